This is an optimization exercise on Yosys and OpenROAD, whose aim is small area, a short achievable clock period and few clock cycles per item, not a production implementation. RTL that was checked went through simulation tests only; none was proved equivalent to the original. Runs are listed by start time; runs that overlapped did not see each other's results, and the first one shown may already differ from the original design. Not every run is shown, and edits may drop behaviour that the tests do not exercise. The RTL of runs 3, 4, 7 to 14, 17, 19, 20, 23, 26 and 27 was laid out without a check of its function.

==> run.sh <==
#!/bin/bash
# synth_recipe.tcl (not shown) runs the flow's synth.tcl, then flattens the netlist and writes it again
# the make line also repeats each setting of config.mk as NAME=value (left out here)
make -C /OpenROAD-flow-scripts/flow DESIGN_CONFIG=/design/flow/config.mk WORK_HOME=/design/flow/orfs CLKGATE_MAP_FILE= SYNTH_SCRIPT=/design/flow/synth_recipe.tcl finish
==> config.mk <==
export PLATFORM = sky130hd
export DESIGN_NAME = RSA_decrypt
export DESIGN_NICKNAME = RSA_decrypt
export VERILOG_FILES = /design/flow/design.v
export SDC_FILE = /design/flow/constraint.sdc
export NUM_CORES = 4
export LEC_CHECK = 0
export CAP_MARGIN = 20
export CORE_MARGIN = 2
export CORE_UTILIZATION = 40
export SLEW_MARGIN = 20
==> constraint.sdc <==
create_clock -name core_clock -period 5.5 [get_ports {clk}]
set_input_delay 1.1000 -clock core_clock [delete_from_list [all_inputs] [get_ports {clk}]]
set_output_delay 1.1000 -clock core_clock [all_outputs]
set_load 0.01 [all_outputs]
==> design.v <==
module RSA_decrypt #(parameter WIDTH = 8)(
    input                clk,
    input                rst_n,
    input                start,
    input  [2*WIDTH-1:0] c,
    input  [2*WIDTH-1:0] d,
    input  [2*WIDTH-1:0] n,
    output [2*WIDTH-1:0] m_decrypted,
    output reg           finish
);
localparam IDLE = 2'd0;
localparam CHK  = 2'd1;
localparam SQ   = 2'd2;
localparam MUL  = 2'd3;
reg  [1:0]  state;
reg  [15:0] r;       
reg  [15:0] a;       
reg  [15:0] nr;      
reg  [15:0] dr;      
reg  [15:0] acc;     
reg  [3:0]  j;       
reg  [3:0]  e;       
reg         full;    
assign m_decrypted = r;
reg [3:0] nl, dl;
integer i;
always @(*) begin
    nl = 4'd0;
    dl = 4'd0;
    for (i = 0; i < 16; i = i + 1) begin
        if (nr[i]) nl = i;
        if (dr[i]) dl = i;
    end
end
wire        x   = (state == CHK) | ((state == SQ) ? r[j] : a[j]);
wire [17:0] s   = {1'b0, acc, 1'b0} + (x ? {2'b00, r} : 18'd0);
wire [18:0] d1  = {1'b0, s} - {3'b000, nr};
wire [18:0] d2  = {1'b0, s} - {2'b00, nr, 1'b0};
wire [15:0] nxt = !d2[18] ? d2[15:0] : !d1[18] ? d1[15:0] : s[15:0];
wire        last  = (j == 4'd0);
wire [3:0]  jmul  = full ? 4'd15 : nl;
always @(posedge clk or negedge rst_n) begin
    if (!rst_n) begin
        state  <= IDLE;
        finish <= 1'b0;
    end else begin
        finish <= 1'b0;
        case (state)
        IDLE: if (start) state <= CHK;
        CHK: begin
            if (!d1[18]) state <= MUL;                   
            else if (dl == 4'd0) begin state <= IDLE; finish <= 1'b1; end
            else state <= SQ;
        end
        SQ: if (last) begin
            if (dr[e]) state <= MUL;
            else if (e == 4'd0) begin state <= IDLE; finish <= 1'b1; end
        end
        MUL: if (last) begin
            if (e == 4'd0) begin state <= IDLE; finish <= 1'b1; end
            else state <= SQ;
        end
        endcase
    end
end
always @(posedge clk) begin
    case (state)
    IDLE: if (start) begin
        r    <= c;
        a    <= c;
        nr   <= n;
        dr   <= d;
        acc  <= 16'd0;
    end
    CHK: begin
        full <= !d1[18];
        if (!d1[18]) begin
            r <= 16'd1;
            e <= dl;
            j <= 4'd15;
        end else begin
            e <= dl - 4'd1;
            j <= nl;
        end
    end
    SQ: if (last) begin
        r   <= nxt;
        acc <= 16'd0;
        if (dr[e]) j <= jmul;
        else begin
            e <= e - 4'd1;
            j <= nl;
        end
    end else begin
        acc <= nxt;
        j   <= j - 4'd1;
    end
    MUL: if (last) begin
        r   <= nxt;
        acc <= 16'd0;
        e   <= e - 4'd1;
        j   <= nl;
    end else begin
        acc <= nxt;
        j   <= j - 4'd1;
    end
    endcase
end
endmodule
==> summary.txt, run 1 <==
- Status: finished with violations
- Blocking Checks: negative setup slack
- Row cnt: 47
- R2R depth: 29
- Final instance area: ~10000 µm²
- Worst R2R Setup Slack: -0.49 ns
- Synth Flop Type: edfxtp_1
- CP Class: reg2reg
- CTS Sinks: 92
- Num CTS Buffers: 9
- Slowest cell on crit path: mux4_2
- Synthesis-to-finish area growth: 50.5%
- Worst hold endpoint: state[0]$_DFFE_PN0P_
- Nets: slightly below 1000
- R2R Path End: r[11]$_DFFE_PP_
- Die area: around 18000 µm²
- CP Launch Type: flop
- Core area: 16500 µm²
- Synth area leader: edfxtp_1
- Synth top area share: 0.400
- Fraction of layout cells with a size suffix above 1: 0.355
- Initial DRC count: 375
- Max cap viols: 0
- Max clock buf depth: 2
- Ys async rst share: 0.0326
- Setup-failing EPs final: 60
- Slowest Stage Delay on Critical Path: roughly 0.53 ns
- Vias in the first global route: approximately 5900
- Post-Syn Area: 6690 µm²
- Htree depth: 3
- Reg2reg start: state[0]$_DFFE_PN0P_
- Initial Util: 0.406
- PortBufs: 67
- Yosys synthesis warning count: 1
- Yosys cell types: approximately 70
- EDFF count, synth: around 90
- GR Util All Layers: 0.221
- Crit path launch: state[0]$_DFFE_PN0P_
- Total gr overflow: 0
- Unrepaired setup endpoints after global routing: yes
- Hold WS: around 0.64 ns
- WL final: approximately 20000 µm
- Setup TNS: -25.37 ns
- Initial antenna violation count: 0
- Register clock-pin slew on the reported worst setup and hold paths: approximately 0.06 ns
- Die Wd: between 100 and 150 µm
- Number of inserted diodes: 0
- Clock skew: 0.0107 ns
- # placed instances: about 1000
- Minimum clock period: about 6.0 ns
- Routed vias: ~5900
- First-pass GRT wire length: around 31000 µm
- Clk root buf: clkbuf_16
- Top post-synthesis cells by area: edfxtp_1, ha_1, mux4_2
- Multi-input gate area: about 4500 µm²
- Endpoints failing hold: 0
- Antenna viol nets, final: 0
- Fillers: 1340
- Placer Congestion: around 0.88
- Worst skew pair latency: roughly 0.36 ns
- Fmax: 167 MHz
- Post-synthesis net count: 742
- Post-route insts no fill: around 1100
- Register Area: 2750 µm²
- Worst Path Arrival: ~6.1 ns
- Post-Syn Instances: 633
- HP Start: state[0]$_DFFE_PN0P_
- Hold Path Class: reg2reg
- Vias/cell: 5.45
- Max Fanout on Critical Path: 16
- Required @ worst endpoint: roughly 5.6 ns
- Die Ht: ~130 µm
- Nature of the critical path endpoint: flop
- First-pass DRT Iterations: 5
- Average size of a mapped cell: between 10 and 15 µm²
- Fin crit share: 1.09
- Min-Delay Path Depth: 3
- Hpwl dp: 14700 µm
- Setup ws final: -0.491 ns
- # DRC: 0
- DR WL/cell: between 15 and 20 µm
- Post-Place Cell Area: approximately 8700 µm²
- Largest net degree at the start of global routing: 33
- Sequential share of the synthesized area: 0.411
- Ports: 68
- Seq cells post-synth: slightly above 90
- Max_slew headroom: 0.215
- CTS Hold Buffers Added: 0
- Max Slew Vio Count: 0
- Pin slew with the least headroom to its limit: 1.17 ns
- CTS tree: yes
==> how the worst max path moves through the flow <==
| stage | endpoint | slack [ns] | cells after the start |
|---|---|---|---|
| after floorplan | r[7]$_DFFE_PP_ | -0.39 | 27 |
| after global placement | r[14]$_DFFE_PP_ | -0.82 | 25 |
| after detailed placement | r[8]$_DFFE_PP_ | -0.96 | 24 |
| after CTS | r[15]$_DFFE_PP_ | -0.50 | 28 |
| after global routing | e[3]$_DFFE_PP_ | -0.74 | 28 |
| final | r[11]$_DFFE_PP_ | -0.49 | 29 |
==> worst max-delay path: cells and delay by family, from the launching register on <==
kind,cells,cell delay [ns]
AOI/OAI and AO/OA,10,1.68
DFF,1,0.39
muxes,1,0.53
buffers and inverters,9,1.22
adders and majority gates,3,0.67
and+or+nand+nor,5,1.00
xor gates and xnor gates,1,0.20
==> through the flow <==
step                       util  worst slack, ns
after floorplan               -           -0.395
after global placement    0.527           -0.820
after CTS                 0.587           -0.501
after global routing      0.611           -0.741
final                     0.611           -0.491
after detailed placement  0.527           -0.958
==> synthesized netlist by cell type, drive strengths merged, types with 6 or more instances <==
library cell,count
a211oi,9
a21o,9
a21oi,52
a22o,7
a31oi,7
and2,26
buf,6
clkbuf,11
edfxtp,89
ha,55
inv,38
mux2,7
mux2i,18
mux4,12
nand2,36
nand3,9
nor2,46
nor2b,15
nor3,15
o21a,8
o21ai,37
o21bai,6
o31ai,8
xnor2,27
xor2,16
==> metal layers <==
layer | track usage | share of wire | vias to the layer above
met4 | 0.0827 | 0.028 | 0
li1 | - | - | 2824
met2 | 0.355 | 0.47 | 153
met3 | 0.0358 | 0.045 | 28
met5 | 0 | 0 | -
met1 | 0.302 | 0.46 | 2896
==> kinds of logic after synthesis <==
logic type	count (synthesis)	synth area share
AOI/OAI and AO/OA	175	0.176
xor gates and xnor gates	43	0.0574
adders and majority gates	58	0.112
buffers and inverters	55	0.0342
DFF	92	0.411
muxes	37	0.0797
and+or+nand+nor	173	0.130
==> area by class of cell <==
cell class / instances / area share
clock buffer: 12 / 0.0235
timing repair inverter: 1 / 0.00112
multi-input combinational: 486 / 0.446
timing repair buffer: 229 / 0.206
tap: 220 / 0.0273
sequential: 92 / 0.273
inverter: 38 / 0.0157
clock inverter: 4 / 0.00733
==> registers in the layout, summed over array words and instances (netlist names) <==
name and count:
r 16, finish 1, dr 16, acc 16
nr 16, j 4, a 16, full 1
state 2, e 4
==> cells in the final DEF (no fill, tap or decap), types with 7 or more instances in the layout <==
cell type / count
ha_1: 43
clkdlybuf4s50_1: 67
nand2_1: 34
and2_1: 21
a21oi_4: 9
inv_1: 35
nor2b_1: 12
a21oi_1: 37
edfxtp_1: 89
a21o_1: 9
ha_4: 11
buf_6: 13
mux4_2: 12
nor3_1: 10
xor2_1: 14
o21ai_0: 16
o21ai_1: 16
mux2i_4: 8
nor2_1: 38
a22o_1: 7
buf_4: 139
o21a_1: 8
clkbuf_16: 9
xnor2_1: 23
==> what timing repair did <==
item	CTS	global route
gates cloned	4	0
pin swaps	44	41
setup endpoints to repair	60	60
buffers inserted	16	8
gates resized for setup	100	66
Testbench counts, summed over its fixed seeds: cycles 4,065, ops 12.
Power of run 1 is not shown: default switching activity piles up to over one toggle a cycle in this logic, so the estimate is an artifact.
==> run 2, diff against run 1 <==
==> design.v (replaced) <==
module RSA_decrypt #(parameter WIDTH = 8)(
    input                clk,
    input                rst_n,
    input                start,
    input  [2*WIDTH-1:0] c,
    input  [2*WIDTH-1:0] d,
    input  [2*WIDTH-1:0] n,
    output [2*WIDTH-1:0] m_decrypted,
    output reg           finish
);
localparam IDLE  = 3'd0;
localparam NORM  = 3'd1;
localparam STEP  = 3'd2;
localparam CONV  = 3'd3;
localparam FIX   = 3'd4;
localparam SHIFT = 3'd5;
localparam OP_INIT = 2'd0;
localparam OP_SQ   = 2'd1;
localparam OP_MUL  = 2'd2;
localparam OP_FIX  = 2'd3;
reg  [2:0]  state;
reg  [1:0]  op;
reg  [16:0] r;       
reg  [15:0] a;       
reg  [15:0] nn;      
reg  [16:0] dd;      
reg  [3:0]  k;       
reg  [4:0]  j;       
reg         xb;      
reg  [17:0] vs, vc;  
assign m_decrypted = r[15:0];
wire        neg  = j[4];                         
wire [18:0] ax   = {{2{r[16]}}, r} ^ {19{neg}};
wire [18:0] x1   = {vs, xb & neg};
wire [18:0] x2   = {vc, 1'b0};
wire [18:0] x3   = ax & {19{xb}};
wire [18:0] s1   = x1 ^ x2 ^ x3;
wire [18:0] c1   = {(x1[17:0] & x2[17:0]) | (x1[17:0] & x3[17:0]) | (x2[17:0] & x3[17:0]), 1'b0};
wire [5:0]  west = s1[18:13] + c1[18:13];
wire signed [5:0] ws = west;
wire        n14  = nn[14];
wire        qz_e = (ws >= -6'sd4) && (ws < 6'sd0);
wire        qp_e = !ws[5];
wire        q2_e = n14 ? ((ws < -6'sd10) || (ws >= 6'sd8)) : ((ws < -6'sd8) || (ws >= 6'sd6));
wire        fixs = (state == FIX);
wire        qz   = fixs ? !r[16] : qz_e;
wire        qp   = fixs ? 1'b0   : qp_e;
wire        q2   = fixs ? 1'b0   : q2_e;
wire [18:0] mag  = q2 ? {2'b00, nn, 1'b0} : {3'b000, nn};
wire [18:0] mm   = qz ? 19'd0 : (qp ? ~mag : mag);
wire [18:0] c1i  = {c1[18:1], qp & !qz};
wire [18:0] s2   = s1 ^ c1i ^ mm;
wire [18:0] c2   = {(s1[17:0] & c1i[17:0]) | (s1[17:0] & mm[17:0]) | (c1i[17:0] & mm[17:0]), 1'b0};
wire [16:0] vsum = vs[16:0] + vc[16:0];
wire        run   = (state == STEP) || (state == FIX);
wire [3:0]  jend  = (op == OP_SQ) ? k : 4'd0;
wire        last  = (j[3:0] == jend) && !j[4];
wire [4:0]  jn    = j - 5'd1;
wire        xsq   = r[jn];
wire        xmul  = a[jn[3:0]];
wire        dlast = (dd[15:0] == 16'h8000);
always @(posedge clk) begin
    vs <= run ? s2[17:0] : 18'd0;
    vc <= run ? c2[17:0] : 18'd0;
end
always @(posedge clk or negedge rst_n) begin
    if (!rst_n) begin
        state  <= IDLE;
        finish <= 1'b0;
    end else begin
        finish <= 1'b0;
        case (state)
        IDLE:  if (start) state <= NORM;
        NORM:  if ((nn[15] | nn[14]) & (dd[16] | dd[15])) state <= STEP;
        STEP:  if (last) state <= CONV;
        FIX:   state <= CONV;
        CONV:  begin
            if (op == OP_FIX) begin
                if (k == 4'd0) begin state <= IDLE; finish <= 1'b1; end
                else state <= SHIFT;
            end else if (!dd[16] && dlast) state <= FIX;
            else state <= STEP;
        end
        SHIFT: if (k == 4'd1) begin state <= IDLE; finish <= 1'b1; end
        default: state <= IDLE;
        endcase
    end
end
always @(posedge clk) begin
    case (state)
    IDLE: if (start) begin
        r  <= {1'b0, c};
        a  <= c;
        nn <= n;
        dd <= {d, 1'b1};
        k  <= 4'd0;
    end
    NORM: begin
        if (!nn[15]) begin
            nn <= {nn[14:0], 1'b0};
            k  <= k + 4'd1;
        end
        if (!dd[16]) dd <= {dd[15:0], 1'b0};
        if ((nn[15] | nn[14]) & (dd[16] | dd[15])) begin
            dd[16] <= 1'b0;
            op     <= OP_INIT;
            j      <= {1'b0, k + {3'b000, !nn[15]}};
            xb     <= 1'b1;
        end
    end
    STEP: begin
        j  <= jn;
        xb <= (op == OP_SQ) ? xsq : (op == OP_MUL) ? xmul : 1'b0;
    end
    CONV: begin
        if (op != OP_FIX) begin
            r <= vsum;
            if (dd[16]) begin
                dd[16] <= 1'b0;
                op     <= OP_MUL;
                j      <= 5'd15;
                xb     <= a[15];
            end else if (dlast) begin
                op     <= OP_FIX;
                xb     <= 1'b1;
                j      <= 5'd0;
            end else begin
                dd     <= {dd[15:0], 1'b0};
                op     <= OP_SQ;
                j      <= 5'd16;
                xb     <= vsum[16];
            end
        end else begin
            r <= vsum;
        end
    end
    SHIFT: begin
        r <= {1'b0, r[16:1]};
        k <= k - 4'd1;
    end
    default: ;
    endcase
end
endmodule
==> run 2 against run 1 <==
Compared with the run above: the run now finishes clean; first-iteration DRC count is 9.3% higher; die area is 21% higher; flip-flop and latch count is 25 higher; critical endpoint is now vs[1]$_SDFF_PN0_.
==> summary.txt, run 2 <==
- Post-Syn Area: 8140 µm² (was 6690 µm²)
- Status: timing/DRC/antenna clean (was finished with violations)
- Top reg by flops: vs
- WL final: 20300 µm (was 19900 µm)
- Register Area: 3140 µm² (was 2750 µm²)
- Total gr overflow: 0 (unchanged)
- Register clock-pin slew on the reported worst setup and hold paths: 0.06 ns (about the same)
- Nets: 973 (was 966)
- Clock skew: 0.0126 ns (was 0.0107 ns)
- Vias/cell: 5.43 (was 5.45)
- Pin slew with the least headroom to its limit: 0.851 ns (was 1.17 ns)
- Nature of the critical path endpoint: flop (unchanged)
- Htree depth: 4 (was 3)
- Most common cell after layout, fill and taps aside: nand2_1 (was buf_4)
- Setup Fix Bufs, Post-CTS: 0 (was 16)
- Number of inserted diodes: 0 (unchanged)
- Clk root buf: clkbuf_16 (unchanged)
- Die Ht: 147 µm (was 133 µm)
- Average size of a mapped cell: 9.87 µm² (was 10.6 µm²)
- Initial DRC count: 410 (was 375)
- Max clock buf depth: 2 (unchanged)
- Max cap viols: 0 (unchanged)
- Endpoints failing hold: 0 (unchanged)
- Die area: 21500 µm² (was 17800 µm²)
- Core area: 20100 µm² (was 16500 µm²)
- Top post-synthesis cells by area: edfxtp_1, dfxtp_1, fa_1 (was edfxtp_1, ha_1, mux4_2)
- CP Class: reg2reg (unchanged)
- Max_slew headroom: 0.431 (was 0.215)
- # placed instances: 1109 (was 1042)
- Fin crit share: 0.880 (was 1.09)
- Yosys cell types: 71 (was 69)
- Max Fanout on Critical Path: 16 (unchanged)
- Fmax: 207 MHz (was 167 MHz)
- Synth area leader: edfxtp_1 (unchanged)
- Post-Syn Instances: 824 (was 633)
- DR WL/cell: 17.8 µm (was 18.4 µm)
- Antenna viol nets, final: 0 (unchanged)
- Seq cells post-synth: 117 (was 92)
- Die Wd: 147 µm (was 133 µm)
- Multi-input gate area: 4420 µm² (was 4490 µm²)
- Hold Path Class: reg2reg (unchanged)
- First-pass DRT Iterations: 5 (unchanged)
- Placer Congestion: 0.853 (was 0.883)
- Worst skew pair latency: 0.43 ns (was 0.36 ns)
- Row cnt: 52 (was 47)
- Number of flip-flops in the largest register: 18
- Hpwl dp: 14800 µm (was 14700 µm)
- Minimum clock period: 4.84 ns (was 5.99 ns)
- Fraction of layout cells with a size suffix above 1: 0.0884 (was 0.355)
- CP Launch Type: flop (unchanged)
- Ys async rst share: 0.0342 (was 0.0326)
- Post-route insts no fill: 1141 (was 1082)
- Setup TNS: 0 ns (was -25.37 ns)
- Routed vias: 6201 (was 5901)
- Synth top area share: 0.288 (was 0.400)
- Initial Util: 0.405 (was 0.406)
- EDFF count, synth: 78 (was 89)
- Synthesis-to-finish area growth: 17.3% (was 50.5%)
- CTS resizes: 0 (was 100)
- Sequential share of the synthesized area: 0.386 (was 0.411)
- Most common cell in the netlist: nand2_1 (was edfxtp_1)
- First-pass GRT wire length: 32700 µm (was 30600 µm)
- Unrepaired setup endpoints after global routing: no (was yes)
- Vias in the first global route: 5956 (was 5918)
- Num CTS Buffers: 17 (was 9)
- Ports: 68 (unchanged)
- Yosys synthesis warning count: 1 (unchanged)
- Required @ worst endpoint: 5.82 ns (was 5.57 ns)
- PortBufs: 67 (unchanged)
- # DRC: 0 (unchanged)
- Setup-failing EPs final: 0 (was 60)
- CTS tree: yes (unchanged)
- CTS Sinks: 117 (was 92)
- Synth Flop Type: edfxtp_1 (unchanged)
- Worst Path Arrival: 5.16 ns (was 6.06 ns)
- Most frequent cells in the layout: nand2_1, edfxtp_1, inv_1, clkdlybuf4s50_1, nor2_1 (was buf_4, edfxtp_1, clkdlybuf4s50_1, ha_1, nor2_1)
- CTS Hold Buffers Added: 0 (unchanged)
- Largest net degree at the start of global routing: 35 (was 33)
- Post-synth top cells: nand2_1, edfxtp_1, inv_1 (was edfxtp_1, ha_1, a21oi_1)
- Fillers: 1905 (was 1340)
- GR Util All Layers: 0.196 (was 0.221)
- Initial antenna violation count: 0 (unchanged)
- Max Slew Vio Count: 0 (unchanged)
- Post-synthesis net count: 939 (was 742)
run 2: layer usage:
metal | track usage | wire [µm] | vias up
li1 | - | - | 3000
met1 | 0.286 | 9740 | 2976
met2 | 0.294 | 8980 | 194
met3 | 0.0397 | 1190 | 31
met4 | 0.0607 | 386 | 0
met5 | 0 | 0 | -
run 2: logic make-up (layout without fill, tap and decap cells):
family | count (synthesis) | in the layout | share of synthesized area
and+or+nand+nor | 228 | 228 | 0.134
AOI/OAI and AO/OA | 207 | 207 | 0.172
buffers and inverters | 132 | 179 | 0.0710
DFF | 117 | 117 | 0.386
adders and majority gates | 64 | 64 | 0.131
xor gates and xnor gates | 40 | 40 | 0.0447
muxes | 36 | 36 | 0.0614
run 2: area by class of cell:
class | instances | share of cell area
Clock buffer | 17 | 0.0446
Clock inverter | 15 | 0.0214
Inverter | 69 | 0.0271
Multi-Input combinational cell | 575 | 0.463
Sequential cell | 117 | 0.329
Tap cell | 270 | 0.0354
Timing Repair Buffer | 78 | 0.0789
run 2: final timing paths:
check                                 from                   end  slack [ns]  cells past startpoint
hold reg to reg            dd[9]$_DFFE_PP_      dd[10]$_DFFE_PP_        0.58                      1
setup reg to reg            j[4]$_DFFE_PP_      vs[1]$_SDFF_PN0_        0.66                     14
setup / recovery            j[4]$_DFFE_PP_      vs[1]$_SDFF_PN0_        0.66                     14
max in group asynchronous            rst_n      finish$_DFF_PN0_        4.46                      1
hold / removal             dd[9]$_DFFE_PP_      dd[10]$_DFFE_PP_        0.58                      1
min in group asynchronous            rst_n  state[2]$_DFFE_PN0P_        0.88                      1
run 2: critical path: stages (launching register included):
cell and delay, ns:
edfxtp_1 0.48, buf_4 0.27, xor2_1 0.16, and2_1 0.18
fa_1 0.52, fa_1 0.47, and3_1 0.19, or3_1 0.38
and4_1 0.25, a22oi_2 0.61, o21ai_1 0.19, nor4b_1 0.31
or3b_1 0.17, fa_1 0.40, and2_1 0.14
run 2: stage by stage:
step	hold WS [ns]	utilization	worst slack [ns]	cell area, µm²
2_1_floorplan	0.552	-	0.712	8140
3_3_place_gp	0.565	0.443	0.780	8910
3_5_place_dp	0.572	0.443	0.672	8910
4_1_cts	0.584	0.475	0.655	9540
5_1_grt	0.602	0.475	0.399	9540
6_report	0.581	0.475	0.660	9540
Testbench counts for the RTL of run 2, summed over its fixed seeds: cycles 4,612, ops 12.
Power of run 2 is left out for the same reason.
==> run 3, diff against run 2 <==
--- a/design.v
+++ b/design.v
@@ -25,15 +25,13 @@
 reg  [15:0] nn;      
 reg  [16:0] dd;      
 reg  [3:0]  k;       
-reg  [4:0]  j;       
+reg  [3:0]  j;       
 reg         xb;      
 reg  [17:0] vs, vc;  
 assign m_decrypted = r[15:0];
-wire        neg  = j[4];                         
-wire [18:0] ax   = {{2{r[16]}}, r} ^ {19{neg}};
-wire [18:0] x1   = {vs, xb & neg};
+wire [18:0] x1   = {vs, 1'b0};
 wire [18:0] x2   = {vc, 1'b0};
-wire [18:0] x3   = ax & {19{xb}};
+wire [18:0] x3   = {{2{r[16]}}, r} & {19{xb}};
 wire [18:0] s1   = x1 ^ x2 ^ x3;
 wire [18:0] c1   = {(x1[17:0] & x2[17:0]) | (x1[17:0] & x3[17:0]) | (x2[17:0] & x3[17:0]), 1'b0};
 wire [5:0]  west = s1[18:13] + c1[18:13];
@@ -54,14 +52,23 @@
 wire [16:0] vsum = vs[16:0] + vc[16:0];
 wire        run   = (state == STEP) || (state == FIX);
 wire [3:0]  jend  = (op == OP_SQ) ? k : 4'd0;
-wire        last  = (j[3:0] == jend) && !j[4];
-wire [4:0]  jn    = j - 5'd1;
+wire        last  = (j == jend);
+wire [3:0]  jn    = j - 4'd1;
 wire        xsq   = r[jn];
-wire        xmul  = a[jn[3:0]];
+wire        xmul  = a[jn];
 wire        dlast = (dd[15:0] == 16'h8000);
+reg  [3:0]  amsb;
+integer i;
+always @(*) begin
+    amsb = 4'd0;
+    for (i = 0; i < 16; i = i + 1)
+        if (a[i]) amsb = i;
+end
+wire        tosq  = (state == CONV) && (op != OP_FIX) && !dd[16] && !dlast;
+wire        sneg  = tosq & vsum[16];
 always @(posedge clk) begin
-    vs <= run ? s2[17:0] : 18'd0;
-    vc <= run ? c2[17:0] : 18'd0;
+    vs <= run ? s2[17:0] : ({18{sneg}} & ~{vsum[16], vsum});
+    vc <= run ? c2[17:0] : {17'd0, sneg};
 end
 always @(posedge clk or negedge rst_n) begin
     if (!rst_n) begin
@@ -104,7 +111,7 @@
         if ((nn[15] | nn[14]) & (dd[16] | dd[15])) begin
             dd[16] <= 1'b0;
             op     <= OP_INIT;
-            j      <= {1'b0, k + {3'b000, !nn[15]}};
+            j      <= k + {3'b000, !nn[15]};
             xb     <= 1'b1;
         end
     end
@@ -118,17 +125,17 @@
             if (dd[16]) begin
                 dd[16] <= 1'b0;
                 op     <= OP_MUL;
-                j      <= 5'd15;
-                xb     <= a[15];
+                j      <= amsb;
+                xb     <= a[amsb];
             end else if (dlast) begin
                 op     <= OP_FIX;
                 xb     <= 1'b1;
-                j      <= 5'd0;
+                j      <= 4'd0;
             end else begin
                 dd     <= {dd[15:0], 1'b0};
                 op     <= OP_SQ;
-                j      <= 5'd16;
-                xb     <= vsum[16];
+                j      <= 4'd15;
+                xb     <= vsum[15];
             end
         end else begin
             r <= vsum;
--- a/config.mk
+++ b/config.mk
@@ -5,7 +5,9 @@
 export SDC_FILE = /design/flow/constraint.sdc
 export NUM_CORES = 4
 export LEC_CHECK = 0
+export ABC_AREA = 1
 export CAP_MARGIN = 20
 export CORE_MARGIN = 2
 export CORE_UTILIZATION = 40
+export SETUP_SLACK_MARGIN = 1.5
 export SLEW_MARGIN = 20
==> run 3 against run 2 <==
Compared with the run above: synthesized cell count increased by 16%; critical path depth rose by 9; flip-flop and latch count unchanged; final cell count is 15% higher; synthesized area down 3.2%; hold slack better by 0.029 ns; die area shrank 3.1%; critical endpoint is now vs[8]$_DFF_P_.
==> summary.txt, run 3 <==
- Status: timing/DRC/antenna clean (unchanged)
- Most used cell, CP: nand2_1 (was fa_1)
- Die Wd: 144 µm (was 147 µm)
- CTS Sinks: 117 (unchanged)
- Max Slew Vio Count: 0 (unchanged)
- Register Area: 3130 µm² (was 3140 µm²)
- Post-route insts no fill: 1314 (was 1141)
- Nets: 1151 (was 973)
- Nature of the critical path endpoint: flop (unchanged)
- Largest net degree at the start of global routing: 35 (unchanged)
- Antenna viol nets, final: 0 (unchanged)
- EDFF count, synth: 77 (was 78)
- Sequential share of the synthesized area: 0.398 (was 0.386)
- Unrepaired setup endpoints after global routing: yes (was no)
- Post-Syn Area: 7880 µm² (was 8140 µm²)
- Fraction of layout cells with a size suffix above 1: 0.109 (was 0.0884)
- Max cap viols: 0 (unchanged)
- Delay-heaviest family, CP: adder cells (was simple AND/OR/NAND/NOR gates)
- Setup-failing EPs final: 0 (unchanged)
- Total gr overflow: 0 (unchanged)
- WL final: 20900 µm (was 20300 µm)
- Worst R2R Setup Slack: 1.48 ns (was 0.66 ns)
- Worst path buffer plus inverter count: 3 (was 1)
- Yosys synthesis warning count: 1 (unchanged)
- Fin crit share: 0.731 (was 0.880)
- R2R Path End: vs[8]$_DFF_P_ (was vs[1]$_SDFF_PN0_)
- Slowest Stage Delay on Critical Path: 0.61 ns (about the same)
- Min-Delay Path Depth: 2 (was 1)
- Post-synth top cells: nand2_1, inv_1, nand3_1 (was nand2_1, edfxtp_1, inv_1)
- First-pass GRT wire length: 33200 µm (was 32700 µm)
- Worst skew pair latency: 0.43 ns (about the same)
- Top post-synthesis cells by area: edfxtp_1, nand2_1, dfxtp_1 (was edfxtp_1, dfxtp_1, fa_1)
- Initial DRC count: 446 (was 410)
- Most common cell in the netlist: nand2_1 (unchanged)
- Routed vias: 6619 (was 6201)
- Most frequent cells in the layout: nand2_1, inv_1, nand3_1, edfxtp_1, clkdlybuf4s50_1 (was nand2_1, edfxtp_1, inv_1, clkdlybuf4s50_1, nor2_1)
- Pin slew with the least headroom to its limit: 1.10 ns (was 0.851 ns)
- Row cnt: 51 (was 52)
- CP Class: reg2reg (unchanged)
- Htree depth: 4 (unchanged)
- Ports: 68 (unchanged)
- Hold Path Class: reg2reg (unchanged)
- Ys async rst share: 0.0342 (unchanged)
- Clk root buf: clkbuf_16 (unchanged)
- Hpwl dp: 15400 µm (was 14800 µm)
- Vias in the first global route: 6412 (was 5956)
- Post-Place Cell Area: 8710 µm² (was 8910 µm²)
- Final instance area: 9730 µm² (was 9540 µm²)
- Synth top area share: 0.294 (was 0.288)
- Number of inserted diodes: 0 (unchanged)
- Die Ht: 144 µm (was 147 µm)
- Reg2reg start: xb$_DFFE_PP_ (was j[4]$_DFFE_PP_)
- GR Util All Layers: 0.208 (was 0.196)
- Num CTS Buffers: 17 (unchanged)
- Most common cell after layout, fill and taps aside: nand2_1 (unchanged)
- Post-Syn Instances: 956 (was 824)
- CTS Hold Buffers Added: 0 (unchanged)
- Vias/cell: 5.04 (was 5.43)
- Synth area leader: edfxtp_1 (unchanged)
- Placer Congestion: 0.898 (was 0.853)
- Worst hold endpoint: dd[12]$_DFFE_PP_ (was dd[10]$_DFFE_PP_)
- Synthesis-to-finish area growth: 23.5% (was 17.3%)
- Slowest cell on crit path: fa_2 (was a22oi_2)
- Core area: 19400 µm² (was 20100 µm²)
- Setup TNS: 0 ns (unchanged)
- Minimum clock period: 4.02 ns (was 4.84 ns)
- Yosys cell types: 46 (was 71)
- Fmax: 249 MHz (was 207 MHz)
- PortBufs: 67 (unchanged)
- Max clock buf depth: 2 (unchanged)
- Worst Path Arrival: 4.29 ns (was 5.16 ns)
- Clock skew: 0.0114 ns (was 0.0126 ns)
- CP Launch Type: flop (unchanged)
- Max_slew headroom: 0.266 (was 0.431)
- HP Start: dd[11]$_DFFE_PP_ (was dd[9]$_DFFE_PP_)
- Required @ worst endpoint: 5.77 ns (was 5.82 ns)
- Multi-input gate area: 4070 µm² (was 4420 µm²)
- Initial antenna violation count: 0 (unchanged)
- Max Fanout on Critical Path: 6 (was 16)
- # DRC: 0 (unchanged)
- Average size of a mapped cell: 8.24 µm² (was 9.87 µm²)
- Post-synthesis net count: 1071 (was 939)
- Seq cells post-synth: 117 (unchanged)
- Cells along the critical path: nand2_1, inv_2, fa_2, ha_4, a21oi_4, nand2_1, nand2_1, nand2_1, a21oi_2, xor2_2, nor2_2, o21ai_2, nand2_2, a21oi_4, buf_12, nand2_8, buf_6, nand2_2, nand2_1, nand2_1, nand3_2, fa_1, o22ai_2 (was buf_4, xor2_1, and2_1, fa_1, fa_1, and3_1, or3_1, and4_1, a22oi_2, o21ai_1, nor4b_1, or3b_1, fa_1, and2_1)
- Register clock-pin slew on the reported worst setup and hold paths: 0.06 ns (about the same)
- CTS tree: yes (unchanged)
- Top flop regs: vc x18, vs x18
- R2R depth: 23 (was 14)
- Fillers: 1863 (was 1905)
- Endpoints failing hold: 0 (unchanged)
- DR WL/cell: 15.9 µm (was 17.8 µm)
- Initial Util: 0.406 (was 0.405)
- # placed instances: 1255 (was 1109)
- Synth Flop Type: edfxtp_1 (unchanged)
- Die area: 20800 µm² (was 21500 µm²)
- First-pass DRT Iterations: 6 (was 5)
run 3: cell types whose count changed after synthesis, moves of 8 or more:
| cell | previous run | this run |
|---|---|---|
| nand3_1 | 6 | 88 |
| buf_2 | 9 | 1 |
| clkbuf_1 | 31 | 21 |
| nand2_1 | 88 | 216 |
| nand2_2 | 0 | 9 |
| o211a_1 | 15 | 0 |
| o21ai_0 | 44 | 62 |
| mux2_2 | 18 | 0 |
| mux2i_1 | 8 | 0 |
| and2_1 | 37 | 1 |
| mux4_2 | 9 | 0 |
| a21oi_1 | 34 | 43 |
| o22ai_1 | 35 | 13 |
| inv_1 | 69 | 157 |
run 3: timing repair:
action,in CTS,in global routing
resized for setup,17,29
endpoints found under the setup margin,34,35
pin swaps,10,22
hold endpoints to repair,0,0
buffers inserted,15,10
cloned,2,0
run 3: metal layers:
metal | vias to the layer above | track usage | share of wire
met2 | 192 | 0.323 | 0.46
met5 | - | 0 | 0
met4 | 0 | 0.0634 | 0.017
met3 | 26 | 0.0391 | 0.053
met1 | 3114 | 0.294 | 0.47
li1 | 3287 | - | -
run 3: stage by stage:
| stage | hold slack, ns | worst slack, ns | util |
|---|---|---|---|
| finish | 0.610 | 1.48 | 0.502 |
| floorplan | 0.574 | 1.50 | - |
| CTS | 0.606 | 1.50 | 0.492 |
| global route | 0.660 | 1.23 | 0.502 |
| global placement | 0.591 | 1.14 | 0.449 |
| detailed placement | 0.594 | 1.08 | 0.449 |
run 3: cell type report:
| cell class | count | share of cell area |
|---|---|---|
| timing repair buffer | 102 | 0.101 |
| multi-input combinational | 637 | 0.419 |
| clock buffer | 19 | 0.0445 |
| tap | 265 | 0.0341 |
| sequential | 117 | 0.322 |
| inverter | 161 | 0.0625 |
| clock inverter | 13 | 0.0167 |
run 3: how the worst max path moves through the flow:
stage / startpoint / to / slack (ns) / cells after the start
after detailed placement: xb$_DFFE_PP_ / vs[3]$_DFF_P_ / 1.08 / 22
after floorplan: xb$_DFFE_PP_ / vs[11]$_DFF_P_ / 1.50 / 22
after global routing: xb$_DFFE_PP_ / vs[8]$_DFF_P_ / 1.23 / 23
final: xb$_DFFE_PP_ / vs[8]$_DFF_P_ / 1.48 / 23
after CTS: xb$_DFFE_PP_ / vs[16]$_DFF_P_ / 1.50 / 23
after global placement: xb$_DFFE_PP_ / vs[15]$_DFF_P_ / 1.14 / 20
run 3: logic make-up (layout without fill, tap and decap cells):
logic type,Yosys count,count (layout),share of synthesized area
AND/OR/NAND/NOR,386,388,0.210
buffers and inverters,204,295,0.107
AO/OA/AOI/OAI,153,153,0.113
flip-flops,117,117,0.398
adder cells (fa/ha/maj),64,64,0.135
XOR/XNOR,32,32,0.0365
run 3: worst reg2reg max path: stages (launching register included):
cell      delay, ns
edfxtp_1       0.45
nand2_1        0.12
inv_2          0.05
fa_2           0.61
ha_4           0.23
a21oi_4        0.13
nand2_1        0.06
nand2_1        0.08
nand2_1        0.07
a21oi_2        0.17
xor2_2         0.23
nor2_2         0.08
o21ai_2        0.07
nand2_2        0.08
a21oi_4        0.19
buf_12         0.15
nand2_8        0.06
buf_6          0.14
nand2_2        0.06
nand2_1        0.04
nand2_1        0.08
nand3_2        0.08
fa_1           0.55
o22ai_2        0.08
Power of run 3 is not shown: the default activity estimate is doubtful for this run.
==> run 4, diff against run 3 <==
--- a/config.mk
+++ b/config.mk
@@ -9,5 +9,4 @@
 export CAP_MARGIN = 20
 export CORE_MARGIN = 2
 export CORE_UTILIZATION = 40
-export SETUP_SLACK_MARGIN = 1.5
 export SLEW_MARGIN = 20
==> run 4 against run 3 <==
Compared with the run above: first-iteration DRC count shrank 4.7%; clock-buffer cell count unchanged; via count fell by 3.0%; critical path depth is 2 lower; die area stayed put; final cell count shrank 2.1%; sequential share of layout area grew 1.5 points; worst setup slack lost 0.44 ns; highest routed layer unchanged.
==> summary.txt, run 4 <==
- Yosys cell types: 46 (unchanged)
- Largest net degree at the start of global routing: 35 (unchanged)
- Nature of the critical path endpoint: flop (unchanged)
- Met2 WL: 8780 µm (was 9520 µm)
- Post-Syn Area: 7880 µm² (unchanged)
- Setup ws final: 1.04 ns (was 1.48 ns)
- Max Slew Vio Count: 0 (unchanged)
- Seq cells post-synth: 117 (unchanged)
- Antenna viol nets, final: 0 (unchanged)
- Synthesis-to-finish area growth: 18.2% (was 23.5%)
- Delay-heaviest family, CP: simple AND/OR/NAND/NOR gates (was adder cells)
- Worst Setup EP: vs[15]$_DFF_P_ (was vs[8]$_DFF_P_)
- Post-synth top cells: nand2_1, inv_1, nand3_1 (unchanged)
- # DRC: 0 (unchanged)
- Worst path buffer plus inverter count: 2 (was 3)
- Fmax: 224 MHz (was 249 MHz)
- Top flop regs: vc x18, vs x18 (unchanged)
- Hold Path Class: reg2reg (unchanged)
- Fraction of layout cells with a size suffix above 1: 0.0528 (was 0.109)
- DR WL/cell: 15.4 µm (was 15.9 µm)
- Cells along the critical path: buf_4, nand2_1, inv_1, fa_1, ha_1, a21oi_1, nand2_1, nand2_1, nand2_1, a21oi_1, xor2_1, nand3_1, o21ai_1, nand2_2, nand2_4, nand2_1, nand3_1, nand2_1, nor2_1, fa_1, a22o_1 (was nand2_1, inv_2, fa_2, ha_4, a21oi_4, nand2_1, nand2_1, nand2_1, a21oi_2, xor2_2, nor2_2, o21ai_2, nand2_2, a21oi_4, buf_12, nand2_8, buf_6, nand2_2, nand2_1, nand2_1, nand3_2, fa_1, o22ai_2)
- Average size of a mapped cell: 8.24 µm² (unchanged)
- Total gr overflow: 0 (unchanged)
- Most common cell in the netlist: nand2_1 (unchanged)
- Setup TNS: 0 ns (unchanged)
- Worst skew pair latency: 0.43 ns (about the same)
- CP Depth: 21 (was 23)
- Fillers: 1914 (was 1863)
- Top post-synthesis cells by area: edfxtp_1, nand2_1, dfxtp_1 (unchanged)
- EDFF count, synth: 77 (unchanged)
- PortBufs: 67 (unchanged)
- Routed vias: 6419 (was 6619)
- Dpl ws: 1.08 ns (unchanged)
- Num CTS Buffers: 17 (unchanged)
- Worst R2R Setup Slack: 1.04 ns (was 1.48 ns)
- Core area: 19400 µm² (unchanged)
- Vias/cell: 4.99 (was 5.04)
- Synth Flop Type: edfxtp_1 (unchanged)
- Hpwl dp: 15400 µm (unchanged)
- Max clock buf depth: 2 (unchanged)
- Nets: 1124 (was 1151)
- Initial antenna violation count: 0 (unchanged)
- Fin crit share: 0.812 (was 0.731)
- Initial Util: 0.406 (unchanged)
- Metal3 WL: 1150 µm (was 1100 µm)
- Endpoints failing hold: 0 (unchanged)
- CP Class: reg2reg (unchanged)
- Synth area leader: edfxtp_1 (unchanged)
- Setup-failing EPs final: 0 (unchanged)
- Ys async rst share: 0.0342 (unchanged)
- HP Start: dd[11]$_DFFE_PP_ (unchanged)
- CTS Hold Buffers Added: 0 (unchanged)
- Slowest Stage Delay on Critical Path: 0.53 ns (was 0.61 ns)
- WL final: 19900 µm (was 20900 µm)
- Register Area: 3130 µm² (unchanged)
- Die area: 20800 µm² (unchanged)
- Post-Syn Instances: 956 (unchanged)
- Minimum clock period: 4.46 ns (was 4.02 ns)
- Setup Fix Bufs, Post-CTS: 0 (was 15)
- Slowest cell on crit path: fa_1 (was fa_2)
- Routed met1 length: 9630 µm (was 9890 µm)
- DR top layer: met4 (unchanged)
- Status: timing/DRC/antenna clean (unchanged)
- Max Fanout on Critical Path: 18 (was 6)
- Row cnt: 51 (unchanged)
- Initial DRC count: 425 (was 446)
- Yosys synthesis warning count: 1 (unchanged)
- First-pass DRT Iterations: 5 (was 6)
- Pin slew with the least headroom to its limit: 1.05 ns (was 1.10 ns)
- Post-synthesis net count: 1071 (unchanged)
- CTS resizes: 0 (was 17)
- Multi-input gate area: 3900 µm² (was 4070 µm²)
- Die Wd: 144 µm (unchanged)
- Unrepaired setup endpoints after global routing: no (was yes)
- Htree depth: 4 (unchanged)
- Sequential share of the synthesized area: 0.398 (unchanged)
- Ports: 68 (unchanged)
- Most frequent cells in the layout: nand2_1, inv_1, nand3_1, edfxtp_1, clkdlybuf4s50_1 (unchanged)
- First-pass GRT wire length: 32400 µm (was 33200 µm)
- Crit path launch: xb$_DFFE_PP_ (unchanged)
- Placer Congestion: 0.898 (unchanged)
- Max cap viols: 0 (unchanged)
- CTS tree: yes (unchanged)
- CTS Sinks: 117 (unchanged)
- Number of inserted diodes: 0 (unchanged)
- R2R Path End: vs[15]$_DFF_P_ (was vs[8]$_DFF_P_)
- Die Ht: 144 µm (unchanged)
- Max_slew headroom: 0.298 (was 0.266)
- R2R depth: 21 (was 23)
- Clk root buf: clkbuf_16 (unchanged)
- Register clock-pin slew on the reported worst setup and hold paths: 0.06 ns (about the same)
- Most used cell, CP: nand2_1 (unchanged)
- Synth top area share: 0.294 (unchanged)
- Required @ worst endpoint: 5.81 ns (was 5.77 ns)
- Reg2reg start: xb$_DFFE_PP_ (unchanged)
- GR Util All Layers: 0.203 (was 0.208)
- Clock skew: 0.0123 ns (was 0.0114 ns)
- Most common cell after layout, fill and taps aside: nand2_1 (unchanged)
- Vias in the first global route: 6272 (was 6412)
- CP Launch Type: flop (unchanged)
- Worst Path Arrival: 4.78 ns (was 4.29 ns)
run 4: kinds of logic after synthesis:
group	synth area share
adder cells (fa/ha/maj)	0.135
XOR/XNOR	0.0365
flip-flops	0.398
AO/OA/AOI/OAI	0.113
buffers and inverters	0.107
AND/OR/NAND/NOR	0.210
run 4: worst reg2reg max path, stage by stage (launching register included):
cell and delay, ns:
edfxtp_1 0.49, buf_4 0.23, nand2_1 0.08, inv_1 0.07
fa_1 0.53, ha_1 0.24, a21oi_1 0.18, nand2_1 0.07
nand2_1 0.07, nand2_1 0.05, a21oi_1 0.15, xor2_1 0.27
nand3_1 0.16, o21ai_1 0.19, nand2_2 0.23, nand2_4 0.31
nand2_1 0.11, nand3_1 0.08, nand2_1 0.06, nor2_1 0.15
fa_1 0.43, a22o_1 0.21
run 4: routing by layer:
metal	global-route usage	up-vias
li1	-	3230
met3	0.0391	21
met2	0.312	177
met4	0.0634	0
met5	0	-
met1	0.291	2991
run 4: worst min-delay path by stage:
stage | end | depth (start not counted)
after floorplan | dd[11]$_DFFE_PP_ | 2
after global placement | dd[12]$_DFFE_PP_ | 2
after detailed placement | dd[12]$_DFFE_PP_ | 2
after CTS | dd[12]$_DFFE_PP_ | 2
after global routing | dd[12]$_DFFE_PP_ | 2
final | dd[12]$_DFFE_PP_ | 2
run 4: through the flow:
step / hold WS (ns) / util / area [µm²] / instances
detailed placement: 0.594 / 0.449 / 8710 / 1255
global route: 0.660 / 0.480 / 9310 / 1287
CTS: 0.606 / 0.480 / 9310 / 1287
global placement: 0.591 / 0.449 / 8710 / 1255
finish: 0.610 / 0.480 / 9310 / 1287
floorplan: 0.574 / - / 7880 / 956
run 4: area by class of cell:
cell class              instances  area share
clock buffers                  19      0.0465
flip-flops and latches        117       0.337
multi-input cells             635       0.419
well taps                     265      0.0356
inverters                     161      0.0649
repair buffers                 77      0.0801
clock inverters                13      0.0175
Power of run 4 is not shown: the default activity estimate is doubtful for this run.
==> run 5, diff against run 4 <==
--- a/design.v
+++ b/design.v
@@ -34,12 +34,12 @@
 wire [18:0] x3   = {{2{r[16]}}, r} & {19{xb}};
 wire [18:0] s1   = x1 ^ x2 ^ x3;
 wire [18:0] c1   = {(x1[17:0] & x2[17:0]) | (x1[17:0] & x3[17:0]) | (x2[17:0] & x3[17:0]), 1'b0};
-wire [5:0]  west = s1[18:13] + c1[18:13];
-wire signed [5:0] ws = west;
+wire [4:0]  west = s1[18:14] + c1[18:14];
+wire signed [4:0] ws = west;
 wire        n14  = nn[14];
-wire        qz_e = (ws >= -6'sd4) && (ws < 6'sd0);
-wire        qp_e = !ws[5];
-wire        q2_e = n14 ? ((ws < -6'sd10) || (ws >= 6'sd8)) : ((ws < -6'sd8) || (ws >= 6'sd6));
+wire        qz_e = (west[4:1] == 4'b1111);           
+wire        qp_e = !west[4];                         
+wire        q2_e = n14 ? ((ws < -5'sd5) || (ws >= 5'sd4)) : ((ws < -5'sd4) || (ws >= 5'sd3));
 wire        fixs = (state == FIX);
 wire        qz   = fixs ? !r[16] : qz_e;
 wire        qp   = fixs ? 1'b0   : qp_e;
--- a/config.mk
+++ b/config.mk
@@ -9,4 +9,6 @@
 export CAP_MARGIN = 20
 export CORE_MARGIN = 2
 export CORE_UTILIZATION = 40
+export CTS_BUF_LIST = sky130_fd_sc_hd__clkbuf_4 sky130_fd_sc_hd__clkbuf_8
+export SETUP_SLACK_MARGIN = 1.5
 export SLEW_MARGIN = 20
==> run 5 against run 4 <==
Compared with the run above: flip-flop and latch count did not move; worst setup slack gained 0.42 ns; critical endpoint unchanged; sequential share of layout area shrank 0.35 points; critical path type unchanged; register-to-register slack gained 0.42 ns; synthesized area down 1.3%; design area grew 1.1%; routed wire length fell by 0.67%; fmax grew 11%; still clean.
==> summary.txt, run 5 <==
- Synth top area share: 0.297 (was 0.294)
- Die Wd: 143 µm (was 144 µm)
- Placer Congestion: 0.914 (was 0.898)
- Pin slew with the least headroom to its limit: 0.810 ns (was 1.05 ns)
- Htree depth: 4 (unchanged)
- Row cnt: 50 (was 51)
- CTS tree: yes (unchanged)
- CP Class: reg2reg (unchanged)
- Initial Util: 0.411 (was 0.406)
- Most frequent cells in the layout: nand2_1, inv_1, edfxtp_1, clkdlybuf4s50_1, o21ai_0 (was nand2_1, inv_1, nand3_1, edfxtp_1, clkdlybuf4s50_1)
- Min-Delay Path Depth: 2 (unchanged)
- Slowest cell on crit path: fa_1 (unchanged)
- Top flop regs: vc x18, vs x18 (unchanged)
- Max clock buf depth: 2 (unchanged)
- Synth area leader: edfxtp_1 (unchanged)
- Nature of the critical path endpoint: flop (unchanged)
- Register clock-pin slew on the reported worst setup and hold paths: 0.07 ns (was 0.06 ns)
- # DRC: 0 (unchanged)
- Required @ worst endpoint: 5.85 ns (was 5.81 ns)
- Status: timing/DRC/antenna clean (unchanged)
- Routed vias: 6314 (was 6419)
- Seq cells post-synth: 117 (unchanged)
- EDFF count, synth: 77 (unchanged)
- Vias/cell: 4.93 (was 4.99)
- First-pass DRT Iterations: 5 (unchanged)
- Initial antenna violation count: 0 (unchanged)
- Endpoints failing hold: 0 (unchanged)
- HP Start: dd[10]$_DFFE_PP_ (was dd[11]$_DFFE_PP_)
- Average size of a mapped cell: 8.31 µm² (was 8.24 µm²)
- Largest net degree at the start of global routing: 36 (was 35)
- Most common cell after layout, fill and taps aside: nand2_1 (unchanged)
- Nets: 1123 (was 1124)
- Cells along the critical path: nand2_1, inv_2, fa_1, ha_2, inv_2, fa_2, or2_4, nand2_2, a21oi_2, xor2_2, nand2_2, a21oi_2, o21ai_2, nand3_4, buf_6, nand2_2, nand3_2, nand2_2, nor2_4, fa_2, a22o_1 (was buf_4, nand2_1, inv_1, fa_1, ha_1, a21oi_1, nand2_1, nand2_1, nand2_1, a21oi_1, xor2_1, nand3_1, o21ai_1, nand2_2, nand2_4, nand2_1, nand3_1, nand2_1, nor2_1, fa_1, a22o_1)
- Delay-heaviest family, CP: adder cells (was simple AND/OR/NAND/NOR gates)
- CTS Hold Buffers Added: 0 (unchanged)
- Ys async rst share: 0.0342 (unchanged)
- Top post-synthesis cells by area: edfxtp_1, nand2_1, dfxtp_1 (unchanged)
- Post-Syn Area: 7770 µm² (was 7880 µm²)
- Post-synth top cells: nand2_1, inv_1, edfxtp_1 (was nand2_1, inv_1, nand3_1)
- CP Depth: 21 (unchanged)
- Ports: 68 (unchanged)
- Synthesis-to-finish area growth: 21.0% (was 18.2%)
- Post-synthesis net count: 1051 (was 1071)
- WL final: 19700 µm (was 19900 µm)
- Synth Flop Type: edfxtp_1 (unchanged)
- Hold Path Class: reg2reg (unchanged)
- Fillers: 1831 (was 1914)
- Worst Path Arrival: 4.39 ns (was 4.78 ns)
- PortBufs: 67 (unchanged)
- Post-route insts no fill: 1281 (was 1287)
- Yosys synthesis warning count: 1 (unchanged)
- CP Launch Type: flop (unchanged)
- Die area: 20600 µm² (was 20800 µm²)
- Setup TNS: 0 ns (unchanged)
- DR WL/cell: 15.4 µm (about the same)
- Fraction of layout cells with a size suffix above 1: 0.113 (was 0.0528)
- Max cap viols: 0 (unchanged)
- GR Util All Layers: 0.198 (was 0.203)
- Reg2reg start: xb$_DFFE_PP_ (unchanged)
- Vias in the first global route: 5979 (was 6272)
- Hpwl dp: 14800 µm (was 15400 µm)
- R2R depth: 21 (unchanged)
- Slowest Stage Delay on Critical Path: 0.54 ns (was 0.53 ns)
- Total gr overflow: 0 (unchanged)
- Worst skew pair latency: 0.46 ns (was 0.43 ns)
- Sequential share of the synthesized area: 0.403 (was 0.398)
- Number of inserted diodes: 0 (unchanged)
- Minimum clock period: 4.04 ns (was 4.46 ns)
- First-pass GRT wire length: 31300 µm (was 32400 µm)
- Most common cell in the netlist: nand2_1 (unchanged)
- Initial DRC count: 374 (was 425)
- Max Fanout on Critical Path: 4 (was 18)
- Most used cell, CP: nand2_2 (was nand2_1)
- Max_slew headroom: 0.456 (was 0.298)
- CTS Sinks: 117 (unchanged)
- Antenna viol nets, final: 0 (unchanged)
- Fmax: 248 MHz (was 224 MHz)
- Clock skew: 0.00891 ns (was 0.0123 ns)
- Num CTS Buffers: 17 (unchanged)
- Unrepaired setup endpoints after global routing: yes (was no)
- Max Slew Vio Count: 0 (unchanged)
- Fin crit share: 0.734 (was 0.812)
- Crit path launch: xb$_DFFE_PP_ (unchanged)
- Core area: 18900 µm² (was 19400 µm²)
- Worst path buffer plus inverter count: 3 (was 2)
- # placed instances: 1231 (was 1255)
- Yosys cell types: 50 (was 46)
- Post-Syn Instances: 936 (was 956)
- Setup-failing EPs final: 0 (unchanged)
- Die Ht: 143 µm (was 144 µm)
- Clk root buf: clkbuf_8 (was clkbuf_16)
-- run 5: worst paths after layout --
| check | to | slack [ns] |
|---|---|---|
| worst min register to register | dd[11]$_DFFE_PP_ | 0.62 |
| worst min-delay path | dd[11]$_DFFE_PP_ | 0.62 |
| max in group asynchronous | state[2]$_DFFE_PN0P_ | 4.49 |
| worst max-delay path | vs[15]$_DFF_P_ | 1.46 |
| min in group asynchronous | finish$_DFF_PN0_ | 0.84 |
| worst max register to register | vs[15]$_DFF_P_ | 1.46 |
-- run 5: kinds of logic after synthesis --
group,share of synthesized area
AND/OR/NAND/NOR,0.197
adder cells (fa/ha/maj),0.137
AO/OA/AOI/OAI,0.119
XOR/XNOR,0.0370
flip-flops,0.403
buffers and inverters,0.107
-- run 5: repair_timing --
item                                    4_1_cts  5_1_grt
pin swaps                                     7       23
resized for setup                            12       39
buffers inserted                             10        8
endpoints found under the setup margin       34       32
-- run 5: area by class of cell --
cell class,count,area (µm²),area share
tap,260,325,0.0346
clock buffer,19,262,0.0278
clock inverter,13,204,0.0217
inverter,154,592,0.0629
timing repair buffer,95,921,0.0979
sequential,117,3130,0.333
multi-input combinational,623,3970,0.422
-- run 5: worst min-delay path, stage by stage, from the launching register on --
cell	delay, ns
edfxtp_1	0.33
inv_1	0.04
o21ai_0	0.14
-- run 5: metrics by stage --
step / instance area [µm²] / hold slack (ns) / setup slack (ns) / util
floorplan: 7800 / 0.574 / 1.46 / -
global placement: 8610 / 0.585 / 0.794 / 0.456
detailed placement: 8610 / 0.600 / 0.728 / 0.456
CTS: 9210 / 0.621 / 1.50 / 0.488
global route: 9410 / 0.658 / 1.25 / 0.498
finish: 9410 / 0.617 / 1.46 / 0.498
-- run 5: layer usage --
layer,GRT usage,vias up,share of wire
li1,-,3192,-
met1,0.288,2960,0.49
met2,0.305,148,0.45
met3,0.0370,14,0.049
met4,0.0526,0,0.0089
met5,0,-,0
Testbench counts for the RTL of run 5, summed over its fixed seeds: cycles 4,286, ops 12.
Power of run 5 is not shown: the default activity estimate is doubtful for this run.
==> run 6, diff against run 5 <==
==> flow/run.sh (new file) <==
#!/bin/bash
set -e
cp standard.sh standard_copy.sh.txt 2>/dev/null || true
export BUFFER_PORTS_ARGS="-buffer_cell sky130_fd_sc_hd__buf_1"
bash standard.sh > standard.log 2>&1
==> standard.sh (new file) <==
#!/bin/bash
# synth_recipe.tcl (not shown) runs the flow's synth.tcl, then flattens the netlist and writes it again
# the make line also repeats each setting of config.mk as NAME=value (left out here)
make -C /OpenROAD-flow-scripts/flow DESIGN_CONFIG=/design/flow/config.mk WORK_HOME=/design/flow/orfs CLKGATE_MAP_FILE= SYNTH_SCRIPT=/design/flow/synth_recipe.tcl "${@:-finish}"
removed: run.sh
==> run 6 against run 5 <==
Compared with the run above: synthesized cell count did not move; fmax fell by 0.74%; critical path depth did not move; non-clock buffer count fell by 9; flip-flop and latch count did not move; register-to-register slack got worse by 0.03 ns; first-iteration DRC count rose by 53%; global-route usage rose by 0.27 points; die area did not move; utilization fell by 3.8 points; final cell count fell by 0.70%; critical path type unchanged; critical endpoint unchanged; largest cell class unchanged; highest routed layer unchanged.
==> summary.txt, run 6 <==
- Vias/cell: 4.99 (was 4.93)
- Synth Flop Type: edfxtp_1 (unchanged)
- Yosys synthesis warning count: 1 (unchanged)
- Nets: 1114 (was 1123)
- Endpoints failing hold: 0 (unchanged)
- Synthesis-to-finish area growth: 11.8% (was 21.0%)
- Final instance area: 8690 µm² (was 9410 µm²)
- R2R Path End: vs[15]$_DFF_P_ (unchanged)
- Yosys cell types: 50 (unchanged)
- First-pass GRT wire length: 31900 µm (was 31300 µm)
- Hold Path Class: in2async (was reg2reg)
- Cells along the critical path: nand2_1, inv_1, fa_1, ha_2, inv_2, fa_2, or2_4, nand2_2, a21oi_2, xor2_2, nand2_2, nor2_2, a21oi_2, nand3_4, buf_12, nand2_1, nand3_1, nand2_1, nor2_2, fa_1, a22o_1 (was nand2_1, inv_2, fa_1, ha_2, inv_2, fa_2, or2_4, nand2_2, a21oi_2, xor2_2, nand2_2, a21oi_2, o21ai_2, nand3_4, buf_6, nand2_2, nand3_2, nand2_2, nor2_4, fa_2, a22o_1)
- Slowest Stage Delay on Critical Path: 0.51 ns (was 0.54 ns)
- Worst R2R Setup Slack: 1.43 ns (was 1.46 ns)
- Met1 Usage GRT: 0.290 (was 0.288)
- Register clock-pin slew on the reported worst setup and hold paths: 0.08 ns (was 0.07 ns)
- Row cnt: 50 (unchanged)
- Hpwl dp: 14800 µm (about the same)
- Reg2reg start: xb$_DFFE_PP_ (unchanged)
- Register Area: 3130 µm² (unchanged)
- Core area: 18900 µm² (unchanged)
- Final Util: 0.460 (was 0.498)
- Initial DRC count: 571 (was 374)
- CP Launch Type: flop (unchanged)
- EDFF count, synth: 77 (unchanged)
- Most common cell in the netlist: nand2_1 (unchanged)
- Vias in the first global route: 6220 (was 5979)
- Worst path buffer plus inverter count: 3 (unchanged)
- R2R depth: 21 (unchanged)
- Max clock buf depth: 2 (unchanged)
- Slowest cell on crit path: fa_1 (unchanged)
- First-pass DRT Iterations: 5 (unchanged)
- Minimum clock period: 4.07 ns (was 4.04 ns)
- Worst skew pair latency: 0.46 ns (about the same)
- Pin slew with the least headroom to its limit: 0.981 ns (was 0.810 ns)
- Synth top area share: 0.297 (unchanged)
- Average size of a mapped cell: 8.31 µm² (unchanged)
- Post-Syn Instances: 936 (unchanged)
- Fillers: 1910 (was 1831)
- Max Fanout on Critical Path: 17 (was 4)
- CTS tree: yes (unchanged)
- Die area: 20600 µm² (unchanged)
- Antenna viol nets, final: 0 (unchanged)
- Setup TNS: 0 ns (unchanged)
- Ports: 68 (unchanged)
- Num CTS Buffers: 17 (unchanged)
- GR Util All Layers: 0.201 (was 0.198)
- Routed vias: 6342 (was 6314)
- Fraction of layout cells with a size suffix above 1: 0.0909 (was 0.113)
- Post-Place Cell Area: 8190 µm² (was 8610 µm²)
- Status: timing/DRC/antenna clean (unchanged)
- Most common cell after layout, fill and taps aside: nand2_1 (unchanged)
- Clock skew: 0.0171 ns (was 0.00891 ns)
- # DRC: 0 (unchanged)
- Fmax: 246 MHz (was 248 MHz)
- Multi-input gate area: 3900 µm² (was 3970 µm²)
- Post-synthesis net count: 1051 (unchanged)
- Fin crit share: 0.740 (was 0.734)
- Top post-synthesis cells by area: edfxtp_1, nand2_1, dfxtp_1 (unchanged)
- Number of inserted diodes: 0 (unchanged)
- Top flop regs: vc x18, vs x18 (unchanged)
- WL final: 19600 µm (was 19700 µm)
- Post-synth top cells: nand2_1, inv_1, edfxtp_1 (unchanged)
- CP Class: reg2reg (unchanged)
- Largest net degree at the start of global routing: 36 (unchanged)
- Ys async rst share: 0.0342 (unchanged)
- Total gr overflow: 0 (unchanged)
- Synth area leader: edfxtp_1 (unchanged)
- Sequential share of the synthesized area: 0.403 (unchanged)
- Delay-heaviest family, CP: adder cells (unchanged)
- Placer Congestion: 0.891 (was 0.914)
- Met2 Resource Use GR: 0.306 (was 0.305)
- Max cap viols: 0 (unchanged)
- Die Ht: 143 µm (unchanged)
- Initial antenna violation count: 0 (unchanged)
- Most used cell, CP: nand2_1 (was nand2_2)
- Most frequent cells in the layout: nand2_1, inv_1, edfxtp_1, buf_1, o21ai_0 (was nand2_1, inv_1, edfxtp_1, clkdlybuf4s50_1, o21ai_0)
- DR WL/cell: 15.4 µm (about the same)
- PortBufs: 67 (unchanged)
- Clk root buf: clkbuf_8 (unchanged)
- Nature of the critical path endpoint: flop (unchanged)
- Unrepaired setup endpoints after global routing: yes (unchanged)
- Met3 usage in global routing: 0.0437 (was 0.0370)
- Htree depth: 4 (unchanged)
- Post-Syn Area: 7770 µm² (unchanged)
- Seq cells post-synth: 117 (unchanged)
- Worst Path Arrival: 4.41 ns (was 4.39 ns)
- Max_slew headroom: 0.341 (was 0.456)
- Die Wd: 143 µm (unchanged)
- CTS Hold Buffers Added: 0 (unchanged)
- CTS Sinks: 117 (unchanged)
- Required @ worst endpoint: 5.84 ns (was 5.85 ns)
- Setup-failing EPs final: 0 (unchanged)
- Initial Util: 0.411 (unchanged)
- Layer with the highest usage: met2 (unchanged)
- Max Slew Vio Count: 0 (unchanged)
-- run 6: cell counts after synthesis --
No cell type changed its count.
-- run 6: metrics by stage --
step | setup WS, ns | instances | hold slack, ns
3_3_place_gp | 0.824 | 1230 | 0.587
4_1_cts | 1.52 | 1270 | 0.456
2_1_floorplan | 1.46 | 936 | 0.574
3_5_place_dp | 0.702 | 1230 | 0.593
5_1_grt | 1.13 | 1272 | 0.463
6_report | 1.43 | 1272 | 0.461
-- run 6: cells by family (layout without fill, tap and decap cells) --
logic type | Yosys count | count (layout) | synth area share
flops | 117 | 117 | 0.403
xor+xnor | 32 | 32 | 0.0370
simple gates | 366 | 366 | 0.197
buf+inv | 196 | 272 | 0.107
compound gates | 161 | 161 | 0.119
fa+ha+maj | 64 | 64 | 0.137
-- run 6: how the worst max path moves through the flow --
stage	from	end	cells after the start
after floorplan	xb$_DFFE_PP_	vs[5]$_DFF_P_	22
after global placement	xb$_DFFE_PP_	vs[15]$_DFF_P_	20
after detailed placement	xb$_DFFE_PP_	vs[15]$_DFF_P_	20
after CTS	r[15]$_DFFE_PP_	vs[15]$_DFF_P_	20
after global routing	xb$_DFFE_PP_	vs[15]$_DFF_P_	21
final	xb$_DFFE_PP_	vs[15]$_DFF_P_	21
-- run 6: final cells by class --
cell class | count | area share
Clock buffer | 22 | 0.0327
Clock inverter | 10 | 0.00648
Inverter | 154 | 0.0676
Multi-Input combinational cell | 623 | 0.449
Sequential cell | 117 | 0.360
Tap cell | 260 | 0.0374
Timing Repair Buffer | 86 | 0.0468
-- run 6: per-layer routing --
metal	routed length (µm)	vias up
met5	0	-
met1	9370	2966
li1	-	3170
met2	8770	180
met3	1140	26
met4	272	0
-- run 6: what timing repair did --
action | CTS | global route
setup endpoints to repair | 34 | 32
buffers inserted | 8 | 2
pin swaps | 4 | 1
resized for setup | 10 | 11
Power of run 6 is not shown: the default activity estimate is doubtful for this run.
==> run 7, diff against run 6 <==
--- a/design.v
+++ b/design.v
@@ -41,14 +41,19 @@
 wire        qp_e = !west[4];                         
 wire        q2_e = n14 ? ((ws < -5'sd5) || (ws >= 5'sd4)) : ((ws < -5'sd4) || (ws >= 5'sd3));
 wire        fixs = (state == FIX);
-wire        qz   = fixs ? !r[16] : qz_e;
-wire        qp   = fixs ? 1'b0   : qp_e;
-wire        q2   = fixs ? 1'b0   : q2_e;
-wire [18:0] mag  = q2 ? {2'b00, nn, 1'b0} : {3'b000, nn};
-wire [18:0] mm   = qz ? 19'd0 : (qp ? ~mag : mag);
-wire [18:0] c1i  = {c1[18:1], qp & !qz};
-wire [18:0] s2   = s1 ^ c1i ^ mm;
-wire [18:0] c2   = {(s1[17:0] & c1i[17:0]) | (s1[17:0] & mm[17:0]) | (c1i[17:0] & mm[17:0]), 1'b0};
+wire        addn  = fixs ? r[16] : (!qz_e && !qp_e && !q2_e);    
+wire        add2n = !fixs && !qp_e && q2_e;                      
+wire        subn  = !fixs && qp_e && !q2_e;                      
+wire        sub2n = !fixs && qp_e && q2_e;                       
+wire [18:0] n1   = {3'b000, nn};
+wire [18:0] n2   = {2'b00, nn, 1'b0};
+wire [18:0] mm   = ({19{addn}} & n1) | ({19{add2n}} & n2) | ({19{subn}} & ~n1) | ({19{sub2n}} & ~n2);
+wire [18:0] c1i  = {c1[18:1], subn | sub2n};
+wire [18:0] p2   = s1 ^ c1i;
+wire [18:0] g2   = s1 & c1i;
+wire [18:0] o2   = s1 | c1i;
+wire [18:0] s2   = p2 ^ mm;
+wire [18:0] c2   = {(mm[17:0] & o2[17:0]) | g2[17:0], 1'b0};
 wire [16:0] vsum = vs[16:0] + vc[16:0];
 wire        run   = (state == STEP) || (state == FIX);
 wire [3:0]  jend  = (op == OP_SQ) ? k : 4'd0;
==> flow/run.sh (replaced) <==
#!/bin/bash
set -e
export BUFFER_PORTS_ARGS="-buffer_cell sky130_fd_sc_hd__buf_1"
bash standard.sh > standard.log 2>&1
==> run 7 against run 6 <==
Compared with the run above: fmax decreased by 1.0%; final cell count decreased by 1.0%; critical path type unchanged; synthesized area decreased by 0.32%; still clean on timing, DRC and antenna; synthesized cell count decreased by 1.5%; worst setup slack got worse by 0.043 ns.
==> summary.txt, run 7 <==
- Status: timing/DRC/antenna clean (unchanged)
- Yosys synthesis warning count: 1 (unchanged)
- Vias in the first global route: 6079 (was 6220)
- Htree depth: 4 (unchanged)
- Fin crit share: 0.748 (was 0.740)
- WL final: 20400 µm (was 19600 µm)
- Initial DRC count: 484 (was 571)
- Fmax: 243 MHz (was 246 MHz)
- Post-synthesis net count: 1037 (was 1051)
- Delay-heaviest family, CP: adder cells (unchanged)
- Worst R2R Setup Slack: 1.39 ns (was 1.43 ns)
- EDFF count, synth: 77 (unchanged)
- Worst Path Arrival: 4.45 ns (was 4.41 ns)
- Post-Syn Instances: 922 (was 936)
- Ys async rst share: 0.0342 (unchanged)
- Placer Congestion: 0.910 (was 0.891)
- Hold Path Class: in2async (unchanged)
- Total gr overflow: 0 (unchanged)
- GR Util All Layers: 0.208 (was 0.201)
- Top flop regs: vc x18, vs x18 (unchanged)
- Die area: 20500 µm² (was 20600 µm²)
- CTS Sinks: 117 (unchanged)
- Die Wd: 143 µm (about the same)
- Sequential share of the synthesized area: 0.404 (was 0.403)
- Synth area leader: edfxtp_1 (unchanged)
- First-pass DRT Iterations: 5 (unchanged)
- Minimum clock period: 4.11 ns (was 4.07 ns)
- Pin slew with the least headroom to its limit: 0.818 ns (was 0.981 ns)
- Most used cell, CP: nand2_2 (was nand2_1)
- Required @ worst endpoint: 5.84 ns (about the same)
- Number of inserted diodes: 0 (unchanged)
- Unrepaired setup endpoints after global routing: yes (unchanged)
- R2R Path End: vs[3]$_DFF_P_ (was vs[15]$_DFF_P_)
- Cells along the critical path: nand2_2, fa_1, inv_2, ha_4, fa_2, nand2_2, nand2_2, a21oi_4, xor2_2, o21ai_1, nand2_1, nand2_2, nand2_4, inv_4, nor3_4, buf_12, nand2_2, o2111ai_2, fa_1, a32o_1 (was nand2_1, inv_1, fa_1, ha_2, inv_2, fa_2, or2_4, nand2_2, a21oi_2, xor2_2, nand2_2, nor2_2, a21oi_2, nand3_4, buf_12, nand2_1, nand3_1, nand2_1, nor2_2, fa_1, a22o_1)
- Top post-synthesis cells by area: edfxtp_1, nand2_1, dfxtp_1 (unchanged)
- Slowest Stage Delay on Critical Path: 0.52 ns (was 0.51 ns)
- CTS Hold Buffers Added: 0 (unchanged)
- Seq cells post-synth: 117 (unchanged)
- Max cap viols: 0 (unchanged)
- Reg2reg start: xb$_DFFE_PP_ (unchanged)
- Worst skew pair latency: 0.45 ns (was 0.46 ns)
- Clk root buf: clkbuf_8 (unchanged)
- Vias/cell: 5.05 (was 4.99)
- Average size of a mapped cell: 8.40 µm² (was 8.31 µm²)
- Post-Syn Area: 7750 µm² (was 7770 µm²)
- Setup-failing EPs final: 0 (unchanged)
- DR WL/cell: 16.2 µm (was 15.4 µm)
- PortBufs: 67 (unchanged)
- Most common cell after layout, fill and taps aside: nand2_1 (unchanged)
- Nets: 1102 (was 1114)
- Synth Flop Type: edfxtp_1 (unchanged)
- First-pass GRT wire length: 32300 µm (was 31900 µm)
- Worst path buffer plus inverter count: 3 (unchanged)
- Synthesis-to-finish area growth: 15.7% (was 11.8%)
- R2R depth: 20 (was 21)
- # DRC: 0 (unchanged)
- Ports: 68 (unchanged)
- Nature of the critical path endpoint: flop (unchanged)
- Fraction of layout cells with a size suffix above 1: 0.102 (was 0.0909)
- Max clock buf depth: 2 (unchanged)
- Most frequent cells in the layout: nand2_1, inv_1, edfxtp_1, buf_1, o21ai_0 (unchanged)
- CP Launch Type: flop (unchanged)
- Hpwl dp: 15400 µm (was 14800 µm)
- Clock skew: 0.00879 ns (was 0.0171 ns)
- Most common cell in the netlist: nand2_1 (unchanged)
- Register clock-pin slew on the reported worst setup and hold paths: 0.07 ns (was 0.08 ns)
- Post-synth top cells: nand2_1, inv_1, edfxtp_1 (unchanged)
- Slowest cell on crit path: fa_1 (unchanged)
- Die Ht: 143 µm (about the same)
- Setup TNS: 0 ns (unchanged)
- Max Fanout on Critical Path: 8 (was 17)
- Antenna viol nets, final: 0 (unchanged)
- Yosys cell types: 46 (was 50)
- Row cnt: 50 (unchanged)
- Endpoints failing hold: 0 (unchanged)
- Initial Util: 0.411 (about the same)
- Crit path launch: xb$_DFFE_PP_ (unchanged)
- CP Class: reg2reg (unchanged)
- Max Slew Vio Count: 0 (unchanged)
- Num CTS Buffers: 17 (unchanged)
- Max_slew headroom: 0.451 (was 0.341)
- Routed vias: 6364 (was 6342)
- Largest net degree at the start of global routing: 36 (unchanged)
- CP Depth: 20 (was 21)
- CTS tree: yes (unchanged)
- Synth top area share: 0.298 (was 0.297)
- Initial antenna violation count: 0 (unchanged)
- Core area: 18800 µm² (was 18900 µm²)
-- run 7: cell families after synthesis --
kind of cell,synth area share
AOI/OAI and AO/OA,0.126
xor gates and xnor gates,0.0381
adders and majority gates,0.137
buffers and inverters,0.104
DFF,0.404
and+or+nand+nor,0.190
-- run 7: worst max path at each step --
stage,to
2_1_floorplan,vs[13]$_DFF_P_
3_3_place_gp,vs[3]$_DFF_P_
3_5_place_dp,vs[13]$_DFF_P_
4_1_cts,vs[13]$_DFF_P_
5_1_grt,vs[3]$_DFF_P_
6_report,vs[3]$_DFF_P_
-- run 7: layout make-up --
class                      instances  area [µm²]
sequential                       117        3130
timing repair inverter             1        7.51
multi-input combinational        613        4060
timing repair buffer              86         440
inverter                         151         573
fill                            1797        9870
tap                              260         325
clock inverter                    13         188
clock buffer                      18         241
-- run 7: per-layer routing --
layer	vias up	track usage	part of all wire
li1	3147	-	-
met1	2987	0.305	0.48
met2	207	0.307	0.44
met3	23	0.0453	0.068
met4	0	0.0578	0.018
met5	-	0	0
-- run 7: metrics by stage --
step	std cells	hold slack [ns]	area (µm²)	util	setup slack, ns
CTS	1255	0.447	8710	0.462	1.47
global route	1259	0.460	8960	0.476	1.19
finish	1259	0.467	8960	0.476	1.39
global placement	1218	0.540	8180	0.434	0.934
floorplan	922	0.521	7770	-	1.51
detailed placement	1218	0.543	8180	0.434	0.807
-- run 7: what timing repair did --
action                     CTS  global route
setup endpoints to repair   34            33
pin swaps                    5            36
buffers inserted             5             3
resized for setup            6            55
cloned                       1             1
Power of run 7 is not shown: the default activity estimate is doubtful for this run.
==> run 8, diff against run 7 <==
--- a/design.v
+++ b/design.v
@@ -34,7 +34,15 @@
 wire [18:0] x3   = {{2{r[16]}}, r} & {19{xb}};
 wire [18:0] s1   = x1 ^ x2 ^ x3;
 wire [18:0] c1   = {(x1[17:0] & x2[17:0]) | (x1[17:0] & x3[17:0]) | (x2[17:0] & x3[17:0]), 1'b0};
-wire [4:0]  west = s1[18:14] + c1[18:14];
+wire [4:0]  eg   = s1[18:14] & c1[18:14];
+wire [4:0]  ep   = s1[18:14] ^ c1[18:14];
+wire [4:0]  ecy;                                     
+assign ecy[0] = 1'b0;
+assign ecy[1] = eg[0];
+assign ecy[2] = eg[1] | (ep[1] & eg[0]);
+assign ecy[3] = eg[2] | (ep[2] & eg[1]) | (ep[2] & ep[1] & eg[0]);
+assign ecy[4] = eg[3] | (ep[3] & eg[2]) | (ep[3] & ep[2] & eg[1]) | (ep[3] & ep[2] & ep[1] & eg[0]);
+wire [4:0]  west = ep ^ ecy;
 wire signed [4:0] ws = west;
 wire        n14  = nn[14];
 wire        qz_e = (west[4:1] == 4'b1111);           
--- a/config.mk
+++ b/config.mk
@@ -10,5 +10,5 @@
 export CORE_MARGIN = 2
 export CORE_UTILIZATION = 40
 export CTS_BUF_LIST = sky130_fd_sc_hd__clkbuf_4 sky130_fd_sc_hd__clkbuf_8
-export SETUP_SLACK_MARGIN = 1.5
+export SETUP_SLACK_MARGIN = 0.8
 export SLEW_MARGIN = 20
==> run 8 against run 7 <==
Compared with the run above: clock skew up 0.0033 ns; worst setup slack worse by 0.11 ns; hold slack better by 0.011 ns; register-to-register slack worse by 0.11 ns.
==> summary.txt, run 8 <==
- Worst skew pair latency: 0.45 ns (about the same)
- Vias in the first global route: 6050 (was 6079)
- Xor/xnor share of the synthesized area: 0.0396 (was 0.0381)
- WL final: 20100 µm (was 20400 µm)
- Slowest Stage Delay on Critical Path: 0.56 ns (was 0.52 ns)
- Yosys cell types: 54 (was 46)
- Initial antenna violation count: 0 (unchanged)
- EDFF count, synth: 77 (unchanged)
- Nature of the critical path endpoint: flop (unchanged)
- Largest net degree at the start of global routing: 32 (was 36)
- Die area: 20400 µm² (was 20500 µm²)
- DR WL/cell: 16.3 µm (was 16.2 µm)
- Post-Syn Area: 7710 µm² (was 7750 µm²)
- Adder-Cell Fraction of Synth Area: 0.136 (was 0.137)
- Post-Syn Instances: 912 (was 922)
- Minimum clock period: 4.22 ns (was 4.11 ns)
- Setup TNS: 0 ns (unchanged)
- Mux contribution to synthesized area: 0 (unchanged)
- Hpwl dp: 15900 µm (was 15400 µm)
- Htree depth: 4 (unchanged)
- Max Slew Vio Count: 0 (unchanged)
- Cells along the critical path: nand2_4, fa_1, inv_1, ha_1, a21oi_1, nand2_1, a21o_1, xor2_2, inv_2, nand2_1, o21ai_1, o21ai_2, nand2_4, nor3_4, nand2_1, o2111ai_1, fa_1, a22o_1 (was nand2_2, fa_1, inv_2, ha_4, fa_2, nand2_2, nand2_2, a21oi_4, xor2_2, o21ai_1, nand2_1, nand2_2, nand2_4, inv_4, nor3_4, buf_12, nand2_2, o2111ai_2, fa_1, a32o_1)
- Dpl ws: 1.08 ns (was 0.807 ns)
- # DRC: 0 (unchanged)
- CTS resizes: 0 (was 6)
- Synth Area in Simple Gates: 0.189 (was 0.190)
- Ports: 68 (unchanged)
- Fraction of layout cells with a size suffix above 1: 0.0573 (was 0.102)
- Clk root buf: clkbuf_8 (unchanged)
- Top post-synthesis cells by area: edfxtp_1, nand2_1, dfxtp_1 (unchanged)
- Post-synthesis net count: 1026 (was 1037)
- Slowest cell on crit path: edfxtp_1 (was fa_1)
- Total gr overflow: 0 (unchanged)
- Vias/cell: 5.06 (was 5.05)
- GR Util All Layers: 0.209 (was 0.208)
- Placer Congestion: 0.888 (was 0.910)
- Nets: 1078 (was 1102)
- Seq cells post-synth: 117 (unchanged)
- Synth top area share: 0.300 (was 0.298)
- Unrepaired setup endpoints after global routing: no (was yes)
- Most common cell in the netlist: nand2_1 (unchanged)
- Max Fanout on Critical Path: 16 (was 8)
- Endpoints failing hold: 0 (unchanged)
- Post-synth top cells: nand2_1, inv_1, edfxtp_1 (unchanged)
- CTS tree: yes (unchanged)
- Antenna viol nets, final: 0 (unchanged)
- Max cap viols: 0 (unchanged)
- PortBufs: 67 (unchanged)
- Yosys synthesis warning count: 1 (unchanged)
- Met3 usage in global routing: 0.0389 (was 0.0453)
- Most used cell, CP: nand2_1 (was nand2_2)
- Worst path buffer plus inverter count: 2 (was 3)
- Layer with the highest usage: met1 (was met2)
- Pin slew with the least headroom to its limit: 0.921 ns (was 0.818 ns)
- Max clock buf depth: 2 (unchanged)
- Row cnt: 50 (unchanged)
- Register clock-pin slew on the reported worst setup and hold paths: 0.07 ns (about the same)
- Synth Flop Type: edfxtp_1 (unchanged)
- Top flop regs: vc x18, vs x18 (unchanged)
- Routed vias: 6256 (was 6364)
- Setup-failing EPs final: 0 (unchanged)
- Largest family of logic cells by synthesized area: simple AND/OR/NAND/NOR gates (unchanged)
- Setup ws final: 1.28 ns (was 1.39 ns)
- Initial DRC count: 478 (was 484)
- Met1 Usage GRT: 0.311 (was 0.305)
- Most common cell after layout, fill and taps aside: nand2_1 (unchanged)
- First-pass DRT Iterations: 4 (was 5)
- Synth Area in Compound Gates: 0.128 (was 0.126)
- Num CTS Buffers: 17 (unchanged)
- Delay-heaviest family, CP: adder cells (unchanged)
- Core area: 18800 µm² (unchanged)
- CP Class: reg2reg (unchanged)
- CP Launch Type: flop (unchanged)
- Die Wd: 143 µm (about the same)
- Die Ht: 143 µm (about the same)
- Ys async rst share: 0.0342 (unchanged)
- CTS Sinks: 117 (unchanged)
- Synthesis-to-finish area growth: 10.9% (was 15.7%)
- Clock skew: 0.0121 ns (was 0.00879 ns)
- Number of inserted diodes: 0 (unchanged)
- Worst Path Arrival: 4.55 ns (was 4.45 ns)
- Average size of a mapped cell: 8.46 µm² (was 8.40 µm²)
- Synth area leader: edfxtp_1 (unchanged)
- Max_slew headroom: 0.381 (was 0.451)
- Fmax: 237 MHz (was 243 MHz)
- Fin crit share: 0.767 (was 0.748)
- Hold Path Class: in2async (unchanged)
- First-pass GRT wire length: 32400 µm (was 32300 µm)
- Required @ worst endpoint: 5.83 ns (was 5.84 ns)
- Initial Util: 0.410 (was 0.411)
- Sequential share of the synthesized area: 0.406 (was 0.404)
- Met2 Resource Use GR: 0.309 (was 0.307)
- Most frequent cells in the layout: nand2_1, inv_1, edfxtp_1, buf_1, o21ai_0 (unchanged)
- Status: timing/DRC/antenna clean (unchanged)
## run 8: final timing paths
| path | from | to | slack [ns] | cells past startpoint |
|---|---|---|---|---|
| worst max-delay path | xb$_DFFE_PP_ | vs[13]$_DFF_P_ | 1.28 | 18 |
| worst min-delay path | rst_n | state[0]$_DFFE_PN0P_ | 0.48 | 1 |
| worst max register to register | xb$_DFFE_PP_ | vs[13]$_DFF_P_ | 1.28 | 18 |
| worst min register to register | dd[14]$_DFFE_PP_ | dd[15]$_DFFE_PP_ | 0.56 | 2 |
| max in group asynchronous | rst_n | state[1]$_DFFE_PN0P_ | 4.84 | 1 |
| min in group core_clock | dd[14]$_DFFE_PP_ | dd[15]$_DFFE_PP_ | 0.56 | 2 |
## run 8: cells by family after synthesis
logic type,count (synthesis)
flops,117
compound gates,161
xor+xnor,31
buf+inv,187
simple gates,353
fa+ha+maj,63
## run 8: final cells by class
class	instances	area [µm²]
fillers	1885	10300
multi-input cells	608	3800
flip-flops and latches	117	3130
inverters	145	544
well taps	260	325
repair buffers	75	312
clock buffers	22	284
clock inverters	10	155
## run 8: metal layers
metal | share of wire | vias to the layer above
met5 | 0 | -
met1 | 0.50 | 2944
met2 | 0.43 | 201
li1 | - | 3085
met3 | 0.059 | 26
met4 | 0.016 | 0
## run 8: what timing repair did
item / 4_1_cts / 5_1_grt
endpoints found under the setup margin: 0 / 15
buffers inserted: 0 / 3
hold buffers: 0 / 0
## run 8: stage by stage
stage	cell area (µm²)	util	hold slack, ns	instances
floorplan	7710	-	0.520	912
global placement	8090	0.430	0.537	1202
detailed placement	8090	0.430	0.542	1202
CTS	8530	0.453	0.465	1234
global route	8550	0.454	0.462	1237
finish	8550	0.454	0.479	1237
Power of run 8 is not shown: the default activity estimate is doubtful for this run.
==> run 9, diff against run 8 <==
--- a/config.mk
+++ b/config.mk
@@ -10,5 +10,5 @@
 export CORE_MARGIN = 2
 export CORE_UTILIZATION = 40
 export CTS_BUF_LIST = sky130_fd_sc_hd__clkbuf_4 sky130_fd_sc_hd__clkbuf_8
-export SETUP_SLACK_MARGIN = 0.8
+export SETUP_SLACK_MARGIN = 1.5
 export SLEW_MARGIN = 20
==> run 9 against run 8 <==
Compared with the run above: non-clock buffer count up 12; via count up 2.0%; final cell count up 1.1%; first-iteration DRC count up 14%; register-to-register slack better by 0.28 ns; critical path type unchanged.
==> summary.txt, run 9 <==
- Setup TNS: 0 ns (unchanged)
- Die area: 20400 µm² (unchanged)
- Initial antenna violation count: 0 (unchanged)
- Hpwl dp: 15900 µm (unchanged)
- Post-Syn Area: 7710 µm² (unchanged)
- Nature of the critical path endpoint: flop (unchanged)
- Pin slew with the least headroom to its limit: 0.891 ns (was 0.921 ns)
- EDFF count, synth: 77 (unchanged)
- Worst Path Arrival: 4.26 ns (was 4.55 ns)
- Synth top area share: 0.300 (unchanged)
- Ports: 68 (unchanged)
- Register clock-pin slew on the reported worst setup and hold paths: 0.07 ns (about the same)
- CP Class: reg2reg (unchanged)
- Initial DRC count: 547 (was 478)
- Placer Congestion: 0.888 (unchanged)
- Fmax: 254 MHz (was 237 MHz)
- Clk root buf: clkbuf_8 (unchanged)
- GR Util All Layers: 0.210 (was 0.209)
- # DRC: 0 (unchanged)
- Post-Syn Instances: 912 (unchanged)
- PortBufs: 67 (unchanged)
- Core area: 18800 µm² (unchanged)
- Fin crit share: 0.717 (was 0.767)
- Seq cells post-synth: 117 (unchanged)
- Routed vias: 6384 (was 6256)
- Row cnt: 50 (unchanged)
- Unrepaired setup endpoints after global routing: yes (was no)
- DR WL/cell: 16.8 µm (was 16.3 µm)
- Die Ht: 143 µm (unchanged)
- Max clock buf depth: 2 (unchanged)
- CTS Sinks: 117 (unchanged)
- CTS tree: yes (unchanged)
- Worst R2R Setup Slack: 1.56 ns (was 1.28 ns)
- Post-synth top cells: nand2_1, inv_1, edfxtp_1 (unchanged)
- Endpoints failing hold: 0 (unchanged)
- Die Wd: 143 µm (unchanged)
- Htree depth: 4 (unchanged)
- Top flop regs: vc x18, vs x18 (unchanged)
- Average size of a mapped cell: 8.46 µm² (unchanged)
- Nets: 1091 (was 1078)
- Sequential share of the synthesized area: 0.406 (unchanged)
- Antenna viol nets, final: 0 (unchanged)
- WL final: 20900 µm (was 20100 µm)
- CP Launch Type: flop (unchanged)
- Max Fanout on Critical Path: 8 (was 16)
- Max cap viols: 0 (unchanged)
- Setup-failing EPs final: 0 (unchanged)
- Required @ worst endpoint: 5.82 ns (was 5.83 ns)
- Clock skew: 0.0171 ns (was 0.0121 ns)
- Yosys synthesis warning count: 1 (unchanged)
- Synth Flop Type: edfxtp_1 (unchanged)
- Fraction of layout cells with a size suffix above 1: 0.104 (was 0.0573)
- Minimum clock period: 3.94 ns (was 4.22 ns)
- Most common cell after layout, fill and taps aside: nand2_1 (unchanged)
- Most frequent cells in the layout: nand2_1, inv_1, edfxtp_1, buf_1, o21ai_0 (unchanged)
- Largest net degree at the start of global routing: 32 (unchanged)
- Synth area leader: edfxtp_1 (unchanged)
- Synthesis-to-finish area growth: 15.3% (was 10.9%)
- Worst skew pair latency: 0.45 ns (about the same)
- Vias/cell: 5.11 (was 5.06)
- Status: timing/DRC/antenna clean (unchanged)
- Vias in the first global route: 6078 (was 6050)
- CTS Hold Buffers Added: 0 (unchanged)
- First-pass DRT Iterations: 5 (was 4)
- Max_slew headroom: 0.401 (was 0.381)
- Ys async rst share: 0.0342 (unchanged)
- Hold Path Class: in2async (unchanged)
- Max Slew Vio Count: 0 (unchanged)
- Number of inserted diodes: 0 (unchanged)
- Total gr overflow: 0 (unchanged)
- First-pass GRT wire length: 32500 µm (was 32400 µm)
- Num CTS Buffers: 17 (unchanged)
- Top post-synthesis cells by area: edfxtp_1, nand2_1, dfxtp_1 (unchanged)
- Yosys cell types: 54 (unchanged)
- Post-synthesis net count: 1026 (unchanged)
- Most common cell in the netlist: nand2_1 (unchanged)
- Initial Util: 0.410 (unchanged)
## run 9: kinds of logic after synthesis
family,synth area share
xor+xnor,0.0396
flops,0.406
simple gates,0.189
buf+inv,0.101
compound gates,0.128
fa+ha+maj,0.136
## run 9: worst max-delay path, stage by stage, from the launching register on
cell and delay (ns):
edfxtp_1 0.54, nand2_4 0.13, fa_1 0.54, inv_2 0.06
ha_4 0.22, a21oi_2 0.11, nand2_1 0.08, a21o_1 0.21
xor2_2 0.19, buf_4 0.16, nand2_2 0.06, o21ai_2 0.06
o21ai_2 0.10, nand2_4 0.12, nor3_4 0.25, clkbuf_16 0.22
nand2_1 0.06, o2111ai_2 0.09, fa_1 0.45, nand2_1 0.09
o21ai_1 0.08
## run 9: final cells by class
cell class	count	area, µm²
fill	1845	9940
multi-input combinational	609	4010
sequential	117	3130
inverter	145	547
timing repair buffer	87	435
tap	260	325
clock buffer	22	284
clock inverter	10	155
## run 9: worst paths after layout
kind	from	to	cells after the start
worst max-delay path	xb$_DFFE_PP_	vs[5]$_DFF_P_	20
worst min-delay path	rst_n	state[0]$_DFFE_PN0P_	1
worst max register to register	xb$_DFFE_PP_	vs[5]$_DFF_P_	20
worst min register to register	dd[12]$_DFFE_PP_	dd[13]$_DFFE_PP_	2
max in group asynchronous	rst_n	state[1]$_DFFE_PN0P_	1
min in group core_clock	dd[12]$_DFFE_PP_	dd[13]$_DFFE_PP_	2
## run 9: timing repair
action | 4_1_cts | 5_1_grt
pin swaps | 1 | 33
cloned | 0 | 2
gates resized for setup | 4 | 45
setup buffers | 4 | 10
setup endpoints to repair | 33 | 21
## run 9: per-layer routing
| layer | up-vias | global-route usage | share of wire | wire length [µm] |
|---|---|---|---|---|
| met2 | 207 | 0.313 | 0.43 | 9050 |
| met5 | - | 0 | 0 | 0 |
| met1 | 3025 | 0.311 | 0.49 | 10300 |
| met4 | 0 | 0.0584 | 0.017 | 353 |
| met3 | 34 | 0.0389 | 0.057 | 1200 |
| li1 | 3118 | - | - | - |
## run 9: metrics by stage
stage / setup WS (ns) / hold slack (ns) / util / area, µm² / instances
finish: 1.56 / 0.477 / 0.472 / 8890 / 1250
detailed placement: 1.08 / 0.542 / 0.430 / 8090 / 1202
CTS: 1.54 / 0.465 / 0.456 / 8590 / 1238
floorplan: 1.65 / 0.520 / - / 7710 / 912
global placement: 1.22 / 0.537 / 0.430 / 8090 / 1202
global route: 1.41 / 0.462 / 0.472 / 8890 / 1250
Power of run 9 is not shown: the default activity estimate is doubtful for this run.
==> run 10, diff against run 9 <==
==> design.v (replaced) <==
module RSA_decrypt #(parameter WIDTH = 8)(
    input                clk,
    input                rst_n,
    input                start,
    input  [2*WIDTH-1:0] c,
    input  [2*WIDTH-1:0] d,
    input  [2*WIDTH-1:0] n,
    output [2*WIDTH-1:0] m_decrypted,
    output reg           finish
);
localparam IDLE  = 3'd0;
localparam NORM  = 3'd1;
localparam STEP  = 3'd2;
localparam CONV  = 3'd3;
localparam SHIFT = 3'd4;
localparam OP_INIT = 2'd0;
localparam OP_SQ   = 2'd1;
localparam OP_MUL  = 2'd2;
localparam OP_FIX  = 2'd3;
reg  [2:0]  state;
reg  [1:0]  op;
reg  [16:0] r;       
reg  [15:0] a;       
reg  [15:0] nn;      
reg  [16:0] dd;      
reg  [3:0]  k;       
reg  [3:0]  j;       
reg         xb;      
reg         lst;     
reg  [18:0] ws, wc;  
reg         pend;    
assign m_decrypted = r[15:0];
wire [4:0]  eg   = ws[18:14] & wc[18:14];
wire [4:0]  ep   = ws[18:14] ^ wc[18:14];
wire [4:0]  ecy;
assign ecy[0] = 1'b0;
assign ecy[1] = eg[0];
assign ecy[2] = eg[1] | (ep[1] & eg[0]);
assign ecy[3] = eg[2] | (ep[2] & eg[1]) | (ep[2] & ep[1] & eg[0]);
assign ecy[4] = eg[3] | (ep[3] & eg[2]) | (ep[3] & ep[2] & eg[1]) | (ep[3] & ep[2] & ep[1] & eg[0]);
wire [4:0]  west = ep ^ ecy;
wire signed [4:0] ws5 = west;
wire        n14  = nn[14];
wire        qz_e = (west[4:1] == 4'b1111);           
wire        qp_e = !west[4];                         
wire        q2_e = n14 ? ((ws5 < -5'sd5) || (ws5 >= 5'sd4)) : ((ws5 < -5'sd4) || (ws5 >= 5'sd3));
wire        fixs = (op == OP_FIX);                   
wire        addn  = fixs ? r[16] : (!qz_e && !qp_e && !q2_e);    
wire        add2n = !fixs && !qp_e && q2_e;                      
wire        subn  = !fixs && qp_e && !q2_e;                      
wire        sub2n = !fixs && qp_e && q2_e;                       
wire [18:0] x1   = {ws[17:0], 1'b0};
wire [18:0] x2   = {wc[17:0], 1'b0};
wire [18:0] x3   = {{2{r[16]}}, r} & {19{xb}};
wire [18:0] s1   = x1 ^ x2 ^ x3;
wire [18:0] c1   = {(x1[17:0] & x2[17:0]) | (x1[17:0] & x3[17:0]) | (x2[17:0] & x3[17:0]), 1'b0};
wire [18:0] n2   = {2'b00, nn, 1'b0};
wire [18:0] n4   = {1'b0, nn, 2'b00};
wire [18:0] mm   = ({19{addn}} & n2) | ({19{add2n}} & n4) | ({19{subn}} & ~n2) | ({19{sub2n}} & ~n4);
wire [18:0] c1i  = {c1[18:2], pend, subn | sub2n};    
wire [18:0] p2   = s1 ^ c1i;
wire [18:0] g2   = s1 & c1i;
wire [18:0] o2   = s1 | c1i;
wire [18:0] s2   = p2 ^ mm;
wire [18:0] c2   = {(mm[17:0] & o2[17:0]) | g2[17:0], 1'b0};
wire [16:0] vsum = ws[17:1] + wc[17:1];
wire [3:0]  jend  = (op == OP_SQ) ? k : 4'd0;
wire [3:0]  jn    = j - 4'd1;
wire        xnext = (op == OP_SQ) ? r[jn] : (op == OP_MUL) ? a[jn] : 1'b0;
wire        dlast = (dd[15:0] == 16'h8000);
reg  [3:0]  amsb;
integer i;
always @(*) begin
    amsb = 4'd0;
    for (i = 0; i < 16; i = i + 1)
        if (a[i]) amsb = i;
end
wire        go_mul = (op != OP_FIX) && dd[16];
wire        go_fix = (op != OP_FIX) && !dd[16] && dlast;
wire        go_sq  = (op != OP_FIX) && !dd[16] && !dlast;
wire        cv     = (state == CONV) && (op != OP_FIX);
wire        ldneg  = cv && go_sq && vsum[16];
wire        ldx1   = cv && (go_sq ? vsum[15] : go_mul ? a[amsb] : 1'b1);
wire [18:0] rx     = {{2{vsum[16]}}, vsum};
always @(posedge clk) begin
    if (state == STEP) begin
        ws   <= s2;
        wc   <= c2;
        pend <= 1'b0;
    end else begin
        ws   <= rx & {19{ldx1}};
        wc   <= {~rx[17:0], 1'b1} & {19{ldneg}};
        pend <= ldneg;
    end
end
always @(posedge clk or negedge rst_n) begin
    if (!rst_n) begin
        state  <= IDLE;
        finish <= 1'b0;
    end else begin
        finish <= 1'b0;
        case (state)
        IDLE:  if (start) state <= NORM;
        NORM:  if ((nn[15] | nn[14]) & (dd[16] | dd[15])) state <= STEP;
        STEP:  if (lst) state <= CONV;
        CONV:  begin
            if (op == OP_FIX) begin
                if (k == 4'd0) begin state <= IDLE; finish <= 1'b1; end
                else state <= SHIFT;
            end else state <= STEP;
        end
        SHIFT: if (k == 4'd1) begin state <= IDLE; finish <= 1'b1; end
        default: state <= IDLE;
        endcase
    end
end
always @(posedge clk) begin
    case (state)
    IDLE: begin                  
        r  <= {1'b0, c};
        a  <= c;
        nn <= n;
        dd <= {d, 1'b1};
        k  <= 4'd0;
    end
    NORM: begin
        if (!nn[15]) begin
            nn <= {nn[14:0], 1'b0};
            k  <= k + 4'd1;
        end
        if (!dd[16]) dd <= {dd[15:0], 1'b0};
        if ((nn[15] | nn[14]) & (dd[16] | dd[15])) begin
            dd[16] <= 1'b0;
            op     <= OP_INIT;
            j      <= k + {3'b000, !nn[15]};
            xb     <= 1'b1;
            lst    <= 1'b0;
        end
    end
    STEP: begin
        if (j == jend) begin
            lst <= 1'b1;
            xb  <= 1'b0;
        end else begin
            j   <= jn;
            xb  <= xnext;
        end
    end
    CONV: begin
        r <= vsum;
        if (go_mul) begin
            dd[16] <= 1'b0;
            op     <= OP_MUL;
            j      <= amsb - 4'd1;
            xb     <= (amsb != 4'd0) & a[amsb - 4'd1];
            lst    <= (amsb == 4'd0);
        end else if (go_fix) begin
            op     <= OP_FIX;
            xb     <= 1'b0;
            lst    <= 1'b1;
        end else if (go_sq) begin
            dd     <= {dd[15:0], 1'b0};
            op     <= OP_SQ;
            j      <= 4'd14;
            xb     <= vsum[14];
            lst    <= 1'b0;
        end
    end
    SHIFT: begin
        r <= {1'b0, r[16:1]};
        k <= k - 4'd1;
    end
    default: ;
    endcase
end
endmodule
--- a/config.mk
+++ b/config.mk
@@ -10,5 +10,5 @@
 export CORE_MARGIN = 2
 export CORE_UTILIZATION = 40
 export CTS_BUF_LIST = sky130_fd_sc_hd__clkbuf_4 sky130_fd_sc_hd__clkbuf_8
-export SETUP_SLACK_MARGIN = 1.5
+export SETUP_SLACK_MARGIN = 1.8
 export SLEW_MARGIN = 20
==> run 10 against run 9 <==
Compared with the run above: still clean on timing, DRC and antenna; clock skew is 0.0024 ns lower; critical path depth is 6 lower; design area is 0.14% lower; clock-buffer cell count is 1 higher; highest routed layer unchanged.
==> summary.txt, run 10 <==
- Yosys synthesis warning count: 1 (unchanged)
- Most common cell after layout, fill and taps aside: nand2_1 (unchanged)
- Xor/xnor share of the synthesized area: 0.0314 (was 0.0396)
- Synth Area in Simple Gates: 0.231 (was 0.189)
- Num CTS Buffers: 17 (unchanged)
- Placer Congestion: 0.879 (was 0.888)
- Setup TNS: 0 ns (unchanged)
- Largest family of logic cells by synthesized area: simple AND/OR/NAND/NOR gates (unchanged)
- DR top layer: met4 (unchanged)
- Routed vias: 6767 (was 6384)
- Hpwl dp: 16400 µm (was 15900 µm)
- Setup-failing EPs final: 0 (unchanged)
- Routed met1 length: 10500 µm (was 10300 µm)
- Max cap viols: 0 (unchanged)
- Total gr overflow: 0 (unchanged)
- Vias in the first global route: 6482 (was 6078)
- Max Slew Vio Count: 0 (unchanged)
- Endpoints failing hold: 0 (unchanged)
- Antenna viol nets, final: 0 (unchanged)
- Required @ worst endpoint: 5.84 ns (was 5.82 ns)
- Number of inserted diodes: 0 (unchanged)
- GR Util All Layers: 0.208 (was 0.210)
- Top flop regs: wc x19, ws x19 (was vc x18, vs x18)
- Worst R2R Setup Slack: 2.14 ns (was 1.56 ns)
- Seq cells post-synth: 120 (was 117)
- Initial antenna violation count: 0 (unchanged)
- Fin crit share: 0.610 (was 0.717)
- R2R depth: 14 (was 20)
- Die Ht: 147 µm (was 143 µm)
- Clock skew: 0.0147 ns (was 0.0171 ns)
- Initial Util: 0.405 (was 0.410)
- DR WL/cell: 16.7 µm (was 16.8 µm)
- PortBufs: 67 (unchanged)
- Vias/cell: 5.21 (was 5.11)
- Metal3 WL: 1220 µm (was 1200 µm)
- Ports: 68 (unchanged)
- First-pass DRT Iterations: 5 (unchanged)
- Synth top area share: 0.288 (was 0.300)
- Fraction of layout cells with a size suffix above 1: 0.0825 (was 0.104)
- Synth area leader: edfxtp_1 (unchanged)
- First-pass GRT wire length: 34700 µm (was 32500 µm)
- Htree depth: 4 (unchanged)
- Reg2reg start: ws[16]$_DFF_P_ (was xb$_DFFE_PP_)
- Max clock buf depth: 2 (unchanged)
- Average size of a mapped cell: 8.37 µm² (was 8.46 µm²)
- Synth Flop Type: edfxtp_1 (unchanged)
- Post-synthesis net count: 1083 (was 1026)
- Post-Syn Instances: 972 (was 912)
- Most common cell in the netlist: nand2_1 (unchanged)
- Minimum clock period: 3.36 ns (was 3.94 ns)
- Fillers: 2032 (was 1845)
- Core area: 20100 µm² (was 18800 µm²)
- Yosys cell types: 49 (was 54)
- Mux contribution to synthesized area: 0 (unchanged)
- Largest net degree at the start of global routing: 38 (was 32)
- # DRC: 0 (unchanged)
- Register clock-pin slew on the reported worst setup and hold paths: 0.07 ns (about the same)
- Met2 WL: 9710 µm (was 9050 µm)
- Hold Path Class: in2async (unchanged)
- Top post-synthesis cells by area: edfxtp_1, nand2_1, dfxtp_1 (unchanged)
- Max_slew headroom: 0.305 (was 0.401)
- Most frequent cells in the layout: nand2_1, inv_1, edfxtp_1, nand3_1, buf_1 (was nand2_1, inv_1, edfxtp_1, buf_1, o21ai_0)
- WL final: 21700 µm (was 20900 µm)
- Pin slew with the least headroom to its limit: 1.04 ns (was 0.891 ns)
- CTS Sinks: 120 (was 117)
- Worst skew pair latency: 0.46 ns (was 0.45 ns)
- Unrepaired setup endpoints after global routing: no (was yes)
- Fmax: 298 MHz (was 254 MHz)
- EDFF count, synth: 78 (was 77)
- R2R Path End: ws[8]$_DFF_P_ (was vs[5]$_DFF_P_)
- Sequential share of the synthesized area: 0.394 (was 0.406)
- CP Class: reg2reg (unchanged)
- Initial DRC count: 533 (was 547)
- Post-Syn Area: 8130 µm² (was 7710 µm²)
- Die area: 21500 µm² (was 20400 µm²)
- Clk root buf: clkbuf_8 (unchanged)
- Nature of the critical path endpoint: flop (unchanged)
- Synth Area in Compound Gates: 0.127 (was 0.128)
- Adder-Cell Fraction of Synth Area: 0.126 (was 0.136)
- Row cnt: 52 (was 50)
- Synthesis-to-finish area growth: 9.18% (was 15.3%)
- Status: timing/DRC/antenna clean (unchanged)
- Ys async rst share: 0.0333 (was 0.0342)
- Worst Path Arrival: 3.69 ns (was 4.26 ns)
- Nets: 1128 (was 1091)
- Max Fanout on Critical Path: 15 (was 8)
- Die Wd: 147 µm (was 143 µm)
- CTS tree: yes (unchanged)
- CP Launch Type: flop (unchanged)
- Post-synth top cells: nand2_1, inv_1, edfxtp_1 (unchanged)
-- run 10: cell types whose count changed after synthesis, moves of 4 or more --
cell,delta
a21oi_1,-8
nand2_1,+53
o21ai_0,-19
nand3_1,+30
o21ai_2,+10
o221ai_1,+7
buf_2,+4
nand2_2,+8
nor4_1,+6
nor2_1,-13
ha_1,-4
inv_1,-22
-- run 10: how the worst max path moves through the flow --
stage          depth (start not counted)  slack, ns                 start              end
5_1_grt                               14       1.89        ws[16]$_DFF_P_    ws[6]$_DFF_P_
6_report                              14       2.14        ws[16]$_DFF_P_    ws[8]$_DFF_P_
3_3_place_gp                           7       1.28  state[2]$_DFFE_PN0P_   j[3]$_DFFE_PP_
3_5_place_dp                           7       1.07  state[2]$_DFFE_PN0P_   j[3]$_DFFE_PP_
4_1_cts                                7       2.06  state[2]$_DFFE_PN0P_   j[3]$_DFFE_PP_
2_1_floorplan                          5       2.16  state[1]$_DFFE_PN0P_  dd[0]$_DFFE_PP_
-- run 10: area by class of cell --
cell class | count | area, µm² | area share
Clock buffer | 23 | 292 | 0.0328
Clock inverter | 9 | 77.6 | 0.00874
Inverter | 125 | 473 | 0.0533
Multi-Input combinational cell | 681 | 4210 | 0.474
Sequential cell | 120 | 3200 | 0.361
Tap cell | 270 | 338 | 0.0380
Timing Repair Buffer | 71 | 282 | 0.0317
Timing Repair inverter | 1 | 5.00 | 0.000564
-- run 10: what timing repair did --
item                                    4_1_cts  5_1_grt
gates cloned                                  1        0
hold buffers                                  0        0
setup buffers                                 0        1
endpoints found under the setup margin      100        5
gates resized for setup                       4        1
endpoints found under the hold margin         0        0
-- run 10: logic make-up (layout without fill, tap and decap cells) --
group	count (synthesis)	count (layout)
DFF	120	120
AOI/OAI and AO/OA	152	152
adders and majority gates	60	60
and+or+nand+nor	442	442
xor gates and xnor gates	27	27
buffers and inverters	171	229
-- run 10: stage by stage --
step	worst slack [ns]	hold WS [ns]	instance area, µm²	instances	util
after floorplan	2.16	0.499	8130	972	-
after global placement	1.28	0.547	8480	1266	0.422
after detailed placement	1.07	0.544	8480	1266	0.422
after CTS	2.06	0.470	8870	1299	0.441
after global routing	1.89	0.471	8880	1300	0.442
final	2.14	0.478	8880	1300	0.442
-- run 10: layer usage --
layer	track usage	up-vias
li1	-	3318
met1	0.299	3201
met2	0.327	226
met3	0.0347	22
met4	0.0539	0
met5	0	-
-- run 10: critical path, cell delays in order, from the launching register on --
cell,delay [ns]
dfxtp_1,0.34
ha_1,0.39
a21oi_4,0.19
nand2_2,0.11
a21oi_4,0.19
xnor2_4,0.17
nor2_2,0.06
nand4_1,0.09
nand3_2,0.16
nor2_2,0.49
nand2_1,0.11
o2111ai_1,0.30
fa_1,0.52
nand2_1,0.08
nand2_1,0.05
Power of run 10 is not shown: the default activity estimate is doubtful for this run.
==> run 11, diff against run 10 <==
--- a/config.mk
+++ b/config.mk
@@ -10,5 +10,5 @@
 export CORE_MARGIN = 2
 export CORE_UTILIZATION = 40
 export CTS_BUF_LIST = sky130_fd_sc_hd__clkbuf_4 sky130_fd_sc_hd__clkbuf_8
-export SETUP_SLACK_MARGIN = 1.8
+export SETUP_SLACK_MARGIN = 2.2
 export SLEW_MARGIN = 20
==> run 11 against run 10 <==
Compared with the run above: still clean; clock skew shrank 0.00055 ns; flip-flop and latch count is the same; synthesized area is the same; final cell count grew 0.92%; critical path depth is the same; global-route usage grew 0.51 points; die area is the same; routed wire length grew 3.1%; utilization grew 1.3 points; non-clock buffer count grew 10; critical path type unchanged; critical endpoint is now ws[1]$_DFF_P_.
==> summary.txt, run 11 <==
- Ys async rst share: 0.0333 (unchanged)
- Hold Path Class: in2async (unchanged)
- Vias/cell: 5.20 (was 5.21)
- Number of inserted diodes: 0 (unchanged)
- Dpl ws: 1.07 ns (about the same)
- Worst path buffer plus inverter count: 0 (unchanged)
- CP Launch Type: flop (unchanged)
- CTS Hold Buffers Added: 0 (unchanged)
- Yosys synthesis warning count: 1 (unchanged)
- Placer Congestion: 0.906 (was 0.879)
- Xor/xnor share of the synthesized area: 0.0314 (unchanged)
- Setup ws final: 2.38 ns (was 2.14 ns)
- Hpwl dp: 16400 µm (about the same)
- EDFF count, synth: 78 (unchanged)
- Final Util: 0.454 (was 0.442)
- Endpoints failing hold: 0 (unchanged)
- Max cap viols: 0 (unchanged)
- Clk root buf: clkbuf_8 (unchanged)
- Top post-synthesis cells by area: edfxtp_1, nand2_1, dfxtp_1 (unchanged)
- Largest net degree at the start of global routing: 37 (was 38)
- Fillers: 1980 (was 2032)
- Initial Util: 0.405 (unchanged)
- Seq cells post-synth: 120 (unchanged)
- Max_slew headroom: 0.270 (was 0.305)
- Fmax: 320 MHz (was 298 MHz)
- Num CTS Buffers: 17 (unchanged)
- Worst Path Arrival: 3.52 ns (was 3.69 ns)
- Fin crit share: 0.568 (was 0.610)
- Status: timing/DRC/antenna clean (unchanged)
- Most common cell after layout, fill and taps aside: nand2_1 (unchanged)
- Yosys cell types: 49 (unchanged)
- Die area: 21500 µm² (unchanged)
- Pin slew with the least headroom to its limit: 1.10 ns (was 1.04 ns)
- Synthesis-to-finish area growth: 12.3% (was 9.18%)
- Average size of a mapped cell: 8.37 µm² (unchanged)
- Unrepaired setup endpoints after global routing: yes (was no)
- Core area: 20100 µm² (unchanged)
- DR WL/cell: 17.0 µm (was 16.7 µm)
- Total gr overflow: 0 (unchanged)
- Slowest cell on crit path: fa_1 (unchanged)
- CTS tree: yes (unchanged)
- Synth Flop Type: edfxtp_1 (unchanged)
- Most frequent cells in the layout: nand2_1, inv_1, edfxtp_1, nand3_1, buf_1 (unchanged)
- Die Wd: 147 µm (unchanged)
- Setup TNS: 0 ns (unchanged)
- Reg2reg start: ws[16]$_DFF_P_ (unchanged)
- Nature of the critical path endpoint: flop (unchanged)
- Crit path launch: ws[16]$_DFF_P_ (unchanged)
- Synth top area share: 0.288 (unchanged)
- Setup-failing EPs final: 0 (unchanged)
- Register clock-pin slew on the reported worst setup and hold paths: 0.09 ns (was 0.07 ns)
- Antenna viol nets, final: 0 (unchanged)
- Post-synthesis net count: 1083 (unchanged)
- First-pass GRT wire length: 35200 µm (was 34700 µm)
- Most common cell in the netlist: nand2_1 (unchanged)
- Synth area leader: edfxtp_1 (unchanged)
- Delay-heaviest family, CP: simple AND/OR/NAND/NOR gates (unchanged)
- Fraction of layout cells with a size suffix above 1: 0.107 (was 0.0825)
- Max clock buf depth: 2 (unchanged)
- Sequential share of the synthesized area: 0.394 (unchanged)
- Post-Syn Instances: 972 (unchanged)
- Synth Area in Compound Gates: 0.127 (unchanged)
- Slowest Stage Delay on Critical Path: 0.44 ns (was 0.52 ns)
- Synth Area in Simple Gates: 0.231 (unchanged)
- Post-synth top cells: nand2_1, inv_1, edfxtp_1 (unchanged)
- Largest family of logic cells by synthesized area: simple AND/OR/NAND/NOR gates (unchanged)
- First-pass DRT Iterations: 5 (unchanged)
- CP Depth: 14 (unchanged)
- CTS Sinks: 120 (unchanged)
- Die Ht: 147 µm (unchanged)
- Vias in the first global route: 6444 (was 6482)
- PortBufs: 67 (unchanged)
- GR Util All Layers: 0.213 (was 0.208)
- Post-Syn Area: 8130 µm² (unchanged)
- Row cnt: 52 (unchanged)
- Max Fanout on Critical Path: 8 (was 15)
- Worst skew pair latency: 0.46 ns (about the same)
- Required @ worst endpoint: 5.90 ns (was 5.84 ns)
- Mux contribution to synthesized area: 0 (unchanged)
- Initial DRC count: 523 (was 533)
- WL final: 22400 µm (was 21700 µm)
- Ports: 68 (unchanged)
- R2R depth: 14 (unchanged)
- Cells along the critical path: ha_2, a21oi_4, nand2_2, a21oi_4, xnor2_4, nor2_2, nand4_1, nand3_4, nand3_2, o21ai_4, a21oi_1, fa_1, or2_2, nand2_1 (was ha_1, a21oi_4, nand2_2, a21oi_4, xnor2_4, nor2_2, nand4_1, nand3_2, nor2_2, nand2_1, o2111ai_1, fa_1, nand2_1, nand2_1)
- CP Class: reg2reg (unchanged)
- Nets: 1140 (was 1128)
- Max Slew Vio Count: 0 (unchanged)
- Most used cell, CP: a21oi_4 (was nand2_1)
- Post-Place Cell Area: 8480 µm² (unchanged)
- Initial antenna violation count: 0 (unchanged)
- Top flop regs: wc x19, ws x19 (unchanged)
- Minimum clock period: 3.12 ns (was 3.36 ns)
- Adder-Cell Fraction of Synth Area: 0.126 (unchanged)
- # DRC: 0 (unchanged)
- Routed vias: 6825 (was 6767)
- Htree depth: 4 (unchanged)
- Clock skew: 0.0142 ns (was 0.0147 ns)
- Final instance area: 9140 µm² (was 8880 µm²)
-- run 11: changes by cell type in the layout (fill, tap and decap cells not counted), moves of 3 or more --
cell       before  now
o2111ai_1      16    5
o2111ai_2       0    9
buf_4           4   12
inv_6           0    6
clkbuf_4        4    0
clkinv_4        1    4
-- run 11: cell type report --
class	count	area (µm²)	area share
Tap cell	270	338	0.0370
Timing Repair inverter	2	10.0	0.00110
Sequential cell	120	3200	0.351
Clock buffer	17	234	0.0256
Timing Repair Buffer	81	382	0.0418
Inverter	125	477	0.0522
Clock inverter	15	143	0.0156
Multi-Input combinational cell	682	4350	0.476
-- run 11: final timing paths --
kind	slack, ns	endpoint
setup / recovery	2.38	ws[1]$_DFF_P_
hold / removal	0.46	state[1]$_DFFE_PN0P_
setup reg to reg	2.38	ws[1]$_DFF_P_
hold reg to reg	0.56	dd[15]$_DFFE_PP_
max in group asynchronous	4.83	state[0]$_DFFE_PN0P_
min in group core_clock	0.56	dd[15]$_DFFE_PP_
-- run 11: metal layers --
metal	wire, µm	track usage	up-vias
met3	1470	0.0453	19
li1	-	-	3345
met1	10500	0.310	3236
met2	10100	0.326	225
met4	245	0.0490	0
met5	0	0	-
-- run 11: cells by family after synthesis --
| family | count (synthesis) |
|---|---|
| simple gates | 442 |
| buf+inv | 171 |
| compound gates | 152 |
| flops | 120 |
| fa+ha+maj | 60 |
| xor+xnor | 27 |
-- run 11: repair_timing --
action                     in CTS  in global routing
buffers inserted                4                  7
setup endpoints to repair     144                 45
gates resized for setup         7                 19
hold endpoints to repair        0                  0
pin swaps                       1                  2
cloned                          2                  1
-- run 11: metrics by stage --
step | hold WS [ns] | instances
finish | 0.460 | 1312
global route | 0.461 | 1312
CTS | 0.452 | 1304
detailed placement | 0.538 | 1266
global placement | 0.541 | 1266
floorplan | 0.499 | 972
Power of run 11 is not shown: the default activity estimate is doubtful for this run.
==> run 12, diff against run 11 <==
--- a/config.mk
+++ b/config.mk
@@ -5,7 +5,7 @@
 export SDC_FILE = /design/flow/constraint.sdc
 export NUM_CORES = 4
 export LEC_CHECK = 0
-export ABC_AREA = 1
+export ABC_AREA = 0
 export CAP_MARGIN = 20
 export CORE_MARGIN = 2
 export CORE_UTILIZATION = 40
==> run 12 against run 11 <==
Compared with the run above: still clean on timing, DRC and antenna; worst setup slack got worse by 0.16 ns; synthesized area rose by 1.4%; clock-buffer cell count is the same; first-iteration DRC count down 9.0%; via count shrank 4.8%; flip-flop and latch count unchanged.
==> summary.txt, run 12 <==
- Status: timing/DRC/antenna clean (unchanged)
- CP Class: reg2reg (unchanged)
- Crit path launch: ws[14]$_DFF_P_ (was ws[16]$_DFF_P_)
- Initial Util: 0.408 (was 0.405)
- Post-synth top cells: nand2_1, edfxtp_1, nor2_1 (was nand2_1, inv_1, edfxtp_1)
- Num CTS Buffers: 17 (unchanged)
- Sequential share of the synthesized area: 0.388 (was 0.394)
- Core area: 20200 µm² (was 20100 µm²)
- Die area: 21800 µm² (was 21500 µm²)
- Cells along the critical path: ha_4, fa_2, nor2_4, o21ba_4, o31ai_4, o211ai_1, nand2_4, nor3_4, buf_6, a221o_1, fa_1, a22o_1 (was ha_2, a21oi_4, nand2_2, a21oi_4, xnor2_4, nor2_2, nand4_1, nand3_4, nand3_2, o21ai_4, a21oi_1, fa_1, or2_2, nand2_1)
- Initial DRC count: 476 (was 523)
- DR WL/cell: 19.6 µm (was 17.0 µm)
- Setup TNS: 0 ns (unchanged)
- Synth area leader: edfxtp_1 (unchanged)
- Synth Flop Type: edfxtp_1 (unchanged)
- Synth Area in Compound Gates: 0.183 (was 0.127)
- PortBufs: 67 (unchanged)
- Nature of the critical path endpoint: flop (unchanged)
- Max Slew Vio Count: 0 (unchanged)
- Ys async rst share: 0.0333 (unchanged)
- Fraction of layout cells with a size suffix above 1: 0.143 (was 0.107)
- Clock skew: 0.0147 ns (was 0.0142 ns)
- Worst Setup EP: ws[16]$_DFF_P_ (was ws[1]$_DFF_P_)
- Most frequent cells in the layout: nand2_1, edfxtp_1, buf_1, nor2_1 (was nand2_1, inv_1, edfxtp_1, nand3_1, buf_1)
- Post-Syn Area: 8250 µm² (was 8130 µm²)
- Htree depth: 4 (unchanged)
- Largest net degree at the start of global routing: 35 (was 37)
- # DRC: 0 (unchanged)
- Yosys cell types: 77 (was 49)
- Nets: 959 (was 1140)
- Max cap viols: 0 (unchanged)
- CP Launch Type: flop (unchanged)
- R2R Path End: ws[16]$_DFF_P_ (was ws[1]$_DFF_P_)
- CTS tree: yes (unchanged)
- Worst Path Arrival: 3.62 ns (was 3.52 ns)
- Adder-Cell Fraction of Synth Area: 0.124 (was 0.126)
- Seq cells post-synth: 120 (unchanged)
- Clk root buf: clkbuf_8 (unchanged)
- First-pass DRT Iterations: 5 (unchanged)
- Xor/xnor share of the synthesized area: 0.0316 (was 0.0314)
- EDFF count, synth: 78 (unchanged)
- Initial antenna violation count: 0 (unchanged)
- Ports: 68 (unchanged)
- Post-Syn Instances: 797 (was 972)
- Max_slew headroom: 0.409 (was 0.270)
- Most common cell in the netlist: nand2_1 (unchanged)
- Yosys synthesis warning count: 1 (unchanged)
- Row cnt: 52 (unchanged)
- Top post-synthesis cells by area: edfxtp_1, dfxtp_1, fa_1 (was edfxtp_1, nand2_1, dfxtp_1)
- Largest family of logic cells by synthesized area: compound AO/OA/AOI/OAI gates (was simple AND/OR/NAND/NOR gates)
- Total gr overflow: 0 (unchanged)
- Synth Area in Simple Gates: 0.150 (was 0.231)
- Top flop regs: wc x19, ws x19 (unchanged)
- CTS Hold Buffers Added: 0 (unchanged)
- Most common cell after layout, fill and taps aside: nand2_1 (unchanged)
- Minimum clock period: 3.28 ns (was 3.12 ns)
- Slowest Stage Delay on Critical Path: 0.48 ns (was 0.44 ns)
- Slowest cell on crit path: fa_2 (was fa_1)
- Synth top area share: 0.284 (was 0.288)
- Vias in the first global route: 6235 (was 6444)
- Hpwl dp: 15900 µm (was 16400 µm)
- Required @ worst endpoint: 5.84 ns (was 5.90 ns)
- CTS Sinks: 120 (unchanged)
- Max Fanout on Critical Path: 8 (unchanged)
- Setup-failing EPs final: 0 (unchanged)
- Pin slew with the least headroom to its limit: 0.886 ns (was 1.10 ns)
- Register clock-pin slew on the reported worst setup and hold paths: 0.08 ns (was 0.09 ns)
- Vias/cell: 5.74 (was 5.20)
- Hold Path Class: in2async (unchanged)
- Die Ht: 148 µm (was 147 µm)
- Synthesis-to-finish area growth: 13.6% (was 12.3%)
- Mux contribution to synthesized area: 0.0759 (was 0)
- Number of inserted diodes: 0 (unchanged)
- Max clock buf depth: 2 (unchanged)
- Unrepaired setup endpoints after global routing: yes (unchanged)
- Worst skew pair latency: 0.45 ns (was 0.46 ns)
- WL final: 22200 µm (was 22400 µm)
- GR Util All Layers: 0.206 (was 0.213)
- Placer Congestion: 0.847 (was 0.906)
- Average size of a mapped cell: 10.3 µm² (was 8.37 µm²)
- Fillers: 1905 (was 1980)
- Worst R2R Setup Slack: 2.22 ns (was 2.38 ns)
- First-pass GRT wire length: 35300 µm (was 35200 µm)
- R2R depth: 12 (was 14)
- Fin crit share: 0.597 (was 0.568)
- Routed vias: 6496 (was 6825)
- Die Wd: 148 µm (was 147 µm)
- Post-synthesis net count: 908 (was 1083)
- Reg2reg start: ws[14]$_DFF_P_ (was ws[16]$_DFF_P_)
- Endpoints failing hold: 0 (unchanged)
- Antenna viol nets, final: 0 (unchanged)
- Fmax: 305 MHz (was 320 MHz)
[run 12: changes by cell type after synthesis, sizes merged, moves of 16 or more]
| cell | previous run | this run |
|---|---|---|
| mux2i | 0 | 22 |
| mux2 | 0 | 16 |
| a221o | 0 | 16 |
| nand2 | 303 | 99 |
| a22o | 0 | 21 |
| nand3 | 74 | 8 |
| inv | 122 | 15 |
| and2 | 0 | 38 |
| o2111ai | 16 | 0 |
[run 12: metrics by stage]
stage,worst slack (ns),hold slack [ns],util,instance area (µm²),std cells
floorplan,2.20,0.483,-,8260,797
global placement,1.58,0.542,0.425,8610,1083
detailed placement,1.52,0.546,0.425,8610,1083
CTS,2.20,0.452,0.451,9130,1122
global route,2.08,0.457,0.463,9370,1131
finish,2.22,0.475,0.463,9370,1131
[run 12: what timing repair did]
action | CTS | global route
setup buffers | 7 | 7
cloned | 0 | 1
resized for setup | 7 | 36
endpoints found under the setup margin | 31 | 33
pin swaps | 4 | 10
[run 12: worst min-delay path by stage]
stage	start	cells past startpoint	end	slack, ns
after floorplan	lst$_DFFE_PP_	2	state[0]$_DFFE_PN0P_	0.48
after global placement	lst$_DFFE_PP_	2	state[0]$_DFFE_PN0P_	0.54
after detailed placement	lst$_DFFE_PP_	2	state[0]$_DFFE_PN0P_	0.55
after CTS	rst_n	1	finish$_DFF_PN0_	0.45
after global routing	rst_n	1	finish$_DFF_PN0_	0.46
final	rst_n	1	finish$_DFF_PN0_	0.48
[run 12: cell families (layout without fill, tap and decap cells)]
kind of cell	Yosys count	in the layout
and+or+nand+nor	252	252
AOI/OAI and AO/OA	213	213
DFF	120	120
buffers and inverters	76	140
adders and majority gates	60	60
muxes	48	48
xor gates and xnor gates	28	28
[run 12: cell type report]
| type | count | area (µm²) | share of cell area |
|---|---|---|---|
| Clock buffer | 17 | 234 | 0.0250 |
| Clock inverter | 15 | 184 | 0.0196 |
| Inverter | 16 | 60.1 | 0.00641 |
| Multi-Input combinational cell | 601 | 4860 | 0.518 |
| Sequential cell | 120 | 3210 | 0.343 |
| Tap cell | 270 | 338 | 0.0361 |
| Timing Repair Buffer | 92 | 487 | 0.0519 |
[run 12: critical path, delay by kind of cell (launching register included)]
| kind | cells | cell delay (ns) |
|---|---|---|
| AOI/OAI and AO/OA | 5 | 1.16 |
| adders and majority gates | 3 | 1.11 |
| buffers and inverters | 1 | 0.17 |
| DFF | 1 | 0.36 |
| and+or+nand+nor | 3 | 0.36 |
[run 12: per-layer routing]
metal,wire [µm],track usage
met1,10500,0.317
met4,333,0.0553
met2,9840,0.301
met5,0,0
met3,1460,0.0340
Power of run 12 is not shown: the default activity estimate is doubtful for this run.
==> run 13, diff against run 12 <==
--- a/config.mk
+++ b/config.mk
@@ -5,10 +5,10 @@
 export SDC_FILE = /design/flow/constraint.sdc
 export NUM_CORES = 4
 export LEC_CHECK = 0
-export ABC_AREA = 0
+export ABC_AREA = 1
 export CAP_MARGIN = 20
 export CORE_MARGIN = 2
 export CORE_UTILIZATION = 40
 export CTS_BUF_LIST = sky130_fd_sc_hd__clkbuf_4 sky130_fd_sc_hd__clkbuf_8
-export SETUP_SLACK_MARGIN = 2.2
+export SETUP_SLACK_MARGIN = 2.6
 export SLEW_MARGIN = 20
==> run 13 against run 12 <==
Compared with the run above: final cell count increased by 19%; sequential share of layout area fell by 1.5 points; largest cell class unchanged; clock skew is 0.0024 ns lower; hold slack worse by 0.0060 ns; synthesized cell count rose by 22%; clock-buffer cell count unchanged; die area down 1.3%; routed wire length grew 6.6%; still clean; utilization grew 2.6 points; first-iteration DRC count grew 17%; synthesized area is 1.4% lower.
==> summary.txt, run 13 <==
- Final Util: 0.489 (was 0.463)
- Setup TNS: 0 ns (unchanged)
- Slowest Stage Delay on Critical Path: 0.60 ns (was 0.48 ns)
- CTS Sinks: 120 (unchanged)
- Initial antenna violation count: 0 (unchanged)
- Synthesis-to-finish area growth: 20.9% (was 13.6%)
- Max cap viols: 0 (unchanged)
- Required @ worst endpoint: 5.90 ns (was 5.84 ns)
- Reg2reg start: ws[15]$_DFF_P_ (was ws[14]$_DFF_P_)
- DR WL/cell: 17.6 µm (was 19.6 µm)
- Worst Path Arrival: 3.49 ns (was 3.62 ns)
- Unrepaired setup endpoints after global routing: yes (unchanged)
- WL final: 23600 µm (was 22200 µm)
- Sequential share of the synthesized area: 0.394 (was 0.388)
- Vias/cell: 5.27 (was 5.74)
- Yosys synthesis warning count: 1 (unchanged)
- Nets: 1169 (was 959)
- Fraction of layout cells with a size suffix above 1: 0.191 (was 0.143)
- Final instance area: 9830 µm² (was 9370 µm²)
- Number of inserted diodes: 0 (unchanged)
- Die area: 21500 µm² (was 21800 µm²)
- Ys async rst share: 0.0333 (unchanged)
- Routed vias: 7067 (was 6496)
- Cells along the critical path: ha_4, nand3_2, nand2_4, xor2_2, inv_1, nor2_2, nand4_1, nand3_4, nor3_4, buf_6, buf_12, buf_4, nand2_4, o2111ai_4, fa_2, nand2_1, nand2_1 (was ha_4, fa_2, nor2_4, o21ba_4, o31ai_4, o211ai_1, nand2_4, nor3_4, buf_6, a221o_1, fa_1, a22o_1)
- Ports: 68 (unchanged)
- Worst skew pair latency: 0.46 ns (was 0.45 ns)
- Placer Congestion: 0.906 (was 0.847)
- Met2 Resource Use GR: 0.348 (was 0.301)
- Post-Syn Instances: 972 (was 797)
- Synth area leader: edfxtp_1 (unchanged)
- CP Class: reg2reg (unchanged)
- Met1 Usage GRT: 0.311 (was 0.317)
- Row cnt: 52 (unchanged)
- Die Ht: 147 µm (was 148 µm)
- Max Slew Vio Count: 0 (unchanged)
- Crit path launch: ws[15]$_DFF_P_ (was ws[14]$_DFF_P_)
- Post-synthesis net count: 1083 (was 908)
- Total gr overflow: 0 (unchanged)
- Core area: 20100 µm² (was 20200 µm²)
- Yosys cell types: 49 (was 77)
- Max Fanout on Critical Path: 7 (was 8)
- Average size of a mapped cell: 8.37 µm² (was 10.3 µm²)
- Layer with the highest usage: met2 (was met1)
- Register clock-pin slew on the reported worst setup and hold paths: 0.09 ns (was 0.08 ns)
- CTS tree: yes (unchanged)
- Max_slew headroom: 0.506 (was 0.409)
- Clock skew: 0.0123 ns (was 0.0147 ns)
- Initial Util: 0.405 (was 0.408)
- First-pass GRT wire length: 36600 µm (was 35300 µm)
- Nature of the critical path endpoint: flop (unchanged)
- First-pass DRT Iterations: 5 (unchanged)
- GR Util All Layers: 0.222 (was 0.206)
- EDFF count, synth: 78 (unchanged)
- Antenna viol nets, final: 0 (unchanged)
- Hpwl dp: 16400 µm (was 15900 µm)
- Fin crit share: 0.562 (was 0.597)
- Synth Flop Type: edfxtp_1 (unchanged)
- Mux contribution to synthesized area: 0 (was 0.0759)
- Synth top area share: 0.288 (was 0.284)
- Fmax: 324 MHz (was 305 MHz)
- Endpoints failing hold: 0 (unchanged)
- Setup-failing EPs final: 0 (unchanged)
- Largest net degree at the start of global routing: 37 (was 35)
- Clk root buf: clkbuf_8 (unchanged)
- Adder-Cell Fraction of Synth Area: 0.126 (was 0.124)
- Met3 usage in global routing: 0.0506 (was 0.0340)
- # DRC: 0 (unchanged)
- Die Wd: 147 µm (was 148 µm)
- PortBufs: 67 (unchanged)
- Post-Place Cell Area: 8480 µm² (was 8610 µm²)
- Hold WS: 0.469 ns (was 0.475 ns)
- Fillers: 1889 (was 1905)
- Slowest cell on crit path: fa_2 (unchanged)
- Num CTS Buffers: 17 (unchanged)
- Synth Area in Simple Gates: 0.231 (was 0.150)
- Xor/xnor share of the synthesized area: 0.0314 (was 0.0316)
- Most frequent cells in the layout: nand2_1, inv_1, edfxtp_1, nand3_1, buf_1 (was nand2_1, edfxtp_1, buf_1, nor2_1)
- Post-Syn Area: 8130 µm² (was 8250 µm²)
- Largest family of logic cells by synthesized area: simple AND/OR/NAND/NOR gates (was compound AO/OA/AOI/OAI gates)
- Max clock buf depth: 2 (unchanged)
- Seq cells post-synth: 120 (unchanged)
- Htree depth: 4 (unchanged)
- Initial DRC count: 558 (was 476)
- Synth Area in Compound Gates: 0.127 (was 0.183)
- Pin slew with the least headroom to its limit: 0.739 ns (was 0.886 ns)
- Hold Path Class: in2async (unchanged)
- Vias in the first global route: 6698 (was 6235)
- CP Launch Type: flop (unchanged)
- Top post-synthesis cells by area: edfxtp_1, nand2_1, dfxtp_1 (was edfxtp_1, dfxtp_1, fa_1)
- Post-synth top cells: nand2_1, inv_1, edfxtp_1 (was nand2_1, edfxtp_1, nor2_1)
- Status: timing/DRC/antenna clean (unchanged)
- Top flop regs: wc x19, ws x19 (unchanged)
- Minimum clock period: 3.09 ns (was 3.28 ns)
- Most common cell in the netlist: nand2_1 (unchanged)
- Most common cell after layout, fill and taps aside: nand2_1 (unchanged)
==> run 13: cell families after synthesis <==
logic type      count (synthesis)
fa+ha+maj                      60
compound gates                152
flops                         120
xor+xnor                       27
buf+inv                       171
simple gates                  442
==> run 13: worst paths after layout <==
kind | cells past startpoint | to | slack (ns)
setup / recovery | 17 | ws[5]$_DFF_P_ | 2.41
min in group core_clock | 2 | dd[15]$_DFFE_PP_ | 0.56
hold / removal | 1 | state[1]$_DFFE_PN0P_ | 0.47
setup reg to reg | 17 | ws[5]$_DFF_P_ | 2.41
hold reg to reg | 2 | dd[15]$_DFFE_PP_ | 0.56
max in group asynchronous | 1 | state[0]$_DFFE_PN0P_ | 4.82
==> run 13: cell type report <==
| type | instances | area (µm²) | area share |
|---|---|---|---|
| tap | 270 | 338 | 0.0344 |
| timing repair inverter | 2 | 10.0 | 0.00102 |
| clock inverter | 15 | 143 | 0.0145 |
| sequential | 120 | 3230 | 0.328 |
| multi-input combinational | 682 | 4740 | 0.482 |
| timing repair buffer | 110 | 659 | 0.0671 |
| inverter | 125 | 485 | 0.0494 |
| clock buffer | 17 | 234 | 0.0238 |
==> run 13: metrics by stage <==
stage,instances,worst slack (ns)
final,1341,2.41
after CTS,1318,2.55
after detailed placement,1266,1.07
after floorplan,972,2.65
after global placement,1266,1.33
after global routing,1341,2.31
==> run 13: critical path: cells and delay by family, from the launching register on <==
kind	cells	cell delay, ns
flops	1	0.38
buf+inv	4	0.47
simple gates	9	0.95
xor+xnor	1	0.18
fa+ha+maj	2	0.89
compound gates	1	0.16
==> run 13: routing by layer <==
metal  part of all wire  vias to the layer above  routed length, µm
li1                   -                     3406                  -
met1               0.46                     3387              10800
met2               0.46                      244              11000
met3              0.061                       30               1450
met4              0.017                        0                412
met5                  0                        -                  0
==> run 13: timing repair <==
action	CTS	global route
setup buffers	16	22
hold buffers	0	0
pin swaps	43	23
gates resized for setup	75	52
endpoints found under the setup margin	145	91
gates cloned	4	1
Power of run 13 is not shown: the default activity estimate is doubtful for this run.
==> run 14, diff against run 13 <==
--- a/design.v
+++ b/design.v
@@ -44,20 +44,24 @@
 wire        qz_e = (west[4:1] == 4'b1111);           
 wire        qp_e = !west[4];                         
 wire        q2_e = n14 ? ((ws5 < -5'sd5) || (ws5 >= 5'sd4)) : ((ws5 < -5'sd4) || (ws5 >= 5'sd3));
+wire        stp  = (state == STEP);
 wire        fixs = (op == OP_FIX);                   
-wire        addn  = fixs ? r[16] : (!qz_e && !qp_e && !q2_e);    
-wire        add2n = !fixs && !qp_e && q2_e;                      
-wire        subn  = !fixs && qp_e && !q2_e;                      
-wire        sub2n = !fixs && qp_e && q2_e;                       
+wire        addn  = stp && (fixs ? r[16] : (!qz_e && !qp_e && !q2_e));    
+wire        add2n = stp && !fixs && !qp_e && q2_e;                      
+wire        subn  = stp && !fixs && qp_e && !q2_e;                      
+wire        sub2n = stp && !fixs && qp_e && q2_e;                       
+wire [18:0] ldws, ldwc;              
 wire [18:0] x1   = {ws[17:0], 1'b0};
 wire [18:0] x2   = {wc[17:0], 1'b0};
 wire [18:0] x3   = {{2{r[16]}}, r} & {19{xb}};
-wire [18:0] s1   = x1 ^ x2 ^ x3;
-wire [18:0] c1   = {(x1[17:0] & x2[17:0]) | (x1[17:0] & x3[17:0]) | (x2[17:0] & x3[17:0]), 1'b0};
+wire [18:0] s1a  = x1 ^ x2 ^ x3;
+wire [18:0] c1a  = {(x1[17:0] & x2[17:0]) | (x1[17:0] & x3[17:0]) | (x2[17:0] & x3[17:0]), 1'b0};
+wire [18:0] s1   = stp ? s1a : ldws;
 wire [18:0] n2   = {2'b00, nn, 1'b0};
 wire [18:0] n4   = {1'b0, nn, 2'b00};
 wire [18:0] mm   = ({19{addn}} & n2) | ({19{add2n}} & n4) | ({19{subn}} & ~n2) | ({19{sub2n}} & ~n4);
-wire [18:0] c1i  = {c1[18:2], pend, subn | sub2n};    
+wire [18:0] c1i  = stp ? {c1a[18:2], pend, subn | sub2n}    
+                        : ldwc;
 wire [18:0] p2   = s1 ^ c1i;
 wire [18:0] g2   = s1 & c1i;
 wire [18:0] o2   = s1 | c1i;
@@ -75,23 +79,19 @@
     for (i = 0; i < 16; i = i + 1)
         if (a[i]) amsb = i;
 end
-wire        go_mul = (op != OP_FIX) && dd[16];
-wire        go_fix = (op != OP_FIX) && !dd[16] && dlast;
-wire        go_sq  = (op != OP_FIX) && !dd[16] && !dlast;
-wire        cv     = (state == CONV) && (op != OP_FIX);
+wire        go_mul = (state == CONV) && (op != OP_FIX) && dd[16];
+wire        go_fix = (state == CONV) && (op != OP_FIX) && !dd[16] && dlast;
+wire        go_sq  = (state == CONV) && (op != OP_FIX) && !dd[16] && !dlast;
+wire        cv     = (state == CONV) || (state == SHIFT);
 wire        ldneg  = cv && go_sq && vsum[16];
 wire        ldx1   = cv && (go_sq ? vsum[15] : go_mul ? a[amsb] : 1'b1);
 wire [18:0] rx     = {{2{vsum[16]}}, vsum};
+assign      ldws   = rx & {19{ldx1}};
+assign      ldwc   = {~rx[17:0], 1'b1} & {19{ldneg}};
 always @(posedge clk) begin
-    if (state == STEP) begin
-        ws   <= s2;
-        wc   <= c2;
-        pend <= 1'b0;
-    end else begin
-        ws   <= rx & {19{ldx1}};
-        wc   <= {~rx[17:0], 1'b1} & {19{ldneg}};
-        pend <= ldneg;
-    end
+    ws   <= s2;
+    wc   <= c2;
+    pend <= !stp && ldneg;
 end
 always @(posedge clk or negedge rst_n) begin
     if (!rst_n) begin
@@ -167,7 +167,7 @@
         end
     end
     SHIFT: begin
-        r <= {1'b0, r[16:1]};
+        r <= vsum;
         k <= k - 4'd1;
     end
     default: ;
--- a/config.mk
+++ b/config.mk
@@ -10,5 +10,5 @@
 export CORE_MARGIN = 2
 export CORE_UTILIZATION = 40
 export CTS_BUF_LIST = sky130_fd_sc_hd__clkbuf_4 sky130_fd_sc_hd__clkbuf_8
-export SETUP_SLACK_MARGIN = 2.6
+export SETUP_SLACK_MARGIN = 2.2
 export SLEW_MARGIN = 20
==> run 14 against run 13 <==
Compared with the run above: critical path type unchanged; largest cell class unchanged; fmax fell by 1.8%; still clean on timing, DRC and antenna; flip-flop and latch count stayed put; die area is 2.2% lower.
==> summary.txt, run 14 <==
- Minimum clock period: 3.15 ns (was 3.09 ns)
- Antenna viol nets, final: 0 (unchanged)
- Ports: 68 (unchanged)
- Hpwl dp: 15300 µm (was 16400 µm)
- Met2 WL: 8960 µm (was 11000 µm)
- Max Slew Vio Count: 0 (unchanged)
- Metal3 WL: 1040 µm (was 1450 µm)
- CTS Hold Buffers Added: 0 (unchanged)
- Vias/cell: 5.06 (was 5.27)
- Fmax: 318 MHz (was 324 MHz)
- Placer Congestion: 0.901 (was 0.906)
- Top flop regs: ws x19, wc x18 (was wc x19, ws x19)
- Delay-heaviest family, CP: adder cells (was simple AND/OR/NAND/NOR gates)
- Initial DRC count: 463 (was 558)
- Register clock-pin slew on the reported worst setup and hold paths: 0.07 ns (was 0.09 ns)
- Die area: 21000 µm² (was 21500 µm²)
- Endpoints failing hold: 0 (unchanged)
- Max clock buf depth: 2 (unchanged)
- Htree depth: 4 (unchanged)
- Max_slew headroom: 0.474 (was 0.506)
- WL final: 20400 µm (was 23600 µm)
- Final instance area: 9150 µm² (was 9830 µm²)
- Clock skew: 0.0124 ns (was 0.0123 ns)
- Unrepaired setup endpoints after global routing: yes (unchanged)
- Max cap viols: 0 (unchanged)
- Slowest Stage Delay on Critical Path: 0.41 ns (was 0.60 ns)
- Most common cell in the netlist: nand2_1 (unchanged)
- Nature of the critical path endpoint: flop (unchanged)
- Fin crit share: 0.572 (was 0.562)
- CP Launch Type: flop (unchanged)
- Number of flip-flops in the largest register: 19
- Setup-failing EPs final: 0 (unchanged)
- Nets: 1123 (was 1169)
- Average size of a mapped cell: 8.46 µm² (was 8.37 µm²)
- Yosys cell types: 56 (was 49)
- CTS Sinks: 120 (unchanged)
- Seq cells post-synth: 120 (unchanged)
- # DRC: 0 (unchanged)
- CP Class: reg2reg (unchanged)
- Max Fanout on Critical Path: 4 (was 7)
- Synth top area share: 0.295 (was 0.288)
- PortBufs: 67 (unchanged)
- DR WL/cell: 15.8 µm (was 17.6 µm)
- Post-Place Cell Area: 8320 µm² (was 8480 µm²)
- EDFF count, synth: 78 (unchanged)
- Sequential share of the synthesized area: 0.403 (was 0.394)
- Worst path buffer plus inverter count: 3 (was 4)
- Die Wd: 145 µm (was 147 µm)
- Hold Path Class: in2async (unchanged)
- Initial antenna violation count: 0 (unchanged)
- Top reg by flops: ws
- DR top layer: met4 (unchanged)
- Synth area leader: edfxtp_1 (unchanged)
- Initial Util: 0.408 (was 0.405)
- Most common cell after layout, fill and taps aside: nand2_1 (unchanged)
- Post-Syn Instances: 939 (was 972)
- Pin slew with the least headroom to its limit: 0.786 ns (was 0.739 ns)
- Ys async rst share: 0.0333 (unchanged)
- Clk root buf: clkbuf_8 (unchanged)
- Worst Path Arrival: 3.48 ns (was 3.49 ns)
- Core area: 19500 µm² (was 20100 µm²)
- Post-synth top cells: nand2_1, inv_1, edfxtp_1 (unchanged)
- Post-Syn Area: 7950 µm² (was 8130 µm²)
- Routed met1 length: 10000 µm (was 10800 µm)
- Row cnt: 51 (was 52)
- Most frequent cells in the layout: nand2_1, inv_1, edfxtp_1, buf_1, o21ai_0 (was nand2_1, inv_1, edfxtp_1, nand3_1, buf_1)
- Status: timing/DRC/antenna clean (unchanged)
- Fraction of layout cells with a size suffix above 1: 0.129 (was 0.191)
- Yosys synthesis warning count: 1 (unchanged)
- Worst R2R Setup Slack: 2.35 ns (was 2.41 ns)
- Routed vias: 6527 (was 7067)
- Vias in the first global route: 6214 (was 6698)
- Largest net degree at the start of global routing: 40 (was 37)
- Synth Flop Type: edfxtp_1 (unchanged)
- First-pass DRT Iterations: 5 (unchanged)
- First-pass GRT wire length: 32900 µm (was 36600 µm)
- Fillers: 1917 (was 1889)
- Total gr overflow: 0 (unchanged)
- Die Ht: 145 µm (was 147 µm)
- Setup TNS: 0 ns (unchanged)
- Cells along the critical path: ha_4, inv_2, fa_2, nand3b_1, nand2_2, inv_2, o21ai_4, a21boi_2, o21ai_2, a21oi_2, o21bai_2, xor2_2, nor2_4, buf_6, nand2_1, nand2_2, fa_1 (was ha_4, nand3_2, nand2_4, xor2_2, inv_1, nor2_2, nand4_1, nand3_4, nor3_4, buf_6, buf_12, buf_4, nand2_4, o2111ai_4, fa_2, nand2_1, nand2_1)
- Worst skew pair latency: 0.45 ns (was 0.46 ns)
- Number of inserted diodes: 0 (unchanged)
- Post-synthesis net count: 1051 (was 1083)
- Num CTS Buffers: 17 (unchanged)
- Slowest cell on crit path: fa_1 (was fa_2)
- CTS tree: yes (unchanged)
- GR Util All Layers: 0.198 (was 0.222)
- Top post-synthesis cells by area: edfxtp_1, nand2_1, dfxtp_1 (unchanged)
- Synthesis-to-finish area growth: 15.1% (was 20.9%)
- Required @ worst endpoint: 5.83 ns (was 5.90 ns)
## run 14: changes by cell type in the layout (fill, tap and decap cells not counted), sizes merged, moves of 4 or more
cell      before  now
o211ai        11    3
o21ai         56   78
clkbuf        18   23
o221ai         9    4
nor3           9    5
inv          124  120
bufinv         1    6
clkinv         9    5
nand3         74   45
clkinvlp       8    2
a31oi          5    1
nand2        304  290
buf          109   93
nor2          40   48
## run 14: metrics by stage
stage,hold WS [ns],instances,util,setup slack (ns)
after floorplan,0.520,939,-,2.54
after global placement,0.536,1234,0.428,1.94
after detailed placement,0.541,1234,0.428,1.82
after CTS,0.462,1273,0.456,2.19
after global routing,0.467,1289,0.470,2.19
final,0.483,1289,0.470,2.35
## run 14: layout make-up
cell class | instances | area [µm²] | area share
multi-input cells | 655 | 4170 | 0.455
flip-flops and latches | 120 | 3210 | 0.351
repair buffers | 93 | 483 | 0.0528
inverters | 123 | 475 | 0.0520
well taps | 265 | 332 | 0.0362
clock buffers | 23 | 285 | 0.0312
clock inverters | 9 | 196 | 0.0215
repair inverters | 1 | 5.00 | 0.000547
## run 14: logic make-up (layout without fill, tap and decap cells)
logic type / Yosys count / after routing / share of synthesized area
AND/OR/NAND/NOR: 403 / 403 / 0.211
buffers and inverters: 164 / 249 / 0.0889
XOR/XNOR: 30 / 30 / 0.0364
AO/OA/AOI/OAI: 161 / 161 / 0.130
flip-flops: 120 / 120 / 0.403
adder cells (fa/ha/maj): 61 / 61 / 0.130
## run 14: layer usage
metal  up-vias  global-route usage
met5         -                   0
met4         0              0.0604
met1      3077               0.294
met3        29              0.0387
met2       187               0.291
li1       3234                   -
## run 14: path summary, 6_finish.rpt
path	startpoint	end	depth (start not counted)
worst max-delay path	wc[1]$_DFF_P_	ws[16]$_DFF_P_	17
worst min-delay path	rst_n	finish$_DFF_PN0_	1
worst max register to register	wc[1]$_DFF_P_	ws[16]$_DFF_P_	17
worst min register to register	dd[14]$_DFFE_PP_	dd[15]$_DFFE_PP_	2
max in group asynchronous	rst_n	state[2]$_DFFE_PN0P_	1
min in group core_clock	dd[14]$_DFFE_PP_	dd[15]$_DFFE_PP_	2
## run 14: worst register-to-register path, stage by stage (launching register included)
cell      delay [ns]
dfxtp_4         0.37
ha_4            0.13
inv_2           0.04
fa_2            0.35
nand3b_1        0.17
nand2_2         0.10
inv_2           0.05
o21ai_4         0.16
a21boi_2        0.09
o21ai_2         0.18
a21oi_2         0.09
o21bai_2        0.21
xor2_2          0.12
nor2_4          0.24
buf_6           0.16
nand2_1         0.06
nand2_2         0.10
fa_1            0.41
## run 14: timing repair
item                                    in CTS  in global routing
endpoints found under the setup margin      52                 37
cloned                                       1                  0
gates resized for setup                      4                 39
pin swaps                                    2                 15
buffers inserted                             6                 16
Power of run 14 is not shown: the default activity estimate is doubtful for this run.
==> run 15, diff against run 14 <==
--- a/design.v
+++ b/design.v
@@ -44,24 +44,20 @@
 wire        qz_e = (west[4:1] == 4'b1111);           
 wire        qp_e = !west[4];                         
 wire        q2_e = n14 ? ((ws5 < -5'sd5) || (ws5 >= 5'sd4)) : ((ws5 < -5'sd4) || (ws5 >= 5'sd3));
-wire        stp  = (state == STEP);
 wire        fixs = (op == OP_FIX);                   
-wire        addn  = stp && (fixs ? r[16] : (!qz_e && !qp_e && !q2_e));    
-wire        add2n = stp && !fixs && !qp_e && q2_e;                      
-wire        subn  = stp && !fixs && qp_e && !q2_e;                      
-wire        sub2n = stp && !fixs && qp_e && q2_e;                       
-wire [18:0] ldws, ldwc;              
+wire        addn  = fixs ? r[16] : (!qz_e && !qp_e && !q2_e);    
+wire        add2n = !fixs && !qp_e && q2_e;                      
+wire        subn  = !fixs && qp_e && !q2_e;                      
+wire        sub2n = !fixs && qp_e && q2_e;                       
 wire [18:0] x1   = {ws[17:0], 1'b0};
 wire [18:0] x2   = {wc[17:0], 1'b0};
 wire [18:0] x3   = {{2{r[16]}}, r} & {19{xb}};
-wire [18:0] s1a  = x1 ^ x2 ^ x3;
-wire [18:0] c1a  = {(x1[17:0] & x2[17:0]) | (x1[17:0] & x3[17:0]) | (x2[17:0] & x3[17:0]), 1'b0};
-wire [18:0] s1   = stp ? s1a : ldws;
+wire [18:0] s1   = x1 ^ x2 ^ x3;
+wire [18:0] c1   = {(x1[17:0] & x2[17:0]) | (x1[17:0] & x3[17:0]) | (x2[17:0] & x3[17:0]), 1'b0};
 wire [18:0] n2   = {2'b00, nn, 1'b0};
 wire [18:0] n4   = {1'b0, nn, 2'b00};
 wire [18:0] mm   = ({19{addn}} & n2) | ({19{add2n}} & n4) | ({19{subn}} & ~n2) | ({19{sub2n}} & ~n4);
-wire [18:0] c1i  = stp ? {c1a[18:2], pend, subn | sub2n}    
-                        : ldwc;
+wire [18:0] c1i  = {c1[18:2], pend, subn | sub2n};    
 wire [18:0] p2   = s1 ^ c1i;
 wire [18:0] g2   = s1 & c1i;
 wire [18:0] o2   = s1 | c1i;
@@ -86,12 +82,16 @@
 wire        ldneg  = cv && go_sq && vsum[16];
 wire        ldx1   = cv && (go_sq ? vsum[15] : go_mul ? a[amsb] : 1'b1);
 wire [18:0] rx     = {{2{vsum[16]}}, vsum};
-assign      ldws   = rx & {19{ldx1}};
-assign      ldwc   = {~rx[17:0], 1'b1} & {19{ldneg}};
 always @(posedge clk) begin
-    ws   <= s2;
-    wc   <= c2;
-    pend <= !stp && ldneg;
+    if (state == STEP) begin
+        ws   <= s2;
+        wc   <= c2;
+        pend <= 1'b0;
+    end else begin
+        ws   <= rx & {19{ldx1}};
+        wc   <= {~rx[17:0], 1'b1} & {19{ldneg}};
+        pend <= ldneg;
+    end
 end
 always @(posedge clk or negedge rst_n) begin
     if (!rst_n) begin
==> run 15 against run 14 <==
Compared with the run above: clock-buffer cell count is 6 lower; die area barely moved; register-to-register slack barely moved; critical endpoint is now ws[1]$_DFF_P_; utilization fell by 1.7 points; clock skew fell by 0.00092 ns; flip-flop and latch count did not move; design area shrank 3.7%; first-iteration DRC count shrank 5.2%; non-clock buffer count decreased by 19; synthesized area hardly changed.
==> summary.txt, run 15 <==
- Status: timing/DRC/antenna clean (unchanged)
- Initial antenna violation count: 0 (unchanged)
- Worst R2R Setup Slack: 2.36 ns (was 2.35 ns)
- Vias/cell: 5.12 (was 5.06)
- Top post-synthesis cells by area: edfxtp_1, nand2_1, dfxtp_1 (unchanged)
- Synthesis-to-finish area growth: 10.8% (was 15.1%)
- Clock skew: 0.0114 ns (was 0.0124 ns)
- Antenna viol nets, final: 0 (unchanged)
- Fmax: 318 MHz (about the same)
- First-pass GRT wire length: 33900 µm (was 32900 µm)
- Fin crit share: 0.571 (was 0.572)
- Max Fanout on Critical Path: 16 (was 4)
- Required @ worst endpoint: 5.89 ns (was 5.83 ns)
- Pin slew with the least headroom to its limit: 0.866 ns (was 0.786 ns)
- Top flop regs: wc x19, ws x19 (was ws x19, wc x18)
- Hold Path Class: in2async (unchanged)
- Total gr overflow: 0 (unchanged)
- GR Util All Layers: 0.205 (was 0.198)
- Fillers: 1963 (was 1917)
- Fraction of layout cells with a size suffix above 1: 0.0917 (was 0.129)
- Max_slew headroom: 0.419 (was 0.474)
- EDFF count, synth: 78 (unchanged)
- Synth Flop Type: edfxtp_1 (unchanged)
- Clk root buf: clkbuf_8 (unchanged)
- Post-synthesis net count: 1052 (was 1051)
- Minimum clock period: 3.14 ns (was 3.15 ns)
- Largest net degree at the start of global routing: 38 (was 40)
- Endpoints failing hold: 0 (unchanged)
- CTS tree: yes (unchanged)
- Crit path launch: wc[14]$_DFF_P_ (was wc[1]$_DFF_P_)
- Ys async rst share: 0.0333 (unchanged)
- Max Slew Vio Count: 0 (unchanged)
- Reg2reg start: wc[14]$_DFF_P_ (was wc[1]$_DFF_P_)
- Core area: 19500 µm² (unchanged)
- First-pass DRT Iterations: 5 (unchanged)
- Unrepaired setup endpoints after global routing: yes (unchanged)
- Dpl ws: 2.28 ns (was 1.82 ns)
- Die Wd: 145 µm (about the same)
- Vias in the first global route: 6234 (was 6214)
- Synth area leader: edfxtp_1 (unchanged)
- Post-Syn Area: 7950 µm² (about the same)
- # DRC: 0 (unchanged)
- Seq cells post-synth: 120 (unchanged)
- Setup ws final: 2.36 ns (was 2.35 ns)
- WL final: 20800 µm (was 20400 µm)
- CP Launch Type: flop (unchanged)
- Max clock buf depth: 2 (unchanged)
- Final instance area: 8820 µm² (was 9150 µm²)
- Yosys cell types: 52 (was 56)
- Most common cell after layout, fill and taps aside: nand2_1 (unchanged)
- Die area: 21000 µm² (about the same)
- Setup TNS: 0 ns (unchanged)
- Hpwl dp: 16100 µm (was 15300 µm)
- Placer Congestion: 0.887 (was 0.901)
- Routed vias: 6488 (was 6527)
- Most frequent cells in the layout: nand2_1, inv_1, edfxtp_1, buf_1, o21ai_0 (unchanged)
- Number of inserted diodes: 0 (unchanged)
- Row cnt: 51 (unchanged)
- Post-synth top cells: nand2_1, inv_1, edfxtp_1 (unchanged)
- CP Class: reg2reg (unchanged)
- Htree depth: 4 (unchanged)
- Worst Path Arrival: 3.54 ns (was 3.48 ns)
- Register clock-pin slew on the reported worst setup and hold paths: 0.08 ns (was 0.07 ns)
- R2R Path End: ws[1]$_DFF_P_ (was ws[16]$_DFF_P_)
- Hold WS: 0.477 ns (was 0.483 ns)
- Initial Util: 0.409 (was 0.408)
- Yosys synthesis warning count: 1 (unchanged)
- Initial DRC count: 439 (was 463)
- Ports: 68 (unchanged)
- Setup-failing EPs final: 0 (unchanged)
- CTS Hold Buffers Added: 0 (unchanged)
- DR WL/cell: 16.4 µm (was 15.8 µm)
- Num CTS Buffers: 17 (unchanged)
- Nature of the critical path endpoint: flop (unchanged)
- Synth top area share: 0.294 (was 0.295)
- Worst skew pair latency: 0.45 ns (about the same)
- Post-Place Cell Area: 8330 µm² (was 8320 µm²)
- R2R depth: 14 (was 17)
- Post-Syn Instances: 941 (was 939)
- Max cap viols: 0 (unchanged)
- CTS Sinks: 120 (unchanged)
- Average size of a mapped cell: 8.45 µm² (was 8.46 µm²)
- PortBufs: 67 (unchanged)
- Nets: 1102 (was 1123)
- Sequential share of the synthesized area: 0.403 (about the same)
- Most common cell in the netlist: nand2_1 (unchanged)
- Die Ht: 145 µm (about the same)
run 15: cell types whose count changed after synthesis, sizes merged, moves of 4 or more:
cell / change
a21oi: +6
buf: +5
inv: -10
nand2: +20
nand3: -5
nand4: +13
o21ai: -21
o311ai: +4
run 15: how the worst max path moves through the flow:
stage / slack [ns] / depth (start not counted) / end
floorplan: 2.35 / 5 / dd[0]$_DFFE_PP_
global placement: 2.30 / 13 / wc[9]$_DFF_P_
detailed placement: 2.28 / 14 / ws[10]$_DFF_P_
CTS: 2.27 / 14 / ws[10]$_DFF_P_
global route: 2.17 / 15 / ws[15]$_DFF_P_
finish: 2.36 / 14 / ws[1]$_DFF_P_
run 15: kinds of logic after synthesis:
group / count (synthesis) / share of synthesized area
buffers and inverters: 155 / 0.0853
adders and majority gates: 60 / 0.128
DFF: 120 / 0.403
xor gates and xnor gates: 31 / 0.0374
and+or+nand+nor: 430 / 0.228
AOI/OAI and AO/OA: 145 / 0.118
run 15: per-layer routing:
layer / up-vias / GRT usage / part of all wire
li1: 3220 / - / -
met1: 3038 / 0.301 / 0.48
met2: 208 / 0.310 / 0.45
met3: 22 / 0.0393 / 0.058
met4: 0 / 0.0540 / 0.013
met5: - / 0 / 0
run 15: cell type report:
class | count | area, µm² | area share
sequential | 120 | 3200 | 0.363
clock inverter | 14 | 141 | 0.0160
tap | 265 | 332 | 0.0376
multi-input combinational | 666 | 4170 | 0.473
inverter | 112 | 420 | 0.0477
clock buffer | 17 | 234 | 0.0265
timing repair buffer | 74 | 317 | 0.0359
run 15: through the flow:
| step | util | std cells |
|---|---|---|
| after floorplan | - | 941 |
| after global placement | 0.428 | 1236 |
| after detailed placement | 0.428 | 1236 |
| after CTS | 0.447 | 1267 |
| after global routing | 0.453 | 1268 |
| final | 0.453 | 1268 |
run 15: critical path, cell delays in order (launching register included):
cell and delay [ns]:
dfxtp_1 0.34, ha_1 0.21, fa_1 0.44, or2_2 0.30
nand2_1 0.06, inv_1 0.06, a31oi_1 0.13, nand3_1 0.11
nand3_2 0.21, nand3_1 0.15, nand2_4 0.19, a21oi_2 0.11
fa_1 0.43, or2_2 0.29, nand2_1 0.06
run 15: repair_timing:
item	4_1_cts	5_1_grt
gates resized for setup	0	16
setup buffers	0	1
hold endpoints to repair	0	0
setup endpoints to repair	0	40
Testbench counts for the RTL of run 15, summed over its fixed seeds: cycles 4,298, ops 12.
Power of run 15 is not shown: the default activity estimate is doubtful for this run.
==> run 16, diff against run 15 <==
--- a/config.mk
+++ b/config.mk
@@ -8,7 +8,7 @@
 export ABC_AREA = 1
 export CAP_MARGIN = 20
 export CORE_MARGIN = 2
-export CORE_UTILIZATION = 40
+export CORE_UTILIZATION = 60
 export CTS_BUF_LIST = sky130_fd_sc_hd__clkbuf_4 sky130_fd_sc_hd__clkbuf_8
 export SETUP_SLACK_MARGIN = 2.2
 export SLEW_MARGIN = 20
==> run 16 against run 15 <==
Compared with the run above: synthesized area stayed put; critical path depth is 1 lower; die area is 33% lower; via count is 4.9% higher; synthesized cell count stayed put; clock skew is 0.00055 ns higher; final cell count is 6.8% lower; routed wire length is 0.36% lower; largest cell class unchanged; first-iteration DRC count is 43% higher; critical path type unchanged; worst setup slack worse by 0.068 ns; register-to-register slack worse by 0.07 ns; fmax is 2.1% lower.
==> summary.txt, run 16 <==
- Status: timing/DRC/antenna clean (unchanged)
- DR WL/cell: 17.6 µm (was 16.4 µm)
- Post-Syn Instances: 941 (unchanged)
- Minimum clock period: 3.21 ns (was 3.14 ns)
- Yosys cell types: 52 (unchanged)
- Top flop regs: wc x19, ws x19 (unchanged)
- Worst Path Arrival: 3.54 ns (about the same)
- Synth top area share: 0.294 (unchanged)
- Core area: 13100 µm² (was 19500 µm²)
- Nets: 1104 (was 1102)
- Top post-synthesis cells by area: edfxtp_1, nand2_1, dfxtp_1 (unchanged)
- Clk root buf: clkbuf_8 (unchanged)
- Ys async rst share: 0.0333 (unchanged)
- First-pass DRT Iterations: 5 (unchanged)
- Fin crit share: 0.584 (was 0.571)
- Clock skew: 0.0120 ns (was 0.0114 ns)
- Met2 Resource Use GR: 0.474 (was 0.310)
- GR Util All Layers: 0.299 (was 0.205)
- Average size of a mapped cell: 8.45 µm² (unchanged)
- Final Util: 0.670 (was 0.453)
- Yosys synthesis warning count: 1 (unchanged)
- CP Class: reg2reg (unchanged)
- Num CTS Buffers: 17 (unchanged)
- EDFF count, synth: 78 (unchanged)
- Post-Syn Area: 7950 µm² (unchanged)
- Synth area leader: edfxtp_1 (unchanged)
- Most frequent cells in the layout: nand2_1, inv_1, edfxtp_1, buf_1, o21ai_0 (unchanged)
- Most used cell, CP: nand2_1
- Die Ht: 119 µm (was 145 µm)
- Met3 usage in global routing: 0.0699 (was 0.0393)
- Unrepaired setup endpoints after global routing: yes (unchanged)
- Sequential share of the synthesized area: 0.403 (unchanged)
- # DRC: 0 (unchanged)
- Initial Util: 0.608 (was 0.409)
- Vias in the first global route: 6411 (was 6234)
- WL final: 20800 µm (about the same)
- Fillers: 1092 (was 1963)
- CP Launch Type: flop (unchanged)
- Row cnt: 42 (was 51)
- Die area: 14200 µm² (was 21000 µm²)
- Met1 Usage GRT: 0.415 (was 0.301)
- Number of inserted diodes: 0 (unchanged)
- PortBufs: 67 (unchanged)
- Worst skew pair latency: 0.45 ns (about the same)
- Htree depth: 4 (unchanged)
- Slowest cell on crit path: fa_1 (unchanged)
- Max Slew Vio Count: 0 (unchanged)
- Antenna viol nets, final: 0 (unchanged)
- Pin slew with the least headroom to its limit: 0.860 ns (was 0.866 ns)
- Die Wd: 119 µm (was 145 µm)
- Most common cell after layout, fill and taps aside: nand2_1 (unchanged)
- Required @ worst endpoint: 5.83 ns (was 5.89 ns)
- Fraction of layout cells with a size suffix above 1: 0.0885 (was 0.0917)
- CTS Hold Buffers Added: 0 (unchanged)
- Max_slew headroom: 0.423 (was 0.419)
- Max clock buf depth: 2 (unchanged)
- Setup-failing EPs final: 0 (unchanged)
- Worst R2R Setup Slack: 2.29 ns (was 2.36 ns)
- Register clock-pin slew on the reported worst setup and hold paths: 0.08 ns (about the same)
- Ports: 68 (unchanged)
- Setup TNS: 0 ns (unchanged)
- Endpoints failing hold: 0 (unchanged)
- Placer Congestion: 0.974 (was 0.887)
- CTS Sinks: 120 (unchanged)
- Routed vias: 6806 (was 6488)
- Initial antenna violation count: 0 (unchanged)
- Max cap viols: 0 (unchanged)
- Post-synth top cells: nand2_1, inv_1, edfxtp_1 (unchanged)
- Largest net degree at the start of global routing: 38 (unchanged)
- Max Fanout on Critical Path: 16 (unchanged)
- Seq cells post-synth: 120 (unchanged)
- Initial DRC count: 627 (was 439)
- Synthesis-to-finish area growth: 10.2% (was 10.8%)
- Slowest Stage Delay on Critical Path: 0.49 ns (was 0.44 ns)
- Fmax: 312 MHz (was 318 MHz)
- Total gr overflow: 0 (unchanged)
- Hold Path Class: in2async (unchanged)
- Nature of the critical path endpoint: flop (unchanged)
- CTS tree: yes (unchanged)
- Vias/cell: 5.76 (was 5.12)
- Layer with the highest usage: met2 (unchanged)
- Post-synthesis net count: 1052 (unchanged)
- Most common cell in the netlist: nand2_1 (unchanged)
- First-pass GRT wire length: 32900 µm (was 33900 µm)
- Cells along the critical path: ha_1, fa_2, or2_2, nand2_1, inv_1, a31oi_1, nand3_1, nand3_4, nand2_4, o2111ai_1, fa_1, nand2_1, nand2_1 (was ha_1, fa_1, or2_2, nand2_1, inv_1, a31oi_1, nand3_1, nand3_2, nand3_1, nand2_4, a21oi_2, fa_1, or2_2, nand2_1)
- Synth Flop Type: edfxtp_1 (unchanged)
- Hpwl dp: 15500 µm (was 16100 µm)
[run 16: cell counts after synthesis]
Identical to the previous run, type by type.
[run 16: timing repair]
action | in CTS | in global routing
buffers inserted | 0 | 4
endpoints found under the setup margin | 0 | 43
gates resized for setup | 0 | 15
[run 16: worst max-delay path: cells and delay by family, from the launching register on]
| kind | cells | cell delay [ns] |
|---|---|---|
| buffers and inverters | 1 | 0.06 |
| adder cells (fa/ha/maj) | 3 | 1.09 |
| flip-flops | 1 | 0.34 |
| AND/OR/NAND/NOR | 7 | 0.99 |
| AO/OA/AOI/OAI | 2 | 0.60 |
[run 16: final timing paths]
check / end / startpoint / cells after the start
worst max-delay path: ws[7]$_DFF_P_ / ws[14]$_DFF_P_ / 13
worst min-delay path: state[1]$_DFFE_PN0P_ / rst_n / 1
worst max register to register: ws[7]$_DFF_P_ / ws[14]$_DFF_P_ / 13
worst min register to register: dd[2]$_DFFE_PP_ / dd[1]$_DFFE_PP_ / 2
max in group asynchronous: state[2]$_DFFE_PN0P_ / rst_n / 1
min in group core_clock: dd[2]$_DFFE_PP_ / dd[1]$_DFFE_PP_ / 2
[run 16: cell families (layout without fill, tap and decap cells)]
| kind of cell | Yosys count | in the layout | synth area share |
|---|---|---|---|
| AO/OA/AOI/OAI | 145 | 145 | 0.118 |
| flip-flops | 120 | 120 | 0.403 |
| AND/OR/NAND/NOR | 430 | 431 | 0.228 |
| XOR/XNOR | 31 | 31 | 0.0374 |
| buffers and inverters | 155 | 219 | 0.0853 |
| adder cells (fa/ha/maj) | 60 | 60 | 0.128 |
[run 16: per-layer routing]
metal	part of all wire	vias to the layer above	wire [µm]
met5	0	-	0
met4	0.019	0	396
met3	0.072	36	1500
met2	0.47	275	9750
met1	0.44	3279	9120
li1	-	3216	-
[run 16: final cells by class]
class                           instances  area (µm²)  area share
Clock buffer                           19         255      0.0291
Timing Repair Buffer                   75         337      0.0384
Inverter                              112         420      0.0480
Tap cell                              176         220      0.0251
Clock inverter                         13         154      0.0176
Multi-Input combinational cell        667        4170       0.476
Sequential cell                       120        3200       0.366
[run 16: through the flow]
| stage | cell area [µm²] | hold WS [ns] | setup slack, ns | cells |
|---|---|---|---|---|
| after detailed placement | 8210 | 0.543 | 2.27 | 1145 |
| after global placement | 8210 | 0.528 | 2.32 | 1145 |
| after floorplan | 7950 | 0.499 | 2.35 | 941 |
| final | 8760 | 0.469 | 2.29 | 1182 |
| after global routing | 8760 | 0.473 | 2.12 | 1182 |
| after CTS | 8620 | 0.451 | 2.25 | 1177 |
Power of run 16 is not shown: the default activity estimate is doubtful for this run.
==> run 17, diff against run 16 <==
--- a/design.v
+++ b/design.v
@@ -78,9 +78,10 @@
 wire        go_mul = (state == CONV) && (op != OP_FIX) && dd[16];
 wire        go_fix = (state == CONV) && (op != OP_FIX) && !dd[16] && dlast;
 wire        go_sq  = (state == CONV) && (op != OP_FIX) && !dd[16] && !dlast;
+wire        fdone  = (op == OP_FIX) || (go_fix && !vsum[16]);
 wire        cv     = (state == CONV) || (state == SHIFT);
 wire        ldneg  = cv && go_sq && vsum[16];
-wire        ldx1   = cv && (go_sq ? vsum[15] : go_mul ? a[amsb] : 1'b1);
+wire        ldx1   = cv && (go_sq ? vsum[15] : go_mul ? (a != 16'd0) : 1'b1);
 wire [18:0] rx     = {{2{vsum[16]}}, vsum};
 always @(posedge clk) begin
     if (state == STEP) begin
@@ -104,7 +105,7 @@
         NORM:  if ((nn[15] | nn[14]) & (dd[16] | dd[15])) state <= STEP;
         STEP:  if (lst) state <= CONV;
         CONV:  begin
-            if (op == OP_FIX) begin
+            if (fdone) begin
                 if (k == 4'd0) begin state <= IDLE; finish <= 1'b1; end
                 else state <= SHIFT;
             end else state <= STEP;
@@ -154,7 +155,7 @@
             j      <= amsb - 4'd1;
             xb     <= (amsb != 4'd0) & a[amsb - 4'd1];
             lst    <= (amsb == 4'd0);
-        end else if (go_fix) begin
+        end else if (go_fix && vsum[16]) begin
             op     <= OP_FIX;
             xb     <= 1'b0;
             lst    <= 1'b1;
--- a/config.mk
+++ b/config.mk
@@ -8,7 +8,7 @@
 export ABC_AREA = 1
 export CAP_MARGIN = 20
 export CORE_MARGIN = 2
-export CORE_UTILIZATION = 60
+export CORE_UTILIZATION = 40
 export CTS_BUF_LIST = sky130_fd_sc_hd__clkbuf_4 sky130_fd_sc_hd__clkbuf_8
 export SETUP_SLACK_MARGIN = 2.2
 export SLEW_MARGIN = 20
==> run 17 against run 16 <==
Compared with the run above: clock-buffer cell count is 1 lower; non-clock buffer count decreased by 3; clock skew is 0.0033 ns lower; hold slack improved by 0.0028 ns; flip-flop and latch count stayed put; largest cell class unchanged; highest routed layer unchanged.
==> summary.txt, run 17 <==
- Max cap viols: 0 (unchanged)
- Top post-synthesis cells by area: edfxtp_1, nand2_1, dfxtp_1 (unchanged)
- Routed met1 length: 9790 µm (was 9120 µm)
- Met2 WL: 9280 µm (was 9750 µm)
- Endpoints failing hold: 0 (unchanged)
- Yosys synthesis warning count: 1 (unchanged)
- Post-Place Cell Area: 8220 µm² (was 8210 µm²)
- Fin crit share: 0.583 (was 0.584)
- GR Util All Layers: 0.210 (was 0.299)
- Setup-failing EPs final: 0 (unchanged)
- Worst skew pair latency: 0.45 ns (about the same)
- Post-synthesis net count: 1026 (was 1052)
- Placer Congestion: 0.883 (was 0.974)
- Sequential share of the synthesized area: 0.408 (was 0.403)
- Max_slew headroom: 0.509 (was 0.423)
- Synth Flop Type: edfxtp_1 (unchanged)
- Register clock-pin slew on the reported worst setup and hold paths: 0.07 ns (was 0.08 ns)
- Largest net degree at the start of global routing: 33 (was 38)
- Ys async rst share: 0.0333 (unchanged)
- Worst Path Arrival: 3.54 ns (about the same)
- Pin slew with the least headroom to its limit: 0.731 ns (was 0.860 ns)
- Multi-input gate area: 4040 µm² (was 4170 µm²)
- First-pass GRT wire length: 33000 µm (was 32900 µm)
- Required @ worst endpoint: 5.83 ns (about the same)
- Nets: 1075 (was 1104)
- Average size of a mapped cell: 8.58 µm² (was 8.45 µm²)
- Status: timing/DRC/antenna clean (unchanged)
- Slowest cell on crit path: fa_1 (unchanged)
- Hpwl dp: 16000 µm (was 15500 µm)
- Vias in the first global route: 6231 (was 6411)
- Post-Syn Area: 7850 µm² (was 7950 µm²)
- CP Launch Type: flop (unchanged)
- Most common cell after layout, fill and taps aside: nand2_1 (unchanged)
- Hold WS: 0.471 ns (was 0.469 ns)
- DR WL/cell: 16.7 µm (was 17.6 µm)
- WL final: 20800 µm (about the same)
- Vias/cell: 5.18 (was 5.76)
- Max Fanout on Critical Path: 16 (unchanged)
- Most frequent cells in the layout: nand2_1, inv_1, edfxtp_1, buf_1, o21ai_0 (unchanged)
- Final instance area: 8740 µm² (was 8760 µm²)
- Register Area: 3200 µm² (unchanged)
- Fraction of layout cells with a size suffix above 1: 0.0757 (was 0.0885)
- Synthesis-to-finish area growth: 11.3% (was 10.2%)
- First-pass DRT Iterations: 5 (unchanged)
- Minimum clock period: 3.21 ns (about the same)
- CTS tree: yes (unchanged)
- Cells along the critical path: ha_2, a21oi_4, nand2_2, a21oi_4, xor2_4, nand4_1, o31ai_1, nand2_2, nand2_4, nand2_4, o2111ai_1, fa_1, nand2_1, o21ai_0 (was ha_1, fa_2, or2_2, nand2_1, inv_1, a31oi_1, nand3_1, nand3_4, nand2_4, o2111ai_1, fa_1, nand2_1, nand2_1)
- Initial DRC count: 500 (was 627)
- Seq cells post-synth: 120 (unchanged)
- Slowest Stage Delay on Critical Path: 0.49 ns (about the same)
- Die Wd: 144 µm (was 119 µm)
- Fillers: 1924 (was 1092)
- Max clock buf depth: 2 (unchanged)
- Initial antenna violation count: 0 (unchanged)
- Htree depth: 4 (unchanged)
- Unrepaired setup endpoints after global routing: yes (unchanged)
- Dpl ws: 1.81 ns (was 2.27 ns)
- Core area: 19300 µm² (was 13100 µm²)
- Die area: 20800 µm² (was 14200 µm²)
- PortBufs: 67 (unchanged)
- Antenna viol nets, final: 0 (unchanged)
- CTS Hold Buffers Added: 0 (unchanged)
- Yosys cell types: 49 (was 52)
- Post-synth top cells: nand2_1, inv_1, edfxtp_1 (unchanged)
- Routed vias: 6439 (was 6806)
- Hold Path Class: in2async (unchanged)
- Total gr overflow: 0 (unchanged)
- Row cnt: 51 (was 42)
- Initial Util: 0.406 (was 0.608)
- Clk root buf: clkbuf_8 (unchanged)
- Post-Syn Instances: 915 (was 941)
- Max Slew Vio Count: 0 (unchanged)
- EDFF count, synth: 78 (unchanged)
- Num CTS Buffers: 17 (unchanged)
- Top flop regs: wc x19, ws x19 (unchanged)
- Nature of the critical path endpoint: flop (unchanged)
- Most common cell in the netlist: nand2_1 (unchanged)
- Clock skew: 0.00874 ns (was 0.0120 ns)
- Metal3 WL: 1170 µm (was 1500 µm)
- Ports: 68 (unchanged)
- CTS Sinks: 120 (unchanged)
- DR top layer: met4 (unchanged)
- Die Ht: 144 µm (was 119 µm)
- Synth top area share: 0.298 (was 0.294)
- CP Class: reg2reg (unchanged)
- Setup TNS: 0 ns (unchanged)
- # DRC: 0 (unchanged)
- Number of inserted diodes: 0 (unchanged)
- Fmax: 312 MHz (about the same)
- Setup ws final: 2.29 ns (about the same)
- Synth area leader: edfxtp_1 (unchanged)
-- run 17: cell types whose count changed in the layout (fill, tap and decap cells not counted), sizes merged, moves of 4 or more --
cell	previous run	this run
inv	110	114
o21ai	57	78
nand4	19	4
nand2	311	269
nor2	47	43
a32o	0	4
-- run 17: final timing paths --
check | start | end | slack (ns) | depth (start not counted)
worst max-delay path | ws[16]$_DFF_P_ | ws[8]$_DFF_P_ | 2.29 | 14
worst min-delay path | rst_n | finish$_DFF_PN0_ | 0.47 | 1
worst max register to register | ws[16]$_DFF_P_ | ws[8]$_DFF_P_ | 2.29 | 14
worst min register to register | dd[3]$_DFFE_PP_ | dd[4]$_DFFE_PP_ | 0.56 | 2
max in group asynchronous | rst_n | state[2]$_DFFE_PN0P_ | 4.84 | 1
min in group core_clock | dd[3]$_DFFE_PP_ | dd[4]$_DFFE_PP_ | 0.56 | 2
-- run 17: cell type report --
cell class	instances	area share
Multi-Input combinational cell	636	0.462
Timing Repair inverter	1	0.000573
Tap cell	265	0.0379
Inverter	116	0.0503
Sequential cell	120	0.367
Timing Repair Buffer	72	0.0345
Clock buffer	18	0.0276
Clock inverter	14	0.0206
-- run 17: stage by stage --
step	utilization	cells
floorplan	-	915
global placement	0.425	1207
detailed placement	0.425	1207
CTS	0.449	1241
global route	0.452	1242
finish	0.452	1242
-- run 17: worst max-delay path: cells and delay by family (launching register included) --
| kind | cells | cell delay, ns |
|---|---|---|
| XOR/XNOR | 1 | 0.24 |
| AO/OA/AOI/OAI | 5 | 0.94 |
| adder cells (fa/ha/maj) | 2 | 0.84 |
| flip-flops | 1 | 0.38 |
| AND/OR/NAND/NOR | 6 | 0.69 |
-- run 17: logic make-up after synthesis --
kind of cell | share of synthesized area
compound gates | 0.136
fa+ha+maj | 0.130
buf+inv | 0.0871
flops | 0.408
simple gates | 0.200
xor+xnor | 0.0398
-- run 17: per-layer routing --
metal / track usage / vias to the layer above
met5: 0 / -
met4: 0.0795 / 0
met3: 0.0450 / 38
met2: 0.320 / 203
met1: 0.294 / 3057
li1: - / 3141
-- run 17: repair_timing --
| action | 4_1_cts | 5_1_grt |
|---|---|---|
| gates cloned | 1 | 0 |
| gates resized for setup | 3 | 8 |
| buffers inserted | 1 | 1 |
| pin swaps | 1 | 0 |
| setup endpoints to repair | 53 | 23 |
Power of run 17 is not shown: the default activity estimate is doubtful for this run.
==> run 18, diff against run 17 <==
--- a/design.v
+++ b/design.v
@@ -78,10 +78,9 @@
 wire        go_mul = (state == CONV) && (op != OP_FIX) && dd[16];
 wire        go_fix = (state == CONV) && (op != OP_FIX) && !dd[16] && dlast;
 wire        go_sq  = (state == CONV) && (op != OP_FIX) && !dd[16] && !dlast;
-wire        fdone  = (op == OP_FIX) || (go_fix && !vsum[16]);
 wire        cv     = (state == CONV) || (state == SHIFT);
 wire        ldneg  = cv && go_sq && vsum[16];
-wire        ldx1   = cv && (go_sq ? vsum[15] : go_mul ? (a != 16'd0) : 1'b1);
+wire        ldx1   = cv && (go_sq ? vsum[15] : go_mul ? a[amsb] : 1'b1);
 wire [18:0] rx     = {{2{vsum[16]}}, vsum};
 always @(posedge clk) begin
     if (state == STEP) begin
@@ -105,7 +104,7 @@
         NORM:  if ((nn[15] | nn[14]) & (dd[16] | dd[15])) state <= STEP;
         STEP:  if (lst) state <= CONV;
         CONV:  begin
-            if (fdone) begin
+            if (op == OP_FIX) begin
                 if (k == 4'd0) begin state <= IDLE; finish <= 1'b1; end
                 else state <= SHIFT;
             end else state <= STEP;
@@ -155,7 +154,7 @@
             j      <= amsb - 4'd1;
             xb     <= (amsb != 4'd0) & a[amsb - 4'd1];
             lst    <= (amsb == 4'd0);
-        end else if (go_fix && vsum[16]) begin
+        end else if (go_fix) begin
             op     <= OP_FIX;
             xb     <= 1'b0;
             lst    <= 1'b1;
--- a/config.mk
+++ b/config.mk
@@ -10,5 +10,7 @@
 export CORE_MARGIN = 2
 export CORE_UTILIZATION = 40
 export CTS_BUF_LIST = sky130_fd_sc_hd__clkbuf_4 sky130_fd_sc_hd__clkbuf_8
+export CTS_CLUSTER_DIAMETER = 100
+export CTS_CLUSTER_SIZE = 40
 export SETUP_SLACK_MARGIN = 2.2
 export SLEW_MARGIN = 20
==> run 18 against run 17 <==
Compared with the run above: hold slack improved by 0.0051 ns; first-iteration DRC count decreased by 12%; clock-buffer cell count decreased by 1; via count increased by 0.76%; critical path type unchanged; fmax increased by 2.0%; global-route usage decreased by 0.55 points.
==> summary.txt, run 18 <==
- Status: timing/DRC/antenna clean (unchanged)
- Largest family of logic cells by synthesized area: simple AND/OR/NAND/NOR gates (unchanged)
- Minimum clock period: 3.14 ns (was 3.21 ns)
- EDFF count, synth: 78 (unchanged)
- Post-Syn Area: 7950 µm² (was 7850 µm²)
- Worst Path Arrival: 3.54 ns (about the same)
- Fmax: 318 MHz (was 312 MHz)
- Number of inserted diodes: 0 (unchanged)
- Cells along the critical path: ha_1, fa_1, or2_2, nand2_1, inv_1, a31oi_1, nand3_1, nand3_2, nand3_1, nand2_4, a21oi_2, fa_1, or2_2, nand2_1 (was ha_2, a21oi_4, nand2_2, a21oi_4, xor2_4, nand4_1, o31ai_1, nand2_2, nand2_4, nand2_4, o2111ai_1, fa_1, nand2_1, o21ai_0)
- Initial DRC count: 439 (was 500)
- WL final: 20800 µm (about the same)
- Num CTS Buffers: 17 (unchanged)
- Post-synth top cells: nand2_1, inv_1, edfxtp_1 (unchanged)
- Vias in the first global route: 6234 (was 6231)
- Post-synthesis net count: 1052 (was 1026)
- DR WL/cell: 16.4 µm (was 16.7 µm)
- Synth area leader: edfxtp_1 (unchanged)
- Xor/xnor share of the synthesized area: 0.0374 (was 0.0398)
- Fillers: 1963 (was 1924)
- Max clock buf depth: 2 (unchanged)
- # DRC: 0 (unchanged)
- Core area: 19500 µm² (was 19300 µm²)
- Max_slew headroom: 0.419 (was 0.509)
- Nature of the critical path endpoint: flop (unchanged)
- Register clock-pin slew on the reported worst setup and hold paths: 0.08 ns (was 0.07 ns)
- Row cnt: 51 (unchanged)
- Fraction of layout cells with a size suffix above 1: 0.0917 (was 0.0757)
- Largest net degree at the start of global routing: 38 (was 33)
- Most frequent cells in the layout: nand2_1, inv_1, edfxtp_1, buf_1, o21ai_0 (unchanged)
- First-pass DRT Iterations: 5 (unchanged)
- Average size of a mapped cell: 8.45 µm² (was 8.58 µm²)
- Clock skew: 0.0114 ns (was 0.00874 ns)
- Synth Area in Compound Gates: 0.118 (was 0.136)
- Worst path buffer plus inverter count: 1 (was 0)
- Seq cells post-synth: 120 (unchanged)
- Mux contribution to synthesized area: 0 (unchanged)
- Max Slew Vio Count: 0 (unchanged)
- Synthesis-to-finish area growth: 10.8% (was 11.3%)
- Yosys synthesis warning count: 1 (unchanged)
- Top flop regs: wc x19, ws x19 (unchanged)
- Placer Congestion: 0.887 (was 0.883)
- Unrepaired setup endpoints after global routing: yes (unchanged)
- Die area: 21000 µm² (was 20800 µm²)
- Post-Syn Instances: 941 (was 915)
- Slowest cell on crit path: fa_1 (unchanged)
- Pin slew with the least headroom to its limit: 0.866 ns (was 0.731 ns)
- Slowest Stage Delay on Critical Path: 0.44 ns (was 0.49 ns)
- Setup-failing EPs final: 0 (unchanged)
- First-pass GRT wire length: 33900 µm (was 33000 µm)
- Adder-Cell Fraction of Synth Area: 0.128 (was 0.130)
- Delay-heaviest family, CP: simple AND/OR/NAND/NOR gates (was compound AO/OA/AOI/OAI gates)
- Total gr overflow: 0 (unchanged)
- Ports: 68 (unchanged)
- PortBufs: 67 (unchanged)
- Setup TNS: 0 ns (unchanged)
- Required @ worst endpoint: 5.89 ns (was 5.83 ns)
- Hpwl dp: 16100 µm (was 16000 µm)
- Ys async rst share: 0.0333 (unchanged)
- Vias/cell: 5.12 (was 5.18)
- Synth Flop Type: edfxtp_1 (unchanged)
- Die Wd: 145 µm (was 144 µm)
- Hold Path Class: in2async (unchanged)
- Initial antenna violation count: 0 (unchanged)
- CP Class: reg2reg (unchanged)
- CTS Sinks: 120 (unchanged)
- Top post-synthesis cells by area: edfxtp_1, nand2_1, dfxtp_1 (unchanged)
- Fin crit share: 0.571 (was 0.583)
- Max cap viols: 0 (unchanged)
- Antenna viol nets, final: 0 (unchanged)
- Synth Area in Simple Gates: 0.228 (was 0.200)
- Sequential share of the synthesized area: 0.403 (was 0.408)
- Synth top area share: 0.294 (was 0.298)
- CTS tree: yes (unchanged)
- CP Launch Type: flop (unchanged)
- Die Ht: 145 µm (was 144 µm)
- Clk root buf: clkbuf_8 (unchanged)
- Routed vias: 6488 (was 6439)
- GR Util All Layers: 0.205 (was 0.210)
- Endpoints failing hold: 0 (unchanged)
- Htree depth: 4 (unchanged)
- Most common cell after layout, fill and taps aside: nand2_1 (unchanged)
- Nets: 1102 (was 1075)
- Initial Util: 0.409 (was 0.406)
- Yosys cell types: 52 (was 49)
- Most common cell in the netlist: nand2_1 (unchanged)
- Max Fanout on Critical Path: 16 (unchanged)
- Worst skew pair latency: 0.45 ns (about the same)
-- run 18: area by class of cell --
class / count / area [µm²] / share of cell area
sequential: 120 / 3200 / 0.363
inverter: 112 / 420 / 0.0477
multi-input combinational: 666 / 4170 / 0.473
clock buffer: 17 / 234 / 0.0265
clock inverter: 14 / 141 / 0.0160
tap: 265 / 332 / 0.0376
timing repair buffer: 74 / 317 / 0.0359
-- run 18: per-stage QoR --
step	hold WS, ns	utilization	instances	instance area, µm²	setup slack [ns]
2_1_floorplan	0.499	-	941	7950	2.35
3_3_place_gp	0.536	0.428	1236	8330	2.30
3_5_place_dp	0.538	0.428	1236	8330	2.28
4_1_cts	0.459	0.447	1267	8710	2.27
5_1_grt	0.470	0.453	1268	8820	2.17
6_report	0.477	0.453	1268	8820	2.36
-- run 18: cell families after synthesis --
| kind of cell | Yosys count |
|---|---|
| and+or+nand+nor | 430 |
| AOI/OAI and AO/OA | 145 |
| DFF | 120 |
| buffers and inverters | 155 |
| xor gates and xnor gates | 31 |
| adders and majority gates | 60 |
-- run 18: worst paths after layout --
kind	from	to	slack, ns	cells after the start
max	wc[14]$_DFF_P_	ws[1]$_DFF_P_	2.36	14
min	rst_n	finish$_DFF_PN0_	0.48	1
max reg2reg	wc[14]$_DFF_P_	ws[1]$_DFF_P_	2.36	14
min reg2reg	dd[1]$_DFFE_PP_	dd[2]$_DFFE_PP_	0.55	2
max in group asynchronous	rst_n	state[1]$_DFFE_PN0P_	4.82	1
min in group core_clock	dd[1]$_DFFE_PP_	dd[2]$_DFFE_PP_	0.55	2
-- run 18: per-layer routing --
metal  part of all wire  up-vias  GRT usage
li1                   -     3220          -
met1               0.48     3038      0.301
met2               0.45      208      0.310
met3              0.058       22     0.0393
met4              0.013        0     0.0540
met5                  0        -          0
-- run 18: repair_timing --
item	CTS	global route
hold buffers	0	0
setup endpoints to repair	0	40
resized for setup	0	16
setup buffers	0	1
Testbench counts for the RTL of run 18, summed over its fixed seeds: cycles 4,298, ops 12.
Power of run 18 is not shown: the default activity estimate is doubtful for this run.
==> run 19, diff against run 18 <==
--- a/design.v
+++ b/design.v
@@ -78,9 +78,10 @@
 wire        go_mul = (state == CONV) && (op != OP_FIX) && dd[16];
 wire        go_fix = (state == CONV) && (op != OP_FIX) && !dd[16] && dlast;
 wire        go_sq  = (state == CONV) && (op != OP_FIX) && !dd[16] && !dlast;
+wire        fdone  = (op == OP_FIX) || (go_fix && !vsum[16]);
 wire        cv     = (state == CONV) || (state == SHIFT);
 wire        ldneg  = cv && go_sq && vsum[16];
-wire        ldx1   = cv && (go_sq ? vsum[15] : go_mul ? a[amsb] : 1'b1);
+wire        ldx1   = cv && (go_sq ? vsum[15] : go_mul ? (a != 16'd0) : 1'b1);
 wire [18:0] rx     = {{2{vsum[16]}}, vsum};
 always @(posedge clk) begin
     if (state == STEP) begin
@@ -104,7 +105,7 @@
         NORM:  if ((nn[15] | nn[14]) & (dd[16] | dd[15])) state <= STEP;
         STEP:  if (lst) state <= CONV;
         CONV:  begin
-            if (op == OP_FIX) begin
+            if (fdone) begin
                 if (k == 4'd0) begin state <= IDLE; finish <= 1'b1; end
                 else state <= SHIFT;
             end else state <= STEP;
@@ -154,7 +155,7 @@
             j      <= amsb - 4'd1;
             xb     <= (amsb != 4'd0) & a[amsb - 4'd1];
             lst    <= (amsb == 4'd0);
-        end else if (go_fix) begin
+        end else if (go_fix && vsum[16]) begin
             op     <= OP_FIX;
             xb     <= 1'b0;
             lst    <= 1'b1;
--- a/config.mk
+++ b/config.mk
@@ -10,7 +10,5 @@
 export CORE_MARGIN = 2
 export CORE_UTILIZATION = 40
 export CTS_BUF_LIST = sky130_fd_sc_hd__clkbuf_4 sky130_fd_sc_hd__clkbuf_8
-export CTS_CLUSTER_DIAMETER = 100
-export CTS_CLUSTER_SIZE = 40
-export SETUP_SLACK_MARGIN = 2.2
+export SETUP_SLACK_MARGIN = 2.4
 export SLEW_MARGIN = 20
==> run 19 against run 18 <==
Compared with the run above: still clean on timing, DRC and antenna; synthesized area decreased by 1.3%; design area rose by 4.5%; fmax increased by 1.6%; flip-flop and latch count unchanged; non-clock buffer count rose by 15; final cell count down 0.71%; critical path depth is 1 higher; global-route usage rose by 1.0 points; register-to-register slack gained 0.05 ns; clock-buffer cell count stayed put; routed wire length increased by 5.4%.
==> summary.txt, run 19 <==
- Status: timing/DRC/antenna clean (unchanged)
- Post-route insts no fill: 1259 (was 1268)
- Max Fanout on Critical Path: 8 (was 16)
- Post-Place Cell Area: 8220 µm² (was 8330 µm²)
- Max Slew Vio Count: 0 (unchanged)
- Metal3 WL: 1300 µm (was 1200 µm)
- Row cnt: 51 (unchanged)
- Most common cell in the netlist: nand2_1 (unchanged)
- Fmax: 323 MHz (was 318 MHz)
- Seq cells post-synth: 120 (unchanged)
- CP Launch Type: flop (unchanged)
- Die Ht: 144 µm (was 145 µm)
- Initial DRC count: 418 (was 439)
- Die Wd: 144 µm (was 145 µm)
- Core area: 19300 µm² (was 19500 µm²)
- Synth top area share: 0.298 (was 0.294)
- Average size of a mapped cell: 8.58 µm² (was 8.45 µm²)
- CTS Sinks: 120 (unchanged)
- Num CTS Buffers: 17 (unchanged)
- Slowest cell on crit path: fa_1 (unchanged)
- EDFF count, synth: 78 (unchanged)
- Clk root buf: clkbuf_8 (unchanged)
- Register Area: 3220 µm² (was 3200 µm²)
- Post-synth top cells: nand2_1, inv_1, edfxtp_1 (unchanged)
- Nature of the critical path endpoint: flop (unchanged)
- Die area: 20800 µm² (was 21000 µm²)
- Max clock buf depth: 2 (unchanged)
- Yosys synthesis warning count: 1 (unchanged)
- Clock skew: 0.0126 ns (was 0.0114 ns)
- # DRC: 0 (unchanged)
- Post-Syn Area: 7850 µm² (was 7950 µm²)
- Number of inserted diodes: 0 (unchanged)
- Routed vias: 6515 (was 6488)
- Required @ worst endpoint: 5.84 ns (was 5.89 ns)
- Fraction of layout cells with a size suffix above 1: 0.139 (was 0.0917)
- Synth area leader: edfxtp_1 (unchanged)
- Synthesis-to-finish area growth: 17.3% (was 10.8%)
- PortBufs: 67 (unchanged)
- Minimum clock period: 3.09 ns (was 3.14 ns)
- DR WL/cell: 17.4 µm (was 16.4 µm)
- Endpoints failing hold: 0 (unchanged)
- Register clock-pin slew on the reported worst setup and hold paths: 0.08 ns (about the same)
- Max_slew headroom: 0.503 (was 0.419)
- Unrepaired setup endpoints after global routing: yes (unchanged)
- Antenna viol nets, final: 0 (unchanged)
- CTS tree: yes (unchanged)
- Initial Util: 0.406 (was 0.409)
- Top flop regs: wc x19, ws x19 (unchanged)
- Worst skew pair latency: 0.45 ns (about the same)
- Initial antenna violation count: 0 (unchanged)
- Multi-input gate area: 4380 µm² (was 4170 µm²)
- Sequential share of the synthesized area: 0.408 (was 0.403)
- Most frequent cells in the layout: nand2_1, inv_1, edfxtp_1, buf_1, o21ai_0 (unchanged)
- Routed met1 length: 10100 µm (about the same)
- Worst Path Arrival: 3.43 ns (was 3.54 ns)
- Pin slew with the least headroom to its limit: 0.745 ns (was 0.866 ns)
- Yosys cell types: 49 (was 52)
- Fillers: 1865 (was 1963)
- Fin crit share: 0.562 (was 0.571)
- Vias in the first global route: 6071 (was 6234)
- Ys async rst share: 0.0333 (unchanged)
- Largest net degree at the start of global routing: 34 (was 38)
- Htree depth: 4 (unchanged)
- Vias/cell: 5.17 (was 5.12)
- Post-synthesis net count: 1026 (was 1052)
- Post-Syn Instances: 915 (was 941)
- Hpwl dp: 16200 µm (was 16100 µm)
- Ports: 68 (unchanged)
- Final instance area: 9210 µm² (was 8820 µm²)
- Placer Congestion: 0.939 (was 0.887)
- First-pass DRT Iterations: 5 (unchanged)
- GR Util All Layers: 0.215 (was 0.205)
- CP Class: reg2reg (unchanged)
- Met2 WL: 10200 µm (was 9320 µm)
- Max cap viols: 0 (unchanged)
- Slowest Stage Delay on Critical Path: 0.46 ns (was 0.44 ns)
- # placed instances: 1207 (was 1236)
- Hold Path Class: in2async (unchanged)
- Most common cell after layout, fill and taps aside: nand2_1 (unchanged)
- Setup-failing EPs final: 0 (unchanged)
- DR top layer: met4 (unchanged)
- First-pass GRT wire length: 33300 µm (was 33900 µm)
- Top post-synthesis cells by area: edfxtp_1, nand2_1, dfxtp_1 (unchanged)
- Nets: 1093 (was 1102)
- Setup TNS: 0 ns (unchanged)
- Synth Flop Type: edfxtp_1 (unchanged)
- Cells along the critical path: ha_4, a21oi_4, nand2_4, a21oi_4, xor2_4, nand4_1, o31ai_2, nand2_2, nand2_4, nand3_4, nand2_8, nand2_1, o2111ai_2, fa_1, a22o_1 (was ha_1, fa_1, or2_2, nand2_1, inv_1, a31oi_1, nand3_1, nand3_2, nand3_1, nand2_4, a21oi_2, fa_1, or2_2, nand2_1)
- WL final: 22000 µm (was 20800 µm)
- Total gr overflow: 0 (unchanged)
[run 19: changes by cell type in the layout (fill, tap and decap cells not counted), moves of 4 or more]
cell       delta
o21ai_0      +14
o2111ai_4     +8
nand4_1      -15
nand2_1      -61
dfxtp_1       -4
nand2_4       +6
nor2_1        -6
o21ai_2       -7
nand2_2      +13
o21ai_1      +14
buf_4        +12
[run 19: stage by stage]
step | worst slack [ns] | utilization | hold slack, ns
after CTS | 2.41 | 0.451 | 0.457
after floorplan | 2.62 | - | 0.520
final | 2.41 | 0.476 | 0.471
after detailed placement | 1.99 | 0.425 | 0.539
after global routing | 2.27 | 0.476 | 0.457
after global placement | 2.19 | 0.425 | 0.534
[run 19: worst paths after layout]
check	startpoint	endpoint	slack (ns)	cells past startpoint
min reg2reg	dd[11]$_DFFE_PP_	dd[12]$_DFFE_PP_	0.55	2
max in group asynchronous	rst_n	state[2]$_DFFE_PN0P_	4.84	1
min	rst_n	state[1]$_DFFE_PN0P_	0.47	1
min in group core_clock	dd[11]$_DFFE_PP_	dd[12]$_DFFE_PP_	0.55	2
max	ws[16]$_DFF_P_	ws[14]$_DFF_P_	2.41	15
max reg2reg	ws[16]$_DFF_P_	ws[14]$_DFF_P_	2.41	15
[run 19: logic make-up after synthesis]
logic type,count (synthesis),synth area share
AOI/OAI and AO/OA,171,0.136
xor gates and xnor gates,34,0.0398
adders and majority gates,60,0.130
buffers and inverters,159,0.0871
DFF,120,0.408
and+or+nand+nor,371,0.200
[run 19: critical path: cells and delay by family, from the launching register on]
kind,cells,cell delay [ns]
AND/OR/NAND/NOR,7,0.91
XOR/XNOR,1,0.23
adder cells (fa/ha/maj),2,0.70
flip-flops,1,0.36
AO/OA/AOI/OAI,5,0.78
[run 19: timing repair]
| item | in CTS | in global routing |
|---|---|---|
| cloned | 1 | 3 |
| hold buffers | 0 | 0 |
| setup endpoints to repair | 80 | 42 |
| pin swaps | 1 | 26 |
| resized for setup | 18 | 67 |
| buffers inserted | 2 | 15 |
[run 19: cell type report]
type / count / share of cell area
multi-input combinational: 637 / 0.475
clock inverter: 14 / 0.0139
inverter: 116 / 0.0481
clock buffer: 17 / 0.0254
tap: 265 / 0.0360
timing repair inverter: 1 / 0.000543
timing repair buffer: 89 / 0.0517
sequential: 120 / 0.349
[run 19: per-layer routing]
layer / global-route usage / vias up
met1: 0.306 / 3118
met4: 0.0588 / 0
met5: 0 / -
met2: 0.335 / 190
li1: - / 3183
met3: 0.0437 / 24
Power of run 19 is not shown: the default activity estimate is doubtful for this run.
==> run 20, diff against run 19 <==
--- a/config.mk
+++ b/config.mk
@@ -10,5 +10,5 @@
 export CORE_MARGIN = 2
 export CORE_UTILIZATION = 40
 export CTS_BUF_LIST = sky130_fd_sc_hd__clkbuf_4 sky130_fd_sc_hd__clkbuf_8
-export SETUP_SLACK_MARGIN = 2.4
+export SETUP_SLACK_MARGIN = 2.0
 export SLEW_MARGIN = 20
==> run 20 against run 19 <==
Compared with the run above: first-iteration DRC count rose by 2.4%; sequential share of layout area rose by 2.0 points; critical path depth fell by 3; synthesized cell count did not move; register-to-register slack got worse by 0.16 ns; global-route usage fell by 0.63 points; flip-flop and latch count did not move.
==> summary.txt, run 20 <==
- Synth top area share: 0.298 (unchanged)
- Clock skew: 0.00946 ns (was 0.0126 ns)
- Most common cell after layout, fill and taps aside: nand2_1 (unchanged)
- Synth area leader: edfxtp_1 (unchanged)
- Antenna viol nets, final: 0 (unchanged)
- Die area: 20800 µm² (unchanged)
- Minimum clock period: 3.26 ns (was 3.09 ns)
- Nets: 1075 (was 1093)
- Required @ worst endpoint: 5.84 ns (about the same)
- Setup-failing EPs final: 0 (unchanged)
- Row cnt: 51 (unchanged)
- Sequential share of the synthesized area: 0.408 (unchanged)
- Post-synthesis net count: 1026 (unchanged)
- Synth Flop Type: edfxtp_1 (unchanged)
- Max Fanout on Critical Path: 15 (was 8)
- Ys async rst share: 0.0333 (unchanged)
- Initial antenna violation count: 0 (unchanged)
- Fillers: 1918 (was 1865)
- Post-synth top cells: nand2_1, inv_1, edfxtp_1 (unchanged)
- Post-Syn Area: 7850 µm² (unchanged)
- Endpoints failing hold: 0 (unchanged)
- Total gr overflow: 0 (unchanged)
- Most frequent cells in the layout: nand2_1, inv_1, edfxtp_1, buf_1, o21ai_0 (unchanged)
- Top post-synthesis cells by area: edfxtp_1, nand2_1, dfxtp_1 (unchanged)
- Ports: 68 (unchanged)
- Core area: 19300 µm² (unchanged)
- Hold Path Class: in2async (unchanged)
- Average size of a mapped cell: 8.58 µm² (unchanged)
- Setup ws final: 2.24 ns (was 2.41 ns)
- DR WL/cell: 16.6 µm (was 17.4 µm)
- Post-Place Cell Area: 8220 µm² (unchanged)
- Num CTS Buffers: 17 (unchanged)
- Final instance area: 8690 µm² (was 9210 µm²)
- GR Util All Layers: 0.209 (was 0.215)
- CTS Hold Buffers Added: 0 (unchanged)
- Max_slew headroom: 0.498 (was 0.503)
- Routed vias: 6428 (was 6515)
- Number of inserted diodes: 0 (unchanged)
- Die Wd: 144 µm (unchanged)
- Most common cell in the netlist: nand2_1 (unchanged)
- CTS tree: yes (unchanged)
- Final Util: 0.449 (was 0.476)
- EDFF count, synth: 78 (unchanged)
- Htree depth: 4 (unchanged)
- CTS Sinks: 120 (unchanged)
- Initial Util: 0.406 (unchanged)
- Fraction of layout cells with a size suffix above 1: 0.0706 (was 0.139)
- Pin slew with the least headroom to its limit: 0.748 ns (was 0.745 ns)
- Nature of the critical path endpoint: flop (unchanged)
- Hpwl dp: 16000 µm (was 16200 µm)
- Max clock buf depth: 2 (unchanged)
- Fin crit share: 0.592 (was 0.562)
- Max Slew Vio Count: 0 (unchanged)
- Top flop regs: wc x19, ws x19 (unchanged)
- Unrepaired setup endpoints after global routing: yes (unchanged)
- Yosys synthesis warning count: 1 (unchanged)
- # DRC: 0 (unchanged)
- Register clock-pin slew on the reported worst setup and hold paths: 0.07 ns (was 0.08 ns)
- Largest net degree at the start of global routing: 33 (was 34)
- Post-Syn Instances: 915 (unchanged)
- Seq cells post-synth: 120 (unchanged)
- Worst Path Arrival: 3.60 ns (was 3.43 ns)
- Status: timing/DRC/antenna clean (unchanged)
- First-pass GRT wire length: 32700 µm (was 33300 µm)
- Vias in the first global route: 6203 (was 6071)
- First-pass DRT Iterations: 4 (was 5)
- Placer Congestion: 0.883 (was 0.939)
- Vias/cell: 5.18 (was 5.17)
- Synthesis-to-finish area growth: 10.7% (was 17.3%)
- Setup TNS: 0 ns (unchanged)
- Yosys cell types: 49 (unchanged)
- Max cap viols: 0 (unchanged)
- PortBufs: 67 (unchanged)
- CP Class: reg2reg (unchanged)
- Worst skew pair latency: 0.45 ns (about the same)
- Initial DRC count: 428 (was 418)
- WL final: 20700 µm (was 22000 µm)
- Clk root buf: clkbuf_8 (unchanged)
- Die Ht: 144 µm (unchanged)
- Fmax: 307 MHz (was 323 MHz)
- Dpl ws: 1.81 ns (was 1.99 ns)
- CP Launch Type: flop (unchanged)
[run 20: kinds of logic (layout without fill, tap and decap cells)]
| group | after synthesis | in the layout | synth area share |
|---|---|---|---|
| and+or+nand+nor | 371 | 371 | 0.200 |
| buffers and inverters | 159 | 221 | 0.0871 |
| DFF | 120 | 120 | 0.408 |
| AOI/OAI and AO/OA | 171 | 171 | 0.136 |
| xor gates and xnor gates | 34 | 34 | 0.0398 |
| adders and majority gates | 60 | 60 | 0.130 |
[run 20: path summary, 6_finish.rpt]
| path | start | slack [ns] | cells after the start | end |
|---|---|---|---|---|
| max reg2reg | ws[16]$_DFF_P_ | 2.24 | 12 | ws[2]$_DFF_P_ |
| max in group asynchronous | rst_n | 4.84 | 1 | state[2]$_DFFE_PN0P_ |
| min reg2reg | dd[3]$_DFFE_PP_ | 0.57 | 2 | dd[4]$_DFFE_PP_ |
| max | ws[16]$_DFF_P_ | 2.24 | 12 | ws[2]$_DFF_P_ |
| min in group core_clock | dd[3]$_DFFE_PP_ | 0.57 | 2 | dd[4]$_DFFE_PP_ |
| min | rst_n | 0.47 | 1 | finish$_DFF_PN0_ |
[run 20: area by class of cell]
cell class	count	area, µm²	share of cell area
timing repair buffer	72	302	0.0347
timing repair inverter	1	5.00	0.000576
clock inverter	14	180	0.0207
tap	265	332	0.0382
inverter	116	439	0.0505
clock buffer	18	241	0.0278
sequential	120	3200	0.369
multi-input combinational	636	3990	0.459
[run 20: timing repair]
item	4_1_cts	5_1_grt
setup buffers	0	2
resized for setup	1	2
pin swaps	0	1
setup endpoints to repair	4	19
cloned	0	1
endpoints found under the hold margin	0	0
[run 20: worst max-delay path, stage by stage (launching register included)]
cell and delay [ns]:
dfxtp_1 0.34, ha_1 0.42, a21oi_4 0.19, nand2_2 0.11
a21oi_4 0.15, xor2_2 0.12, nor2_1 0.36, inv_2 0.15
nor2_4 0.33, nand2_1 0.10, o2111ai_1 0.19, fa_1 0.48
a22o_1 0.21
[run 20: layer usage]
metal | GRT usage | vias up | part of all wire
li1 | - | 3139 | -
met1 | 0.291 | 3053 | 0.47
met2 | 0.318 | 205 | 0.45
met3 | 0.0450 | 31 | 0.058
met4 | 0.0795 | 0 | 0.023
met5 | 0 | - | 0
[run 20: stage by stage]
step / hold slack, ns / std cells
final: 0.473 / 1242
after global placement: 0.541 / 1207
after detailed placement: 0.541 / 1207
after CTS: 0.449 / 1239
after global routing: 0.443 / 1242
after floorplan: 0.520 / 915
Power of run 20 is not shown: the default activity estimate is doubtful for this run.
==> run 21, diff against run 20 <==
--- a/design.v
+++ b/design.v
@@ -78,10 +78,9 @@
 wire        go_mul = (state == CONV) && (op != OP_FIX) && dd[16];
 wire        go_fix = (state == CONV) && (op != OP_FIX) && !dd[16] && dlast;
 wire        go_sq  = (state == CONV) && (op != OP_FIX) && !dd[16] && !dlast;
-wire        fdone  = (op == OP_FIX) || (go_fix && !vsum[16]);
 wire        cv     = (state == CONV) || (state == SHIFT);
 wire        ldneg  = cv && go_sq && vsum[16];
-wire        ldx1   = cv && (go_sq ? vsum[15] : go_mul ? (a != 16'd0) : 1'b1);
+wire        ldx1   = cv && (go_sq ? vsum[15] : go_mul ? a[amsb] : 1'b1);
 wire [18:0] rx     = {{2{vsum[16]}}, vsum};
 always @(posedge clk) begin
     if (state == STEP) begin
@@ -105,7 +104,7 @@
         NORM:  if ((nn[15] | nn[14]) & (dd[16] | dd[15])) state <= STEP;
         STEP:  if (lst) state <= CONV;
         CONV:  begin
-            if (fdone) begin
+            if (op == OP_FIX) begin
                 if (k == 4'd0) begin state <= IDLE; finish <= 1'b1; end
                 else state <= SHIFT;
             end else state <= STEP;
@@ -155,7 +154,7 @@
             j      <= amsb - 4'd1;
             xb     <= (amsb != 4'd0) & a[amsb - 4'd1];
             lst    <= (amsb == 4'd0);
-        end else if (go_fix && vsum[16]) begin
+        end else if (go_fix) begin
             op     <= OP_FIX;
             xb     <= 1'b0;
             lst    <= 1'b1;
--- a/config.mk
+++ b/config.mk
@@ -6,9 +6,9 @@
 export NUM_CORES = 4
 export LEC_CHECK = 0
 export ABC_AREA = 1
-export CAP_MARGIN = 20
+export CAP_MARGIN = 0
 export CORE_MARGIN = 2
 export CORE_UTILIZATION = 40
 export CTS_BUF_LIST = sky130_fd_sc_hd__clkbuf_4 sky130_fd_sc_hd__clkbuf_8
-export SETUP_SLACK_MARGIN = 2.0
-export SLEW_MARGIN = 20
+export SETUP_SLACK_MARGIN = 2.2
+export SLEW_MARGIN = 0
==> run 21 against run 20 <==
Compared with the run above: sequential share of layout area shrank 0.52 points; utilization grew 0.35 points; critical endpoint is now ws[1]$_DFF_P_; flip-flop and latch count is the same; still clean on timing, DRC and antenna; worst setup slack gained 0.11 ns; largest cell class unchanged.
==> summary.txt, run 21 <==
- Sequential share of the synthesized area: 0.403 (was 0.408)
- Slowest Stage Delay on Critical Path: 0.44 ns (was 0.48 ns)
- Slowest cell on crit path: fa_1 (unchanged)
- Delay-heaviest family, CP: simple AND/OR/NAND/NOR gates (unchanged)
- R2R depth: 14 (was 12)
- Synth top area share: 0.294 (was 0.298)
- Clock skew: 0.0114 ns (was 0.00946 ns)
- CP Launch Type: flop (unchanged)
- Nature of the critical path endpoint: flop (unchanged)
- Vias/cell: 5.12 (was 5.18)
- Clk root buf: clkbuf_8 (unchanged)
- Post-Syn Area: 7950 µm² (was 7850 µm²)
- Core area: 19500 µm² (was 19300 µm²)
- Top post-synthesis cells by area: edfxtp_1, nand2_1, dfxtp_1 (unchanged)
- CTS tree: yes (unchanged)
- Hold WS: 0.477 ns (was 0.473 ns)
- Routed vias: 6488 (was 6428)
- Top flop regs: wc x19, ws x19 (unchanged)
- Max Fanout on Critical Path: 16 (was 15)
- Ports: 68 (unchanged)
- Worst R2R Setup Slack: 2.36 ns (was 2.24 ns)
- Htree depth: 4 (unchanged)
- PortBufs: 67 (unchanged)
- Synth Flop Type: edfxtp_1 (unchanged)
- # DRC: 0 (unchanged)
- Required @ worst endpoint: 5.89 ns (was 5.84 ns)
- Post-synthesis net count: 1052 (was 1026)
- Antenna viol nets, final: 0 (unchanged)
- Minimum clock period: 3.14 ns (was 3.26 ns)
- Hpwl dp: 16100 µm (was 16000 µm)
- Max_slew headroom: 0.419 (was 0.498)
- Largest net degree at the start of global routing: 38 (was 33)
- Pin slew with the least headroom to its limit: 0.866 ns (was 0.748 ns)
- Nets: 1102 (was 1075)
- CTS Hold Buffers Added: 0 (unchanged)
- WL final: 20800 µm (was 20700 µm)
- Die area: 21000 µm² (was 20800 µm²)
- Max clock buf depth: 2 (unchanged)
- Ys async rst share: 0.0333 (unchanged)
- Synth area leader: edfxtp_1 (unchanged)
- Register clock-pin slew on the reported worst setup and hold paths: 0.08 ns (was 0.07 ns)
- DR WL/cell: 16.4 µm (was 16.6 µm)
- Worst path buffer plus inverter count: 1 (unchanged)
- Num CTS Buffers: 17 (unchanged)
- R2R Path End: ws[1]$_DFF_P_ (was ws[2]$_DFF_P_)
- First-pass GRT wire length: 33900 µm (was 32700 µm)
- Endpoints failing hold: 0 (unchanged)
- Die Wd: 145 µm (was 144 µm)
- Post-Syn Instances: 941 (was 915)
- Vias in the first global route: 6234 (was 6203)
- Yosys synthesis warning count: 1 (unchanged)
- Fraction of layout cells with a size suffix above 1: 0.0917 (was 0.0706)
- Worst Path Arrival: 3.54 ns (was 3.60 ns)
- Final instance area: 8820 µm² (was 8690 µm²)
- Hold Path Class: in2async (unchanged)
- Post-Place Cell Area: 8330 µm² (was 8220 µm²)
- CTS Sinks: 120 (unchanged)
- Total gr overflow: 0 (unchanged)
- EDFF count, synth: 78 (unchanged)
- Average size of a mapped cell: 8.45 µm² (was 8.58 µm²)
- Initial DRC count: 439 (was 428)
- Yosys cell types: 52 (was 49)
- Worst skew pair latency: 0.45 ns (about the same)
- Placer Congestion: 0.887 (was 0.883)
- Fmax: 318 MHz (was 307 MHz)
- Synthesis-to-finish area growth: 10.8% (was 10.7%)
- First-pass DRT Iterations: 5 (was 4)
- GR Util All Layers: 0.205 (was 0.209)
- Setup TNS: 0 ns (unchanged)
- Most frequent cells in the layout: nand2_1, inv_1, edfxtp_1, buf_1, o21ai_0 (unchanged)
- Initial Util: 0.409 (was 0.406)
- Row cnt: 51 (unchanged)
- Post-synth top cells: nand2_1, inv_1, edfxtp_1 (unchanged)
- Reg2reg start: wc[14]$_DFF_P_ (was ws[16]$_DFF_P_)
- Die Ht: 145 µm (was 144 µm)
- CP Class: reg2reg (unchanged)
- Most common cell in the netlist: nand2_1 (unchanged)
- Most common cell after layout, fill and taps aside: nand2_1 (unchanged)
- Status: timing/DRC/antenna clean (unchanged)
- Fin crit share: 0.571 (was 0.592)
- Seq cells post-synth: 120 (unchanged)
- Max Slew Vio Count: 0 (unchanged)
- Max cap viols: 0 (unchanged)
- Initial antenna violation count: 0 (unchanged)
- Unrepaired setup endpoints after global routing: yes (unchanged)
- Cells along the critical path: ha_1, fa_1, or2_2, nand2_1, inv_1, a31oi_1, nand3_1, nand3_2, nand3_1, nand2_4, a21oi_2, fa_1, or2_2, nand2_1 (was ha_1, a21oi_4, nand2_2, a21oi_4, xor2_2, nor2_1, inv_2, nor2_4, nand2_1, o2111ai_1, fa_1, a22o_1)
- Number of inserted diodes: 0 (unchanged)
- Setup-failing EPs final: 0 (unchanged)
==> run 21: worst reg2reg max path, stage by stage, from the launching register on <==
cell and delay, ns:
dfxtp_1 0.34, ha_1 0.21, fa_1 0.44, or2_2 0.30, nand2_1 0.06, inv_1 0.06, a31oi_1 0.13, nand3_1 0.11
nand3_2 0.21, nand3_1 0.15, nand2_4 0.19, a21oi_2 0.11, fa_1 0.43, or2_2 0.29, nand2_1 0.06
==> run 21: final cells by class <==
cell class                      instances  area (µm²)
Clock buffer                           17         234
Clock inverter                         14         141
Fill cell                            1963       10600
Inverter                              112         420
Multi-Input combinational cell        666        4170
Sequential cell                       120        3200
Tap cell                              265         332
Timing Repair Buffer                   74         317
==> run 21: worst max path at each step <==
stage,startpoint,endpoint,slack [ns],cells past startpoint
3_5_place_dp,ws[16]$_DFF_P_,ws[10]$_DFF_P_,2.28,14
3_3_place_gp,ws[1]$_DFF_P_,wc[9]$_DFF_P_,2.30,13
4_1_cts,ws[15]$_DFF_P_,ws[10]$_DFF_P_,2.27,14
2_1_floorplan,state[0]$_DFFE_PN0P_,dd[0]$_DFFE_PP_,2.35,5
5_1_grt,ws[15]$_DFF_P_,ws[15]$_DFF_P_,2.17,15
6_report,wc[14]$_DFF_P_,ws[1]$_DFF_P_,2.36,14
==> run 21: cell families after synthesis <==
family / Yosys count / share of synthesized area
AOI/OAI and AO/OA: 145 / 0.118
xor gates and xnor gates: 31 / 0.0374
adders and majority gates: 60 / 0.128
buffers and inverters: 155 / 0.0853
DFF: 120 / 0.403
and+or+nand+nor: 430 / 0.228
==> run 21: metal layers <==
layer	vias up	global-route usage	wire length [µm]
li1	3220	-	-
met1	3038	0.301	10100
met2	208	0.310	9320
met3	22	0.0393	1200
met4	0	0.0540	262
met5	-	0	0
==> run 21: repair_timing <==
action                     in CTS  in global routing
gates resized for setup         0                 16
setup endpoints to repair       0                 40
buffers inserted                0                  1
==> run 21: through the flow <==
| step | instances | setup slack [ns] | util |
|---|---|---|---|
| after floorplan | 941 | 2.35 | - |
| after global routing | 1268 | 2.17 | 0.453 |
| after CTS | 1267 | 2.27 | 0.447 |
| after global placement | 1236 | 2.30 | 0.428 |
| after detailed placement | 1236 | 2.28 | 0.428 |
| final | 1268 | 2.36 | 0.453 |
Testbench counts for the RTL of run 21, summed over its fixed seeds: cycles 4,298, ops 12.
Power of run 21 is not shown: the default activity estimate is doubtful for this run.
==> run 22, diff against run 21 <==
--- a/config.mk
+++ b/config.mk
@@ -6,9 +6,10 @@
 export NUM_CORES = 4
 export LEC_CHECK = 0
 export ABC_AREA = 1
-export CAP_MARGIN = 0
+export CAP_MARGIN = 20
 export CORE_MARGIN = 2
 export CORE_UTILIZATION = 40
 export CTS_BUF_LIST = sky130_fd_sc_hd__clkbuf_4 sky130_fd_sc_hd__clkbuf_8
+export PLACE_DENSITY = 0.75
 export SETUP_SLACK_MARGIN = 2.2
-export SLEW_MARGIN = 0
+export SLEW_MARGIN = 20
==> run 22 against run 21 <==
Compared with the run above: fmax is 1.8% lower; worst setup slack worse by 0.056 ns; non-clock buffer count fell by 1; design area down 0.11%; die area unchanged; synthesized cell count unchanged; utilization shrank 0.051 points; still clean on timing, DRC and antenna; critical path type unchanged; flip-flop and latch count unchanged.
==> summary.txt, run 22 <==
- Status: timing/DRC/antenna clean (unchanged)
- Endpoints failing hold: 0 (unchanged)
- Most used cell, CP: nand2_1
- Post-Syn Instances: 941 (unchanged)
- Worst Path Arrival: 3.55 ns (was 3.54 ns)
- Max Fanout on Critical Path: 16 (unchanged)
- Core area: 19500 µm² (unchanged)
- Total gr overflow: 0 (unchanged)
- Max clock buf depth: 2 (unchanged)
- Largest net degree at the start of global routing: 38 (unchanged)
- Most common cell in the netlist: nand2_1 (unchanged)
- Nature of the critical path endpoint: flop (unchanged)
- Unrepaired setup endpoints after global routing: yes (unchanged)
- Antenna viol nets, final: 0 (unchanged)
- Most common cell after layout, fill and taps aside: nand2_1 (unchanged)
- Worst path buffer plus inverter count: 1 (unchanged)
- Htree depth: 4 (unchanged)
- Mux contribution to synthesized area: 0 (unchanged)
- Vias/cell: 5.28 (was 5.12)
- Hpwl dp: 15600 µm (was 16100 µm)
- Most frequent cells in the layout: nand2_1, inv_1, edfxtp_1, buf_1, o21ai_0 (unchanged)
- CTS tree: yes (unchanged)
- Top post-synthesis cells by area: edfxtp_1, nand2_1, dfxtp_1 (unchanged)
- First-pass GRT wire length: 33500 µm (was 33900 µm)
- Seq cells post-synth: 120 (unchanged)
- Largest family of logic cells by synthesized area: simple AND/OR/NAND/NOR gates (unchanged)
- CP Launch Type: flop (unchanged)
- Die Ht: 145 µm (unchanged)
- Vias in the first global route: 6499 (was 6234)
- Post-Syn Area: 7950 µm² (unchanged)
- Yosys synthesis warning count: 1 (unchanged)
- Slowest Stage Delay on Critical Path: 0.48 ns (was 0.44 ns)
- Max cap viols: 0 (unchanged)
- Required @ worst endpoint: 5.85 ns (was 5.89 ns)
- WL final: 20600 µm (was 20800 µm)
- Average size of a mapped cell: 8.45 µm² (unchanged)
- Synth Area in Simple Gates: 0.228 (unchanged)
- Fmax: 313 MHz (was 318 MHz)
- Die Wd: 145 µm (unchanged)
- Initial antenna violation count: 0 (unchanged)
- Ys async rst share: 0.0333 (unchanged)
- Placer Congestion: 0.918 (was 0.887)
- First-pass DRT Iterations: 5 (unchanged)
- Synthesis-to-finish area growth: 10.7% (was 10.8%)
- Adder-Cell Fraction of Synth Area: 0.128 (unchanged)
- GR Util All Layers: 0.200 (was 0.205)
- Synth top area share: 0.294 (unchanged)
- Setup TNS: 0 ns (unchanged)
- Delay-heaviest family, CP: adder cells (was simple AND/OR/NAND/NOR gates)
- EDFF count, synth: 78 (unchanged)
- Ports: 68 (unchanged)
- DR WL/cell: 16.2 µm (was 16.4 µm)
- Synth Flop Type: edfxtp_1 (unchanged)
- Die area: 21000 µm² (unchanged)
- Routed vias: 6699 (was 6488)
- Initial Util: 0.409 (unchanged)
- Row cnt: 51 (unchanged)
- Number of inserted diodes: 0 (unchanged)
- Post-synth top cells: nand2_1, inv_1, edfxtp_1 (unchanged)
- Fin crit share: 0.581 (was 0.571)
- Clk root buf: clkbuf_8 (unchanged)
- Register clock-pin slew on the reported worst setup and hold paths: 0.08 ns (about the same)
- Cells along the critical path: ha_1, fa_1, or2_2, nand2_1, inv_1, a31oi_1, nand3_1, nand3_2, nand2_2, o2111ai_1, fa_1, nand2_1, nand2_1 (was ha_1, fa_1, or2_2, nand2_1, inv_1, a31oi_1, nand3_1, nand3_2, nand3_1, nand2_4, a21oi_2, fa_1, or2_2, nand2_1)
- PortBufs: 67 (unchanged)
- Xor/xnor share of the synthesized area: 0.0374 (unchanged)
- CTS Sinks: 120 (unchanged)
- Clock skew: 0.00779 ns (was 0.0114 ns)
- Setup-failing EPs final: 0 (unchanged)
- Sequential share of the synthesized area: 0.403 (unchanged)
- Top flop regs: wc x19, ws x19 (unchanged)
- Max_slew headroom: 0.392 (was 0.419)
- Minimum clock period: 3.20 ns (was 3.14 ns)
- Post-synthesis net count: 1052 (unchanged)
- Pin slew with the least headroom to its limit: 0.907 ns (was 0.866 ns)
- CP Class: reg2reg (unchanged)
- Yosys cell types: 52 (unchanged)
- Synth Area in Compound Gates: 0.118 (unchanged)
- Num CTS Buffers: 17 (unchanged)
- Slowest cell on crit path: fa_1 (unchanged)
- Initial DRC count: 535 (was 439)
- Nets: 1101 (was 1102)
- # DRC: 0 (unchanged)
- Worst skew pair latency: 0.46 ns (was 0.45 ns)
- Fillers: 1888 (was 1963)
- Fraction of layout cells with a size suffix above 1: 0.0818 (was 0.0917)
- Hold Path Class: in2async (unchanged)
- Max Slew Vio Count: 0 (unchanged)
- Synth area leader: edfxtp_1 (unchanged)
run 22: layout make-up:
cell class	instances	area [µm²]	area share
inverters	112	420	0.0477
clock buffers	17	234	0.0266
well taps	265	332	0.0377
flip-flops and latches	120	3200	0.364
clock inverters	15	201	0.0229
multi-input cells	666	4110	0.466
repair buffers	73	309	0.0351
run 22: worst paths after layout:
kind / from / end / slack [ns] / cells after the start
min: rst_n / finish$_DFF_PN0_ / 0.45 / 1
min in group core_clock: dd[2]$_DFFE_PP_ / dd[3]$_DFFE_PP_ / 0.56 / 2
max: ws[14]$_DFF_P_ / ws[9]$_DFF_P_ / 2.30 / 13
max in group asynchronous: rst_n / state[2]$_DFFE_PN0P_ / 4.86 / 1
max reg2reg: ws[14]$_DFF_P_ / ws[9]$_DFF_P_ / 2.30 / 13
min reg2reg: dd[2]$_DFFE_PP_ / dd[3]$_DFFE_PP_ / 0.56 / 2
run 22: cells by family (layout without fill, tap and decap cells):
family / after synthesis / after routing
and+or+nand+nor: 430 / 430
buffers and inverters: 155 / 217
DFF: 120 / 120
AOI/OAI and AO/OA: 145 / 145
adders and majority gates: 60 / 60
xor gates and xnor gates: 31 / 31
run 22: metrics by stage:
stage	instances	cell area, µm²	worst slack [ns]	hold slack (ns)	util
after CTS	1267	8760	2.31	0.452	0.450
after floorplan	941	7950	2.35	0.499	-
final	1268	8810	2.30	0.453	0.452
after global routing	1268	8810	2.16	0.444	0.452
after global placement	1235	8330	2.35	0.532	0.428
after detailed placement	1235	8330	2.32	0.547	0.428
run 22: routing by layer:
metal | part of all wire | GRT usage | up-vias
met5 | 0 | 0 | -
met4 | 0.014 | 0.0609 | 0
met3 | 0.086 | 0.0575 | 27
met2 | 0.43 | 0.296 | 294
met1 | 0.46 | 0.285 | 3163
li1 | - | - | 3215
run 22: timing repair:
action	4_1_cts	5_1_grt
endpoints found under the setup margin	0	37
buffers inserted	0	1
resized for setup	0	5
hold buffers	0	0
Power of run 22 is not shown: the default activity estimate is doubtful for this run.
==> run 23, diff against run 22 <==
--- a/design.v
+++ b/design.v
@@ -78,9 +78,10 @@
 wire        go_mul = (state == CONV) && (op != OP_FIX) && dd[16];
 wire        go_fix = (state == CONV) && (op != OP_FIX) && !dd[16] && dlast;
 wire        go_sq  = (state == CONV) && (op != OP_FIX) && !dd[16] && !dlast;
+wire        fdone  = (op == OP_FIX) || (go_fix && !vsum[16]);
 wire        cv     = (state == CONV) || (state == SHIFT);
 wire        ldneg  = cv && go_sq && vsum[16];
-wire        ldx1   = cv && (go_sq ? vsum[15] : go_mul ? a[amsb] : 1'b1);
+wire        ldx1   = cv && (go_sq ? vsum[15] : go_mul ? (a != 16'd0) : 1'b1);
 wire [18:0] rx     = {{2{vsum[16]}}, vsum};
 always @(posedge clk) begin
     if (state == STEP) begin
@@ -104,7 +105,7 @@
         NORM:  if ((nn[15] | nn[14]) & (dd[16] | dd[15])) state <= STEP;
         STEP:  if (lst) state <= CONV;
         CONV:  begin
-            if (op == OP_FIX) begin
+            if (fdone) begin
                 if (k == 4'd0) begin state <= IDLE; finish <= 1'b1; end
                 else state <= SHIFT;
             end else state <= STEP;
@@ -154,7 +155,7 @@
             j      <= amsb - 4'd1;
             xb     <= (amsb != 4'd0) & a[amsb - 4'd1];
             lst    <= (amsb == 4'd0);
-        end else if (go_fix) begin
+        end else if (go_fix && vsum[16]) begin
             op     <= OP_FIX;
             xb     <= 1'b0;
             lst    <= 1'b1;
--- a/config.mk
+++ b/config.mk
@@ -10,6 +10,5 @@
 export CORE_MARGIN = 2
 export CORE_UTILIZATION = 40
 export CTS_BUF_LIST = sky130_fd_sc_hd__clkbuf_4 sky130_fd_sc_hd__clkbuf_8
-export PLACE_DENSITY = 0.75
-export SETUP_SLACK_MARGIN = 2.2
+export SETUP_SLACK_MARGIN = 2.3
 export SLEW_MARGIN = 20
==> run 23 against run 22 <==
Compared with the run above: synthesized cell count decreased by 2.8%; via count decreased by 3.5%; routed wire length up 1.6%.
==> summary.txt, run 23 <==
- Register clock-pin slew on the reported worst setup and hold paths: 0.07 ns (was 0.08 ns)
- Row cnt: 51 (unchanged)
- Worst Path Arrival: 3.42 ns (was 3.55 ns)
- Synth top area share: 0.298 (was 0.294)
- Initial DRC count: 380 (was 535)
- Multi-input gate area: 4080 µm² (was 4110 µm²)
- First-pass GRT wire length: 33100 µm (was 33500 µm)
- Clock skew: 0.00897 ns (was 0.00779 ns)
- Max cap viols: 0 (unchanged)
- Required @ worst endpoint: 5.83 ns (was 5.85 ns)
- Ports: 68 (unchanged)
- Vias in the first global route: 6273 (was 6499)
- Post-synthesis net count: 1026 (was 1052)
- CP Depth: 14 (was 13)
- Nets: 1083 (was 1101)
- Htree depth: 4 (unchanged)
- GR Util All Layers: 0.211 (was 0.200)
- # DRC: 0 (unchanged)
- Hpwl dp: 16000 µm (was 15600 µm)
- Hold Path Class: in2async (unchanged)
- R2R Path End: ws[9]$_DFF_P_ (unchanged)
- Slowest cell on crit path: fa_1 (unchanged)
- Delay-heaviest family, CP: compound AO/OA/AOI/OAI gates (was adder cells)
- Minimum clock period: 3.09 ns (was 3.20 ns)
- PortBufs: 67 (unchanged)
- Fin crit share: 0.562 (was 0.581)
- Cells along the critical path: ha_4, a21oi_4, nand2_2, a21oi_4, xor2_4, nand4_1, o31ai_1, nand2_2, nand2_4, nand2_4, o2111ai_1, fa_1, nand2_1, o21ai_0 (was ha_1, fa_1, or2_2, nand2_1, inv_1, a31oi_1, nand3_1, nand3_2, nand2_2, o2111ai_1, fa_1, nand2_1, nand2_1)
- Pin slew with the least headroom to its limit: 0.735 ns (was 0.907 ns)
- Reg2reg start: wc[16]$_DFF_P_ (was ws[14]$_DFF_P_)
- Worst R2R Setup Slack: 2.41 ns (was 2.30 ns)
- Top post-synthesis cells by area: edfxtp_1, nand2_1, dfxtp_1 (unchanged)
- Most common cell after layout, fill and taps aside: nand2_1 (unchanged)
- Die Wd: 144 µm (was 145 µm)
- R2R depth: 14 (was 13)
- Yosys cell types: 49 (was 52)
- Max_slew headroom: 0.506 (was 0.392)
- Yosys synthesis warning count: 1 (unchanged)
- Max Slew Vio Count: 0 (unchanged)
- Setup TNS: 0 ns (unchanged)
- Initial antenna violation count: 0 (unchanged)
- DR WL/cell: 16.7 µm (was 16.2 µm)
- EDFF count, synth: 78 (unchanged)
- Fraction of layout cells with a size suffix above 1: 0.0934 (was 0.0818)
- Seq cells post-synth: 120 (unchanged)
- Unrepaired setup endpoints after global routing: yes (unchanged)
- Worst path buffer plus inverter count: 0 (was 1)
- CTS tree: yes (unchanged)
- CTS Sinks: 120 (unchanged)
- Average size of a mapped cell: 8.58 µm² (was 8.45 µm²)
- Die Ht: 144 µm (was 145 µm)
- Antenna viol nets, final: 0 (unchanged)
- Setup-failing EPs final: 0 (unchanged)
- Max clock buf depth: 2 (unchanged)
- Number of inserted diodes: 0 (unchanged)
- Fmax: 324 MHz (was 313 MHz)
- Fillers: 1920 (was 1888)
- Num CTS Buffers: 17 (unchanged)
- Routed vias: 6466 (was 6699)
- Register Area: 3210 µm² (was 3200 µm²)
- CP Launch Type: flop (unchanged)
- Endpoints failing hold: 0 (unchanged)
- Vias/cell: 5.17 (was 5.28)
- Max Fanout on Critical Path: 16 (unchanged)
- Post-Syn Instances: 915 (was 941)
- Worst skew pair latency: 0.45 ns (was 0.46 ns)
- Most common cell in the netlist: nand2_1 (unchanged)
- Initial Util: 0.406 (was 0.409)
- Placer Congestion: 0.883 (was 0.918)
- Nature of the critical path endpoint: flop (unchanged)
- Slowest Stage Delay on Critical Path: 0.47 ns (was 0.48 ns)
- Synthesis-to-finish area growth: 12.7% (was 10.7%)
- Post-synth top cells: nand2_1, inv_1, edfxtp_1 (unchanged)
- Ys async rst share: 0.0333 (unchanged)
- CP Class: reg2reg (unchanged)
- First-pass DRT Iterations: 5 (unchanged)
- Synth Flop Type: edfxtp_1 (unchanged)
- WL final: 20900 µm (was 20600 µm)
- Clk root buf: clkbuf_8 (unchanged)
- Most frequent cells in the layout: nand2_1, inv_1, edfxtp_1, buf_1, o21ai_0 (unchanged)
- Status: timing/DRC/antenna clean (unchanged)
- Largest net degree at the start of global routing: 33 (was 38)
- Die area: 20800 µm² (was 21000 µm²)
- Synth area leader: edfxtp_1 (unchanged)
- Total gr overflow: 0 (unchanged)
- Post-Syn Area: 7850 µm² (was 7950 µm²)
- Sequential share of the synthesized area: 0.408 (was 0.403)
- Top flop regs: wc x19, ws x19 (unchanged)
- Core area: 19300 µm² (was 19500 µm²)
run 23: changes by cell type after synthesis, moves of 5 or more:
cell,change
inv_1,+5
nand2_1,-42
nand4_1,-15
o21ai_0,+20
o21ai_1,+8
o21ai_2,-7
run 23: timing repair:
action                                  in CTS  in global routing
endpoints found under the setup margin      82                 40
resized for setup                            6                 16
buffers inserted                             2                  8
hold buffers                                 0                  0
pin swaps                                    1                  1
gates cloned                                 1                  0
run 23: how the worst max path moves through the flow:
stage | startpoint | to | slack (ns)
after floorplan | state[1]$_DFFE_PN0P_ | dd[0]$_DFFE_PP_ | 2.31
after global placement | state[2]$_DFFE_PN0P_ | j[1]$_DFFE_PP_ | 2.09
after detailed placement | state[2]$_DFFE_PN0P_ | j[1]$_DFFE_PP_ | 1.81
after CTS | ws[16]$_DFF_P_ | wc[5]$_DFF_P_ | 2.30
after global routing | wc[16]$_DFF_P_ | ws[9]$_DFF_P_ | 2.23
final | wc[16]$_DFF_P_ | ws[9]$_DFF_P_ | 2.41
run 23: cells by family (layout without fill, tap and decap cells):
group | after synthesis | count (layout) | synth area share
fa+ha+maj | 60 | 60 | 0.130
compound gates | 171 | 171 | 0.136
simple gates | 371 | 371 | 0.200
flops | 120 | 120 | 0.408
buf+inv | 159 | 229 | 0.0871
xor+xnor | 34 | 34 | 0.0398
run 23: routing by layer:
metal	routed length [µm]	track usage	part of all wire
met5	0	0	0
met4	554	0.0836	0.027
met3	1120	0.0457	0.054
met2	9370	0.322	0.45
met1	9840	0.294	0.47
run 23: area by class of cell:
type / instances / area share
clock inverter: 14 / 0.0204
timing repair inverter: 1 / 0.000566
tap: 265 / 0.0375
timing repair buffer: 80 / 0.0409
clock buffer: 18 / 0.0273
multi-input combinational: 636 / 0.461
sequential: 120 / 0.362
inverter: 116 / 0.0500
run 23: worst register-to-register path: stages, from the launching register on:
cell       delay (ns)
dfxtp_1          0.41
ha_4             0.26
a21oi_4          0.15
nand2_2          0.11
a21oi_4          0.19
xor2_4           0.24
nand4_1          0.11
o31ai_1          0.10
nand2_2          0.10
nand2_4          0.16
nand2_4          0.16
o2111ai_1        0.36
fa_1             0.47
nand2_1          0.07
o21ai_0          0.07
run 23: per-stage QoR:
stage / cells / setup WS [ns] / utilization / area (µm²) / hold WS (ns)
floorplan: 915 / 2.31 / - / 7850 / 0.520
global placement: 1207 / 2.09 / 0.425 / 8220 / 0.541
detailed placement: 1207 / 1.81 / 0.425 / 8220 / 0.541
CTS: 1242 / 2.30 / 0.450 / 8700 / 0.449
global route: 1250 / 2.23 / 0.458 / 8850 / 0.443
finish: 1250 / 2.41 / 0.458 / 8850 / 0.470
Power of run 23 is not shown: the default activity estimate is doubtful for this run.
==> run 24, diff against run 23 <==
--- a/design.v
+++ b/design.v
@@ -78,10 +78,9 @@
 wire        go_mul = (state == CONV) && (op != OP_FIX) && dd[16];
 wire        go_fix = (state == CONV) && (op != OP_FIX) && !dd[16] && dlast;
 wire        go_sq  = (state == CONV) && (op != OP_FIX) && !dd[16] && !dlast;
-wire        fdone  = (op == OP_FIX) || (go_fix && !vsum[16]);
 wire        cv     = (state == CONV) || (state == SHIFT);
 wire        ldneg  = cv && go_sq && vsum[16];
-wire        ldx1   = cv && (go_sq ? vsum[15] : go_mul ? (a != 16'd0) : 1'b1);
+wire        ldx1   = cv && (go_sq ? vsum[15] : go_mul ? a[amsb] : 1'b1);
 wire [18:0] rx     = {{2{vsum[16]}}, vsum};
 always @(posedge clk) begin
     if (state == STEP) begin
@@ -105,7 +104,7 @@
         NORM:  if ((nn[15] | nn[14]) & (dd[16] | dd[15])) state <= STEP;
         STEP:  if (lst) state <= CONV;
         CONV:  begin
-            if (fdone) begin
+            if (op == OP_FIX) begin
                 if (k == 4'd0) begin state <= IDLE; finish <= 1'b1; end
                 else state <= SHIFT;
             end else state <= STEP;
@@ -155,7 +154,7 @@
             j      <= amsb - 4'd1;
             xb     <= (amsb != 4'd0) & a[amsb - 4'd1];
             lst    <= (amsb == 4'd0);
-        end else if (go_fix && vsum[16]) begin
+        end else if (go_fix) begin
             op     <= OP_FIX;
             xb     <= 1'b0;
             lst    <= 1'b1;
==> run 24 against run 23 <==
Compared with the run above: still clean; first-iteration DRC count increased by 20%; die area up 1.2%; clock skew is 0.0018 ns higher; global-route usage down 0.63 points; largest cell class unchanged; via count up 0.97%.
==> summary.txt, run 24 <==
- Fin crit share: 0.548 (was 0.562)
- Hold WS: 0.477 ns (was 0.470 ns)
- Initial antenna violation count: 0 (unchanged)
- Hpwl dp: 16100 µm (was 16000 µm)
- Status: timing/DRC/antenna clean (unchanged)
- Die Ht: 145 µm (was 144 µm)
- Row cnt: 51 (unchanged)
- Pin slew with the least headroom to its limit: 0.889 ns (was 0.735 ns)
- Worst skew pair latency: 0.45 ns (about the same)
- R2R depth: 13 (was 14)
- First-pass GRT wire length: 34000 µm (was 33100 µm)
- Post-synth top cells: nand2_1, inv_1, edfxtp_1 (unchanged)
- Initial Util: 0.409 (was 0.406)
- Yosys cell types: 52 (was 49)
- Fillers: 1949 (was 1920)
- Endpoints failing hold: 0 (unchanged)
- Synthesis-to-finish area growth: 12.7% (about the same)
- Top post-synthesis cells by area: edfxtp_1, nand2_1, dfxtp_1 (unchanged)
- Worst Path Arrival: 3.36 ns (was 3.42 ns)
- Synth area leader: edfxtp_1 (unchanged)
- Synth top area share: 0.294 (was 0.298)
- Average size of a mapped cell: 8.45 µm² (was 8.58 µm²)
- CP Class: reg2reg (unchanged)
- Synth Area in Simple Gates: 0.228 (was 0.200)
- Yosys synthesis warning count: 1 (unchanged)
- Top flop regs: wc x19, ws x19 (unchanged)
- Minimum clock period: 3.02 ns (was 3.09 ns)
- Xor/xnor share of the synthesized area: 0.0374 (was 0.0398)
- CTS Hold Buffers Added: 0 (unchanged)
- Reg2reg start: wc[14]$_DFF_P_ (was wc[16]$_DFF_P_)
- Setup-failing EPs final: 0 (unchanged)
- Hold Path Class: in2async (unchanged)
- Vias/cell: 5.13 (was 5.17)
- Post-Syn Instances: 941 (was 915)
- Die Wd: 145 µm (was 144 µm)
- CTS Sinks: 120 (unchanged)
- Nature of the critical path endpoint: flop (unchanged)
- Post-synthesis net count: 1052 (was 1026)
- Max Fanout on Critical Path: 16 (unchanged)
- Synth Flop Type: edfxtp_1 (unchanged)
- Core area: 19500 µm² (was 19300 µm²)
- Most common cell after layout, fill and taps aside: nand2_1 (unchanged)
- Most used cell, CP: nand2_1
- GR Util All Layers: 0.205 (was 0.211)
- Setup TNS: 0 ns (unchanged)
- Register clock-pin slew on the reported worst setup and hold paths: 0.08 ns (was 0.07 ns)
- Cells along the critical path: ha_1, fa_2, or2_2, nand2_1, inv_1, a31oi_1, nand3_1, nand3_4, nand2_4, o2111ai_1, fa_1, nand2_1, nand2_1 (was ha_4, a21oi_4, nand2_2, a21oi_4, xor2_4, nand4_1, o31ai_1, nand2_2, nand2_4, nand2_4, o2111ai_1, fa_1, nand2_1, o21ai_0)
- Slowest cell on crit path: fa_1 (unchanged)
- Num CTS Buffers: 17 (unchanged)
- Htree depth: 4 (unchanged)
- First-pass DRT Iterations: 5 (unchanged)
- Most frequent cells in the layout: nand2_1, inv_1, edfxtp_1, buf_1, o21ai_0 (unchanged)
- Vias in the first global route: 6243 (was 6273)
- Total gr overflow: 0 (unchanged)
- Die area: 21000 µm² (was 20800 µm²)
- Largest family of logic cells by synthesized area: simple AND/OR/NAND/NOR gates (unchanged)
- Fmax: 332 MHz (was 324 MHz)
- Placer Congestion: 0.887 (was 0.883)
- Seq cells post-synth: 120 (unchanged)
- Unrepaired setup endpoints after global routing: yes (unchanged)
- WL final: 21100 µm (was 20900 µm)
- Slowest Stage Delay on Critical Path: 0.47 ns (about the same)
- Fraction of layout cells with a size suffix above 1: 0.105 (was 0.0934)
- PortBufs: 67 (unchanged)
- Ys async rst share: 0.0333 (unchanged)
- Ports: 68 (unchanged)
- Initial DRC count: 457 (was 380)
- Max_slew headroom: 0.404 (was 0.506)
- Required @ worst endpoint: 5.84 ns (was 5.83 ns)
- Post-Syn Area: 7950 µm² (was 7850 µm²)
- Number of inserted diodes: 0 (unchanged)
- Largest net degree at the start of global routing: 38 (was 33)
- Worst R2R Setup Slack: 2.48 ns (was 2.41 ns)
- Synth Area in Compound Gates: 0.118 (was 0.136)
- EDFF count, synth: 78 (unchanged)
- Routed vias: 6529 (was 6466)
- Most common cell in the netlist: nand2_1 (unchanged)
- Clock skew: 0.0108 ns (was 0.00897 ns)
- Adder-Cell Fraction of Synth Area: 0.128 (was 0.130)
- Max Slew Vio Count: 0 (unchanged)
- Max clock buf depth: 2 (unchanged)
- # DRC: 0 (unchanged)
- Nets: 1107 (was 1083)
- CP Launch Type: flop (unchanged)
- Sequential share of the synthesized area: 0.403 (was 0.408)
- Mux contribution to synthesized area: 0 (unchanged)
- CTS tree: yes (unchanged)
- Clk root buf: clkbuf_8 (unchanged)
- DR WL/cell: 16.6 µm (was 16.7 µm)
- Max cap viols: 0 (unchanged)
- R2R Path End: ws[12]$_DFF_P_ (was ws[9]$_DFF_P_)
- Worst path buffer plus inverter count: 1 (was 0)
- Antenna viol nets, final: 0 (unchanged)
- Delay-heaviest family, CP: adder cells (was compound AO/OA/AOI/OAI gates)
[run 24: cell count changes after synthesis, moves of 3 or more]
cell and change:
nor2_1 +4, a22o_1 -3, clkbuf_1 -4, o21ai_0 -20, a32o_1 -4, nand2_1 +42
nand4_1 +15, o21ai_1 -8, inv_1 -5, o21ai_2 +7, or2_2 +3
[run 24: area by class of cell]
cell class | count | area, µm² | share of cell area
inverter | 112 | 424 | 0.0473
timing repair buffer | 78 | 372 | 0.0415
clock buffer | 17 | 234 | 0.0261
clock inverter | 14 | 141 | 0.0158
multi-input combinational | 667 | 4260 | 0.475
sequential | 120 | 3200 | 0.357
tap | 265 | 332 | 0.0370
[run 24: how the worst max path moves through the flow]
stage | from | to | slack, ns | cells after the start
floorplan | state[0]$_DFFE_PN0P_ | dd[0]$_DFFE_PP_ | 2.35 | 5
global placement | ws[1]$_DFF_P_ | wc[9]$_DFF_P_ | 2.30 | 13
detailed placement | ws[16]$_DFF_P_ | ws[10]$_DFF_P_ | 2.28 | 14
CTS | ws[15]$_DFF_P_ | ws[10]$_DFF_P_ | 2.28 | 14
global route | ws[15]$_DFF_P_ | ws[15]$_DFF_P_ | 2.27 | 15
finish | wc[14]$_DFF_P_ | ws[12]$_DFF_P_ | 2.48 | 13
[run 24: kinds of logic after synthesis]
family / after synthesis
AOI/OAI and AO/OA: 145
adders and majority gates: 60
buffers and inverters: 155
DFF: 120
xor gates and xnor gates: 31
and+or+nand+nor: 430
[run 24: layer usage]
metal	vias up	share of wire	GRT usage
met1	3052	0.48	0.301
met4	0	0.013	0.0540
met5	-	0	0
met2	220	0.45	0.311
li1	3237	-	-
met3	20	0.058	0.0393
[run 24: metrics by stage]
stage                util  setup slack [ns]  area (µm²)  std cells
detailed placement  0.428              2.28        8330       1236
global route        0.461              2.27        8960       1273
global placement    0.428              2.30        8330       1236
floorplan               -              2.35        7950        941
finish              0.461              2.48        8960       1273
CTS                 0.448              2.28        8720       1267
[run 24: timing repair]
action / in CTS / in global routing
gates resized for setup: 2 / 27
pin swaps: 0 / 8
gates cloned: 0 / 1
setup buffers: 0 / 5
setup endpoints to repair: 2 / 50
Testbench counts for the RTL of run 24, summed over its fixed seeds: cycles 4,298, ops 12.
Power of run 24 is not shown: the default activity estimate is doubtful for this run.
==> run 25, diff against run 24 <==
--- a/config.mk
+++ b/config.mk
@@ -10,5 +10,5 @@
 export CORE_MARGIN = 2
 export CORE_UTILIZATION = 40
 export CTS_BUF_LIST = sky130_fd_sc_hd__clkbuf_4 sky130_fd_sc_hd__clkbuf_8
-export SETUP_SLACK_MARGIN = 2.3
+export SETUP_SLACK_MARGIN = 2.4
 export SLEW_MARGIN = 20
==> run 25 against run 24 <==
Compared with the run above: fmax shrank 4.9%; flip-flop and latch count unchanged; final cell count is 1.4% higher; clock skew grew 0.0027 ns; worst setup slack got worse by 0.16 ns; critical path type unchanged; highest routed layer unchanged.
==> summary.txt, run 25 <==
- Most frequent cells in the layout: nand2_1, inv_1, edfxtp_1, buf_1, o21ai_0 (unchanged)
- Post-synthesis net count: 1052 (unchanged)
- CTS tree: yes (unchanged)
- First-pass GRT wire length: 33700 µm (was 34000 µm)
- Placer Congestion: 0.889 (was 0.887)
- Synth Flop Type: edfxtp_1 (unchanged)
- Final Util: 0.488 (was 0.461)
- GR Util All Layers: 0.202 (was 0.205)
- Row cnt: 51 (unchanged)
- Max Fanout on Critical Path: 7 (was 16)
- Most common cell after layout, fill and taps aside: nand2_1 (unchanged)
- Fraction of layout cells with a size suffix above 1: 0.153 (was 0.105)
- Register clock-pin slew on the reported worst setup and hold paths: 0.08 ns (about the same)
- Minimum clock period: 3.17 ns (was 3.02 ns)
- Pin slew with the least headroom to its limit: 0.813 ns (was 0.889 ns)
- Max clock buf depth: 2 (unchanged)
- DR WL/cell: 16.9 µm (was 16.6 µm)
- Synth top area share: 0.294 (unchanged)
- Post-route insts no fill: 1291 (was 1273)
- Setup TNS: 0 ns (unchanged)
- Nets: 1124 (was 1107)
- Seq cells post-synth: 120 (unchanged)
- Top post-synthesis cells by area: edfxtp_1, nand2_1, dfxtp_1 (unchanged)
- Ys async rst share: 0.0333 (unchanged)
- CP Launch Type: flop (unchanged)
- Synthesis-to-finish area growth: 19.4% (was 12.7%)
- Nature of the critical path endpoint: flop (unchanged)
- Post-Syn Instances: 941 (unchanged)
- Initial Util: 0.409 (unchanged)
- Slowest Stage Delay on Critical Path: 0.44 ns (was 0.47 ns)
- Slowest cell on crit path: fa_1 (unchanged)
- Hold WS: 0.476 ns (was 0.477 ns)
- Num CTS Buffers: 17 (unchanged)
- Clk root buf: clkbuf_8 (unchanged)
- PortBufs: 67 (unchanged)
- Max_slew headroom: 0.454 (was 0.404)
- Hold Path Class: in2async (unchanged)
- Max Slew Vio Count: 0 (unchanged)
- Yosys cell types: 52 (unchanged)
- Unrepaired setup endpoints after global routing: yes (unchanged)
- Total gr overflow: 0 (unchanged)
- Antenna viol nets, final: 0 (unchanged)
- Cells along the critical path: ha_4, a21oi_4, o21ai_4, a21oi_4, xnor2_4, nor2_2, nand4_1, nand3_4, nor3_4, buf_12, buf_4, nand2_2, o2111ai_4, fa_1, nand2_1, nand2_1 (was ha_1, fa_2, or2_2, nand2_1, inv_1, a31oi_1, nand3_1, nand3_4, nand2_4, o2111ai_1, fa_1, nand2_1, nand2_1)
- Clock skew: 0.0135 ns (was 0.0108 ns)
- Max cap viols: 0 (unchanged)
- Largest net degree at the start of global routing: 38 (unchanged)
- Sequential share of the synthesized area: 0.403 (unchanged)
- # placed instances: 1236 (unchanged)
- # DRC: 0 (unchanged)
- Die Wd: 145 µm (unchanged)
- Fin crit share: 0.577 (was 0.548)
- Hpwl dp: 15900 µm (was 16100 µm)
- First-pass DRT Iterations: 5 (unchanged)
- Synth area leader: edfxtp_1 (unchanged)
- Top flop regs: wc x19, ws x19 (unchanged)
- Delay-heaviest family, CP: simple AND/OR/NAND/NOR gates (was adder cells)
- Routed vias: 6623 (was 6529)
- Post-Syn Area: 7950 µm² (unchanged)
- Initial antenna violation count: 0 (unchanged)
- Worst Path Arrival: 3.52 ns (was 3.36 ns)
- Die area: 21000 µm² (unchanged)
- Vias/cell: 5.13 (about the same)
- Vias in the first global route: 6173 (was 6243)
- Setup-failing EPs final: 0 (unchanged)
- Endpoints failing hold: 0 (unchanged)
- EDFF count, synth: 78 (unchanged)
- Fmax: 315 MHz (was 332 MHz)
- Number of inserted diodes: 0 (unchanged)
- WL final: 21800 µm (was 21100 µm)
- Fillers: 1900 (was 1949)
- Core area: 19500 µm² (unchanged)
- Ports: 68 (unchanged)
- CTS Sinks: 120 (unchanged)
- Most common cell in the netlist: nand2_1 (unchanged)
- CP Class: reg2reg (unchanged)
- Average size of a mapped cell: 8.45 µm² (unchanged)
- Die Ht: 145 µm (unchanged)
- Status: timing/DRC/antenna clean (unchanged)
- Required @ worst endpoint: 5.84 ns (about the same)
- Htree depth: 4 (unchanged)
- Worst skew pair latency: 0.46 ns (was 0.45 ns)
- Yosys synthesis warning count: 1 (unchanged)
- Initial DRC count: 452 (was 457)
- Worst path buffer plus inverter count: 2 (was 1)
- Post-synth top cells: nand2_1, inv_1, edfxtp_1 (unchanged)
==> run 25: final cells by class <==
class	count	area (µm²)	area share
Sequential cell	120	3220	0.339
Clock buffer	17	234	0.0246
Tap cell	265	332	0.0349
Inverter	112	428	0.0450
Clock inverter	15	189	0.0199
Multi-Input combinational cell	667	4580	0.482
Timing Repair Buffer	95	524	0.0552
==> run 25: worst reg2reg max path: cells and delay by family, from the launching register on <==
kind,cells,cell delay [ns]
buffers and inverters,2,0.28
AND/OR/NAND/NOR,7,0.94
AO/OA/AOI/OAI,4,0.61
adder cells (fa/ha/maj),2,0.71
XOR/XNOR,1,0.16
flip-flops,1,0.37
==> run 25: kinds of logic after synthesis <==
| kind of cell | Yosys count | synth area share |
|---|---|---|
| buffers and inverters | 155 | 0.0853 |
| and+or+nand+nor | 430 | 0.228 |
| AOI/OAI and AO/OA | 145 | 0.118 |
| adders and majority gates | 60 | 0.128 |
| xor gates and xnor gates | 31 | 0.0374 |
| DFF | 120 | 0.403 |
==> run 25: path summary, 6_finish.rpt <==
| path | from | to | slack (ns) | depth (start not counted) |
|---|---|---|---|---|
| worst max register to register | wc[16]$_DFF_P_ | ws[14]$_DFF_P_ | 2.33 | 16 |
| worst max-delay path | wc[16]$_DFF_P_ | ws[14]$_DFF_P_ | 2.33 | 16 |
| worst min register to register | dd[13]$_DFFE_PP_ | dd[14]$_DFFE_PP_ | 0.56 | 2 |
| worst min-delay path | rst_n | finish$_DFF_PN0_ | 0.48 | 1 |
| min in group core_clock | dd[13]$_DFFE_PP_ | dd[14]$_DFFE_PP_ | 0.56 | 2 |
| max in group asynchronous | rst_n | state[1]$_DFFE_PN0P_ | 4.81 | 1 |
==> run 25: what timing repair did <==
item                       CTS  global route
cloned                       1             1
resized for setup            7            92
hold buffers                 0             0
setup endpoints to repair   17            78
hold endpoints to repair     0             0
pin swaps                    2            53
setup buffers                1            20
==> run 25: metrics by stage <==
step / area [µm²] / worst slack [ns]
global route: 9500 / 2.22
finish: 9500 / 2.33
floorplan: 7960 / 2.59
detailed placement: 8330 / 2.29
CTS: 8820 / 2.39
global placement: 8330 / 2.32
==> run 25: layer usage <==
layer  wire length (µm)  GRT usage  share of wire  vias up
met4                344     0.0515          0.016        0
met3               1070     0.0406          0.049       30
li1                   -          -              -     3257
met2               9850      0.305           0.45      215
met1              10500      0.298           0.48     3121
met5                  0          0              0        -
Power of run 25 is not shown: the default activity estimate is doubtful for this run.
==> run 26, diff against run 25 <==
--- a/design.v
+++ b/design.v
@@ -93,6 +93,35 @@
         pend <= ldneg;
     end
 end
+always @(posedge clk) begin
+    case (state)
+    NORM: begin
+        j   <= k + {3'b000, !nn[15]};
+        xb  <= 1'b1;
+        lst <= 1'b0;
+    end
+    CONV: begin
+        if (go_mul) begin
+            j   <= amsb - 4'd1;
+            xb  <= (amsb != 4'd0) & a[amsb - 4'd1];
+            lst <= (amsb == 4'd0);
+        end else if (go_sq) begin
+            j   <= 4'd14;
+            xb  <= vsum[14];
+            lst <= 1'b0;
+        end else begin
+            j   <= jn;
+            xb  <= 1'b0;
+            lst <= 1'b1;
+        end
+    end
+    default: begin
+        j   <= jn;
+        xb  <= (j != jend) & xnext;
+        lst <= (j == jend);
+    end
+    endcase
+end
 always @(posedge clk or negedge rst_n) begin
     if (!rst_n) begin
         state  <= IDLE;
@@ -132,18 +161,6 @@
         if ((nn[15] | nn[14]) & (dd[16] | dd[15])) begin
             dd[16] <= 1'b0;
             op     <= OP_INIT;
-            j      <= k + {3'b000, !nn[15]};
-            xb     <= 1'b1;
-            lst    <= 1'b0;
-        end
-    end
-    STEP: begin
-        if (j == jend) begin
-            lst <= 1'b1;
-            xb  <= 1'b0;
-        end else begin
-            j   <= jn;
-            xb  <= xnext;
         end
     end
     CONV: begin
@@ -151,19 +168,11 @@
         if (go_mul) begin
             dd[16] <= 1'b0;
             op     <= OP_MUL;
-            j      <= amsb - 4'd1;
-            xb     <= (amsb != 4'd0) & a[amsb - 4'd1];
-            lst    <= (amsb == 4'd0);
         end else if (go_fix) begin
             op     <= OP_FIX;
-            xb     <= 1'b0;
-            lst    <= 1'b1;
         end else if (go_sq) begin
             dd     <= {dd[15:0], 1'b0};
             op     <= OP_SQ;
-            j      <= 4'd14;
-            xb     <= vsum[14];
-            lst    <= 1'b0;
         end
     end
     SHIFT: begin
--- a/config.mk
+++ b/config.mk
@@ -10,5 +10,5 @@
 export CORE_MARGIN = 2
 export CORE_UTILIZATION = 40
 export CTS_BUF_LIST = sky130_fd_sc_hd__clkbuf_4 sky130_fd_sc_hd__clkbuf_8
-export SETUP_SLACK_MARGIN = 2.4
+export SETUP_SLACK_MARGIN = 2.2
 export SLEW_MARGIN = 20
==> run 26 against run 25 <==
Compared with the run above: global-route usage increased by 0.96 points; sequential share of layout area grew 1.8 points; first-iteration DRC count grew 16%; worst setup slack gained 0.0011 ns; fmax barely moved; critical path depth down 1; final cell count shrank 0.93%; synthesized cell count rose by 0.96%.
==> summary.txt, run 26 <==
- Top post-synthesis cells by area: edfxtp_1, nand2_1, dfxtp_1 (unchanged)
- Max_slew headroom: 0.478 (was 0.454)
- Vias/cell: 5.09 (was 5.13)
- Post-Syn Instances: 950 (was 941)
- Max Fanout on Critical Path: 15 (was 7)
- Final Util: 0.456 (was 0.488)
- Post-Syn Area: 7830 µm² (was 7950 µm²)
- Initial Util: 0.405 (was 0.409)
- Post-synth top cells: nand2_1, inv_1, edfxtp_1 (unchanged)
- Core area: 19300 µm² (was 19500 µm²)
- Placer Congestion: 0.887 (was 0.889)
- Hold Path Class: in2async (unchanged)
- Die area: 20700 µm² (was 21000 µm²)
- Max clock buf depth: 2 (unchanged)
- Total gr overflow: 0 (unchanged)
- Reg2reg start: ws[16]$_DFF_P_ (was wc[16]$_DFF_P_)
- Yosys cell types: 48 (was 52)
- Fin crit share: 0.577 (about the same)
- Number of inserted diodes: 0 (unchanged)
- Endpoints failing hold: 0 (unchanged)
- Ys async rst share: 0.0333 (unchanged)
- # placed instances: 1243 (was 1236)
- Initial DRC count: 526 (was 452)
- First-pass DRT Iterations: 6 (was 5)
- Synth area leader: edfxtp_1 (unchanged)
- Row cnt: 51 (unchanged)
- Max Slew Vio Count: 0 (unchanged)
- Fmax: 315 MHz (about the same)
- Worst Path Arrival: 3.57 ns (was 3.52 ns)
- Antenna viol nets, final: 0 (unchanged)
- CTS Sinks: 120 (unchanged)
- Register Area: 3140 µm² (was 3220 µm²)
- Sequential share of the synthesized area: 0.401 (was 0.403)
- Most frequent cells in the layout: nand2_1, inv_1, edfxtp_1, buf_1, nand3_1 (was nand2_1, inv_1, edfxtp_1, buf_1, o21ai_0)
- Htree depth: 4 (unchanged)
- Most common cell in the netlist: nand2_1 (unchanged)
- Synthesis-to-finish area growth: 12.6% (was 19.4%)
- Unrepaired setup endpoints after global routing: yes (unchanged)
- Fillers: 1963 (was 1900)
- Status: timing/DRC/antenna clean (unchanged)
- Worst R2R Setup Slack: 2.33 ns (about the same)
- Setup TNS: 0 ns (unchanged)
- CTS tree: yes (unchanged)
- Top flop regs: wc x19, ws x19 (unchanged)
- DR WL/cell: 16.3 µm (was 16.9 µm)
- WL final: 20900 µm (was 21800 µm)
- CP Class: reg2reg (unchanged)
- Final instance area: 8820 µm² (was 9500 µm²)
- Synth top area share: 0.276 (was 0.294)
- Initial antenna violation count: 0 (unchanged)
- Most common cell after layout, fill and taps aside: nand2_1 (unchanged)
- Average size of a mapped cell: 8.24 µm² (was 8.45 µm²)
- Num CTS Buffers: 17 (unchanged)
- Max cap viols: 0 (unchanged)
- Crit path launch: ws[16]$_DFF_P_ (was wc[16]$_DFF_P_)
- Register clock-pin slew on the reported worst setup and hold paths: 0.08 ns (about the same)
- Nature of the critical path endpoint: flop (unchanged)
- Ports: 68 (unchanged)
- Post-synthesis net count: 1060 (was 1052)
- Routed vias: 6515 (was 6623)
- Yosys synthesis warning count: 1 (unchanged)
- Synth Flop Type: edfxtp_1 (unchanged)
- Hpwl dp: 15400 µm (was 15900 µm)
- Setup-failing EPs final: 0 (unchanged)
- Required @ worst endpoint: 5.90 ns (was 5.84 ns)
- Nets: 1111 (was 1124)
- Die Wd: 144 µm (was 145 µm)
- Post-route insts no fill: 1279 (was 1291)
- Clk root buf: clkbuf_8 (unchanged)
- Pin slew with the least headroom to its limit: 0.782 ns (was 0.813 ns)
- Multi-input gate area: 4180 µm² (was 4580 µm²)
- R2R Path End: ws[8]$_DFF_P_ (was ws[14]$_DFF_P_)
- Post-Place Cell Area: 8200 µm² (was 8330 µm²)
- Minimum clock period: 3.17 ns (about the same)
- CP Launch Type: flop (unchanged)
- EDFF count, synth: 72 (was 78)
- Die Ht: 144 µm (was 145 µm)
- GR Util All Layers: 0.212 (was 0.202)
- Worst skew pair latency: 0.46 ns (about the same)
- First-pass GRT wire length: 33300 µm (was 33700 µm)
- Vias in the first global route: 6088 (was 6173)
- R2R depth: 15 (was 16)
- # DRC: 0 (unchanged)
- Largest net degree at the start of global routing: 35 (was 38)
- Seq cells post-synth: 120 (unchanged)
- Clock skew: 0.0147 ns (was 0.0135 ns)
- Fraction of layout cells with a size suffix above 1: 0.0917 (was 0.153)
- PortBufs: 67 (unchanged)
run 26: layout make-up:
| cell class | count | area share |
|---|---|---|
| Sequential cell | 120 | 0.357 |
| Inverter | 118 | 0.0508 |
| Clock inverter | 14 | 0.0167 |
| Tap cell | 265 | 0.0376 |
| Multi-Input combinational cell | 670 | 0.474 |
| Timing Repair Buffer | 74 | 0.0359 |
| Clock buffer | 18 | 0.0281 |
run 26: routing by layer:
| metal | GRT usage | vias up | part of all wire |
|---|---|---|---|
| met4 | 0.0562 | 0 | 0.016 |
| li1 | - | 3207 | - |
| met5 | 0 | - | 0 |
| met3 | 0.0433 | 20 | 0.059 |
| met1 | 0.310 | 3081 | 0.48 |
| met2 | 0.320 | 207 | 0.45 |
run 26: timing repair:
item,in CTS,in global routing
hold endpoints to repair,0,0
cloned,0,1
buffers inserted,2,1
resized for setup,5,29
hold buffers,0,0
endpoints found under the setup margin,39,59
pin swaps,1,5
run 26: cell families (layout without fill, tap and decap cells):
logic type | after synthesis | after routing | synth area share
AND/OR/NAND/NOR | 429 | 430 | 0.225
buffers and inverters | 161 | 224 | 0.0887
AO/OA/AOI/OAI | 151 | 151 | 0.119
flip-flops | 120 | 120 | 0.401
adder cells (fa/ha/maj) | 59 | 59 | 0.129
XOR/XNOR | 30 | 30 | 0.0379
run 26: worst max-delay path by stage:
stage                       end  cells past startpoint
3_5_place_dp   nn[11]$_DFFE_PP_                      5
4_1_cts           ws[6]$_DFF_P_                     14
6_report          ws[8]$_DFF_P_                     15
5_1_grt          ws[18]$_DFF_P_                     12
2_1_floorplan   dd[0]$_DFFE_PP_                      9
3_3_place_gp   nn[10]$_DFFE_PP_                      5
run 26: critical path, stage by stage (launching register included):
cell and delay, ns:
dfxtp_1 0.41, ha_4 0.25, a21oi_2 0.22, o21ai_4 0.10
nand2_1 0.08, nand2_2 0.09, xor2_4 0.22, o21ai_1 0.14
o21ai_4 0.31, or2_4 0.19, clkinv_4 0.11, nand2_1 0.10
o2111ai_2 0.20, fa_1 0.55, nand2_1 0.05, nand2_1 0.07
run 26: metrics by stage:
stage	setup slack (ns)	hold slack (ns)
2_1_floorplan	2.52	0.421
3_3_place_gp	1.84	0.467
3_5_place_dp	1.77	0.470
4_1_cts	2.13	0.457
5_1_grt	2.19	0.453
6_report	2.33	0.470
Power of run 26 is not shown: the default activity estimate is doubtful for this run.
==> run 27, diff against run 26 <==
--- a/config.mk
+++ b/config.mk
@@ -10,5 +10,5 @@
 export CORE_MARGIN = 2
 export CORE_UTILIZATION = 40
 export CTS_BUF_LIST = sky130_fd_sc_hd__clkbuf_4 sky130_fd_sc_hd__clkbuf_8
-export SETUP_SLACK_MARGIN = 2.2
+export SETUP_SLACK_MARGIN = 2.3
 export SLEW_MARGIN = 20
==> run 27 against run 26 <==
Compared with the run above: final cell count grew 0.63%; flip-flop and latch count did not move; clock-buffer cell count is the same; global-route usage up 0.21 points; hold slack worse by 0.0031 ns; design area increased by 5.6%; fmax down 2.7%; clock skew increased by 0.00059 ns; critical path type unchanged; critical endpoint is now ws[7]$_DFF_P_.
==> summary.txt, run 27 <==
- Status: timing/DRC/antenna clean (unchanged)
- Initial antenna violation count: 0 (unchanged)
- WL final: 21900 µm (was 20900 µm)
- Met3 usage in global routing: 0.0433 (unchanged)
- Synthesis-to-finish area growth: 18.9% (was 12.6%)
- Layer with the highest usage: met2 (unchanged)
- Routed vias: 6624 (was 6515)
- Clk root buf: clkbuf_8 (unchanged)
- Die Wd: 144 µm (unchanged)
- Max_slew headroom: 0.480 (was 0.478)
- CP Class: reg2reg (unchanged)
- Largest net degree at the start of global routing: 35 (unchanged)
- Unrepaired setup endpoints after global routing: yes (unchanged)
- Worst skew pair latency: 0.46 ns (about the same)
- # DRC: 0 (unchanged)
- DR WL/cell: 17.0 µm (was 16.3 µm)
- Pin slew with the least headroom to its limit: 0.779 ns (was 0.782 ns)
- Row cnt: 51 (unchanged)
- Nets: 1119 (was 1111)
- Initial Util: 0.405 (unchanged)
- Max Fanout on Critical Path: 7 (was 15)
- Seq cells post-synth: 120 (unchanged)
- Max cap viols: 0 (unchanged)
- Ports: 68 (unchanged)
- Most common cell after layout, fill and taps aside: nand2_1 (unchanged)
- Met2 Resource Use GR: 0.325 (was 0.320)
- Ys async rst share: 0.0333 (unchanged)
- Endpoints failing hold: 0 (unchanged)
- CTS Hold Buffers Added: 0 (unchanged)
- Top post-synthesis cells by area: edfxtp_1, nand2_1, dfxtp_1 (unchanged)
- Num CTS Buffers: 17 (unchanged)
- First-pass DRT Iterations: 6 (unchanged)
- Synth Flop Type: edfxtp_1 (unchanged)
- Die Ht: 144 µm (unchanged)
- Max Slew Vio Count: 0 (unchanged)
- Setup ws final: 2.24 ns (was 2.33 ns)
- CP Launch Type: flop (unchanged)
- Register clock-pin slew on the reported worst setup and hold paths: 0.08 ns (about the same)
- Post-synth top cells: nand2_1, inv_1, edfxtp_1 (unchanged)
- Post-Place Cell Area: 8200 µm² (unchanged)
- Required @ worst endpoint: 5.85 ns (was 5.90 ns)
- Htree depth: 4 (unchanged)
- Setup TNS: 0 ns (unchanged)
- Hpwl dp: 15400 µm (unchanged)
- Final Util: 0.482 (was 0.456)
- Placer Congestion: 0.887 (unchanged)
- Hold Path Class: in2async (unchanged)
- CTS tree: yes (unchanged)
- PortBufs: 67 (unchanged)
- Met1 Usage GRT: 0.312 (was 0.310)
- Yosys cell types: 48 (unchanged)
- EDFF count, synth: 72 (unchanged)
- Antenna viol nets, final: 0 (unchanged)
- Worst Path Arrival: 3.60 ns (was 3.57 ns)
- Clock skew: 0.0153 ns (was 0.0147 ns)
- Dpl ws: 1.77 ns (unchanged)
- Most common cell in the netlist: nand2_1 (unchanged)
- Synth area leader: edfxtp_1 (unchanged)
- Post-Syn Area: 7830 µm² (unchanged)
- Vias in the first global route: 6137 (was 6088)
- Die area: 20700 µm² (unchanged)
- Post-synthesis net count: 1060 (unchanged)
- GR Util All Layers: 0.214 (was 0.212)
- Setup-failing EPs final: 0 (unchanged)
- Synth top area share: 0.276 (unchanged)
- Vias/cell: 5.15 (was 5.09)
- First-pass GRT wire length: 33600 µm (was 33300 µm)
- Nature of the critical path endpoint: flop (unchanged)
- Post-Syn Instances: 950 (unchanged)
- CTS Sinks: 120 (unchanged)
- Number of inserted diodes: 0 (unchanged)
- Total gr overflow: 0 (unchanged)
- Yosys synthesis warning count: 1 (unchanged)
- Fraction of layout cells with a size suffix above 1: 0.145 (was 0.0917)
- Fin crit share: 0.593 (was 0.577)
- Core area: 19300 µm² (unchanged)
- Max clock buf depth: 2 (unchanged)
- Top flop regs: wc x19, ws x19 (unchanged)
- Sequential share of the synthesized area: 0.401 (unchanged)
- Initial DRC count: 646 (was 526)
- Final instance area: 9310 µm² (was 8820 µm²)
- Fmax: 307 MHz (was 315 MHz)
- Minimum clock period: 3.26 ns (was 3.17 ns)
- Average size of a mapped cell: 8.24 µm² (unchanged)
- Most frequent cells in the layout: nand2_1, inv_1, edfxtp_1, buf_1, nand3_1 (unchanged)
==> run 27: repair_timing <==
action                     4_1_cts  5_1_grt
buffers inserted                 4        5
setup endpoints to repair       77       51
pin swaps                        3       42
gates cloned                     1        2
gates resized for setup         16      104
==> run 27: path summary, 6_finish.rpt <==
| check | cells after the start | from | to | slack (ns) |
|---|---|---|---|---|
| setup / recovery | 17 | wc[16]$_DFF_P_ | ws[7]$_DFF_P_ | 2.24 |
| hold / removal | 1 | rst_n | finish$_DFF_PN0_ | 0.47 |
| setup reg to reg | 17 | wc[16]$_DFF_P_ | ws[7]$_DFF_P_ | 2.24 |
| hold reg to reg | 1 | lst$_DFF_P_ | state[1]$_DFFE_PN0P_ | 0.48 |
| max in group asynchronous | 1 | rst_n | state[0]$_DFFE_PN0P_ | 4.83 |
| min in group core_clock | 1 | lst$_DFF_P_ | state[1]$_DFFE_PN0P_ | 0.48 |
==> run 27: per-stage QoR <==
step	hold slack, ns	cells
floorplan	0.421	950
CTS	0.457	1280
finish	0.467	1287
global route	0.453	1287
global placement	0.467	1243
detailed placement	0.470	1243
==> run 27: cell families (layout without fill, tap and decap cells) <==
group           count (synthesis)  count (layout)  synth area share
compound gates                151             151             0.119
flops                         120             120             0.401
simple gates                  429             430             0.225
buf+inv                       161             232            0.0887
xor+xnor                       30              30            0.0379
fa+ha+maj                      59              59             0.129
==> run 27: cell type report <==
class                   instances  area, µm²
clock buffers                  18        248
clock inverters                14        148
fillers                      1901      10000
inverters                     118        448
multi-input cells             670       4570
flip-flops and latches        120       3150
well taps                     265        332
repair buffers                 81        407
repair inverters                1       5.00
==> run 27: layer usage <==
layer	wire, µm	vias up
met4	274	0
met3	1170	20
met5	0	-
li1	-	3231
met1	10200	3172
met2	10300	201
==> run 27: critical path, cell delays in order (launching register included) <==
cell and delay [ns]:
dfxtp_2 0.35, ha_4 0.34, nand2_4 0.08, o21ai_4 0.16, nand2_1 0.08, nand2_2 0.11
xor2_4 0.22, inv_2 0.08, buf_4 0.15, nor2_4 0.17, inv_1 0.12, or2_4 0.30
clkinv_2 0.13, nand2_1 0.12, o2111ai_4 0.15, fa_2 0.48, nand2_1 0.08, nand2_1 0.05
Power of run 27 is not shown: the default activity estimate is doubtful for this run.
==> run 28, diff against run 27 <==
--- a/design.v
+++ b/design.v
@@ -93,35 +93,6 @@
         pend <= ldneg;
     end
 end
-always @(posedge clk) begin
-    case (state)
-    NORM: begin
-        j   <= k + {3'b000, !nn[15]};
-        xb  <= 1'b1;
-        lst <= 1'b0;
-    end
-    CONV: begin
-        if (go_mul) begin
-            j   <= amsb - 4'd1;
-            xb  <= (amsb != 4'd0) & a[amsb - 4'd1];
-            lst <= (amsb == 4'd0);
-        end else if (go_sq) begin
-            j   <= 4'd14;
-            xb  <= vsum[14];
-            lst <= 1'b0;
-        end else begin
-            j   <= jn;
-            xb  <= 1'b0;
-            lst <= 1'b1;
-        end
-    end
-    default: begin
-        j   <= jn;
-        xb  <= (j != jend) & xnext;
-        lst <= (j == jend);
-    end
-    endcase
-end
 always @(posedge clk or negedge rst_n) begin
     if (!rst_n) begin
         state  <= IDLE;
@@ -161,6 +132,18 @@
         if ((nn[15] | nn[14]) & (dd[16] | dd[15])) begin
             dd[16] <= 1'b0;
             op     <= OP_INIT;
+            j      <= k + {3'b000, !nn[15]};
+            xb     <= 1'b1;
+            lst    <= 1'b0;
+        end
+    end
+    STEP: begin
+        if (j == jend) begin
+            lst <= 1'b1;
+            xb  <= 1'b0;
+        end else begin
+            j   <= jn;
+            xb  <= xnext;
         end
     end
     CONV: begin
@@ -168,11 +151,19 @@
         if (go_mul) begin
             dd[16] <= 1'b0;
             op     <= OP_MUL;
+            j      <= amsb - 4'd1;
+            xb     <= (amsb != 4'd0) & a[amsb - 4'd1];
+            lst    <= (amsb == 4'd0);
         end else if (go_fix) begin
             op     <= OP_FIX;
+            xb     <= 1'b0;
+            lst    <= 1'b1;
         end else if (go_sq) begin
             dd     <= {dd[15:0], 1'b0};
             op     <= OP_SQ;
+            j      <= 4'd14;
+            xb     <= vsum[14];
+            lst    <= 1'b0;
         end
     end
     SHIFT: begin
--- a/config.mk
+++ b/config.mk
@@ -8,7 +8,7 @@
 export ABC_AREA = 1
 export CAP_MARGIN = 20
 export CORE_MARGIN = 2
-export CORE_UTILIZATION = 40
+export CORE_UTILIZATION = 35
 export CTS_BUF_LIST = sky130_fd_sc_hd__clkbuf_4 sky130_fd_sc_hd__clkbuf_8
 export SETUP_SLACK_MARGIN = 2.3
 export SLEW_MARGIN = 20
==> run 28 against run 27 <==
Compared with the run above: still clean; register-to-register slack improved by 0.17 ns; via count decreased by 1.5%; global-route usage decreased by 3.4 points; critical path depth decreased by 2; routed wire length decreased by 4.0%; first-iteration DRC count decreased by 28%; fmax increased by 5.4%; worst setup slack improved by 0.17 ns; flip-flop and latch count unchanged; clock-buffer cell count decreased by 1; design area decreased by 4.2%; utilization decreased by 8.5 points; highest routed layer unchanged.
==> summary.txt, run 28 <==
- Status: timing/DRC/antenna clean (unchanged)
- Max cap viols: 0 (unchanged)
- Minimum clock period: 3.09 ns (was 3.26 ns)
- Routed vias: 6524 (was 6624)
- Worst skew pair latency: 0.48 ns (was 0.46 ns)
- CP Class: reg2reg (unchanged)
- Nets: 1104 (was 1119)
- Num CTS Buffers: 17 (unchanged)
- # DRC: 0 (unchanged)
- Max clock buf depth: 2 (unchanged)
- Fmax: 323 MHz (was 307 MHz)
- Placer Congestion: 0.863 (was 0.887)
- Average size of a mapped cell: 8.45 µm² (was 8.24 µm²)
- Fillers: 2257 (was 1901)
- Clk root buf: clkbuf_8 (unchanged)
- Worst Path Arrival: 3.45 ns (was 3.60 ns)
- Max Fanout on Critical Path: 8 (was 7)
- Endpoints failing hold: 0 (unchanged)
- CTS Sinks: 120 (unchanged)
- Pin slew with the least headroom to its limit: 0.854 ns (was 0.779 ns)
- Reg2reg start: ws[14]$_DFF_P_ (was wc[16]$_DFF_P_)
- Max Slew Vio Count: 0 (unchanged)
- Die Ht: 155 µm (was 144 µm)
- EDFF count, synth: 78 (was 72)
- CTS Hold Buffers Added: 0 (unchanged)
- Core area: 22500 µm² (was 19300 µm²)
- Setup-failing EPs final: 0 (unchanged)
- Clock skew: 0.0135 ns (was 0.0153 ns)
- Worst Setup EP: ws[15]$_DFF_P_ (was ws[7]$_DFF_P_)
- Largest net degree at the start of global routing: 38 (was 35)
- Hpwl dp: 16000 µm (was 15400 µm)
- WL final: 21000 µm (was 21900 µm)
- Post-synth top cells: nand2_1, inv_1, edfxtp_1 (unchanged)
- Setup TNS: 0 ns (unchanged)
- Max_slew headroom: 0.426 (was 0.480)
- Htree depth: 4 (unchanged)
- R2R depth: 15 (was 17)
- Total gr overflow: 0 (unchanged)
- First-pass GRT wire length: 33400 µm (was 33600 µm)
- Vias in the first global route: 6262 (was 6137)
- Yosys synthesis warning count: 1 (unchanged)
- Synth Flop Type: edfxtp_1 (unchanged)
- Fraction of layout cells with a size suffix above 1: 0.0984 (was 0.145)
- Unrepaired setup endpoints after global routing: yes (unchanged)
- Fin crit share: 0.562 (was 0.593)
- Number of inserted diodes: 0 (unchanged)
- Initial Util: 0.353 (was 0.405)
- R2R Path End: ws[15]$_DFF_P_ (was ws[7]$_DFF_P_)
- Register clock-pin slew on the reported worst setup and hold paths: 0.09 ns (was 0.08 ns)
- Required @ worst endpoint: 5.86 ns (was 5.85 ns)
- Crit path launch: ws[14]$_DFF_P_ (was wc[16]$_DFF_P_)
- CP Launch Type: flop (unchanged)
- Top post-synthesis cells by area: edfxtp_1, nand2_1, dfxtp_1 (unchanged)
- Row cnt: 55 (was 51)
- Most common cell in the netlist: nand2_1 (unchanged)
- Die area: 23900 µm² (was 20700 µm²)
- Initial antenna violation count: 0 (unchanged)
- First-pass DRT Iterations: 5 (was 6)
- Sequential share of the synthesized area: 0.403 (was 0.401)
- Synth area leader: edfxtp_1 (unchanged)
- Ys async rst share: 0.0333 (unchanged)
- Synthesis-to-finish area growth: 12.2% (was 18.9%)
- Most common cell after layout, fill and taps aside: nand2_1 (unchanged)
- Post-synthesis net count: 1052 (was 1060)
- Post-Syn Area: 7950 µm² (was 7830 µm²)
- Antenna viol nets, final: 0 (unchanged)
- Worst R2R Setup Slack: 2.41 ns (was 2.24 ns)
- Top flop regs: wc x19, ws x19 (unchanged)
- PortBufs: 67 (unchanged)
- Hold Path Class: in2async (unchanged)
- Nature of the critical path endpoint: flop (unchanged)
- DR WL/cell: 16.3 µm (was 17.0 µm)
- Most frequent cells in the layout: nand2_1, inv_1, edfxtp_1, buf_1, o21ai_0 (was nand2_1, inv_1, edfxtp_1, buf_1, nand3_1)
- Initial DRC count: 466 (was 646)
- Vias/cell: 5.05 (was 5.15)
- Post-Syn Instances: 941 (was 950)
- Multi-input gate area: 4220 µm² (was 4570 µm²)
- Register Area: 3200 µm² (was 3150 µm²)
- CTS tree: yes (unchanged)
- Seq cells post-synth: 120 (unchanged)
- Synth top area share: 0.294 (was 0.276)
- Ports: 68 (unchanged)
- GR Util All Layers: 0.180 (was 0.214)
- Yosys cell types: 52 (was 48)
- Die Wd: 155 µm (was 144 µm)
==> run 28: cell types whose count changed in the layout (fill, tap and decap cells not counted), sizes merged, moves of 3 or more <==
cell    delta
nor2       -4
edfxtp     +6
clkinv     -5
nand2      +7
nand4     +15
o21ai     -11
nand3     -17
inv        -3
buf        -5
dfxtp      -6
==> run 28: worst max-delay path, stage by stage (launching register included) <==
cell and delay (ns):
dfxtp_1 0.34, ha_1 0.23, fa_1 0.43, or2_2 0.29, nand2_1 0.06, inv_1 0.05
a31oi_1 0.14, nand3_1 0.14, nand3_4 0.17, nand3_2 0.16, nand2_4 0.18, a22oi_1 0.09
o211ai_1 0.13, fa_1 0.45, nand2_1 0.08, nand2_1 0.05
==> run 28: area by class of cell <==
type,count,share of cell area
Clock inverter,15,0.0189
Sequential cell,120,0.359
Multi-Input combinational cell,667,0.473
Inverter,112,0.0471
Clock buffer,17,0.0262
Timing Repair Buffer,75,0.0363
Tap cell,285,0.0400
==> run 28: how the worst min path moves through the flow <==
stage                                       to            start
after CTS                 state[1]$_DFFE_PN0P_            rst_n
after global routing          finish$_DFF_PN0_            rst_n
after global placement         dd[2]$_DFFE_PP_  dd[1]$_DFFE_PP_
after floorplan                  ws[0]$_DFF_P_   r[0]$_DFFE_PP_
final                     state[1]$_DFFE_PN0P_            rst_n
after detailed placement       dd[1]$_DFFE_PP_  dd[0]$_DFFE_PP_
==> run 28: per-stage QoR <==
stage          area, µm²   util  setup WS, ns  cells  hold WS (ns)
4_1_cts             8790  0.390          2.30   1289         0.446
2_1_floorplan       7950      -          2.35    941         0.499
6_report            8920  0.397          2.41   1291         0.445
3_3_place_gp        8360  0.371          2.34   1256         0.534
5_1_grt             8920  0.397          2.22   1291         0.441
3_5_place_dp        8360  0.371          2.28   1256         0.533
==> run 28: what timing repair did <==
action	4_1_cts	5_1_grt
setup endpoints to repair	8	52
gates resized for setup	1	22
gates cloned	0	1
pin swaps	1	1
buffers inserted	1	1
==> run 28: cells by family (layout without fill, tap and decap cells) <==
kind of cell	Yosys count	in the layout	synth area share
AOI/OAI and AO/OA	145	145	0.118
and+or+nand+nor	430	431	0.228
buffers and inverters	155	219	0.0853
DFF	120	120	0.403
xor gates and xnor gates	31	31	0.0374
adders and majority gates	60	60	0.128
==> run 28: routing by layer <==
metal,GRT usage,vias to the layer above,part of all wire
li1,-,3218,-
met1,0.252,3061,0.46
met2,0.277,228,0.44
met3,0.0412,17,0.078
met4,0.0578,0,0.014
met5,0,-,0
Testbench counts for the RTL of run 28, summed over its fixed seeds: cycles 4,298, ops 12.
Power of run 28 is not shown: the default activity estimate is doubtful for this run.
==> run 29, diff against run 28 <==
--- a/config.mk
+++ b/config.mk
@@ -8,7 +8,7 @@
 export ABC_AREA = 1
 export CAP_MARGIN = 20
 export CORE_MARGIN = 2
-export CORE_UTILIZATION = 35
+export CORE_UTILIZATION = 45
 export CTS_BUF_LIST = sky130_fd_sc_hd__clkbuf_4 sky130_fd_sc_hd__clkbuf_8
 export SETUP_SLACK_MARGIN = 2.3
 export SLEW_MARGIN = 20
==> run 29 against run 28 <==
Compared with the run above: clock skew rose by 0.0027 ns; register-to-register slack better by 0.03 ns; die area fell by 22%; critical endpoint is now ws[7]$_DFF_P_; highest routed layer unchanged; largest cell class unchanged; fmax is 1.1% higher; still clean on timing, DRC and antenna; clock-buffer cell count unchanged.
==> summary.txt, run 29 <==
- Post-synthesis net count: 1052 (unchanged)
- # DRC: 0 (unchanged)
- PortBufs: 67 (unchanged)
- Minimum clock period: 3.06 ns (was 3.09 ns)
- First-pass DRT Iterations: 5 (unchanged)
- Setup TNS: 0 ns (unchanged)
- Row cnt: 48 (was 55)
- Vias in the first global route: 6210 (was 6262)
- Synth area leader: edfxtp_1 (unchanged)
- Synth Area in Compound Gates: 0.118 (unchanged)
- Post-synth top cells: nand2_1, inv_1, edfxtp_1 (unchanged)
- Fraction of layout cells with a size suffix above 1: 0.104 (was 0.0984)
- Yosys synthesis warning count: 1 (unchanged)
- Mux contribution to synthesized area: 0 (unchanged)
- Setup-failing EPs final: 0 (unchanged)
- WL final: 21300 µm (was 21000 µm)
- Initial antenna violation count: 0 (unchanged)
- GR Util All Layers: 0.239 (was 0.180)
- Number of inserted diodes: 0 (unchanged)
- Die Wd: 137 µm (was 155 µm)
- Nature of the critical path endpoint: flop (unchanged)
- Clock skew: 0.0162 ns (was 0.0135 ns)
- Die area: 18800 µm² (was 23900 µm²)
- Largest family of logic cells by synthesized area: simple AND/OR/NAND/NOR gates (unchanged)
- Antenna viol nets, final: 0 (unchanged)
- Initial DRC count: 622 (was 466)
- Worst skew pair latency: 0.46 ns (was 0.48 ns)
- Synth Area in Simple Gates: 0.228 (unchanged)
- DR WL/cell: 17.3 µm (was 16.3 µm)
- Fmax: 327 MHz (was 323 MHz)
- Yosys cell types: 52 (unchanged)
- Max_slew headroom: 0.491 (was 0.426)
- Most common cell after layout, fill and taps aside: nand2_1 (unchanged)
- Ys async rst share: 0.0333 (unchanged)
- CP Class: reg2reg (unchanged)
- Top post-synthesis cells by area: edfxtp_1, nand2_1, dfxtp_1 (unchanged)
- Clk root buf: clkbuf_8 (unchanged)
- Synth Flop Type: edfxtp_1 (unchanged)
- Largest net degree at the start of global routing: 38 (unchanged)
- Pin slew with the least headroom to its limit: 0.762 ns (was 0.854 ns)
- EDFF count, synth: 78 (unchanged)
- CTS Hold Buffers Added: 0 (unchanged)
- Seq cells post-synth: 120 (unchanged)
- Total gr overflow: 0 (unchanged)
- Max cap viols: 0 (unchanged)
- Sequential share of the synthesized area: 0.403 (unchanged)
- Fin crit share: 0.556 (was 0.562)
- Status: timing/DRC/antenna clean (unchanged)
- Max Fanout on Critical Path: 14 (was 8)
- CP Launch Type: flop (unchanged)
- Average size of a mapped cell: 8.45 µm² (unchanged)
- Die Ht: 137 µm (was 155 µm)
- Most frequent cells in the layout: nand2_1, inv_1, edfxtp_1, buf_1, o21ai_0 (unchanged)
- Worst Path Arrival: 3.46 ns (was 3.45 ns)
- Xor/xnor share of the synthesized area: 0.0374 (unchanged)
- Synthesis-to-finish area growth: 11.9% (was 12.2%)
- Post-Syn Area: 7950 µm² (unchanged)
- Fillers: 1674 (was 2257)
- Nets: 1105 (was 1104)
- Max clock buf depth: 2 (unchanged)
- Required @ worst endpoint: 5.90 ns (was 5.86 ns)
- Initial Util: 0.460 (was 0.353)
- Register clock-pin slew on the reported worst setup and hold paths: 0.08 ns (was 0.09 ns)
- Most common cell in the netlist: nand2_1 (unchanged)
- CTS Sinks: 120 (unchanged)
- Vias/cell: 5.32 (was 5.05)
- Endpoints failing hold: 0 (unchanged)
- Hold Path Class: in2async (unchanged)
- Placer Congestion: 0.907 (was 0.863)
- Top flop regs: wc x19, ws x19 (unchanged)
- Max Slew Vio Count: 0 (unchanged)
- Num CTS Buffers: 17 (unchanged)
- Hpwl dp: 15700 µm (was 16000 µm)
- Routed vias: 6558 (was 6524)
- Core area: 17300 µm² (was 22500 µm²)
- Adder-Cell Fraction of Synth Area: 0.128 (unchanged)
- Ports: 68 (unchanged)
- First-pass GRT wire length: 33900 µm (was 33400 µm)
- Unrepaired setup endpoints after global routing: no (was yes)
- Post-Syn Instances: 941 (unchanged)
- Htree depth: 4 (unchanged)
- Synth top area share: 0.294 (unchanged)
- CTS tree: yes (unchanged)
run 29: cell counts after synthesis:
No cell type changed its count.
run 29: layer usage:
| metal | global-route usage | share of wire | vias to the layer above |
|---|---|---|---|
| met2 | 0.368 | 0.46 | 204 |
| li1 | - | - | 3222 |
| met3 | 0.0422 | 0.057 | 25 |
| met4 | 0.0538 | 0.012 | 0 |
| met5 | 0 | 0 | - |
| met1 | 0.352 | 0.47 | 3107 |
run 29: critical path, cell delays in order (launching register included):
cell       delay [ns]
dfxtp_1          0.33
ha_1             0.23
fa_2             0.37
or2_2            0.28
nand2_1          0.06
inv_1            0.06
a31oi_1          0.15
nand3_1          0.16
nand3_4          0.20
nor2_4           0.07
buf_12           0.15
nand2_1          0.08
o2111ai_2        0.19
fa_1             0.54
nand2_1          0.06
nand2_1          0.08
run 29: stage by stage:
stage / area [µm²] / util / hold WS [ns] / setup slack [ns] / cells
2_1_floorplan: 7950 / - / 0.499 / 2.35 / 941
3_3_place_gp: 8270 / 0.478 / 0.535 / 2.31 / 1194
3_5_place_dp: 8270 / 0.478 / 0.538 / 2.26 / 1194
4_1_cts: 8700 / 0.503 / 0.440 / 2.28 / 1227
5_1_grt: 8900 / 0.515 / 0.431 / 2.25 / 1232
6_report: 8900 / 0.515 / 0.450 / 2.44 / 1232
run 29: path summary, 6_finish.rpt:
kind	slack [ns]	endpoint	cells after the start	startpoint
max reg2reg	2.44	ws[7]$_DFF_P_	15	ws[14]$_DFF_P_
min in group core_clock	0.55	dd[3]$_DFFE_PP_	2	dd[2]$_DFFE_PP_
max	2.44	ws[7]$_DFF_P_	15	ws[14]$_DFF_P_
min reg2reg	0.55	dd[3]$_DFFE_PP_	2	dd[2]$_DFFE_PP_
min	0.45	finish$_DFF_PN0_	1	rst_n
max in group asynchronous	4.87	state[1]$_DFFE_PN0P_	1	rst_n
run 29: logic make-up (layout without fill, tap and decap cells):
| family | after synthesis | after routing |
|---|---|---|
| AO/OA/AOI/OAI | 145 | 145 |
| buffers and inverters | 155 | 220 |
| adder cells (fa/ha/maj) | 60 | 60 |
| XOR/XNOR | 31 | 31 |
| AND/OR/NAND/NOR | 430 | 431 |
| flip-flops | 120 | 120 |
run 29: final cells by class:
type	count	area, µm²	area share
multi-input cells	667	4250	0.477
clock buffers	17	234	0.0263
inverters	112	424	0.0477
flip-flops and latches	120	3200	0.360
repair buffers	76	344	0.0387
clock inverters	15	168	0.0188
well taps	225	282	0.0316
run 29: what timing repair did:
item | 4_1_cts | 5_1_grt
gates cloned | 0 | 1
resized for setup | 2 | 27
buffers inserted | 1 | 4
endpoints found under the setup margin | 29 | 54
endpoints found under the hold margin | 0 | 0
pin swaps | 1 | 6
Power of run 29 is not shown: the default activity estimate is doubtful for this run.
==> run 30, diff against run 29 <==
==> config.mk (replaced) <==
export PLATFORM = sky130hd
export DESIGN_NAME = RSA_decrypt
export DESIGN_NICKNAME = RSA_decrypt
export VERILOG_FILES = /design/flow/design.v
export SDC_FILE = /design/flow/constraint.sdc
export NUM_CORES = 4
export LEC_CHECK = 0
export ABC_AREA = 0
export CAP_MARGIN = 20
export CORE_MARGIN = 2
export CORE_UTILIZATION = 40
export CTS_BUF_LIST = sky130_fd_sc_hd__clkbuf_4 sky130_fd_sc_hd__clkbuf_8
export SETUP_SLACK_MARGIN = 2.5
export SLEW_MARGIN = 20
==> run 30 against run 29 <==
Compared with the run above: flip-flop and latch count unchanged; register-to-register slack worse by 0.28 ns; sequential share of layout area down 1.2 points; largest cell class unchanged; highest routed layer unchanged.
==> summary.txt, run 30 <==
- Synth Flop Type: edfxtp_1 (unchanged)
- Initial antenna violation count: 0 (unchanged)
- Initial Util: 0.409 (was 0.460)
- Met1 Usage GRT: 0.296 (was 0.352)
- Top post-synthesis cells by area: edfxtp_1, dfxtp_1, fa_1 (was edfxtp_1, nand2_1, dfxtp_1)
- Minimum clock period: 3.33 ns (was 3.06 ns)
- Top flop regs: wc x19, ws x19 (unchanged)
- Die Wd: 145 µm (was 137 µm)
- Clock skew: 0.0172 ns (was 0.0162 ns)
- Routed vias: 6362 (was 6558)
- Vias in the first global route: 6355 (was 6210)
- Xor/xnor share of the synthesized area: 0.0295 (was 0.0374)
- Die area: 21100 µm² (was 18800 µm²)
- Synthesis-to-finish area growth: 15.8% (was 11.9%)
- Die Ht: 145 µm (was 137 µm)
- Ys async rst share: 0.0333 (unchanged)
- Most common cell after layout, fill and taps aside: nand2_1 (unchanged)
- Slowest Stage Delay on Critical Path: 0.41 ns (was 0.54 ns)
- Slowest cell on crit path: fa_2 (was fa_1)
- Status: timing/DRC/antenna clean (unchanged)
- Max_slew headroom: 0.311 (was 0.491)
- Row cnt: 51 (was 48)
- CP Class: reg2reg (unchanged)
- Hold Path Class: in2async (unchanged)
- # DRC: 0 (unchanged)
- Adder-Cell Fraction of Synth Area: 0.128 (about the same)
- Post-Syn Area: 7980 µm² (was 7950 µm²)
- Worst skew pair latency: 0.46 ns (about the same)
- Yosys cell types: 75 (was 52)
- Num CTS Buffers: 17 (unchanged)
- Worst Path Arrival: 3.69 ns (was 3.46 ns)
- Endpoints failing hold: 0 (unchanged)
- Post-synth top cells: nand2_1, edfxtp_1, nor2_1 (was nand2_1, inv_1, edfxtp_1)
- PortBufs: 67 (unchanged)
- Synth Area in Simple Gates: 0.177 (was 0.228)
- Register clock-pin slew on the reported worst setup and hold paths: 0.10 ns (was 0.08 ns)
- Fin crit share: 0.606 (was 0.556)
- Total gr overflow: 0 (unchanged)
- Met3 usage in global routing: 0.0443 (was 0.0422)
- WL final: 22000 µm (was 21300 µm)
- EDFF count, synth: 78 (unchanged)
- Delay-heaviest family, CP: compound AO/OA/AOI/OAI gates (was adder cells)
- Post-Syn Instances: 798 (was 941)
- Seq cells post-synth: 120 (unchanged)
- Clk root buf: clkbuf_8 (unchanged)
- Unrepaired setup endpoints after global routing: yes (was no)
- Largest family of logic cells by synthesized area: simple AND/OR/NAND/NOR gates (unchanged)
- First-pass GRT wire length: 35000 µm (was 33900 µm)
- First-pass DRT Iterations: 6 (was 5)
- Placer Congestion: 0.858 (was 0.907)
- Nets: 973 (was 1105)
- Worst path buffer plus inverter count: 2 (unchanged)
- Htree depth: 4 (unchanged)
- CTS Sinks: 120 (unchanged)
- Initial DRC count: 415 (was 622)
- Max Slew Vio Count: 0 (unchanged)
- Max Fanout on Critical Path: 8 (was 14)
- GR Util All Layers: 0.212 (was 0.239)
- Setup TNS: 0 ns (unchanged)
- DR WL/cell: 19.3 µm (was 17.3 µm)
- Antenna viol nets, final: 0 (unchanged)
- Most frequent cells in the layout: nand2_1, edfxtp_1, buf_1, nor2_1, and2_1 (was nand2_1, inv_1, edfxtp_1, buf_1, o21ai_0)
- Synth area leader: edfxtp_1 (unchanged)
- Ports: 68 (unchanged)
- Number of inserted diodes: 0 (unchanged)
- Required @ worst endpoint: 5.86 ns (was 5.90 ns)
- Setup-failing EPs final: 0 (unchanged)
- Max cap viols: 0 (unchanged)
- Synth Area in Compound Gates: 0.162 (was 0.118)
- Layer with the highest usage: met2 (unchanged)
- Fmax: 300 MHz (was 327 MHz)
- Average size of a mapped cell: 10.0 µm² (was 8.45 µm²)
- Nature of the critical path endpoint: flop (unchanged)
- Sequential share of the synthesized area: 0.401 (was 0.403)
- Yosys synthesis warning count: 1 (unchanged)
- Hpwl dp: 15700 µm (about the same)
- Most common cell in the netlist: nand2_1 (unchanged)
- Mux contribution to synthesized area: 0.0561 (was 0)
- Cells along the critical path: ha_4, a211oi_4, o21bai_4, xor2_4, mux2_4, a221oi_4, buf_6, buf_16, mux2i_1, a221o_1, fa_2, a22o_1 (was ha_1, fa_2, or2_2, nand2_1, inv_1, a31oi_1, nand3_1, nand3_4, nor2_4, buf_12, nand2_1, o2111ai_2, fa_1, nand2_1, nand2_1)
- Pin slew with the least headroom to its limit: 1.02 ns (was 0.762 ns)
- Fraction of layout cells with a size suffix above 1: 0.162 (was 0.104)
- Max clock buf depth: 2 (unchanged)
- CTS tree: yes (unchanged)
- Met2 Resource Use GR: 0.340 (was 0.368)
- Largest net degree at the start of global routing: 34 (was 38)
- Vias/cell: 5.58 (was 5.32)
- CP Launch Type: flop (unchanged)
- Synth top area share: 0.294 (about the same)
- Post-synthesis net count: 909 (was 1052)
- Core area: 19500 µm² (was 17300 µm²)
- Fillers: 1888 (was 1674)
## run 30: cell count changes after synthesis, sizes merged, moves of 14 or more
cell     before  now
a221o         0   17
and2          0   38
inv         110   20
nand3        40    7
a22o          0   15
nand4        19    1
o2111ai      16    1
nand2       310  154
mux2i         0   14
## run 30: cells by family (layout without fill, tap and decap cells)
family,Yosys count,in the layout
and+or+nand+nor,303,306
adders and majority gates,60,60
muxes,29,29
AOI/OAI and AO/OA,184,184
xor gates and xnor gates,26,26
DFF,120,120
buffers and inverters,76,150
## run 30: what timing repair did
| action | 4_1_cts | 5_1_grt |
|---|---|---|
| cloned | 3 | 2 |
| gates resized for setup | 47 | 28 |
| pin swaps | 4 | 12 |
| setup endpoints to repair | 40 | 42 |
| hold buffers | 0 | 0 |
| setup buffers | 18 | 2 |
## run 30: area by class of cell
class | instances | area [µm²] | area share
clock buffers | 17 | 234 | 0.0253
multi-input cells | 605 | 4700 | 0.509
flip-flops and latches | 120 | 3220 | 0.348
inverters | 20 | 78.8 | 0.00853
well taps | 265 | 332 | 0.0359
repair buffers | 97 | 520 | 0.0563
clock inverters | 15 | 155 | 0.0168
repair inverters | 1 | 5.00 | 0.000541
## run 30: worst paths after layout
check | from | end | slack (ns) | depth (start not counted)
min in group core_clock | dd[13]$_DFFE_PP_ | dd[14]$_DFFE_PP_ | 0.55 | 2
worst min register to register | dd[13]$_DFFE_PP_ | dd[14]$_DFFE_PP_ | 0.55 | 2
worst min-delay path | rst_n | finish$_DFF_PN0_ | 0.44 | 1
worst max register to register | ws[15]$_DFF_P_ | ws[9]$_DFF_P_ | 2.17 | 12
worst max-delay path | ws[15]$_DFF_P_ | ws[9]$_DFF_P_ | 2.17 | 12
max in group asynchronous | rst_n | state[2]$_DFFE_PN0P_ | 4.87 | 1
## run 30: per-stage QoR
| stage | instances | instance area (µm²) | hold slack, ns | utilization | setup WS (ns) |
|---|---|---|---|---|---|
| floorplan | 798 | 8050 | 0.510 | - | 2.23 |
| global placement | 1083 | 8390 | 0.521 | 0.430 | 1.70 |
| detailed placement | 1083 | 8390 | 0.537 | 0.430 | 1.63 |
| CTS | 1136 | 9120 | 0.433 | 0.467 | 2.23 |
| global route | 1140 | 9240 | 0.433 | 0.473 | 2.07 |
| finish | 1140 | 9240 | 0.440 | 0.473 | 2.17 |
## run 30: per-layer routing
metal | vias up | wire length (µm)
li1 | 3009 | -
met5 | - | 0
met4 | 0 | 298
met1 | 3123 | 10100
met2 | 212 | 10300
met3 | 18 | 1330
Power of run 30 is not shown: the default activity estimate is doubtful for this run.
==> run 31, diff against run 30 <==
--- a/config.mk
+++ b/config.mk
@@ -10,5 +10,5 @@
 export CORE_MARGIN = 2
 export CORE_UTILIZATION = 40
 export CTS_BUF_LIST = sky130_fd_sc_hd__clkbuf_4 sky130_fd_sc_hd__clkbuf_8
-export SETUP_SLACK_MARGIN = 2.5
+export SETUP_SLACK_MARGIN = 2.3
 export SLEW_MARGIN = 20
==> run 31 against run 30 <==
Compared with the run above: still clean; critical path depth unchanged; synthesized cell count unchanged; worst setup slack got worse by 0.040 ns; via count decreased by 0.20%; global-route usage decreased by 0.11 points; largest cell class unchanged; highest routed layer unchanged.
==> summary.txt, run 31 <==
- Hold Path Class: in2async (unchanged)
- Synth area leader: edfxtp_1 (unchanged)
- Post-synthesis net count: 909 (unchanged)
- Adder-Cell Fraction of Synth Area: 0.128 (unchanged)
- Worst skew pair latency: 0.47 ns (was 0.46 ns)
- Register clock-pin slew on the reported worst setup and hold paths: 0.10 ns (about the same)
- Initial DRC count: 481 (was 415)
- Most common cell after layout, fill and taps aside: nand2_1 (unchanged)
- CTS tree: yes (unchanged)
- Vias/cell: 5.58 (about the same)
- Total gr overflow: 0 (unchanged)
- Hpwl dp: 15600 µm (was 15700 µm)
- CP Class: reg2reg (unchanged)
- Average size of a mapped cell: 10.0 µm² (unchanged)
- Num CTS Buffers: 17 (unchanged)
- Minimum clock period: 3.37 ns (was 3.33 ns)
- First-pass DRT Iterations: 5 (was 6)
- Fin crit share: 0.614 (was 0.606)
- GR Util All Layers: 0.211 (was 0.212)
- Seq cells post-synth: 120 (unchanged)
- Setup TNS: 0 ns (unchanged)
- Max Slew Vio Count: 0 (unchanged)
- CTS Hold Buffers Added: 0 (unchanged)
- Max Fanout on Critical Path: 8 (unchanged)
- Die Ht: 145 µm (unchanged)
- Synth Area in Simple Gates: 0.177 (unchanged)
- Clock skew: 0.0207 ns (was 0.0172 ns)
- Vias in the first global route: 6217 (was 6355)
- Largest net degree at the start of global routing: 34 (unchanged)
- Post-Syn Instances: 798 (unchanged)
- WL final: 22100 µm (was 22000 µm)
- Unrepaired setup endpoints after global routing: yes (unchanged)
- Number of inserted diodes: 0 (unchanged)
- Nets: 970 (was 973)
- Antenna viol nets, final: 0 (unchanged)
- Fillers: 1891 (was 1888)
- Synth Area in Compound Gates: 0.162 (unchanged)
- Largest family of logic cells by synthesized area: simple AND/OR/NAND/NOR gates (unchanged)
- Top flop regs: wc x19, ws x19 (unchanged)
- Ys async rst share: 0.0333 (unchanged)
- CTS Sinks: 120 (unchanged)
- Endpoints failing hold: 0 (unchanged)
- EDFF count, synth: 78 (unchanged)
- Clk root buf: clkbuf_8 (unchanged)
- Fraction of layout cells with a size suffix above 1: 0.139 (was 0.162)
- Initial antenna violation count: 0 (unchanged)
- Synth Flop Type: edfxtp_1 (unchanged)
- Status: timing/DRC/antenna clean (unchanged)
- Most frequent cells in the layout: nand2_1, edfxtp_1, buf_1, nor2_1 (was nand2_1, edfxtp_1, buf_1, nor2_1, and2_1)
- # DRC: 0 (unchanged)
- DR WL/cell: 19.5 µm (was 19.3 µm)
- Die area: 21100 µm² (unchanged)
- Synth top area share: 0.294 (unchanged)
- Routed vias: 6349 (was 6362)
- Post-synth top cells: nand2_1, edfxtp_1, nor2_1 (unchanged)
- Nature of the critical path endpoint: flop (unchanged)
- Required @ worst endpoint: 5.85 ns (was 5.86 ns)
- Final Util: 0.469 (was 0.473)
- Pin slew with the least headroom to its limit: 1.02 ns (about the same)
- Post-Syn Area: 7980 µm² (unchanged)
- Htree depth: 4 (unchanged)
- Most common cell in the netlist: nand2_1 (unchanged)
- Synthesis-to-finish area growth: 14.7% (was 15.8%)
- Fmax: 296 MHz (was 300 MHz)
- First-pass GRT wire length: 34800 µm (was 35000 µm)
- Yosys synthesis warning count: 1 (unchanged)
- Mux contribution to synthesized area: 0.0561 (unchanged)
- Sequential share of the synthesized area: 0.401 (unchanged)
- Xor/xnor share of the synthesized area: 0.0295 (unchanged)
- Setup-failing EPs final: 0 (unchanged)
- Core area: 19500 µm² (unchanged)
- Ports: 68 (unchanged)
- Worst Path Arrival: 3.73 ns (was 3.69 ns)
- Initial Util: 0.409 (unchanged)
- Top post-synthesis cells by area: edfxtp_1, dfxtp_1, fa_1 (unchanged)
- Row cnt: 51 (unchanged)
- Placer Congestion: 0.862 (was 0.858)
- Max_slew headroom: 0.317 (was 0.311)
- Die Wd: 145 µm (unchanged)
- CP Launch Type: flop (unchanged)
- Max cap viols: 0 (unchanged)
- Yosys cell types: 75 (unchanged)
- Max clock buf depth: 2 (unchanged)
- PortBufs: 67 (unchanged)
-- run 31: cell counts after synthesis --
Identical to the previous run, type by type.
-- run 31: final timing paths --
kind,startpoint,endpoint,slack (ns),cells past startpoint
max,wc[15]$_DFF_P_,ws[12]$_DFF_P_,2.13,12
min,rst_n,finish$_DFF_PN0_,0.42,1
max reg2reg,wc[15]$_DFF_P_,ws[12]$_DFF_P_,2.13,12
min reg2reg,dd[6]$_DFFE_PP_,dd[7]$_DFFE_PP_,0.56,2
max in group asynchronous,rst_n,state[2]$_DFFE_PN0P_,4.89,1
min in group core_clock,dd[6]$_DFFE_PP_,dd[7]$_DFFE_PP_,0.56,2
-- run 31: layout make-up --
| class | instances | area, µm² | area share |
|---|---|---|---|
| clock inverters | 15 | 154 | 0.0168 |
| inverters | 20 | 75.1 | 0.00820 |
| repair buffers | 96 | 513 | 0.0560 |
| well taps | 265 | 332 | 0.0362 |
| clock buffers | 17 | 234 | 0.0256 |
| multi-input cells | 604 | 4630 | 0.506 |
| flip-flops and latches | 120 | 3220 | 0.351 |
-- run 31: critical path: stages (launching register included) --
cell and delay (ns):
dfxtp_4 0.37, ha_4 0.26, a211oi_4 0.29, o21bai_4 0.11, xor2_4 0.18, mux2_4 0.33, a221oi_4 0.34, buf_6 0.17
buf_16 0.13, mux2i_2 0.07, a221o_1 0.33, fa_2 0.46, a22o_1 0.22
-- run 31: cells by family after synthesis --
kind of cell               Yosys count
adders and majority gates           60
AOI/OAI and AO/OA                  184
DFF                                120
and+or+nand+nor                    303
muxes                               29
xor gates and xnor gates            26
buffers and inverters               76
-- run 31: repair_timing --
action | CTS | global route
resized for setup | 27 | 23
gates cloned | 2 | 1
setup buffers | 15 | 4
pin swaps | 10 | 12
endpoints found under the setup margin | 35 | 39
-- run 31: routing by layer --
metal	routed length, µm	part of all wire	global-route usage
met5	0	0	0
met4	361	0.016	0.0593
met3	1250	0.057	0.0415
met2	10100	0.46	0.327
met1	10400	0.47	0.303
-- run 31: metrics by stage --
stage	cells	hold slack, ns	worst slack [ns]	instance area, µm²
after floorplan	798	0.510	2.23	8040
after global placement	1083	0.519	1.71	8390
after detailed placement	1083	0.536	1.63	8390
after CTS	1132	0.416	2.18	9030
after global routing	1137	0.437	2.04	9150
final	1137	0.423	2.13	9150
Power of run 31 is not shown: the default activity estimate is doubtful for this run.

## what the ideal ports hide
How much do the figures lean on ideal ports? The routed layouts below were timed once more, with nothing changed but the port constraints. Step 1: set_driving_cell puts a clkbuf_16 on clk and a buf_2 on each other input, an assumption about the parent block. Step 2 adds t to the input delays and takes it off the output delays; t is the mean of the earliest and latest rising clock arrival at the registers after step 1. Input paths then give back, and output paths get back, about the clock's delay inside the block. a / b / c = ideal ports / drivers / drivers and shift; a / b = the first two.
run | t (ns) | slack for setup (ns) | slew at the worst register clock pin (ns)
run 1 | 0.396 | -0.491 / -0.491 / -0.491 | 0.07 / 0.07
run 2 | 0.468 | 0.660 / 0.660 / 0.660 | 0.06 / 0.06
run 3 | 0.462 | 1.481 / 1.481 / 1.481 | 0.06 / 0.06
run 4 | 0.459 | 1.036 / 1.036 / 1.036 | 0.06 / 0.06
run 5 | 0.496 | 1.461 / 1.461 / 1.461 | 0.08 / 0.08
run 6 | 0.485 | 1.431 / 1.431 / 1.431 | 0.08 / 0.08
run 7 | 0.483 | 1.388 / 1.388 / 1.388 | 0.07 / 0.07
run 8 | 0.479 | 1.280 / 1.280 / 1.280 | 0.08 / 0.08
run 9 | 0.483 | 1.557 / 1.557 / 1.557 | 0.08 / 0.08
run 10 | 0.487 | 2.143 / 2.143 / 2.143 | 0.08 / 0.08
run 11 | 0.499 | 2.376 / 2.376 / 2.376 | 0.09 / 0.09
run 12 | 0.482 | 2.217 / 2.217 / 2.217 | 0.09 / 0.09
run 13 | 0.497 | 2.409 / 2.409 / 2.409 | 0.09 / 0.09
run 14 | 0.489 | 2.353 / 2.353 / 2.353 | 0.08 / 0.08
run 15 | 0.486 | 2.358 / 2.358 / 2.358 | 0.08 / 0.08
run 16 | 0.481 | 2.290 / 2.290 / 2.290 | 0.08 / 0.08
run 17 | 0.488 | 2.295 / 2.295 / 2.295 | 0.08 / 0.08
run 18 | 0.486 | 2.358 / 2.358 / 2.358 | 0.08 / 0.08
run 19 | 0.482 | 2.408 / 2.408 / 2.408 | 0.08 / 0.08
run 20 | 0.488 | 2.244 / 2.244 / 2.244 | 0.08 / 0.08
run 21 | 0.486 | 2.358 / 2.358 / 2.358 | 0.08 / 0.08
run 22 | 0.501 | 2.302 / 2.302 / 2.302 | 0.08 / 0.08
run 23 | 0.490 | 2.411 / 2.411 / 2.411 | 0.08 / 0.08
run 24 | 0.485 | 2.484 / 2.484 / 2.484 | 0.08 / 0.08
run 25 | 0.489 | 2.327 / 2.327 / 2.327 | 0.09 / 0.09
run 26 | 0.487 | 2.328 / 2.328 / 2.328 | 0.08 / 0.08
run 27 | 0.492 | 2.241 / 2.241 / 2.241 | 0.08 / 0.08
run 28 | 0.508 | 2.408 / 2.408 / 2.408 | 0.09 / 0.09
run 29 | 0.491 | 2.442 / 2.442 / 2.442 | 0.09 / 0.09
run 30 | 0.498 | 2.165 / 2.165 / 2.165 | 0.10 / 0.10
run 31 | 0.506 | 2.125 / 2.125 / 2.125 | 0.10 / 0.10
